Source: an optimization exercise on an open RTL-to-GDS flow (aim: small area, a short achievable clock period and few clock cycles). Production flows keep margins and buffers that such runs may drop. RTL that was checked went through simulation tests only; none was proved equivalent to the original. Runs are listed by start time; runs that overlapped did not see each other's results, and the first one shown may already differ from the original design. Not every run is shown, and edits may drop behaviour that the tests do not exercise. No functional check of the RTL was part of runs 6 and 16.

File: flow/run.sh
#!/bin/bash
# synth_recipe.tcl (not shown) runs the flow's synth.tcl, then flattens the netlist and writes it again
# the make line also repeats each setting of config.mk as NAME=value (left out here)
make -C /OpenROAD-flow-scripts/flow DESIGN_CONFIG=/design/flow/config.mk WORK_HOME=/design/flow/orfs CLKGATE_MAP_FILE= SYNTH_SCRIPT=/design/flow/synth_recipe.tcl finish
File: flow/config.mk
export PLATFORM = sky130hd
export DESIGN_NAME = geofence
export DESIGN_NICKNAME = geofence
export VERILOG_FILES = /design/flow/design.v
export SDC_FILE = /design/flow/constraint.sdc
export NUM_CORES = 4
export LEC_CHECK = 0
export CAP_MARGIN = 20
export CORE_MARGIN = 2
export CORE_UTILIZATION = 40
export PLACE_DENSITY = 0.6
export SLEW_MARGIN = 20
File: flow/constraint.sdc
create_clock -name core_clock -period 10.0 [get_ports {clk}]
set_input_delay 2.0000 -clock core_clock [delete_from_list [all_inputs] [get_ports {clk}]]
set_output_delay 2.0000 -clock core_clock [all_outputs]
set_load 0.01 [all_outputs]
File: flow/design.v
module geofence (clk, reset, X, Y, valid, is_inside);
input               clk;
input               reset;
input       [9:0]   X;
input       [9:0]   Y;
output              valid;
output  reg     is_inside;
reg         [19:0]  OBJ;     
reg         [19:0]  SEN0;    
reg         [19:0]  SEN1;
reg         [19:0]  SEN2;
reg         [19:0]  SEN3;
reg         [19:0]  SEN4;
reg         [19:0]  SEN5;
reg         [19:0]  A;
reg         [19:0]  B;
reg         [19:0]  C;
wire                buff_out;  
reg         [2:0]   cnt;             
reg         [2:0]   cnt_sort;        
integer i;
reg     [4:0]   state;
reg     [4:0]   nstate;
parameter READ_XY   = 0,
            SORT1   = 1,
            EXCH1   = 2,  
            SORT2   = 3,
            EXCH2   = 4,
            SORT3   = 5,
            EXCH3   = 6,
            SORT4   = 7,
            EXCH4   = 8,
            COMP01  = 9,
            COMP12  = 10,  
            COMP23  = 11,
            COMP34  = 12,
            COMP45  = 13,
            COMP50  = 14,
            FINISH  = 15;
assign valid = (state == FINISH) ? 1'b1 : 1'b0;
cross_product u_cross_product(.x0({1'b0, A[19:10]}), .y0({1'b0, A[9:0]}), .x1({1'b0, B[19:10]}), .y1({1'b0, B[9:0]}), .x2({1'b0, C[19:10]}), .y2({1'b0, C[9:0]}), .out(buff_out));
always @(posedge clk or posedge reset) begin
    if (reset) begin
        is_inside <= 1'b1;
    end
    else begin
        if (state == READ_XY) begin
            is_inside <= 1'b1;
        end
        else if (state == COMP01 || state == COMP12 || state == COMP23 || state == COMP34 || state == COMP45 || state == COMP50) begin
            is_inside <= is_inside & (~buff_out);
        end
    end
end
always @(posedge clk or posedge reset) begin : CROSS_PRODUCT_INPUT
    if (reset) begin
        {A, B, C} <= 60'b0;
    end
    else begin
        case (state)
            SORT1   : {A, B, C} <= {SEN0, SEN1, SEN2};
            SORT2   : {A, B, C} <= {SEN0, SEN2, SEN3};
            SORT3   : {A, B, C} <= {SEN0, SEN3, SEN4};
            SORT4   : {A, B, C} <= {SEN0, SEN4, SEN5};
            EXCH4   : {A, B, C} <= {OBJ , SEN0, SEN1};
            COMP01  : {A, B, C} <= {OBJ , SEN1, SEN2};
            COMP12  : {A, B, C} <= {OBJ , SEN2, SEN3};
            COMP23  : {A, B, C} <= {OBJ , SEN3, SEN4};
            COMP34  : {A, B, C} <= {OBJ , SEN4, SEN5};
            COMP45  : {A, B, C} <= {OBJ , SEN5, SEN0};
            default : {A, B, C} <= {A, B, C};
        endcase
    end
end
always @(posedge clk or posedge reset) begin : READ_INPUT
    if (reset) begin
        OBJ     <= 20'b0;
        SEN0    <= 20'b0;
        SEN1    <= 20'b0;
        SEN2    <= 20'b0;
        SEN3    <= 20'b0;
        SEN4    <= 20'b0;
        SEN5    <= 20'b0;
    end
    else begin
        if (state == READ_XY) begin
            case(cnt)
                3'd0 : OBJ  <= {X, Y};
                3'd1 : SEN0 <= {X, Y};
                3'd2 : SEN1 <= {X, Y};
                3'd3 : SEN2 <= {X, Y};
                3'd4 : SEN3 <= {X, Y};
                3'd5 : SEN4 <= {X, Y};
                3'd6 : SEN5 <= {X, Y};
                default : OBJ  <= OBJ;
            endcase
        end
        else begin
            case (state)
                EXCH1 : {SEN1, SEN2} <= (buff_out) ? {SEN2, SEN1} : {SEN1, SEN2};
                EXCH2 : {SEN2, SEN3} <= (buff_out) ? {SEN3, SEN2} : {SEN2, SEN3};
                EXCH3 : {SEN3, SEN4} <= (buff_out) ? {SEN4, SEN3} : {SEN3, SEN4};
                EXCH4 : {SEN4, SEN5} <= (buff_out) ? {SEN5, SEN4} : {SEN4, SEN5};
                default : OBJ  <= OBJ;
            endcase
        end
    end
end
always @(posedge clk or posedge reset) begin
    if (reset) begin
        cnt_sort <= 3'd0;
    end
    else begin
        if (state == FINISH) begin
            cnt_sort <= 3'd0;
        end
        else if (state == EXCH4) begin
            cnt_sort <= cnt_sort + 3'd1;
        end
    end
end
always @(posedge clk or posedge reset) begin : COUNTER_INPUT
    if (reset) begin
        cnt <= 3'b0;
    end
    else begin
        if (state == FINISH) begin
            cnt <= 3'b0;
        end
        else if (state == READ_XY) begin
            cnt <= cnt + 3'b1;
        end
    end
end
always @(*) begin
    case(state)
        READ_XY : nstate = (cnt == 3'd6) ? SORT1 : READ_XY;
        SORT1   : nstate = EXCH1;
        EXCH1   : nstate = SORT2;
        SORT2   : nstate = EXCH2;
        EXCH2   : nstate = SORT3;
        SORT3   : nstate = EXCH3;
        EXCH3   : nstate = SORT4;
        SORT4   : nstate = EXCH4;
        EXCH4   : nstate = (cnt_sort == 3'd3) ? COMP01 : SORT1;
        COMP01  : nstate = COMP12;
        COMP12  : nstate = COMP23;
        COMP23  : nstate = COMP34;
        COMP34  : nstate = COMP45;
        COMP45  : nstate = COMP50;
        COMP50  : nstate = FINISH;
        FINISH  : nstate = READ_XY;
        default : nstate = READ_XY;
    endcase
end
always @(posedge clk or posedge reset) begin
    if (reset) begin
        state <= READ_XY;
    end
    else begin
        state <= nstate;
    end
end
endmodule
module cross_product(x0, y0, x1, y1, x2, y2, out);
    input signed    [10:0]  x0, y0;  
    input signed    [10:0]  x1, y1;
    input signed    [10:0]  x2, y2;
    output          out;  
    wire signed     [10:0]  x1_x0;  
    wire signed     [10:0]  y2_y0;  
    wire signed     [10:0]  x2_x0;  
    wire signed     [10:0]  y1_y0;  
    wire signed     [20:0]  Ax_By;  
    wire signed     [20:0]  Bx_Ay;  
    assign x1_x0 = x1 - x0;
    assign y2_y0 = y2 - y0;
    assign x2_x0 = x2 - x0;
    assign y1_y0 = y1 - y0;
    assign Ax_By = x1_x0 * y2_y0; 
    assign Bx_Ay = x2_x0 * y1_y0;
    assign out = (Ax_By > Bx_Ay) ? 1'b1 : 1'b0;
endmodule
==> impl_summary.log, run 1 <==
[metrics] H-tree levels: 1
[metrics] post-layout instance count excluding filler cells: 3155
[metrics] Clk Tree Root Cell: sky130_fd_sc_hd__clkbuf_16
[metrics] Pre-Repair DR Iteration Count: 10
[metrics] worst setup path class: reg -> reg
[metrics] required time of the worst setup path: 10.39 ns
[metrics] reg-to-reg endpoint: SEN3[11]$_DFFE_PP0P_
[metrics] antenna viol nets, final: 0
[metrics] placeable core area: 54000 um^2
[metrics] Max Cap Viol: 0
[metrics] global route total overflow: 0
[metrics] Worst Reg-to-Reg Cells: 34
[metrics] placed wire-length estimate: 47100 um
[metrics] filler cell count: 5199
[metrics] Max Root-Sink Buffers: 3
[metrics] crit end category: flop
[metrics] share of the clock period used by the worst path: 94.7%
[metrics] number of global-route vias before repair: 18300
[metrics] launch point of the worst reg-to-reg path: B[10]$_DFFE_PP0P_
[metrics] count of port buffers added during placement: 23
[metrics] CP peak stage delay: 0.56 ns
[metrics] slew at the pin closest to its max-slew limit: 1.05 ns
[metrics] Die Ht: 238 um
[metrics] Synth top area share: 23.9%
[metrics] clock network latency to the later pin of the worst-skew pair: 0.51 ns
[metrics] number of design rule violations left after detail routing: 0
[metrics] endpoint arrival time on the critical path: 9.87 ns
[metrics] combined area of the multi-input logic cells: 14900 um^2
[metrics] layout cells sized above 1: 8.62%
[metrics] combined flip-flop and latch cell area: 5280 um^2
[metrics] count of yosys warnings during synthesis: 1
[metrics] result of the run: no timing/DRC/antenna violations
[metrics] Setup violations, final: 0
[metrics] maximum number of pins on one net before global-route repair: 138
[metrics] Initial Util: 40.7%
[metrics] number of design-rule violations left by the first detailed-router iteration: 1800
[metrics] synth top area cells: sky130_fd_sc_hd__dfrtp_1, sky130_fd_sc_hd__fa_1, sky130_fd_sc_hd__ha_1
[metrics] number of endpoints with negative hold slack in the final report: 0
[metrics] clock-pin slew on the worst setup and hold paths: 0.06 ns
[metrics] post-synthesis cell type with the largest combined area: sky130_fd_sc_hd__dfrtp_1
[metrics] mean instance size in the synthesized netlist: 8.91 um^2
[metrics] width of the die: 238 um
[metrics] part of the Yosys area used for sequential elements: 24.0%
[metrics] finished layout cell area: 23800 um^2
[metrics] std cell rows: 85
[metrics] last weighted congestion value of the routability-driven placer: 0.869
[metrics] classification of the worst-slack hold path: reg -> reg
[metrics] type of origin of the critical path: flop
[metrics] wire length of the first global-routing pass: 103000 um
[metrics] nets: 2853
[metrics] initial antenna violation count: 2
[metrics] Fin Clk Skew: 0.0126 ns
[metrics] cell total after placement: 3114
[metrics] Area growth, synth to finish: 8.56%
[metrics] library cell appearing most often on the critical path: sky130_fd_sc_hd__fa_1
[metrics] Vias/cell: 5.60
[metrics] number of instances in the synthesized netlist: 2466
[metrics] RSZ-0062 raised after global routing: false
[metrics] wire length after detailed routing: 63500 um
[metrics] Final TNS setup: 0 ns
[metrics] routed length per placed instance: 20.1 um
[metrics] number of clock sinks: 211
[metrics] number of register bits inferred by synthesis: 211
[metrics] all-layer global routing usage: 22.7%
[metrics] number of top-level pins: 24
[metrics] via count: 17700
[metrics] Syn Std Cell Area: 22000 um^2
[metrics] antenna diode instance count: 0
[metrics] total cell area at the placement stage: 23100 um^2
[metrics] dominant register cell in the synthesized netlist: sky130_fd_sc_hd__dfrtp_1
[metrics] Post-synth EDFFs: 0
[metrics] Net Count, Synth: 2876
[metrics] maximum fanout count along the critical path: 14
[metrics] area enclosed by the die boundary: 56800 um^2
[metrics] r2r setup slk: 0.53 ns
[metrics] CTS tree: yes
[metrics] slowest stage cell, crit path: sky130_fd_sc_hd__fa_1
[metrics] Slew HR: 29.3%
[metrics] Critical path destination: SEN3[11]$_DFFE_PP0P_
[metrics] Netlist cell types: 63
[metrics] number of clock buffers inserted by TritonCTS: 22
[metrics] fmax: 106 MHz
[metrics] post-synthesis async set-or-reset flop share: 100%
[metrics] number of pins with negative max-slew slack in the final report: 0
[metrics] beginning of the critical path: B[10]$_DFFE_PP0P_
[metrics] hold path start: OBJ[19]$_DFFE_PP0P_
[metrics] shortest period the worst path allows: 9.47 ns
## through the flow
step                utilization, %  setup slack [ns]  hold slack (ns)
finish                        44.1             0.528            0.475
global route                  44.1            0.0130            0.502
CTS                           44.1             0.406            0.480
detailed placement            42.7             0.390            0.470
global placement              42.6             0.635            0.459
floorplan                        -              1.44            0.446
## worst min path at each step
stage | end | slack (ns) | cells past startpoint
after global routing | A[12]$_DFFE_PP0P_ | 0.50 | 2
after detailed placement | A[11]$_DFFE_PP0P_ | 0.47 | 2
after CTS | A[19]$_DFFE_PP0P_ | 0.48 | 2
after floorplan | A[0]$_DFFE_PP0P_ | 0.45 | 2
final | A[19]$_DFFE_PP0P_ | 0.48 | 2
after global placement | A[12]$_DFFE_PP0P_ | 0.46 | 2
## worst max-delay path: cells and delay by family, from the launching register on
| family | cells | cell delay [ns] |
|---|---|---|
| adder cells (fa/ha/maj) | 9 | 3.73 |
| XOR/XNOR | 2 | 0.71 |
| AO/OA/AOI/OAI | 10 | 2.29 |
| multiplexers | 1 | 0.37 |
| AND/OR/NAND/NOR | 7 | 1.37 |
| buffers and inverters | 5 | 0.52 |
| flip-flops | 1 | 0.36 |
## timing repair
| item | 4_1_cts | 5_1_grt |
|---|---|---|
| setup buffers | 0 | 1 |
| gates resized for setup | 0 | 7 |
| hold buffers | 0 | 0 |
| endpoints found under the setup margin | 0 | 97 |
## kinds of logic (layout without fill, tap and decap cells)
logic type / count (synthesis) / count (layout) / share of synthesized area [%]
compound gates: 452 / 452 / 14.3
xor+xnor: 96 / 96 / 3.83
fa+ha+maj: 388 / 388 / 30.0
buf+inv: 495 / 488 / 8.71
flops: 211 / 211 / 24.0
mux: 85 / 85 / 4.67
simple gates: 739 / 739 / 14.4
## placed cells by master, fill, tap and decap left out, drive strengths merged, types with 40 or more instances in the layout
master,Yosys,layout
a21oi,96,96
o21ai,65,65
inv,368,368
a31oi,83,83
a222oi,40,40
nor2,252,252
mux2,80,80
ha,158,158
xnor2,61,61
nand3,56,56
nand2,292,292
buf,30,57
fa,230,230
a221oi,42,42
dfrtp,210,210
## area by class of cell
type / count / area share, %
multi-input combinational: 1760 / 62.3
sequential: 211 / 22.1
inverter: 368 / 5.82
tap: 696 / 3.65
clock buffer: 35 / 2.90
timing repair buffer: 80 / 2.83
clock inverter: 5 / 0.315
## synth_stat cells, types with 56 or more instances
cell type                  count
sky130_fd_sc_hd__clkbuf_1     96
sky130_fd_sc_hd__xnor2_1      61
sky130_fd_sc_hd__mux2_2       60
sky130_fd_sc_hd__nor2_1      252
sky130_fd_sc_hd__nand3_1      56
sky130_fd_sc_hd__ha_1        158
sky130_fd_sc_hd__a31oi_1      81
sky130_fd_sc_hd__nand2_1     292
sky130_fd_sc_hd__dfrtp_1     210
sky130_fd_sc_hd__a21oi_1      96
sky130_fd_sc_hd__o21ai_0      59
sky130_fd_sc_hd__inv_1       368
sky130_fd_sc_hd__fa_1        230
## layer usage
metal / part of all wire (%) / wire (um) / up-vias / track usage [%]
met5: 0.027 / 17 / - / 0
met4: 3.0 / 1870 / 2 / 7.29
met3: 6.2 / 3960 / 116 / 2.05
met2: 46 / 29500 / 682 / 37.5
met1: 44 / 28100 / 8708 / 31.6
li1: - / - / 8146 / -
Testbench counts, summed over its fixed seeds: cycles 147,200.
Power of run 1 is not shown: default switching activity piles up to over one toggle a cycle in this logic, so the estimate is an artifact.
==> run 2: changes to the inputs <==
==> flow/design.v (replaced) <==
module geofence (clk, reset, X, Y, valid, is_inside);
input               clk;
input               reset;
input       [9:0]   X;
input       [9:0]   Y;
output  reg         valid;
output  reg         is_inside;
reg     [3:0]   cnt;         
reg     [9:0]   PX, PY;
reg signed [10:0] VX, VY;    
reg signed [10:0] LX, LY, RX, RY;
reg             deg;         
wire signed [10:0] dx = {1'b0, X} - {1'b0, PX};
wire signed [10:0] dy = {1'b0, Y} - {1'b0, PY};
wire signed [21:0] a = LX * VY - LY * VX;
wire signed [21:0] b = VX * RY - VY * RX;
wire a_neg = a[21];
wire b_neg = b[21];
wire a_pos = ~a[21] & (|a);
wire b_pos = ~b[21] & (|b);
wire v_zero = ~(|VX) & ~(|VY);
wire opp = (|LX) ? (VX[10] ^ LX[10]) : (VY[10] ^ LY[10]);
wire first = (cnt == 4'd2);
wire step  = (cnt >= 4'd2) && (cnt <= 4'd7);
wire cov_now = v_zero | (~a_pos & ~b_pos & (~deg | opp));
always @(posedge clk or posedge reset) begin
    if (reset) begin
        cnt   <= 4'd0;
        valid <= 1'b0;
    end else begin
        cnt   <= (cnt == 4'd8) ? 4'd0 : cnt + 4'd1;
        valid <= (cnt == 4'd7);
    end
end
always @(posedge clk) begin
    if (cnt == 4'd0) begin
        PX <= X;
        PY <= Y;
    end
    VX <= dx;
    VY <= dy;
    if (first) begin
        LX <= VX; LY <= VY;
        RX <= VX; RY <= VY;
        deg <= 1'b1;
        is_inside <= v_zero;
    end else if (step) begin
        if (a_neg) begin LX <= VX; LY <= VY; end
        if (b_neg) begin RX <= VX; RY <= VY; end
        if (a_neg | b_neg) deg <= 1'b0;
        is_inside <= is_inside | cov_now;
    end
end
endmodule
==> run 2 against run 1 <==
Still clean on timing, DRC and antenna. Clock skew shrank 0.0049 ns. Global-route usage shrank 3.5 points. Worst hold slack gained 0.021 ns. Via count shrank 10%. Register-to-register slack gained 1.6 ns. Cell count grew 1.8%. Flip-flop and latch count shrank 118. Sequential share of layout area shrank 12 points. Critical path type unchanged. Critical endpoint is now is_inside$_DFFE_PP_.
==> impl_summary.log, run 2 <==
[metrics] Post-synth EDFFs: 65 (was 0)
[metrics] Slew HR: 35.2% (was 29.3%)
[metrics] post-synthesis cell type with the largest combined area: sky130_fd_sc_hd__fa_1 (was sky130_fd_sc_hd__dfrtp_1)
[metrics] count of yosys warnings during synthesis: 1 (unchanged)
[metrics] number of clock sinks: 93 (was 211)
[metrics] antenna viol nets, final: 0 (unchanged)
[metrics] Max Root-Sink Buffers: 2 (was 3)
[metrics] required time of the worst setup path: 10.23 ns (was 10.39 ns)
[metrics] Synth top area share: 44.8% (was 23.9%)
[metrics] crit end category: flop (unchanged)
[metrics] Post-CTS Resized: 0 (unchanged)
[metrics] antenna diode instance count: 0 (unchanged)
[metrics] RSZ-0062 raised after global routing: false (unchanged)
[metrics] Initial Util: 40.3% (was 40.7%)
[metrics] placed wire-length estimate: 44800 um (was 47100 um)
[metrics] synth top area cells: sky130_fd_sc_hd__fa_1, sky130_fd_sc_hd__inv_1, sky130_fd_sc_hd__ha_1 (was sky130_fd_sc_hd__dfrtp_1, sky130_fd_sc_hd__fa_1, sky130_fd_sc_hd__ha_1)
[metrics] Setup violations, final: 0 (unchanged)
[metrics] number of global-route vias before repair: 17600 (was 18300)
[metrics] Final TNS setup: 0 ns (unchanged)
[metrics] combined flip-flop and latch cell area: 2540 um^2 (was 5280 um^2)
[metrics] critical-path cell list: buf_4 -> nand2_1 -> fa_1 -> inv_1 -> fa_1 -> inv_1 -> fa_1 -> inv_1 -> fa_1 -> fa_1 -> fa_1 -> inv_1 -> fa_1 -> inv_1 -> ha_1 -> o21a_1 -> o21ai_0 -> nor2b_1 -> o21ai_0 -> nand4_1 -> nor3_1 -> nand3_1 -> o41ai_1 -> a221o_1
[metrics] post-synthesis async set-or-reset flop share: 5.38% (was 100%)
[metrics] worst setup path class: reg -> reg (unchanged)
[metrics] commonest non-fill, non-tap cells in the layout: sky130_fd_sc_hd__inv_1, sky130_fd_sc_hd__fa_1, sky130_fd_sc_hd__and2_1, sky130_fd_sc_hd__nand2_1, sky130_fd_sc_hd__ha_1 (was sky130_fd_sc_hd__inv_1, sky130_fd_sc_hd__nand2_1, sky130_fd_sc_hd__nor2_1, sky130_fd_sc_hd__fa_1, sky130_fd_sc_hd__dfrtp_1)
[metrics] Worst Reg-to-Reg Cells: 24 (was 34)
[metrics] area enclosed by the die boundary: 61400 um^2 (was 56800 um^2)
[metrics] number of top-level pins: 24 (unchanged)
[metrics] initial antenna violation count: 0 (was 2)
[metrics] Fin Clk Skew: 0.00770 ns (was 0.0126 ns)
[metrics] filler cell count: 5697 (was 5199)
[metrics] Net Count, Synth: 3218 (was 2876)
[metrics] count of port buffers added during placement: 23 (unchanged)
[metrics] width of the die: 248 um (was 238 um)
[metrics] nets: 3176 (was 2853)
[metrics] clock network latency to the later pin of the worst-skew pair: 0.36 ns (was 0.51 ns)
[metrics] mean instance size in the synthesized netlist: 9.59 um^2 (was 8.91 um^2)
[metrics] fmax: 126 MHz (was 106 MHz)
[metrics] number of endpoints with negative hold slack in the final report: 0 (unchanged)
[metrics] part of the Yosys area used for sequential elements: 10.7% (was 24.0%)
[metrics] maximum fanout count along the critical path: 27 (was 14)
[metrics] wire length after detailed routing: 54500 um (was 63500 um)
[metrics] slew at the pin closest to its max-slew limit: 0.971 ns (was 1.05 ns)
[metrics] all-layer global routing usage: 19.2% (was 22.7%)
[metrics] number of design-rule violations left by the first detailed-router iteration: 933 (was 1800)
[metrics] H-tree levels: 3 (was 1)
[metrics] Max Cap Viol: 0 (unchanged)
[metrics] result of the run: no timing/DRC/antenna violations (unchanged)
[metrics] number of pins with negative max-slew slack in the final report: 0 (unchanged)
[metrics] Die Ht: 248 um (was 238 um)
[metrics] number of clock buffers inserted by TritonCTS: 9 (was 22)
[metrics] routed length per placed instance: 17.0 um (was 20.1 um)
[metrics] Clk Tree Root Cell: sky130_fd_sc_hd__clkbuf_16 (unchanged)
[metrics] layout cells sized above 1: 2.66% (was 8.62%)
[metrics] share of the clock period used by the worst path: 79.1% (was 94.7%)
[metrics] type of origin of the critical path: flop (unchanged)
[metrics] dominant register cell in the synthesized netlist: sky130_fd_sc_hd__edfxtp_1 (was sky130_fd_sc_hd__dfrtp_1)
[metrics] via count: 15800 (was 17700)
[metrics] Vias/cell: 4.92 (was 5.60)
[metrics] global route total overflow: 0 (unchanged)
[metrics] last weighted congestion value of the routability-driven placer: 0.902 (was 0.869)
[metrics] number of design rule violations left after detail routing: 0 (unchanged)
[metrics] Post-CTS Hold Buffers: 0 (unchanged)
[metrics] placeable core area: 58900 um^2 (was 54000 um^2)
[metrics] clock-pin slew on the worst setup and hold paths: 0.07 ns (was 0.06 ns)
[metrics] number of instances in the synthesized netlist: 2477 (was 2466)
[metrics] Syn Std Cell Area: 23800 um^2 (was 22000 um^2)
[metrics] Area growth, synth to finish: 5.47% (was 8.56%)
[metrics] number of register bits inferred by synthesis: 93 (was 211)
[metrics] commonest cells in the netlist: sky130_fd_sc_hd__inv_1, sky130_fd_sc_hd__fa_1, sky130_fd_sc_hd__and2_1 (was sky130_fd_sc_hd__inv_1, sky130_fd_sc_hd__nand2_1, sky130_fd_sc_hd__nor2_1)
[metrics] wire length of the first global-routing pass: 92300 um (was 103000 um)
[metrics] maximum number of pins on one net before global-route repair: 28 (was 138)
[metrics] leading cell type by number of instances after synthesis: sky130_fd_sc_hd__inv_1 (unchanged)
[metrics] depth of the worst hold-timing path: 1 (was 2)
[metrics] Pre-Repair DR Iteration Count: 7 (was 10)
[metrics] combined area of the multi-input logic cells: 18200 um^2 (was 14900 um^2)
[metrics] commonest non-fill, non-tap cell in the layout: sky130_fd_sc_hd__inv_1 (unchanged)
[metrics] slowest stage cell, crit path: sky130_fd_sc_hd__o41ai_1 (was sky130_fd_sc_hd__fa_1)
[metrics] shortest period the worst path allows: 7.91 ns (was 9.47 ns)
[metrics] Setup Fix Bufs, Post-CTS: 0 (unchanged)
[metrics] endpoint arrival time on the critical path: 8.14 ns (was 9.87 ns)
[metrics] CTS tree: yes (unchanged)
[metrics] std cell rows: 89 (was 85)
[metrics] CP peak stage delay: 0.74 ns (was 0.56 ns)
[metrics] Netlist cell types: 77 (was 63)
[metrics] classification of the worst-slack hold path: reg -> reg (unchanged)
[metrics] library cell appearing most often on the critical path: sky130_fd_sc_hd__fa_1 (unchanged)
[run 2: through the flow]
stage	std cells	instance area [um^2]	setup slack [ns]	util (%)	hold slack, ns
finish	3213	25100	2.09	42.5	0.496
global route	3213	25100	1.60	42.5	0.509
CTS	3213	25000	1.95	42.5	0.493
detailed placement	3197	24700	1.96	42.0	0.486
global placement	3196	24700	2.12	42.0	0.467
floorplan	2477	23800	2.25	-	0.424
[run 2: cell type report]
class                      count  share of cell area, %
multi-input combinational   1597                   72.8
inverter                     687                   10.3
clock buffer                   9                  0.899
tap                          773                   3.86
clock inverter                 7                  0.370
sequential                    93                   10.1
timing repair buffer          47                   1.65
[run 2: critical path: cells and delay by family (launching register included)]
kind / cells / cell delay [ns]
and+or+nand+nor: 5 / 0.85
adders and majority gates: 8 / 4.23
buffers and inverters: 6 / 0.74
AOI/OAI and AO/OA: 5 / 1.65
DFF: 1 / 0.31
[run 2: final timing paths]
kind,startpoint,slack (ns),end
min in group asynchronous,reset,1.87,cnt[2]$_DFF_PP0_
hold / removal,cnt[0]$_DFF_PP0_,0.50,cnt[0]$_DFF_PP0_
setup / recovery,VX[10]$_DFF_P_,2.09,is_inside$_DFFE_PP_
hold reg to reg,cnt[0]$_DFF_PP0_,0.50,cnt[0]$_DFF_PP0_
setup reg to reg,VX[10]$_DFF_P_,2.09,is_inside$_DFFE_PP_
max in group asynchronous,reset,7.96,cnt[3]$_DFF_PP0_
[run 2: kinds of logic after synthesis]
group,count (synthesis),share of synthesized area (%)
AOI/OAI and AO/OA,159,4.79
xor gates and xnor gates,61,2.31
adders and majority gates,719,54.7
buffers and inverters,787,12.6
DFF,93,10.7
muxes,5,0.216
and+or+nand+nor,653,14.7
[run 2: routing by layer]
metal  wire, um  track usage, %  vias up
li1           -               -     7184
met1      23800            25.9     8174
met2      27000            33.0      365
met3       2150            1.90       78
met4       1550            5.53        0
met5          0               0        -
Testbench counts for the RTL of run 2, summed over its fixed seeds: cycles 28,800.
Power of run 2 is left out for the same reason.
==> run 3: changes to the inputs <==
--- a/flow/design.v
+++ b/flow/design.v
@@ -14,8 +14,7 @@
 wire signed [10:0] dy = {1'b0, Y} - {1'b0, PY};
-wire signed [21:0] a = LX * VY - LY * VX;
-wire signed [21:0] b = VX * RY - VY * RX;
-wire a_neg = a[21];
-wire b_neg = b[21];
-wire a_pos = ~a[21] & (|a);
-wire b_pos = ~b[21] & (|b);
+wire a_neg, a_zero, b_neg, b_zero;
+cross_sign u_a (.ax(LX), .ay(LY), .bx(VX), .by(VY), .neg(a_neg), .zero(a_zero));
+cross_sign u_b (.ax(VX), .ay(VY), .bx(RX), .by(RY), .neg(b_neg), .zero(b_zero));
+wire a_pos = ~a_neg & ~a_zero;
+wire b_pos = ~b_neg & ~b_zero;
 wire v_zero = ~(|VX) & ~(|VY);
@@ -54 +53,941 @@
 endmodule
+module cross_sign (ax, ay, bx, by, neg, zero);
+input  [10:0] ax, ay, bx, by;
+output neg, zero;
+wire t1;
+wire t2;
+wire t3;
+wire t4;
+wire t5;
+wire t6;
+wire t7;
+wire t8;
+wire t9;
+wire t10;
+wire t11;
+wire t12;
+wire t13;
+wire t14;
+wire t15;
+wire t16;
+wire t17;
+wire t18;
+wire t19;
+wire t20;
+wire t21;
+wire t22;
+wire t23;
+wire t24;
+wire t25;
+wire t26;
+wire t27;
+wire t28;
+wire t29;
+wire t30;
+wire t31;
+wire t32;
+wire t33;
+wire t34;
+wire t35;
+wire t36;
+wire t37;
+wire t38;
+wire t39;
+wire t40;
+wire t41;
+wire t42;
+wire t43;
+wire t44;
+wire t45;
+wire t46;
+wire t47;
+wire t48;
+wire t49;
+wire t50;
+wire t51;
+wire t52;
+wire t53;
+wire t54;
+wire t55;
+wire t56;
+wire t57;
+wire t58;
+wire t59;
+wire t60;
+wire t61;
+wire t62;
+wire t63;
+wire t64;
+wire t65;
+wire t66;
+wire t67;
+wire t68;
+wire t69;
+wire t70;
+wire t71;
+wire t72;
+wire t73;
+wire t74;
+wire t75;
+wire t76;
+wire t77;
+wire t78;
+wire t79;
+wire t80;
+wire t81;
+wire t82;
+wire t83;
+wire t84;
+wire t85;
+wire t86;
+wire t87;
+wire t88;
+wire t89;
+wire t90;
+wire t91;
+wire t92;
+wire t93;
+wire t94;
+wire t95;
+wire t96;
+wire t97;
+wire t98;
+wire t99;
+wire t100;
+wire t101;
+wire t102;
+wire t103;
+wire t104;
+wire t105;
+wire t106;
+wire t107;
+wire t108;
+wire t109;
+wire t110;
+wire t111;
+wire t112;
+wire t113;
+wire t114;
+wire t115;
+wire t116;
+wire t117;
+wire t118;
+wire t119;
+wire t120;
+wire t121;
+wire t122;
+wire t123;
+wire t124;
+wire t125;
+wire t126;
+wire t127;
+wire t128;
+wire t129;
+wire t130;
+wire t131;
+wire t132;
+wire t133;
+wire t134;
+wire t135;
+wire t136;
+wire t137;
+wire t138;
+wire t139;
+wire t140;
+wire t141;
+wire t142;
+wire t143;
+wire t144;
+wire t145;
+wire t146;
+wire t147;
+wire t148;
+wire t149;
+wire t150;
+wire t151;
+wire t152;
+wire t153;
+wire t154;
+wire t155;
+wire t156;
+wire t157;
+wire t158;
+wire t159;
+wire t160;
+wire t161;
+wire t162;
+wire t163;
+wire t164;
+wire t165;
+wire t166;
+wire t167;
+wire t168;
+wire t169;
+wire t170;
+wire t171;
+wire t172;
+wire t173;
+wire t174;
+wire t175;
+wire t176;
+wire t177;
+wire t178;
+wire t179;
+wire t180;
+wire t181;
+wire t182;
+wire t183;
+wire t184;
+wire t185;
+wire t186;
+wire t187;
+wire t188;
+wire t189;
+wire t190;
+wire t191;
+wire t192;
+wire t193;
+wire t194;
+wire t195;
+wire t196;
+wire t197;
+wire t198;
+wire t199;
+wire t200;
+wire t201;
+wire t202;
+wire t203;
+wire t204;
+wire t205;
+wire t206;
+wire t207;
+wire t208;
+wire t209;
+wire t210;
+wire t211;
+wire t212;
+wire t213;
+wire t214;
+wire t215;
+wire t216;
+wire t217;
+wire t218;
+wire t219;
+wire t220;
+wire t221;
+wire t222;
+wire t223;
+wire t224;
+wire t225;
+wire t226;
+wire t227;
+wire t228;
+wire t229;
+wire t230;
+wire t231;
+wire t232;
+wire t233;
+wire t234;
+wire t235;
+wire t236;
+wire t237;
+wire t238;
+wire t239;
+wire t240;
+wire t241;
+wire t242;
+wire t243;
+wire t244;
+wire t245;
+wire t246;
+wire t247;
+wire t248;
+wire t249;
+wire t250;
+wire t251;
+wire t252;
+wire t253;
+wire t254;
+wire t255;
+wire t256;
+wire t257;
+wire t258;
+wire t259;
+wire t260;
+wire t261;
+wire t262;
+wire t263;
+wire t264;
+wire t265;
+wire t266;
+wire t267;
+wire t268;
+wire t269;
+wire t270;
+wire t271;
+wire t272;
+wire t273;
+wire t274;
+wire t275;
+wire t276;
+wire t277;
+wire t278;
+wire t279;
+wire t280;
+wire t281;
+wire t282;
+wire t283;
+wire t284;
+wire t285;
+wire t286;
+wire t287;
+wire t288;
+wire t289;
+wire t290;
+wire t291;
+wire t292;
+wire t293;
+wire t294;
+wire t295;
+wire t296;
+wire t297;
+wire t298;
+wire t299;
+wire t300;
+wire t301;
+wire t302;
+wire t303;
+wire t304;
+wire t305;
+wire t306;
+wire t307;
+wire t308;
+wire t309;
+wire t310;
+wire t311;
+wire t312;
+wire t313;
+wire t314;
+wire t315;
+wire t316;
+wire t317;
+wire t318;
+wire t319;
+wire t320;
+wire t321;
+wire t322;
+wire t323;
+wire t324;
+wire t325;
+wire t326;
+wire t327;
+wire t328;
+wire t329;
+wire t330;
+wire t331;
+wire t332;
+wire t333;
+wire t334;
+wire t335;
+wire t336;
+wire t337;
+wire t338;
+wire t339;
+wire t340;
+wire t341;
+wire t342;
+wire t343;
+wire t344;
+wire t345;
+wire t346;
+wire t347;
+wire t348;
+wire t349;
+wire t350;
+wire t351;
+wire t352;
+wire t353;
+wire t354;
+wire t355;
+wire t356;
+wire t357;
+wire t358;
+wire t359;
+wire t360;
+wire t361;
+wire t362;
+wire t363;
+wire t364;
+wire t365;
+wire t366;
+wire t367;
+wire t368;
+wire t369;
+wire t370;
+wire t371;
+wire t372;
+wire t373;
+wire t374;
+wire t375;
+wire t376;
+wire t377;
+wire t378;
+wire t379;
+wire t380;
+wire t381;
+wire t382;
+wire t383;
+wire t384;
+wire t385;
+wire t386;
+wire t387;
+wire t388;
+wire t389;
+wire t390;
+wire t391;
+wire t392;
+wire t393;
+wire t394;
+wire t395;
+wire t396;
+wire t397;
+wire t398;
+wire t399;
+wire t400;
+wire t401;
+wire t402;
+wire t403;
+wire t404;
+wire t405;
+wire t406;
+wire t407;
+wire t408;
+wire t409;
+wire t410;
+wire t411;
+wire t412;
+wire t413;
+wire t414;
+wire t415;
+wire t416;
+wire t417;
+wire t418;
+wire t419;
+wire t420;
+wire t421;
+wire t422;
+wire t423;
+wire t424;
+wire t425;
+wire t426;
+wire t427;
+wire t428;
+wire t429;
+wire t430;
+wire t431;
+wire t432;
+wire t433;
+wire t434;
+wire t435;
+wire t436;
+wire t437;
+wire t438;
+wire t439;
+wire t440;
+wire t441;
+wire t442;
+wire t443;
+wire t444;
+wire t445;
+wire t446;
+assign t1 = 1'b1 ^ (ax[0] & by[9]) ^ (ax[1] & by[8]);
+assign t2 = (1'b1 & (ax[0] & by[9])) | (1'b1 & (ax[1] & by[8])) | ((ax[0] & by[9]) & (ax[1] & by[8]));
+assign t3 = 1'b1 ^ (ax[1] & by[9]) ^ (ax[2] & by[8]);
+assign t4 = (1'b1 & (ax[1] & by[9])) | (1'b1 & (ax[2] & by[8])) | ((ax[1] & by[9]) & (ax[2] & by[8]));
+assign t5 = (ax[3] & by[7]) ^ (ax[4] & by[6]) ^ (ax[5] & by[5]);
+assign t6 = ((ax[3] & by[7]) & (ax[4] & by[6])) | ((ax[3] & by[7]) & (ax[5] & by[5])) | ((ax[4] & by[6]) & (ax[5] & by[5]));
+assign t7 = (ax[6] & by[4]) ^ (ax[7] & by[3]);
+assign t8 = (ax[6] & by[4]) & (ax[7] & by[3]);
+assign t9 = 1'b1 ^ (ax[2] & by[9]) ^ (ax[3] & by[8]);
+assign t10 = (1'b1 & (ax[2] & by[9])) | (1'b1 & (ax[3] & by[8])) | ((ax[2] & by[9]) & (ax[3] & by[8]));
+assign t11 = (ax[4] & by[7]) ^ (ax[5] & by[6]) ^ (ax[6] & by[5]);
+assign t12 = ((ax[4] & by[7]) & (ax[5] & by[6])) | ((ax[4] & by[7]) & (ax[6] & by[5])) | ((ax[5] & by[6]) & (ax[6] & by[5]));
+assign t13 = (ax[7] & by[4]) ^ (ax[8] & by[3]);
+assign t14 = (ax[7] & by[4]) & (ax[8] & by[3]);
+assign t15 = (ax[3] & by[9]) ^ (ax[4] & by[8]) ^ (ax[5] & by[7]);
+assign t16 = ((ax[3] & by[9]) & (ax[4] & by[8])) | ((ax[3] & by[9]) & (ax[5] & by[7])) | ((ax[4] & by[8]) & (ax[5] & by[7]));
+assign t17 = 1'b1 ^ (ax[0] & by[6]) ^ (ax[1] & by[5]);
+assign t18 = (1'b1 & (ax[0] & by[6])) | (1'b1 & (ax[1] & by[5])) | ((ax[0] & by[6]) & (ax[1] & by[5]));
+assign t19 = 1'b1 ^ (ax[0] & by[7]) ^ (ax[1] & by[6]);
+assign t20 = (1'b1 & (ax[0] & by[7])) | (1'b1 & (ax[1] & by[6])) | ((ax[0] & by[7]) & (ax[1] & by[6]));
+assign t21 = (ax[2] & by[5]) ^ (ax[3] & by[4]) ^ (ax[4] & by[3]);
+assign t22 = ((ax[2] & by[5]) & (ax[3] & by[4])) | ((ax[2] & by[5]) & (ax[4] & by[3])) | ((ax[3] & by[4]) & (ax[4] & by[3]));
+assign t23 = (ax[5] & by[2]) ^ (ax[6] & by[1]);
+assign t24 = (ax[5] & by[2]) & (ax[6] & by[1]);
+assign t25 = 1'b1 ^ (ax[0] & by[8]) ^ (ax[1] & by[7]);
+assign t26 = (1'b1 & (ax[0] & by[8])) | (1'b1 & (ax[1] & by[7])) | ((ax[0] & by[8]) & (ax[1] & by[7]));
+assign t27 = (ax[2] & by[6]) ^ (ax[3] & by[5]) ^ (ax[4] & by[4]);
+assign t28 = ((ax[2] & by[6]) & (ax[3] & by[5])) | ((ax[2] & by[6]) & (ax[4] & by[4])) | ((ax[3] & by[5]) & (ax[4] & by[4]));
+assign t29 = (ax[5] & by[3]) ^ (ax[6] & by[2]) ^ (ax[7] & by[1]);
+assign t30 = ((ax[5] & by[3]) & (ax[6] & by[2])) | ((ax[5] & by[3]) & (ax[7] & by[1])) | ((ax[6] & by[2]) & (ax[7] & by[1]));
+assign t31 = (ax[8] & by[0]) ^ ~(ay[0] & bx[8]) ^ ~(ay[1] & bx[7]);
+assign t32 = ((ax[8] & by[0]) & ~(ay[0] & bx[8])) | ((ax[8] & by[0]) & ~(ay[1] & bx[7])) | (~(ay[0] & bx[8]) & ~(ay[1] & bx[7]));
+assign t33 = ~(ay[2] & bx[6]) ^ ~(ay[3] & bx[5]);
+assign t34 = ~(ay[2] & bx[6]) & ~(ay[3] & bx[5]);
+assign t35 = t1 ^ (ax[2] & by[7]) ^ (ax[3] & by[6]);
+assign t36 = (t1 & (ax[2] & by[7])) | (t1 & (ax[3] & by[6])) | ((ax[2] & by[7]) & (ax[3] & by[6]));
+assign t37 = (ax[4] & by[5]) ^ (ax[5] & by[4]) ^ (ax[6] & by[3]);
+assign t38 = ((ax[4] & by[5]) & (ax[5] & by[4])) | ((ax[4] & by[5]) & (ax[6] & by[3])) | ((ax[5] & by[4]) & (ax[6] & by[3]));
+assign t39 = (ax[7] & by[2]) ^ (ax[8] & by[1]) ^ (ax[9] & by[0]);
+assign t40 = ((ax[7] & by[2]) & (ax[8] & by[1])) | ((ax[7] & by[2]) & (ax[9] & by[0])) | ((ax[8] & by[1]) & (ax[9] & by[0]));
+assign t41 = ~(ay[0] & bx[9]) ^ ~(ay[1] & bx[8]) ^ ~(ay[2] & bx[7]);
+assign t42 = (~(ay[0] & bx[9]) & ~(ay[1] & bx[8])) | (~(ay[0] & bx[9]) & ~(ay[2] & bx[7])) | (~(ay[1] & bx[8]) & ~(ay[2] & bx[7]));
+assign t43 = ~(ay[3] & bx[6]) ^ ~(ay[4] & bx[5]) ^ ~(ay[5] & bx[4]);
+assign t44 = (~(ay[3] & bx[6]) & ~(ay[4] & bx[5])) | (~(ay[3] & bx[6]) & ~(ay[5] & bx[4])) | (~(ay[4] & bx[5]) & ~(ay[5] & bx[4]));
+assign t45 = ~(ay[6] & bx[3]) ^ ~(ay[7] & bx[2]);
+assign t46 = ~(ay[6] & bx[3]) & ~(ay[7] & bx[2]);
+assign t47 = t2 ^ t3 ^ t5;
+assign t48 = (t2 & t3) | (t2 & t5) | (t3 & t5);
+assign t49 = t7 ^ (ax[8] & by[2]) ^ (ax[9] & by[1]);
+assign t50 = (t7 & (ax[8] & by[2])) | (t7 & (ax[9] & by[1])) | ((ax[8] & by[2]) & (ax[9] & by[1]));
+assign t51 = (ay[0] & bx[10]) ^ (ay[10] & bx[0]) ^ ~(ax[0] & by[10]);
+assign t52 = ((ay[0] & bx[10]) & (ay[10] & bx[0])) | ((ay[0] & bx[10]) & ~(ax[0] & by[10])) | ((ay[10] & bx[0]) & ~(ax[0] & by[10]));
+assign t53 = ~(ax[10] & by[0]) ^ ~(ay[1] & bx[9]) ^ ~(ay[2] & bx[8]);
+assign t54 = (~(ax[10] & by[0]) & ~(ay[1] & bx[9])) | (~(ax[10] & by[0]) & ~(ay[2] & bx[8])) | (~(ay[1] & bx[9]) & ~(ay[2] & bx[8]));
+assign t55 = ~(ay[3] & bx[7]) ^ ~(ay[4] & bx[6]) ^ ~(ay[5] & bx[5]);
+assign t56 = (~(ay[3] & bx[7]) & ~(ay[4] & bx[6])) | (~(ay[3] & bx[7]) & ~(ay[5] & bx[5])) | (~(ay[4] & bx[6]) & ~(ay[5] & bx[5]));
+assign t57 = ~(ay[6] & bx[4]) ^ ~(ay[7] & bx[3]) ^ ~(ay[8] & bx[2]);
+assign t58 = (~(ay[6] & bx[4]) & ~(ay[7] & bx[3])) | (~(ay[6] & bx[4]) & ~(ay[8] & bx[2])) | (~(ay[7] & bx[3]) & ~(ay[8] & bx[2]));
+assign t59 = t4 ^ t6 ^ t8;
+assign t60 = (t4 & t6) | (t4 & t8) | (t6 & t8);
+assign t61 = t9 ^ t11 ^ t13;
+assign t62 = (t9 & t11) | (t9 & t13) | (t11 & t13);
+assign t63 = (ax[9] & by[2]) ^ (ay[10] & bx[1]) ^ (ay[1] & bx[10]);
+assign t64 = ((ax[9] & by[2]) & (ay[10] & bx[1])) | ((ax[9] & by[2]) & (ay[1] & bx[10])) | ((ay[10] & bx[1]) & (ay[1] & bx[10]));
+assign t65 = ~(ax[10] & by[1]) ^ ~(ax[1] & by[10]) ^ ~(ay[2] & bx[9]);
+assign t66 = (~(ax[10] & by[1]) & ~(ax[1] & by[10])) | (~(ax[10] & by[1]) & ~(ay[2] & bx[9])) | (~(ax[1] & by[10]) & ~(ay[2] & bx[9]));
+assign t67 = ~(ay[3] & bx[8]) ^ ~(ay[4] & bx[7]) ^ ~(ay[5] & bx[6]);
+assign t68 = (~(ay[3] & bx[8]) & ~(ay[4] & bx[7])) | (~(ay[3] & bx[8]) & ~(ay[5] & bx[6])) | (~(ay[4] & bx[7]) & ~(ay[5] & bx[6]));
+assign t69 = ~(ay[6] & bx[5]) ^ ~(ay[7] & bx[4]) ^ ~(ay[8] & bx[3]);
+assign t70 = (~(ay[6] & bx[5]) & ~(ay[7] & bx[4])) | (~(ay[6] & bx[5]) & ~(ay[8] & bx[3])) | (~(ay[7] & bx[4]) & ~(ay[8] & bx[3]));
+assign t71 = t10 ^ t12 ^ t14;
+assign t72 = (t10 & t12) | (t10 & t14) | (t12 & t14);
+assign t73 = t15 ^ (ax[6] & by[6]) ^ (ax[7] & by[5]);
+assign t74 = (t15 & (ax[6] & by[6])) | (t15 & (ax[7] & by[5])) | ((ax[6] & by[6]) & (ax[7] & by[5]));
+assign t75 = (ax[8] & by[4]) ^ (ax[9] & by[3]) ^ (ay[10] & bx[2]);
+assign t76 = ((ax[8] & by[4]) & (ax[9] & by[3])) | ((ax[8] & by[4]) & (ay[10] & bx[2])) | ((ax[9] & by[3]) & (ay[10] & bx[2]));
+assign t77 = (ay[2] & bx[10]) ^ ~(ax[10] & by[2]) ^ ~(ax[2] & by[10]);
+assign t78 = ((ay[2] & bx[10]) & ~(ax[10] & by[2])) | ((ay[2] & bx[10]) & ~(ax[2] & by[10])) | (~(ax[10] & by[2]) & ~(ax[2] & by[10]));
+assign t79 = ~(ay[3] & bx[9]) ^ ~(ay[4] & bx[8]) ^ ~(ay[5] & bx[7]);
+assign t80 = (~(ay[3] & bx[9]) & ~(ay[4] & bx[8])) | (~(ay[3] & bx[9]) & ~(ay[5] & bx[7])) | (~(ay[4] & bx[8]) & ~(ay[5] & bx[7]));
+assign t81 = ~(ay[6] & bx[6]) ^ ~(ay[7] & bx[5]) ^ ~(ay[8] & bx[4]);
+assign t82 = (~(ay[6] & bx[6]) & ~(ay[7] & bx[5])) | (~(ay[6] & bx[6]) & ~(ay[8] & bx[4])) | (~(ay[7] & bx[5]) & ~(ay[8] & bx[4]));
+assign t83 = t16 ^ (ax[4] & by[9]) ^ (ax[5] & by[8]);
+assign t84 = (t16 & (ax[4] & by[9])) | (t16 & (ax[5] & by[8])) | ((ax[4] & by[9]) & (ax[5] & by[8]));
+assign t85 = (ax[6] & by[7]) ^ (ax[7] & by[6]) ^ (ax[8] & by[5]);
+assign t86 = ((ax[6] & by[7]) & (ax[7] & by[6])) | ((ax[6] & by[7]) & (ax[8] & by[5])) | ((ax[7] & by[6]) & (ax[8] & by[5]));
+assign t87 = (ax[9] & by[4]) ^ (ay[10] & bx[3]) ^ (ay[3] & bx[10]);
+assign t88 = ((ax[9] & by[4]) & (ay[10] & bx[3])) | ((ax[9] & by[4]) & (ay[3] & bx[10])) | ((ay[10] & bx[3]) & (ay[3] & bx[10]));
+assign t89 = ~(ax[10] & by[3]) ^ ~(ax[3] & by[10]) ^ ~(ay[4] & bx[9]);
+assign t90 = (~(ax[10] & by[3]) & ~(ax[3] & by[10])) | (~(ax[10] & by[3]) & ~(ay[4] & bx[9])) | (~(ax[3] & by[10]) & ~(ay[4] & bx[9]));
+assign t91 = ~(ay[5] & bx[8]) ^ ~(ay[6] & bx[7]) ^ ~(ay[7] & bx[6]);
+assign t92 = (~(ay[5] & bx[8]) & ~(ay[6] & bx[7])) | (~(ay[5] & bx[8]) & ~(ay[7] & bx[6])) | (~(ay[6] & bx[7]) & ~(ay[7] & bx[6]));
+assign t93 = (ax[5] & by[9]) ^ (ax[6] & by[8]) ^ (ax[7] & by[7]);
+assign t94 = ((ax[5] & by[9]) & (ax[6] & by[8])) | ((ax[5] & by[9]) & (ax[7] & by[7])) | ((ax[6] & by[8]) & (ax[7] & by[7]));
+assign t95 = (ax[8] & by[6]) ^ (ax[9] & by[5]) ^ (ay[10] & bx[4]);
+assign t96 = ((ax[8] & by[6]) & (ax[9] & by[5])) | ((ax[8] & by[6]) & (ay[10] & bx[4])) | ((ax[9] & by[5]) & (ay[10] & bx[4]));
+assign t97 = (ay[4] & bx[10]) ^ ~(ax[10] & by[4]) ^ ~(ax[4] & by[10]);
+assign t98 = ((ay[4] & bx[10]) & ~(ax[10] & by[4])) | ((ay[4] & bx[10]) & ~(ax[4] & by[10])) | (~(ax[10] & by[4]) & ~(ax[4] & by[10]));
+assign t99 = (ax[6] & by[9]) ^ (ax[7] & by[8]) ^ (ax[8] & by[7]);
+assign t100 = ((ax[6] & by[9]) & (ax[7] & by[8])) | ((ax[6] & by[9]) & (ax[8] & by[7])) | ((ax[7] & by[8]) & (ax[8] & by[7]));
+assign t101 = 1'b1 ^ (ax[0] & by[4]) ^ (ax[1] & by[3]);
+assign t102 = (1'b1 & (ax[0] & by[4])) | (1'b1 & (ax[1] & by[3])) | ((ax[0] & by[4]) & (ax[1] & by[3]));
+assign t103 = 1'b1 ^ (ax[0] & by[5]) ^ (ax[1] & by[4]);
+assign t104 = (1'b1 & (ax[0] & by[5])) | (1'b1 & (ax[1] & by[4])) | ((ax[0] & by[5]) & (ax[1] & by[4]));
+assign t105 = (ax[2] & by[3]) ^ (ax[3] & by[2]) ^ (ax[4] & by[1]);
+assign t106 = ((ax[2] & by[3]) & (ax[3] & by[2])) | ((ax[2] & by[3]) & (ax[4] & by[1])) | ((ax[3] & by[2]) & (ax[4] & by[1]));
+assign t107 = (ax[5] & by[0]) ^ ~(ay[0] & bx[5]);
+assign t108 = (ax[5] & by[0]) & ~(ay[0] & bx[5]);
+assign t109 = t17 ^ (ax[2] & by[4]) ^ (ax[3] & by[3]);
+assign t110 = (t17 & (ax[2] & by[4])) | (t17 & (ax[3] & by[3])) | ((ax[2] & by[4]) & (ax[3] & by[3]));
+assign t111 = (ax[4] & by[2]) ^ (ax[5] & by[1]) ^ (ax[6] & by[0]);
+assign t112 = ((ax[4] & by[2]) & (ax[5] & by[1])) | ((ax[4] & by[2]) & (ax[6] & by[0])) | ((ax[5] & by[1]) & (ax[6] & by[0]));
+assign t113 = ~(ay[0] & bx[6]) ^ ~(ay[1] & bx[5]) ^ ~(ay[2] & bx[4]);
+assign t114 = (~(ay[0] & bx[6]) & ~(ay[1] & bx[5])) | (~(ay[0] & bx[6]) & ~(ay[2] & bx[4])) | (~(ay[1] & bx[5]) & ~(ay[2] & bx[4]));
+assign t115 = ~(ay[3] & bx[3]) ^ ~(ay[4] & bx[2]);
+assign t116 = ~(ay[3] & bx[3]) & ~(ay[4] & bx[2]);
+assign t117 = t18 ^ t19 ^ t21;
+assign t118 = (t18 & t19) | (t18 & t21) | (t19 & t21);
+assign t119 = t23 ^ (ax[7] & by[0]) ^ ~(ay[0] & bx[7]);
+assign t120 = (t23 & (ax[7] & by[0])) | (t23 & ~(ay[0] & bx[7])) | ((ax[7] & by[0]) & ~(ay[0] & bx[7]));
+assign t121 = ~(ay[1] & bx[6]) ^ ~(ay[2] & bx[5]) ^ ~(ay[3] & bx[4]);
+assign t122 = (~(ay[1] & bx[6]) & ~(ay[2] & bx[5])) | (~(ay[1] & bx[6]) & ~(ay[3] & bx[4])) | (~(ay[2] & bx[5]) & ~(ay[3] & bx[4]));
+assign t123 = ~(ay[4] & bx[3]) ^ ~(ay[5] & bx[2]) ^ ~(ay[6] & bx[1]);
+assign t124 = (~(ay[4] & bx[3]) & ~(ay[5] & bx[2])) | (~(ay[4] & bx[3]) & ~(ay[6] & bx[1])) | (~(ay[5] & bx[2]) & ~(ay[6] & bx[1]));
+assign t125 = t20 ^ t22 ^ t24;
+assign t126 = (t20 & t22) | (t20 & t24) | (t22 & t24);
+assign t127 = t25 ^ t27 ^ t29;
+assign t128 = (t25 & t27) | (t25 & t29) | (t27 & t29);
+assign t129 = t31 ^ t33 ^ ~(ay[4] & bx[4]);
+assign t130 = (t31 & t33) | (t31 & ~(ay[4] & bx[4])) | (t33 & ~(ay[4] & bx[4]));
+assign t131 = ~(ay[5] & bx[3]) ^ ~(ay[6] & bx[2]) ^ ~(ay[7] & bx[1]);
+assign t132 = (~(ay[5] & bx[3]) & ~(ay[6] & bx[2])) | (~(ay[5] & bx[3]) & ~(ay[7] & bx[1])) | (~(ay[6] & bx[2]) & ~(ay[7] & bx[1]));
+assign t133 = t26 ^ t28 ^ t30;
+assign t134 = (t26 & t28) | (t26 & t30) | (t28 & t30);
+assign t135 = t32 ^ t34 ^ t35;
+assign t136 = (t32 & t34) | (t32 & t35) | (t34 & t35);
+assign t137 = t37 ^ t39 ^ t41;
+assign t138 = (t37 & t39) | (t37 & t41) | (t39 & t41);
+assign t139 = t43 ^ t45 ^ ~(ay[8] & bx[1]);
+assign t140 = (t43 & t45) | (t43 & ~(ay[8] & bx[1])) | (t45 & ~(ay[8] & bx[1]));
+assign t141 = t36 ^ t38 ^ t40;
+assign t142 = (t36 & t38) | (t36 & t40) | (t38 & t40);
+assign t143 = t42 ^ t44 ^ t46;
+assign t144 = (t42 & t44) | (t42 & t46) | (t44 & t46);
+assign t145 = t47 ^ t49 ^ t51;
+assign t146 = (t47 & t49) | (t47 & t51) | (t49 & t51);
+assign t147 = t53 ^ t55 ^ t57;
+assign t148 = (t53 & t55) | (t53 & t57) | (t55 & t57);
+assign t149 = t48 ^ t50 ^ t52;
+assign t150 = (t48 & t50) | (t48 & t52) | (t50 & t52);
+assign t151 = t54 ^ t56 ^ t58;
+assign t152 = (t54 & t56) | (t54 & t58) | (t56 & t58);
+assign t153 = t59 ^ t61 ^ t63;
+assign t154 = (t59 & t61) | (t59 & t63) | (t61 & t63);
+assign t155 = t65 ^ t67 ^ t69;
+assign t156 = (t65 & t67) | (t65 & t69) | (t67 & t69);
+assign t157 = t60 ^ t62 ^ t64;
+assign t158 = (t60 & t62) | (t60 & t64) | (t62 & t64);
+assign t159 = t66 ^ t68 ^ t70;
+assign t160 = (t66 & t68) | (t66 & t70) | (t68 & t70);
+assign t161 = t71 ^ t73 ^ t75;
+assign t162 = (t71 & t73) | (t71 & t75) | (t73 & t75);
+assign t163 = t77 ^ t79 ^ t81;
+assign t164 = (t77 & t79) | (t77 & t81) | (t79 & t81);
+assign t165 = t72 ^ t74 ^ t76;
+assign t166 = (t72 & t74) | (t72 & t76) | (t74 & t76);
+assign t167 = t78 ^ t80 ^ t82;
+assign t168 = (t78 & t80) | (t78 & t82) | (t80 & t82);
+assign t169 = t83 ^ t85 ^ t87;
+assign t170 = (t83 & t85) | (t83 & t87) | (t85 & t87);
+assign t171 = t89 ^ t91 ^ ~(ay[8] & bx[5]);
+assign t172 = (t89 & t91) | (t89 & ~(ay[8] & bx[5])) | (t91 & ~(ay[8] & bx[5]));
+assign t173 = t84 ^ t86 ^ t88;
+assign t174 = (t84 & t86) | (t84 & t88) | (t86 & t88);
+assign t175 = t90 ^ t92 ^ t93;
+assign t176 = (t90 & t92) | (t90 & t93) | (t92 & t93);
+assign t177 = t95 ^ t97 ^ ~(ay[5] & bx[9]);
+assign t178 = (t95 & t97) | (t95 & ~(ay[5] & bx[9])) | (t97 & ~(ay[5] & bx[9]));
+assign t179 = ~(ay[6] & bx[8]) ^ ~(ay[7] & bx[7]) ^ ~(ay[8] & bx[6]);
+assign t180 = (~(ay[6] & bx[8]) & ~(ay[7] & bx[7])) | (~(ay[6] & bx[8]) & ~(ay[8] & bx[6])) | (~(ay[7] & bx[7]) & ~(ay[8] & bx[6]));
+assign t181 = t94 ^ t96 ^ t98;
+assign t182 = (t94 & t96) | (t94 & t98) | (t96 & t98);
+assign t183 = t99 ^ (ax[9] & by[6]) ^ (ay[10] & bx[5]);
+assign t184 = (t99 & (ax[9] & by[6])) | (t99 & (ay[10] & bx[5])) | ((ax[9] & by[6]) & (ay[10] & bx[5]));
+assign t185 = (ay[5] & bx[10]) ^ ~(ax[10] & by[5]) ^ ~(ax[5] & by[10]);
+assign t186 = ((ay[5] & bx[10]) & ~(ax[10] & by[5])) | ((ay[5] & bx[10]) & ~(ax[5] & by[10])) | (~(ax[10] & by[5]) & ~(ax[5] & by[10]));
+assign t187 = ~(ay[6] & bx[9]) ^ ~(ay[7] & bx[8]) ^ ~(ay[8] & bx[7]);
+assign t188 = (~(ay[6] & bx[9]) & ~(ay[7] & bx[8])) | (~(ay[6] & bx[9]) & ~(ay[8] & bx[7])) | (~(ay[7] & bx[8]) & ~(ay[8] & bx[7]));
+assign t189 = t100 ^ (ax[7] & by[9]) ^ (ax[8] & by[8]);
+assign t190 = (t100 & (ax[7] & by[9])) | (t100 & (ax[8] & by[8])) | ((ax[7] & by[9]) & (ax[8] & by[8]));
+assign t191 = (ax[9] & by[7]) ^ (ay[10] & bx[6]) ^ (ay[6] & bx[10]);
+assign t192 = ((ax[9] & by[7]) & (ay[10] & bx[6])) | ((ax[9] & by[7]) & (ay[6] & bx[10])) | ((ay[10] & bx[6]) & (ay[6] & bx[10]));
+assign t193 = ~(ax[10] & by[6]) ^ ~(ax[6] & by[10]) ^ ~(ay[7] & bx[9]);
+assign t194 = (~(ax[10] & by[6]) & ~(ax[6] & by[10])) | (~(ax[10] & by[6]) & ~(ay[7] & bx[9])) | (~(ax[6] & by[10]) & ~(ay[7] & bx[9]));
+assign t195 = (ax[8] & by[9]) ^ (ax[9] & by[8]) ^ (ay[10] & bx[7]);
+assign t196 = ((ax[8] & by[9]) & (ax[9] & by[8])) | ((ax[8] & by[9]) & (ay[10] & bx[7])) | ((ax[9] & by[8]) & (ay[10] & bx[7]));
+assign t197 = 1'b1 ^ (ax[0] & by[2]);
+assign t198 = 1'b1 & (ax[0] & by[2]);
+assign t199 = 1'b1 ^ (ax[0] & by[3]) ^ (ax[1] & by[2]);
+assign t200 = (1'b1 & (ax[0] & by[3])) | (1'b1 & (ax[1] & by[2])) | ((ax[0] & by[3]) & (ax[1] & by[2]));
+assign t201 = (ax[2] & by[1]) ^ (ax[3] & by[0]) ^ ~(ay[0] & bx[3]);
+assign t202 = ((ax[2] & by[1]) & (ax[3] & by[0])) | ((ax[2] & by[1]) & ~(ay[0] & bx[3])) | ((ax[3] & by[0]) & ~(ay[0] & bx[3]));
+assign t203 = t101 ^ (ax[2] & by[2]) ^ (ax[3] & by[1]);
+assign t204 = (t101 & (ax[2] & by[2])) | (t101 & (ax[3] & by[1])) | ((ax[2] & by[2]) & (ax[3] & by[1]));
+assign t205 = (ax[4] & by[0]) ^ ~(ay[0] & bx[4]) ^ ~(ay[1] & bx[3]);
+assign t206 = ((ax[4] & by[0]) & ~(ay[0] & bx[4])) | ((ax[4] & by[0]) & ~(ay[1] & bx[3])) | (~(ay[0] & bx[4]) & ~(ay[1] & bx[3]));
+assign t207 = ~(ay[2] & bx[2]) ^ ~(ay[3] & bx[1]);
+assign t208 = ~(ay[2] & bx[2]) & ~(ay[3] & bx[1]);
+assign t209 = t102 ^ t103 ^ t105;
+assign t210 = (t102 & t103) | (t102 & t105) | (t103 & t105);
+assign t211 = t107 ^ ~(ay[1] & bx[4]) ^ ~(ay[2] & bx[3]);
+assign t212 = (t107 & ~(ay[1] & bx[4])) | (t107 & ~(ay[2] & bx[3])) | (~(ay[1] & bx[4]) & ~(ay[2] & bx[3]));
+assign t213 = ~(ay[3] & bx[2]) ^ ~(ay[4] & bx[1]) ^ ~(ay[5] & bx[0]);
+assign t214 = (~(ay[3] & bx[2]) & ~(ay[4] & bx[1])) | (~(ay[3] & bx[2]) & ~(ay[5] & bx[0])) | (~(ay[4] & bx[1]) & ~(ay[5] & bx[0]));
+assign t215 = t104 ^ t106 ^ t108;
+assign t216 = (t104 & t106) | (t104 & t108) | (t106 & t108);
+assign t217 = t109 ^ t111 ^ t113;
+assign t218 = (t109 & t111) | (t109 & t113) | (t111 & t113);
+assign t219 = t115 ^ ~(ay[5] & bx[1]) ^ ~(ay[6] & bx[0]);
+assign t220 = (t115 & ~(ay[5] & bx[1])) | (t115 & ~(ay[6] & bx[0])) | (~(ay[5] & bx[1]) & ~(ay[6] & bx[0]));
+assign t221 = t110 ^ t112 ^ t114;
+assign t222 = (t110 & t112) | (t110 & t114) | (t112 & t114);
+assign t223 = t116 ^ t117 ^ t119;
+assign t224 = (t116 & t117) | (t116 & t119) | (t117 & t119);
+assign t225 = t121 ^ t123 ^ ~(ay[7] & bx[0]);
+assign t226 = (t121 & t123) | (t121 & ~(ay[7] & bx[0])) | (t123 & ~(ay[7] & bx[0]));
+assign t227 = t118 ^ t120 ^ t122;
+assign t228 = (t118 & t120) | (t118 & t122) | (t120 & t122);
+assign t229 = t124 ^ t125 ^ t127;
+assign t230 = (t124 & t125) | (t124 & t127) | (t125 & t127);
+assign t231 = t129 ^ t131 ^ ~(ay[8] & bx[0]);
+assign t232 = (t129 & t131) | (t129 & ~(ay[8] & bx[0])) | (t131 & ~(ay[8] & bx[0]));
+assign t233 = t126 ^ t128 ^ t130;
+assign t234 = (t126 & t128) | (t126 & t130) | (t128 & t130);
+assign t235 = t132 ^ t133 ^ t135;
+assign t236 = (t132 & t133) | (t132 & t135) | (t133 & t135);
+assign t237 = t137 ^ t139 ^ ~(ay[9] & bx[0]);
+assign t238 = (t137 & t139) | (t137 & ~(ay[9] & bx[0])) | (t139 & ~(ay[9] & bx[0]));
+assign t239 = t134 ^ t136 ^ t138;
+assign t240 = (t134 & t136) | (t134 & t138) | (t136 & t138);
+assign t241 = t140 ^ t141 ^ t143;
+assign t242 = (t140 & t141) | (t140 & t143) | (t141 & t143);
+assign t243 = t145 ^ t147 ^ ~(ay[9] & bx[1]);
+assign t244 = (t145 & t147) | (t145 & ~(ay[9] & bx[1])) | (t147 & ~(ay[9] & bx[1]));
+assign t245 = t142 ^ t144 ^ t146;
+assign t246 = (t142 & t144) | (t142 & t146) | (t144 & t146);
+assign t247 = t148 ^ t149 ^ t151;
+assign t248 = (t148 & t149) | (t148 & t151) | (t149 & t151);
+assign t249 = t153 ^ t155 ^ ~(ay[9] & bx[2]);
+assign t250 = (t153 & t155) | (t153 & ~(ay[9] & bx[2])) | (t155 & ~(ay[9] & bx[2]));
+assign t251 = t150 ^ t152 ^ t154;
+assign t252 = (t150 & t152) | (t150 & t154) | (t152 & t154);
+assign t253 = t156 ^ t157 ^ t159;
+assign t254 = (t156 & t157) | (t156 & t159) | (t157 & t159);
+assign t255 = t161 ^ t163 ^ ~(ay[9] & bx[3]);
+assign t256 = (t161 & t163) | (t161 & ~(ay[9] & bx[3])) | (t163 & ~(ay[9] & bx[3]));
+assign t257 = t158 ^ t160 ^ t162;
+assign t258 = (t158 & t160) | (t158 & t162) | (t160 & t162);
+assign t259 = t164 ^ t165 ^ t167;
+assign t260 = (t164 & t165) | (t164 & t167) | (t165 & t167);
+assign t261 = t169 ^ t171 ^ ~(ay[9] & bx[4]);
+assign t262 = (t169 & t171) | (t169 & ~(ay[9] & bx[4])) | (t171 & ~(ay[9] & bx[4]));
+assign t263 = t166 ^ t168 ^ t170;
+assign t264 = (t166 & t168) | (t166 & t170) | (t168 & t170);
+assign t265 = t172 ^ t173 ^ t175;
+assign t266 = (t172 & t173) | (t172 & t175) | (t173 & t175);
+assign t267 = t177 ^ t179 ^ ~(ay[9] & bx[5]);
+assign t268 = (t177 & t179) | (t177 & ~(ay[9] & bx[5])) | (t179 & ~(ay[9] & bx[5]));
+assign t269 = t174 ^ t176 ^ t178;
+assign t270 = (t174 & t176) | (t174 & t178) | (t176 & t178);
+assign t271 = t180 ^ t181 ^ t183;
+assign t272 = (t180 & t181) | (t180 & t183) | (t181 & t183);
+assign t273 = t185 ^ t187 ^ ~(ay[9] & bx[6]);
+assign t274 = (t185 & t187) | (t185 & ~(ay[9] & bx[6])) | (t187 & ~(ay[9] & bx[6]));
+assign t275 = t182 ^ t184 ^ t186;
+assign t276 = (t182 & t184) | (t182 & t186) | (t184 & t186);
+assign t277 = t188 ^ t189 ^ t191;
+assign t278 = (t188 & t189) | (t188 & t191) | (t189 & t191);
+assign t279 = t193 ^ ~(ay[8] & bx[8]) ^ ~(ay[9] & bx[7]);
+assign t280 = (t193 & ~(ay[8] & bx[8])) | (t193 & ~(ay[9] & bx[7])) | (~(ay[8] & bx[8]) & ~(ay[9] & bx[7]));
+assign t281 = t190 ^ t192 ^ t194;
+assign t282 = (t190 & t192) | (t190 & t194) | (t192 & t194);
+assign t283 = t195 ^ (ay[7] & bx[10]) ^ ~(ax[10] & by[7]);
+assign t284 = (t195 & (ay[7] & bx[10])) | (t195 & ~(ax[10] & by[7])) | ((ay[7] & bx[10]) & ~(ax[10] & by[7]));
+assign t285 = ~(ax[7] & by[10]) ^ ~(ay[8] & bx[9]) ^ ~(ay[9] & bx[8]);
+assign t286 = (~(ax[7] & by[10]) & ~(ay[8] & bx[9])) | (~(ax[7] & by[10]) & ~(ay[9] & bx[8])) | (~(ay[8] & bx[9]) & ~(ay[9] & bx[8]));
+assign t287 = t196 ^ (ax[9] & by[9]) ^ (ay[10] & bx[8]);
+assign t288 = (t196 & (ax[9] & by[9])) | (t196 & (ay[10] & bx[8])) | ((ax[9] & by[9]) & (ay[10] & bx[8]));
+assign t289 = (ay[8] & bx[10]) ^ ~(ax[10] & by[8]) ^ ~(ax[8] & by[10]);
+assign t290 = ((ay[8] & bx[10]) & ~(ax[10] & by[8])) | ((ay[8] & bx[10]) & ~(ax[8] & by[10])) | (~(ax[10] & by[8]) & ~(ax[8] & by[10]));
+assign t291 = 1'b1 ^ (ax[0] & by[1]);
+assign t292 = 1'b1 & (ax[0] & by[1]);
+assign t293 = t197 ^ (ax[1] & by[1]) ^ (ax[2] & by[0]);
+assign t294 = (t197 & (ax[1] & by[1])) | (t197 & (ax[2] & by[0])) | ((ax[1] & by[1]) & (ax[2] & by[0]));
+assign t295 = ~(ay[0] & bx[2]) ^ ~(ay[1] & bx[1]);
+assign t296 = ~(ay[0] & bx[2]) & ~(ay[1] & bx[1]);
+assign t297 = t198 ^ t199 ^ t201;
+assign t298 = (t198 & t199) | (t198 & t201) | (t199 & t201);
+assign t299 = ~(ay[1] & bx[2]) ^ ~(ay[2] & bx[1]) ^ ~(ay[3] & bx[0]);
+assign t300 = (~(ay[1] & bx[2]) & ~(ay[2] & bx[1])) | (~(ay[1] & bx[2]) & ~(ay[3] & bx[0])) | (~(ay[2] & bx[1]) & ~(ay[3] & bx[0]));
+assign t301 = t200 ^ t202 ^ t203;
+assign t302 = (t200 & t202) | (t200 & t203) | (t202 & t203);
+assign t303 = t205 ^ t207 ^ ~(ay[4] & bx[0]);
+assign t304 = (t205 & t207) | (t205 & ~(ay[4] & bx[0])) | (t207 & ~(ay[4] & bx[0]));
+assign t305 = t204 ^ t206 ^ t208;
+assign t306 = (t204 & t206) | (t204 & t208) | (t206 & t208);
+assign t307 = t209 ^ t211 ^ t213;
+assign t308 = (t209 & t211) | (t209 & t213) | (t211 & t213);
+assign t309 = t210 ^ t212 ^ t214;
+assign t310 = (t210 & t212) | (t210 & t214) | (t212 & t214);
+assign t311 = t215 ^ t217 ^ t219;
+assign t312 = (t215 & t217) | (t215 & t219) | (t217 & t219);
+assign t313 = t216 ^ t218 ^ t220;
+assign t314 = (t216 & t218) | (t216 & t220) | (t218 & t220);
+assign t315 = t221 ^ t223 ^ t225;
+assign t316 = (t221 & t223) | (t221 & t225) | (t223 & t225);
+assign t317 = t222 ^ t224 ^ t226;
+assign t318 = (t222 & t224) | (t222 & t226) | (t224 & t226);
+assign t319 = t227 ^ t229 ^ t231;
+assign t320 = (t227 & t229) | (t227 & t231) | (t229 & t231);
+assign t321 = t228 ^ t230 ^ t232;
+assign t322 = (t228 & t230) | (t228 & t232) | (t230 & t232);
+assign t323 = t233 ^ t235 ^ t237;
+assign t324 = (t233 & t235) | (t233 & t237) | (t235 & t237);
+assign t325 = t234 ^ t236 ^ t238;
+assign t326 = (t234 & t236) | (t234 & t238) | (t236 & t238);
+assign t327 = t239 ^ t241 ^ t243;
+assign t328 = (t239 & t241) | (t239 & t243) | (t241 & t243);
+assign t329 = t240 ^ t242 ^ t244;
+assign t330 = (t240 & t242) | (t240 & t244) | (t242 & t244);
+assign t331 = t245 ^ t247 ^ t249;
+assign t332 = (t245 & t247) | (t245 & t249) | (t247 & t249);
+assign t333 = t246 ^ t248 ^ t250;
+assign t334 = (t246 & t248) | (t246 & t250) | (t248 & t250);
+assign t335 = t251 ^ t253 ^ t255;
+assign t336 = (t251 & t253) | (t251 & t255) | (t253 & t255);
+assign t337 = t252 ^ t254 ^ t256;
+assign t338 = (t252 & t254) | (t252 & t256) | (t254 & t256);
+assign t339 = t257 ^ t259 ^ t261;
+assign t340 = (t257 & t259) | (t257 & t261) | (t259 & t261);
+assign t341 = t258 ^ t260 ^ t262;
+assign t342 = (t258 & t260) | (t258 & t262) | (t260 & t262);
+assign t343 = t263 ^ t265 ^ t267;
+assign t344 = (t263 & t265) | (t263 & t267) | (t265 & t267);
+assign t345 = t264 ^ t266 ^ t268;
+assign t346 = (t264 & t266) | (t264 & t268) | (t266 & t268);
+assign t347 = t269 ^ t271 ^ t273;
+assign t348 = (t269 & t271) | (t269 & t273) | (t271 & t273);
+assign t349 = t270 ^ t272 ^ t274;
+assign t350 = (t270 & t272) | (t270 & t274) | (t272 & t274);
+assign t351 = t275 ^ t277 ^ t279;
+assign t352 = (t275 & t277) | (t275 & t279) | (t277 & t279);
+assign t353 = t276 ^ t278 ^ t280;
+assign t354 = (t276 & t278) | (t276 & t280) | (t278 & t280);
+assign t355 = t281 ^ t283 ^ t285;
+assign t356 = (t281 & t283) | (t281 & t285) | (t283 & t285);
+assign t357 = t282 ^ t284 ^ t286;
+assign t358 = (t282 & t284) | (t282 & t286) | (t284 & t286);
+assign t359 = t287 ^ t289 ^ ~(ay[9] & bx[9]);
+assign t360 = (t287 & t289) | (t287 & ~(ay[9] & bx[9])) | (t289 & ~(ay[9] & bx[9]));
+assign t361 = t288 ^ t290 ^ (ay[10] & bx[9]);
+assign t362 = (t288 & t290) | (t288 & (ay[10] & bx[9])) | (t290 & (ay[10] & bx[9]));
+assign t363 = (ay[9] & bx[10]) ^ ~(ax[10] & by[9]) ^ ~(ax[9] & by[10]);
+assign t364 = ((ay[9] & bx[10]) & ~(ax[10] & by[9])) | ((ay[9] & bx[10]) & ~(ax[9] & by[10])) | (~(ax[10] & by[9]) & ~(ax[9] & by[10]));
+assign t365 = t291 ^ (ax[1] & by[0]);
+assign t366 = t291 & (ax[1] & by[0]);
+assign t367 = t292 ^ t293 ^ t295;
+assign t368 = (t292 & t293) | (t292 & t295) | (t293 & t295);
+assign t369 = t294 ^ t296 ^ t297;
+assign t370 = (t294 & t296) | (t294 & t297) | (t296 & t297);
+assign t371 = t298 ^ t300 ^ t301;
+assign t372 = (t298 & t300) | (t298 & t301) | (t300 & t301);
+assign t373 = t302 ^ t304 ^ t305;
+assign t374 = (t302 & t304) | (t302 & t305) | (t304 & t305);
+assign t375 = t306 ^ t308 ^ t309;
+assign t376 = (t306 & t308) | (t306 & t309) | (t308 & t309);
+assign t377 = t310 ^ t312 ^ t313;
+assign t378 = (t310 & t312) | (t310 & t313) | (t312 & t313);
+assign t379 = t314 ^ t316 ^ t317;
+assign t380 = (t314 & t316) | (t314 & t317) | (t316 & t317);
+assign t381 = t318 ^ t320 ^ t321;
+assign t382 = (t318 & t320) | (t318 & t321) | (t320 & t321);
+assign t383 = t322 ^ t324 ^ t325;
+assign t384 = (t322 & t324) | (t322 & t325) | (t324 & t325);
+assign t385 = t326 ^ t328 ^ t329;
+assign t386 = (t326 & t328) | (t326 & t329) | (t328 & t329);
+assign t387 = t330 ^ t332 ^ t333;
+assign t388 = (t330 & t332) | (t330 & t333) | (t332 & t333);
+assign t389 = t334 ^ t336 ^ t337;
+assign t390 = (t334 & t336) | (t334 & t337) | (t336 & t337);
+assign t391 = t338 ^ t340 ^ t341;
+assign t392 = (t338 & t340) | (t338 & t341) | (t340 & t341);
+assign t393 = t342 ^ t344 ^ t345;
+assign t394 = (t342 & t344) | (t342 & t345) | (t344 & t345);
+assign t395 = t346 ^ t348 ^ t349;
+assign t396 = (t346 & t348) | (t346 & t349) | (t348 & t349);
+assign t397 = t350 ^ t352 ^ t353;
+assign t398 = (t350 & t352) | (t350 & t353) | (t352 & t353);
+assign t399 = t354 ^ t356 ^ t357;
+assign t400 = (t354 & t356) | (t354 & t357) | (t356 & t357);
+assign t401 = t358 ^ t360 ^ t361;
+assign t402 = (t358 & t360) | (t358 & t361) | (t360 & t361);
+assign t403 = t362 ^ t364 ^ (ax[10] & by[10]);
+assign t404 = (t362 & t364) | (t362 & (ax[10] & by[10])) | (t364 & (ax[10] & by[10]));
+assign t405 = 1'b1 ^ (ax[0] & by[0]);
+assign t406 = 1'b1 & (ax[0] & by[0]);
+assign t407 = t365 ^ ~(ay[0] & bx[1]) ^ ~(ay[1] & bx[0]);
+assign t408 = (t365 & ~(ay[0] & bx[1])) | (t365 & ~(ay[1] & bx[0])) | (~(ay[0] & bx[1]) & ~(ay[1] & bx[0]));
+assign t409 = t366 ^ t367 ^ ~(ay[2] & bx[0]);
+assign t410 = (t366 & t367) | (t366 & ~(ay[2] & bx[0])) | (t367 & ~(ay[2] & bx[0]));
+assign t411 = t368 ^ t369 ^ t299;
+assign t412 = (t368 & t369) | (t368 & t299) | (t369 & t299);
+assign t413 = t370 ^ t371 ^ t303;
+assign t414 = (t370 & t371) | (t370 & t303) | (t371 & t303);
+assign t415 = t372 ^ t373 ^ t307;
+assign t416 = (t372 & t373) | (t372 & t307) | (t373 & t307);
+assign t417 = t374 ^ t375 ^ t311;
+assign t418 = (t374 & t375) | (t374 & t311) | (t375 & t311);
+assign t419 = t376 ^ t377 ^ t315;
+assign t420 = (t376 & t377) | (t376 & t315) | (t377 & t315);
+assign t421 = t378 ^ t379 ^ t319;
+assign t422 = (t378 & t379) | (t378 & t319) | (t379 & t319);
+assign t423 = t380 ^ t381 ^ t323;
+assign t424 = (t380 & t381) | (t380 & t323) | (t381 & t323);
+assign t425 = t382 ^ t383 ^ t327;
+assign t426 = (t382 & t383) | (t382 & t327) | (t383 & t327);
+assign t427 = t384 ^ t385 ^ t331;
+assign t428 = (t384 & t385) | (t384 & t331) | (t385 & t331);
+assign t429 = t386 ^ t387 ^ t335;
+assign t430 = (t386 & t387) | (t386 & t335) | (t387 & t335);
+assign t431 = t388 ^ t389 ^ t339;
+assign t432 = (t388 & t389) | (t388 & t339) | (t389 & t339);
+assign t433 = t390 ^ t391 ^ t343;
+assign t434 = (t390 & t391) | (t390 & t343) | (t391 & t343);
+assign t435 = t392 ^ t393 ^ t347;
+assign t436 = (t392 & t393) | (t392 & t347) | (t393 & t347);
+assign t437 = t394 ^ t395 ^ t351;
+assign t438 = (t394 & t395) | (t394 & t351) | (t395 & t351);
+assign t439 = t396 ^ t397 ^ t355;
+assign t440 = (t396 & t397) | (t396 & t355) | (t397 & t355);
+assign t441 = t398 ^ t399 ^ t359;
+assign t442 = (t398 & t399) | (t398 & t359) | (t399 & t359);
+assign t443 = t400 ^ t401 ^ t363;
+assign t444 = (t400 & t401) | (t400 & t363) | (t401 & t363);
+assign t445 = t402 ^ t403 ^ ~(ay[10] & bx[10]);
+assign t446 = (t402 & t403) | (t402 & ~(ay[10] & bx[10])) | (t403 & ~(ay[10] & bx[10]));
+wire [21:0] ra = {t404, t444, t442, t440, t438, t436, t434, t432, t430, t428, t426, t424, t422, t420, t418, t416, t414, t412, t410, t408, t406, t405};
+wire [21:0] rb = {t446, t445, t443, t441, t439, t437, t435, t433, t431, t429, t427, t425, t423, t421, t419, t417, t415, t413, t411, t409, t407, ~(ay[0] & bx[0])};
+wire g0_0 = (ra[1] & rb[1]) | ((ra[1] | rb[1]) & (ra[0] & rb[0]));
+wire p0_0 = (ra[1] | rb[1]) & (ra[0] | rb[0]);
+wire g0_2 = (ra[3] & rb[3]) | ((ra[3] | rb[3]) & (ra[2] & rb[2]));
+wire p0_2 = (ra[3] | rb[3]) & (ra[2] | rb[2]);
+wire g0_4 = (ra[5] & rb[5]) | ((ra[5] | rb[5]) & (ra[4] & rb[4]));
+wire p0_4 = (ra[5] | rb[5]) & (ra[4] | rb[4]);
+wire g0_6 = (ra[7] & rb[7]) | ((ra[7] | rb[7]) & (ra[6] & rb[6]));
+wire p0_6 = (ra[7] | rb[7]) & (ra[6] | rb[6]);
+wire g0_8 = (ra[9] & rb[9]) | ((ra[9] | rb[9]) & (ra[8] & rb[8]));
+wire p0_8 = (ra[9] | rb[9]) & (ra[8] | rb[8]);
+wire g0_10 = (ra[11] & rb[11]) | ((ra[11] | rb[11]) & (ra[10] & rb[10]));
+wire p0_10 = (ra[11] | rb[11]) & (ra[10] | rb[10]);
+wire g0_12 = (ra[13] & rb[13]) | ((ra[13] | rb[13]) & (ra[12] & rb[12]));
+wire p0_12 = (ra[13] | rb[13]) & (ra[12] | rb[12]);
+wire g0_14 = (ra[15] & rb[15]) | ((ra[15] | rb[15]) & (ra[14] & rb[14]));
+wire p0_14 = (ra[15] | rb[15]) & (ra[14] | rb[14]);
+wire g0_16 = (ra[17] & rb[17]) | ((ra[17] | rb[17]) & (ra[16] & rb[16]));
+wire p0_16 = (ra[17] | rb[17]) & (ra[16] | rb[16]);
+wire g0_18 = (ra[19] & rb[19]) | ((ra[19] | rb[19]) & (ra[18] & rb[18]));
+wire p0_18 = (ra[19] | rb[19]) & (ra[18] | rb[18]);
+wire g1_0 = g0_2 | (p0_2 & g0_0);
+wire p1_0 = p0_2 & p0_0;
+wire g1_2 = g0_6 | (p0_6 & g0_4);
+wire p1_2 = p0_6 & p0_4;
+wire g1_4 = g0_10 | (p0_10 & g0_8);
+wire p1_4 = p0_10 & p0_8;
+wire g1_6 = g0_14 | (p0_14 & g0_12);
+wire p1_6 = p0_14 & p0_12;
+wire g1_8 = g0_18 | (p0_18 & g0_16);
+wire p1_8 = p0_18 & p0_16;
+wire g2_0 = g1_2 | (p1_2 & g1_0);
+wire p2_0 = p1_2 & p1_0;
+wire g2_2 = g1_6 | (p1_6 & g1_4);
+wire p2_2 = p1_6 & p1_4;
+wire g2_4 = (ra[20] & rb[20]) | ((ra[20] | rb[20]) & g1_8);
+wire p2_4 = (ra[20] | rb[20]) & p1_8;
+wire g3_0 = g2_2 | (p2_2 & g2_0);
+wire p3_0 = p2_2 & p2_0;
+wire g4_0 = g2_4 | (p2_4 & g3_0);
+wire p4_0 = p2_4 & p3_0;
+assign neg = ra[21] ^ rb[21] ^ g4_0;
+assign zero = ((ra ^ rb) == {(ra[20:0] | rb[20:0]), 1'b0});
+endmodule
==> run 3 against run 2 <==
Still clean. Clock skew is 0.0032 ns higher. Core utilization is 0.25 points higher. First-iteration DRC count is 19% lower.
==> impl_summary.log, run 3 <==
[metrics] Initial Util: 40.3% (about the same)
[metrics] Vias/cell: 5.00 (was 4.92)
[metrics] Post-Place Setup Slack: 2.69 ns (was 1.96 ns)
[metrics] Pre-Repair DR Iteration Count: 5 (was 7)
[metrics] clock-pin slew on the worst setup and hold paths: 0.06 ns (was 0.07 ns)
[metrics] initial antenna violation count: 0 (unchanged)
[metrics] via count: 12600 (was 15800)
[metrics] commonest cells in the netlist: sky130_fd_sc_hd__inv_1, sky130_fd_sc_hd__fa_1, sky130_fd_sc_hd__nand2_1 (was sky130_fd_sc_hd__inv_1, sky130_fd_sc_hd__fa_1, sky130_fd_sc_hd__and2_1)
[metrics] type of origin of the critical path: flop (unchanged)
[metrics] maximum number of pins on one net before global-route repair: 28 (unchanged)
[metrics] Synth top area share: 43.4% (was 44.8%)
[metrics] all-layer global routing usage: 21.0% (was 19.2%)
[metrics] clock network latency to the later pin of the worst-skew pair: 0.35 ns (was 0.36 ns)
[metrics] commonest non-fill, non-tap cell in the layout: sky130_fd_sc_hd__inv_1 (unchanged)
[metrics] nets: 2490 (was 3176)
[metrics] routed length per placed instance: 18.9 um (was 17.0 um)
[metrics] total cell area at the placement stage: 19500 um^2 (was 24700 um^2)
[metrics] layout cells sized above 1: 2.55% (was 2.66%)
[metrics] Setup Fix Bufs, Post-CTS: 0 (unchanged)
[metrics] Post-CTS Hold Buffers: 0 (unchanged)
[metrics] number of instances in the synthesized netlist: 1951 (was 2477)
[metrics] number of endpoints with negative hold slack in the final report: 0 (unchanged)
[metrics] width of the die: 220 um (was 248 um)
[metrics] finished layout cell area: 19800 um^2 (was 25100 um^2)
[metrics] Fin Clk Skew: 0.0109 ns (was 0.00770 ns)
[metrics] worst setup path class: reg -> reg (unchanged)
[metrics] r2r setup slk: 2.74 ns (was 2.09 ns)
[metrics] number of top-level pins: 24 (unchanged)
[metrics] minimum hold slack: 0.506 ns (was 0.496 ns)
[metrics] part of the Yosys area used for sequential elements: 13.6% (was 10.7%)
[metrics] mean instance size in the synthesized netlist: 9.55 um^2 (was 9.59 um^2)
[metrics] crit end category: flop (unchanged)
[metrics] Max Root-Sink Buffers: 2 (unchanged)
[metrics] Syn Std Cell Area: 18600 um^2 (was 23800 um^2)
[metrics] slew at the pin closest to its max-slew limit: 0.941 ns (was 0.971 ns)
[metrics] Slew HR: 37.2% (was 35.2%)
[metrics] result of the run: no timing/DRC/antenna violations (unchanged)
[metrics] wire length after detailed routing: 47800 um (was 54500 um)
[metrics] count of yosys warnings during synthesis: 1 (unchanged)
[metrics] dominant register cell in the synthesized netlist: sky130_fd_sc_hd__edfxtp_1 (unchanged)
[metrics] fmax: 138 MHz (was 126 MHz)
[metrics] Post-CTS Resized: 0 (unchanged)
[metrics] Area growth, synth to finish: 6.18% (was 5.47%)
[metrics] required time of the worst setup path: 9.97 ns (was 10.23 ns)
[metrics] Net Count, Synth: 2522 (was 3218)
[metrics] Final TNS setup: 0 ns (unchanged)
[metrics] Die Ht: 220 um (was 248 um)
[metrics] Setup violations, final: 0 (unchanged)
[metrics] global route total overflow: 0 (unchanged)
[metrics] number of register bits inferred by synthesis: 93 (unchanged)
[metrics] H-tree levels: 3 (unchanged)
[metrics] count of port buffers added during placement: 23 (unchanged)
[metrics] number of design-rule violations left by the first detailed-router iteration: 759 (was 933)
[metrics] placeable core area: 46300 um^2 (was 58900 um^2)
[metrics] combined area of the multi-input logic cells: 13900 um^2 (was 18200 um^2)
[metrics] RSZ-0062 raised after global routing: false (unchanged)
[metrics] antenna viol nets, final: 0 (unchanged)
[metrics] combined flip-flop and latch cell area: 2540 um^2 (unchanged)
[metrics] classification of the worst-slack hold path: reg -> reg (unchanged)
[metrics] leading cell type by number of instances after synthesis: sky130_fd_sc_hd__inv_1 (unchanged)
[metrics] number of global-route vias before repair: 14300 (was 17600)
[metrics] Post-synth EDFFs: 65 (unchanged)
[metrics] share of the clock period used by the worst path: 72.6% (was 79.1%)
[metrics] placed wire-length estimate: 35400 um (was 44800 um)
[metrics] std cell rows: 79 (was 89)
[metrics] endpoint arrival time on the critical path: 7.23 ns (was 8.14 ns)
[metrics] area enclosed by the die boundary: 48300 um^2 (was 61400 um^2)
[metrics] Clk Tree Root Cell: sky130_fd_sc_hd__clkbuf_16 (unchanged)
[metrics] CTS tree: yes (unchanged)
[metrics] last weighted congestion value of the routability-driven placer: 0.892 (was 0.902)
[metrics] maximum fanout count along the critical path: 22 (was 27)
[metrics] commonest non-fill, non-tap cells in the layout: sky130_fd_sc_hd__inv_1, sky130_fd_sc_hd__fa_1, sky130_fd_sc_hd__nand2_1, sky130_fd_sc_hd__and2_1, sky130_fd_sc_hd__ha_1 (was sky130_fd_sc_hd__inv_1, sky130_fd_sc_hd__fa_1, sky130_fd_sc_hd__and2_1, sky130_fd_sc_hd__nand2_1, sky130_fd_sc_hd__ha_1)
[metrics] number of design rule violations left after detail routing: 0 (unchanged)
[metrics] Netlist cell types: 44 (was 77)
[metrics] number of pins with negative max-slew slack in the final report: 0 (unchanged)
[metrics] filler cell count: 4553 (was 5697)
[metrics] post-synthesis cell type with the largest combined area: sky130_fd_sc_hd__fa_1 (unchanged)
[metrics] Max Cap Viol: 0 (unchanged)
[metrics] shortest period the worst path allows: 7.26 ns (was 7.91 ns)
[metrics] synth top area cells: sky130_fd_sc_hd__fa_1, sky130_fd_sc_hd__edfxtp_1, sky130_fd_sc_hd__inv_1 (was sky130_fd_sc_hd__fa_1, sky130_fd_sc_hd__inv_1, sky130_fd_sc_hd__ha_1)
[metrics] number of clock buffers inserted by TritonCTS: 9 (unchanged)
[metrics] wire length of the first global-routing pass: 77100 um (was 92300 um)
[metrics] post-synthesis async set-or-reset flop share: 5.38% (unchanged)
[metrics] number of clock sinks: 93 (unchanged)
[metrics] least setup slack across all paths after layout: 2.74 ns (was 2.09 ns)
-- run 3: cell count changes after synthesis, moves of 23 or more --
cell | before | now
sky130_fd_sc_hd__ha_1 | 187 | 145
sky130_fd_sc_hd__fa_1 | 532 | 404
sky130_fd_sc_hd__inv_1 | 686 | 493
sky130_fd_sc_hd__and2_1 | 286 | 238
sky130_fd_sc_hd__nand2_1 | 187 | 267
sky130_fd_sc_hd__nor2_1 | 44 | 21
-- run 3: worst paths after layout --
check | to | startpoint | depth (start not counted)
setup / recovery | RX[4]$_DFFE_PP_ | VY[5]$_DFF_P_ | 19
hold / removal | cnt[0]$_DFF_PP0_ | cnt[0]$_DFF_PP0_ | 1
setup reg to reg | RX[4]$_DFFE_PP_ | VY[5]$_DFF_P_ | 19
hold reg to reg | cnt[0]$_DFF_PP0_ | cnt[0]$_DFF_PP0_ | 1
max in group asynchronous | cnt[2]$_DFF_PP0_ | reset | 2
min in group asynchronous | valid$_DFF_PP0_ | reset | 2
-- run 3: worst max-delay path, cell delays in order, from the launching register on --
cell	delay (ns)
sky130_fd_sc_hd__dfxtp_1	0.80
sky130_fd_sc_hd__buf_4	0.38
sky130_fd_sc_hd__nand2_1	0.12
sky130_fd_sc_hd__fa_1	0.56
sky130_fd_sc_hd__inv_1	0.05
sky130_fd_sc_hd__fa_1	0.51
sky130_fd_sc_hd__inv_1	0.06
sky130_fd_sc_hd__fa_1	0.55
sky130_fd_sc_hd__inv_1	0.06
sky130_fd_sc_hd__fa_1	0.38
sky130_fd_sc_hd__fa_1	0.50
sky130_fd_sc_hd__fa_1	0.55
sky130_fd_sc_hd__ha_1	0.27
sky130_fd_sc_hd__nor3b_1	0.08
sky130_fd_sc_hd__nor3_1	0.17
sky130_fd_sc_hd__o21bai_1	0.11
sky130_fd_sc_hd__nor4_1	0.56
sky130_fd_sc_hd__mux2_2	0.36
sky130_fd_sc_hd__nor2_1	0.12
sky130_fd_sc_hd__a21oi_4	0.67
-- run 3: final cells by class --
type / instances / share of cell area [%]
Sequential cell: 93 / 12.8
Clock inverter: 7 / 0.373
Timing Repair Buffer: 45 / 2.00
Tap cell: 607 / 3.84
Clock buffer: 9 / 1.14
Antenna cell: 1 / 0.0126
Inverter: 494 / 9.37
Multi-Input combinational cell: 1276 / 70.4
-- run 3: kinds of logic (layout without fill, tap and decap cells) --
group                      count (synthesis)  count (layout)  synth area share [%]
and+or+nand+nor                          598             598                  16.2
buffers and inverters                    582             555                  11.7
adders and majority gates                549             549                  53.1
DFF                                       93              93                  13.6
AOI/OAI and AO/OA                         70              70                  2.59
xor gates and xnor gates                  57              57                  2.68
muxes                                      2               2                 0.114
other                                      0               1                     0
-- run 3: metal layers --
metal	share of wire, %	vias to the layer above	GRT usage [%]
met4	3.0	0	6.55
met2	50	403	36.7
li1	-	5579	-
met1	41	6574	26.9
met5	0	-	0
met3	5.5	93	3.15
-- run 3: metrics by stage --
| stage | util [%] | std cells |
|---|---|---|
| after floorplan | - | 1951 |
| after global placement | 42.1 | 2515 |
| after detailed placement | 42.1 | 2515 |
| after CTS | 42.8 | 2531 |
| after global routing | 42.8 | 2531 |
| final | 42.8 | 2532 |
Testbench counts for the RTL of run 3, summed over its fixed seeds: cycles 28,800.
Power of run 3 is left out for the same reason.
==> run 4: changes to the inputs <==
--- a/flow/config.mk
+++ b/flow/config.mk
@@ -7,2 +7,3 @@
 export LEC_CHECK = 0
+export ABC_CLOCK_PERIOD_IN_PS = 5000
 export CAP_MARGIN = 20
@@ -11,2 +12,3 @@
 export PLACE_DENSITY = 0.6
+export SETUP_SLACK_MARGIN = 4
 export SLEW_MARGIN = 20
==> run 4 against run 3 <==
Still clean. Synthesized cell count stayed put. Cell count grew 4.6%. Non-clock buffer count up 116. Critical path depth unchanged. Area after synthesis unchanged. Count of clock-buffer cells in the layout stayed put. Flip-flop and latch count unchanged. Register-to-register slack better by 1.1 ns. Via count increased by 5.2%. First-iteration DRC count up 27%. Global-route usage rose by 2.0 points. Highest routed layer is now met5.
==> impl_summary.log, run 4 <==
[metrics] number of top-level pins: 24 (unchanged)
[metrics] Initial Util: 40.3% (unchanged)
[metrics] CTS tree: yes (unchanged)
[metrics] classification of the worst-slack hold path: reg -> reg (unchanged)
[metrics] synth top area cells: sky130_fd_sc_hd__fa_1, sky130_fd_sc_hd__edfxtp_1, sky130_fd_sc_hd__inv_1 (unchanged)
[metrics] wire length of the first global-routing pass: 83400 um (was 77100 um)
[metrics] Synth top area share: 43.4% (unchanged)
[metrics] Final Core Density: 46.0% (was 42.8%)
[metrics] fmax: 161 MHz (was 138 MHz)
[metrics] all-layer global routing usage: 23.0% (was 21.0%)
[metrics] result of the run: no timing/DRC/antenna violations (unchanged)
[metrics] initial antenna violation count: 4 (was 0)
[metrics] dominant register cell in the synthesized netlist: sky130_fd_sc_hd__edfxtp_1 (unchanged)
[metrics] area enclosed by the die boundary: 48300 um^2 (unchanged)
[metrics] antenna viol nets, final: 0 (unchanged)
[metrics] Clk Tree Root Cell: sky130_fd_sc_hd__clkbuf_16 (unchanged)
[metrics] placed wire-length estimate: 34900 um (was 35400 um)
[metrics] type of origin of the critical path: flop (unchanged)
[metrics] number of endpoints with negative hold slack in the final report: 0 (unchanged)
[metrics] part of the Yosys area used for sequential elements: 13.6% (unchanged)
[metrics] Vias/cell: 5.02 (was 5.00)
[metrics] number of clock buffers inserted by TritonCTS: 9 (unchanged)
[metrics] RSZ-0062 raised after global routing: true (was false)
[metrics] number of register bits inferred by synthesis: 93 (unchanged)
[metrics] global route total overflow: 0 (unchanged)
[metrics] required time of the worst setup path: 10.08 ns (was 9.97 ns)
[metrics] library cell appearing most often on the critical path: sky130_fd_sc_hd__fa_1 (unchanged)
[metrics] Max Cap Viol: 0 (unchanged)
[metrics] number of design rule violations left after detail routing: 0 (unchanged)
[metrics] Final TNS setup: 0 ns (unchanged)
[metrics] endpoint arrival time on the critical path: 6.28 ns (was 7.23 ns)
[metrics] filler cell count: 4355 (was 4553)
[metrics] maximum fanout count along the critical path: 5 (was 22)
[metrics] Netlist cell types: 44 (unchanged)
[metrics] std cell rows: 79 (unchanged)
[metrics] number of design-rule violations left by the first detailed-router iteration: 965 (was 759)
[metrics] routed length per placed instance: 19.5 um (was 18.9 um)
[metrics] wire length after detailed routing: 51700 um (was 47800 um)
[metrics] count of yosys warnings during synthesis: 1 (unchanged)
[metrics] share of the clock period used by the worst path: 62.1% (was 72.6%)
[metrics] Largest delay share family, worst path: adder cells (unchanged)
[metrics] number of global-route vias before repair: 15100 (was 14300)
[metrics] post-synthesis cell type with the largest combined area: sky130_fd_sc_hd__fa_1 (unchanged)
[metrics] CP peak stage delay: 0.56 ns (was 0.80 ns)
[metrics] Syn Std Cell Area: 18600 um^2 (unchanged)
[metrics] combined flip-flop and latch cell area: 2570 um^2 (was 2540 um^2)
[metrics] via count: 13300 (was 12600)
[metrics] clock network latency to the later pin of the worst-skew pair: 0.36 ns (was 0.35 ns)
[metrics] nets: 2608 (was 2490)
[metrics] mean instance size in the synthesized netlist: 9.55 um^2 (unchanged)
[metrics] crit end category: flop (unchanged)
[metrics] Bufs and invs on worst path: 4 (unchanged)
[metrics] placeable core area: 46300 um^2 (unchanged)
[metrics] Pre-Repair DR Iteration Count: 5 (unchanged)
[metrics] slowest stage cell, crit path: sky130_fd_sc_hd__fa_2 (was sky130_fd_sc_hd__dfxtp_1)
[metrics] slew at the pin closest to its max-slew limit: 1.03 ns (was 0.941 ns)
[metrics] Area growth, synth to finish: 14.2% (was 6.18%)
[metrics] Max Root-Sink Buffers: 2 (unchanged)
[metrics] count of port buffers added during placement: 23 (unchanged)
[metrics] number of pins with negative max-slew slack in the final report: 0 (unchanged)
[metrics] post-synthesis async set-or-reset flop share: 5.38% (unchanged)
[metrics] last weighted congestion value of the routability-driven placer: 0.833 (was 0.892)
[metrics] antenna diode instance count: 0 (was 1)
[metrics] Fin Clk Skew: 0.00861 ns (was 0.0109 ns)
[metrics] critical-path cell list: buf_6 -> and2_4 -> fa_1 -> fa_1 -> fa_1 -> fa_2 -> inv_2 -> fa_2 -> fa_1 -> fa_1 -> ha_2 -> or4_4 -> a31oi_4 -> a2111oi_4 -> nor3_2 -> nor2_2 -> buf_6 -> a21oi_4 -> clkbuf_16 (was buf_4 -> nand2_1 -> fa_1 -> inv_1 -> fa_1 -> inv_1 -> fa_1 -> inv_1 -> fa_1 -> fa_1 -> fa_1 -> ha_1 -> nor3b_1 -> nor3_1 -> o21bai_1 -> nor4_1 -> mux2_2 -> nor2_1 -> a21oi_4)
[metrics] number of clock sinks: 93 (unchanged)
[metrics] Post-synth EDFFs: 65 (unchanged)
[metrics] worst setup path class: reg -> reg (unchanged)
[metrics] leading cell type by number of instances after synthesis: sky130_fd_sc_hd__inv_1 (unchanged)
[metrics] H-tree levels: 3 (unchanged)
[metrics] Die Ht: 220 um (unchanged)
[metrics] Net Count, Synth: 2522 (unchanged)
[metrics] maximum number of pins on one net before global-route repair: 28 (unchanged)
[metrics] width of the die: 220 um (unchanged)
[metrics] combined area of the multi-input logic cells: 14200 um^2 (was 13900 um^2)
[metrics] commonest cells in the netlist: sky130_fd_sc_hd__inv_1, sky130_fd_sc_hd__fa_1, sky130_fd_sc_hd__nand2_1 (unchanged)
[metrics] Post-CTS Hold Buffers: 0 (unchanged)
[metrics] shortest period the worst path allows: 6.21 ns (was 7.26 ns)
[metrics] Slew HR: 31.2% (was 37.2%)
[metrics] number of instances in the synthesized netlist: 1951 (unchanged)
[metrics] Setup violations, final: 0 (unchanged)
[metrics] commonest non-fill, non-tap cell in the layout: sky130_fd_sc_hd__inv_1 (unchanged)
[metrics] commonest non-fill, non-tap cells in the layout: sky130_fd_sc_hd__inv_1, sky130_fd_sc_hd__fa_1, sky130_fd_sc_hd__nand2_1, sky130_fd_sc_hd__and2_1, sky130_fd_sc_hd__ha_1 (unchanged)
[metrics] layout cells sized above 1: 11.7% (was 2.55%)
[metrics] clock-pin slew on the worst setup and hold paths: 0.07 ns (was 0.06 ns)
run 4: cell counts after synthesis:
Identical to the previous run, type by type.
run 4: metrics by stage:
| stage | instances | hold WS [ns] | area, um^2 | setup slack (ns) |
|---|---|---|---|---|
| 2_1_floorplan | 1951 | 0.449 | 18800 | 3.96 |
| 3_3_place_gp | 2511 | 0.470 | 19500 | 3.23 |
| 3_5_place_dp | 2511 | 0.487 | 19500 | 3.01 |
| 4_1_cts | 2633 | 0.495 | 21100 | 3.87 |
| 5_1_grt | 2649 | 0.533 | 21300 | 3.59 |
| 6_report | 2649 | 0.494 | 21300 | 3.79 |
run 4: worst paths after layout:
path / from / to / slack (ns) / depth (start not counted)
setup / recovery: LX[3]$_DFFE_PP_ / LY[3]$_DFFE_PP_ / 3.79 / 19
hold / removal: cnt[0]$_DFF_PP0_ / cnt[0]$_DFF_PP0_ / 0.49 / 1
hold reg to reg: cnt[0]$_DFF_PP0_ / cnt[0]$_DFF_PP0_ / 0.49 / 1
setup reg to reg: LX[3]$_DFFE_PP_ / LY[3]$_DFFE_PP_ / 3.79 / 19
min in group asynchronous: reset / valid$_DFF_PP0_ / 1.83 / 2
max in group asynchronous: reset / cnt[3]$_DFF_PP0_ / 8.00 / 2
run 4: layer usage:
layer | wire (um) | track usage, % | share of wire (%)
met1 | 20700 | 29.6 | 40
met3 | 4190 | 4.51 | 8.1
met4 | 2070 | 8.68 | 4.0
met5 | 25 | 0 | 0.048
met2 | 24700 | 38.4 | 48
run 4: timing repair:
item | CTS | global route
pin swaps | 39 | 16
setup buffers | 100 | 15
hold endpoints to repair | 0 | 0
gates cloned | 6 | 1
resized for setup | 92 | 22
endpoints found under the setup margin | 46 | 46
run 4: area by class of cell:
cell class / count / area share, %
clock buffers: 9 / 1.06
clock inverters: 7 / 0.370
inverters: 494 / 8.71
multi-input cells: 1278 / 66.9
flip-flops and latches: 93 / 12.1
well taps: 607 / 3.57
repair buffers: 161 / 7.34
run 4: kinds of logic (layout without fill, tap and decap cells):
group           after synthesis  count (layout)  synth area share (%)
xor+xnor                     57              57                  2.68
mux                           2               2                 0.114
compound gates               70              72                  2.59
fa+ha+maj                   549             549                  53.1
flops                        93              93                  13.6
buf+inv                     582             671                  11.7
simple gates                598             598                  16.2
Power of run 4 is left out for the same reason.
==> run 5: changes to the inputs <==
--- a/flow/config.mk
+++ b/flow/config.mk
@@ -7,3 +7,2 @@
 export LEC_CHECK = 0
-export ABC_CLOCK_PERIOD_IN_PS = 5000
 export CAP_MARGIN = 20
==> run 5 against run 4 <==
Flip-flop and latch count stayed put. Setup slack stayed put. Critical path depth stayed put. Via count stayed put. Count of clock-buffer cells in the layout stayed put. Clock skew stayed put. Synthesized cell count stayed put. Critical endpoint unchanged. Final area stayed put. Worst hold slack stayed put. Core utilization stayed put. First-iteration DRC count stayed put.
==> impl_summary.log, run 5 <==
[metrics] crit end category: flop (unchanged)
[metrics] Netlist cell types: 44 (unchanged)
[metrics] number of design-rule violations left by the first detailed-router iteration: 965 (unchanged)
[metrics] number of instances in the synthesized netlist: 1951 (unchanged)
[metrics] placed wire-length estimate: 34900 um (unchanged)
[metrics] number of clock buffers inserted by TritonCTS: 9 (unchanged)
[metrics] mean instance size in the synthesized netlist: 9.55 um^2 (unchanged)
[metrics] clock network latency to the later pin of the worst-skew pair: 0.36 ns (about the same)
[metrics] initial antenna violation count: 4 (unchanged)
[metrics] Die Ht: 220 um (unchanged)
[metrics] all-layer global routing usage: 23.0% (unchanged)
[metrics] routed length per placed instance: 19.5 um (unchanged)
[metrics] maximum fanout count along the critical path: 5 (unchanged)
[metrics] wire length of the first global-routing pass: 83400 um (unchanged)
[metrics] count of yosys warnings during synthesis: 1 (unchanged)
[metrics] Post-synth EDFFs: 65 (unchanged)
[metrics] library cell appearing most often on the critical path: sky130_fd_sc_hd__fa_1 (unchanged)
[metrics] antenna diode instance count: 0 (unchanged)
[metrics] clock-pin slew on the worst setup and hold paths: 0.07 ns (about the same)
[metrics] Initial Util: 40.3% (unchanged)
[metrics] number of design rule violations left after detail routing: 0 (unchanged)
[metrics] CP peak stage delay: 0.56 ns (about the same)
[metrics] fmax: 161 MHz (unchanged)
[metrics] Setup violations, final: 0 (unchanged)
[metrics] number of clock sinks: 93 (unchanged)
[metrics] area enclosed by the die boundary: 48300 um^2 (unchanged)
[metrics] slew at the pin closest to its max-slew limit: 1.03 ns (unchanged)
[metrics] Slew HR: 31.2% (unchanged)
[metrics] number of pins with negative max-slew slack in the final report: 0 (unchanged)
[metrics] Syn Std Cell Area: 18600 um^2 (unchanged)
[metrics] synth top area cells: sky130_fd_sc_hd__fa_1, sky130_fd_sc_hd__edfxtp_1, sky130_fd_sc_hd__inv_1 (unchanged)
[metrics] placeable core area: 46300 um^2 (unchanged)
[metrics] maximum number of pins on one net before global-route repair: 28 (unchanged)
[metrics] nets: 2608 (unchanged)
[metrics] Vias/cell: 5.02 (unchanged)
[metrics] commonest non-fill, non-tap cell in the layout: sky130_fd_sc_hd__inv_1 (unchanged)
[metrics] required time of the worst setup path: 10.08 ns (about the same)
[metrics] shortest period the worst path allows: 6.21 ns (unchanged)
[metrics] Synth top area share: 43.4% (unchanged)
[metrics] endpoint arrival time on the critical path: 6.28 ns (about the same)
[metrics] share of the clock period used by the worst path: 62.1% (unchanged)
[metrics] post-synthesis async set-or-reset flop share: 5.38% (unchanged)
[metrics] number of global-route vias before repair: 15100 (unchanged)
[metrics] number of top-level pins: 24 (unchanged)
[metrics] wire length after detailed routing: 51700 um (unchanged)
[metrics] count of port buffers added during placement: 23 (unchanged)
[metrics] worst setup path class: reg -> reg (unchanged)
[metrics] type of origin of the critical path: flop (unchanged)
[metrics] commonest cells in the netlist: sky130_fd_sc_hd__inv_1, sky130_fd_sc_hd__fa_1, sky130_fd_sc_hd__nand2_1 (unchanged)
[metrics] Max Cap Viol: 0 (unchanged)
[metrics] std cell rows: 79 (unchanged)
[metrics] Net Count, Synth: 2522 (unchanged)
[metrics] Bufs and invs on worst path: 4 (unchanged)
[metrics] Max Root-Sink Buffers: 2 (unchanged)
[metrics] width of the die: 220 um (unchanged)
[metrics] leading cell type by number of instances after synthesis: sky130_fd_sc_hd__inv_1 (unchanged)
[metrics] Largest delay share family, worst path: adder cells (unchanged)
[metrics] via count: 13300 (unchanged)
[metrics] critical-path cell list: buf_6 -> and2_4 -> fa_1 -> fa_1 -> fa_1 -> fa_2 -> inv_2 -> fa_2 -> fa_1 -> fa_1 -> ha_2 -> or4_4 -> a31oi_4 -> a2111oi_4 -> nor3_2 -> nor2_2 -> buf_6 -> a21oi_4 -> clkbuf_16 (unchanged)
[metrics] post-synthesis cell type with the largest combined area: sky130_fd_sc_hd__fa_1 (unchanged)
[metrics] part of the Yosys area used for sequential elements: 13.6% (unchanged)
[metrics] antenna viol nets, final: 0 (unchanged)
[metrics] last weighted congestion value of the routability-driven placer: 0.833 (unchanged)
[metrics] dominant register cell in the synthesized netlist: sky130_fd_sc_hd__edfxtp_1 (unchanged)
[metrics] Final TNS setup: 0 ns (unchanged)
[metrics] number of register bits inferred by synthesis: 93 (unchanged)
[metrics] Area growth, synth to finish: 14.2% (unchanged)
[metrics] commonest non-fill, non-tap cells in the layout: sky130_fd_sc_hd__inv_1, sky130_fd_sc_hd__fa_1, sky130_fd_sc_hd__nand2_1, sky130_fd_sc_hd__and2_1, sky130_fd_sc_hd__ha_1 (unchanged)
[metrics] RSZ-0062 raised after global routing: true (unchanged)
[metrics] H-tree levels: 3 (unchanged)
[metrics] Clk Tree Root Cell: sky130_fd_sc_hd__clkbuf_16 (unchanged)
[metrics] number of endpoints with negative hold slack in the final report: 0 (unchanged)
[metrics] layout cells sized above 1: 11.7% (unchanged)
[metrics] Pre-Repair DR Iteration Count: 5 (unchanged)
[metrics] CTS tree: yes (unchanged)
[metrics] result of the run: no timing/DRC/antenna violations (unchanged)
[metrics] Fin Clk Skew: 0.00861 ns (unchanged)
[metrics] global route total overflow: 0 (unchanged)
[metrics] slowest stage cell, crit path: sky130_fd_sc_hd__fa_2 (unchanged)
[metrics] classification of the worst-slack hold path: reg -> reg (unchanged)
-- run 5: cell counts after synthesis --
Identical to the previous run, type by type.
-- run 5: timing repair --
action,in CTS,in global routing
setup buffers,100,15
gates resized for setup,92,22
hold buffers,0,0
endpoints found under the setup margin,46,46
pin swaps,39,16
cloned,6,1
-- run 5: worst paths after layout --
path	start	to	slack [ns]	depth (start not counted)
min in group asynchronous	reset	valid$_DFF_PP0_	1.83	2
max	LX[3]$_DFFE_PP_	LY[3]$_DFFE_PP_	3.79	19
min reg2reg	cnt[0]$_DFF_PP0_	cnt[0]$_DFF_PP0_	0.49	1
min	cnt[0]$_DFF_PP0_	cnt[0]$_DFF_PP0_	0.49	1
max in group asynchronous	reset	cnt[3]$_DFF_PP0_	8.00	2
max reg2reg	LX[3]$_DFFE_PP_	LY[3]$_DFFE_PP_	3.79	19
-- run 5: layer usage --
| metal | wire (um) | vias to the layer above | global-route usage, % |
|---|---|---|---|
| li1 | - | 5812 | - |
| met1 | 20700 | 6799 | 29.6 |
| met2 | 24700 | 563 | 38.4 |
| met3 | 4190 | 123 | 4.51 |
| met4 | 2070 | 4 | 8.68 |
| met5 | 25 | - | 0 |
-- run 5: kinds of logic (layout without fill, tap and decap cells) --
logic type               Yosys count  count (layout)  share of synthesized area (%)
flip-flops                        93              93                           13.6
AND/OR/NAND/NOR                  598             598                           16.2
adder cells (fa/ha/maj)          549             549                           53.1
XOR/XNOR                          57              57                           2.68
multiplexers                       2               2                          0.114
AO/OA/AOI/OAI                     70              72                           2.59
buffers and inverters            582             671                           11.7
-- run 5: worst register-to-register path: stages (launching register included) --
cell and delay, ns:
sky130_fd_sc_hd__edfxtp_1 0.44, sky130_fd_sc_hd__buf_6 0.16, sky130_fd_sc_hd__and2_4 0.15, sky130_fd_sc_hd__fa_1 0.46
sky130_fd_sc_hd__fa_1 0.51, sky130_fd_sc_hd__fa_1 0.52, sky130_fd_sc_hd__fa_2 0.56, sky130_fd_sc_hd__inv_2 0.04
sky130_fd_sc_hd__fa_2 0.33, sky130_fd_sc_hd__fa_1 0.51, sky130_fd_sc_hd__fa_1 0.44, sky130_fd_sc_hd__ha_2 0.23
sky130_fd_sc_hd__or4_4 0.44, sky130_fd_sc_hd__a31oi_4 0.20, sky130_fd_sc_hd__a2111oi_4 0.11, sky130_fd_sc_hd__nor3_2 0.18
sky130_fd_sc_hd__nor2_2 0.07, sky130_fd_sc_hd__buf_6 0.14, sky130_fd_sc_hd__a21oi_4 0.23, sky130_fd_sc_hd__clkbuf_16 0.20
-- run 5: through the flow --
stage / utilization, % / hold slack, ns / cells / area [um^2] / setup slack (ns)
6_report: 46.0 / 0.494 / 2649 / 21300 / 3.79
5_1_grt: 46.0 / 0.533 / 2649 / 21300 / 3.59
4_1_cts: 45.5 / 0.495 / 2633 / 21100 / 3.87
3_5_place_dp: 42.1 / 0.487 / 2511 / 19500 / 3.01
3_3_place_gp: 42.1 / 0.470 / 2511 / 19500 / 3.23
2_1_floorplan: - / 0.449 / 1951 / 18800 / 3.96
-- run 5: final cells by class --
class | instances | area [um^2]
Sequential cell | 93 | 2570
Clock buffer | 9 | 225
Tap cell | 607 | 759
Inverter | 494 | 1850
Multi-Input combinational cell | 1278 | 14200
Clock inverter | 7 | 78.8
Timing Repair Buffer | 161 | 1560
Fill cell | 4355 | 25000
Power of run 5 is left out for the same reason.
==> run 6: changes to the inputs <==
==> flow/design.v (replaced) <==
module geofence (clk, reset, X, Y, valid, is_inside);
input               clk;
input               reset;
input       [9:0]   X;
input       [9:0]   Y;
output  reg         valid;
output  reg         is_inside;
reg     [3:0]   cnt;         
reg     [9:0]   PX, PY;
reg signed [10:0] VX, VY;    
reg signed [10:0] LX, LY, RX, RY;
reg             deg;         
wire signed [10:0] dx = {1'b0, X} - {1'b0, PX};
wire signed [10:0] dy = {1'b0, Y} - {1'b0, PY};
wire a_neg, a_zero, b_neg, b_zero;
cross_pair u_ab (.lx(LX), .ly(LY), .rx(RX), .ry(RY), .vx(VX), .vy(VY),
                 .a_neg(a_neg), .a_zero(a_zero), .b_neg(b_neg), .b_zero(b_zero));
wire a_pos = ~a_neg & ~a_zero;
wire b_pos = ~b_neg & ~b_zero;
wire v_zero = ~(|VX) & ~(|VY);
wire opp = (|LX) ? (VX[10] ^ LX[10]) : (VY[10] ^ LY[10]);
wire first = (cnt == 4'd2);
wire step  = (cnt >= 4'd2) && (cnt <= 4'd7);
wire cov_now = v_zero | (~a_pos & ~b_pos & (~deg | opp));
always @(posedge clk or posedge reset) begin
    if (reset) begin
        cnt   <= 4'd0;
        valid <= 1'b0;
    end else begin
        cnt   <= (cnt == 4'd8) ? 4'd0 : cnt + 4'd1;
        valid <= (cnt == 4'd7);
    end
end
always @(posedge clk) begin
    if (cnt == 4'd0) begin
        PX <= X;
        PY <= Y;
    end
    VX <= dx;
    VY <= dy;
    if (first) begin
        LX <= VX; LY <= VY;
        RX <= VX; RY <= VY;
        deg <= 1'b1;
        is_inside <= v_zero;
    end else if (step) begin
        if (a_neg) begin LX <= VX; LY <= VY; end
        if (b_neg) begin RX <= VX; RY <= VY; end
        if (a_neg | b_neg) deg <= 1'b0;
        is_inside <= is_inside | cov_now;
    end
end
endmodule
module cross_pair (lx, ly, rx, ry, vx, vy, a_neg, a_zero, b_neg, b_zero);
input  [10:0] lx, ly, rx, ry, vx, vy;
output a_neg, a_zero, b_neg, b_zero;
wire t1 = vx[0] ^ 1'b0;
wire t2 = (vx[1] & ~vx[0] & ~1'b0) | (~vx[1] & vx[0] & 1'b0);
wire t3 = vx[2] ^ vx[1];
wire t4 = (vx[3] & ~vx[2] & ~vx[1]) | (~vx[3] & vx[2] & vx[1]);
wire t5 = vx[4] ^ vx[3];
wire t6 = (vx[5] & ~vx[4] & ~vx[3]) | (~vx[5] & vx[4] & vx[3]);
wire t7 = vx[6] ^ vx[5];
wire t8 = (vx[7] & ~vx[6] & ~vx[5]) | (~vx[7] & vx[6] & vx[5]);
wire t9 = vx[8] ^ vx[7];
wire t10 = (vx[9] & ~vx[8] & ~vx[7]) | (~vx[9] & vx[8] & vx[7]);
wire t11 = vx[10] ^ vx[9];
wire t12 = (vx[10] & ~vx[10] & ~vx[9]) | (~vx[10] & vx[10] & vx[9]);
wire t13 = vy[0] ^ 1'b0;
wire t14 = (vy[1] & ~vy[0] & ~1'b0) | (~vy[1] & vy[0] & 1'b0);
wire t15 = vy[2] ^ vy[1];
wire t16 = (vy[3] & ~vy[2] & ~vy[1]) | (~vy[3] & vy[2] & vy[1]);
wire t17 = vy[4] ^ vy[3];
wire t18 = (vy[5] & ~vy[4] & ~vy[3]) | (~vy[5] & vy[4] & vy[3]);
wire t19 = vy[6] ^ vy[5];
wire t20 = (vy[7] & ~vy[6] & ~vy[5]) | (~vy[7] & vy[6] & vy[5]);
wire t21 = vy[8] ^ vy[7];
wire t22 = (vy[9] & ~vy[8] & ~vy[7]) | (~vy[9] & vy[8] & vy[7]);
wire t23 = vy[10] ^ vy[9];
wire t24 = (vy[10] & ~vy[10] & ~vy[9]) | (~vy[10] & vy[10] & vy[9]);
wire t25 = ((t13 & lx[0]) ^ vy[1]);
wire t26 = (((t13 & lx[1]) | (t14 & lx[0])) ^ vy[1]);
wire t27 = (((t13 & lx[2]) | (t14 & lx[1])) ^ vy[1]);
wire t28 = (((t13 & lx[3]) | (t14 & lx[2])) ^ vy[1]);
wire t29 = (((t13 & lx[4]) | (t14 & lx[3])) ^ vy[1]);
wire t30 = (((t13 & lx[5]) | (t14 & lx[4])) ^ vy[1]);
wire t31 = (((t13 & lx[6]) | (t14 & lx[5])) ^ vy[1]);
wire t32 = (((t13 & lx[7]) | (t14 & lx[6])) ^ vy[1]);
wire t33 = (((t13 & lx[8]) | (t14 & lx[7])) ^ vy[1]);
wire t34 = (((t13 & lx[9]) | (t14 & lx[8])) ^ vy[1]);
wire t35 = (((t13 & lx[10]) | (t14 & lx[9])) ^ vy[1]);
wire t36 = ~((((t13 & lx[10]) | (t14 & lx[10])) ^ vy[1]));
wire t37 = ((t15 & lx[0]) ^ vy[3]);
wire t38 = (((t15 & lx[1]) | (t16 & lx[0])) ^ vy[3]);
wire t39 = (((t15 & lx[2]) | (t16 & lx[1])) ^ vy[3]);
wire t40 = (((t15 & lx[3]) | (t16 & lx[2])) ^ vy[3]);
wire t41 = (((t15 & lx[4]) | (t16 & lx[3])) ^ vy[3]);
wire t42 = (((t15 & lx[5]) | (t16 & lx[4])) ^ vy[3]);
wire t43 = (((t15 & lx[6]) | (t16 & lx[5])) ^ vy[3]);
wire t44 = (((t15 & lx[7]) | (t16 & lx[6])) ^ vy[3]);
wire t45 = (((t15 & lx[8]) | (t16 & lx[7])) ^ vy[3]);
wire t46 = (((t15 & lx[9]) | (t16 & lx[8])) ^ vy[3]);
wire t47 = (((t15 & lx[10]) | (t16 & lx[9])) ^ vy[3]);
wire t48 = ~((((t15 & lx[10]) | (t16 & lx[10])) ^ vy[3]));
wire t49 = ((t17 & lx[0]) ^ vy[5]);
wire t50 = (((t17 & lx[1]) | (t18 & lx[0])) ^ vy[5]);
wire t51 = (((t17 & lx[2]) | (t18 & lx[1])) ^ vy[5]);
wire t52 = (((t17 & lx[3]) | (t18 & lx[2])) ^ vy[5]);
wire t53 = (((t17 & lx[4]) | (t18 & lx[3])) ^ vy[5]);
wire t54 = (((t17 & lx[5]) | (t18 & lx[4])) ^ vy[5]);
wire t55 = (((t17 & lx[6]) | (t18 & lx[5])) ^ vy[5]);
wire t56 = (((t17 & lx[7]) | (t18 & lx[6])) ^ vy[5]);
wire t57 = (((t17 & lx[8]) | (t18 & lx[7])) ^ vy[5]);
wire t58 = (((t17 & lx[9]) | (t18 & lx[8])) ^ vy[5]);
wire t59 = (((t17 & lx[10]) | (t18 & lx[9])) ^ vy[5]);
wire t60 = ~((((t17 & lx[10]) | (t18 & lx[10])) ^ vy[5]));
wire t61 = ((t19 & lx[0]) ^ vy[7]);
wire t62 = (((t19 & lx[1]) | (t20 & lx[0])) ^ vy[7]);
wire t63 = (((t19 & lx[2]) | (t20 & lx[1])) ^ vy[7]);
wire t64 = (((t19 & lx[3]) | (t20 & lx[2])) ^ vy[7]);
wire t65 = (((t19 & lx[4]) | (t20 & lx[3])) ^ vy[7]);
wire t66 = (((t19 & lx[5]) | (t20 & lx[4])) ^ vy[7]);
wire t67 = (((t19 & lx[6]) | (t20 & lx[5])) ^ vy[7]);
wire t68 = (((t19 & lx[7]) | (t20 & lx[6])) ^ vy[7]);
wire t69 = (((t19 & lx[8]) | (t20 & lx[7])) ^ vy[7]);
wire t70 = (((t19 & lx[9]) | (t20 & lx[8])) ^ vy[7]);
wire t71 = (((t19 & lx[10]) | (t20 & lx[9])) ^ vy[7]);
wire t72 = ~((((t19 & lx[10]) | (t20 & lx[10])) ^ vy[7]));
wire t73 = ((t21 & lx[0]) ^ vy[9]);
wire t74 = (((t21 & lx[1]) | (t22 & lx[0])) ^ vy[9]);
wire t75 = (((t21 & lx[2]) | (t22 & lx[1])) ^ vy[9]);
wire t76 = (((t21 & lx[3]) | (t22 & lx[2])) ^ vy[9]);
wire t77 = (((t21 & lx[4]) | (t22 & lx[3])) ^ vy[9]);
wire t78 = (((t21 & lx[5]) | (t22 & lx[4])) ^ vy[9]);
wire t79 = (((t21 & lx[6]) | (t22 & lx[5])) ^ vy[9]);
wire t80 = (((t21 & lx[7]) | (t22 & lx[6])) ^ vy[9]);
wire t81 = (((t21 & lx[8]) | (t22 & lx[7])) ^ vy[9]);
wire t82 = (((t21 & lx[9]) | (t22 & lx[8])) ^ vy[9]);
wire t83 = (((t21 & lx[10]) | (t22 & lx[9])) ^ vy[9]);
wire t84 = ~((((t21 & lx[10]) | (t22 & lx[10])) ^ vy[9]));
wire t85 = ((t23 & lx[0]) ^ vy[10]);
wire t86 = (((t23 & lx[1]) | (t24 & lx[0])) ^ vy[10]);
wire t87 = (((t23 & lx[2]) | (t24 & lx[1])) ^ vy[10]);
wire t88 = (((t23 & lx[3]) | (t24 & lx[2])) ^ vy[10]);
wire t89 = (((t23 & lx[4]) | (t24 & lx[3])) ^ vy[10]);
wire t90 = (((t23 & lx[5]) | (t24 & lx[4])) ^ vy[10]);
wire t91 = (((t23 & lx[6]) | (t24 & lx[5])) ^ vy[10]);
wire t92 = (((t23 & lx[7]) | (t24 & lx[6])) ^ vy[10]);
wire t93 = (((t23 & lx[8]) | (t24 & lx[7])) ^ vy[10]);
wire t94 = (((t23 & lx[9]) | (t24 & lx[8])) ^ vy[10]);
wire t95 = (((t23 & lx[10]) | (t24 & lx[9])) ^ vy[10]);
wire t96 = ~((((t23 & lx[10]) | (t24 & lx[10])) ^ vy[10]));
wire t97 = ~((t1 & ly[0]) ^ vx[1]);
wire t98 = ~(((t1 & ly[1]) | (t2 & ly[0])) ^ vx[1]);
wire t99 = ~(((t1 & ly[2]) | (t2 & ly[1])) ^ vx[1]);
wire t100 = ~(((t1 & ly[3]) | (t2 & ly[2])) ^ vx[1]);
wire t101 = ~(((t1 & ly[4]) | (t2 & ly[3])) ^ vx[1]);
wire t102 = ~(((t1 & ly[5]) | (t2 & ly[4])) ^ vx[1]);
wire t103 = ~(((t1 & ly[6]) | (t2 & ly[5])) ^ vx[1]);
wire t104 = ~(((t1 & ly[7]) | (t2 & ly[6])) ^ vx[1]);
wire t105 = ~(((t1 & ly[8]) | (t2 & ly[7])) ^ vx[1]);
wire t106 = ~(((t1 & ly[9]) | (t2 & ly[8])) ^ vx[1]);
wire t107 = ~(((t1 & ly[10]) | (t2 & ly[9])) ^ vx[1]);
wire t108 = ~(~(((t1 & ly[10]) | (t2 & ly[10])) ^ vx[1]));
wire t109 = ~((t3 & ly[0]) ^ vx[3]);
wire t110 = ~(((t3 & ly[1]) | (t4 & ly[0])) ^ vx[3]);
wire t111 = ~(((t3 & ly[2]) | (t4 & ly[1])) ^ vx[3]);
wire t112 = ~(((t3 & ly[3]) | (t4 & ly[2])) ^ vx[3]);
wire t113 = ~(((t3 & ly[4]) | (t4 & ly[3])) ^ vx[3]);
wire t114 = ~(((t3 & ly[5]) | (t4 & ly[4])) ^ vx[3]);
wire t115 = ~(((t3 & ly[6]) | (t4 & ly[5])) ^ vx[3]);
wire t116 = ~(((t3 & ly[7]) | (t4 & ly[6])) ^ vx[3]);
wire t117 = ~(((t3 & ly[8]) | (t4 & ly[7])) ^ vx[3]);
wire t118 = ~(((t3 & ly[9]) | (t4 & ly[8])) ^ vx[3]);
wire t119 = ~(((t3 & ly[10]) | (t4 & ly[9])) ^ vx[3]);
wire t120 = ~(~(((t3 & ly[10]) | (t4 & ly[10])) ^ vx[3]));
wire t121 = ~((t5 & ly[0]) ^ vx[5]);
wire t122 = ~(((t5 & ly[1]) | (t6 & ly[0])) ^ vx[5]);
wire t123 = ~(((t5 & ly[2]) | (t6 & ly[1])) ^ vx[5]);
wire t124 = ~(((t5 & ly[3]) | (t6 & ly[2])) ^ vx[5]);
wire t125 = ~(((t5 & ly[4]) | (t6 & ly[3])) ^ vx[5]);
wire t126 = ~(((t5 & ly[5]) | (t6 & ly[4])) ^ vx[5]);
wire t127 = ~(((t5 & ly[6]) | (t6 & ly[5])) ^ vx[5]);
wire t128 = ~(((t5 & ly[7]) | (t6 & ly[6])) ^ vx[5]);
wire t129 = ~(((t5 & ly[8]) | (t6 & ly[7])) ^ vx[5]);
wire t130 = ~(((t5 & ly[9]) | (t6 & ly[8])) ^ vx[5]);
wire t131 = ~(((t5 & ly[10]) | (t6 & ly[9])) ^ vx[5]);
wire t132 = ~(~(((t5 & ly[10]) | (t6 & ly[10])) ^ vx[5]));
wire t133 = ~((t7 & ly[0]) ^ vx[7]);
wire t134 = ~(((t7 & ly[1]) | (t8 & ly[0])) ^ vx[7]);
wire t135 = ~(((t7 & ly[2]) | (t8 & ly[1])) ^ vx[7]);
wire t136 = ~(((t7 & ly[3]) | (t8 & ly[2])) ^ vx[7]);
wire t137 = ~(((t7 & ly[4]) | (t8 & ly[3])) ^ vx[7]);
wire t138 = ~(((t7 & ly[5]) | (t8 & ly[4])) ^ vx[7]);
wire t139 = ~(((t7 & ly[6]) | (t8 & ly[5])) ^ vx[7]);
wire t140 = ~(((t7 & ly[7]) | (t8 & ly[6])) ^ vx[7]);
wire t141 = ~(((t7 & ly[8]) | (t8 & ly[7])) ^ vx[7]);
wire t142 = ~(((t7 & ly[9]) | (t8 & ly[8])) ^ vx[7]);
wire t143 = ~(((t7 & ly[10]) | (t8 & ly[9])) ^ vx[7]);
wire t144 = ~(~(((t7 & ly[10]) | (t8 & ly[10])) ^ vx[7]));
wire t145 = ~((t9 & ly[0]) ^ vx[9]);
wire t146 = ~(((t9 & ly[1]) | (t10 & ly[0])) ^ vx[9]);
wire t147 = ~(((t9 & ly[2]) | (t10 & ly[1])) ^ vx[9]);
wire t148 = ~(((t9 & ly[3]) | (t10 & ly[2])) ^ vx[9]);
wire t149 = ~(((t9 & ly[4]) | (t10 & ly[3])) ^ vx[9]);
wire t150 = ~(((t9 & ly[5]) | (t10 & ly[4])) ^ vx[9]);
wire t151 = ~(((t9 & ly[6]) | (t10 & ly[5])) ^ vx[9]);
wire t152 = ~(((t9 & ly[7]) | (t10 & ly[6])) ^ vx[9]);
wire t153 = ~(((t9 & ly[8]) | (t10 & ly[7])) ^ vx[9]);
wire t154 = ~(((t9 & ly[9]) | (t10 & ly[8])) ^ vx[9]);
wire t155 = ~(((t9 & ly[10]) | (t10 & ly[9])) ^ vx[9]);
wire t156 = ~(~(((t9 & ly[10]) | (t10 & ly[10])) ^ vx[9]));
wire t157 = ~((t11 & ly[0]) ^ vx[10]);
wire t158 = ~(((t11 & ly[1]) | (t12 & ly[0])) ^ vx[10]);
wire t159 = ~(((t11 & ly[2]) | (t12 & ly[1])) ^ vx[10]);
wire t160 = ~(((t11 & ly[3]) | (t12 & ly[2])) ^ vx[10]);
wire t161 = ~(((t11 & ly[4]) | (t12 & ly[3])) ^ vx[10]);
wire t162 = ~(((t11 & ly[5]) | (t12 & ly[4])) ^ vx[10]);
wire t163 = ~(((t11 & ly[6]) | (t12 & ly[5])) ^ vx[10]);
wire t164 = ~(((t11 & ly[7]) | (t12 & ly[6])) ^ vx[10]);
wire t165 = ~(((t11 & ly[8]) | (t12 & ly[7])) ^ vx[10]);
wire t166 = ~(((t11 & ly[9]) | (t12 & ly[8])) ^ vx[10]);
wire t167 = ~(((t11 & ly[10]) | (t12 & ly[9])) ^ vx[10]);
wire t168 = ~(~(((t11 & ly[10]) | (t12 & ly[10])) ^ vx[10]));
wire t169 = vy[10] ^ ~vx[10];
wire t170 = vy[10] & ~vx[10];
wire t171 = t31 ^ t41;
wire t172 = t31 & t41;
wire t173 = t33 ^ t43 ^ t53;
wire t174 = (t33 & t43) | (t33 & t53) | (t43 & t53);
wire t175 = t63 ^ t73;
wire t176 = t63 & t73;
wire t177 = t34 ^ t44 ^ t54;
wire t178 = (t34 & t44) | (t34 & t54) | (t44 & t54);
wire t179 = t64 ^ t74;
wire t180 = t64 & t74;
wire t181 = t35 ^ t45 ^ t55;
wire t182 = (t35 & t45) | (t35 & t55) | (t45 & t55);
wire t183 = t65 ^ t75 ^ t85;
wire t184 = (t65 & t75) | (t65 & t85) | (t75 & t85);
wire t185 = t107 ^ t117 ^ t127;
wire t186 = (t107 & t117) | (t107 & t127) | (t117 & t127);
wire t187 = t36 ^ t46 ^ t56;
wire t188 = (t36 & t46) | (t36 & t56) | (t46 & t56);
wire t189 = t66 ^ t76 ^ t86;
wire t190 = (t66 & t76) | (t66 & t86) | (t76 & t86);
wire t191 = t108 ^ t118 ^ t128;
wire t192 = (t108 & t118) | (t108 & t128) | (t118 & t128);
wire t193 = t138 ^ t148;
wire t194 = t138 & t148;
wire t195 = t47 ^ t57 ^ t67;
wire t196 = (t47 & t57) | (t47 & t67) | (t57 & t67);
wire t197 = t77 ^ t87 ^ t119;
wire t198 = (t77 & t87) | (t77 & t119) | (t87 & t119);
wire t199 = t129 ^ t139 ^ t149;
wire t200 = (t129 & t139) | (t129 & t149) | (t139 & t149);
wire t201 = t48 ^ t58 ^ t68;
wire t202 = (t48 & t58) | (t48 & t68) | (t58 & t68);
wire t203 = t78 ^ t88 ^ t120;
wire t204 = (t78 & t88) | (t78 & t120) | (t88 & t120);
wire t205 = t130 ^ t140;
wire t206 = t130 & t140;
wire t207 = t59 ^ t69 ^ t79;
wire t208 = (t59 & t69) | (t59 & t79) | (t69 & t79);
wire t209 = t60 ^ t70;
wire t210 = t60 & t70;
wire t211 = t29 ^ t39 ^ t49;
wire t212 = (t29 & t39) | (t29 & t49) | (t39 & t49);
wire t213 = t30 ^ t40;
wire t214 = t30 & t40;
wire t215 = t171 ^ t51 ^ t61;
wire t216 = (t171 & t51) | (t171 & t61) | (t51 & t61);
wire t217 = vy[7] ^ t103 ^ t113;
wire t218 = (vy[7] & t103) | (vy[7] & t113) | (t103 & t113);
wire t219 = t172 ^ t32 ^ t42;
wire t220 = (t172 & t32) | (t172 & t42) | (t32 & t42);
wire t221 = t52 ^ t62 ^ t104;
wire t222 = (t52 & t62) | (t52 & t104) | (t62 & t104);
wire t223 = t114 ^ t124;
wire t224 = t114 & t124;
wire t225 = t173 ^ t175 ^ vy[9];
wire t226 = (t173 & t175) | (t173 & vy[9]) | (t175 & vy[9]);
wire t227 = t105 ^ t115 ^ t125;
wire t228 = (t105 & t115) | (t105 & t125) | (t115 & t125);
wire t229 = t135 ^ t145 ^ ~vx[9];
wire t230 = (t135 & t145) | (t135 & ~vx[9]) | (t145 & ~vx[9]);
wire t231 = t174 ^ t176 ^ t177;
wire t232 = (t174 & t176) | (t174 & t177) | (t176 & t177);
wire t233 = t179 ^ t106 ^ t116;
wire t234 = (t179 & t106) | (t179 & t116) | (t106 & t116);
wire t235 = t126 ^ t136 ^ t146;
wire t236 = (t126 & t136) | (t126 & t146) | (t136 & t146);
wire t237 = t178 ^ t180 ^ t181;
wire t238 = (t178 & t180) | (t178 & t181) | (t180 & t181);
wire t239 = t183 ^ t185 ^ t137;
wire t240 = (t183 & t185) | (t183 & t137) | (t185 & t137);
wire t241 = t147 ^ t157 ^ t169;
wire t242 = (t147 & t157) | (t147 & t169) | (t157 & t169);
wire t243 = t182 ^ t184 ^ t186;
wire t244 = (t182 & t184) | (t182 & t186) | (t184 & t186);
wire t245 = t187 ^ t189 ^ t191;
wire t246 = (t187 & t189) | (t187 & t191) | (t189 & t191);
wire t247 = t193 ^ t158 ^ t170;
wire t248 = (t193 & t158) | (t193 & t170) | (t158 & t170);
wire t249 = t188 ^ t190 ^ t192;
wire t250 = (t188 & t190) | (t188 & t192) | (t190 & t192);
wire t251 = t194 ^ t195 ^ t197;
wire t252 = (t194 & t195) | (t194 & t197) | (t195 & t197);
wire t253 = t199 ^ t159 ^ 1'b1;
wire t254 = (t199 & t159) | (t199 & 1'b1) | (t159 & 1'b1);
wire t255 = t196 ^ t198 ^ t200;
wire t256 = (t196 & t198) | (t196 & t200) | (t198 & t200);
wire t257 = t201 ^ t203 ^ t205;
wire t258 = (t201 & t203) | (t201 & t205) | (t203 & t205);
wire t259 = t150 ^ t160 ^ 1'b1;
wire t260 = (t150 & t160) | (t150 & 1'b1) | (t160 & 1'b1);
wire t261 = t202 ^ t204 ^ t206;
wire t262 = (t202 & t204) | (t202 & t206) | (t204 & t206);
wire t263 = t207 ^ t89 ^ t131;
wire t264 = (t207 & t89) | (t207 & t131) | (t89 & t131);
wire t265 = t141 ^ t151 ^ t161;
wire t266 = (t141 & t151) | (t141 & t161) | (t151 & t161);
wire t267 = t208 ^ t209 ^ t80;
wire t268 = (t208 & t209) | (t208 & t80) | (t209 & t80);
wire t269 = t90 ^ t132 ^ t142;
wire t270 = (t90 & t132) | (t90 & t142) | (t132 & t142);
wire t271 = t152 ^ t162 ^ 1'b1;
wire t272 = (t152 & t162) | (t152 & 1'b1) | (t162 & 1'b1);
wire t273 = t210 ^ t71 ^ t81;
wire t274 = (t210 & t71) | (t210 & t81) | (t71 & t81);
wire t275 = t91 ^ t143 ^ t153;
wire t276 = (t91 & t143) | (t91 & t153) | (t143 & t153);
wire t277 = t72 ^ t82 ^ t92;
wire t278 = (t72 & t82) | (t72 & t92) | (t82 & t92);
wire t279 = t144 ^ t154;
wire t280 = t144 & t154;
wire t281 = t27 ^ t37 ^ vy[3];
wire t282 = (t27 & t37) | (t27 & vy[3]) | (t37 & vy[3]);
wire t283 = t28 ^ t38;
wire t284 = t28 & t38;
wire t285 = t211 ^ vy[5] ^ t101;
wire t286 = (t211 & vy[5]) | (t211 & t101) | (vy[5] & t101);
wire t287 = t111 ^ t121;
wire t288 = t111 & t121;
wire t289 = t212 ^ t213 ^ t50;
wire t290 = (t212 & t213) | (t212 & t50) | (t213 & t50);
wire t291 = t102 ^ t112 ^ t122;
wire t292 = (t102 & t112) | (t102 & t122) | (t112 & t122);
wire t293 = t214 ^ t215 ^ t217;
wire t294 = (t214 & t215) | (t214 & t217) | (t215 & t217);
wire t295 = t123 ^ t133 ^ ~vx[7];
wire t296 = (t123 & t133) | (t123 & ~vx[7]) | (t133 & ~vx[7]);
wire t297 = t216 ^ t218 ^ t219;
wire t298 = (t216 & t218) | (t216 & t219) | (t218 & t219);
wire t299 = t221 ^ t223 ^ t134;
wire t300 = (t221 & t223) | (t221 & t134) | (t223 & t134);
wire t301 = t220 ^ t222 ^ t224;
wire t302 = (t220 & t222) | (t220 & t224) | (t222 & t224);
wire t303 = t225 ^ t227 ^ t229;
wire t304 = (t225 & t227) | (t225 & t229) | (t227 & t229);
wire t305 = t226 ^ t228 ^ t230;
wire t306 = (t226 & t228) | (t226 & t230) | (t228 & t230);
wire t307 = t231 ^ t233 ^ t235;
wire t308 = (t231 & t233) | (t231 & t235) | (t233 & t235);
wire t309 = t232 ^ t234 ^ t236;
wire t310 = (t232 & t234) | (t232 & t236) | (t234 & t236);
wire t311 = t237 ^ t239 ^ t241;
wire t312 = (t237 & t239) | (t237 & t241) | (t239 & t241);
wire t313 = t238 ^ t240 ^ t242;
wire t314 = (t238 & t240) | (t238 & t242) | (t240 & t242);
wire t315 = t243 ^ t245 ^ t247;
wire t316 = (t243 & t245) | (t243 & t247) | (t245 & t247);
wire t317 = t244 ^ t246 ^ t248;
wire t318 = (t244 & t246) | (t244 & t248) | (t246 & t248);
wire t319 = t249 ^ t251 ^ t253;
wire t320 = (t249 & t251) | (t249 & t253) | (t251 & t253);
wire t321 = t250 ^ t252 ^ t254;
wire t322 = (t250 & t252) | (t250 & t254) | (t252 & t254);
wire t323 = t255 ^ t257 ^ t259;
wire t324 = (t255 & t257) | (t255 & t259) | (t257 & t259);
wire t325 = t256 ^ t258 ^ t260;
wire t326 = (t256 & t258) | (t256 & t260) | (t258 & t260);
wire t327 = t261 ^ t263 ^ t265;
wire t328 = (t261 & t263) | (t261 & t265) | (t263 & t265);
wire t329 = t262 ^ t264 ^ t266;
wire t330 = (t262 & t264) | (t262 & t266) | (t264 & t266);
wire t331 = t267 ^ t269 ^ t271;
wire t332 = (t267 & t269) | (t267 & t271) | (t269 & t271);
wire t333 = t268 ^ t270 ^ t272;
wire t334 = (t268 & t270) | (t268 & t272) | (t270 & t272);
wire t335 = t273 ^ t275 ^ t163;
wire t336 = (t273 & t275) | (t273 & t163) | (t275 & t163);
wire t337 = t274 ^ t276 ^ t277;
wire t338 = (t274 & t276) | (t274 & t277) | (t276 & t277);
wire t339 = t279 ^ t164 ^ 1'b1;
wire t340 = (t279 & t164) | (t279 & 1'b1) | (t164 & 1'b1);
wire t341 = t278 ^ t280 ^ t83;
wire t342 = (t278 & t280) | (t278 & t83) | (t280 & t83);
wire t343 = t93 ^ t155 ^ t165;
wire t344 = (t93 & t155) | (t93 & t165) | (t155 & t165);
wire t345 = t84 ^ t94 ^ t156;
wire t346 = (t84 & t94) | (t84 & t156) | (t94 & t156);
wire t347 = t166 ^ 1'b1;
wire t348 = t166 & 1'b1;
wire t349 = t25 ^ vy[1];
wire t350 = t25 & vy[1];
wire t351 = t281 ^ t99;
wire t352 = t281 & t99;
wire t353 = t282 ^ t283 ^ t100;
wire t354 = (t282 & t283) | (t282 & t100) | (t283 & t100);
wire t355 = t284 ^ t285 ^ t287;
wire t356 = (t284 & t285) | (t284 & t287) | (t285 & t287);
wire t357 = t286 ^ t288 ^ t289;
wire t358 = (t286 & t288) | (t286 & t289) | (t288 & t289);
wire t359 = t290 ^ t292 ^ t293;
wire t360 = (t290 & t292) | (t290 & t293) | (t292 & t293);
wire t361 = t294 ^ t296 ^ t297;
wire t362 = (t294 & t296) | (t294 & t297) | (t296 & t297);
wire t363 = t298 ^ t300 ^ t301;
wire t364 = (t298 & t300) | (t298 & t301) | (t300 & t301);
wire t365 = t302 ^ t304 ^ t305;
wire t366 = (t302 & t304) | (t302 & t305) | (t304 & t305);
wire t367 = t306 ^ t308 ^ t309;
wire t368 = (t306 & t308) | (t306 & t309) | (t308 & t309);
wire t369 = t310 ^ t312 ^ t313;
wire t370 = (t310 & t312) | (t310 & t313) | (t312 & t313);
wire t371 = t314 ^ t316 ^ t317;
wire t372 = (t314 & t316) | (t314 & t317) | (t316 & t317);
wire t373 = t318 ^ t320 ^ t321;
wire t374 = (t318 & t320) | (t318 & t321) | (t320 & t321);
wire t375 = t322 ^ t324 ^ t325;
wire t376 = (t322 & t324) | (t322 & t325) | (t324 & t325);
wire t377 = t326 ^ t328 ^ t329;
wire t378 = (t326 & t328) | (t326 & t329) | (t328 & t329);
wire t379 = t330 ^ t332 ^ t333;
wire t380 = (t330 & t332) | (t330 & t333) | (t332 & t333);
wire t381 = t334 ^ t336 ^ t337;
wire t382 = (t334 & t336) | (t334 & t337) | (t336 & t337);
wire t383 = t338 ^ t340 ^ t341;
wire t384 = (t338 & t340) | (t338 & t341) | (t340 & t341);
wire t385 = t342 ^ t344 ^ t345;
wire t386 = (t342 & t344) | (t342 & t345) | (t344 & t345);
wire t387 = t346 ^ t348 ^ t95;
wire t388 = (t346 & t348) | (t346 & t95) | (t348 & t95);
wire t389 = t96 ^ t168;
wire t390 = t96 & t168;
wire t391 = t349 ^ t97;
wire t392 = t349 & t97;
wire t393 = t350 ^ t26 ^ t98;
wire t394 = (t350 & t26) | (t350 & t98) | (t26 & t98);
wire t395 = t351 ^ t109 ^ ~vx[3];
wire t396 = (t351 & t109) | (t351 & ~vx[3]) | (t109 & ~vx[3]);
wire t397 = t352 ^ t353 ^ t110;
wire t398 = (t352 & t353) | (t352 & t110) | (t353 & t110);
wire t399 = t354 ^ t355 ^ ~vx[5];
wire t400 = (t354 & t355) | (t354 & ~vx[5]) | (t355 & ~vx[5]);
wire t401 = t356 ^ t357 ^ t291;
wire t402 = (t356 & t357) | (t356 & t291) | (t357 & t291);
wire t403 = t358 ^ t359 ^ t295;
wire t404 = (t358 & t359) | (t358 & t295) | (t359 & t295);
wire t405 = t360 ^ t361 ^ t299;
wire t406 = (t360 & t361) | (t360 & t299) | (t361 & t299);
wire t407 = t362 ^ t363 ^ t303;
wire t408 = (t362 & t363) | (t362 & t303) | (t363 & t303);
wire t409 = t364 ^ t365 ^ t307;
wire t410 = (t364 & t365) | (t364 & t307) | (t365 & t307);
wire t411 = t366 ^ t367 ^ t311;
wire t412 = (t366 & t367) | (t366 & t311) | (t367 & t311);
wire t413 = t368 ^ t369 ^ t315;
wire t414 = (t368 & t369) | (t368 & t315) | (t369 & t315);
wire t415 = t370 ^ t371 ^ t319;
wire t416 = (t370 & t371) | (t370 & t319) | (t371 & t319);
wire t417 = t372 ^ t373 ^ t323;
wire t418 = (t372 & t373) | (t372 & t323) | (t373 & t323);
wire t419 = t374 ^ t375 ^ t327;
wire t420 = (t374 & t375) | (t374 & t327) | (t375 & t327);
wire t421 = t376 ^ t377 ^ t331;
wire t422 = (t376 & t377) | (t376 & t331) | (t377 & t331);
wire t423 = t378 ^ t379 ^ t335;
wire t424 = (t378 & t379) | (t378 & t335) | (t379 & t335);
wire t425 = t380 ^ t381 ^ t339;
wire t426 = (t380 & t381) | (t380 & t339) | (t381 & t339);
wire t427 = t382 ^ t383 ^ t343;
wire t428 = (t382 & t383) | (t382 & t343) | (t383 & t343);
wire t429 = t384 ^ t385 ^ t347;
wire t430 = (t384 & t385) | (t384 & t347) | (t385 & t347);
wire t431 = t386 ^ t387 ^ t167;
wire t432 = (t386 & t387) | (t386 & t167) | (t387 & t167);
wire t433 = t388 ^ t389 ^ 1'b1;
wire t434 = (t388 & t389) | (t388 & 1'b1) | (t389 & 1'b1);
wire t435 = t391 & ~vx[1];
wire t436 = t391 | ~vx[1];
wire t437 = t392 & t393;
wire t438 = t392 | t393;
wire t439 = t394 & t395;
wire t440 = t394 | t395;
wire t441 = t396 & t397;
wire t442 = t396 | t397;
wire t443 = t398 & t399;
wire t444 = t398 | t399;
wire t445 = t400 & t401;
wire t446 = t400 | t401;
wire t447 = t402 & t403;
wire t448 = t402 | t403;
wire t449 = t404 & t405;
wire t450 = t404 | t405;
wire t451 = t406 & t407;
wire t452 = t406 | t407;
wire t453 = t408 & t409;
wire t454 = t408 | t409;
wire t455 = t410 & t411;
wire t456 = t410 | t411;
wire t457 = t412 & t413;
wire t458 = t412 | t413;
wire t459 = t414 & t415;
wire t460 = t414 | t415;
wire t461 = t416 & t417;
wire t462 = t416 | t417;
wire t463 = t418 & t419;
wire t464 = t418 | t419;
wire t465 = t420 & t421;
wire t466 = t420 | t421;
wire t467 = t422 & t423;
wire t468 = t422 | t423;
wire t469 = t424 & t425;
wire t470 = t424 | t425;
wire t471 = t426 & t427;
wire t472 = t426 | t427;
wire t473 = t428 & t429;
wire t474 = t428 | t429;
wire t475 = t430 & t431;
wire t476 = t430 | t431;
wire t477 = t437 | (t438 & t435);
wire t478 = t438 & t436;
wire t479 = t441 | (t442 & t439);
wire t480 = t442 & t440;
wire t481 = t445 | (t446 & t443);
wire t482 = t446 & t444;
wire t483 = t449 | (t450 & t447);
wire t484 = t450 & t448;
wire t485 = t453 | (t454 & t451);
wire t486 = t454 & t452;
wire t487 = t457 | (t458 & t455);
wire t488 = t458 & t456;
wire t489 = t461 | (t462 & t459);
wire t490 = t462 & t460;
wire t491 = t465 | (t466 & t463);
wire t492 = t466 & t464;
wire t493 = t469 | (t470 & t467);
wire t494 = t470 & t468;
wire t495 = t473 | (t474 & t471);
wire t496 = t474 & t472;
wire t497 = t479 | (t480 & t477);
wire t498 = t480 & t478;
wire t499 = t483 | (t484 & t481);
wire t500 = t484 & t482;
wire t501 = t487 | (t488 & t485);
wire t502 = t488 & t486;
wire t503 = t491 | (t492 & t489);
wire t504 = t492 & t490;
wire t505 = t495 | (t496 & t493);
wire t506 = t496 & t494;
wire t507 = t499 | (t500 & t497);
wire t508 = t500 & t498;
wire t509 = t503 | (t504 & t501);
wire t510 = t504 & t502;
wire t511 = t475 | (t476 & t505);
wire t512 = t476 & t506;
wire t513 = t509 | (t510 & t507);
wire t514 = t510 & t508;
wire t515 = t511 | (t512 & t513);
wire t516 = t512 & t514;
wire t517 = t432 ^ t433 ^ t515;
wire t518 = (t391 ^ ~vx[1]);
wire t519 = (t392 ^ t393) ^ (t391 | ~vx[1]);
wire t520 = (t394 ^ t395) ^ (t392 | t393);
wire t521 = (t396 ^ t397) ^ (t394 | t395);
wire t522 = (t398 ^ t399) ^ (t396 | t397);
wire t523 = (t400 ^ t401) ^ (t398 | t399);
wire t524 = (t402 ^ t403) ^ (t400 | t401);
wire t525 = (t404 ^ t405) ^ (t402 | t403);
wire t526 = (t406 ^ t407) ^ (t404 | t405);
wire t527 = (t408 ^ t409) ^ (t406 | t407);
wire t528 = (t410 ^ t411) ^ (t408 | t409);
wire t529 = (t412 ^ t413) ^ (t410 | t411);
wire t530 = (t414 ^ t415) ^ (t412 | t413);
wire t531 = (t416 ^ t417) ^ (t414 | t415);
wire t532 = (t418 ^ t419) ^ (t416 | t417);
wire t533 = (t420 ^ t421) ^ (t418 | t419);
wire t534 = (t422 ^ t423) ^ (t420 | t421);
wire t535 = (t424 ^ t425) ^ (t422 | t423);
wire t536 = (t426 ^ t427) ^ (t424 | t425);
wire t537 = (t428 ^ t429) ^ (t426 | t427);
wire t538 = (t430 ^ t431) ^ (t428 | t429);
wire t539 = (t432 ^ t433) ^ (t430 | t431);
wire t540 = ~(t518 | t519 | t520 | t521 | t522 | t523 | t524 | t525 | t526 | t527 | t528 | t529 | t530 | t531 | t532 | t533 | t534 | t535 | t536 | t537 | t538 | t539);
wire t541 = ((t1 & ry[0]) ^ vx[1]);
wire t542 = (((t1 & ry[1]) | (t2 & ry[0])) ^ vx[1]);
wire t543 = (((t1 & ry[2]) | (t2 & ry[1])) ^ vx[1]);
wire t544 = (((t1 & ry[3]) | (t2 & ry[2])) ^ vx[1]);
wire t545 = (((t1 & ry[4]) | (t2 & ry[3])) ^ vx[1]);
wire t546 = (((t1 & ry[5]) | (t2 & ry[4])) ^ vx[1]);
wire t547 = (((t1 & ry[6]) | (t2 & ry[5])) ^ vx[1]);
wire t548 = (((t1 & ry[7]) | (t2 & ry[6])) ^ vx[1]);
wire t549 = (((t1 & ry[8]) | (t2 & ry[7])) ^ vx[1]);
wire t550 = (((t1 & ry[9]) | (t2 & ry[8])) ^ vx[1]);
wire t551 = (((t1 & ry[10]) | (t2 & ry[9])) ^ vx[1]);
wire t552 = ~((((t1 & ry[10]) | (t2 & ry[10])) ^ vx[1]));
wire t553 = ((t3 & ry[0]) ^ vx[3]);
wire t554 = (((t3 & ry[1]) | (t4 & ry[0])) ^ vx[3]);
wire t555 = (((t3 & ry[2]) | (t4 & ry[1])) ^ vx[3]);
wire t556 = (((t3 & ry[3]) | (t4 & ry[2])) ^ vx[3]);
wire t557 = (((t3 & ry[4]) | (t4 & ry[3])) ^ vx[3]);
wire t558 = (((t3 & ry[5]) | (t4 & ry[4])) ^ vx[3]);
wire t559 = (((t3 & ry[6]) | (t4 & ry[5])) ^ vx[3]);
wire t560 = (((t3 & ry[7]) | (t4 & ry[6])) ^ vx[3]);
wire t561 = (((t3 & ry[8]) | (t4 & ry[7])) ^ vx[3]);
wire t562 = (((t3 & ry[9]) | (t4 & ry[8])) ^ vx[3]);
wire t563 = (((t3 & ry[10]) | (t4 & ry[9])) ^ vx[3]);
wire t564 = ~((((t3 & ry[10]) | (t4 & ry[10])) ^ vx[3]));
wire t565 = ((t5 & ry[0]) ^ vx[5]);
wire t566 = (((t5 & ry[1]) | (t6 & ry[0])) ^ vx[5]);
wire t567 = (((t5 & ry[2]) | (t6 & ry[1])) ^ vx[5]);
wire t568 = (((t5 & ry[3]) | (t6 & ry[2])) ^ vx[5]);
wire t569 = (((t5 & ry[4]) | (t6 & ry[3])) ^ vx[5]);
wire t570 = (((t5 & ry[5]) | (t6 & ry[4])) ^ vx[5]);
wire t571 = (((t5 & ry[6]) | (t6 & ry[5])) ^ vx[5]);
wire t572 = (((t5 & ry[7]) | (t6 & ry[6])) ^ vx[5]);
wire t573 = (((t5 & ry[8]) | (t6 & ry[7])) ^ vx[5]);
wire t574 = (((t5 & ry[9]) | (t6 & ry[8])) ^ vx[5]);
wire t575 = (((t5 & ry[10]) | (t6 & ry[9])) ^ vx[5]);
wire t576 = ~((((t5 & ry[10]) | (t6 & ry[10])) ^ vx[5]));
wire t577 = ((t7 & ry[0]) ^ vx[7]);
wire t578 = (((t7 & ry[1]) | (t8 & ry[0])) ^ vx[7]);
wire t579 = (((t7 & ry[2]) | (t8 & ry[1])) ^ vx[7]);
wire t580 = (((t7 & ry[3]) | (t8 & ry[2])) ^ vx[7]);
wire t581 = (((t7 & ry[4]) | (t8 & ry[3])) ^ vx[7]);
wire t582 = (((t7 & ry[5]) | (t8 & ry[4])) ^ vx[7]);
wire t583 = (((t7 & ry[6]) | (t8 & ry[5])) ^ vx[7]);
wire t584 = (((t7 & ry[7]) | (t8 & ry[6])) ^ vx[7]);
wire t585 = (((t7 & ry[8]) | (t8 & ry[7])) ^ vx[7]);
wire t586 = (((t7 & ry[9]) | (t8 & ry[8])) ^ vx[7]);
wire t587 = (((t7 & ry[10]) | (t8 & ry[9])) ^ vx[7]);
wire t588 = ~((((t7 & ry[10]) | (t8 & ry[10])) ^ vx[7]));
wire t589 = ((t9 & ry[0]) ^ vx[9]);
wire t590 = (((t9 & ry[1]) | (t10 & ry[0])) ^ vx[9]);
wire t591 = (((t9 & ry[2]) | (t10 & ry[1])) ^ vx[9]);
wire t592 = (((t9 & ry[3]) | (t10 & ry[2])) ^ vx[9]);
wire t593 = (((t9 & ry[4]) | (t10 & ry[3])) ^ vx[9]);
wire t594 = (((t9 & ry[5]) | (t10 & ry[4])) ^ vx[9]);
wire t595 = (((t9 & ry[6]) | (t10 & ry[5])) ^ vx[9]);
wire t596 = (((t9 & ry[7]) | (t10 & ry[6])) ^ vx[9]);
wire t597 = (((t9 & ry[8]) | (t10 & ry[7])) ^ vx[9]);
wire t598 = (((t9 & ry[9]) | (t10 & ry[8])) ^ vx[9]);
wire t599 = (((t9 & ry[10]) | (t10 & ry[9])) ^ vx[9]);
wire t600 = ~((((t9 & ry[10]) | (t10 & ry[10])) ^ vx[9]));
wire t601 = ((t11 & ry[0]) ^ vx[10]);
wire t602 = (((t11 & ry[1]) | (t12 & ry[0])) ^ vx[10]);
wire t603 = (((t11 & ry[2]) | (t12 & ry[1])) ^ vx[10]);
wire t604 = (((t11 & ry[3]) | (t12 & ry[2])) ^ vx[10]);
wire t605 = (((t11 & ry[4]) | (t12 & ry[3])) ^ vx[10]);
wire t606 = (((t11 & ry[5]) | (t12 & ry[4])) ^ vx[10]);
wire t607 = (((t11 & ry[6]) | (t12 & ry[5])) ^ vx[10]);
wire t608 = (((t11 & ry[7]) | (t12 & ry[6])) ^ vx[10]);
wire t609 = (((t11 & ry[8]) | (t12 & ry[7])) ^ vx[10]);
wire t610 = (((t11 & ry[9]) | (t12 & ry[8])) ^ vx[10]);
wire t611 = (((t11 & ry[10]) | (t12 & ry[9])) ^ vx[10]);
wire t612 = ~((((t11 & ry[10]) | (t12 & ry[10])) ^ vx[10]));
wire t613 = ~((t13 & rx[0]) ^ vy[1]);
wire t614 = ~(((t13 & rx[1]) | (t14 & rx[0])) ^ vy[1]);
wire t615 = ~(((t13 & rx[2]) | (t14 & rx[1])) ^ vy[1]);
wire t616 = ~(((t13 & rx[3]) | (t14 & rx[2])) ^ vy[1]);
wire t617 = ~(((t13 & rx[4]) | (t14 & rx[3])) ^ vy[1]);
wire t618 = ~(((t13 & rx[5]) | (t14 & rx[4])) ^ vy[1]);
wire t619 = ~(((t13 & rx[6]) | (t14 & rx[5])) ^ vy[1]);
wire t620 = ~(((t13 & rx[7]) | (t14 & rx[6])) ^ vy[1]);
wire t621 = ~(((t13 & rx[8]) | (t14 & rx[7])) ^ vy[1]);
wire t622 = ~(((t13 & rx[9]) | (t14 & rx[8])) ^ vy[1]);
wire t623 = ~(((t13 & rx[10]) | (t14 & rx[9])) ^ vy[1]);
wire t624 = ~(~(((t13 & rx[10]) | (t14 & rx[10])) ^ vy[1]));
wire t625 = ~((t15 & rx[0]) ^ vy[3]);
wire t626 = ~(((t15 & rx[1]) | (t16 & rx[0])) ^ vy[3]);
wire t627 = ~(((t15 & rx[2]) | (t16 & rx[1])) ^ vy[3]);
wire t628 = ~(((t15 & rx[3]) | (t16 & rx[2])) ^ vy[3]);
wire t629 = ~(((t15 & rx[4]) | (t16 & rx[3])) ^ vy[3]);
wire t630 = ~(((t15 & rx[5]) | (t16 & rx[4])) ^ vy[3]);
wire t631 = ~(((t15 & rx[6]) | (t16 & rx[5])) ^ vy[3]);
wire t632 = ~(((t15 & rx[7]) | (t16 & rx[6])) ^ vy[3]);
wire t633 = ~(((t15 & rx[8]) | (t16 & rx[7])) ^ vy[3]);
wire t634 = ~(((t15 & rx[9]) | (t16 & rx[8])) ^ vy[3]);
wire t635 = ~(((t15 & rx[10]) | (t16 & rx[9])) ^ vy[3]);
wire t636 = ~(~(((t15 & rx[10]) | (t16 & rx[10])) ^ vy[3]));
wire t637 = ~((t17 & rx[0]) ^ vy[5]);
wire t638 = ~(((t17 & rx[1]) | (t18 & rx[0])) ^ vy[5]);
wire t639 = ~(((t17 & rx[2]) | (t18 & rx[1])) ^ vy[5]);
wire t640 = ~(((t17 & rx[3]) | (t18 & rx[2])) ^ vy[5]);
wire t641 = ~(((t17 & rx[4]) | (t18 & rx[3])) ^ vy[5]);
wire t642 = ~(((t17 & rx[5]) | (t18 & rx[4])) ^ vy[5]);
wire t643 = ~(((t17 & rx[6]) | (t18 & rx[5])) ^ vy[5]);
wire t644 = ~(((t17 & rx[7]) | (t18 & rx[6])) ^ vy[5]);
wire t645 = ~(((t17 & rx[8]) | (t18 & rx[7])) ^ vy[5]);
wire t646 = ~(((t17 & rx[9]) | (t18 & rx[8])) ^ vy[5]);
wire t647 = ~(((t17 & rx[10]) | (t18 & rx[9])) ^ vy[5]);
wire t648 = ~(~(((t17 & rx[10]) | (t18 & rx[10])) ^ vy[5]));
wire t649 = ~((t19 & rx[0]) ^ vy[7]);
wire t650 = ~(((t19 & rx[1]) | (t20 & rx[0])) ^ vy[7]);
wire t651 = ~(((t19 & rx[2]) | (t20 & rx[1])) ^ vy[7]);
wire t652 = ~(((t19 & rx[3]) | (t20 & rx[2])) ^ vy[7]);
wire t653 = ~(((t19 & rx[4]) | (t20 & rx[3])) ^ vy[7]);
wire t654 = ~(((t19 & rx[5]) | (t20 & rx[4])) ^ vy[7]);
wire t655 = ~(((t19 & rx[6]) | (t20 & rx[5])) ^ vy[7]);
wire t656 = ~(((t19 & rx[7]) | (t20 & rx[6])) ^ vy[7]);
wire t657 = ~(((t19 & rx[8]) | (t20 & rx[7])) ^ vy[7]);
wire t658 = ~(((t19 & rx[9]) | (t20 & rx[8])) ^ vy[7]);
wire t659 = ~(((t19 & rx[10]) | (t20 & rx[9])) ^ vy[7]);
wire t660 = ~(~(((t19 & rx[10]) | (t20 & rx[10])) ^ vy[7]));
wire t661 = ~((t21 & rx[0]) ^ vy[9]);
wire t662 = ~(((t21 & rx[1]) | (t22 & rx[0])) ^ vy[9]);
wire t663 = ~(((t21 & rx[2]) | (t22 & rx[1])) ^ vy[9]);
wire t664 = ~(((t21 & rx[3]) | (t22 & rx[2])) ^ vy[9]);
wire t665 = ~(((t21 & rx[4]) | (t22 & rx[3])) ^ vy[9]);
wire t666 = ~(((t21 & rx[5]) | (t22 & rx[4])) ^ vy[9]);
wire t667 = ~(((t21 & rx[6]) | (t22 & rx[5])) ^ vy[9]);
wire t668 = ~(((t21 & rx[7]) | (t22 & rx[6])) ^ vy[9]);
wire t669 = ~(((t21 & rx[8]) | (t22 & rx[7])) ^ vy[9]);
wire t670 = ~(((t21 & rx[9]) | (t22 & rx[8])) ^ vy[9]);
wire t671 = ~(((t21 & rx[10]) | (t22 & rx[9])) ^ vy[9]);
wire t672 = ~(~(((t21 & rx[10]) | (t22 & rx[10])) ^ vy[9]));
wire t673 = ~((t23 & rx[0]) ^ vy[10]);
wire t674 = ~(((t23 & rx[1]) | (t24 & rx[0])) ^ vy[10]);
wire t675 = ~(((t23 & rx[2]) | (t24 & rx[1])) ^ vy[10]);
wire t676 = ~(((t23 & rx[3]) | (t24 & rx[2])) ^ vy[10]);
wire t677 = ~(((t23 & rx[4]) | (t24 & rx[3])) ^ vy[10]);
wire t678 = ~(((t23 & rx[5]) | (t24 & rx[4])) ^ vy[10]);
wire t679 = ~(((t23 & rx[6]) | (t24 & rx[5])) ^ vy[10]);
wire t680 = ~(((t23 & rx[7]) | (t24 & rx[6])) ^ vy[10]);
wire t681 = ~(((t23 & rx[8]) | (t24 & rx[7])) ^ vy[10]);
wire t682 = ~(((t23 & rx[9]) | (t24 & rx[8])) ^ vy[10]);
wire t683 = ~(((t23 & rx[10]) | (t24 & rx[9])) ^ vy[10]);
wire t684 = ~(~(((t23 & rx[10]) | (t24 & rx[10])) ^ vy[10]));
wire t685 = vx[10] ^ ~vy[10];
wire t686 = vx[10] & ~vy[10];
wire t687 = t547 ^ t557;
wire t688 = t547 & t557;
wire t689 = t549 ^ t559 ^ t569;
wire t690 = (t549 & t559) | (t549 & t569) | (t559 & t569);
wire t691 = t579 ^ t589;
wire t692 = t579 & t589;
wire t693 = t550 ^ t560 ^ t570;
wire t694 = (t550 & t560) | (t550 & t570) | (t560 & t570);
wire t695 = t580 ^ t590;
wire t696 = t580 & t590;
wire t697 = t551 ^ t561 ^ t571;
wire t698 = (t551 & t561) | (t551 & t571) | (t561 & t571);
wire t699 = t581 ^ t591 ^ t601;
wire t700 = (t581 & t591) | (t581 & t601) | (t591 & t601);
wire t701 = t623 ^ t633 ^ t643;
wire t702 = (t623 & t633) | (t623 & t643) | (t633 & t643);
wire t703 = t552 ^ t562 ^ t572;
wire t704 = (t552 & t562) | (t552 & t572) | (t562 & t572);
wire t705 = t582 ^ t592 ^ t602;
wire t706 = (t582 & t592) | (t582 & t602) | (t592 & t602);
wire t707 = t624 ^ t634 ^ t644;
wire t708 = (t624 & t634) | (t624 & t644) | (t634 & t644);
wire t709 = t654 ^ t664;
wire t710 = t654 & t664;
wire t711 = t563 ^ t573 ^ t583;
wire t712 = (t563 & t573) | (t563 & t583) | (t573 & t583);
wire t713 = t593 ^ t603 ^ t635;
wire t714 = (t593 & t603) | (t593 & t635) | (t603 & t635);
wire t715 = t645 ^ t655 ^ t665;
wire t716 = (t645 & t655) | (t645 & t665) | (t655 & t665);
wire t717 = t564 ^ t574 ^ t584;
wire t718 = (t564 & t574) | (t564 & t584) | (t574 & t584);
wire t719 = t594 ^ t604 ^ t636;
wire t720 = (t594 & t604) | (t594 & t636) | (t604 & t636);
wire t721 = t646 ^ t656;
wire t722 = t646 & t656;
wire t723 = t575 ^ t585 ^ t595;
wire t724 = (t575 & t585) | (t575 & t595) | (t585 & t595);
wire t725 = t576 ^ t586;
wire t726 = t576 & t586;
wire t727 = t545 ^ t555 ^ t565;
wire t728 = (t545 & t555) | (t545 & t565) | (t555 & t565);
wire t729 = t546 ^ t556;
wire t730 = t546 & t556;
wire t731 = t687 ^ t567 ^ t577;
wire t732 = (t687 & t567) | (t687 & t577) | (t567 & t577);
wire t733 = vx[7] ^ t619 ^ t629;
wire t734 = (vx[7] & t619) | (vx[7] & t629) | (t619 & t629);
wire t735 = t688 ^ t548 ^ t558;
wire t736 = (t688 & t548) | (t688 & t558) | (t548 & t558);
wire t737 = t568 ^ t578 ^ t620;
wire t738 = (t568 & t578) | (t568 & t620) | (t578 & t620);
wire t739 = t630 ^ t640;
wire t740 = t630 & t640;
wire t741 = t689 ^ t691 ^ vx[9];
wire t742 = (t689 & t691) | (t689 & vx[9]) | (t691 & vx[9]);
wire t743 = t621 ^ t631 ^ t641;
wire t744 = (t621 & t631) | (t621 & t641) | (t631 & t641);
wire t745 = t651 ^ t661 ^ ~vy[9];
wire t746 = (t651 & t661) | (t651 & ~vy[9]) | (t661 & ~vy[9]);
wire t747 = t690 ^ t692 ^ t693;
wire t748 = (t690 & t692) | (t690 & t693) | (t692 & t693);
wire t749 = t695 ^ t622 ^ t632;
wire t750 = (t695 & t622) | (t695 & t632) | (t622 & t632);
wire t751 = t642 ^ t652 ^ t662;
wire t752 = (t642 & t652) | (t642 & t662) | (t652 & t662);
wire t753 = t694 ^ t696 ^ t697;
wire t754 = (t694 & t696) | (t694 & t697) | (t696 & t697);
wire t755 = t699 ^ t701 ^ t653;
wire t756 = (t699 & t701) | (t699 & t653) | (t701 & t653);
wire t757 = t663 ^ t673 ^ t685;
wire t758 = (t663 & t673) | (t663 & t685) | (t673 & t685);
wire t759 = t698 ^ t700 ^ t702;
wire t760 = (t698 & t700) | (t698 & t702) | (t700 & t702);
wire t761 = t703 ^ t705 ^ t707;
wire t762 = (t703 & t705) | (t703 & t707) | (t705 & t707);
wire t763 = t709 ^ t674 ^ t686;
wire t764 = (t709 & t674) | (t709 & t686) | (t674 & t686);
wire t765 = t704 ^ t706 ^ t708;
wire t766 = (t704 & t706) | (t704 & t708) | (t706 & t708);
wire t767 = t710 ^ t711 ^ t713;
wire t768 = (t710 & t711) | (t710 & t713) | (t711 & t713);
wire t769 = t715 ^ t675 ^ 1'b1;
wire t770 = (t715 & t675) | (t715 & 1'b1) | (t675 & 1'b1);
wire t771 = t712 ^ t714 ^ t716;
wire t772 = (t712 & t714) | (t712 & t716) | (t714 & t716);
wire t773 = t717 ^ t719 ^ t721;
wire t774 = (t717 & t719) | (t717 & t721) | (t719 & t721);
wire t775 = t666 ^ t676 ^ 1'b1;
wire t776 = (t666 & t676) | (t666 & 1'b1) | (t676 & 1'b1);
wire t777 = t718 ^ t720 ^ t722;
wire t778 = (t718 & t720) | (t718 & t722) | (t720 & t722);
wire t779 = t723 ^ t605 ^ t647;
wire t780 = (t723 & t605) | (t723 & t647) | (t605 & t647);
wire t781 = t657 ^ t667 ^ t677;
wire t782 = (t657 & t667) | (t657 & t677) | (t667 & t677);
wire t783 = t724 ^ t725 ^ t596;
wire t784 = (t724 & t725) | (t724 & t596) | (t725 & t596);
wire t785 = t606 ^ t648 ^ t658;
wire t786 = (t606 & t648) | (t606 & t658) | (t648 & t658);
wire t787 = t668 ^ t678 ^ 1'b1;
wire t788 = (t668 & t678) | (t668 & 1'b1) | (t678 & 1'b1);
wire t789 = t726 ^ t587 ^ t597;
wire t790 = (t726 & t587) | (t726 & t597) | (t587 & t597);
wire t791 = t607 ^ t659 ^ t669;
wire t792 = (t607 & t659) | (t607 & t669) | (t659 & t669);
wire t793 = t588 ^ t598 ^ t608;
wire t794 = (t588 & t598) | (t588 & t608) | (t598 & t608);
wire t795 = t660 ^ t670;
wire t796 = t660 & t670;
wire t797 = t543 ^ t553 ^ vx[3];
wire t798 = (t543 & t553) | (t543 & vx[3]) | (t553 & vx[3]);
wire t799 = t544 ^ t554;
wire t800 = t544 & t554;
wire t801 = t727 ^ vx[5] ^ t617;
wire t802 = (t727 & vx[5]) | (t727 & t617) | (vx[5] & t617);
wire t803 = t627 ^ t637;
wire t804 = t627 & t637;
wire t805 = t728 ^ t729 ^ t566;
wire t806 = (t728 & t729) | (t728 & t566) | (t729 & t566);
wire t807 = t618 ^ t628 ^ t638;
wire t808 = (t618 & t628) | (t618 & t638) | (t628 & t638);
wire t809 = t730 ^ t731 ^ t733;
wire t810 = (t730 & t731) | (t730 & t733) | (t731 & t733);
wire t811 = t639 ^ t649 ^ ~vy[7];
wire t812 = (t639 & t649) | (t639 & ~vy[7]) | (t649 & ~vy[7]);
wire t813 = t732 ^ t734 ^ t735;
wire t814 = (t732 & t734) | (t732 & t735) | (t734 & t735);
wire t815 = t737 ^ t739 ^ t650;
wire t816 = (t737 & t739) | (t737 & t650) | (t739 & t650);
wire t817 = t736 ^ t738 ^ t740;
wire t818 = (t736 & t738) | (t736 & t740) | (t738 & t740);
wire t819 = t741 ^ t743 ^ t745;
wire t820 = (t741 & t743) | (t741 & t745) | (t743 & t745);
wire t821 = t742 ^ t744 ^ t746;
wire t822 = (t742 & t744) | (t742 & t746) | (t744 & t746);
wire t823 = t747 ^ t749 ^ t751;
wire t824 = (t747 & t749) | (t747 & t751) | (t749 & t751);
wire t825 = t748 ^ t750 ^ t752;
wire t826 = (t748 & t750) | (t748 & t752) | (t750 & t752);
wire t827 = t753 ^ t755 ^ t757;
wire t828 = (t753 & t755) | (t753 & t757) | (t755 & t757);
wire t829 = t754 ^ t756 ^ t758;
wire t830 = (t754 & t756) | (t754 & t758) | (t756 & t758);
wire t831 = t759 ^ t761 ^ t763;
wire t832 = (t759 & t761) | (t759 & t763) | (t761 & t763);
wire t833 = t760 ^ t762 ^ t764;
wire t834 = (t760 & t762) | (t760 & t764) | (t762 & t764);
wire t835 = t765 ^ t767 ^ t769;
wire t836 = (t765 & t767) | (t765 & t769) | (t767 & t769);
wire t837 = t766 ^ t768 ^ t770;
wire t838 = (t766 & t768) | (t766 & t770) | (t768 & t770);
wire t839 = t771 ^ t773 ^ t775;
wire t840 = (t771 & t773) | (t771 & t775) | (t773 & t775);
wire t841 = t772 ^ t774 ^ t776;
wire t842 = (t772 & t774) | (t772 & t776) | (t774 & t776);
wire t843 = t777 ^ t779 ^ t781;
wire t844 = (t777 & t779) | (t777 & t781) | (t779 & t781);
wire t845 = t778 ^ t780 ^ t782;
wire t846 = (t778 & t780) | (t778 & t782) | (t780 & t782);
wire t847 = t783 ^ t785 ^ t787;
wire t848 = (t783 & t785) | (t783 & t787) | (t785 & t787);
wire t849 = t784 ^ t786 ^ t788;
wire t850 = (t784 & t786) | (t784 & t788) | (t786 & t788);
wire t851 = t789 ^ t791 ^ t679;
wire t852 = (t789 & t791) | (t789 & t679) | (t791 & t679);
wire t853 = t790 ^ t792 ^ t793;
wire t854 = (t790 & t792) | (t790 & t793) | (t792 & t793);
wire t855 = t795 ^ t680 ^ 1'b1;
wire t856 = (t795 & t680) | (t795 & 1'b1) | (t680 & 1'b1);
wire t857 = t794 ^ t796 ^ t599;
wire t858 = (t794 & t796) | (t794 & t599) | (t796 & t599);
wire t859 = t609 ^ t671 ^ t681;
wire t860 = (t609 & t671) | (t609 & t681) | (t671 & t681);
wire t861 = t600 ^ t610 ^ t672;
wire t862 = (t600 & t610) | (t600 & t672) | (t610 & t672);
wire t863 = t682 ^ 1'b1;
wire t864 = t682 & 1'b1;
wire t865 = t541 ^ vx[1];
wire t866 = t541 & vx[1];
wire t867 = t797 ^ t615;
wire t868 = t797 & t615;
wire t869 = t798 ^ t799 ^ t616;
wire t870 = (t798 & t799) | (t798 & t616) | (t799 & t616);
wire t871 = t800 ^ t801 ^ t803;
wire t872 = (t800 & t801) | (t800 & t803) | (t801 & t803);
wire t873 = t802 ^ t804 ^ t805;
wire t874 = (t802 & t804) | (t802 & t805) | (t804 & t805);
wire t875 = t806 ^ t808 ^ t809;
wire t876 = (t806 & t808) | (t806 & t809) | (t808 & t809);
wire t877 = t810 ^ t812 ^ t813;
wire t878 = (t810 & t812) | (t810 & t813) | (t812 & t813);
wire t879 = t814 ^ t816 ^ t817;
wire t880 = (t814 & t816) | (t814 & t817) | (t816 & t817);
wire t881 = t818 ^ t820 ^ t821;
wire t882 = (t818 & t820) | (t818 & t821) | (t820 & t821);
wire t883 = t822 ^ t824 ^ t825;
wire t884 = (t822 & t824) | (t822 & t825) | (t824 & t825);
wire t885 = t826 ^ t828 ^ t829;
wire t886 = (t826 & t828) | (t826 & t829) | (t828 & t829);
wire t887 = t830 ^ t832 ^ t833;
wire t888 = (t830 & t832) | (t830 & t833) | (t832 & t833);
wire t889 = t834 ^ t836 ^ t837;
wire t890 = (t834 & t836) | (t834 & t837) | (t836 & t837);
wire t891 = t838 ^ t840 ^ t841;
wire t892 = (t838 & t840) | (t838 & t841) | (t840 & t841);
wire t893 = t842 ^ t844 ^ t845;
wire t894 = (t842 & t844) | (t842 & t845) | (t844 & t845);
wire t895 = t846 ^ t848 ^ t849;
wire t896 = (t846 & t848) | (t846 & t849) | (t848 & t849);
wire t897 = t850 ^ t852 ^ t853;
wire t898 = (t850 & t852) | (t850 & t853) | (t852 & t853);
wire t899 = t854 ^ t856 ^ t857;
wire t900 = (t854 & t856) | (t854 & t857) | (t856 & t857);
wire t901 = t858 ^ t860 ^ t861;
wire t902 = (t858 & t860) | (t858 & t861) | (t860 & t861);
wire t903 = t862 ^ t864 ^ t611;
wire t904 = (t862 & t864) | (t862 & t611) | (t864 & t611);
wire t905 = t612 ^ t684;
wire t906 = t612 & t684;
wire t907 = t865 ^ t613;
wire t908 = t865 & t613;
wire t909 = t866 ^ t542 ^ t614;
wire t910 = (t866 & t542) | (t866 & t614) | (t542 & t614);
wire t911 = t867 ^ t625 ^ ~vy[3];
wire t912 = (t867 & t625) | (t867 & ~vy[3]) | (t625 & ~vy[3]);
wire t913 = t868 ^ t869 ^ t626;
wire t914 = (t868 & t869) | (t868 & t626) | (t869 & t626);
wire t915 = t870 ^ t871 ^ ~vy[5];
wire t916 = (t870 & t871) | (t870 & ~vy[5]) | (t871 & ~vy[5]);
wire t917 = t872 ^ t873 ^ t807;
wire t918 = (t872 & t873) | (t872 & t807) | (t873 & t807);
wire t919 = t874 ^ t875 ^ t811;
wire t920 = (t874 & t875) | (t874 & t811) | (t875 & t811);
wire t921 = t876 ^ t877 ^ t815;
wire t922 = (t876 & t877) | (t876 & t815) | (t877 & t815);
wire t923 = t878 ^ t879 ^ t819;
wire t924 = (t878 & t879) | (t878 & t819) | (t879 & t819);
wire t925 = t880 ^ t881 ^ t823;
wire t926 = (t880 & t881) | (t880 & t823) | (t881 & t823);
wire t927 = t882 ^ t883 ^ t827;
wire t928 = (t882 & t883) | (t882 & t827) | (t883 & t827);
wire t929 = t884 ^ t885 ^ t831;
wire t930 = (t884 & t885) | (t884 & t831) | (t885 & t831);
wire t931 = t886 ^ t887 ^ t835;
wire t932 = (t886 & t887) | (t886 & t835) | (t887 & t835);
wire t933 = t888 ^ t889 ^ t839;
wire t934 = (t888 & t889) | (t888 & t839) | (t889 & t839);
wire t935 = t890 ^ t891 ^ t843;
wire t936 = (t890 & t891) | (t890 & t843) | (t891 & t843);
wire t937 = t892 ^ t893 ^ t847;
wire t938 = (t892 & t893) | (t892 & t847) | (t893 & t847);
wire t939 = t894 ^ t895 ^ t851;
wire t940 = (t894 & t895) | (t894 & t851) | (t895 & t851);
wire t941 = t896 ^ t897 ^ t855;
wire t942 = (t896 & t897) | (t896 & t855) | (t897 & t855);
wire t943 = t898 ^ t899 ^ t859;
wire t944 = (t898 & t899) | (t898 & t859) | (t899 & t859);
wire t945 = t900 ^ t901 ^ t863;
wire t946 = (t900 & t901) | (t900 & t863) | (t901 & t863);
wire t947 = t902 ^ t903 ^ t683;
wire t948 = (t902 & t903) | (t902 & t683) | (t903 & t683);
wire t949 = t904 ^ t905 ^ 1'b1;
wire t950 = (t904 & t905) | (t904 & 1'b1) | (t905 & 1'b1);
wire t951 = t907 & ~vy[1];
wire t952 = t907 | ~vy[1];
wire t953 = t908 & t909;
wire t954 = t908 | t909;
wire t955 = t910 & t911;
wire t956 = t910 | t911;
wire t957 = t912 & t913;
wire t958 = t912 | t913;
wire t959 = t914 & t915;
wire t960 = t914 | t915;
wire t961 = t916 & t917;
wire t962 = t916 | t917;
wire t963 = t918 & t919;
wire t964 = t918 | t919;
wire t965 = t920 & t921;
wire t966 = t920 | t921;
wire t967 = t922 & t923;
wire t968 = t922 | t923;
wire t969 = t924 & t925;
wire t970 = t924 | t925;
wire t971 = t926 & t927;
wire t972 = t926 | t927;
wire t973 = t928 & t929;
wire t974 = t928 | t929;
wire t975 = t930 & t931;
wire t976 = t930 | t931;
wire t977 = t932 & t933;
wire t978 = t932 | t933;
wire t979 = t934 & t935;
wire t980 = t934 | t935;
wire t981 = t936 & t937;
wire t982 = t936 | t937;
wire t983 = t938 & t939;
wire t984 = t938 | t939;
wire t985 = t940 & t941;
wire t986 = t940 | t941;
wire t987 = t942 & t943;
wire t988 = t942 | t943;
wire t989 = t944 & t945;
wire t990 = t944 | t945;
wire t991 = t946 & t947;
wire t992 = t946 | t947;
wire t993 = t953 | (t954 & t951);
wire t994 = t954 & t952;
wire t995 = t957 | (t958 & t955);
wire t996 = t958 & t956;
wire t997 = t961 | (t962 & t959);
wire t998 = t962 & t960;
wire t999 = t965 | (t966 & t963);
wire t1000 = t966 & t964;
wire t1001 = t969 | (t970 & t967);
wire t1002 = t970 & t968;
wire t1003 = t973 | (t974 & t971);
wire t1004 = t974 & t972;
wire t1005 = t977 | (t978 & t975);
wire t1006 = t978 & t976;
wire t1007 = t981 | (t982 & t979);
wire t1008 = t982 & t980;
wire t1009 = t985 | (t986 & t983);
wire t1010 = t986 & t984;
wire t1011 = t989 | (t990 & t987);
wire t1012 = t990 & t988;
wire t1013 = t995 | (t996 & t993);
wire t1014 = t996 & t994;
wire t1015 = t999 | (t1000 & t997);
wire t1016 = t1000 & t998;
wire t1017 = t1003 | (t1004 & t1001);
wire t1018 = t1004 & t1002;
wire t1019 = t1007 | (t1008 & t1005);
wire t1020 = t1008 & t1006;
wire t1021 = t1011 | (t1012 & t1009);
wire t1022 = t1012 & t1010;
wire t1023 = t1015 | (t1016 & t1013);
wire t1024 = t1016 & t1014;
wire t1025 = t1019 | (t1020 & t1017);
wire t1026 = t1020 & t1018;
wire t1027 = t991 | (t992 & t1021);
wire t1028 = t992 & t1022;
wire t1029 = t1025 | (t1026 & t1023);
wire t1030 = t1026 & t1024;
wire t1031 = t1027 | (t1028 & t1029);
wire t1032 = t1028 & t1030;
wire t1033 = t948 ^ t949 ^ t1031;
wire t1034 = (t907 ^ ~vy[1]);
wire t1035 = (t908 ^ t909) ^ (t907 | ~vy[1]);
wire t1036 = (t910 ^ t911) ^ (t908 | t909);
wire t1037 = (t912 ^ t913) ^ (t910 | t911);
wire t1038 = (t914 ^ t915) ^ (t912 | t913);
wire t1039 = (t916 ^ t917) ^ (t914 | t915);
wire t1040 = (t918 ^ t919) ^ (t916 | t917);
wire t1041 = (t920 ^ t921) ^ (t918 | t919);
wire t1042 = (t922 ^ t923) ^ (t920 | t921);
wire t1043 = (t924 ^ t925) ^ (t922 | t923);
wire t1044 = (t926 ^ t927) ^ (t924 | t925);
wire t1045 = (t928 ^ t929) ^ (t926 | t927);
wire t1046 = (t930 ^ t931) ^ (t928 | t929);
wire t1047 = (t932 ^ t933) ^ (t930 | t931);
wire t1048 = (t934 ^ t935) ^ (t932 | t933);
wire t1049 = (t936 ^ t937) ^ (t934 | t935);
wire t1050 = (t938 ^ t939) ^ (t936 | t937);
wire t1051 = (t940 ^ t941) ^ (t938 | t939);
wire t1052 = (t942 ^ t943) ^ (t940 | t941);
wire t1053 = (t944 ^ t945) ^ (t942 | t943);
wire t1054 = (t946 ^ t947) ^ (t944 | t945);
wire t1055 = (t948 ^ t949) ^ (t946 | t947);
wire t1056 = ~(t1034 | t1035 | t1036 | t1037 | t1038 | t1039 | t1040 | t1041 | t1042 | t1043 | t1044 | t1045 | t1046 | t1047 | t1048 | t1049 | t1050 | t1051 | t1052 | t1053 | t1054 | t1055);
assign a_neg = t517;
assign a_zero = t540;
assign b_neg = t1033;
assign b_zero = t1056;
endmodule
==> run 6 against run 5 <==
Register-to-register slack gained 0.23 ns. Clock skew grew 0.0044 ns. Critical path depth grew 4. Final area grew 10%.
==> impl_summary.log, run 6 <==
[metrics] Pre-Repair DR Iteration Count: 6 (was 5)
[metrics] Bufs and invs on worst path: 7 (was 4)
[metrics] number of design-rule violations left by the first detailed-router iteration: 2836 (was 965)
[metrics] number of clock sinks: 93 (unchanged)
[metrics] commonest non-fill, non-tap cells in the layout: sky130_fd_sc_hd__inv_1, sky130_fd_sc_hd__fa_1, sky130_fd_sc_hd__a21oi_1, sky130_fd_sc_hd__nand2_1, sky130_fd_sc_hd__nor2_1 (was sky130_fd_sc_hd__inv_1, sky130_fd_sc_hd__fa_1, sky130_fd_sc_hd__nand2_1, sky130_fd_sc_hd__and2_1, sky130_fd_sc_hd__ha_1)
[metrics] result of the run: no timing/DRC/antenna violations (unchanged)
[metrics] shortest period the worst path allows: 5.98 ns (was 6.21 ns)
[metrics] Slew HR: 37.4% (was 31.2%)
[metrics] wire length of the first global-routing pass: 113000 um (was 83400 um)
[metrics] all-layer global routing usage: 28.9% (was 23.0%)
[metrics] area fraction in compound gates after synthesis: 23.0% (was 2.59%)
[metrics] type of origin of the critical path: flop (unchanged)
[metrics] count of port buffers added during placement: 23 (unchanged)
[metrics] nets: 2927 (was 2608)
[metrics] maximum number of pins on one net before global-route repair: 74 (was 28)
[metrics] fmax: 167 MHz (was 161 MHz)
[metrics] fraction of the mapped netlist area in simple logic gates: 12.2% (was 16.2%)
[metrics] filler cell count: 4746 (was 4355)
[metrics] slowest stage cell, crit path: sky130_fd_sc_hd__fa_2 (unchanged)
[metrics] number of instances in the synthesized netlist: 2559 (was 1951)
[metrics] CP peak stage delay: 0.54 ns (was 0.56 ns)
[metrics] xor and xnor fraction of the mapped netlist area: 4.80% (was 2.68%)
[metrics] number of global-route vias before repair: 18300 (was 15100)
[metrics] Max Cap Viol: 0 (unchanged)
[metrics] dominant register cell in the synthesized netlist: sky130_fd_sc_hd__edfxtp_1 (unchanged)
[metrics] clock-pin slew on the worst setup and hold paths: 0.07 ns (about the same)
[metrics] required time of the worst setup path: 10.09 ns (was 10.08 ns)
[metrics] number of design rule violations left after detail routing: 0 (unchanged)
[metrics] placeable core area: 49200 um^2 (was 46300 um^2)
[metrics] post-synthesis adder-cell area fraction: 34.0% (was 53.1%)
[metrics] Syn Std Cell Area: 20000 um^2 (was 18600 um^2)
[metrics] combined area of the multi-input logic cells: 15900 um^2 (was 14200 um^2)
[metrics] Post-CTS Hold Buffers: 0 (unchanged)
[metrics] crit end category: flop (unchanged)
[metrics] global route total overflow: 0 (unchanged)
[metrics] number of clock buffers inserted by TritonCTS: 9 (unchanged)
[metrics] clock network latency to the later pin of the worst-skew pair: 0.37 ns (was 0.36 ns)
[metrics] Largest delay share family, worst path: adder cells (unchanged)
[metrics] Net Count, Synth: 2941 (was 2522)
[metrics] Final TNS setup: 0 ns (unchanged)
[metrics] commonest non-fill, non-tap cell in the layout: sky130_fd_sc_hd__inv_1 (unchanged)
[metrics] part of the Yosys area used for sequential elements: 12.7% (was 13.6%)
[metrics] Setup violations, final: 0 (unchanged)
[metrics] share of synthesized area spent on multiplexers: 1.50% (was 0.114%)
[metrics] Max Root-Sink Buffers: 2 (unchanged)
[metrics] antenna viol nets, final: 0 (unchanged)
[metrics] placed wire-length estimate: 50300 um (was 34900 um)
[metrics] number of top-level pins: 24 (unchanged)
[metrics] combinational family with the most area after synthesis: adder cells (unchanged)
[metrics] share of the clock period used by the worst path: 59.8% (was 62.1%)
[metrics] maximum fanout count along the critical path: 20 (was 5)
[metrics] combined flip-flop and latch cell area: 2600 um^2 (was 2570 um^2)
[metrics] CTS tree: yes (unchanged)
[metrics] width of the die: 228 um (was 220 um)
[metrics] antenna diode instance count: 0 (unchanged)
[metrics] post-synthesis cell type with the largest combined area: sky130_fd_sc_hd__fa_1 (unchanged)
[metrics] leading cell type by number of instances after synthesis: sky130_fd_sc_hd__inv_1 (unchanged)
[metrics] mean instance size in the synthesized netlist: 7.81 um^2 (was 9.55 um^2)
[metrics] layout cells sized above 1: 15.5% (was 11.7%)
[metrics] slew at the pin closest to its max-slew limit: 0.938 ns (was 1.03 ns)
[metrics] RSZ-0062 raised after global routing: true (unchanged)
[metrics] synth top area cells: sky130_fd_sc_hd__fa_1, sky130_fd_sc_hd__edfxtp_1, sky130_fd_sc_hd__ha_1 (was sky130_fd_sc_hd__fa_1, sky130_fd_sc_hd__edfxtp_1, sky130_fd_sc_hd__inv_1)
[metrics] endpoint arrival time on the critical path: 6.07 ns (was 6.28 ns)
[metrics] post-synthesis async set-or-reset flop share: 5.38% (unchanged)
[metrics] critical-path cell list: buf_12 -> xor2_4 -> and2_4 -> buf_12 -> a22oi_2 -> o21ai_1 -> fa_2 -> inv_1 -> fa_1 -> inv_2 -> fa_1 -> fa_2 -> inv_1 -> fa_2 -> inv_1 -> ha_2 -> or4_1 -> nor2_2 -> o21ai_2 -> and2_4 -> xnor2_4 -> a21oi_4 -> clkbuf_16 (was buf_6 -> and2_4 -> fa_1 -> fa_1 -> fa_1 -> fa_2 -> inv_2 -> fa_2 -> fa_1 -> fa_1 -> ha_2 -> or4_4 -> a31oi_4 -> a2111oi_4 -> nor3_2 -> nor2_2 -> buf_6 -> a21oi_4 -> clkbuf_16)
[metrics] std cell rows: 81 (was 79)
[metrics] last weighted congestion value of the routability-driven placer: 0.921 (was 0.833)
[metrics] Synth top area share: 21.6% (was 43.4%)
[metrics] wire length after detailed routing: 76600 um (was 51700 um)
[metrics] Post-synth EDFFs: 65 (unchanged)
[metrics] r2r setup slk: 4.02 ns (was 3.79 ns)
[metrics] via count: 19600 (was 13300)
[metrics] area enclosed by the die boundary: 51800 um^2 (was 48300 um^2)
[metrics] initial antenna violation count: 1 (was 4)
[metrics] Netlist cell types: 62 (was 44)
[metrics] commonest cells in the netlist: sky130_fd_sc_hd__inv_1, sky130_fd_sc_hd__fa_1, sky130_fd_sc_hd__clkbuf_1 (was sky130_fd_sc_hd__inv_1, sky130_fd_sc_hd__fa_1, sky130_fd_sc_hd__nand2_1)
[metrics] number of endpoints with negative hold slack in the final report: 0 (unchanged)
[metrics] number of register bits inferred by synthesis: 93 (unchanged)
[metrics] classification of the worst-slack hold path: reg -> reg (unchanged)
[metrics] H-tree levels: 3 (unchanged)
[metrics] Initial Util: 40.7% (was 40.3%)
[metrics] number of pins with negative max-slew slack in the final report: 0 (unchanged)
[metrics] Die Ht: 228 um (was 220 um)
[metrics] Vias/cell: 6.10 (was 5.02)
[metrics] Clk Tree Root Cell: sky130_fd_sc_hd__clkbuf_16 (unchanged)
[metrics] count of yosys warnings during synthesis: 1 (unchanged)
[metrics] Area growth, synth to finish: 17.5% (was 14.2%)
[metrics] routed length per placed instance: 23.8 um (was 19.5 um)
[metrics] Fin Clk Skew: 0.0130 ns (was 0.00861 ns)
[metrics] worst setup path class: reg -> reg (unchanged)
[run 6: routing by layer]
layer / GRT usage (%) / part of all wire (%) / wire length, um
met1: 37.7 / 38 / 28900
met2: 44.8 / 44 / 33500
met3: 6.21 / 12 / 9000
met4: 15.5 / 6.8 / 5180
met5: 0 / 0.014 / 11
[run 6: kinds of logic (layout without fill, tap and decap cells)]
family          count (synthesis)  count (layout)
buf+inv                       622             608
mux                            28              28
fa+ha+maj                     427             427
flops                          93              93
xor+xnor                      108             108
compound gates                732             734
simple gates                  549             552
[run 6: final timing paths]
check,start,end,cells after the start
worst max register to register,VY[8]$_DFF_P_,LX[4]$_DFFE_PP_,23
worst max-delay path,VY[8]$_DFF_P_,LX[4]$_DFFE_PP_,23
worst min-delay path,PX[0]$_DFFE_PN_,VX[0]$_DFF_P_,2
min in group asynchronous,reset,valid$_DFF_PP0_,2
max in group asynchronous,reset,cnt[1]$_DFF_PP0_,2
worst min register to register,PX[0]$_DFFE_PN_,VX[0]$_DFF_P_,2
[run 6: area by class of cell]
| type | instances | area share (%) |
|---|---|---|
| multi-input combinational | 1849 | 67.7 |
| sequential | 93 | 11.1 |
| timing repair buffer | 227 | 10.5 |
| inverter | 365 | 5.98 |
| tap | 664 | 3.54 |
| clock buffer | 11 | 1.03 |
| clock inverter | 5 | 0.181 |
[run 6: through the flow]
step | worst slack (ns) | hold slack (ns) | area [um^2] | utilization [%] | cells
after global placement | 2.73 | 0.467 | 20500 | 41.6 | 3035
after floorplan | 4.01 | 0.420 | 20000 | - | 2559
final | 4.02 | 0.511 | 23500 | 47.8 | 3214
after global routing | 3.90 | 0.527 | 23500 | 47.8 | 3214
after detailed placement | 2.50 | 0.495 | 20500 | 41.6 | 3035
after CTS | 4.00 | 0.505 | 22100 | 44.9 | 3127
[run 6: worst min-delay path: stages, from the launching register on]
cell and delay, ns:
sky130_fd_sc_hd__edfxtp_1 0.33, sky130_fd_sc_hd__ha_1 0.12, sky130_fd_sc_hd__inv_1 0.03
[run 6: repair_timing]
| item | 4_1_cts | 5_1_grt |
|---|---|---|
| setup endpoints to repair | 46 | 46 |
| pin swaps | 13 | 31 |
| buffers inserted | 66 | 78 |
| gates resized for setup | 131 | 130 |
| cloned | 10 | 8 |
Power of run 6 is left out for the same reason.
==> run 7: changes to the inputs <==
==> flow/design.v: back to that of run 3 <==
==> flow/flow/run.sh (new file) <==
#!/bin/bash
# Standard ORFS layout, with one extra step between synthesis and floorplan:
# flow/polfix.py rewrites the synthesized netlist (same registers, same
# function) to drop the inverters between full adders and to turn half
# adders with an unused output into plain gates.
set -euo pipefail
bash standard.sh synth > synth.log 2>&1
R=orfs/results/${FLOW_PLATFORM}/geofence/base
cp $R/1_2_yosys.v 1_2_yosys.orig.v
python3 flow/polfix.py $R/1_2_yosys.v > polfix.log 2>&1
bash standard.sh finish > finish.log 2>&1
==> flow/flow/polfix.py (new file) <==
#!/usr/bin/env python3
"""Clean up a Yosys gate netlist (sky130hd) without changing its function
or its registers:
  * a half adder whose SUM (COUT) drives nothing becomes an and2 (xor2);
  * full adders are self-dual (inverting all three inputs inverts both
    outputs), so each full adder may be flipped; the flips are chosen by
    local search to need as few inverters as possible, and the inverters
    are then rebuilt, one per net that needs its inverse.
usage: polfix.py netlist.v  (rewritten in place)"""
import re, sys

path = sys.argv[1]
txt = open(path).read()
m = re.search(r'\n\s*sky130_fd_sc_hd__', txt)
head, body = txt[:m.start() + 1], txt[m.start() + 1:]
end = body.rindex('endmodule')
tail = body[end:]
body = body[:end]
cell_re = re.compile(r'\s*(sky130_fd_sc_hd__\w+)\s+(\\\S+ |\S+)\s*\((.*?)\);\s*', re.S)
pin_re = re.compile(r'\.(\w+)\(\s*((?:\\\S+ )|[^()\s]+)\s*\)')
cells = []
pos = 0
while pos < len(body):
    mm = cell_re.match(body, pos)
    if not mm:
        raise SystemExit(f"cannot parse near: {body[pos:pos+200]!r}")
    typ, name, pins = mm.group(1), mm.group(2), mm.group(3)
    cells.append({"type": typ, "name": name, "pins": {p: n.strip() if not n.startswith('\\') else n
                                                      for p, n in pin_re.findall(pins)}})
    pos = mm.end()

ports = set()
mh = re.search(r'module\s+\w+\s*\((.*?)\);', head, re.S)
for p in mh.group(1).split(','):
    ports.add(p.strip())
def is_port(n):
    base = n.split('[')[0].strip()
    return base in ports

OUTS = {"X", "Y", "Q", "Q_N", "SUM", "COUT", "HI", "LO"}
def norm(n):
    return n.strip()

def loads_of():
    ld = {}
    for i, c in enumerate(cells):
        for p, n in c["pins"].items():
            if p not in OUTS:
                ld.setdefault(norm(n), []).append((i, p))
    return ld

# 1. half adders with one output unused
ld = loads_of()
nha = 0
for c in cells:
    if re.fullmatch(r'sky130_fd_sc_hd__ha_\d', c["type"]):
        s, co = c["pins"].get("SUM"), c["pins"].get("COUT")
        if s is not None and norm(s) not in ld and not is_port(s):
            c["type"] = "sky130_fd_sc_hd__and2_1"
            c["pins"] = {"A": c["pins"]["A"], "B": c["pins"]["B"], "X": co}
            nha += 1
        elif co is not None and norm(co) not in ld and not is_port(co):
            c["type"] = "sky130_fd_sc_hd__xor2_1"
            c["pins"] = {"A": c["pins"]["A"], "B": c["pins"]["B"], "X": s}
            nha += 1

# 2. full adder polarity
drv = {}
for i, c in enumerate(cells):
    for p, n in c["pins"].items():
        if p in OUTS:
            drv[norm(n)] = (i, p)
ld = loads_of()
isinv = lambda c: re.fullmatch(r'sky130_fd_sc_hd__inv_\d+', c["type"]) is not None
isfa = lambda c: re.fullmatch(r'sky130_fd_sc_hd__fa_\d+', c["type"]) is not None
removable = set()
for i, c in enumerate(cells):
    if isinv(c) and not is_port(c["pins"]["A"]) and not is_port(c["pins"]["Y"]):
        removable.add(i)
def resolve(n):
    n = norm(n); pol = 0
    seen = 0
    while n in drv and drv[n][0] in removable:
        n = norm(cells[drv[n][0]]["pins"]["A"]); pol ^= 1
        seen += 1
        if seen > 100: raise SystemExit("inverter loop")
    return n, pol
# every load pin of a kept cell, with the root net and polarity it wants
reqs = []     # (cell, pin, root, pol)
for i, c in enumerate(cells):
    if i in removable: continue
    for p, n in c["pins"].items():
        if p in OUTS: continue
        r, pol = resolve(n)
        reqs.append((i, p, r, pol))
before_inv = len(removable)
fa_ids = [i for i, c in enumerate(cells) if isfa(c)]
flip = {i: 0 for i in fa_ids}
by_root = {}
for k, (i, p, r, pol) in enumerate(reqs):
    by_root.setdefault(r, []).append(k)
def root_phys(r):
    d = drv.get(r)
    if d and d[0] in flip: return flip[d[0]]
    return 0
def need(k):
    i, p, r, pol = reqs[k]
    return pol ^ flip.get(i, 0) ^ root_phys(r)
def root_cost(r):
    return 1 if any(need(k) for k in by_root.get(r, [])) else 0
fa_roots = {}
for i in fa_ids:
    rs = set()
    for p in ("A", "B", "CIN"):
        rs.add(resolve(cells[i]["pins"][p])[0])
    for p in ("SUM", "COUT"):
        if p in cells[i]["pins"]: rs.add(norm(cells[i]["pins"][p]))
    fa_roots[i] = rs
total0 = sum(root_cost(r) for r in by_root)
improved = True
it = 0
while improved and it < 50:
    improved = False; it += 1
    for i in fa_ids:
        rs = fa_roots[i]
        b = sum(root_cost(r) for r in rs)
        flip[i] ^= 1
        a = sum(root_cost(r) for r in rs)
        if a < b:
            improved = True
        else:
            flip[i] ^= 1
# simulated annealing on top of the greedy result
import random, math
rng = random.Random(1)
cur = sum(root_cost(r) for r in by_root)
best = cur; best_flip = dict(flip)
T = 2.0
steps = 200000
for st in range(steps):
    i = fa_ids[rng.randrange(len(fa_ids))]
    rs = fa_roots[i]
    b = sum(root_cost(r) for r in rs)
    flip[i] ^= 1
    a = sum(root_cost(r) for r in rs)
    d = a - b
    if d <= 0 or rng.random() < math.exp(-d / T):
        cur += d
        if cur < best:
            best = cur; best_flip = dict(flip)
    else:
        flip[i] ^= 1
    T = max(0.02, 2.0 * (1 - st / steps))
flip.update(best_flip)
total1 = sum(root_cost(r) for r in by_root)
# rebuild
newcells = [c for i, c in enumerate(cells) if i not in removable]
idx_map = {}
j = 0
for i in range(len(cells)):
    if i not in removable:
        idx_map[i] = j; j += 1
invnet = {}
extra_wires = []
for r, ks in by_root.items():
    if any(need(k) for k in ks):
        nn = f"polfix_n{len(invnet)}"
        invnet[r] = nn
        extra_wires.append(nn)
        newcells.append({"type": "sky130_fd_sc_hd__inv_1", "name": f"polfix_inv{len(invnet)}",
                         "pins": {"A": r, "Y": nn}})
for k, (i, p, r, pol) in enumerate(reqs):
    c = newcells[idx_map[i]]
    c["pins"][p] = invnet[r] if need(k) else r
# nets that were only inverter outputs and now float are simply unused wires
def esc(n):
    n = n.strip()
    return n + " " if n.startswith("\\") else n
out = [head.rstrip('\n')]
for w in extra_wires:
    out.append(f"  wire {w};")
for c in newcells:
    pins = ",\n".join(f"    .{p}({esc(n)})" for p, n in c["pins"].items())
    out.append(f"  {c['type']} {c['name']} (\n{pins}\n  );")
out.append(tail)
open(path, "w").write("\n".join(out))
print(f"polfix: {nha} half adders reduced, inverters {before_inv} -> {total0} (merged) -> {total1}, "
      f"{sum(flip.values())} of {len(fa_ids)} full adders flipped, {it} passes")
==> flow/standard.sh (new file) <==
#!/bin/bash
# synth_recipe.tcl (not shown) runs the flow's synth.tcl, then flattens the netlist and writes it again
# the make line also repeats each setting of config.mk as NAME=value (left out here)
make -C /OpenROAD-flow-scripts/flow DESIGN_CONFIG=/design/flow/config.mk WORK_HOME=/design/flow/orfs CLKGATE_MAP_FILE= SYNTH_SCRIPT=/design/flow/synth_recipe.tcl "${@:-finish}"
--- a/flow/config.mk
+++ b/flow/config.mk
@@ -11,3 +11,3 @@
 export PLACE_DENSITY = 0.6
-export SETUP_SLACK_MARGIN = 4
+export SETUP_SLACK_MARGIN = 5
 export SLEW_MARGIN = 20
removed: flow/run.sh
==> run 7 against run 6 <==
Critical endpoint is now LX[2]$_DFFE_PP_. Flip-flop and latch count stayed put. Critical path depth decreased by 4. Fmax down 1.8%. Via count is 36% lower. Global-route usage shrank 5.6 points. Critical path type unchanged. Count of clock-buffer cells in the layout is 1 lower.
==> impl_summary.log, run 7 <==
[metrics] number of top-level pins: 24 (unchanged)
[metrics] Clk Tree Root Cell: sky130_fd_sc_hd__clkbuf_16 (unchanged)
[metrics] clock network latency to the later pin of the worst-skew pair: 0.35 ns (was 0.37 ns)
[metrics] Max Cap Viol: 0 (unchanged)
[metrics] layout cells sized above 1: 16.0% (was 15.5%)
[metrics] placeable core area: 43300 um^2 (was 49200 um^2)
[metrics] width of the die: 214 um (was 228 um)
[metrics] slowest stage cell, crit path: sky130_fd_sc_hd__fa_2 (unchanged)
[metrics] endpoint arrival time on the critical path: 6.15 ns (was 6.07 ns)
[metrics] Largest delay share family, worst path: adder cells (unchanged)
[metrics] CTS tree: yes (unchanged)
[metrics] number of design-rule violations left by the first detailed-router iteration: 830 (was 2836)
[metrics] total cell area at the placement stage: 18500 um^2 (was 20500 um^2)
[metrics] area enclosed by the die boundary: 45700 um^2 (was 51800 um^2)
[metrics] number of global-route vias before repair: 14000 (was 18300)
[metrics] type of origin of the critical path: flop (unchanged)
[metrics] number of design rule violations left after detail routing: 0 (unchanged)
[metrics] number of endpoints with negative hold slack in the final report: 0 (unchanged)
[metrics] slew at the pin closest to its max-slew limit: 0.912 ns (was 0.938 ns)
[metrics] Area growth, synth to finish: 17.0% (was 17.5%)
[metrics] worst setup path class: reg -> reg (unchanged)
[metrics] Slew HR: 39.1% (was 37.4%)
[metrics] Fin Clk Skew: 0.0146 ns (was 0.0130 ns)
[metrics] count of port buffers added during placement: 23 (unchanged)
[metrics] count of yosys warnings during synthesis: 1 (unchanged)
[metrics] clock-pin slew on the worst setup and hold paths: 0.08 ns (was 0.07 ns)
[metrics] routed length per placed instance: 20.8 um (was 23.8 um)
[metrics] required time of the worst setup path: 10.06 ns (was 10.09 ns)
[metrics] placed wire-length estimate: 33900 um (was 50300 um)
[metrics] nets: 2377 (was 2927)
[metrics] maximum number of pins on one net before global-route repair: 28 (was 74)
[metrics] fmax: 164 MHz (was 167 MHz)
[metrics] commonest non-fill, non-tap cell in the layout: sky130_fd_sc_hd__fa_1 (was sky130_fd_sc_hd__inv_1)
[metrics] Pre-Repair DR Iteration Count: 5 (was 6)
[metrics] share of the clock period used by the worst path: 60.9% (was 59.8%)
[metrics] number of pins with negative max-slew slack in the final report: 0 (unchanged)
[metrics] least setup slack across all paths after layout: 3.91 ns (was 4.02 ns)
[metrics] shortest period the worst path allows: 6.09 ns (was 5.98 ns)
[metrics] Routed met1 length: 19900 um (was 28900 um)
[metrics] Final Core Density: 47.6% (was 47.8%)
[metrics] Net Count, Synth: 2275 (was 2941)
[metrics] result of the run: no timing/DRC/antenna violations (unchanged)
[metrics] antenna diode instance count: 0 (unchanged)
[metrics] Max Root-Sink Buffers: 2 (unchanged)
[metrics] Syn Std Cell Area: 17600 um^2 (was 20000 um^2)
[metrics] antenna viol nets, final: 0 (unchanged)
[metrics] maximum fanout count along the critical path: 11 (was 20)
[metrics] all-layer global routing usage: 23.3% (was 28.9%)
[metrics] Setup violations, final: 0 (unchanged)
[metrics] H-tree levels: 3 (unchanged)
[metrics] Max Used Layer: met5 (unchanged)
[metrics] initial antenna violation count: 1 (unchanged)
[metrics] critical-path cell list: buf_6 -> and2_4 -> fa_1 -> fa_2 -> fa_1 -> fa_2 -> fa_1 -> fa_1 -> fa_1 -> inv_2 -> ha_4 -> or4_4 -> a31oi_4 -> a2111oi_4 -> nor3_2 -> nor2_2 -> buf_12 -> a21oi_4 -> buf_12 (was buf_12 -> xor2_4 -> and2_4 -> buf_12 -> a22oi_2 -> o21ai_1 -> fa_2 -> inv_1 -> fa_1 -> inv_2 -> fa_1 -> fa_2 -> inv_1 -> fa_2 -> inv_1 -> ha_2 -> or4_1 -> nor2_2 -> o21ai_2 -> and2_4 -> xnor2_4 -> a21oi_4 -> clkbuf_16)
[metrics] std cell rows: 76 (was 81)
[metrics] global route total overflow: 0 (unchanged)
[metrics] via count: 12600 (was 19600)
[metrics] number of clock sinks: 93 (unchanged)
[metrics] CP peak stage delay: 0.56 ns (was 0.54 ns)
[metrics] finished layout cell area: 20600 um^2 (was 23500 um^2)
[metrics] Die Ht: 214 um (was 228 um)
[metrics] RSZ-0062 raised after global routing: true (unchanged)
[metrics] wire length after detailed routing: 50800 um (was 76600 um)
[metrics] mean instance size in the synthesized netlist: 10.1 um^2 (was 7.81 um^2)
[metrics] Post-Place Setup Slack: 3.02 ns (was 2.50 ns)
[metrics] last weighted congestion value of the routability-driven placer: 0.839 (was 0.921)
[metrics] routed length on met2: 25100 um (was 33500 um)
[metrics] wire length of the first global-routing pass: 79200 um (was 113000 um)
[metrics] Vias/cell: 5.18 (was 6.10)
[metrics] Final TNS setup: 0 ns (unchanged)
[metrics] classification of the worst-slack hold path: reg -> reg (unchanged)
[metrics] Bufs and invs on worst path: 4 (was 7)
[metrics] number of instances in the synthesized netlist: 1748 (was 2559)
[metrics] library cell appearing most often on the critical path: sky130_fd_sc_hd__fa_1
[metrics] met3 routed wirelength: 3530 um (was 9000 um)
[metrics] crit end category: flop (unchanged)
[metrics] number of clock buffers inserted by TritonCTS: 9 (unchanged)
[metrics] Initial Util: 40.7% (about the same)
[metrics] commonest non-fill, non-tap cells in the layout: sky130_fd_sc_hd__fa_1, sky130_fd_sc_hd__inv_1, sky130_fd_sc_hd__and2_1, sky130_fd_sc_hd__nand2_1, sky130_fd_sc_hd__buf_4 (was sky130_fd_sc_hd__inv_1, sky130_fd_sc_hd__fa_1, sky130_fd_sc_hd__a21oi_1, sky130_fd_sc_hd__nand2_1, sky130_fd_sc_hd__nor2_1)
run 7: cell count changes in the layout (fill, tap and decap cells not counted), moves of 45 or more:
cell,change
sky130_fd_sc_hd__o22ai_1,-99
sky130_fd_sc_hd__and2_1,+271
sky130_fd_sc_hd__fa_2,+45
sky130_fd_sc_hd__nor2_1,-156
sky130_fd_sc_hd__a22oi_1,-73
sky130_fd_sc_hd__nand2_1,+80
sky130_fd_sc_hd__fa_1,+143
sky130_fd_sc_hd__inv_1,-60
sky130_fd_sc_hd__maj3_1,-67
sky130_fd_sc_hd__o21ai_0,-82
sky130_fd_sc_hd__o21ai_1,-67
sky130_fd_sc_hd__a21oi_1,-168
run 7: path summary, 6_finish.rpt:
kind,from,endpoint,slack (ns),cells past startpoint
worst min-delay path,cnt[0]$_DFF_PP0_,cnt[0]$_DFF_PP0_,0.48,1
min in group asynchronous,reset,cnt[1]$_DFF_PP0_,1.84,2
worst max-delay path,LX[3]$_DFFE_PP_,LX[2]$_DFFE_PP_,3.91,19
max in group asynchronous,reset,cnt[0]$_DFF_PP0_,7.99,2
worst min register to register,cnt[0]$_DFF_PP0_,cnt[0]$_DFF_PP0_,0.48,1
worst max register to register,LX[3]$_DFFE_PP_,LX[2]$_DFFE_PP_,3.91,19
run 7: repair_timing:
item	CTS	global route
endpoints found under the setup margin	46	46
gates cloned	7	3
resized for setup	109	32
hold buffers	0	0
buffers inserted	92	36
pin swaps	36	15
run 7: final cells by class:
| cell class | instances | area (um^2) |
|---|---|---|
| fill | 3920 | 22700 |
| multi-input combinational | 1278 | 14100 |
| sequential | 93 | 2580 |
| timing repair buffer | 177 | 1780 |
| inverter | 291 | 1090 |
| tap | 585 | 732 |
| clock buffer | 10 | 229 |
| clock inverter | 6 | 103 |
run 7: through the flow:
step / hold WS [ns] / std cells
floorplan: 0.435 / 1748
global placement: 0.454 / 2286
detailed placement: 0.467 / 2286
CTS: 0.475 / 2401
global route: 0.506 / 2440
finish: 0.481 / 2440
run 7: metal layers:
| metal | track usage (%) | vias up |
|---|---|---|
| met5 | 0 | - |
| met4 | 8.84 | 2 |
| met3 | 3.53 | 143 |
| met2 | 40.3 | 544 |
| met1 | 29.6 | 6485 |
| li1 | - | 5455 |
Testbench counts for the RTL of run 7, summed over its fixed seeds: cycles 28,800.
Power of run 7 is left out for the same reason.
==> run 8: changes to the inputs <==
==> flow/run.sh (new file) <==
#!/bin/bash
# synth_recipe.tcl (not shown) runs the flow's synth.tcl, then flattens the netlist and writes it again
# the make line also repeats each setting of config.mk as NAME=value (left out here)
make -C /OpenROAD-flow-scripts/flow DESIGN_CONFIG=/design/flow/config.mk WORK_HOME=/design/flow/orfs CLKGATE_MAP_FILE= SYNTH_SCRIPT=/design/flow/synth_recipe.tcl finish
removed: flow/flow/run.sh
removed: flow/flow/polfix.py
removed: flow/standard.sh
==> run 8 against run 7 <==
Wire length is 0.49% lower. Register-to-register slack got worse by 0.11 ns. Still clean. Setup slack lost 0.11 ns. Core utilization shrank 2.0 points. Highest routed layer unchanged.
==> impl_summary.log, run 8 <==
[metrics] result of the run: no timing/DRC/antenna violations (unchanged)
[metrics] fmax: 161 MHz (was 164 MHz)
[metrics] antenna viol nets, final: 0 (unchanged)
[metrics] reg-to-reg endpoint: LY[6]$_DFFE_PP_ (was LX[2]$_DFFE_PP_)
[metrics] Initial Util: 40.3% (was 40.7%)
[metrics] initial antenna violation count: 2 (was 1)
[metrics] wire length after detailed routing: 50500 um (was 50800 um)
[metrics] Clk Tree Root Cell: sky130_fd_sc_hd__clkbuf_16 (unchanged)
[metrics] Post-synth EDFFs: 65
[metrics] Final TNS setup: 0 ns (unchanged)
[metrics] last weighted congestion value of the routability-driven placer: 0.850 (was 0.839)
[metrics] commonest non-fill, non-tap cells in the layout: sky130_fd_sc_hd__inv_1, sky130_fd_sc_hd__fa_1, sky130_fd_sc_hd__nand2_1, sky130_fd_sc_hd__and2_1, sky130_fd_sc_hd__ha_1 (was sky130_fd_sc_hd__fa_1, sky130_fd_sc_hd__inv_1, sky130_fd_sc_hd__and2_1, sky130_fd_sc_hd__nand2_1, sky130_fd_sc_hd__buf_4)
[metrics] number of clock sinks: 93 (unchanged)
[metrics] Worst Reg-to-Reg Cells: 18 (was 19)
[metrics] fraction of met3 tracks used by global routing: 4.72% (was 3.53%)
[metrics] CTS tree: yes (unchanged)
[metrics] layout cells sized above 1: 10.7% (was 16.0%)
[metrics] filler cell count: 4362 (was 3920)
[metrics] type of origin of the critical path: flop (unchanged)
[metrics] number of design-rule violations left by the first detailed-router iteration: 861 (was 830)
[metrics] post-synthesis async set-or-reset flop share: 5.38%
[metrics] Net Count, Synth: 2522 (was 2275)
[metrics] slew at the pin closest to its max-slew limit: 1.12 ns (was 0.912 ns)
[metrics] number of endpoints with negative hold slack in the final report: 0 (unchanged)
[metrics] count of port buffers added during placement: 23 (unchanged)
[metrics] least setup slack across all paths after layout: 3.80 ns (was 3.91 ns)
[metrics] mean instance size in the synthesized netlist: 9.55 um^2 (was 10.1 um^2)
[metrics] Slew HR: 24.5% (was 39.1%)
[metrics] worst setup path class: reg -> reg (unchanged)
[metrics] Pre-Repair DR Iteration Count: 5 (unchanged)
[metrics] Fin Clk Skew: 0.00834 ns (was 0.0146 ns)
[metrics] Post-Place Setup Slack: 3.09 ns (was 3.02 ns)
[metrics] area enclosed by the die boundary: 48300 um^2 (was 45700 um^2)
[metrics] hold path start: cnt[0]$_DFF_PP0_ (unchanged)
[metrics] clock network latency to the later pin of the worst-skew pair: 0.34 ns (was 0.35 ns)
[metrics] number of design rule violations left after detail routing: 0 (unchanged)
[metrics] std cell rows: 79 (was 76)
[metrics] Setup violations, final: 0 (unchanged)
[metrics] wire length of the first global-routing pass: 81000 um (was 79200 um)
[metrics] r2r setup slk: 3.80 ns (was 3.91 ns)
[metrics] maximum fanout count along the critical path: 5 (was 11)
[metrics] Post-CTS Hold Buffers: 0 (unchanged)
[metrics] via count: 13100 (was 12600)
[metrics] worst hold path endpoint: cnt[0]$_DFF_PP0_ (unchanged)
[metrics] synth top area cells: sky130_fd_sc_hd__fa_1, sky130_fd_sc_hd__edfxtp_1, sky130_fd_sc_hd__inv_1
[metrics] endpoint arrival time on the critical path: 6.26 ns (was 6.15 ns)
[metrics] H-tree levels: 3 (unchanged)
[metrics] global route total overflow: 0 (unchanged)
[metrics] clock-pin slew on the worst setup and hold paths: 0.06 ns (was 0.08 ns)
[metrics] number of register bits inferred by synthesis: 93
[metrics] classification of the worst-slack hold path: reg -> reg (unchanged)
[metrics] required time of the worst setup path: 10.06 ns (about the same)
[metrics] part of the Yosys area used for sequential elements: 13.6%
[metrics] placed wire-length estimate: 35100 um (was 33900 um)
[metrics] launch point of the worst reg-to-reg path: LX[5]$_DFFE_PP_ (was LX[3]$_DFFE_PP_)
[metrics] count of yosys warnings during synthesis: 1 (unchanged)
[metrics] nets: 2585 (was 2377)
[metrics] GRT busiest layer: met2 (unchanged)
[metrics] Max Cap Viol: 0 (unchanged)
[metrics] placeable core area: 46300 um^2 (was 43300 um^2)
[metrics] Vias/cell: 4.99 (was 5.18)
[metrics] crit end category: flop (unchanged)
[metrics] cell total after placement: 2510 (was 2286)
[metrics] commonest cells in the netlist: sky130_fd_sc_hd__inv_1, sky130_fd_sc_hd__fa_1, sky130_fd_sc_hd__nand2_1
[metrics] Netlist cell types: 44
[metrics] leading cell type by number of instances after synthesis: sky130_fd_sc_hd__inv_1
[metrics] shortest period the worst path allows: 6.20 ns (was 6.09 ns)
[metrics] maximum number of pins on one net before global-route repair: 27 (was 28)
[metrics] number of global-route vias before repair: 14800 (was 14000)
[metrics] RSZ-0062 raised after global routing: true (unchanged)
[metrics] share of the clock period used by the worst path: 62.0% (was 60.9%)
[metrics] routed length per placed instance: 19.2 um (was 20.8 um)
[metrics] Syn Std Cell Area: 18600 um^2 (was 17600 um^2)
[metrics] number of clock buffers inserted by TritonCTS: 9 (unchanged)
[metrics] number of instances in the synthesized netlist: 1951 (was 1748)
[metrics] all-layer global routing usage: 22.3% (was 23.3%)
[metrics] dominant register cell in the synthesized netlist: sky130_fd_sc_hd__edfxtp_1
[metrics] met1 routing resource usage after global routing: 28.1% (was 29.6%)
[metrics] Max Root-Sink Buffers: 2 (unchanged)
[metrics] width of the die: 220 um (was 214 um)
[metrics] number of top-level pins: 24 (unchanged)
[metrics] met2 Usage GRT: 37.8% (was 40.3%)
[metrics] post-synthesis cell type with the largest combined area: sky130_fd_sc_hd__fa_1
[metrics] Final Core Density: 45.6% (was 47.6%)
[metrics] number of pins with negative max-slew slack in the final report: 0 (unchanged)
[metrics] Synth top area share: 43.4%
[metrics] Die Ht: 220 um (was 214 um)
[metrics] post-layout instance count excluding filler cells: 2627 (was 2440)
[metrics] Area growth, synth to finish: 13.2% (was 17.0%)
[metrics] commonest non-fill, non-tap cell in the layout: sky130_fd_sc_hd__inv_1 (was sky130_fd_sc_hd__fa_1)
[metrics] depth of the worst hold-timing path: 1 (unchanged)
## run 8: cell type report
class,instances,area (um^2),share of cell area [%]
Inverter,494,1850,8.79
Timing Repair Buffer,138,1400,6.63
Antenna cell,1,2.50,0.0119
Clock inverter,7,42.5,0.202
Sequential cell,93,2580,12.2
Clock buffer,9,225,1.07
Multi-Input combinational cell,1278,14200,67.5
Tap cell,607,759,3.60
## run 8: repair_timing
item | 4_1_cts | 5_1_grt
pin swaps | 15 | 11
setup buffers | 72 | 21
cloned | 5 | 2
gates resized for setup | 57 | 36
setup endpoints to repair | 46 | 46
## run 8: worst max-delay path, cell delays in order, from the launching register on
cell and delay (ns):
sky130_fd_sc_hd__edfxtp_1 0.52, sky130_fd_sc_hd__and2_4 0.22, sky130_fd_sc_hd__fa_2 0.57, sky130_fd_sc_hd__fa_1 0.43, sky130_fd_sc_hd__fa_1 0.48, sky130_fd_sc_hd__fa_2 0.55
sky130_fd_sc_hd__inv_2 0.04, sky130_fd_sc_hd__fa_2 0.33, sky130_fd_sc_hd__fa_1 0.53, sky130_fd_sc_hd__fa_1 0.45, sky130_fd_sc_hd__ha_2 0.23, sky130_fd_sc_hd__or4_4 0.44
sky130_fd_sc_hd__a31oi_4 0.19, sky130_fd_sc_hd__a2111oi_4 0.12, sky130_fd_sc_hd__nor3_2 0.20, sky130_fd_sc_hd__nor2_2 0.07, sky130_fd_sc_hd__buf_6 0.14, sky130_fd_sc_hd__a21oi_4 0.21
sky130_fd_sc_hd__clkbuf_16 0.19
## run 8: cells by family after synthesis
logic type / after synthesis / synth area share, %
compound gates: 70 / 2.59
xor+xnor: 57 / 2.68
simple gates: 598 / 16.2
buf+inv: 582 / 11.7
flops: 93 / 13.6
fa+ha+maj: 549 / 53.1
mux: 2 / 0.114
## run 8: worst max path at each step
stage	startpoint	to	cells past startpoint
final	LX[5]$_DFFE_PP_	LY[6]$_DFFE_PP_	18
after global routing	RY[6]$_DFFE_PP_	RX[5]$_DFFE_PP_	20
after CTS	LX[3]$_DFFE_PP_	is_inside$_DFFE_PP_	17
after detailed placement	LX[1]$_DFFE_PP_	LY[6]$_DFFE_PP_	19
after global placement	VY[9]$_DFF_P_	LY[6]$_DFFE_PP_	19
after floorplan	LX[5]$_DFFE_PP_	LX[0]$_DFFE_PP_	17
## run 8: metal layers
metal,vias to the layer above,wire [um],share of wire (%)
met4,2,1880,3.7
met2,524,24800,49
li1,5777,-,-
met5,-,13,0.026
met3,124,4090,8.1
met1,6669,19800,39
## run 8: through the flow
stage | hold WS, ns | cell area, um^2
floorplan | 0.449 | 18900
global placement | 0.473 | 19500
detailed placement | 0.490 | 19500
CTS | 0.499 | 20800
global route | 0.538 | 21100
finish | 0.492 | 21100
Power of run 8 is left out for the same reason.
==> run 9: changes to the inputs <==
--- a/flow/config.mk
+++ b/flow/config.mk
@@ -9,4 +9,4 @@
 export CORE_MARGIN = 2
-export CORE_UTILIZATION = 40
-export PLACE_DENSITY = 0.6
+export CORE_UTILIZATION = 60
+export PLACE_DENSITY = 0.75
 export SETUP_SLACK_MARGIN = 5
==> run 9 against run 8 <==
Non-clock buffer count is 2 lower. Sequential share of layout area is 0.11 points higher. Final area is 1.2% lower. Setup slack worse by 0.094 ns. Wire length is 1.6% lower. Clock skew is 0.0039 ns higher. Die area is 33% lower. Cell count is 8.1% lower. Critical path type unchanged.
==> impl_summary.log, run 9 <==
[metrics] width of the die: 180 um (was 220 um)
[metrics] last weighted congestion value of the routability-driven placer: 0.905 (was 0.850)
[metrics] fmax: 159 MHz (was 161 MHz)
[metrics] type of origin of the critical path: flop (unchanged)
[metrics] post-synthesis adder-cell area fraction: 53.1% (unchanged)
[metrics] Syn Std Cell Area: 18600 um^2 (unchanged)
[metrics] area fraction in compound gates after synthesis: 2.59% (unchanged)
[metrics] area enclosed by the die boundary: 32500 um^2 (was 48300 um^2)
[metrics] Clk Tree Root Cell: sky130_fd_sc_hd__clkbuf_16 (unchanged)
[metrics] Net Count, Synth: 2522 (unchanged)
[metrics] Pre-Repair DR Iteration Count: 5 (unchanged)
[metrics] shortest period the worst path allows: 6.30 ns (was 6.20 ns)
[metrics] routed length per placed instance: 20.6 um (was 19.2 um)
[metrics] number of design-rule violations left by the first detailed-router iteration: 1081 (was 861)
[metrics] worst setup path class: reg -> reg (unchanged)
[metrics] Die Ht: 180 um (was 220 um)
[metrics] fraction of the mapped netlist area in simple logic gates: 16.2% (unchanged)
[metrics] Area growth, synth to finish: 11.8% (was 13.2%)
[metrics] Final TNS setup: 0 ns (unchanged)
[metrics] critical-path cell list: buf_6 -> nand2_2 -> fa_1 -> inv_1 -> fa_1 -> fa_1 -> fa_2 -> inv_2 -> fa_2 -> fa_1 -> fa_1 -> inv_1 -> ha_2 -> nor3b_1 -> nor3_1 -> o21bai_1 -> nor4_4 -> mux2_4 -> nor2_4 -> a21oi_4 -> clkbuf_16 (was and2_4 -> fa_2 -> fa_1 -> fa_1 -> fa_2 -> inv_2 -> fa_2 -> fa_1 -> fa_1 -> ha_2 -> or4_4 -> a31oi_4 -> a2111oi_4 -> nor3_2 -> nor2_2 -> buf_6 -> a21oi_4 -> clkbuf_16)
[metrics] slowest stage cell, crit path: sky130_fd_sc_hd__fa_2 (unchanged)
[metrics] number of instances in the synthesized netlist: 1951 (unchanged)
[metrics] number of clock buffers inserted by TritonCTS: 9 (unchanged)
[metrics] antenna viol nets, final: 0 (unchanged)
[metrics] leading cell type by number of instances after synthesis: sky130_fd_sc_hd__inv_1 (unchanged)
[metrics] CP peak stage delay: 0.55 ns (was 0.57 ns)
[metrics] all-layer global routing usage: 32.3% (was 22.3%)
[metrics] number of register bits inferred by synthesis: 93 (unchanged)
[metrics] global route total overflow: 0 (unchanged)
[metrics] initial antenna violation count: 1 (was 2)
[metrics] Final Core Density: 68.1% (was 45.6%)
[metrics] Setup violations, final: 0 (unchanged)
[metrics] commonest non-fill, non-tap cell in the layout: sky130_fd_sc_hd__inv_1 (unchanged)
[metrics] nets: 2583 (was 2585)
[metrics] library cell appearing most often on the critical path: sky130_fd_sc_hd__fa_1 (unchanged)
[metrics] number of top-level pins: 24 (unchanged)
[metrics] clock network latency to the later pin of the worst-skew pair: 0.35 ns (was 0.34 ns)
[metrics] slew at the pin closest to its max-slew limit: 1.01 ns (was 1.12 ns)
[metrics] filler cell count: 2237 (was 4362)
[metrics] mean instance size in the synthesized netlist: 9.55 um^2 (unchanged)
[metrics] dominant register cell in the synthesized netlist: sky130_fd_sc_hd__edfxtp_1 (unchanged)
[metrics] maximum number of pins on one net before global-route repair: 27 (unchanged)
[metrics] maximum fanout count along the critical path: 5 (unchanged)
[metrics] post-synthesis cell type with the largest combined area: sky130_fd_sc_hd__fa_1 (unchanged)
[metrics] required time of the worst setup path: 10.13 ns (was 10.06 ns)
[metrics] Max Root-Sink Buffers: 2 (unchanged)
[metrics] synth top area cells: sky130_fd_sc_hd__fa_1, sky130_fd_sc_hd__edfxtp_1, sky130_fd_sc_hd__inv_1 (unchanged)
[metrics] xor and xnor fraction of the mapped netlist area: 2.68% (unchanged)
[metrics] classification of the worst-slack hold path: reg -> reg (unchanged)
[metrics] placed wire-length estimate: 33200 um (was 35100 um)
[metrics] count of yosys warnings during synthesis: 1 (unchanged)
[metrics] via count: 13600 (was 13100)
[metrics] clock-pin slew on the worst setup and hold paths: 0.07 ns (was 0.06 ns)
[metrics] result of the run: no timing/DRC/antenna violations (unchanged)
[metrics] placeable core area: 30600 um^2 (was 46300 um^2)
[metrics] Fin Clk Skew: 0.0123 ns (was 0.00834 ns)
[metrics] CTS tree: yes (unchanged)
[metrics] share of synthesized area spent on multiplexers: 0.114% (unchanged)
[metrics] Vias/cell: 5.64 (was 4.99)
[metrics] number of endpoints with negative hold slack in the final report: 0 (unchanged)
[metrics] RSZ-0062 raised after global routing: true (unchanged)
[metrics] combinational family with the most area after synthesis: adder cells (unchanged)
[metrics] wire length after detailed routing: 49700 um (was 50500 um)
[metrics] std cell rows: 64 (was 79)
[metrics] number of design rule violations left after detail routing: 0 (unchanged)
[metrics] Initial Util: 60.9% (was 40.3%)
[metrics] Max Cap Viol: 0 (unchanged)
[metrics] layout cells sized above 1: 11.1% (was 10.7%)
[metrics] number of pins with negative max-slew slack in the final report: 0 (unchanged)
[metrics] Post-synth EDFFs: 65 (unchanged)
[metrics] post-synthesis async set-or-reset flop share: 5.38% (unchanged)
[metrics] Netlist cell types: 44 (unchanged)
[metrics] number of global-route vias before repair: 15600 (was 14800)
[metrics] number of clock sinks: 93 (unchanged)
[metrics] commonest non-fill, non-tap cells in the layout: sky130_fd_sc_hd__inv_1, sky130_fd_sc_hd__fa_1, sky130_fd_sc_hd__nand2_1, sky130_fd_sc_hd__and2_1, sky130_fd_sc_hd__ha_1 (unchanged)
[metrics] Slew HR: 31.9% (was 24.5%)
[metrics] share of the clock period used by the worst path: 63.0% (was 62.0%)
[metrics] Synth top area share: 43.4% (unchanged)
[metrics] part of the Yosys area used for sequential elements: 13.6% (unchanged)
[metrics] H-tree levels: 3 (unchanged)
[metrics] endpoint arrival time on the critical path: 6.42 ns (was 6.26 ns)
[metrics] commonest cells in the netlist: sky130_fd_sc_hd__inv_1, sky130_fd_sc_hd__fa_1, sky130_fd_sc_hd__nand2_1 (unchanged)
[metrics] wire length of the first global-routing pass: 80400 um (was 81000 um)
[metrics] count of port buffers added during placement: 23 (unchanged)
[metrics] crit end category: flop (unchanged)
## run 9: critical path, delay by kind of cell, from the launching register on
family / cells / cell delay (ns)
adder cells (fa/ha/maj): 8 / 3.52
AO/OA/AOI/OAI: 2 / 0.24
flip-flops: 1 / 0.52
multiplexers: 1 / 0.38
AND/OR/NAND/NOR: 5 / 0.91
buffers and inverters: 5 / 0.49
## run 9: path summary, 6_finish.rpt
path / from / slack [ns] / depth (start not counted) / end
min: cnt[0]$_DFF_PP0_ / 0.49 / 1 / cnt[0]$_DFF_PP0_
min in group asynchronous: reset / 1.86 / 2 / valid$_DFF_PP0_
max in group asynchronous: reset / 7.97 / 2 / cnt[0]$_DFF_PP0_
min reg2reg: cnt[0]$_DFF_PP0_ / 0.49 / 1 / cnt[0]$_DFF_PP0_
max: RY[7]$_DFFE_PP_ / 3.70 / 21 / RX[1]$_DFFE_PP_
max reg2reg: RY[7]$_DFFE_PP_ / 3.70 / 21 / RX[1]$_DFFE_PP_
## run 9: per-layer routing
metal  routed length, um  track usage, %
met5                   0               0
met4                3040            17.6
met3                4950            6.91
met2               24100            54.7
met1               17600            38.5
## run 9: kinds of logic after synthesis
family | count (synthesis)
and+or+nand+nor | 598
buffers and inverters | 582
adders and majority gates | 549
DFF | 93
AOI/OAI and AO/OA | 70
xor gates and xnor gates | 57
muxes | 2
## run 9: per-stage QoR
stage / hold WS (ns) / instance area [um^2] / std cells / setup WS (ns)
2_1_floorplan: 0.449 / 18900 / 1951 / 3.96
3_3_place_gp: 0.478 / 19300 / 2299 / 3.08
3_5_place_dp: 0.497 / 19300 / 2299 / 2.94
4_1_cts: 0.505 / 20700 / 2404 / 3.77
5_1_grt: 0.553 / 20800 / 2413 / 3.52
6_report: 0.494 / 20800 / 2414 / 3.70
## run 9: final cells by class
type	count	area (um^2)	area share (%)
clock buffers	10	229	1.10
repair buffers	136	1310	6.30
inverters	494	1850	8.90
diodes	1	2.50	0.0120
well taps	396	495	2.38
multi-input cells	1278	14300	68.5
flip-flops and latches	93	2570	12.3
clock inverters	6	93.8	0.450
## run 9: timing repair
item,4_1_cts,5_1_grt
resized for setup,78,25
buffers inserted,83,9
pin swaps,34,19
hold buffers,0,0
hold endpoints to repair,0,0
gates cloned,6,0
endpoints found under the setup margin,46,46
Power of run 9 is left out for the same reason.
==> run 10: changes to the inputs <==
==> flow/flow/run.sh (new file) <==
#!/bin/bash
# Standard ORFS layout, with one extra step between synthesis and floorplan:
# flow/polfix.py rewrites the synthesized netlist (same registers, same
# function) to drop the inverters between full adders and to turn half
# adders with an unused output into plain gates.
set -euo pipefail
bash standard.sh synth > synth.log 2>&1
R=orfs/results/${FLOW_PLATFORM}/geofence/base
cp $R/1_2_yosys.v 1_2_yosys.orig.v
python3 flow/polfix.py $R/1_2_yosys.v > polfix.log 2>&1
bash standard.sh finish > finish.log 2>&1
==> flow/flow/polfix.py (new file) <==
#!/usr/bin/env python3
"""Clean up a Yosys gate netlist (sky130hd) without changing its function
or its registers:
  * a half adder whose SUM (COUT) drives nothing becomes an and2 (xor2);
  * full adders are self-dual (inverting all three inputs inverts both
    outputs), so each full adder may be flipped; the flips are chosen by
    local search to need as few inverters as possible, and the inverters
    are then rebuilt, one per net that needs its inverse.
usage: polfix.py netlist.v  (rewritten in place)"""
import re, sys

path = sys.argv[1]
txt = open(path).read()
m = re.search(r'\n\s*sky130_fd_sc_hd__', txt)
head, body = txt[:m.start() + 1], txt[m.start() + 1:]
end = body.rindex('endmodule')
tail = body[end:]
body = body[:end]
cell_re = re.compile(r'\s*(sky130_fd_sc_hd__\w+)\s+(\\\S+ |\S+)\s*\((.*?)\);\s*', re.S)
pin_re = re.compile(r'\.(\w+)\(\s*((?:\\\S+ )|[^()\s]+)\s*\)')
cells = []
pos = 0
while pos < len(body):
    mm = cell_re.match(body, pos)
    if not mm:
        raise SystemExit(f"cannot parse near: {body[pos:pos+200]!r}")
    typ, name, pins = mm.group(1), mm.group(2), mm.group(3)
    cells.append({"type": typ, "name": name, "pins": {p: n.strip() if not n.startswith('\\') else n
                                                      for p, n in pin_re.findall(pins)}})
    pos = mm.end()

ports = set()
mh = re.search(r'module\s+\w+\s*\((.*?)\);', head, re.S)
for p in mh.group(1).split(','):
    ports.add(p.strip())
def is_port(n):
    base = n.split('[')[0].strip()
    return base in ports

OUTS = {"X", "Y", "Q", "Q_N", "SUM", "COUT", "HI", "LO"}
def norm(n):
    return n.strip()

def loads_of():
    ld = {}
    for i, c in enumerate(cells):
        for p, n in c["pins"].items():
            if p not in OUTS:
                ld.setdefault(norm(n), []).append((i, p))
    return ld

# 1. half adders with one output unused
ld = loads_of()
nha = 0
for c in cells:
    if re.fullmatch(r'sky130_fd_sc_hd__ha_\d', c["type"]):
        s, co = c["pins"].get("SUM"), c["pins"].get("COUT")
        if s is not None and norm(s) not in ld and not is_port(s):
            c["type"] = "sky130_fd_sc_hd__and2_1"
            c["pins"] = {"A": c["pins"]["A"], "B": c["pins"]["B"], "X": co}
            nha += 1
        elif co is not None and norm(co) not in ld and not is_port(co):
            c["type"] = "sky130_fd_sc_hd__xor2_1"
            c["pins"] = {"A": c["pins"]["A"], "B": c["pins"]["B"], "X": s}
            nha += 1

# 2. polarity: full adders may be flipped (self-dual); 2-input AND-family
# gates may flip inputs and/or output (De Morgan, cell swap); XOR-family
# gates absorb input inversions and may flip their output for free.
drv = {}
for i, c in enumerate(cells):
    for p, n in c["pins"].items():
        if p in OUTS:
            drv[norm(n)] = (i, p)
ld = loads_of()
isinv = lambda c: re.fullmatch(r'sky130_fd_sc_hd__inv_\d+', c["type"]) is not None
isfa = lambda c: re.fullmatch(r'sky130_fd_sc_hd__fa_\d+', c["type"]) is not None
ANDF = {"sky130_fd_sc_hd__and2_1": (0, 0), "sky130_fd_sc_hd__nand2_1": (0, 1),
        "sky130_fd_sc_hd__nor2_1": (1, 0), "sky130_fd_sc_hd__or2_1": (1, 1)}
ANDF_BY = {v: k for k, v in ANDF.items()}
XORF = {"sky130_fd_sc_hd__xor2_1": 0, "sky130_fd_sc_hd__xnor2_1": 1}
INV_AREA = 3.7536
OUTPIN = {"sky130_fd_sc_hd__and2_1": "X", "sky130_fd_sc_hd__or2_1": "X", "sky130_fd_sc_hd__xor2_1": "X",
          "sky130_fd_sc_hd__nand2_1": "Y", "sky130_fd_sc_hd__nor2_1": "Y", "sky130_fd_sc_hd__xnor2_1": "Y"}
def andf_area(i1, o1):
    return 3.7536 if (i1 ^ o1) else 6.256
removable = set()
for i, c in enumerate(cells):
    if isinv(c) and not is_port(c["pins"]["A"]) and not is_port(c["pins"]["Y"]):
        removable.add(i)
def resolve(n):
    n = norm(n); pol = 0
    seen = 0
    while n in drv and drv[n][0] in removable:
        n = norm(cells[drv[n][0]]["pins"]["A"]); pol ^= 1
        seen += 1
        if seen > 100: raise SystemExit("inverter loop")
    return n, pol
kind = {}
for i, c in enumerate(cells):
    if i in removable: continue
    if isfa(c): kind[i] = "fa"
    elif c["type"] in ANDF and set(c["pins"]) in ({"A", "B", "X"}, {"A", "B", "Y"}): kind[i] = "and"
    elif c["type"] in XORF and set(c["pins"]) in ({"A", "B", "X"}, {"A", "B", "Y"}): kind[i] = "xor"
fi = {i: 0 for i in kind}
fo = {i: 0 for i in kind}
reqs = []     # (cell, pin, root, pol)
for i, c in enumerate(cells):
    if i in removable: continue
    for p, n in c["pins"].items():
        if p in OUTS: continue
        r, pol = resolve(n)
        reqs.append((i, p, r, pol))
before_inv = len(removable)
by_root = {}
for k, (i, p, r, pol) in enumerate(reqs):
    by_root.setdefault(r, []).append(k)
def root_phys(r):
    d = drv.get(r)
    if d and d[0] in fo: return fo[d[0]]
    return 0
def mismatch(k):
    i, p, r, pol = reqs[k]
    return pol ^ fi.get(i, 0) ^ root_phys(r)
def need(k):
    if kind.get(reqs[k][0]) == "xor": return 0
    return mismatch(k)
def root_cost(r):
    return INV_AREA if any(need(k) for k in by_root.get(r, [])) else 0.0
def cell_cost(i):
    if kind.get(i) == "and":
        i0, o0 = ANDF[cells[i]["type"]]
        return andf_area(i0 ^ fi[i], o0 ^ fo[i])
    return 0.0
touch = {}
for i in kind:
    rs = set()
    for p, n in cells[i]["pins"].items():
        if p in OUTS: rs.add(norm(n))
        else: rs.add(resolve(n)[0])
    touch[i] = rs
var_ids = list(kind)
def total():
    return sum(root_cost(r) for r in by_root) + sum(cell_cost(i) for i in kind)
cost0 = total()
import random, math
rng = random.Random(1)
def move(i, which):
    if kind[i] == "fa":
        fi[i] ^= 1; fo[i] ^= 1
    elif kind[i] == "and":
        if which == 0: fi[i] ^= 1
        elif which == 1: fo[i] ^= 1
        else: fi[i] ^= 1; fo[i] ^= 1
    else:
        fo[i] ^= 1
def local(i):
    return sum(root_cost(r) for r in touch[i]) + cell_cost(i)
cur = cost0; best = cur
best_state = (dict(fi), dict(fo))
steps = 300000
for st in range(steps):
    T = max(0.05, 4.0 * (1 - st / steps))
    i = var_ids[rng.randrange(len(var_ids))]
    w = rng.randrange(3)
    b = local(i)
    move(i, w)
    a = local(i)
    d = a - b
    if d <= 0 or rng.random() < math.exp(-d / T):
        cur += d
        if cur < best - 1e-9:
            best = cur; best_state = (dict(fi), dict(fo))
    else:
        move(i, w)
fi.update(best_state[0]); fo.update(best_state[1])
cost1 = total()
# rebuild
newcells = [c for i, c in enumerate(cells) if i not in removable]
idx_map = {}
j = 0
for i in range(len(cells)):
    if i not in removable:
        idx_map[i] = j; j += 1
invnet = {}
extra_wires = []
for r, ks in by_root.items():
    if any(need(k) for k in ks):
        nn = f"polfix_n{len(invnet)}"
        invnet[r] = nn
        extra_wires.append(nn)
        newcells.append({"type": "sky130_fd_sc_hd__inv_1", "name": f"polfix_inv{len(invnet)}",
                         "pins": {"A": r, "Y": nn}})
xpar = {}
for k, (i, p, r, pol) in enumerate(reqs):
    c = newcells[idx_map[i]]
    if kind.get(i) == "xor":
        c["pins"][p] = r
        xpar[i] = xpar.get(i, 0) ^ mismatch(k)
    else:
        c["pins"][p] = invnet[r] if need(k) else r
nswap = 0
for i, kd in kind.items():
    c = newcells[idx_map[i]]
    if kd == "and":
        i0, o0 = ANDF[c["type"]]
        t = ANDF_BY[(i0 ^ fi[i], o0 ^ fo[i])]
    elif kd == "xor":
        t0 = XORF[c["type"]]
        t1 = t0 ^ fo[i] ^ xpar.get(i, 0)
        t = "sky130_fd_sc_hd__xnor2_1" if t1 else "sky130_fd_sc_hd__xor2_1"
    else:
        continue
    if t != c["type"]:
        nswap += 1
        onet = c["pins"].get("X", c["pins"].get("Y"))
        c["pins"] = {"A": c["pins"]["A"], "B": c["pins"]["B"],
                     OUTPIN[t]: onet}
        c["type"] = t
total0 = cost0; total1 = cost1
# nets that were only inverter outputs and now float are simply unused wires
def esc(n):
    n = n.strip()
    return n + " " if n.startswith("\\") else n
out = [head.rstrip('\n')]
for w in extra_wires:
    out.append(f"  wire {w};")
for c in newcells:
    pins = ",\n".join(f"    .{p}({esc(n)})" for p, n in c["pins"].items())
    out.append(f"  {c['type']} {c['name']} (\n{pins}\n  );")
out.append(tail)
open(path, "w").write("\n".join(out))
print(f"polfix: {nha} half adders reduced, {before_inv} inverters removed, {len(invnet)} rebuilt, "
      f"{nswap} gates swapped, polarity cost {total0:.1f} -> {total1:.1f} um2")
==> flow/standard.sh (new file) <==
#!/bin/bash
# synth_recipe.tcl (not shown) runs the flow's synth.tcl, then flattens the netlist and writes it again
# the make line also repeats each setting of config.mk as NAME=value (left out here)
make -C /OpenROAD-flow-scripts/flow DESIGN_CONFIG=/design/flow/config.mk WORK_HOME=/design/flow/orfs CLKGATE_MAP_FILE= SYNTH_SCRIPT=/design/flow/synth_recipe.tcl "${@:-finish}"
--- a/flow/config.mk
+++ b/flow/config.mk
@@ -9,4 +9,4 @@
 export CORE_MARGIN = 2
-export CORE_UTILIZATION = 60
-export PLACE_DENSITY = 0.75
+export CORE_UTILIZATION = 40
+export PLACE_DENSITY = 0.6
 export SETUP_SLACK_MARGIN = 5
removed: flow/run.sh
==> run 10 against run 9 <==
Still clean. Flip-flop and latch count did not move. Via count fell by 9.5%. Non-clock buffer count rose by 3. Final area fell by 8.4%. Fmax rose by 0.88%. Count of clock-buffer cells in the layout did not move. Cell count fell by 6.3%. Die area rose by 33%. Global-route usage fell by 5.8 points. Critical path depth did not move. Clock skew rose by 0.0043 ns. Core utilization fell by 21 points. Critical path type unchanged. Highest routed layer unchanged.
==> impl_summary.log, run 10 <==
[metrics] all-layer global routing usage: 26.5% (was 32.3%)
[metrics] antenna viol nets, final: 0 (unchanged)
[metrics] wire length of the first global-routing pass: 84400 um (was 80400 um)
[metrics] CTS tree: yes (unchanged)
[metrics] required time of the worst setup path: 10.13 ns (about the same)
[metrics] number of clock buffers inserted by TritonCTS: 9 (unchanged)
[metrics] routed length per placed instance: 24.2 um (was 20.6 um)
[metrics] width of the die: 208 um (was 180 um)
[metrics] wire length after detailed routing: 54700 um (was 49700 um)
[metrics] Die Ht: 208 um (was 180 um)
[metrics] via count: 12300 (was 13600)
[metrics] number of top-level pins: 24 (unchanged)
[metrics] commonest non-fill, non-tap cells in the layout: sky130_fd_sc_hd__fa_1, sky130_fd_sc_hd__nand2_1, sky130_fd_sc_hd__nor2_1, sky130_fd_sc_hd__inv_1, sky130_fd_sc_hd__ha_1 (was sky130_fd_sc_hd__inv_1, sky130_fd_sc_hd__fa_1, sky130_fd_sc_hd__nand2_1, sky130_fd_sc_hd__and2_1, sky130_fd_sc_hd__ha_1)
[metrics] maximum number of pins on one net before global-route repair: 27 (unchanged)
[metrics] Post-CTS Hold Buffers: 0 (unchanged)
[metrics] Initial Util: 40.7% (was 60.9%)
[metrics] Net Count, Synth: 2188 (was 2522)
[metrics] maximum fanout count along the critical path: 6 (was 5)
[metrics] commonest non-fill, non-tap cell in the layout: sky130_fd_sc_hd__fa_1 (was sky130_fd_sc_hd__inv_1)
[metrics] shortest period the worst path allows: 6.24 ns (was 6.30 ns)
[metrics] Area growth, synth to finish: 14.7% (was 11.8%)
[metrics] Pre-Repair DR Iteration Count: 6 (was 5)
[metrics] Max Root-Sink Buffers: 2 (unchanged)
[metrics] fmax: 160 MHz (was 159 MHz)
[metrics] number of instances in the synthesized netlist: 1661 (was 1951)
[metrics] clock-pin slew on the worst setup and hold paths: 0.08 ns (was 0.07 ns)
[metrics] launch point of the worst reg-to-reg path: RY[7]$_DFFE_PP_ (unchanged)
[metrics] Fin Clk Skew: 0.0166 ns (was 0.0123 ns)
[metrics] number of design-rule violations left by the first detailed-router iteration: 1098 (was 1081)
[metrics] number of design rule violations left after detail routing: 0 (unchanged)
[metrics] Vias/cell: 5.45 (was 5.64)
[metrics] initial antenna violation count: 0 (was 1)
[metrics] antenna diode instance count: 0 (was 1)
[metrics] crit end category: flop (unchanged)
[metrics] Clk Tree Root Cell: sky130_fd_sc_hd__clkbuf_16 (unchanged)
[metrics] number of clock sinks: 93 (unchanged)
[metrics] beginning of the critical path: RY[7]$_DFFE_PP_ (unchanged)
[metrics] area enclosed by the die boundary: 43300 um^2 (was 32500 um^2)
[metrics] RSZ-0062 raised after global routing: true (unchanged)
[metrics] slew at the pin closest to its max-slew limit: 0.947 ns (was 1.01 ns)
[metrics] clock network latency to the later pin of the worst-skew pair: 0.36 ns (was 0.35 ns)
[metrics] H-tree levels: 3 (unchanged)
[metrics] r2r setup slk: 3.76 ns (was 3.70 ns)
[metrics] type of origin of the critical path: flop (unchanged)
[metrics] std cell rows: 74 (was 64)
[metrics] Setup violations, final: 0 (unchanged)
[metrics] Critical path destination: RX[1]$_DFFE_PP_ (unchanged)
[metrics] result of the run: no timing/DRC/antenna violations (unchanged)
[metrics] number of endpoints with negative hold slack in the final report: 0 (unchanged)
[metrics] Final TNS setup: 0 ns (unchanged)
[metrics] filler cell count: 3806 (was 2237)
[metrics] last weighted congestion value of the routability-driven placer: 0.953 (was 0.905)
[metrics] Worst Reg-to-Reg Cells: 21 (unchanged)
[metrics] Syn Std Cell Area: 16700 um^2 (was 18600 um^2)
[metrics] placed wire-length estimate: 39700 um (was 33200 um)
[metrics] classification of the worst-slack hold path: reg -> reg (unchanged)
[metrics] number of pins with negative max-slew slack in the final report: 0 (unchanged)
[metrics] number of global-route vias before repair: 14100 (was 15600)
[metrics] reg-to-reg endpoint: RX[1]$_DFFE_PP_ (unchanged)
[metrics] nets: 2252 (was 2583)
[metrics] placeable core area: 40900 um^2 (was 30600 um^2)
[metrics] Max Cap Viol: 0 (unchanged)
[metrics] count of yosys warnings during synthesis: 1 (unchanged)
[metrics] endpoint arrival time on the critical path: 6.37 ns (was 6.42 ns)
[metrics] mean instance size in the synthesized netlist: 10.0 um^2 (was 9.55 um^2)
[metrics] share of the clock period used by the worst path: 62.4% (was 63.0%)
[metrics] worst setup path class: reg -> reg (unchanged)
[metrics] Slew HR: 36.8% (was 31.9%)
[metrics] layout cells sized above 1: 14.8% (was 11.1%)
[metrics] global route total overflow: 0 (unchanged)
[metrics] count of port buffers added during placement: 23 (unchanged)
[run 10: changes by cell type in the layout (fill, tap and decap cells not counted), moves of 6 or more]
| cell | delta |
|---|---|
| sky130_fd_sc_hd__nor2_1 | +193 |
| sky130_fd_sc_hd__fa_2 | +21 |
| sky130_fd_sc_hd__inv_1 | -304 |
| sky130_fd_sc_hd__buf_6 | -8 |
| sky130_fd_sc_hd__clkinvlp_4 | +11 |
| sky130_fd_sc_hd__and2_1 | -203 |
| sky130_fd_sc_hd__buf_4 | +6 |
| sky130_fd_sc_hd__nor2_2 | +10 |
| sky130_fd_sc_hd__ha_2 | -6 |
| sky130_fd_sc_hd__ha_1 | -36 |
| sky130_fd_sc_hd__nand2_1 | +45 |
| sky130_fd_sc_hd__fa_1 | -21 |
[run 10: critical path, cell delays in order, from the launching register on]
cell                       delay, ns
sky130_fd_sc_hd__edfxtp_1       0.47
sky130_fd_sc_hd__buf_6          0.17
sky130_fd_sc_hd__inv_2          0.06
sky130_fd_sc_hd__nor2_2         0.04
sky130_fd_sc_hd__fa_1           0.41
sky130_fd_sc_hd__fa_2           0.60
sky130_fd_sc_hd__fa_2           0.47
sky130_fd_sc_hd__fa_2           0.40
sky130_fd_sc_hd__fa_2           0.35
sky130_fd_sc_hd__fa_1           0.50
sky130_fd_sc_hd__fa_1           0.54
sky130_fd_sc_hd__inv_2          0.06
sky130_fd_sc_hd__ha_4           0.17
sky130_fd_sc_hd__nor4_4         0.35
sky130_fd_sc_hd__nand3_2        0.16
sky130_fd_sc_hd__a211oi_4       0.29
sky130_fd_sc_hd__nor4_4         0.10
sky130_fd_sc_hd__mux2_4         0.37
sky130_fd_sc_hd__nor2_4         0.14
sky130_fd_sc_hd__buf_6          0.14
sky130_fd_sc_hd__a21oi_4        0.06
sky130_fd_sc_hd__buf_6          0.16
[run 10: cell type report]
type                    instances  area [um^2]  share of cell area [%]
multi-input cells            1278        13400                    70.2
well taps                     532          666                    3.49
repair buffers                139         1340                    7.04
clock inverters                 6         68.8                   0.360
flip-flops and latches         93         2580                    13.5
inverters                     204          803                    4.21
clock buffers                  10          229                    1.20
[run 10: metal layers]
| layer | up-vias | GRT usage [%] | routed length (um) |
|---|---|---|---|
| met5 | - | 0 | 0 |
| met4 | 0 | 10.6 | 2470 |
| met3 | 150 | 6.87 | 5460 |
| met2 | 615 | 42.8 | 25600 |
| met1 | 6377 | 34.1 | 21200 |
| li1 | 5195 | - | - |
[run 10: how the worst min path moves through the flow]
stage	from	endpoint	slack [ns]	cells after the start
floorplan	cnt[0]$_DFF_PP0_	cnt[0]$_DFF_PP0_	0.44	1
global placement	cnt[0]$_DFF_PP0_	cnt[0]$_DFF_PP0_	0.46	1
detailed placement	cnt[0]$_DFF_PP0_	cnt[0]$_DFF_PP0_	0.47	1
CTS	cnt[0]$_DFF_PP0_	cnt[0]$_DFF_PP0_	0.48	1
global route	cnt[0]$_DFF_PP0_	cnt[0]$_DFF_PP0_	0.50	1
finish	cnt[0]$_DFF_PP0_	cnt[0]$_DFF_PP0_	0.49	1
[run 10: timing repair]
item | CTS | global route
pin swaps | 36 | 23
setup endpoints to repair | 46 | 46
endpoints found under the hold margin | 0 | 0
setup buffers | 87 | 15
gates cloned | 5 | 0
gates resized for setup | 90 | 46
[run 10: per-stage QoR]
| step | util, % | cells | hold WS, ns | area, um^2 | worst slack [ns] |
|---|---|---|---|---|---|
| final | 46.7 | 2262 | 0.487 | 19100 | 3.76 |
| after detailed placement | 42.5 | 2139 | 0.471 | 17400 | 2.63 |
| after global placement | 42.5 | 2139 | 0.456 | 17400 | 2.70 |
| after floorplan | - | 1661 | 0.444 | 16800 | 4.12 |
| after CTS | 46.0 | 2247 | 0.481 | 18800 | 3.72 |
| after global routing | 46.7 | 2262 | 0.503 | 19100 | 3.63 |
Power of run 10 is left out for the same reason.
==> run 11: changes to the inputs <==
==> flow/design.v (replaced) <==
module geofence (clk, reset, X, Y, valid, is_inside);
input               clk;
input               reset;
input       [9:0]   X;
input       [9:0]   Y;
output  reg         valid;
output  reg         is_inside;
reg     [3:0]   cnt;         
reg     [9:0]   PX, PY;
reg signed [10:0] VX, VY;    
reg signed [11:0] VD;        
reg signed [10:0] LX, LY, RX, RY;
reg             deg;         
wire signed [10:0] dx = {1'b0, X} - {1'b0, PX};
wire signed [10:0] dy = {1'b0, Y} - {1'b0, PY};
wire signed [11:0] dd = {1'b0, PX} - {1'b0, X} + {1'b0, Y} - {1'b0, PY};
wire a_neg, a_zero, b_neg, b_zero;
cross_pair u_ab (.lx(LX), .ly(LY), .rx(RX), .ry(RY), .vx(VX), .vy(VY), .d(VD),
                 .a_neg(a_neg), .a_zero(a_zero), .b_neg(b_neg), .b_zero(b_zero));
wire a_pos = ~a_neg & ~a_zero;
wire b_pos = ~b_neg & ~b_zero;
wire v_zero = ~(|VX) & ~(|VY);
wire opp = (|LX) ? (VX[10] ^ LX[10]) : (VY[10] ^ LY[10]);
wire first = (cnt == 4'd2);
wire step  = (cnt >= 4'd2) && (cnt <= 4'd7);
wire cov_now = v_zero | (~a_pos & ~b_pos & (~deg | opp));
always @(posedge clk or posedge reset) begin
    if (reset) begin
        cnt   <= 4'd0;
        valid <= 1'b0;
    end else begin
        cnt   <= (cnt == 4'd8) ? 4'd0 : cnt + 4'd1;
        valid <= (cnt == 4'd7);
    end
end
always @(posedge clk) begin
    if (cnt == 4'd0) begin
        PX <= X;
        PY <= Y;
    end
    VX <= dx;
    VY <= dy;
    VD <= dd;
    if (first) begin
        LX <= VX; LY <= VY;
        RX <= VX; RY <= VY;
        deg <= 1'b1;
        is_inside <= v_zero;
    end else if (step) begin
        if (a_neg) begin LX <= VX; LY <= VY; end
        if (b_neg) begin RX <= VX; RY <= VY; end
        if (a_neg | b_neg) deg <= 1'b0;
        is_inside <= is_inside | cov_now;
    end
end
endmodule
module cross_pair (lx, ly, rx, ry, vx, vy, d, a_neg, a_zero, b_neg, b_zero);
input  [10:0] lx, ly, rx, ry, vx, vy;
input  [11:0] d;
output a_neg, a_zero, b_neg, b_zero;
wire t1 = lx[0] & ~ly[0];
wire t2 = ~lx[0] & ly[0];
wire t3 = lx[0] & ly[0];
wire t4 = (t1 & vy[0]) | (t2 & ~vx[0]) | (t3 & d[0]);
wire t5 = (t1 & vy[1]) | (t2 & ~vx[1]) | (t3 & d[1]);
wire t6 = (t1 & vy[2]) | (t2 & ~vx[2]) | (t3 & d[2]);
wire t7 = (t1 & vy[3]) | (t2 & ~vx[3]) | (t3 & d[3]);
wire t8 = (t1 & vy[4]) | (t2 & ~vx[4]) | (t3 & d[4]);
wire t9 = (t1 & vy[5]) | (t2 & ~vx[5]) | (t3 & d[5]);
wire t10 = (t1 & vy[6]) | (t2 & ~vx[6]) | (t3 & d[6]);
wire t11 = (t1 & vy[7]) | (t2 & ~vx[7]) | (t3 & d[7]);
wire t12 = (t1 & vy[8]) | (t2 & ~vx[8]) | (t3 & d[8]);
wire t13 = (t1 & vy[9]) | (t2 & ~vx[9]) | (t3 & d[9]);
wire t14 = (t1 & vy[10]) | (t2 & ~vx[10]) | (t3 & d[10]);
wire t15 = ~((t1 & vy[10]) | (t2 & ~vx[10]) | (t3 & d[11]));
wire t16 = t2;
wire t17 = lx[1] & ~ly[1];
wire t18 = ~lx[1] & ly[1];
wire t19 = lx[1] & ly[1];
wire t20 = (t17 & vy[0]) | (t18 & ~vx[0]) | (t19 & d[0]);
wire t21 = (t17 & vy[1]) | (t18 & ~vx[1]) | (t19 & d[1]);
wire t22 = (t17 & vy[2]) | (t18 & ~vx[2]) | (t19 & d[2]);
wire t23 = (t17 & vy[3]) | (t18 & ~vx[3]) | (t19 & d[3]);
wire t24 = (t17 & vy[4]) | (t18 & ~vx[4]) | (t19 & d[4]);
wire t25 = (t17 & vy[5]) | (t18 & ~vx[5]) | (t19 & d[5]);
wire t26 = (t17 & vy[6]) | (t18 & ~vx[6]) | (t19 & d[6]);
wire t27 = (t17 & vy[7]) | (t18 & ~vx[7]) | (t19 & d[7]);
wire t28 = (t17 & vy[8]) | (t18 & ~vx[8]) | (t19 & d[8]);
wire t29 = (t17 & vy[9]) | (t18 & ~vx[9]) | (t19 & d[9]);
wire t30 = (t17 & vy[10]) | (t18 & ~vx[10]) | (t19 & d[10]);
wire t31 = ~((t17 & vy[10]) | (t18 & ~vx[10]) | (t19 & d[11]));
wire t32 = t18;
wire t33 = lx[2] & ~ly[2];
wire t34 = ~lx[2] & ly[2];
wire t35 = lx[2] & ly[2];
wire t36 = (t33 & vy[0]) | (t34 & ~vx[0]) | (t35 & d[0]);
wire t37 = (t33 & vy[1]) | (t34 & ~vx[1]) | (t35 & d[1]);
wire t38 = (t33 & vy[2]) | (t34 & ~vx[2]) | (t35 & d[2]);
wire t39 = (t33 & vy[3]) | (t34 & ~vx[3]) | (t35 & d[3]);
wire t40 = (t33 & vy[4]) | (t34 & ~vx[4]) | (t35 & d[4]);
wire t41 = (t33 & vy[5]) | (t34 & ~vx[5]) | (t35 & d[5]);
wire t42 = (t33 & vy[6]) | (t34 & ~vx[6]) | (t35 & d[6]);
wire t43 = (t33 & vy[7]) | (t34 & ~vx[7]) | (t35 & d[7]);
wire t44 = (t33 & vy[8]) | (t34 & ~vx[8]) | (t35 & d[8]);
wire t45 = (t33 & vy[9]) | (t34 & ~vx[9]) | (t35 & d[9]);
wire t46 = (t33 & vy[10]) | (t34 & ~vx[10]) | (t35 & d[10]);
wire t47 = ~((t33 & vy[10]) | (t34 & ~vx[10]) | (t35 & d[11]));
wire t48 = t34;
wire t49 = lx[3] & ~ly[3];
wire t50 = ~lx[3] & ly[3];
wire t51 = lx[3] & ly[3];
wire t52 = (t49 & vy[0]) | (t50 & ~vx[0]) | (t51 & d[0]);
wire t53 = (t49 & vy[1]) | (t50 & ~vx[1]) | (t51 & d[1]);
wire t54 = (t49 & vy[2]) | (t50 & ~vx[2]) | (t51 & d[2]);
wire t55 = (t49 & vy[3]) | (t50 & ~vx[3]) | (t51 & d[3]);
wire t56 = (t49 & vy[4]) | (t50 & ~vx[4]) | (t51 & d[4]);
wire t57 = (t49 & vy[5]) | (t50 & ~vx[5]) | (t51 & d[5]);
wire t58 = (t49 & vy[6]) | (t50 & ~vx[6]) | (t51 & d[6]);
wire t59 = (t49 & vy[7]) | (t50 & ~vx[7]) | (t51 & d[7]);
wire t60 = (t49 & vy[8]) | (t50 & ~vx[8]) | (t51 & d[8]);
wire t61 = (t49 & vy[9]) | (t50 & ~vx[9]) | (t51 & d[9]);
wire t62 = (t49 & vy[10]) | (t50 & ~vx[10]) | (t51 & d[10]);
wire t63 = ~((t49 & vy[10]) | (t50 & ~vx[10]) | (t51 & d[11]));
wire t64 = t50;
wire t65 = lx[4] & ~ly[4];
wire t66 = ~lx[4] & ly[4];
wire t67 = lx[4] & ly[4];
wire t68 = (t65 & vy[0]) | (t66 & ~vx[0]) | (t67 & d[0]);
wire t69 = (t65 & vy[1]) | (t66 & ~vx[1]) | (t67 & d[1]);
wire t70 = (t65 & vy[2]) | (t66 & ~vx[2]) | (t67 & d[2]);
wire t71 = (t65 & vy[3]) | (t66 & ~vx[3]) | (t67 & d[3]);
wire t72 = (t65 & vy[4]) | (t66 & ~vx[4]) | (t67 & d[4]);
wire t73 = (t65 & vy[5]) | (t66 & ~vx[5]) | (t67 & d[5]);
wire t74 = (t65 & vy[6]) | (t66 & ~vx[6]) | (t67 & d[6]);
wire t75 = (t65 & vy[7]) | (t66 & ~vx[7]) | (t67 & d[7]);
wire t76 = (t65 & vy[8]) | (t66 & ~vx[8]) | (t67 & d[8]);
wire t77 = (t65 & vy[9]) | (t66 & ~vx[9]) | (t67 & d[9]);
wire t78 = (t65 & vy[10]) | (t66 & ~vx[10]) | (t67 & d[10]);
wire t79 = ~((t65 & vy[10]) | (t66 & ~vx[10]) | (t67 & d[11]));
wire t80 = t66;
wire t81 = lx[5] & ~ly[5];
wire t82 = ~lx[5] & ly[5];
wire t83 = lx[5] & ly[5];
wire t84 = (t81 & vy[0]) | (t82 & ~vx[0]) | (t83 & d[0]);
wire t85 = (t81 & vy[1]) | (t82 & ~vx[1]) | (t83 & d[1]);
wire t86 = (t81 & vy[2]) | (t82 & ~vx[2]) | (t83 & d[2]);
wire t87 = (t81 & vy[3]) | (t82 & ~vx[3]) | (t83 & d[3]);
wire t88 = (t81 & vy[4]) | (t82 & ~vx[4]) | (t83 & d[4]);
wire t89 = (t81 & vy[5]) | (t82 & ~vx[5]) | (t83 & d[5]);
wire t90 = (t81 & vy[6]) | (t82 & ~vx[6]) | (t83 & d[6]);
wire t91 = (t81 & vy[7]) | (t82 & ~vx[7]) | (t83 & d[7]);
wire t92 = (t81 & vy[8]) | (t82 & ~vx[8]) | (t83 & d[8]);
wire t93 = (t81 & vy[9]) | (t82 & ~vx[9]) | (t83 & d[9]);
wire t94 = (t81 & vy[10]) | (t82 & ~vx[10]) | (t83 & d[10]);
wire t95 = ~((t81 & vy[10]) | (t82 & ~vx[10]) | (t83 & d[11]));
wire t96 = t82;
wire t97 = lx[6] & ~ly[6];
wire t98 = ~lx[6] & ly[6];
wire t99 = lx[6] & ly[6];
wire t100 = (t97 & vy[0]) | (t98 & ~vx[0]) | (t99 & d[0]);
wire t101 = (t97 & vy[1]) | (t98 & ~vx[1]) | (t99 & d[1]);
wire t102 = (t97 & vy[2]) | (t98 & ~vx[2]) | (t99 & d[2]);
wire t103 = (t97 & vy[3]) | (t98 & ~vx[3]) | (t99 & d[3]);
wire t104 = (t97 & vy[4]) | (t98 & ~vx[4]) | (t99 & d[4]);
wire t105 = (t97 & vy[5]) | (t98 & ~vx[5]) | (t99 & d[5]);
wire t106 = (t97 & vy[6]) | (t98 & ~vx[6]) | (t99 & d[6]);
wire t107 = (t97 & vy[7]) | (t98 & ~vx[7]) | (t99 & d[7]);
wire t108 = (t97 & vy[8]) | (t98 & ~vx[8]) | (t99 & d[8]);
wire t109 = (t97 & vy[9]) | (t98 & ~vx[9]) | (t99 & d[9]);
wire t110 = (t97 & vy[10]) | (t98 & ~vx[10]) | (t99 & d[10]);
wire t111 = ~((t97 & vy[10]) | (t98 & ~vx[10]) | (t99 & d[11]));
wire t112 = t98;
wire t113 = lx[7] & ~ly[7];
wire t114 = ~lx[7] & ly[7];
wire t115 = lx[7] & ly[7];
wire t116 = (t113 & vy[0]) | (t114 & ~vx[0]) | (t115 & d[0]);
wire t117 = (t113 & vy[1]) | (t114 & ~vx[1]) | (t115 & d[1]);
wire t118 = (t113 & vy[2]) | (t114 & ~vx[2]) | (t115 & d[2]);
wire t119 = (t113 & vy[3]) | (t114 & ~vx[3]) | (t115 & d[3]);
wire t120 = (t113 & vy[4]) | (t114 & ~vx[4]) | (t115 & d[4]);
wire t121 = (t113 & vy[5]) | (t114 & ~vx[5]) | (t115 & d[5]);
wire t122 = (t113 & vy[6]) | (t114 & ~vx[6]) | (t115 & d[6]);
wire t123 = (t113 & vy[7]) | (t114 & ~vx[7]) | (t115 & d[7]);
wire t124 = (t113 & vy[8]) | (t114 & ~vx[8]) | (t115 & d[8]);
wire t125 = (t113 & vy[9]) | (t114 & ~vx[9]) | (t115 & d[9]);
wire t126 = (t113 & vy[10]) | (t114 & ~vx[10]) | (t115 & d[10]);
wire t127 = ~((t113 & vy[10]) | (t114 & ~vx[10]) | (t115 & d[11]));
wire t128 = t114;
wire t129 = lx[8] & ~ly[8];
wire t130 = ~lx[8] & ly[8];
wire t131 = lx[8] & ly[8];
wire t132 = (t129 & vy[0]) | (t130 & ~vx[0]) | (t131 & d[0]);
wire t133 = (t129 & vy[1]) | (t130 & ~vx[1]) | (t131 & d[1]);
wire t134 = (t129 & vy[2]) | (t130 & ~vx[2]) | (t131 & d[2]);
wire t135 = (t129 & vy[3]) | (t130 & ~vx[3]) | (t131 & d[3]);
wire t136 = (t129 & vy[4]) | (t130 & ~vx[4]) | (t131 & d[4]);
wire t137 = (t129 & vy[5]) | (t130 & ~vx[5]) | (t131 & d[5]);
wire t138 = (t129 & vy[6]) | (t130 & ~vx[6]) | (t131 & d[6]);
wire t139 = (t129 & vy[7]) | (t130 & ~vx[7]) | (t131 & d[7]);
wire t140 = (t129 & vy[8]) | (t130 & ~vx[8]) | (t131 & d[8]);
wire t141 = (t129 & vy[9]) | (t130 & ~vx[9]) | (t131 & d[9]);
wire t142 = (t129 & vy[10]) | (t130 & ~vx[10]) | (t131 & d[10]);
wire t143 = ~((t129 & vy[10]) | (t130 & ~vx[10]) | (t131 & d[11]));
wire t144 = t130;
wire t145 = lx[9] & ~ly[9];
wire t146 = ~lx[9] & ly[9];
wire t147 = lx[9] & ly[9];
wire t148 = (t145 & vy[0]) | (t146 & ~vx[0]) | (t147 & d[0]);
wire t149 = (t145 & vy[1]) | (t146 & ~vx[1]) | (t147 & d[1]);
wire t150 = (t145 & vy[2]) | (t146 & ~vx[2]) | (t147 & d[2]);
wire t151 = (t145 & vy[3]) | (t146 & ~vx[3]) | (t147 & d[3]);
wire t152 = (t145 & vy[4]) | (t146 & ~vx[4]) | (t147 & d[4]);
wire t153 = (t145 & vy[5]) | (t146 & ~vx[5]) | (t147 & d[5]);
wire t154 = (t145 & vy[6]) | (t146 & ~vx[6]) | (t147 & d[6]);
wire t155 = (t145 & vy[7]) | (t146 & ~vx[7]) | (t147 & d[7]);
wire t156 = (t145 & vy[8]) | (t146 & ~vx[8]) | (t147 & d[8]);
wire t157 = (t145 & vy[9]) | (t146 & ~vx[9]) | (t147 & d[9]);
wire t158 = (t145 & vy[10]) | (t146 & ~vx[10]) | (t147 & d[10]);
wire t159 = ~((t145 & vy[10]) | (t146 & ~vx[10]) | (t147 & d[11]));
wire t160 = t146;
wire t161 = lx[10] & ~ly[10];
wire t162 = ~lx[10] & ly[10];
wire t163 = lx[10] & ly[10];
wire t164 = (t161 & ~vy[0]) | (t162 & vx[0]) | (t163 & ~d[0]);
wire t165 = (t161 & ~vy[1]) | (t162 & vx[1]) | (t163 & ~d[1]);
wire t166 = (t161 & ~vy[2]) | (t162 & vx[2]) | (t163 & ~d[2]);
wire t167 = (t161 & ~vy[3]) | (t162 & vx[3]) | (t163 & ~d[3]);
wire t168 = (t161 & ~vy[4]) | (t162 & vx[4]) | (t163 & ~d[4]);
wire t169 = (t161 & ~vy[5]) | (t162 & vx[5]) | (t163 & ~d[5]);
wire t170 = (t161 & ~vy[6]) | (t162 & vx[6]) | (t163 & ~d[6]);
wire t171 = (t161 & ~vy[7]) | (t162 & vx[7]) | (t163 & ~d[7]);
wire t172 = (t161 & ~vy[8]) | (t162 & vx[8]) | (t163 & ~d[8]);
wire t173 = (t161 & ~vy[9]) | (t162 & vx[9]) | (t163 & ~d[9]);
wire t174 = (t161 & ~vy[10]) | (t162 & vx[10]) | (t163 & ~d[10]);
wire t175 = ~((t161 & ~vy[10]) | (t162 & vx[10]) | (t163 & ~d[11]));
wire t176 = t161 | t163;
wire t177 = t12 ^ t27;
wire t178 = t12 & t27;
wire t179 = t13 ^ t28 ^ t43;
wire t180 = (t13 & t28) | (t13 & t43) | (t28 & t43);
wire t181 = t58 ^ t73;
wire t182 = t58 & t73;
wire t183 = t14 ^ t29 ^ t44;
wire t184 = (t14 & t29) | (t14 & t44) | (t29 & t44);
wire t185 = t59 ^ t74 ^ t89;
wire t186 = (t59 & t74) | (t59 & t89) | (t74 & t89);
wire t187 = t104 ^ t119;
wire t188 = t104 & t119;
wire t189 = t15 ^ t30 ^ t45;
wire t190 = (t15 & t30) | (t15 & t45) | (t30 & t45);
wire t191 = t60 ^ t75 ^ t90;
wire t192 = (t60 & t75) | (t60 & t90) | (t75 & t90);
wire t193 = t105 ^ t120 ^ t135;
wire t194 = (t105 & t120) | (t105 & t135) | (t120 & t135);
wire t195 = t31 ^ t46 ^ t61;
wire t196 = (t31 & t46) | (t31 & t61) | (t46 & t61);
wire t197 = t76 ^ t91 ^ t106;
wire t198 = (t76 & t91) | (t76 & t106) | (t91 & t106);
wire t199 = t47 ^ t62 ^ t77;
wire t200 = (t47 & t62) | (t47 & t77) | (t62 & t77);
wire t201 = t9 ^ t24;
wire t202 = t9 & t24;
wire t203 = t10 ^ t25 ^ t40;
wire t204 = (t10 & t25) | (t10 & t40) | (t25 & t40);
wire t205 = t55 ^ t70;
wire t206 = t55 & t70;
wire t207 = t11 ^ t26 ^ t41;
wire t208 = (t11 & t26) | (t11 & t41) | (t26 & t41);
wire t209 = t56 ^ t71 ^ t86;
wire t210 = (t56 & t71) | (t56 & t86) | (t71 & t86);
wire t211 = t101 ^ t116;
wire t212 = t101 & t116;
wire t213 = t177 ^ t42 ^ t57;
wire t214 = (t177 & t42) | (t177 & t57) | (t42 & t57);
wire t215 = t72 ^ t87 ^ t102;
wire t216 = (t72 & t87) | (t72 & t102) | (t87 & t102);
wire t217 = t117 ^ t132 ^ t144;
wire t218 = (t117 & t132) | (t117 & t144) | (t132 & t144);
wire t219 = t178 ^ t179 ^ t181;
wire t220 = (t178 & t179) | (t178 & t181) | (t179 & t181);
wire t221 = t88 ^ t103 ^ t118;
wire t222 = (t88 & t103) | (t88 & t118) | (t103 & t118);
wire t223 = t133 ^ t148 ^ t160;
wire t224 = (t133 & t148) | (t133 & t160) | (t148 & t160);
wire t225 = t180 ^ t182 ^ t183;
wire t226 = (t180 & t182) | (t180 & t183) | (t182 & t183);
wire t227 = t185 ^ t187 ^ t134;
wire t228 = (t185 & t187) | (t185 & t134) | (t187 & t134);
wire t229 = t149 ^ t164 ^ t176;
wire t230 = (t149 & t164) | (t149 & t176) | (t164 & t176);
wire t231 = t184 ^ t186 ^ t188;
wire t232 = (t184 & t186) | (t184 & t188) | (t186 & t188);
wire t233 = t189 ^ t191 ^ t193;
wire t234 = (t189 & t191) | (t189 & t193) | (t191 & t193);
wire t235 = t150 ^ t165 ^ 1'b1;
wire t236 = (t150 & t165) | (t150 & 1'b1) | (t165 & 1'b1);
wire t237 = t190 ^ t192 ^ t194;
wire t238 = (t190 & t192) | (t190 & t194) | (t192 & t194);
wire t239 = t195 ^ t197 ^ t121;
wire t240 = (t195 & t197) | (t195 & t121) | (t197 & t121);
wire t241 = t136 ^ t151 ^ t166;
wire t242 = (t136 & t151) | (t136 & t166) | (t151 & t166);
wire t243 = t196 ^ t198 ^ t199;
wire t244 = (t196 & t198) | (t196 & t199) | (t198 & t199);
wire t245 = t92 ^ t107 ^ t122;
wire t246 = (t92 & t107) | (t92 & t122) | (t107 & t122);
wire t247 = t137 ^ t152 ^ t167;
wire t248 = (t137 & t152) | (t137 & t167) | (t152 & t167);
wire t249 = t200 ^ t63 ^ t78;
wire t250 = (t200 & t63) | (t200 & t78) | (t63 & t78);
wire t251 = t93 ^ t108 ^ t123;
wire t252 = (t93 & t108) | (t93 & t123) | (t108 & t123);
wire t253 = t138 ^ t153 ^ t168;
wire t254 = (t138 & t153) | (t138 & t168) | (t153 & t168);
wire t255 = t79 ^ t94 ^ t109;
wire t256 = (t79 & t94) | (t79 & t109) | (t94 & t109);
wire t257 = t124 ^ t139 ^ t154;
wire t258 = (t124 & t139) | (t124 & t154) | (t139 & t154);
wire t259 = t95 ^ t110 ^ t125;
wire t260 = (t95 & t110) | (t95 & t125) | (t110 & t125);
wire t261 = t7 ^ t22;
wire t262 = t7 & t22;
wire t263 = t8 ^ t23 ^ t38;
wire t264 = (t8 & t23) | (t8 & t38) | (t23 & t38);
wire t265 = t53 ^ t68;
wire t266 = t53 & t68;
wire t267 = t201 ^ t39 ^ t54;
wire t268 = (t201 & t39) | (t201 & t54) | (t39 & t54);
wire t269 = t69 ^ t84 ^ t96;
wire t270 = (t69 & t84) | (t69 & t96) | (t84 & t96);
wire t271 = t202 ^ t203 ^ t205;
wire t272 = (t202 & t203) | (t202 & t205) | (t203 & t205);
wire t273 = t85 ^ t100 ^ t112;
wire t274 = (t85 & t100) | (t85 & t112) | (t100 & t112);
wire t275 = t204 ^ t206 ^ t207;
wire t276 = (t204 & t206) | (t204 & t207) | (t206 & t207);
wire t277 = t209 ^ t211 ^ t128;
wire t278 = (t209 & t211) | (t209 & t128) | (t211 & t128);
wire t279 = t208 ^ t210 ^ t212;
wire t280 = (t208 & t210) | (t208 & t212) | (t210 & t212);
wire t281 = t213 ^ t215 ^ t217;
wire t282 = (t213 & t215) | (t213 & t217) | (t215 & t217);
wire t283 = t214 ^ t216 ^ t218;
wire t284 = (t214 & t216) | (t214 & t218) | (t216 & t218);
wire t285 = t219 ^ t221 ^ t223;
wire t286 = (t219 & t221) | (t219 & t223) | (t221 & t223);
wire t287 = t220 ^ t222 ^ t224;
wire t288 = (t220 & t222) | (t220 & t224) | (t222 & t224);
wire t289 = t225 ^ t227 ^ t229;
wire t290 = (t225 & t227) | (t225 & t229) | (t227 & t229);
wire t291 = t226 ^ t228 ^ t230;
wire t292 = (t226 & t228) | (t226 & t230) | (t228 & t230);
wire t293 = t231 ^ t233 ^ t235;
wire t294 = (t231 & t233) | (t231 & t235) | (t233 & t235);
wire t295 = t232 ^ t234 ^ t236;
wire t296 = (t232 & t234) | (t232 & t236) | (t234 & t236);
wire t297 = t237 ^ t239 ^ t241;
wire t298 = (t237 & t239) | (t237 & t241) | (t239 & t241);
wire t299 = t238 ^ t240 ^ t242;
wire t300 = (t238 & t240) | (t238 & t242) | (t240 & t242);
wire t301 = t243 ^ t245 ^ t247;
wire t302 = (t243 & t245) | (t243 & t247) | (t245 & t247);
wire t303 = t244 ^ t246 ^ t248;
wire t304 = (t244 & t246) | (t244 & t248) | (t246 & t248);
wire t305 = t249 ^ t251 ^ t253;
wire t306 = (t249 & t251) | (t249 & t253) | (t251 & t253);
wire t307 = t250 ^ t252 ^ t254;
wire t308 = (t250 & t252) | (t250 & t254) | (t252 & t254);
wire t309 = t255 ^ t257 ^ t169;
wire t310 = (t255 & t257) | (t255 & t169) | (t257 & t169);
wire t311 = t256 ^ t258 ^ t259;
wire t312 = (t256 & t258) | (t256 & t259) | (t258 & t259);
wire t313 = t140 ^ t155 ^ t170;
wire t314 = (t140 & t155) | (t140 & t170) | (t155 & t170);
wire t315 = t260 ^ t111 ^ t126;
wire t316 = (t260 & t111) | (t260 & t126) | (t111 & t126);
wire t317 = t141 ^ t156 ^ t171;
wire t318 = (t141 & t156) | (t141 & t171) | (t156 & t171);
wire t319 = t127 ^ t142 ^ t157;
wire t320 = (t127 & t142) | (t127 & t157) | (t142 & t157);
wire t321 = t6 ^ t21;
wire t322 = t6 & t21;
wire t323 = t261 ^ t37 ^ t52;
wire t324 = (t261 & t37) | (t261 & t52) | (t37 & t52);
wire t325 = t262 ^ t263 ^ t265;
wire t326 = (t262 & t263) | (t262 & t265) | (t263 & t265);
wire t327 = t264 ^ t266 ^ t267;
wire t328 = (t264 & t266) | (t264 & t267) | (t266 & t267);
wire t329 = t268 ^ t270 ^ t271;
wire t330 = (t268 & t270) | (t268 & t271) | (t270 & t271);
wire t331 = t272 ^ t274 ^ t275;
wire t332 = (t272 & t274) | (t272 & t275) | (t274 & t275);
wire t333 = t276 ^ t278 ^ t279;
wire t334 = (t276 & t278) | (t276 & t279) | (t278 & t279);
wire t335 = t280 ^ t282 ^ t283;
wire t336 = (t280 & t282) | (t280 & t283) | (t282 & t283);
wire t337 = t284 ^ t286 ^ t287;
wire t338 = (t284 & t286) | (t284 & t287) | (t286 & t287);
wire t339 = t288 ^ t290 ^ t291;
wire t340 = (t288 & t290) | (t288 & t291) | (t290 & t291);
wire t341 = t292 ^ t294 ^ t295;
wire t342 = (t292 & t294) | (t292 & t295) | (t294 & t295);
wire t343 = t296 ^ t298 ^ t299;
wire t344 = (t296 & t298) | (t296 & t299) | (t298 & t299);
wire t345 = t300 ^ t302 ^ t303;
wire t346 = (t300 & t302) | (t300 & t303) | (t302 & t303);
wire t347 = t304 ^ t306 ^ t307;
wire t348 = (t304 & t306) | (t304 & t307) | (t306 & t307);
wire t349 = t308 ^ t310 ^ t311;
wire t350 = (t308 & t310) | (t308 & t311) | (t310 & t311);
wire t351 = t312 ^ t314 ^ t315;
wire t352 = (t312 & t314) | (t312 & t315) | (t314 & t315);
wire t353 = t316 ^ t318 ^ t319;
wire t354 = (t316 & t318) | (t316 & t319) | (t318 & t319);
wire t355 = t320 ^ t143 ^ t158;
wire t356 = (t320 & t143) | (t320 & t158) | (t143 & t158);
wire t357 = t5 ^ t20;
wire t358 = t5 & t20;
wire t359 = t321 ^ t36 ^ t48;
wire t360 = (t321 & t36) | (t321 & t48) | (t36 & t48);
wire t361 = t322 ^ t323 ^ t64;
wire t362 = (t322 & t323) | (t322 & t64) | (t323 & t64);
wire t363 = t324 ^ t325 ^ t80;
wire t364 = (t324 & t325) | (t324 & t80) | (t325 & t80);
wire t365 = t326 ^ t327 ^ t269;
wire t366 = (t326 & t327) | (t326 & t269) | (t327 & t269);
wire t367 = t328 ^ t329 ^ t273;
wire t368 = (t328 & t329) | (t328 & t273) | (t329 & t273);
wire t369 = t330 ^ t331 ^ t277;
wire t370 = (t330 & t331) | (t330 & t277) | (t331 & t277);
wire t371 = t332 ^ t333 ^ t281;
wire t372 = (t332 & t333) | (t332 & t281) | (t333 & t281);
wire t373 = t334 ^ t335 ^ t285;
wire t374 = (t334 & t335) | (t334 & t285) | (t335 & t285);
wire t375 = t336 ^ t337 ^ t289;
wire t376 = (t336 & t337) | (t336 & t289) | (t337 & t289);
wire t377 = t338 ^ t339 ^ t293;
wire t378 = (t338 & t339) | (t338 & t293) | (t339 & t293);
wire t379 = t340 ^ t341 ^ t297;
wire t380 = (t340 & t341) | (t340 & t297) | (t341 & t297);
wire t381 = t342 ^ t343 ^ t301;
wire t382 = (t342 & t343) | (t342 & t301) | (t343 & t301);
wire t383 = t344 ^ t345 ^ t305;
wire t384 = (t344 & t345) | (t344 & t305) | (t345 & t305);
wire t385 = t346 ^ t347 ^ t309;
wire t386 = (t346 & t347) | (t346 & t309) | (t347 & t309);
wire t387 = t348 ^ t349 ^ t313;
wire t388 = (t348 & t349) | (t348 & t313) | (t349 & t313);
wire t389 = t350 ^ t351 ^ t317;
wire t390 = (t350 & t351) | (t350 & t317) | (t351 & t317);
wire t391 = t352 ^ t353 ^ t172;
wire t392 = (t352 & t353) | (t352 & t172) | (t353 & t172);
wire t393 = t354 ^ t355 ^ t173;
wire t394 = (t354 & t355) | (t354 & t173) | (t355 & t173);
wire t395 = t356 ^ t159 ^ t174;
wire t396 = (t356 & t159) | (t356 & t174) | (t159 & t174);
wire t397 = t4 & t16;
wire t398 = t4 | t16;
wire t399 = t357 & t32;
wire t400 = t357 | t32;
wire t401 = t358 & t359;
wire t402 = t358 | t359;
wire t403 = t360 & t361;
wire t404 = t360 | t361;
wire t405 = t362 & t363;
wire t406 = t362 | t363;
wire t407 = t364 & t365;
wire t408 = t364 | t365;
wire t409 = t366 & t367;
wire t410 = t366 | t367;
wire t411 = t368 & t369;
wire t412 = t368 | t369;
wire t413 = t370 & t371;
wire t414 = t370 | t371;
wire t415 = t372 & t373;
wire t416 = t372 | t373;
wire t417 = t374 & t375;
wire t418 = t374 | t375;
wire t419 = t376 & t377;
wire t420 = t376 | t377;
wire t421 = t378 & t379;
wire t422 = t378 | t379;
wire t423 = t380 & t381;
wire t424 = t380 | t381;
wire t425 = t382 & t383;
wire t426 = t382 | t383;
wire t427 = t384 & t385;
wire t428 = t384 | t385;
wire t429 = t386 & t387;
wire t430 = t386 | t387;
wire t431 = t388 & t389;
wire t432 = t388 | t389;
wire t433 = t390 & t391;
wire t434 = t390 | t391;
wire t435 = t392 & t393;
wire t436 = t392 | t393;
wire t437 = t394 & t395;
wire t438 = t394 | t395;
wire t439 = t399 | (t400 & t397);
wire t440 = t400 & t398;
wire t441 = t403 | (t404 & t401);
wire t442 = t404 & t402;
wire t443 = t407 | (t408 & t405);
wire t444 = t408 & t406;
wire t445 = t411 | (t412 & t409);
wire t446 = t412 & t410;
wire t447 = t415 | (t416 & t413);
wire t448 = t416 & t414;
wire t449 = t419 | (t420 & t417);
wire t450 = t420 & t418;
wire t451 = t423 | (t424 & t421);
wire t452 = t424 & t422;
wire t453 = t427 | (t428 & t425);
wire t454 = t428 & t426;
wire t455 = t431 | (t432 & t429);
wire t456 = t432 & t430;
wire t457 = t435 | (t436 & t433);
wire t458 = t436 & t434;
wire t459 = t441 | (t442 & t439);
wire t460 = t442 & t440;
wire t461 = t445 | (t446 & t443);
wire t462 = t446 & t444;
wire t463 = t449 | (t450 & t447);
wire t464 = t450 & t448;
wire t465 = t453 | (t454 & t451);
wire t466 = t454 & t452;
wire t467 = t457 | (t458 & t455);
wire t468 = t458 & t456;
wire t469 = t461 | (t462 & t459);
wire t470 = t462 & t460;
wire t471 = t465 | (t466 & t463);
wire t472 = t466 & t464;
wire t473 = t437 | (t438 & t467);
wire t474 = t438 & t468;
wire t475 = t471 | (t472 & t469);
wire t476 = t472 & t470;
wire t477 = t473 | (t474 & t475);
wire t478 = t474 & t476;
wire t479 = t396 ^ t175 ^ t477;
wire t480 = (t4 ^ t16);
wire t481 = (t357 ^ t32) ^ (t4 | t16);
wire t482 = (t358 ^ t359) ^ (t357 | t32);
wire t483 = (t360 ^ t361) ^ (t358 | t359);
wire t484 = (t362 ^ t363) ^ (t360 | t361);
wire t485 = (t364 ^ t365) ^ (t362 | t363);
wire t486 = (t366 ^ t367) ^ (t364 | t365);
wire t487 = (t368 ^ t369) ^ (t366 | t367);
wire t488 = (t370 ^ t371) ^ (t368 | t369);
wire t489 = (t372 ^ t373) ^ (t370 | t371);
wire t490 = (t374 ^ t375) ^ (t372 | t373);
wire t491 = (t376 ^ t377) ^ (t374 | t375);
wire t492 = (t378 ^ t379) ^ (t376 | t377);
wire t493 = (t380 ^ t381) ^ (t378 | t379);
wire t494 = (t382 ^ t383) ^ (t380 | t381);
wire t495 = (t384 ^ t385) ^ (t382 | t383);
wire t496 = (t386 ^ t387) ^ (t384 | t385);
wire t497 = (t388 ^ t389) ^ (t386 | t387);
wire t498 = (t390 ^ t391) ^ (t388 | t389);
wire t499 = (t392 ^ t393) ^ (t390 | t391);
wire t500 = (t394 ^ t395) ^ (t392 | t393);
wire t501 = (t396 ^ t175) ^ (t394 | t395);
wire t502 = ~(t480 | t481 | t482 | t483 | t484 | t485 | t486 | t487 | t488 | t489 | t490 | t491 | t492 | t493 | t494 | t495 | t496 | t497 | t498 | t499 | t500 | t501);
wire t503 = ry[0] & ~rx[0];
wire t504 = ~ry[0] & rx[0];
wire t505 = ry[0] & rx[0];
wire t506 = (t503 & vx[0]) | (t504 & ~vy[0]) | (t505 & ~d[0]);
wire t507 = (t503 & vx[1]) | (t504 & ~vy[1]) | (t505 & ~d[1]);
wire t508 = (t503 & vx[2]) | (t504 & ~vy[2]) | (t505 & ~d[2]);
wire t509 = (t503 & vx[3]) | (t504 & ~vy[3]) | (t505 & ~d[3]);
wire t510 = (t503 & vx[4]) | (t504 & ~vy[4]) | (t505 & ~d[4]);
wire t511 = (t503 & vx[5]) | (t504 & ~vy[5]) | (t505 & ~d[5]);
wire t512 = (t503 & vx[6]) | (t504 & ~vy[6]) | (t505 & ~d[6]);
wire t513 = (t503 & vx[7]) | (t504 & ~vy[7]) | (t505 & ~d[7]);
wire t514 = (t503 & vx[8]) | (t504 & ~vy[8]) | (t505 & ~d[8]);
wire t515 = (t503 & vx[9]) | (t504 & ~vy[9]) | (t505 & ~d[9]);
wire t516 = (t503 & vx[10]) | (t504 & ~vy[10]) | (t505 & ~d[10]);
wire t517 = ~((t503 & vx[10]) | (t504 & ~vy[10]) | (t505 & ~d[11]));
wire t518 = t504 | t505;
wire t519 = ry[1] & ~rx[1];
wire t520 = ~ry[1] & rx[1];
wire t521 = ry[1] & rx[1];
wire t522 = (t519 & vx[0]) | (t520 & ~vy[0]) | (t521 & ~d[0]);
wire t523 = (t519 & vx[1]) | (t520 & ~vy[1]) | (t521 & ~d[1]);
wire t524 = (t519 & vx[2]) | (t520 & ~vy[2]) | (t521 & ~d[2]);
wire t525 = (t519 & vx[3]) | (t520 & ~vy[3]) | (t521 & ~d[3]);
wire t526 = (t519 & vx[4]) | (t520 & ~vy[4]) | (t521 & ~d[4]);
wire t527 = (t519 & vx[5]) | (t520 & ~vy[5]) | (t521 & ~d[5]);
wire t528 = (t519 & vx[6]) | (t520 & ~vy[6]) | (t521 & ~d[6]);
wire t529 = (t519 & vx[7]) | (t520 & ~vy[7]) | (t521 & ~d[7]);
wire t530 = (t519 & vx[8]) | (t520 & ~vy[8]) | (t521 & ~d[8]);
wire t531 = (t519 & vx[9]) | (t520 & ~vy[9]) | (t521 & ~d[9]);
wire t532 = (t519 & vx[10]) | (t520 & ~vy[10]) | (t521 & ~d[10]);
wire t533 = ~((t519 & vx[10]) | (t520 & ~vy[10]) | (t521 & ~d[11]));
wire t534 = t520 | t521;
wire t535 = ry[2] & ~rx[2];
wire t536 = ~ry[2] & rx[2];
wire t537 = ry[2] & rx[2];
wire t538 = (t535 & vx[0]) | (t536 & ~vy[0]) | (t537 & ~d[0]);
wire t539 = (t535 & vx[1]) | (t536 & ~vy[1]) | (t537 & ~d[1]);
wire t540 = (t535 & vx[2]) | (t536 & ~vy[2]) | (t537 & ~d[2]);
wire t541 = (t535 & vx[3]) | (t536 & ~vy[3]) | (t537 & ~d[3]);
wire t542 = (t535 & vx[4]) | (t536 & ~vy[4]) | (t537 & ~d[4]);
wire t543 = (t535 & vx[5]) | (t536 & ~vy[5]) | (t537 & ~d[5]);
wire t544 = (t535 & vx[6]) | (t536 & ~vy[6]) | (t537 & ~d[6]);
wire t545 = (t535 & vx[7]) | (t536 & ~vy[7]) | (t537 & ~d[7]);
wire t546 = (t535 & vx[8]) | (t536 & ~vy[8]) | (t537 & ~d[8]);
wire t547 = (t535 & vx[9]) | (t536 & ~vy[9]) | (t537 & ~d[9]);
wire t548 = (t535 & vx[10]) | (t536 & ~vy[10]) | (t537 & ~d[10]);
wire t549 = ~((t535 & vx[10]) | (t536 & ~vy[10]) | (t537 & ~d[11]));
wire t550 = t536 | t537;
wire t551 = ry[3] & ~rx[3];
wire t552 = ~ry[3] & rx[3];
wire t553 = ry[3] & rx[3];
wire t554 = (t551 & vx[0]) | (t552 & ~vy[0]) | (t553 & ~d[0]);
wire t555 = (t551 & vx[1]) | (t552 & ~vy[1]) | (t553 & ~d[1]);
wire t556 = (t551 & vx[2]) | (t552 & ~vy[2]) | (t553 & ~d[2]);
wire t557 = (t551 & vx[3]) | (t552 & ~vy[3]) | (t553 & ~d[3]);
wire t558 = (t551 & vx[4]) | (t552 & ~vy[4]) | (t553 & ~d[4]);
wire t559 = (t551 & vx[5]) | (t552 & ~vy[5]) | (t553 & ~d[5]);
wire t560 = (t551 & vx[6]) | (t552 & ~vy[6]) | (t553 & ~d[6]);
wire t561 = (t551 & vx[7]) | (t552 & ~vy[7]) | (t553 & ~d[7]);
wire t562 = (t551 & vx[8]) | (t552 & ~vy[8]) | (t553 & ~d[8]);
wire t563 = (t551 & vx[9]) | (t552 & ~vy[9]) | (t553 & ~d[9]);
wire t564 = (t551 & vx[10]) | (t552 & ~vy[10]) | (t553 & ~d[10]);
wire t565 = ~((t551 & vx[10]) | (t552 & ~vy[10]) | (t553 & ~d[11]));
wire t566 = t552 | t553;
wire t567 = ry[4] & ~rx[4];
wire t568 = ~ry[4] & rx[4];
wire t569 = ry[4] & rx[4];
wire t570 = (t567 & vx[0]) | (t568 & ~vy[0]) | (t569 & ~d[0]);
wire t571 = (t567 & vx[1]) | (t568 & ~vy[1]) | (t569 & ~d[1]);
wire t572 = (t567 & vx[2]) | (t568 & ~vy[2]) | (t569 & ~d[2]);
wire t573 = (t567 & vx[3]) | (t568 & ~vy[3]) | (t569 & ~d[3]);
wire t574 = (t567 & vx[4]) | (t568 & ~vy[4]) | (t569 & ~d[4]);
wire t575 = (t567 & vx[5]) | (t568 & ~vy[5]) | (t569 & ~d[5]);
wire t576 = (t567 & vx[6]) | (t568 & ~vy[6]) | (t569 & ~d[6]);
wire t577 = (t567 & vx[7]) | (t568 & ~vy[7]) | (t569 & ~d[7]);
wire t578 = (t567 & vx[8]) | (t568 & ~vy[8]) | (t569 & ~d[8]);
wire t579 = (t567 & vx[9]) | (t568 & ~vy[9]) | (t569 & ~d[9]);
wire t580 = (t567 & vx[10]) | (t568 & ~vy[10]) | (t569 & ~d[10]);
wire t581 = ~((t567 & vx[10]) | (t568 & ~vy[10]) | (t569 & ~d[11]));
wire t582 = t568 | t569;
wire t583 = ry[5] & ~rx[5];
wire t584 = ~ry[5] & rx[5];
wire t585 = ry[5] & rx[5];
wire t586 = (t583 & vx[0]) | (t584 & ~vy[0]) | (t585 & ~d[0]);
wire t587 = (t583 & vx[1]) | (t584 & ~vy[1]) | (t585 & ~d[1]);
wire t588 = (t583 & vx[2]) | (t584 & ~vy[2]) | (t585 & ~d[2]);
wire t589 = (t583 & vx[3]) | (t584 & ~vy[3]) | (t585 & ~d[3]);
wire t590 = (t583 & vx[4]) | (t584 & ~vy[4]) | (t585 & ~d[4]);
wire t591 = (t583 & vx[5]) | (t584 & ~vy[5]) | (t585 & ~d[5]);
wire t592 = (t583 & vx[6]) | (t584 & ~vy[6]) | (t585 & ~d[6]);
wire t593 = (t583 & vx[7]) | (t584 & ~vy[7]) | (t585 & ~d[7]);
wire t594 = (t583 & vx[8]) | (t584 & ~vy[8]) | (t585 & ~d[8]);
wire t595 = (t583 & vx[9]) | (t584 & ~vy[9]) | (t585 & ~d[9]);
wire t596 = (t583 & vx[10]) | (t584 & ~vy[10]) | (t585 & ~d[10]);
wire t597 = ~((t583 & vx[10]) | (t584 & ~vy[10]) | (t585 & ~d[11]));
wire t598 = t584 | t585;
wire t599 = ry[6] & ~rx[6];
wire t600 = ~ry[6] & rx[6];
wire t601 = ry[6] & rx[6];
wire t602 = (t599 & vx[0]) | (t600 & ~vy[0]) | (t601 & ~d[0]);
wire t603 = (t599 & vx[1]) | (t600 & ~vy[1]) | (t601 & ~d[1]);
wire t604 = (t599 & vx[2]) | (t600 & ~vy[2]) | (t601 & ~d[2]);
wire t605 = (t599 & vx[3]) | (t600 & ~vy[3]) | (t601 & ~d[3]);
wire t606 = (t599 & vx[4]) | (t600 & ~vy[4]) | (t601 & ~d[4]);
wire t607 = (t599 & vx[5]) | (t600 & ~vy[5]) | (t601 & ~d[5]);
wire t608 = (t599 & vx[6]) | (t600 & ~vy[6]) | (t601 & ~d[6]);
wire t609 = (t599 & vx[7]) | (t600 & ~vy[7]) | (t601 & ~d[7]);
wire t610 = (t599 & vx[8]) | (t600 & ~vy[8]) | (t601 & ~d[8]);
wire t611 = (t599 & vx[9]) | (t600 & ~vy[9]) | (t601 & ~d[9]);
wire t612 = (t599 & vx[10]) | (t600 & ~vy[10]) | (t601 & ~d[10]);
wire t613 = ~((t599 & vx[10]) | (t600 & ~vy[10]) | (t601 & ~d[11]));
wire t614 = t600 | t601;
wire t615 = ry[7] & ~rx[7];
wire t616 = ~ry[7] & rx[7];
wire t617 = ry[7] & rx[7];
wire t618 = (t615 & vx[0]) | (t616 & ~vy[0]) | (t617 & ~d[0]);
wire t619 = (t615 & vx[1]) | (t616 & ~vy[1]) | (t617 & ~d[1]);
wire t620 = (t615 & vx[2]) | (t616 & ~vy[2]) | (t617 & ~d[2]);
wire t621 = (t615 & vx[3]) | (t616 & ~vy[3]) | (t617 & ~d[3]);
wire t622 = (t615 & vx[4]) | (t616 & ~vy[4]) | (t617 & ~d[4]);
wire t623 = (t615 & vx[5]) | (t616 & ~vy[5]) | (t617 & ~d[5]);
wire t624 = (t615 & vx[6]) | (t616 & ~vy[6]) | (t617 & ~d[6]);
wire t625 = (t615 & vx[7]) | (t616 & ~vy[7]) | (t617 & ~d[7]);
wire t626 = (t615 & vx[8]) | (t616 & ~vy[8]) | (t617 & ~d[8]);
wire t627 = (t615 & vx[9]) | (t616 & ~vy[9]) | (t617 & ~d[9]);
wire t628 = (t615 & vx[10]) | (t616 & ~vy[10]) | (t617 & ~d[10]);
wire t629 = ~((t615 & vx[10]) | (t616 & ~vy[10]) | (t617 & ~d[11]));
wire t630 = t616 | t617;
wire t631 = ry[8] & ~rx[8];
wire t632 = ~ry[8] & rx[8];
wire t633 = ry[8] & rx[8];
wire t634 = (t631 & vx[0]) | (t632 & ~vy[0]) | (t633 & ~d[0]);
wire t635 = (t631 & vx[1]) | (t632 & ~vy[1]) | (t633 & ~d[1]);
wire t636 = (t631 & vx[2]) | (t632 & ~vy[2]) | (t633 & ~d[2]);
wire t637 = (t631 & vx[3]) | (t632 & ~vy[3]) | (t633 & ~d[3]);
wire t638 = (t631 & vx[4]) | (t632 & ~vy[4]) | (t633 & ~d[4]);
wire t639 = (t631 & vx[5]) | (t632 & ~vy[5]) | (t633 & ~d[5]);
wire t640 = (t631 & vx[6]) | (t632 & ~vy[6]) | (t633 & ~d[6]);
wire t641 = (t631 & vx[7]) | (t632 & ~vy[7]) | (t633 & ~d[7]);
wire t642 = (t631 & vx[8]) | (t632 & ~vy[8]) | (t633 & ~d[8]);
wire t643 = (t631 & vx[9]) | (t632 & ~vy[9]) | (t633 & ~d[9]);
wire t644 = (t631 & vx[10]) | (t632 & ~vy[10]) | (t633 & ~d[10]);
wire t645 = ~((t631 & vx[10]) | (t632 & ~vy[10]) | (t633 & ~d[11]));
wire t646 = t632 | t633;
wire t647 = ry[9] & ~rx[9];
wire t648 = ~ry[9] & rx[9];
wire t649 = ry[9] & rx[9];
wire t650 = (t647 & vx[0]) | (t648 & ~vy[0]) | (t649 & ~d[0]);
wire t651 = (t647 & vx[1]) | (t648 & ~vy[1]) | (t649 & ~d[1]);
wire t652 = (t647 & vx[2]) | (t648 & ~vy[2]) | (t649 & ~d[2]);
wire t653 = (t647 & vx[3]) | (t648 & ~vy[3]) | (t649 & ~d[3]);
wire t654 = (t647 & vx[4]) | (t648 & ~vy[4]) | (t649 & ~d[4]);
wire t655 = (t647 & vx[5]) | (t648 & ~vy[5]) | (t649 & ~d[5]);
wire t656 = (t647 & vx[6]) | (t648 & ~vy[6]) | (t649 & ~d[6]);
wire t657 = (t647 & vx[7]) | (t648 & ~vy[7]) | (t649 & ~d[7]);
wire t658 = (t647 & vx[8]) | (t648 & ~vy[8]) | (t649 & ~d[8]);
wire t659 = (t647 & vx[9]) | (t648 & ~vy[9]) | (t649 & ~d[9]);
wire t660 = (t647 & vx[10]) | (t648 & ~vy[10]) | (t649 & ~d[10]);
wire t661 = ~((t647 & vx[10]) | (t648 & ~vy[10]) | (t649 & ~d[11]));
wire t662 = t648 | t649;
wire t663 = ry[10] & ~rx[10];
wire t664 = ~ry[10] & rx[10];
wire t665 = ry[10] & rx[10];
wire t666 = (t663 & ~vx[0]) | (t664 & vy[0]) | (t665 & d[0]);
wire t667 = (t663 & ~vx[1]) | (t664 & vy[1]) | (t665 & d[1]);
wire t668 = (t663 & ~vx[2]) | (t664 & vy[2]) | (t665 & d[2]);
wire t669 = (t663 & ~vx[3]) | (t664 & vy[3]) | (t665 & d[3]);
wire t670 = (t663 & ~vx[4]) | (t664 & vy[4]) | (t665 & d[4]);
wire t671 = (t663 & ~vx[5]) | (t664 & vy[5]) | (t665 & d[5]);
wire t672 = (t663 & ~vx[6]) | (t664 & vy[6]) | (t665 & d[6]);
wire t673 = (t663 & ~vx[7]) | (t664 & vy[7]) | (t665 & d[7]);
wire t674 = (t663 & ~vx[8]) | (t664 & vy[8]) | (t665 & d[8]);
wire t675 = (t663 & ~vx[9]) | (t664 & vy[9]) | (t665 & d[9]);
wire t676 = (t663 & ~vx[10]) | (t664 & vy[10]) | (t665 & d[10]);
wire t677 = ~((t663 & ~vx[10]) | (t664 & vy[10]) | (t665 & d[11]));
wire t678 = t663;
wire t679 = t514 ^ t529;
wire t680 = t514 & t529;
wire t681 = t515 ^ t530 ^ t545;
wire t682 = (t515 & t530) | (t515 & t545) | (t530 & t545);
wire t683 = t560 ^ t575;
wire t684 = t560 & t575;
wire t685 = t516 ^ t531 ^ t546;
wire t686 = (t516 & t531) | (t516 & t546) | (t531 & t546);
wire t687 = t561 ^ t576 ^ t591;
wire t688 = (t561 & t576) | (t561 & t591) | (t576 & t591);
wire t689 = t606 ^ t621;
wire t690 = t606 & t621;
wire t691 = t517 ^ t532 ^ t547;
wire t692 = (t517 & t532) | (t517 & t547) | (t532 & t547);
wire t693 = t562 ^ t577 ^ t592;
wire t694 = (t562 & t577) | (t562 & t592) | (t577 & t592);
wire t695 = t607 ^ t622 ^ t637;
wire t696 = (t607 & t622) | (t607 & t637) | (t622 & t637);
wire t697 = t533 ^ t548 ^ t563;
wire t698 = (t533 & t548) | (t533 & t563) | (t548 & t563);
wire t699 = t578 ^ t593 ^ t608;
wire t700 = (t578 & t593) | (t578 & t608) | (t593 & t608);
wire t701 = t549 ^ t564 ^ t579;
wire t702 = (t549 & t564) | (t549 & t579) | (t564 & t579);
wire t703 = t511 ^ t526;
wire t704 = t511 & t526;
wire t705 = t512 ^ t527 ^ t542;
wire t706 = (t512 & t527) | (t512 & t542) | (t527 & t542);
wire t707 = t557 ^ t572;
wire t708 = t557 & t572;
wire t709 = t513 ^ t528 ^ t543;
wire t710 = (t513 & t528) | (t513 & t543) | (t528 & t543);
wire t711 = t558 ^ t573 ^ t588;
wire t712 = (t558 & t573) | (t558 & t588) | (t573 & t588);
wire t713 = t603 ^ t618;
wire t714 = t603 & t618;
wire t715 = t679 ^ t544 ^ t559;
wire t716 = (t679 & t544) | (t679 & t559) | (t544 & t559);
wire t717 = t574 ^ t589 ^ t604;
wire t718 = (t574 & t589) | (t574 & t604) | (t589 & t604);
wire t719 = t619 ^ t634 ^ t646;
wire t720 = (t619 & t634) | (t619 & t646) | (t634 & t646);
wire t721 = t680 ^ t681 ^ t683;
wire t722 = (t680 & t681) | (t680 & t683) | (t681 & t683);
wire t723 = t590 ^ t605 ^ t620;
wire t724 = (t590 & t605) | (t590 & t620) | (t605 & t620);
wire t725 = t635 ^ t650 ^ t662;
wire t726 = (t635 & t650) | (t635 & t662) | (t650 & t662);
wire t727 = t682 ^ t684 ^ t685;
wire t728 = (t682 & t684) | (t682 & t685) | (t684 & t685);
wire t729 = t687 ^ t689 ^ t636;
wire t730 = (t687 & t689) | (t687 & t636) | (t689 & t636);
wire t731 = t651 ^ t666 ^ t678;
wire t732 = (t651 & t666) | (t651 & t678) | (t666 & t678);
wire t733 = t686 ^ t688 ^ t690;
wire t734 = (t686 & t688) | (t686 & t690) | (t688 & t690);
wire t735 = t691 ^ t693 ^ t695;
wire t736 = (t691 & t693) | (t691 & t695) | (t693 & t695);
wire t737 = t652 ^ t667 ^ 1'b1;
wire t738 = (t652 & t667) | (t652 & 1'b1) | (t667 & 1'b1);
wire t739 = t692 ^ t694 ^ t696;
wire t740 = (t692 & t694) | (t692 & t696) | (t694 & t696);
wire t741 = t697 ^ t699 ^ t623;
wire t742 = (t697 & t699) | (t697 & t623) | (t699 & t623);
wire t743 = t638 ^ t653 ^ t668;
wire t744 = (t638 & t653) | (t638 & t668) | (t653 & t668);
wire t745 = t698 ^ t700 ^ t701;
wire t746 = (t698 & t700) | (t698 & t701) | (t700 & t701);
wire t747 = t594 ^ t609 ^ t624;
wire t748 = (t594 & t609) | (t594 & t624) | (t609 & t624);
wire t749 = t639 ^ t654 ^ t669;
wire t750 = (t639 & t654) | (t639 & t669) | (t654 & t669);
wire t751 = t702 ^ t565 ^ t580;
wire t752 = (t702 & t565) | (t702 & t580) | (t565 & t580);
wire t753 = t595 ^ t610 ^ t625;
wire t754 = (t595 & t610) | (t595 & t625) | (t610 & t625);
wire t755 = t640 ^ t655 ^ t670;
wire t756 = (t640 & t655) | (t640 & t670) | (t655 & t670);
wire t757 = t581 ^ t596 ^ t611;
wire t758 = (t581 & t596) | (t581 & t611) | (t596 & t611);
wire t759 = t626 ^ t641 ^ t656;
wire t760 = (t626 & t641) | (t626 & t656) | (t641 & t656);
wire t761 = t597 ^ t612 ^ t627;
wire t762 = (t597 & t612) | (t597 & t627) | (t612 & t627);
wire t763 = t509 ^ t524;
wire t764 = t509 & t524;
wire t765 = t510 ^ t525 ^ t540;
wire t766 = (t510 & t525) | (t510 & t540) | (t525 & t540);
wire t767 = t555 ^ t570;
wire t768 = t555 & t570;
wire t769 = t703 ^ t541 ^ t556;
wire t770 = (t703 & t541) | (t703 & t556) | (t541 & t556);
wire t771 = t571 ^ t586 ^ t598;
wire t772 = (t571 & t586) | (t571 & t598) | (t586 & t598);
wire t773 = t704 ^ t705 ^ t707;
wire t774 = (t704 & t705) | (t704 & t707) | (t705 & t707);
wire t775 = t587 ^ t602 ^ t614;
wire t776 = (t587 & t602) | (t587 & t614) | (t602 & t614);
wire t777 = t706 ^ t708 ^ t709;
wire t778 = (t706 & t708) | (t706 & t709) | (t708 & t709);
wire t779 = t711 ^ t713 ^ t630;
wire t780 = (t711 & t713) | (t711 & t630) | (t713 & t630);
wire t781 = t710 ^ t712 ^ t714;
wire t782 = (t710 & t712) | (t710 & t714) | (t712 & t714);
wire t783 = t715 ^ t717 ^ t719;
wire t784 = (t715 & t717) | (t715 & t719) | (t717 & t719);
wire t785 = t716 ^ t718 ^ t720;
wire t786 = (t716 & t718) | (t716 & t720) | (t718 & t720);
wire t787 = t721 ^ t723 ^ t725;
wire t788 = (t721 & t723) | (t721 & t725) | (t723 & t725);
wire t789 = t722 ^ t724 ^ t726;
wire t790 = (t722 & t724) | (t722 & t726) | (t724 & t726);
wire t791 = t727 ^ t729 ^ t731;
wire t792 = (t727 & t729) | (t727 & t731) | (t729 & t731);
wire t793 = t728 ^ t730 ^ t732;
wire t794 = (t728 & t730) | (t728 & t732) | (t730 & t732);
wire t795 = t733 ^ t735 ^ t737;
wire t796 = (t733 & t735) | (t733 & t737) | (t735 & t737);
wire t797 = t734 ^ t736 ^ t738;
wire t798 = (t734 & t736) | (t734 & t738) | (t736 & t738);
wire t799 = t739 ^ t741 ^ t743;
wire t800 = (t739 & t741) | (t739 & t743) | (t741 & t743);
wire t801 = t740 ^ t742 ^ t744;
wire t802 = (t740 & t742) | (t740 & t744) | (t742 & t744);
wire t803 = t745 ^ t747 ^ t749;
wire t804 = (t745 & t747) | (t745 & t749) | (t747 & t749);
wire t805 = t746 ^ t748 ^ t750;
wire t806 = (t746 & t748) | (t746 & t750) | (t748 & t750);
wire t807 = t751 ^ t753 ^ t755;
wire t808 = (t751 & t753) | (t751 & t755) | (t753 & t755);
wire t809 = t752 ^ t754 ^ t756;
wire t810 = (t752 & t754) | (t752 & t756) | (t754 & t756);
wire t811 = t757 ^ t759 ^ t671;
wire t812 = (t757 & t759) | (t757 & t671) | (t759 & t671);
wire t813 = t758 ^ t760 ^ t761;
wire t814 = (t758 & t760) | (t758 & t761) | (t760 & t761);
wire t815 = t642 ^ t657 ^ t672;
wire t816 = (t642 & t657) | (t642 & t672) | (t657 & t672);
wire t817 = t762 ^ t613 ^ t628;
wire t818 = (t762 & t613) | (t762 & t628) | (t613 & t628);
wire t819 = t643 ^ t658 ^ t673;
wire t820 = (t643 & t658) | (t643 & t673) | (t658 & t673);
wire t821 = t629 ^ t644 ^ t659;
wire t822 = (t629 & t644) | (t629 & t659) | (t644 & t659);
wire t823 = t508 ^ t523;
wire t824 = t508 & t523;
wire t825 = t763 ^ t539 ^ t554;
wire t826 = (t763 & t539) | (t763 & t554) | (t539 & t554);
wire t827 = t764 ^ t765 ^ t767;
wire t828 = (t764 & t765) | (t764 & t767) | (t765 & t767);
wire t829 = t766 ^ t768 ^ t769;
wire t830 = (t766 & t768) | (t766 & t769) | (t768 & t769);
wire t831 = t770 ^ t772 ^ t773;
wire t832 = (t770 & t772) | (t770 & t773) | (t772 & t773);
wire t833 = t774 ^ t776 ^ t777;
wire t834 = (t774 & t776) | (t774 & t777) | (t776 & t777);
wire t835 = t778 ^ t780 ^ t781;
wire t836 = (t778 & t780) | (t778 & t781) | (t780 & t781);
wire t837 = t782 ^ t784 ^ t785;
wire t838 = (t782 & t784) | (t782 & t785) | (t784 & t785);
wire t839 = t786 ^ t788 ^ t789;
wire t840 = (t786 & t788) | (t786 & t789) | (t788 & t789);
wire t841 = t790 ^ t792 ^ t793;
wire t842 = (t790 & t792) | (t790 & t793) | (t792 & t793);
wire t843 = t794 ^ t796 ^ t797;
wire t844 = (t794 & t796) | (t794 & t797) | (t796 & t797);
wire t845 = t798 ^ t800 ^ t801;
wire t846 = (t798 & t800) | (t798 & t801) | (t800 & t801);
wire t847 = t802 ^ t804 ^ t805;
wire t848 = (t802 & t804) | (t802 & t805) | (t804 & t805);
wire t849 = t806 ^ t808 ^ t809;
wire t850 = (t806 & t808) | (t806 & t809) | (t808 & t809);
wire t851 = t810 ^ t812 ^ t813;
wire t852 = (t810 & t812) | (t810 & t813) | (t812 & t813);
wire t853 = t814 ^ t816 ^ t817;
wire t854 = (t814 & t816) | (t814 & t817) | (t816 & t817);
wire t855 = t818 ^ t820 ^ t821;
wire t856 = (t818 & t820) | (t818 & t821) | (t820 & t821);
wire t857 = t822 ^ t645 ^ t660;
wire t858 = (t822 & t645) | (t822 & t660) | (t645 & t660);
wire t859 = t507 ^ t522;
wire t860 = t507 & t522;
wire t861 = t823 ^ t538 ^ t550;
wire t862 = (t823 & t538) | (t823 & t550) | (t538 & t550);
wire t863 = t824 ^ t825 ^ t566;
wire t864 = (t824 & t825) | (t824 & t566) | (t825 & t566);
wire t865 = t826 ^ t827 ^ t582;
wire t866 = (t826 & t827) | (t826 & t582) | (t827 & t582);
wire t867 = t828 ^ t829 ^ t771;
wire t868 = (t828 & t829) | (t828 & t771) | (t829 & t771);
wire t869 = t830 ^ t831 ^ t775;
wire t870 = (t830 & t831) | (t830 & t775) | (t831 & t775);
wire t871 = t832 ^ t833 ^ t779;
wire t872 = (t832 & t833) | (t832 & t779) | (t833 & t779);
wire t873 = t834 ^ t835 ^ t783;
wire t874 = (t834 & t835) | (t834 & t783) | (t835 & t783);
wire t875 = t836 ^ t837 ^ t787;
wire t876 = (t836 & t837) | (t836 & t787) | (t837 & t787);
wire t877 = t838 ^ t839 ^ t791;
wire t878 = (t838 & t839) | (t838 & t791) | (t839 & t791);
wire t879 = t840 ^ t841 ^ t795;
wire t880 = (t840 & t841) | (t840 & t795) | (t841 & t795);
wire t881 = t842 ^ t843 ^ t799;
wire t882 = (t842 & t843) | (t842 & t799) | (t843 & t799);
wire t883 = t844 ^ t845 ^ t803;
wire t884 = (t844 & t845) | (t844 & t803) | (t845 & t803);
wire t885 = t846 ^ t847 ^ t807;
wire t886 = (t846 & t847) | (t846 & t807) | (t847 & t807);
wire t887 = t848 ^ t849 ^ t811;
wire t888 = (t848 & t849) | (t848 & t811) | (t849 & t811);
wire t889 = t850 ^ t851 ^ t815;
wire t890 = (t850 & t851) | (t850 & t815) | (t851 & t815);
wire t891 = t852 ^ t853 ^ t819;
wire t892 = (t852 & t853) | (t852 & t819) | (t853 & t819);
wire t893 = t854 ^ t855 ^ t674;
wire t894 = (t854 & t855) | (t854 & t674) | (t855 & t674);
wire t895 = t856 ^ t857 ^ t675;
wire t896 = (t856 & t857) | (t856 & t675) | (t857 & t675);
wire t897 = t858 ^ t661 ^ t676;
wire t898 = (t858 & t661) | (t858 & t676) | (t661 & t676);
wire t899 = t506 & t518;
wire t900 = t506 | t518;
wire t901 = t859 & t534;
wire t902 = t859 | t534;
wire t903 = t860 & t861;
wire t904 = t860 | t861;
wire t905 = t862 & t863;
wire t906 = t862 | t863;
wire t907 = t864 & t865;
wire t908 = t864 | t865;
wire t909 = t866 & t867;
wire t910 = t866 | t867;
wire t911 = t868 & t869;
wire t912 = t868 | t869;
wire t913 = t870 & t871;
wire t914 = t870 | t871;
wire t915 = t872 & t873;
wire t916 = t872 | t873;
wire t917 = t874 & t875;
wire t918 = t874 | t875;
wire t919 = t876 & t877;
wire t920 = t876 | t877;
wire t921 = t878 & t879;
wire t922 = t878 | t879;
wire t923 = t880 & t881;
wire t924 = t880 | t881;
wire t925 = t882 & t883;
wire t926 = t882 | t883;
wire t927 = t884 & t885;
wire t928 = t884 | t885;
wire t929 = t886 & t887;
wire t930 = t886 | t887;
wire t931 = t888 & t889;
wire t932 = t888 | t889;
wire t933 = t890 & t891;
wire t934 = t890 | t891;
wire t935 = t892 & t893;
wire t936 = t892 | t893;
wire t937 = t894 & t895;
wire t938 = t894 | t895;
wire t939 = t896 & t897;
wire t940 = t896 | t897;
wire t941 = t901 | (t902 & t899);
wire t942 = t902 & t900;
wire t943 = t905 | (t906 & t903);
wire t944 = t906 & t904;
wire t945 = t909 | (t910 & t907);
wire t946 = t910 & t908;
wire t947 = t913 | (t914 & t911);
wire t948 = t914 & t912;
wire t949 = t917 | (t918 & t915);
wire t950 = t918 & t916;
wire t951 = t921 | (t922 & t919);
wire t952 = t922 & t920;
wire t953 = t925 | (t926 & t923);
wire t954 = t926 & t924;
wire t955 = t929 | (t930 & t927);
wire t956 = t930 & t928;
wire t957 = t933 | (t934 & t931);
wire t958 = t934 & t932;
wire t959 = t937 | (t938 & t935);
wire t960 = t938 & t936;
wire t961 = t943 | (t944 & t941);
wire t962 = t944 & t942;
wire t963 = t947 | (t948 & t945);
wire t964 = t948 & t946;
wire t965 = t951 | (t952 & t949);
wire t966 = t952 & t950;
wire t967 = t955 | (t956 & t953);
wire t968 = t956 & t954;
wire t969 = t959 | (t960 & t957);
wire t970 = t960 & t958;
wire t971 = t963 | (t964 & t961);
wire t972 = t964 & t962;
wire t973 = t967 | (t968 & t965);
wire t974 = t968 & t966;
wire t975 = t939 | (t940 & t969);
wire t976 = t940 & t970;
wire t977 = t973 | (t974 & t971);
wire t978 = t974 & t972;
wire t979 = t975 | (t976 & t977);
wire t980 = t976 & t978;
wire t981 = t898 ^ t677 ^ t979;
wire t982 = (t506 ^ t518);
wire t983 = (t859 ^ t534) ^ (t506 | t518);
wire t984 = (t860 ^ t861) ^ (t859 | t534);
wire t985 = (t862 ^ t863) ^ (t860 | t861);
wire t986 = (t864 ^ t865) ^ (t862 | t863);
wire t987 = (t866 ^ t867) ^ (t864 | t865);
wire t988 = (t868 ^ t869) ^ (t866 | t867);
wire t989 = (t870 ^ t871) ^ (t868 | t869);
wire t990 = (t872 ^ t873) ^ (t870 | t871);
wire t991 = (t874 ^ t875) ^ (t872 | t873);
wire t992 = (t876 ^ t877) ^ (t874 | t875);
wire t993 = (t878 ^ t879) ^ (t876 | t877);
wire t994 = (t880 ^ t881) ^ (t878 | t879);
wire t995 = (t882 ^ t883) ^ (t880 | t881);
wire t996 = (t884 ^ t885) ^ (t882 | t883);
wire t997 = (t886 ^ t887) ^ (t884 | t885);
wire t998 = (t888 ^ t889) ^ (t886 | t887);
wire t999 = (t890 ^ t891) ^ (t888 | t889);
wire t1000 = (t892 ^ t893) ^ (t890 | t891);
wire t1001 = (t894 ^ t895) ^ (t892 | t893);
wire t1002 = (t896 ^ t897) ^ (t894 | t895);
wire t1003 = (t898 ^ t677) ^ (t896 | t897);
wire t1004 = ~(t982 | t983 | t984 | t985 | t986 | t987 | t988 | t989 | t990 | t991 | t992 | t993 | t994 | t995 | t996 | t997 | t998 | t999 | t1000 | t1001 | t1002 | t1003);
assign a_neg = t479;
assign a_zero = t502;
assign b_neg = t981;
assign b_zero = t1004;
endmodule
==> run 11 against run 10 <==
Final area increased by 1.1%. First-iteration DRC count grew 47%. Die area down 0.41%. Via count is 15% higher. Wire length up 2.6%. Flip-flop and latch count grew 12. Non-clock buffer count increased by 40. Global-route usage decreased by 0.78 points. Synthesized cell count increased by 7.9%. Register-to-register slack better by 0.45 ns. Area after synthesis shrank 0.42%.
==> impl_summary.log, run 11 <==
[metrics] result of the run: no timing/DRC/antenna violations (unchanged)
[metrics] CP peak stage delay: 0.55 ns (was 0.60 ns)
[metrics] fmax: 173 MHz (was 160 MHz)
[metrics] required time of the worst setup path: 10.08 ns (was 10.13 ns)
[metrics] Net Count, Synth: 2122 (was 2188)
[metrics] antenna viol nets, final: 0 (unchanged)
[metrics] width of the die: 208 um (about the same)
[metrics] Worst Reg-to-Reg Cells: 21 (unchanged)
[metrics] number of design rule violations left after detail routing: 0 (unchanged)
[metrics] std cell rows: 74 (unchanged)
[metrics] count of port buffers added during placement: 23 (unchanged)
[metrics] nets: 2145 (was 2252)
[metrics] shortest period the worst path allows: 5.79 ns (was 6.24 ns)
[metrics] wire length of the first global-routing pass: 85700 um (was 84400 um)
[metrics] maximum fanout count along the critical path: 13 (was 6)
[metrics] Slew HR: 47.9% (was 36.8%)
[metrics] filler cell count: 3833 (was 3806)
[metrics] finished layout cell area: 19300 um^2 (was 19100 um^2)
[metrics] Die Ht: 208 um (about the same)
[metrics] crit end category: flop (unchanged)
[metrics] number of design-rule violations left by the first detailed-router iteration: 1610 (was 1098)
[metrics] critical-path cell list: buf_6 -> inv_1 -> mux2i_1 -> a22oi_1 -> fa_1 -> inv_1 -> fa_2 -> fa_2 -> fa_2 -> fa_1 -> inv_1 -> ha_2 -> or4_4 -> nor3_4 -> o2111ai_2 -> a41oi_2 -> nor4b_4 -> xnor2_2 -> buf_6 -> o21ai_4 -> buf_6 (was buf_6 -> inv_2 -> nor2_2 -> fa_1 -> fa_2 -> fa_2 -> fa_2 -> fa_2 -> fa_1 -> fa_1 -> inv_2 -> ha_4 -> nor4_4 -> nand3_2 -> a211oi_4 -> nor4_4 -> mux2_4 -> nor2_4 -> buf_6 -> a21oi_4 -> buf_6)
[metrics] flip-flop count of the largest register, all copies and words added: 12
[metrics] reg-to-reg endpoint: LY[7]$_DFFE_PP_ (was RX[1]$_DFFE_PP_)
[metrics] last weighted congestion value of the routability-driven placer: 0.915 (was 0.953)
[metrics] initial antenna violation count: 0 (unchanged)
[metrics] commonest non-fill, non-tap cell in the layout: sky130_fd_sc_hd__fa_1 (unchanged)
[metrics] antenna diode instance count: 0 (unchanged)
[metrics] area enclosed by the die boundary: 43100 um^2 (was 43300 um^2)
[metrics] Max Cap Viol: 0 (unchanged)
[metrics] CTS tree: yes (unchanged)
[metrics] number of clock buffers inserted by TritonCTS: 9 (unchanged)
[metrics] clock network latency to the later pin of the worst-skew pair: 0.36 ns (about the same)
[metrics] worst setup path class: reg -> reg (unchanged)
[metrics] count of yosys warnings during synthesis: 1 (unchanged)
[metrics] number of endpoints with negative hold slack in the final report: 0 (unchanged)
[metrics] Setup violations, final: 0 (unchanged)
[metrics] total cell area at the placement stage: 17300 um^2 (was 17400 um^2)
[metrics] layout cells sized above 1: 17.8% (was 14.8%)
[metrics] r2r setup slk: 4.21 ns (was 3.76 ns)
[metrics] share of the clock period used by the worst path: 57.9% (was 62.4%)
[metrics] number of clock sinks: 105 (was 93)
[metrics] Final Core Density: 47.2% (was 46.7%)
[metrics] Fin Clk Skew: 0.0168 ns (was 0.0166 ns)
[metrics] classification of the worst-slack hold path: reg -> reg (unchanged)
[metrics] Area growth, synth to finish: 16.4% (was 14.7%)
[metrics] Max Root-Sink Buffers: 2 (unchanged)
[metrics] number of top-level pins: 24 (unchanged)
[metrics] clock-pin slew on the worst setup and hold paths: 0.08 ns (about the same)
[metrics] number of pins with negative max-slew slack in the final report: 0 (unchanged)
[metrics] register with the highest flop count: VD
[metrics] placeable core area: 40900 um^2 (unchanged)
[metrics] global route total overflow: 0 (unchanged)
[metrics] RSZ-0062 raised after global routing: true (unchanged)
[metrics] wire length after detailed routing: 56100 um (was 54700 um)
[metrics] maximum number of pins on one net before global-route repair: 47 (was 27)
[metrics] worst hold path endpoint: cnt[0]$_DFF_PP0_ (unchanged)
[metrics] Vias/cell: 6.04 (was 5.45)
[metrics] Initial Util: 40.5% (was 40.7%)
[metrics] Syn Std Cell Area: 16600 um^2 (was 16700 um^2)
[metrics] slowest stage cell, crit path: sky130_fd_sc_hd__fa_1 (was sky130_fd_sc_hd__fa_2)
[metrics] via count: 14200 (was 12300)
[metrics] placed wire-length estimate: 36400 um (was 39700 um)
[metrics] H-tree levels: 3 (unchanged)
[metrics] all-layer global routing usage: 25.7% (was 26.5%)
[metrics] routed length per placed instance: 23.9 um (was 24.2 um)
[metrics] launch point of the worst reg-to-reg path: VD[6]$_DFF_P_ (was RY[7]$_DFFE_PP_)
[metrics] Post-Place Setup Slack: 2.95 ns (was 2.63 ns)
[metrics] mean instance size in the synthesized netlist: 9.26 um^2 (was 10.0 um^2)
[metrics] slew at the pin closest to its max-slew limit: 0.771 ns (was 0.947 ns)
[metrics] number of global-route vias before repair: 14600 (was 14100)
[metrics] number of instances in the synthesized netlist: 1792 (was 1661)
[metrics] depth of the worst hold-timing path: 1 (unchanged)
[metrics] Pre-Repair DR Iteration Count: 6 (unchanged)
[metrics] Clk Tree Root Cell: sky130_fd_sc_hd__clkbuf_16 (unchanged)
[metrics] endpoint arrival time on the critical path: 5.87 ns (was 6.37 ns)
[metrics] type of origin of the critical path: flop (unchanged)
[metrics] hold path start: cnt[0]$_DFF_PP0_ (unchanged)
[metrics] least setup slack across all paths after layout: 4.21 ns (was 3.76 ns)
[metrics] Post-CTS Hold Buffers: 0 (unchanged)
[metrics] commonest non-fill, non-tap cells in the layout: sky130_fd_sc_hd__fa_1, sky130_fd_sc_hd__inv_1, sky130_fd_sc_hd__nand2_1, sky130_fd_sc_hd__a22o_1, sky130_fd_sc_hd__o21ai_0 (was sky130_fd_sc_hd__fa_1, sky130_fd_sc_hd__nand2_1, sky130_fd_sc_hd__nor2_1, sky130_fd_sc_hd__inv_1, sky130_fd_sc_hd__ha_1)
[metrics] Final TNS setup: 0 ns (unchanged)
-- run 11: how the worst max path moves through the flow --
stage                            endpoint            start  cells after the start  slack, ns
after detailed placement  LY[7]$_DFFE_PP_  LX[0]$_DFFE_PP_                     17       2.95
after floorplan           LX[0]$_DFFE_PP_  LY[2]$_DFFE_PP_                     17       4.41
final                     LY[7]$_DFFE_PP_    VD[6]$_DFF_P_                     21       4.21
after global routing      RX[3]$_DFFE_PP_  RY[6]$_DFFE_PP_                     19       4.02
after CTS                 LY[1]$_DFFE_PP_  LX[3]$_DFFE_PP_                     19       4.16
after global placement    LY[7]$_DFFE_PP_  LX[1]$_DFFE_PP_                     16       3.21
-- run 11: repair_timing --
item                       CTS  global route
pin swaps                   45            25
buffers inserted            98            17
cloned                       4             0
setup endpoints to repair   51            50
resized for setup          109            57
-- run 11: routing by layer --
metal / wire length, um / share of wire [%] / track usage [%]
met1: 22200 / 40 / 33.3
met2: 25500 / 45 / 40.9
met3: 5630 / 10 / 5.98
met4: 2740 / 4.9 / 12.0
met5: 0 / 0 / 0
-- run 11: final cells by class --
class	count	area [um^2]	area share, %
clock inverter	7	98.8	0.512
clock buffer	9	225	1.17
inverter	165	619	3.21
tap	532	666	3.45
sequential	105	2790	14.5
timing repair buffer	179	1680	8.68
multi-input combinational	1355	13200	68.5
-- run 11: metrics by stage --
stage               hold WS (ns)  std cells
floorplan                  0.422       1792
global placement           0.450       2217
detailed placement         0.456       2217
CTS                        0.469       2335
global route               0.520       2352
finish                     0.465       2352
-- run 11: worst max-delay path, delay by kind of cell (launching register included) --
family	cells	cell delay, ns
compound gates	4	0.71
xor+xnor	1	0.15
fa+ha+maj	6	2.47
buf+inv	6	0.82
flops	1	0.43
mux	1	0.15
simple gates	3	0.80
Testbench counts for the RTL of run 11, summed over its fixed seeds: cycles 28,800.
Power of run 11 is left out for the same reason.
==> run 12: changes to the inputs <==
--- a/flow/config.mk
+++ b/flow/config.mk
@@ -11,3 +11,3 @@
 export PLACE_DENSITY = 0.6
-export SETUP_SLACK_MARGIN = 5
+export SETUP_SLACK_MARGIN = 3
 export SLEW_MARGIN = 20
==> run 12 against run 11 <==
Highest routed layer unchanged. Setup slack got worse by 0.90 ns. Global-route usage down 0.73 points. Cell count decreased by 3.8%. Via count is 2.7% lower. Largest cell class unchanged. Still clean on timing, DRC and antenna.
==> impl_summary.log, run 12 <==
[metrics] result of the run: no timing/DRC/antenna violations (unchanged)
[metrics] slew at the pin closest to its max-slew limit: 0.936 ns (was 0.771 ns)
[metrics] wire length after detailed routing: 54100 um (was 56100 um)
[metrics] layout cells sized above 1: 8.09% (was 17.8%)
[metrics] Area growth, synth to finish: 7.10% (was 16.4%)
[metrics] flip-flop count of the largest register, all copies and words added: 12 (unchanged)
[metrics] maximum fanout count along the critical path: 13 (unchanged)
[metrics] crit end category: flop (unchanged)
[metrics] wire length of the first global-routing pass: 83700 um (was 85700 um)
[metrics] std cell rows: 74 (unchanged)
[metrics] Clk Tree Root Cell: sky130_fd_sc_hd__clkbuf_16 (unchanged)
[metrics] clock network latency to the later pin of the worst-skew pair: 0.36 ns (about the same)
[metrics] Max Root-Sink Buffers: 2 (unchanged)
[metrics] Net Count, Synth: 2122 (unchanged)
[metrics] count of yosys warnings during synthesis: 1 (unchanged)
[metrics] Final TNS setup: 0 ns (unchanged)
[metrics] area enclosed by the die boundary: 43100 um^2 (unchanged)
[metrics] number of top-level pins: 24 (unchanged)
[metrics] filler cell count: 4004 (was 3833)
[metrics] Syn Std Cell Area: 16600 um^2 (unchanged)
[metrics] clock-pin slew on the worst setup and hold paths: 0.08 ns (about the same)
[metrics] number of endpoints with negative hold slack in the final report: 0 (unchanged)
[metrics] number of pins with negative max-slew slack in the final report: 0 (unchanged)
[metrics] placeable core area: 40900 um^2 (unchanged)
[metrics] Max Cap Viol: 0 (unchanged)
[metrics] Vias/cell: 6.11 (was 6.04)
[metrics] commonest non-fill, non-tap cells in the layout: sky130_fd_sc_hd__fa_1, sky130_fd_sc_hd__inv_1, sky130_fd_sc_hd__nand2_1, sky130_fd_sc_hd__a22o_1, sky130_fd_sc_hd__o21ai_0 (unchanged)
[metrics] commonest non-fill, non-tap cell in the layout: sky130_fd_sc_hd__fa_1 (unchanged)
[metrics] share of the clock period used by the worst path: 66.9% (was 57.9%)
[metrics] CTS tree: yes (unchanged)
[metrics] finished layout cell area: 17800 um^2 (was 19300 um^2)
[metrics] shortest period the worst path allows: 6.69 ns (was 5.79 ns)
[metrics] RSZ-0062 raised after global routing: false (was true)
[metrics] Post-CTS Hold Buffers: 0 (unchanged)
[metrics] maximum number of pins on one net before global-route repair: 28 (was 47)
[metrics] classification of the worst-slack hold path: reg -> reg (unchanged)
[metrics] number of clock buffers inserted by TritonCTS: 9 (unchanged)
[metrics] nets: 2056 (was 2145)
[metrics] Setup violations, final: 0 (unchanged)
[metrics] type of origin of the critical path: flop (unchanged)
[metrics] register with the highest flop count: VD (unchanged)
[metrics] antenna diode instance count: 0 (unchanged)
[metrics] antenna viol nets, final: 0 (unchanged)
[metrics] Fin Clk Skew: 0.0112 ns (was 0.0168 ns)
[metrics] fmax: 150 MHz (was 173 MHz)
[metrics] endpoint arrival time on the critical path: 6.69 ns (was 5.87 ns)
[metrics] Die Ht: 208 um (unchanged)
[metrics] number of instances in the synthesized netlist: 1792 (unchanged)
[metrics] mean instance size in the synthesized netlist: 9.26 um^2 (unchanged)
[metrics] placed wire-length estimate: 37300 um (was 36400 um)
[metrics] last weighted congestion value of the routability-driven placer: 0.917 (was 0.915)
[metrics] routed length per placed instance: 23.9 um (about the same)
[metrics] initial antenna violation count: 0 (unchanged)
[metrics] global route total overflow: 0 (unchanged)
[metrics] minimum hold slack: 0.468 ns (was 0.465 ns)
[metrics] Slew HR: 37.5% (was 47.9%)
[metrics] r2r setup slk: 3.31 ns (was 4.21 ns)
[metrics] Pre-Repair DR Iteration Count: 6 (unchanged)
[metrics] via count: 13800 (was 14200)
[metrics] all-layer global routing usage: 25.0% (was 25.7%)
[metrics] number of design rule violations left after detail routing: 0 (unchanged)
[metrics] total cell area at the placement stage: 17200 um^2 (was 17300 um^2)
[metrics] worst setup path class: reg -> reg (unchanged)
[metrics] count of port buffers added during placement: 23 (unchanged)
[metrics] width of the die: 208 um (unchanged)
[metrics] H-tree levels: 3 (unchanged)
[metrics] Initial Util: 40.5% (unchanged)
[metrics] number of clock sinks: 105 (unchanged)
[metrics] number of global-route vias before repair: 14200 (was 14600)
[metrics] number of design-rule violations left by the first detailed-router iteration: 1361 (was 1610)
[metrics] required time of the worst setup path: 10.00 ns (was 10.08 ns)
-- run 12: cell count changes in the layout (fill, tap and decap cells not counted), sizes merged --
cell / delta
dlymetal6s2s: -1
clkinvlp: -1
dlygate4sd2: -2
inv: +1
clkdlybuf4s50: +3
bufinv: -1
buf: -87
bufbuf: -1
-- run 12: per-stage QoR --
stage | instances | setup slack (ns) | utilization [%]
final | 2263 | 3.31 | 43.4
after global routing | 2263 | 3.03 | 43.4
after CTS | 2236 | 3.02 | 42.8
after detailed placement | 2218 | 2.48 | 41.9
after global placement | 2218 | 2.68 | 41.9
after floorplan | 1792 | 3.41 | -
-- run 12: routing by layer --
metal | up-vias | routed length, um | GRT usage [%]
met1 | 6716 | 21200 | 32.1
li1 | 6101 | - | -
met2 | 814 | 25400 | 41.2
met3 | 186 | 4920 | 4.40
met4 | 0 | 2620 | 11.4
met5 | - | 0 | 0
-- run 12: layout make-up --
class                      instances  area, um^2  share of cell area (%)
clock buffer                      10         239                    1.35
clock inverter                     6        67.6                   0.380
inverter                         165         619                    3.49
multi-input combinational       1355       12700                    71.3
sequential                       105        2780                    15.6
tap                              532         666                    3.75
timing repair buffer              90         733                    4.13
-- run 12: worst paths after layout --
path                       depth (start not counted)               end        startpoint
hold reg to reg                                    1  cnt[0]$_DFF_PP0_  cnt[0]$_DFF_PP0_
hold / removal                                     1  cnt[0]$_DFF_PP0_  cnt[0]$_DFF_PP0_
max in group asynchronous                          2   valid$_DFF_PP0_             reset
min in group asynchronous                          2  cnt[3]$_DFF_PP0_             reset
setup / recovery                                  17   RY[5]$_DFFE_PP_   RY[5]$_DFFE_PP_
setup reg to reg                                  17   RY[5]$_DFFE_PP_   RY[5]$_DFFE_PP_
-- run 12: timing repair --
action	in CTS	in global routing
pin swaps	0	1
setup buffers	1	26
setup endpoints to repair	44	45
gates resized for setup	12	7
cloned	1	1
-- run 12: critical path, stage by stage (launching register included) --
cell,delay [ns]
sky130_fd_sc_hd__edfxtp_1,0.77
sky130_fd_sc_hd__nor2b_2,0.55
sky130_fd_sc_hd__a22oi_1,0.20
sky130_fd_sc_hd__fa_1,0.51
sky130_fd_sc_hd__inv_1,0.06
sky130_fd_sc_hd__fa_1,0.49
sky130_fd_sc_hd__fa_1,0.43
sky130_fd_sc_hd__fa_1,0.50
sky130_fd_sc_hd__fa_1,0.52
sky130_fd_sc_hd__inv_1,0.05
sky130_fd_sc_hd__ha_1,0.22
sky130_fd_sc_hd__or4_1,0.56
sky130_fd_sc_hd__a311oi_2,0.20
sky130_fd_sc_hd__o211ai_1,0.12
sky130_fd_sc_hd__a41o_1,0.27
sky130_fd_sc_hd__nand3_2,0.11
sky130_fd_sc_hd__xor2_2,0.17
sky130_fd_sc_hd__o21ai_2,0.58
Power of run 12 is left out for the same reason.
==> run 13: changes to the inputs <==
--- a/flow/config.mk
+++ b/flow/config.mk
@@ -10,4 +10,4 @@
 export CORE_UTILIZATION = 40
-export PLACE_DENSITY = 0.6
-export SETUP_SLACK_MARGIN = 3
+export PLACE_DENSITY = 0.75
+export SETUP_SLACK_MARGIN = 5
 export SLEW_MARGIN = 20
==> run 13 against run 12 <==
Still clean on timing, DRC and antenna. Via count up 8.3%. Core utilization up 4.7 points. Die area unchanged. Count of clock-buffer cells in the layout unchanged. Register-to-register slack better by 0.89 ns. Non-clock buffer count up 117. Clock skew about the same. Synthesized cell count unchanged. Fmax up 15%. Worst hold slack better by 0.030 ns. Global-route usage up 0.48 points. Highest routed layer unchanged.
==> impl_summary.log, run 13 <==
[metrics] Clk Tree Root Cell: sky130_fd_sc_hd__clkbuf_16 (unchanged)
[metrics] share of the clock period used by the worst path: 57.9% (was 66.9%)
[metrics] last weighted congestion value of the routability-driven placer: 0.933 (was 0.917)
[metrics] count of port buffers added during placement: 23 (unchanged)
[metrics] placed wire-length estimate: 35300 um (was 37300 um)
[metrics] all-layer global routing usage: 25.5% (was 25.0%)
[metrics] count of yosys warnings during synthesis: 1 (unchanged)
[metrics] via count: 15000 (was 13800)
[metrics] r2r setup slk: 4.21 ns (was 3.31 ns)
[metrics] RSZ-0062 raised after global routing: true (was false)
[metrics] Area growth, synth to finish: 18.7% (was 7.10%)
[metrics] shortest period the worst path allows: 5.79 ns (was 6.69 ns)
[metrics] Final TNS setup: 0 ns (unchanged)
[metrics] Setup violations, final: 0 (unchanged)
[metrics] filler cell count: 3629 (was 4004)
[metrics] maximum fanout count along the critical path: 5 (was 13)
[metrics] area enclosed by the die boundary: 43100 um^2 (unchanged)
[metrics] commonest non-fill, non-tap cell in the layout: sky130_fd_sc_hd__fa_1 (unchanged)
[metrics] number of global-route vias before repair: 15300 (was 14200)
[metrics] Slew HR: 48.0% (was 37.5%)
[metrics] total cell area at the placement stage: 17300 um^2 (was 17200 um^2)
[metrics] type of origin of the critical path: flop (unchanged)
[metrics] fraction of met3 tracks used by global routing: 6.23% (was 4.40%)
[metrics] initial antenna violation count: 0 (unchanged)
[metrics] Max Cap Viol: 0 (unchanged)
[metrics] number of clock buffers inserted by TritonCTS: 9 (unchanged)
[metrics] clock network latency to the later pin of the worst-skew pair: 0.36 ns (about the same)
[metrics] Vias/cell: 6.29 (was 6.11)
[metrics] Initial Util: 40.5% (unchanged)
[metrics] Max Root-Sink Buffers: 2 (unchanged)
[metrics] Fin Clk Skew: 0.0113 ns (was 0.0112 ns)
[metrics] Largest delay share family, worst path: adder cells (unchanged)
[metrics] Worst Reg-to-Reg Cells: 20 (was 17)
[metrics] classification of the worst-slack hold path: reg -> reg (unchanged)
[metrics] nets: 2173 (was 2056)
[metrics] layout cells sized above 1: 20.7% (was 8.09%)
[metrics] number of design rule violations left after detail routing: 0 (unchanged)
[metrics] clock-pin slew on the worst setup and hold paths: 0.08 ns (about the same)
[metrics] number of top-level pins: 24 (unchanged)
[metrics] number of clock sinks: 105 (unchanged)
[metrics] Die Ht: 208 um (unchanged)
[metrics] Pre-Repair DR Iteration Count: 8 (was 6)
[metrics] CP peak stage delay: 0.57 ns (was 0.77 ns)
[metrics] met2 Usage GRT: 39.7% (was 41.2%)
[metrics] fmax: 173 MHz (was 150 MHz)
[metrics] slowest stage cell, crit path: sky130_fd_sc_hd__fa_1 (was sky130_fd_sc_hd__edfxtp_1)
[metrics] commonest non-fill, non-tap cells in the layout: sky130_fd_sc_hd__fa_1, sky130_fd_sc_hd__inv_1, sky130_fd_sc_hd__nand2_1, sky130_fd_sc_hd__a22o_1, sky130_fd_sc_hd__mux2i_1 (was sky130_fd_sc_hd__fa_1, sky130_fd_sc_hd__inv_1, sky130_fd_sc_hd__nand2_1, sky130_fd_sc_hd__a22o_1, sky130_fd_sc_hd__o21ai_0)
[metrics] mean instance size in the synthesized netlist: 9.26 um^2 (unchanged)
[metrics] finished layout cell area: 19700 um^2 (was 17800 um^2)
[metrics] Syn Std Cell Area: 16600 um^2 (unchanged)
[metrics] global route total overflow: 0 (unchanged)
[metrics] number of pins with negative max-slew slack in the final report: 0 (unchanged)
[metrics] launch point of the worst reg-to-reg path: RX[3]$_DFFE_PP_ (was RY[5]$_DFFE_PP_)
[metrics] result of the run: no timing/DRC/antenna violations (unchanged)
[metrics] Bufs and invs on worst path: 5 (was 2)
[metrics] required time of the worst setup path: 10.08 ns (was 10.00 ns)
[metrics] maximum number of pins on one net before global-route repair: 29 (was 28)
[metrics] number of design-rule violations left by the first detailed-router iteration: 2047 (was 1361)
[metrics] library cell appearing most often on the critical path: sky130_fd_sc_hd__fa_1 (unchanged)
[metrics] placeable core area: 40900 um^2 (unchanged)
[metrics] number of endpoints with negative hold slack in the final report: 0 (unchanged)
[metrics] reg-to-reg endpoint: RX[4]$_DFFE_PP_ (was RY[5]$_DFFE_PP_)
[metrics] depth of the worst hold-timing path: 1 (unchanged)
[metrics] wire length after detailed routing: 57000 um (was 54100 um)
[metrics] cell total after placement: 2213 (was 2218)
[metrics] crit end category: flop (unchanged)
[metrics] worst setup path class: reg -> reg (unchanged)
[metrics] worst hold path endpoint: cnt[0]$_DFF_PP0_ (unchanged)
[metrics] minimum hold slack: 0.498 ns (was 0.468 ns)
[metrics] endpoint arrival time on the critical path: 5.88 ns (was 6.69 ns)
[metrics] wire length of the first global-routing pass: 86700 um (was 83700 um)
[metrics] H-tree levels: 3 (unchanged)
[metrics] slew at the pin closest to its max-slew limit: 0.770 ns (was 0.936 ns)
[metrics] std cell rows: 74 (unchanged)
[metrics] antenna diode instance count: 0 (unchanged)
[metrics] antenna viol nets, final: 0 (unchanged)
[metrics] routed length per placed instance: 23.9 um (about the same)
[metrics] Net Count, Synth: 2122 (unchanged)
[metrics] width of the die: 208 um (unchanged)
[metrics] critical-path cell list: nor2b_4 -> buf_6 -> a22oi_2 -> fa_1 -> inv_2 -> fa_2 -> fa_1 -> fa_1 -> fa_1 -> inv_1 -> ha_2 -> or4_4 -> a311oi_2 -> o211ai_1 -> a41o_1 -> nand3_4 -> xor2_4 -> buf_12 -> o21ai_4 -> clkbuf_16 (was nor2b_2 -> a22oi_1 -> fa_1 -> inv_1 -> fa_1 -> fa_1 -> fa_1 -> fa_1 -> inv_1 -> ha_1 -> or4_1 -> a311oi_2 -> o211ai_1 -> a41o_1 -> nand3_2 -> xor2_2 -> o21ai_2)
[metrics] GRT busiest layer: met2 (unchanged)
[metrics] number of instances in the synthesized netlist: 1792 (unchanged)
[metrics] hold path start: cnt[0]$_DFF_PP0_ (unchanged)
[metrics] met1 routing resource usage after global routing: 32.9% (was 32.1%)
[metrics] post-layout instance count excluding filler cells: 2380 (was 2263)
[metrics] flip-flop count of the largest register, all copies and words added: 12 (unchanged)
[metrics] register with the highest flop count: VD (unchanged)
[metrics] CTS tree: yes (unchanged)
-- run 13: cell types whose count changed in the layout (fill, tap and decap cells not counted), sizes merged --
cell           previous run  this run
bufbuf                    0         1
dlymetal6s2s              0         1
buf                      67       181
clkbuf                   10        14
clkinv                    2         1
clkinvlp                  0         1
dlygate4sd2               0         1
clkdlybuf4s50            23        19
-- run 13: cell type report --
type                            instances  area, um^2  area share, %
Multi-Input combinational cell       1355       13400           67.8
Sequential cell                       105        2790           14.2
Timing Repair Buffer                  207        1960           9.96
Tap cell                              532         666           3.38
Inverter                              165         623           3.16
Clock buffer                           10         239           1.21
Clock inverter                          6        57.6          0.292
-- run 13: through the flow --
step | worst slack, ns | utilization, %
floorplan | 4.41 | -
global placement | 3.17 | 42.3
detailed placement | 3.01 | 42.3
CTS | 4.31 | 46.3
global route | 4.06 | 48.1
finish | 4.21 | 48.1
-- run 13: how the worst max path moves through the flow --
stage	startpoint	end	cells past startpoint
after CTS	LX[3]$_DFFE_PP_	LY[6]$_DFFE_PP_	22
after floorplan	LY[2]$_DFFE_PP_	LX[0]$_DFFE_PP_	17
after detailed placement	LX[1]$_DFFE_PP_	LX[8]$_DFFE_PP_	16
final	RX[3]$_DFFE_PP_	RX[4]$_DFFE_PP_	20
after global routing	RX[6]$_DFFE_PP_	RX[4]$_DFFE_PP_	18
after global placement	RY[5]$_DFFE_PP_	RX[10]$_DFFE_PP_	17
-- run 13: layer usage --
layer  wire length, um  part of all wire [%]
met1             20800                    37
met2             25500                    45
met3              7120                    12
met4              3510                   6.2
met5                 0                     0
-- run 13: what timing repair did --
action                                  4_1_cts  5_1_grt
resized for setup                           123       94
setup buffers                               106       40
endpoints found under the hold margin         0        0
endpoints found under the setup margin       51       50
hold buffers                                  0        0
pin swaps                                    46       45
cloned                                        3        2
Power of run 13 is left out for the same reason.
==> run 14: changes to the inputs <==
--- a/flow/config.mk
+++ b/flow/config.mk
@@ -7,7 +7,7 @@
 export LEC_CHECK = 0
-export CAP_MARGIN = 20
+export CAP_MARGIN = 0
 export CORE_MARGIN = 2
 export CORE_UTILIZATION = 40
-export PLACE_DENSITY = 0.75
+export PLACE_DENSITY = 0.6
 export SETUP_SLACK_MARGIN = 5
-export SLEW_MARGIN = 20
+export SLEW_MARGIN = 0
==> run 14 against run 13 <==
Wire length down 1.5%. Largest cell class unchanged. Via count decreased by 5.1%. Area after synthesis unchanged.
==> impl_summary.log, run 14 <==
[metrics] number of clock buffers inserted by TritonCTS: 9 (unchanged)
[metrics] RSZ-0062 raised after global routing: true (unchanged)
[metrics] width of the die: 208 um (unchanged)
[metrics] CP peak stage delay: 0.55 ns (was 0.57 ns)
[metrics] worst setup path class: reg -> reg (unchanged)
[metrics] routed length on met2: 25500 um (about the same)
[metrics] initial antenna violation count: 0 (unchanged)
[metrics] count of port buffers added during placement: 23 (unchanged)
[metrics] number of top-level pins: 24 (unchanged)
[metrics] commonest non-fill, non-tap cell in the layout: sky130_fd_sc_hd__fa_1 (unchanged)
[metrics] Clk Tree Root Cell: sky130_fd_sc_hd__clkbuf_16 (unchanged)
[metrics] launch point of the worst reg-to-reg path: VD[6]$_DFF_P_ (was RX[3]$_DFFE_PP_)
[metrics] type of origin of the critical path: flop (unchanged)
[metrics] Pre-Repair DR Iteration Count: 6 (was 8)
[metrics] required time of the worst setup path: 10.08 ns (about the same)
[metrics] classification of the worst-slack hold path: reg -> reg (unchanged)
[metrics] number of pins with negative max-slew slack in the final report: 0 (unchanged)
[metrics] std cell rows: 74 (unchanged)
[metrics] maximum number of pins on one net before global-route repair: 47 (was 29)
[metrics] Net Count, Synth: 2122 (unchanged)
[metrics] all-layer global routing usage: 25.7% (was 25.5%)
[metrics] Bufs and invs on worst path: 6 (was 5)
[metrics] register with the highest flop count: VD (unchanged)
[metrics] Routed met1 length: 22200 um (was 20800 um)
[metrics] Max Cap Viol: 0 (unchanged)
[metrics] global route total overflow: 0 (unchanged)
[metrics] slew at the pin closest to its max-slew limit: 0.771 ns (was 0.770 ns)
[metrics] Final TNS setup: 0 ns (unchanged)
[metrics] Fin Clk Skew: 0.0168 ns (was 0.0113 ns)
[metrics] Max Root-Sink Buffers: 2 (unchanged)
[metrics] placed wire-length estimate: 36400 um (was 35300 um)
[metrics] Final Core Density: 47.2% (was 48.1%)
[metrics] H-tree levels: 3 (unchanged)
[metrics] Die Ht: 208 um (unchanged)
[metrics] Initial Util: 40.5% (unchanged)
[metrics] placeable core area: 40900 um^2 (unchanged)
[metrics] mean instance size in the synthesized netlist: 9.26 um^2 (unchanged)
[metrics] Max Used Layer: met4 (unchanged)
[metrics] shortest period the worst path allows: 5.79 ns (about the same)
[metrics] antenna diode instance count: 0 (unchanged)
[metrics] last weighted congestion value of the routability-driven placer: 0.915 (was 0.933)
[metrics] clock network latency to the later pin of the worst-skew pair: 0.36 ns (about the same)
[metrics] Slew HR: 47.9% (was 48.0%)
[metrics] routed length per placed instance: 23.9 um (about the same)
[metrics] Syn Std Cell Area: 16600 um^2 (unchanged)
[metrics] Largest delay share family, worst path: adder cells (unchanged)
[metrics] share of the clock period used by the worst path: 57.9% (about the same)
[metrics] r2r setup slk: 4.21 ns (about the same)
[metrics] layout cells sized above 1: 17.8% (was 20.7%)
[metrics] result of the run: no timing/DRC/antenna violations (unchanged)
[metrics] number of global-route vias before repair: 14600 (was 15300)
[metrics] number of endpoints with negative hold slack in the final report: 0 (unchanged)
[metrics] area enclosed by the die boundary: 43100 um^2 (unchanged)
[metrics] number of clock sinks: 105 (unchanged)
[metrics] Vias/cell: 6.04 (was 6.29)
[metrics] worst hold path endpoint: cnt[0]$_DFF_PP0_ (unchanged)
[metrics] wire length of the first global-routing pass: 85700 um (was 86700 um)
[metrics] antenna viol nets, final: 0 (unchanged)
[metrics] endpoint arrival time on the critical path: 5.87 ns (was 5.88 ns)
[metrics] clock-pin slew on the worst setup and hold paths: 0.08 ns (about the same)
[metrics] via count: 14200 (was 15000)
[metrics] hold path start: cnt[0]$_DFF_PP0_ (unchanged)
[metrics] critical-path cell list: buf_6 -> inv_1 -> mux2i_1 -> a22oi_1 -> fa_1 -> inv_1 -> fa_2 -> fa_2 -> fa_2 -> fa_1 -> inv_1 -> ha_2 -> or4_4 -> nor3_4 -> o2111ai_2 -> a41oi_2 -> nor4b_4 -> xnor2_2 -> buf_6 -> o21ai_4 -> buf_6 (was nor2b_4 -> buf_6 -> a22oi_2 -> fa_1 -> inv_2 -> fa_2 -> fa_1 -> fa_1 -> fa_1 -> inv_1 -> ha_2 -> or4_4 -> a311oi_2 -> o211ai_1 -> a41o_1 -> nand3_4 -> xor2_4 -> buf_12 -> o21ai_4 -> clkbuf_16)
[metrics] number of design-rule violations left by the first detailed-router iteration: 1610 (was 2047)
[metrics] flip-flop count of the largest register, all copies and words added: 12 (unchanged)
[metrics] reg-to-reg endpoint: LY[7]$_DFFE_PP_ (was RX[4]$_DFFE_PP_)
[metrics] Area growth, synth to finish: 16.4% (was 18.7%)
[metrics] wire length after detailed routing: 56100 um (was 57000 um)
[metrics] nets: 2145 (was 2173)
[metrics] number of instances in the synthesized netlist: 1792 (unchanged)
[metrics] commonest non-fill, non-tap cells in the layout: sky130_fd_sc_hd__fa_1, sky130_fd_sc_hd__inv_1, sky130_fd_sc_hd__nand2_1, sky130_fd_sc_hd__a22o_1, sky130_fd_sc_hd__o21ai_0 (was sky130_fd_sc_hd__fa_1, sky130_fd_sc_hd__inv_1, sky130_fd_sc_hd__nand2_1, sky130_fd_sc_hd__a22o_1, sky130_fd_sc_hd__mux2i_1)
[metrics] number of design rule violations left after detail routing: 0 (unchanged)
[metrics] Worst Reg-to-Reg Cells: 21 (was 20)
[metrics] crit end category: flop (unchanged)
[metrics] maximum fanout count along the critical path: 13 (was 5)
[metrics] CTS tree: yes (unchanged)
[metrics] slowest stage cell, crit path: sky130_fd_sc_hd__fa_1 (unchanged)
[metrics] depth of the worst hold-timing path: 1 (unchanged)
[metrics] fmax: 173 MHz (about the same)
[metrics] Setup violations, final: 0 (unchanged)
[metrics] count of yosys warnings during synthesis: 1 (unchanged)
[metrics] met3 routed wirelength: 5630 um (was 7120 um)
run 14: worst max path at each step:
stage                     from               to  cells after the start
6_report         VD[6]$_DFF_P_  LY[7]$_DFFE_PP_                     21
4_1_cts        LX[3]$_DFFE_PP_  LY[1]$_DFFE_PP_                     19
3_5_place_dp   LX[0]$_DFFE_PP_  LY[7]$_DFFE_PP_                     17
2_1_floorplan  LY[2]$_DFFE_PP_  LX[0]$_DFFE_PP_                     17
3_3_place_gp   LX[1]$_DFFE_PP_  LY[7]$_DFFE_PP_                     16
5_1_grt        RY[6]$_DFFE_PP_  RX[3]$_DFFE_PP_                     19
run 14: per-layer routing:
layer	up-vias	track usage [%]
li1	6286	-
met1	6885	33.3
met2	828	40.9
met3	202	5.98
met4	0	12.0
met5	-	0
run 14: area by class of cell:
class                           count  area, um^2
Fill cell                        3833       21600
Inverter                          165         619
Clock inverter                      7        98.8
Sequential cell                   105        2790
Tap cell                          532         666
Multi-Input combinational cell   1355       13200
Clock buffer                        9         225
Timing Repair Buffer              179        1680
run 14: metrics by stage:
stage | setup slack [ns] | cell area, um^2 | hold WS [ns] | instances
5_1_grt | 4.02 | 19300 | 0.520 | 2352
2_1_floorplan | 4.41 | 17000 | 0.422 | 1792
3_3_place_gp | 3.21 | 17300 | 0.450 | 2217
6_report | 4.21 | 19300 | 0.465 | 2352
3_5_place_dp | 2.95 | 17300 | 0.456 | 2217
4_1_cts | 4.16 | 19000 | 0.469 | 2335
run 14: repair_timing:
item | in CTS | in global routing
gates cloned | 4 | 0
resized for setup | 109 | 57
hold buffers | 0 | 0
buffers inserted | 98 | 17
setup endpoints to repair | 51 | 50
pin swaps | 45 | 25
run 14: worst reg2reg max path, stage by stage, from the launching register on:
cell and delay, ns:
sky130_fd_sc_hd__dfxtp_4 0.43, sky130_fd_sc_hd__buf_6 0.24, sky130_fd_sc_hd__inv_1 0.14, sky130_fd_sc_hd__mux2i_1 0.15
sky130_fd_sc_hd__a22oi_1 0.12, sky130_fd_sc_hd__fa_1 0.52, sky130_fd_sc_hd__inv_1 0.07, sky130_fd_sc_hd__fa_2 0.45
sky130_fd_sc_hd__fa_2 0.38, sky130_fd_sc_hd__fa_2 0.38, sky130_fd_sc_hd__fa_1 0.55, sky130_fd_sc_hd__inv_1 0.06
sky130_fd_sc_hd__ha_2 0.19, sky130_fd_sc_hd__or4_4 0.55, sky130_fd_sc_hd__nor3_4 0.15, sky130_fd_sc_hd__o2111ai_2 0.14
sky130_fd_sc_hd__a41oi_2 0.26, sky130_fd_sc_hd__nor4b_4 0.10, sky130_fd_sc_hd__xnor2_2 0.15, sky130_fd_sc_hd__buf_6 0.15
sky130_fd_sc_hd__o21ai_4 0.19, sky130_fd_sc_hd__buf_6 0.16
Power of run 14 is left out for the same reason.
==> run 15: changes to the inputs <==
--- a/flow/config.mk
+++ b/flow/config.mk
@@ -7,3 +7,4 @@
 export LEC_CHECK = 0
-export CAP_MARGIN = 0
+export ABC_AREA = 1
+export CAP_MARGIN = 20
 export CORE_MARGIN = 2
@@ -12,2 +13,2 @@
 export SETUP_SLACK_MARGIN = 5
-export SLEW_MARGIN = 0
+export SLEW_MARGIN = 20
==> run 15 against run 14 <==
Via count increased by 5.5%. First-iteration DRC count rose by 14%. Non-clock buffer count increased by 7. Count of clock-buffer cells in the layout increased by 2. Critical path depth stayed put. Core utilization rose by 2.3 points. Global-route usage rose by 6.5 points. Synthesized cell count rose by 1.1%. Flip-flop and latch count unchanged. Critical path type unchanged. Largest cell class unchanged.
==> impl_summary.log, run 15 <==
[metrics] Max Root-Sink Buffers: 2 (unchanged)
[metrics] Pre-Repair DR Iteration Count: 6 (unchanged)
[metrics] CP peak stage delay: 0.55 ns (about the same)
[metrics] fmax: 185 MHz (was 173 MHz)
[metrics] Post-CTS Hold Buffers: 0 (unchanged)
[metrics] number of instances in the synthesized netlist: 1811 (was 1792)
[metrics] layout cells sized above 1: 22.3% (was 17.8%)
[metrics] minimum hold slack: 0.490 ns (was 0.465 ns)
[metrics] number of clock sinks: 105 (unchanged)
[metrics] commonest non-fill, non-tap cell in the layout: sky130_fd_sc_hd__nand2_1 (was sky130_fd_sc_hd__fa_1)
[metrics] Final Core Density: 49.5% (was 47.2%)
[metrics] mean instance size in the synthesized netlist: 8.43 um^2 (was 9.26 um^2)
[metrics] Net Count, Synth: 2141 (was 2122)
[metrics] shortest period the worst path allows: 5.39 ns (was 5.79 ns)
[metrics] Clk Tree Root Cell: sky130_fd_sc_hd__clkbuf_16 (unchanged)
[metrics] number of global-route vias before repair: 15000 (was 14600)
[metrics] r2r setup slk: 4.61 ns (was 4.21 ns)
[metrics] number of design-rule violations left by the first detailed-router iteration: 1838 (was 1610)
[metrics] endpoint arrival time on the critical path: 5.44 ns (was 5.87 ns)
[metrics] commonest non-fill, non-tap cells in the layout: sky130_fd_sc_hd__nand2_1, sky130_fd_sc_hd__inv_1, sky130_fd_sc_hd__fa_1, sky130_fd_sc_hd__o221ai_1, sky130_fd_sc_hd__buf_4 (was sky130_fd_sc_hd__fa_1, sky130_fd_sc_hd__inv_1, sky130_fd_sc_hd__nand2_1, sky130_fd_sc_hd__a22o_1, sky130_fd_sc_hd__o21ai_0)
[metrics] antenna diode instance count: 0 (unchanged)
[metrics] number of pins with negative max-slew slack in the final report: 0 (unchanged)
[metrics] combined area of the multi-input logic cells: 12200 um^2 (was 13200 um^2)
[metrics] Initial Util: 40.5% (about the same)
[metrics] slowest stage cell, crit path: sky130_fd_sc_hd__dfxtp_4 (was sky130_fd_sc_hd__fa_1)
[metrics] number of top-level pins: 24 (unchanged)
[metrics] RSZ-0062 raised after global routing: true (unchanged)
[metrics] clock-pin slew on the worst setup and hold paths: 0.07 ns (was 0.08 ns)
[metrics] std cell rows: 71 (was 74)
[metrics] count of port buffers added during placement: 23 (unchanged)
[metrics] Vias/cell: 6.21 (was 6.04)
[metrics] slew at the pin closest to its max-slew limit: 1.42 ns (was 0.771 ns)
[metrics] result of the run: no timing/DRC/antenna violations (unchanged)
[metrics] clock network latency to the later pin of the worst-skew pair: 0.35 ns (was 0.36 ns)
[metrics] width of the die: 199 um (was 208 um)
[metrics] placed wire-length estimate: 44000 um (was 36400 um)
[metrics] last weighted congestion value of the routability-driven placer: 0.989 (was 0.915)
[metrics] CTS tree: yes (unchanged)
[metrics] placeable core area: 37700 um^2 (was 40900 um^2)
[metrics] library cell appearing most often on the critical path: sky130_fd_sc_hd__fa_1
[metrics] number of clock buffers inserted by TritonCTS: 9 (unchanged)
[metrics] Max Used Layer: met4 (unchanged)
[metrics] share of the clock period used by the worst path: 53.9% (was 57.9%)
[metrics] number of endpoints with negative hold slack in the final report: 0 (unchanged)
[metrics] met3 routed wirelength: 6970 um (was 5630 um)
[metrics] combined flip-flop and latch cell area: 2820 um^2 (was 2790 um^2)
[metrics] nets: 2226 (was 2145)
[metrics] H-tree levels: 3 (unchanged)
[metrics] classification of the worst-slack hold path: reg -> reg (unchanged)
[metrics] Setup violations, final: 0 (unchanged)
[metrics] Area growth, synth to finish: 22.0% (was 16.4%)
[metrics] area enclosed by the die boundary: 39800 um^2 (was 43100 um^2)
[metrics] wire length after detailed routing: 62900 um (was 56100 um)
[metrics] via count: 15000 (was 14200)
[metrics] critical-path cell list: clkinv_2 -> o22ai_1 -> a21oi_1 -> fa_1 -> inv_1 -> fa_1 -> fa_1 -> fa_1 -> fa_1 -> inv_1 -> ha_1 -> nor3_4 -> nor2b_1 -> nand2_1 -> nand2_2 -> nand2_4 -> nand2_2 -> nand2_2 -> nand2_4 -> nand2_8 -> nand2_8 (was buf_6 -> inv_1 -> mux2i_1 -> a22oi_1 -> fa_1 -> inv_1 -> fa_2 -> fa_2 -> fa_2 -> fa_1 -> inv_1 -> ha_2 -> or4_4 -> nor3_4 -> o2111ai_2 -> a41oi_2 -> nor4b_4 -> xnor2_2 -> buf_6 -> o21ai_4 -> buf_6)
[metrics] Syn Std Cell Area: 15300 um^2 (was 16600 um^2)
[metrics] type of origin of the critical path: flop (unchanged)
[metrics] number of design rule violations left after detail routing: 0 (unchanged)
[metrics] Final TNS setup: 0 ns (unchanged)
[metrics] maximum fanout count along the critical path: 17 (was 13)
[metrics] worst setup path class: reg -> reg (unchanged)
[metrics] all-layer global routing usage: 32.2% (was 25.7%)
[metrics] initial antenna violation count: 0 (unchanged)
[metrics] Die Ht: 199 um (was 208 um)
[metrics] Routed met1 length: 24700 um (was 22200 um)
[metrics] wire length of the first global-routing pass: 93700 um (was 85700 um)
[metrics] routed length on met2: 26600 um (was 25500 um)
[metrics] global route total overflow: 0 (unchanged)
[metrics] Max Cap Viol: 0 (unchanged)
[metrics] flip-flop count of the largest register, all copies and words added: 12 (unchanged)
[metrics] Slew HR: 4.88% (was 47.9%)
[metrics] maximum number of pins on one net before global-route repair: 21 (was 47)
[metrics] required time of the worst setup path: 10.05 ns (was 10.08 ns)
[metrics] antenna viol nets, final: 0 (unchanged)
[metrics] routed length per placed instance: 26.1 um (was 23.9 um)
[metrics] count of yosys warnings during synthesis: 1 (unchanged)
[metrics] register with the highest flop count: VD (unchanged)
[metrics] crit end category: flop (unchanged)
[metrics] filler cell count: 3566 (was 3833)
[metrics] Fin Clk Skew: 0.00897 ns (was 0.0168 ns)
## run 15: cell types whose count changed in the layout (fill, tap and decap cells not counted), moves of 22 or more
cell	before	now
sky130_fd_sc_hd__o221ai_1	1	152
sky130_fd_sc_hd__a22o_1	142	1
sky130_fd_sc_hd__mux2i_1	132	0
sky130_fd_sc_hd__nand2_1	145	266
sky130_fd_sc_hd__o21ai_0	134	30
sky130_fd_sc_hd__a22oi_1	66	0
sky130_fd_sc_hd__a21oi_1	42	106
sky130_fd_sc_hd__o22ai_1	1	62
sky130_fd_sc_hd__inv_1	160	220
sky130_fd_sc_hd__buf_4	111	145
sky130_fd_sc_hd__nand2_4	0	29
sky130_fd_sc_hd__xnor2_1	44	16
sky130_fd_sc_hd__mux2_2	26	0
sky130_fd_sc_hd__buf_6	28	6
## run 15: area by class of cell
cell class / instances / area share (%)
repair buffers: 186 / 8.65
clock buffers: 11 / 1.25
inverters: 273 / 6.01
multi-input cells: 1321 / 65.3
well taps: 511 / 3.43
clock inverters: 5 / 0.248
flip-flops and latches: 105 / 15.1
## run 15: final timing paths
| path | from | end | cells after the start |
|---|---|---|---|
| min reg2reg | deg$_SDFFE_PP1P_ | deg$_SDFFE_PP1P_ | 2 |
| min in group asynchronous | reset | valid$_DFF_PP0_ | 2 |
| max | VX[5]$_DFF_P_ | RX[8]$_DFFE_PP_ | 21 |
| min | deg$_SDFFE_PP1P_ | deg$_SDFFE_PP1P_ | 2 |
| max in group asynchronous | reset | cnt[1]$_DFF_PP0_ | 2 |
| max reg2reg | VX[5]$_DFF_P_ | RX[8]$_DFFE_PP_ | 21 |
## run 15: layer usage
layer / vias to the layer above / global-route usage, %
met3: 280 / 7.16
li1: 6370 / -
met2: 1119 / 48.5
met4: 0 / 18.1
met1: 7216 / 42.8
met5: - / 0
## run 15: through the flow
step	setup slack, ns	cell area [um^2]	instances
global placement	3.44	16000	2256
detailed placement	3.41	16000	2256
floorplan	5.01	15300	1811
finish	4.61	18600	2412
global route	4.44	18600	2412
CTS	4.57	17900	2379
## run 15: worst max-delay path, delay by kind of cell (launching register included)
kind,cells,cell delay (ns)
AOI/OAI and AO/OA,2,0.31
adders and majority gates,6,2.65
buffers and inverters,3,0.39
DFF,1,0.55
and+or+nand+nor,10,1.16
## run 15: repair_timing
action / 4_1_cts / 5_1_grt
endpoints found under the setup margin: 52 / 50
buffers inserted: 101 / 33
resized for setup: 224 / 113
gates cloned: 6 / 0
pin swaps: 49 / 58
Power of run 15 is left out for the same reason.
==> run 16: changes to the inputs <==
--- a/flow/design.v
+++ b/flow/design.v
@@ -11,2 +11,4 @@
 reg signed [11:0] VD;        
+reg        [10:0] NVX, NVY;  
+reg        [11:0] NVD;       
 reg signed [10:0] LX, LY, RX, RY;
@@ -18,2 +20,3 @@
 cross_pair u_ab (.lx(LX), .ly(LY), .rx(RX), .ry(RY), .vx(VX), .vy(VY), .d(VD),
+                 .nvx(NVX), .nvy(NVY), .nd(NVD),
                  .a_neg(a_neg), .a_zero(a_zero), .b_neg(b_neg), .b_zero(b_zero));
@@ -43,2 +46,5 @@
     VD <= dd;
+    NVX <= ~dx;
+    NVY <= ~dy;
+    NVD <= ~dd;
     if (first) begin
@@ -56,5 +62,5 @@
 endmodule
-module cross_pair (lx, ly, rx, ry, vx, vy, d, a_neg, a_zero, b_neg, b_zero);
-input  [10:0] lx, ly, rx, ry, vx, vy;
-input  [11:0] d;
+module cross_pair (lx, ly, rx, ry, vx, vy, d, nvx, nvy, nd, a_neg, a_zero, b_neg, b_zero);
+input  [10:0] lx, ly, rx, ry, vx, vy, nvx, nvy;
+input  [11:0] d, nd;
 output a_neg, a_zero, b_neg, b_zero;
@@ -63,14 +69,14 @@
 wire t3 = lx[0] & ly[0];
-wire t4 = (t1 & vy[0]) | (t2 & ~vx[0]) | (t3 & d[0]);
-wire t5 = (t1 & vy[1]) | (t2 & ~vx[1]) | (t3 & d[1]);
-wire t6 = (t1 & vy[2]) | (t2 & ~vx[2]) | (t3 & d[2]);
-wire t7 = (t1 & vy[3]) | (t2 & ~vx[3]) | (t3 & d[3]);
-wire t8 = (t1 & vy[4]) | (t2 & ~vx[4]) | (t3 & d[4]);
-wire t9 = (t1 & vy[5]) | (t2 & ~vx[5]) | (t3 & d[5]);
-wire t10 = (t1 & vy[6]) | (t2 & ~vx[6]) | (t3 & d[6]);
-wire t11 = (t1 & vy[7]) | (t2 & ~vx[7]) | (t3 & d[7]);
-wire t12 = (t1 & vy[8]) | (t2 & ~vx[8]) | (t3 & d[8]);
-wire t13 = (t1 & vy[9]) | (t2 & ~vx[9]) | (t3 & d[9]);
-wire t14 = (t1 & vy[10]) | (t2 & ~vx[10]) | (t3 & d[10]);
-wire t15 = ~((t1 & vy[10]) | (t2 & ~vx[10]) | (t3 & d[11]));
+wire t4 = (t1 & vy[0]) | (t2 & nvx[0]) | (t3 & d[0]);
+wire t5 = (t1 & vy[1]) | (t2 & nvx[1]) | (t3 & d[1]);
+wire t6 = (t1 & vy[2]) | (t2 & nvx[2]) | (t3 & d[2]);
+wire t7 = (t1 & vy[3]) | (t2 & nvx[3]) | (t3 & d[3]);
+wire t8 = (t1 & vy[4]) | (t2 & nvx[4]) | (t3 & d[4]);
+wire t9 = (t1 & vy[5]) | (t2 & nvx[5]) | (t3 & d[5]);
+wire t10 = (t1 & vy[6]) | (t2 & nvx[6]) | (t3 & d[6]);
+wire t11 = (t1 & vy[7]) | (t2 & nvx[7]) | (t3 & d[7]);
+wire t12 = (t1 & vy[8]) | (t2 & nvx[8]) | (t3 & d[8]);
+wire t13 = (t1 & vy[9]) | (t2 & nvx[9]) | (t3 & d[9]);
+wire t14 = (t1 & vy[10]) | (t2 & nvx[10]) | (t3 & d[10]);
+wire t15 = ~((t1 & vy[10]) | (t2 & nvx[10]) | (t3 & d[11]));
 wire t16 = t2;
@@ -79,14 +85,14 @@
 wire t19 = lx[1] & ly[1];
-wire t20 = (t17 & vy[0]) | (t18 & ~vx[0]) | (t19 & d[0]);
-wire t21 = (t17 & vy[1]) | (t18 & ~vx[1]) | (t19 & d[1]);
-wire t22 = (t17 & vy[2]) | (t18 & ~vx[2]) | (t19 & d[2]);
-wire t23 = (t17 & vy[3]) | (t18 & ~vx[3]) | (t19 & d[3]);
-wire t24 = (t17 & vy[4]) | (t18 & ~vx[4]) | (t19 & d[4]);
-wire t25 = (t17 & vy[5]) | (t18 & ~vx[5]) | (t19 & d[5]);
-wire t26 = (t17 & vy[6]) | (t18 & ~vx[6]) | (t19 & d[6]);
-wire t27 = (t17 & vy[7]) | (t18 & ~vx[7]) | (t19 & d[7]);
-wire t28 = (t17 & vy[8]) | (t18 & ~vx[8]) | (t19 & d[8]);
-wire t29 = (t17 & vy[9]) | (t18 & ~vx[9]) | (t19 & d[9]);
-wire t30 = (t17 & vy[10]) | (t18 & ~vx[10]) | (t19 & d[10]);
-wire t31 = ~((t17 & vy[10]) | (t18 & ~vx[10]) | (t19 & d[11]));
+wire t20 = (t17 & vy[0]) | (t18 & nvx[0]) | (t19 & d[0]);
+wire t21 = (t17 & vy[1]) | (t18 & nvx[1]) | (t19 & d[1]);
+wire t22 = (t17 & vy[2]) | (t18 & nvx[2]) | (t19 & d[2]);
+wire t23 = (t17 & vy[3]) | (t18 & nvx[3]) | (t19 & d[3]);
+wire t24 = (t17 & vy[4]) | (t18 & nvx[4]) | (t19 & d[4]);
+wire t25 = (t17 & vy[5]) | (t18 & nvx[5]) | (t19 & d[5]);
+wire t26 = (t17 & vy[6]) | (t18 & nvx[6]) | (t19 & d[6]);
+wire t27 = (t17 & vy[7]) | (t18 & nvx[7]) | (t19 & d[7]);
+wire t28 = (t17 & vy[8]) | (t18 & nvx[8]) | (t19 & d[8]);
+wire t29 = (t17 & vy[9]) | (t18 & nvx[9]) | (t19 & d[9]);
+wire t30 = (t17 & vy[10]) | (t18 & nvx[10]) | (t19 & d[10]);
+wire t31 = ~((t17 & vy[10]) | (t18 & nvx[10]) | (t19 & d[11]));
 wire t32 = t18;
@@ -95,14 +101,14 @@
 wire t35 = lx[2] & ly[2];
-wire t36 = (t33 & vy[0]) | (t34 & ~vx[0]) | (t35 & d[0]);
-wire t37 = (t33 & vy[1]) | (t34 & ~vx[1]) | (t35 & d[1]);
-wire t38 = (t33 & vy[2]) | (t34 & ~vx[2]) | (t35 & d[2]);
-wire t39 = (t33 & vy[3]) | (t34 & ~vx[3]) | (t35 & d[3]);
-wire t40 = (t33 & vy[4]) | (t34 & ~vx[4]) | (t35 & d[4]);
-wire t41 = (t33 & vy[5]) | (t34 & ~vx[5]) | (t35 & d[5]);
-wire t42 = (t33 & vy[6]) | (t34 & ~vx[6]) | (t35 & d[6]);
-wire t43 = (t33 & vy[7]) | (t34 & ~vx[7]) | (t35 & d[7]);
-wire t44 = (t33 & vy[8]) | (t34 & ~vx[8]) | (t35 & d[8]);
-wire t45 = (t33 & vy[9]) | (t34 & ~vx[9]) | (t35 & d[9]);
-wire t46 = (t33 & vy[10]) | (t34 & ~vx[10]) | (t35 & d[10]);
-wire t47 = ~((t33 & vy[10]) | (t34 & ~vx[10]) | (t35 & d[11]));
+wire t36 = (t33 & vy[0]) | (t34 & nvx[0]) | (t35 & d[0]);
+wire t37 = (t33 & vy[1]) | (t34 & nvx[1]) | (t35 & d[1]);
+wire t38 = (t33 & vy[2]) | (t34 & nvx[2]) | (t35 & d[2]);
+wire t39 = (t33 & vy[3]) | (t34 & nvx[3]) | (t35 & d[3]);
+wire t40 = (t33 & vy[4]) | (t34 & nvx[4]) | (t35 & d[4]);
+wire t41 = (t33 & vy[5]) | (t34 & nvx[5]) | (t35 & d[5]);
+wire t42 = (t33 & vy[6]) | (t34 & nvx[6]) | (t35 & d[6]);
+wire t43 = (t33 & vy[7]) | (t34 & nvx[7]) | (t35 & d[7]);
+wire t44 = (t33 & vy[8]) | (t34 & nvx[8]) | (t35 & d[8]);
+wire t45 = (t33 & vy[9]) | (t34 & nvx[9]) | (t35 & d[9]);
+wire t46 = (t33 & vy[10]) | (t34 & nvx[10]) | (t35 & d[10]);
+wire t47 = ~((t33 & vy[10]) | (t34 & nvx[10]) | (t35 & d[11]));
 wire t48 = t34;
@@ -111,14 +117,14 @@
 wire t51 = lx[3] & ly[3];
-wire t52 = (t49 & vy[0]) | (t50 & ~vx[0]) | (t51 & d[0]);
-wire t53 = (t49 & vy[1]) | (t50 & ~vx[1]) | (t51 & d[1]);
-wire t54 = (t49 & vy[2]) | (t50 & ~vx[2]) | (t51 & d[2]);
-wire t55 = (t49 & vy[3]) | (t50 & ~vx[3]) | (t51 & d[3]);
-wire t56 = (t49 & vy[4]) | (t50 & ~vx[4]) | (t51 & d[4]);
-wire t57 = (t49 & vy[5]) | (t50 & ~vx[5]) | (t51 & d[5]);
-wire t58 = (t49 & vy[6]) | (t50 & ~vx[6]) | (t51 & d[6]);
-wire t59 = (t49 & vy[7]) | (t50 & ~vx[7]) | (t51 & d[7]);
-wire t60 = (t49 & vy[8]) | (t50 & ~vx[8]) | (t51 & d[8]);
-wire t61 = (t49 & vy[9]) | (t50 & ~vx[9]) | (t51 & d[9]);
-wire t62 = (t49 & vy[10]) | (t50 & ~vx[10]) | (t51 & d[10]);
-wire t63 = ~((t49 & vy[10]) | (t50 & ~vx[10]) | (t51 & d[11]));
+wire t52 = (t49 & vy[0]) | (t50 & nvx[0]) | (t51 & d[0]);
+wire t53 = (t49 & vy[1]) | (t50 & nvx[1]) | (t51 & d[1]);
+wire t54 = (t49 & vy[2]) | (t50 & nvx[2]) | (t51 & d[2]);
+wire t55 = (t49 & vy[3]) | (t50 & nvx[3]) | (t51 & d[3]);
+wire t56 = (t49 & vy[4]) | (t50 & nvx[4]) | (t51 & d[4]);
+wire t57 = (t49 & vy[5]) | (t50 & nvx[5]) | (t51 & d[5]);
+wire t58 = (t49 & vy[6]) | (t50 & nvx[6]) | (t51 & d[6]);
+wire t59 = (t49 & vy[7]) | (t50 & nvx[7]) | (t51 & d[7]);
+wire t60 = (t49 & vy[8]) | (t50 & nvx[8]) | (t51 & d[8]);
+wire t61 = (t49 & vy[9]) | (t50 & nvx[9]) | (t51 & d[9]);
+wire t62 = (t49 & vy[10]) | (t50 & nvx[10]) | (t51 & d[10]);
+wire t63 = ~((t49 & vy[10]) | (t50 & nvx[10]) | (t51 & d[11]));
 wire t64 = t50;
@@ -127,14 +133,14 @@
 wire t67 = lx[4] & ly[4];
-wire t68 = (t65 & vy[0]) | (t66 & ~vx[0]) | (t67 & d[0]);
-wire t69 = (t65 & vy[1]) | (t66 & ~vx[1]) | (t67 & d[1]);
-wire t70 = (t65 & vy[2]) | (t66 & ~vx[2]) | (t67 & d[2]);
-wire t71 = (t65 & vy[3]) | (t66 & ~vx[3]) | (t67 & d[3]);
-wire t72 = (t65 & vy[4]) | (t66 & ~vx[4]) | (t67 & d[4]);
-wire t73 = (t65 & vy[5]) | (t66 & ~vx[5]) | (t67 & d[5]);
-wire t74 = (t65 & vy[6]) | (t66 & ~vx[6]) | (t67 & d[6]);
-wire t75 = (t65 & vy[7]) | (t66 & ~vx[7]) | (t67 & d[7]);
-wire t76 = (t65 & vy[8]) | (t66 & ~vx[8]) | (t67 & d[8]);
-wire t77 = (t65 & vy[9]) | (t66 & ~vx[9]) | (t67 & d[9]);
-wire t78 = (t65 & vy[10]) | (t66 & ~vx[10]) | (t67 & d[10]);
-wire t79 = ~((t65 & vy[10]) | (t66 & ~vx[10]) | (t67 & d[11]));
+wire t68 = (t65 & vy[0]) | (t66 & nvx[0]) | (t67 & d[0]);
+wire t69 = (t65 & vy[1]) | (t66 & nvx[1]) | (t67 & d[1]);
+wire t70 = (t65 & vy[2]) | (t66 & nvx[2]) | (t67 & d[2]);
+wire t71 = (t65 & vy[3]) | (t66 & nvx[3]) | (t67 & d[3]);
+wire t72 = (t65 & vy[4]) | (t66 & nvx[4]) | (t67 & d[4]);
+wire t73 = (t65 & vy[5]) | (t66 & nvx[5]) | (t67 & d[5]);
+wire t74 = (t65 & vy[6]) | (t66 & nvx[6]) | (t67 & d[6]);
+wire t75 = (t65 & vy[7]) | (t66 & nvx[7]) | (t67 & d[7]);
+wire t76 = (t65 & vy[8]) | (t66 & nvx[8]) | (t67 & d[8]);
+wire t77 = (t65 & vy[9]) | (t66 & nvx[9]) | (t67 & d[9]);
+wire t78 = (t65 & vy[10]) | (t66 & nvx[10]) | (t67 & d[10]);
+wire t79 = ~((t65 & vy[10]) | (t66 & nvx[10]) | (t67 & d[11]));
 wire t80 = t66;
@@ -143,14 +149,14 @@
 wire t83 = lx[5] & ly[5];
-wire t84 = (t81 & vy[0]) | (t82 & ~vx[0]) | (t83 & d[0]);
-wire t85 = (t81 & vy[1]) | (t82 & ~vx[1]) | (t83 & d[1]);
-wire t86 = (t81 & vy[2]) | (t82 & ~vx[2]) | (t83 & d[2]);
-wire t87 = (t81 & vy[3]) | (t82 & ~vx[3]) | (t83 & d[3]);
-wire t88 = (t81 & vy[4]) | (t82 & ~vx[4]) | (t83 & d[4]);
-wire t89 = (t81 & vy[5]) | (t82 & ~vx[5]) | (t83 & d[5]);
-wire t90 = (t81 & vy[6]) | (t82 & ~vx[6]) | (t83 & d[6]);
-wire t91 = (t81 & vy[7]) | (t82 & ~vx[7]) | (t83 & d[7]);
-wire t92 = (t81 & vy[8]) | (t82 & ~vx[8]) | (t83 & d[8]);
-wire t93 = (t81 & vy[9]) | (t82 & ~vx[9]) | (t83 & d[9]);
-wire t94 = (t81 & vy[10]) | (t82 & ~vx[10]) | (t83 & d[10]);
-wire t95 = ~((t81 & vy[10]) | (t82 & ~vx[10]) | (t83 & d[11]));
+wire t84 = (t81 & vy[0]) | (t82 & nvx[0]) | (t83 & d[0]);
+wire t85 = (t81 & vy[1]) | (t82 & nvx[1]) | (t83 & d[1]);
+wire t86 = (t81 & vy[2]) | (t82 & nvx[2]) | (t83 & d[2]);
+wire t87 = (t81 & vy[3]) | (t82 & nvx[3]) | (t83 & d[3]);
+wire t88 = (t81 & vy[4]) | (t82 & nvx[4]) | (t83 & d[4]);
+wire t89 = (t81 & vy[5]) | (t82 & nvx[5]) | (t83 & d[5]);
+wire t90 = (t81 & vy[6]) | (t82 & nvx[6]) | (t83 & d[6]);
+wire t91 = (t81 & vy[7]) | (t82 & nvx[7]) | (t83 & d[7]);
+wire t92 = (t81 & vy[8]) | (t82 & nvx[8]) | (t83 & d[8]);
+wire t93 = (t81 & vy[9]) | (t82 & nvx[9]) | (t83 & d[9]);
+wire t94 = (t81 & vy[10]) | (t82 & nvx[10]) | (t83 & d[10]);
+wire t95 = ~((t81 & vy[10]) | (t82 & nvx[10]) | (t83 & d[11]));
 wire t96 = t82;
@@ -159,14 +165,14 @@
 wire t99 = lx[6] & ly[6];
-wire t100 = (t97 & vy[0]) | (t98 & ~vx[0]) | (t99 & d[0]);
-wire t101 = (t97 & vy[1]) | (t98 & ~vx[1]) | (t99 & d[1]);
-wire t102 = (t97 & vy[2]) | (t98 & ~vx[2]) | (t99 & d[2]);
-wire t103 = (t97 & vy[3]) | (t98 & ~vx[3]) | (t99 & d[3]);
-wire t104 = (t97 & vy[4]) | (t98 & ~vx[4]) | (t99 & d[4]);
-wire t105 = (t97 & vy[5]) | (t98 & ~vx[5]) | (t99 & d[5]);
-wire t106 = (t97 & vy[6]) | (t98 & ~vx[6]) | (t99 & d[6]);
-wire t107 = (t97 & vy[7]) | (t98 & ~vx[7]) | (t99 & d[7]);
-wire t108 = (t97 & vy[8]) | (t98 & ~vx[8]) | (t99 & d[8]);
-wire t109 = (t97 & vy[9]) | (t98 & ~vx[9]) | (t99 & d[9]);
-wire t110 = (t97 & vy[10]) | (t98 & ~vx[10]) | (t99 & d[10]);
-wire t111 = ~((t97 & vy[10]) | (t98 & ~vx[10]) | (t99 & d[11]));
+wire t100 = (t97 & vy[0]) | (t98 & nvx[0]) | (t99 & d[0]);
+wire t101 = (t97 & vy[1]) | (t98 & nvx[1]) | (t99 & d[1]);
+wire t102 = (t97 & vy[2]) | (t98 & nvx[2]) | (t99 & d[2]);
+wire t103 = (t97 & vy[3]) | (t98 & nvx[3]) | (t99 & d[3]);
+wire t104 = (t97 & vy[4]) | (t98 & nvx[4]) | (t99 & d[4]);
+wire t105 = (t97 & vy[5]) | (t98 & nvx[5]) | (t99 & d[5]);
+wire t106 = (t97 & vy[6]) | (t98 & nvx[6]) | (t99 & d[6]);
+wire t107 = (t97 & vy[7]) | (t98 & nvx[7]) | (t99 & d[7]);
+wire t108 = (t97 & vy[8]) | (t98 & nvx[8]) | (t99 & d[8]);
+wire t109 = (t97 & vy[9]) | (t98 & nvx[9]) | (t99 & d[9]);
+wire t110 = (t97 & vy[10]) | (t98 & nvx[10]) | (t99 & d[10]);
+wire t111 = ~((t97 & vy[10]) | (t98 & nvx[10]) | (t99 & d[11]));
 wire t112 = t98;
@@ -175,14 +181,14 @@
 wire t115 = lx[7] & ly[7];
-wire t116 = (t113 & vy[0]) | (t114 & ~vx[0]) | (t115 & d[0]);
-wire t117 = (t113 & vy[1]) | (t114 & ~vx[1]) | (t115 & d[1]);
-wire t118 = (t113 & vy[2]) | (t114 & ~vx[2]) | (t115 & d[2]);
-wire t119 = (t113 & vy[3]) | (t114 & ~vx[3]) | (t115 & d[3]);
-wire t120 = (t113 & vy[4]) | (t114 & ~vx[4]) | (t115 & d[4]);
-wire t121 = (t113 & vy[5]) | (t114 & ~vx[5]) | (t115 & d[5]);
-wire t122 = (t113 & vy[6]) | (t114 & ~vx[6]) | (t115 & d[6]);
-wire t123 = (t113 & vy[7]) | (t114 & ~vx[7]) | (t115 & d[7]);
-wire t124 = (t113 & vy[8]) | (t114 & ~vx[8]) | (t115 & d[8]);
-wire t125 = (t113 & vy[9]) | (t114 & ~vx[9]) | (t115 & d[9]);
-wire t126 = (t113 & vy[10]) | (t114 & ~vx[10]) | (t115 & d[10]);
-wire t127 = ~((t113 & vy[10]) | (t114 & ~vx[10]) | (t115 & d[11]));
+wire t116 = (t113 & vy[0]) | (t114 & nvx[0]) | (t115 & d[0]);
+wire t117 = (t113 & vy[1]) | (t114 & nvx[1]) | (t115 & d[1]);
+wire t118 = (t113 & vy[2]) | (t114 & nvx[2]) | (t115 & d[2]);
+wire t119 = (t113 & vy[3]) | (t114 & nvx[3]) | (t115 & d[3]);
+wire t120 = (t113 & vy[4]) | (t114 & nvx[4]) | (t115 & d[4]);
+wire t121 = (t113 & vy[5]) | (t114 & nvx[5]) | (t115 & d[5]);
+wire t122 = (t113 & vy[6]) | (t114 & nvx[6]) | (t115 & d[6]);
+wire t123 = (t113 & vy[7]) | (t114 & nvx[7]) | (t115 & d[7]);
+wire t124 = (t113 & vy[8]) | (t114 & nvx[8]) | (t115 & d[8]);
+wire t125 = (t113 & vy[9]) | (t114 & nvx[9]) | (t115 & d[9]);
+wire t126 = (t113 & vy[10]) | (t114 & nvx[10]) | (t115 & d[10]);
+wire t127 = ~((t113 & vy[10]) | (t114 & nvx[10]) | (t115 & d[11]));
 wire t128 = t114;
@@ -191,14 +197,14 @@
 wire t131 = lx[8] & ly[8];
-wire t132 = (t129 & vy[0]) | (t130 & ~vx[0]) | (t131 & d[0]);
-wire t133 = (t129 & vy[1]) | (t130 & ~vx[1]) | (t131 & d[1]);
-wire t134 = (t129 & vy[2]) | (t130 & ~vx[2]) | (t131 & d[2]);
-wire t135 = (t129 & vy[3]) | (t130 & ~vx[3]) | (t131 & d[3]);
-wire t136 = (t129 & vy[4]) | (t130 & ~vx[4]) | (t131 & d[4]);
-wire t137 = (t129 & vy[5]) | (t130 & ~vx[5]) | (t131 & d[5]);
-wire t138 = (t129 & vy[6]) | (t130 & ~vx[6]) | (t131 & d[6]);
-wire t139 = (t129 & vy[7]) | (t130 & ~vx[7]) | (t131 & d[7]);
-wire t140 = (t129 & vy[8]) | (t130 & ~vx[8]) | (t131 & d[8]);
-wire t141 = (t129 & vy[9]) | (t130 & ~vx[9]) | (t131 & d[9]);
-wire t142 = (t129 & vy[10]) | (t130 & ~vx[10]) | (t131 & d[10]);
-wire t143 = ~((t129 & vy[10]) | (t130 & ~vx[10]) | (t131 & d[11]));
+wire t132 = (t129 & vy[0]) | (t130 & nvx[0]) | (t131 & d[0]);
+wire t133 = (t129 & vy[1]) | (t130 & nvx[1]) | (t131 & d[1]);
+wire t134 = (t129 & vy[2]) | (t130 & nvx[2]) | (t131 & d[2]);
+wire t135 = (t129 & vy[3]) | (t130 & nvx[3]) | (t131 & d[3]);
+wire t136 = (t129 & vy[4]) | (t130 & nvx[4]) | (t131 & d[4]);
+wire t137 = (t129 & vy[5]) | (t130 & nvx[5]) | (t131 & d[5]);
+wire t138 = (t129 & vy[6]) | (t130 & nvx[6]) | (t131 & d[6]);
+wire t139 = (t129 & vy[7]) | (t130 & nvx[7]) | (t131 & d[7]);
+wire t140 = (t129 & vy[8]) | (t130 & nvx[8]) | (t131 & d[8]);
+wire t141 = (t129 & vy[9]) | (t130 & nvx[9]) | (t131 & d[9]);
+wire t142 = (t129 & vy[10]) | (t130 & nvx[10]) | (t131 & d[10]);
+wire t143 = ~((t129 & vy[10]) | (t130 & nvx[10]) | (t131 & d[11]));
 wire t144 = t130;
@@ -207,14 +213,14 @@
 wire t147 = lx[9] & ly[9];
-wire t148 = (t145 & vy[0]) | (t146 & ~vx[0]) | (t147 & d[0]);
-wire t149 = (t145 & vy[1]) | (t146 & ~vx[1]) | (t147 & d[1]);
-wire t150 = (t145 & vy[2]) | (t146 & ~vx[2]) | (t147 & d[2]);
-wire t151 = (t145 & vy[3]) | (t146 & ~vx[3]) | (t147 & d[3]);
-wire t152 = (t145 & vy[4]) | (t146 & ~vx[4]) | (t147 & d[4]);
-wire t153 = (t145 & vy[5]) | (t146 & ~vx[5]) | (t147 & d[5]);
-wire t154 = (t145 & vy[6]) | (t146 & ~vx[6]) | (t147 & d[6]);
-wire t155 = (t145 & vy[7]) | (t146 & ~vx[7]) | (t147 & d[7]);
-wire t156 = (t145 & vy[8]) | (t146 & ~vx[8]) | (t147 & d[8]);
-wire t157 = (t145 & vy[9]) | (t146 & ~vx[9]) | (t147 & d[9]);
-wire t158 = (t145 & vy[10]) | (t146 & ~vx[10]) | (t147 & d[10]);
-wire t159 = ~((t145 & vy[10]) | (t146 & ~vx[10]) | (t147 & d[11]));
+wire t148 = (t145 & vy[0]) | (t146 & nvx[0]) | (t147 & d[0]);
+wire t149 = (t145 & vy[1]) | (t146 & nvx[1]) | (t147 & d[1]);
+wire t150 = (t145 & vy[2]) | (t146 & nvx[2]) | (t147 & d[2]);
+wire t151 = (t145 & vy[3]) | (t146 & nvx[3]) | (t147 & d[3]);
+wire t152 = (t145 & vy[4]) | (t146 & nvx[4]) | (t147 & d[4]);
+wire t153 = (t145 & vy[5]) | (t146 & nvx[5]) | (t147 & d[5]);
+wire t154 = (t145 & vy[6]) | (t146 & nvx[6]) | (t147 & d[6]);
+wire t155 = (t145 & vy[7]) | (t146 & nvx[7]) | (t147 & d[7]);
+wire t156 = (t145 & vy[8]) | (t146 & nvx[8]) | (t147 & d[8]);
+wire t157 = (t145 & vy[9]) | (t146 & nvx[9]) | (t147 & d[9]);
+wire t158 = (t145 & vy[10]) | (t146 & nvx[10]) | (t147 & d[10]);
+wire t159 = ~((t145 & vy[10]) | (t146 & nvx[10]) | (t147 & d[11]));
 wire t160 = t146;
@@ -223,14 +229,14 @@
 wire t163 = lx[10] & ly[10];
-wire t164 = (t161 & ~vy[0]) | (t162 & vx[0]) | (t163 & ~d[0]);
-wire t165 = (t161 & ~vy[1]) | (t162 & vx[1]) | (t163 & ~d[1]);
-wire t166 = (t161 & ~vy[2]) | (t162 & vx[2]) | (t163 & ~d[2]);
-wire t167 = (t161 & ~vy[3]) | (t162 & vx[3]) | (t163 & ~d[3]);
-wire t168 = (t161 & ~vy[4]) | (t162 & vx[4]) | (t163 & ~d[4]);
-wire t169 = (t161 & ~vy[5]) | (t162 & vx[5]) | (t163 & ~d[5]);
-wire t170 = (t161 & ~vy[6]) | (t162 & vx[6]) | (t163 & ~d[6]);
-wire t171 = (t161 & ~vy[7]) | (t162 & vx[7]) | (t163 & ~d[7]);
-wire t172 = (t161 & ~vy[8]) | (t162 & vx[8]) | (t163 & ~d[8]);
-wire t173 = (t161 & ~vy[9]) | (t162 & vx[9]) | (t163 & ~d[9]);
-wire t174 = (t161 & ~vy[10]) | (t162 & vx[10]) | (t163 & ~d[10]);
-wire t175 = ~((t161 & ~vy[10]) | (t162 & vx[10]) | (t163 & ~d[11]));
+wire t164 = (t161 & nvy[0]) | (t162 & vx[0]) | (t163 & nd[0]);
+wire t165 = (t161 & nvy[1]) | (t162 & vx[1]) | (t163 & nd[1]);
+wire t166 = (t161 & nvy[2]) | (t162 & vx[2]) | (t163 & nd[2]);
+wire t167 = (t161 & nvy[3]) | (t162 & vx[3]) | (t163 & nd[3]);
+wire t168 = (t161 & nvy[4]) | (t162 & vx[4]) | (t163 & nd[4]);
+wire t169 = (t161 & nvy[5]) | (t162 & vx[5]) | (t163 & nd[5]);
+wire t170 = (t161 & nvy[6]) | (t162 & vx[6]) | (t163 & nd[6]);
+wire t171 = (t161 & nvy[7]) | (t162 & vx[7]) | (t163 & nd[7]);
+wire t172 = (t161 & nvy[8]) | (t162 & vx[8]) | (t163 & nd[8]);
+wire t173 = (t161 & nvy[9]) | (t162 & vx[9]) | (t163 & nd[9]);
+wire t174 = (t161 & nvy[10]) | (t162 & vx[10]) | (t163 & nd[10]);
+wire t175 = ~((t161 & nvy[10]) | (t162 & vx[10]) | (t163 & nd[11]));
 wire t176 = t161 | t163;
@@ -565,14 +571,14 @@
 wire t505 = ry[0] & rx[0];
-wire t506 = (t503 & vx[0]) | (t504 & ~vy[0]) | (t505 & ~d[0]);
-wire t507 = (t503 & vx[1]) | (t504 & ~vy[1]) | (t505 & ~d[1]);
-wire t508 = (t503 & vx[2]) | (t504 & ~vy[2]) | (t505 & ~d[2]);
-wire t509 = (t503 & vx[3]) | (t504 & ~vy[3]) | (t505 & ~d[3]);
-wire t510 = (t503 & vx[4]) | (t504 & ~vy[4]) | (t505 & ~d[4]);
-wire t511 = (t503 & vx[5]) | (t504 & ~vy[5]) | (t505 & ~d[5]);
-wire t512 = (t503 & vx[6]) | (t504 & ~vy[6]) | (t505 & ~d[6]);
-wire t513 = (t503 & vx[7]) | (t504 & ~vy[7]) | (t505 & ~d[7]);
-wire t514 = (t503 & vx[8]) | (t504 & ~vy[8]) | (t505 & ~d[8]);
-wire t515 = (t503 & vx[9]) | (t504 & ~vy[9]) | (t505 & ~d[9]);
-wire t516 = (t503 & vx[10]) | (t504 & ~vy[10]) | (t505 & ~d[10]);
-wire t517 = ~((t503 & vx[10]) | (t504 & ~vy[10]) | (t505 & ~d[11]));
+wire t506 = (t503 & vx[0]) | (t504 & nvy[0]) | (t505 & nd[0]);
+wire t507 = (t503 & vx[1]) | (t504 & nvy[1]) | (t505 & nd[1]);
+wire t508 = (t503 & vx[2]) | (t504 & nvy[2]) | (t505 & nd[2]);
+wire t509 = (t503 & vx[3]) | (t504 & nvy[3]) | (t505 & nd[3]);
+wire t510 = (t503 & vx[4]) | (t504 & nvy[4]) | (t505 & nd[4]);
+wire t511 = (t503 & vx[5]) | (t504 & nvy[5]) | (t505 & nd[5]);
+wire t512 = (t503 & vx[6]) | (t504 & nvy[6]) | (t505 & nd[6]);
+wire t513 = (t503 & vx[7]) | (t504 & nvy[7]) | (t505 & nd[7]);
+wire t514 = (t503 & vx[8]) | (t504 & nvy[8]) | (t505 & nd[8]);
+wire t515 = (t503 & vx[9]) | (t504 & nvy[9]) | (t505 & nd[9]);
+wire t516 = (t503 & vx[10]) | (t504 & nvy[10]) | (t505 & nd[10]);
+wire t517 = ~((t503 & vx[10]) | (t504 & nvy[10]) | (t505 & nd[11]));
 wire t518 = t504 | t505;
@@ -581,14 +587,14 @@
 wire t521 = ry[1] & rx[1];
-wire t522 = (t519 & vx[0]) | (t520 & ~vy[0]) | (t521 & ~d[0]);
-wire t523 = (t519 & vx[1]) | (t520 & ~vy[1]) | (t521 & ~d[1]);
-wire t524 = (t519 & vx[2]) | (t520 & ~vy[2]) | (t521 & ~d[2]);
-wire t525 = (t519 & vx[3]) | (t520 & ~vy[3]) | (t521 & ~d[3]);
-wire t526 = (t519 & vx[4]) | (t520 & ~vy[4]) | (t521 & ~d[4]);
-wire t527 = (t519 & vx[5]) | (t520 & ~vy[5]) | (t521 & ~d[5]);
-wire t528 = (t519 & vx[6]) | (t520 & ~vy[6]) | (t521 & ~d[6]);
-wire t529 = (t519 & vx[7]) | (t520 & ~vy[7]) | (t521 & ~d[7]);
-wire t530 = (t519 & vx[8]) | (t520 & ~vy[8]) | (t521 & ~d[8]);
-wire t531 = (t519 & vx[9]) | (t520 & ~vy[9]) | (t521 & ~d[9]);
-wire t532 = (t519 & vx[10]) | (t520 & ~vy[10]) | (t521 & ~d[10]);
-wire t533 = ~((t519 & vx[10]) | (t520 & ~vy[10]) | (t521 & ~d[11]));
+wire t522 = (t519 & vx[0]) | (t520 & nvy[0]) | (t521 & nd[0]);
+wire t523 = (t519 & vx[1]) | (t520 & nvy[1]) | (t521 & nd[1]);
+wire t524 = (t519 & vx[2]) | (t520 & nvy[2]) | (t521 & nd[2]);
+wire t525 = (t519 & vx[3]) | (t520 & nvy[3]) | (t521 & nd[3]);
+wire t526 = (t519 & vx[4]) | (t520 & nvy[4]) | (t521 & nd[4]);
+wire t527 = (t519 & vx[5]) | (t520 & nvy[5]) | (t521 & nd[5]);
+wire t528 = (t519 & vx[6]) | (t520 & nvy[6]) | (t521 & nd[6]);
+wire t529 = (t519 & vx[7]) | (t520 & nvy[7]) | (t521 & nd[7]);
+wire t530 = (t519 & vx[8]) | (t520 & nvy[8]) | (t521 & nd[8]);
+wire t531 = (t519 & vx[9]) | (t520 & nvy[9]) | (t521 & nd[9]);
+wire t532 = (t519 & vx[10]) | (t520 & nvy[10]) | (t521 & nd[10]);
+wire t533 = ~((t519 & vx[10]) | (t520 & nvy[10]) | (t521 & nd[11]));
 wire t534 = t520 | t521;
@@ -597,14 +603,14 @@
 wire t537 = ry[2] & rx[2];
-wire t538 = (t535 & vx[0]) | (t536 & ~vy[0]) | (t537 & ~d[0]);
-wire t539 = (t535 & vx[1]) | (t536 & ~vy[1]) | (t537 & ~d[1]);
-wire t540 = (t535 & vx[2]) | (t536 & ~vy[2]) | (t537 & ~d[2]);
-wire t541 = (t535 & vx[3]) | (t536 & ~vy[3]) | (t537 & ~d[3]);
-wire t542 = (t535 & vx[4]) | (t536 & ~vy[4]) | (t537 & ~d[4]);
-wire t543 = (t535 & vx[5]) | (t536 & ~vy[5]) | (t537 & ~d[5]);
-wire t544 = (t535 & vx[6]) | (t536 & ~vy[6]) | (t537 & ~d[6]);
-wire t545 = (t535 & vx[7]) | (t536 & ~vy[7]) | (t537 & ~d[7]);
-wire t546 = (t535 & vx[8]) | (t536 & ~vy[8]) | (t537 & ~d[8]);
-wire t547 = (t535 & vx[9]) | (t536 & ~vy[9]) | (t537 & ~d[9]);
-wire t548 = (t535 & vx[10]) | (t536 & ~vy[10]) | (t537 & ~d[10]);
-wire t549 = ~((t535 & vx[10]) | (t536 & ~vy[10]) | (t537 & ~d[11]));
+wire t538 = (t535 & vx[0]) | (t536 & nvy[0]) | (t537 & nd[0]);
+wire t539 = (t535 & vx[1]) | (t536 & nvy[1]) | (t537 & nd[1]);
+wire t540 = (t535 & vx[2]) | (t536 & nvy[2]) | (t537 & nd[2]);
+wire t541 = (t535 & vx[3]) | (t536 & nvy[3]) | (t537 & nd[3]);
+wire t542 = (t535 & vx[4]) | (t536 & nvy[4]) | (t537 & nd[4]);
+wire t543 = (t535 & vx[5]) | (t536 & nvy[5]) | (t537 & nd[5]);
+wire t544 = (t535 & vx[6]) | (t536 & nvy[6]) | (t537 & nd[6]);
+wire t545 = (t535 & vx[7]) | (t536 & nvy[7]) | (t537 & nd[7]);
+wire t546 = (t535 & vx[8]) | (t536 & nvy[8]) | (t537 & nd[8]);
+wire t547 = (t535 & vx[9]) | (t536 & nvy[9]) | (t537 & nd[9]);
+wire t548 = (t535 & vx[10]) | (t536 & nvy[10]) | (t537 & nd[10]);
+wire t549 = ~((t535 & vx[10]) | (t536 & nvy[10]) | (t537 & nd[11]));
 wire t550 = t536 | t537;
@@ -613,14 +619,14 @@
 wire t553 = ry[3] & rx[3];
-wire t554 = (t551 & vx[0]) | (t552 & ~vy[0]) | (t553 & ~d[0]);
-wire t555 = (t551 & vx[1]) | (t552 & ~vy[1]) | (t553 & ~d[1]);
-wire t556 = (t551 & vx[2]) | (t552 & ~vy[2]) | (t553 & ~d[2]);
-wire t557 = (t551 & vx[3]) | (t552 & ~vy[3]) | (t553 & ~d[3]);
-wire t558 = (t551 & vx[4]) | (t552 & ~vy[4]) | (t553 & ~d[4]);
-wire t559 = (t551 & vx[5]) | (t552 & ~vy[5]) | (t553 & ~d[5]);
-wire t560 = (t551 & vx[6]) | (t552 & ~vy[6]) | (t553 & ~d[6]);
-wire t561 = (t551 & vx[7]) | (t552 & ~vy[7]) | (t553 & ~d[7]);
-wire t562 = (t551 & vx[8]) | (t552 & ~vy[8]) | (t553 & ~d[8]);
-wire t563 = (t551 & vx[9]) | (t552 & ~vy[9]) | (t553 & ~d[9]);
-wire t564 = (t551 & vx[10]) | (t552 & ~vy[10]) | (t553 & ~d[10]);
-wire t565 = ~((t551 & vx[10]) | (t552 & ~vy[10]) | (t553 & ~d[11]));
+wire t554 = (t551 & vx[0]) | (t552 & nvy[0]) | (t553 & nd[0]);
+wire t555 = (t551 & vx[1]) | (t552 & nvy[1]) | (t553 & nd[1]);
+wire t556 = (t551 & vx[2]) | (t552 & nvy[2]) | (t553 & nd[2]);
+wire t557 = (t551 & vx[3]) | (t552 & nvy[3]) | (t553 & nd[3]);
+wire t558 = (t551 & vx[4]) | (t552 & nvy[4]) | (t553 & nd[4]);
+wire t559 = (t551 & vx[5]) | (t552 & nvy[5]) | (t553 & nd[5]);
+wire t560 = (t551 & vx[6]) | (t552 & nvy[6]) | (t553 & nd[6]);
+wire t561 = (t551 & vx[7]) | (t552 & nvy[7]) | (t553 & nd[7]);
+wire t562 = (t551 & vx[8]) | (t552 & nvy[8]) | (t553 & nd[8]);
+wire t563 = (t551 & vx[9]) | (t552 & nvy[9]) | (t553 & nd[9]);
+wire t564 = (t551 & vx[10]) | (t552 & nvy[10]) | (t553 & nd[10]);
+wire t565 = ~((t551 & vx[10]) | (t552 & nvy[10]) | (t553 & nd[11]));
 wire t566 = t552 | t553;
@@ -629,14 +635,14 @@
 wire t569 = ry[4] & rx[4];
-wire t570 = (t567 & vx[0]) | (t568 & ~vy[0]) | (t569 & ~d[0]);
-wire t571 = (t567 & vx[1]) | (t568 & ~vy[1]) | (t569 & ~d[1]);
-wire t572 = (t567 & vx[2]) | (t568 & ~vy[2]) | (t569 & ~d[2]);
-wire t573 = (t567 & vx[3]) | (t568 & ~vy[3]) | (t569 & ~d[3]);
-wire t574 = (t567 & vx[4]) | (t568 & ~vy[4]) | (t569 & ~d[4]);
-wire t575 = (t567 & vx[5]) | (t568 & ~vy[5]) | (t569 & ~d[5]);
-wire t576 = (t567 & vx[6]) | (t568 & ~vy[6]) | (t569 & ~d[6]);
-wire t577 = (t567 & vx[7]) | (t568 & ~vy[7]) | (t569 & ~d[7]);
-wire t578 = (t567 & vx[8]) | (t568 & ~vy[8]) | (t569 & ~d[8]);
-wire t579 = (t567 & vx[9]) | (t568 & ~vy[9]) | (t569 & ~d[9]);
-wire t580 = (t567 & vx[10]) | (t568 & ~vy[10]) | (t569 & ~d[10]);
-wire t581 = ~((t567 & vx[10]) | (t568 & ~vy[10]) | (t569 & ~d[11]));
+wire t570 = (t567 & vx[0]) | (t568 & nvy[0]) | (t569 & nd[0]);
+wire t571 = (t567 & vx[1]) | (t568 & nvy[1]) | (t569 & nd[1]);
+wire t572 = (t567 & vx[2]) | (t568 & nvy[2]) | (t569 & nd[2]);
+wire t573 = (t567 & vx[3]) | (t568 & nvy[3]) | (t569 & nd[3]);
+wire t574 = (t567 & vx[4]) | (t568 & nvy[4]) | (t569 & nd[4]);
+wire t575 = (t567 & vx[5]) | (t568 & nvy[5]) | (t569 & nd[5]);
+wire t576 = (t567 & vx[6]) | (t568 & nvy[6]) | (t569 & nd[6]);
+wire t577 = (t567 & vx[7]) | (t568 & nvy[7]) | (t569 & nd[7]);
+wire t578 = (t567 & vx[8]) | (t568 & nvy[8]) | (t569 & nd[8]);
+wire t579 = (t567 & vx[9]) | (t568 & nvy[9]) | (t569 & nd[9]);
+wire t580 = (t567 & vx[10]) | (t568 & nvy[10]) | (t569 & nd[10]);
+wire t581 = ~((t567 & vx[10]) | (t568 & nvy[10]) | (t569 & nd[11]));
 wire t582 = t568 | t569;
@@ -645,14 +651,14 @@
 wire t585 = ry[5] & rx[5];
-wire t586 = (t583 & vx[0]) | (t584 & ~vy[0]) | (t585 & ~d[0]);
-wire t587 = (t583 & vx[1]) | (t584 & ~vy[1]) | (t585 & ~d[1]);
-wire t588 = (t583 & vx[2]) | (t584 & ~vy[2]) | (t585 & ~d[2]);
-wire t589 = (t583 & vx[3]) | (t584 & ~vy[3]) | (t585 & ~d[3]);
-wire t590 = (t583 & vx[4]) | (t584 & ~vy[4]) | (t585 & ~d[4]);
-wire t591 = (t583 & vx[5]) | (t584 & ~vy[5]) | (t585 & ~d[5]);
-wire t592 = (t583 & vx[6]) | (t584 & ~vy[6]) | (t585 & ~d[6]);
-wire t593 = (t583 & vx[7]) | (t584 & ~vy[7]) | (t585 & ~d[7]);
-wire t594 = (t583 & vx[8]) | (t584 & ~vy[8]) | (t585 & ~d[8]);
-wire t595 = (t583 & vx[9]) | (t584 & ~vy[9]) | (t585 & ~d[9]);
-wire t596 = (t583 & vx[10]) | (t584 & ~vy[10]) | (t585 & ~d[10]);
-wire t597 = ~((t583 & vx[10]) | (t584 & ~vy[10]) | (t585 & ~d[11]));
+wire t586 = (t583 & vx[0]) | (t584 & nvy[0]) | (t585 & nd[0]);
+wire t587 = (t583 & vx[1]) | (t584 & nvy[1]) | (t585 & nd[1]);
+wire t588 = (t583 & vx[2]) | (t584 & nvy[2]) | (t585 & nd[2]);
+wire t589 = (t583 & vx[3]) | (t584 & nvy[3]) | (t585 & nd[3]);
+wire t590 = (t583 & vx[4]) | (t584 & nvy[4]) | (t585 & nd[4]);
+wire t591 = (t583 & vx[5]) | (t584 & nvy[5]) | (t585 & nd[5]);
+wire t592 = (t583 & vx[6]) | (t584 & nvy[6]) | (t585 & nd[6]);
+wire t593 = (t583 & vx[7]) | (t584 & nvy[7]) | (t585 & nd[7]);
+wire t594 = (t583 & vx[8]) | (t584 & nvy[8]) | (t585 & nd[8]);
+wire t595 = (t583 & vx[9]) | (t584 & nvy[9]) | (t585 & nd[9]);
+wire t596 = (t583 & vx[10]) | (t584 & nvy[10]) | (t585 & nd[10]);
+wire t597 = ~((t583 & vx[10]) | (t584 & nvy[10]) | (t585 & nd[11]));
 wire t598 = t584 | t585;
@@ -661,14 +667,14 @@
 wire t601 = ry[6] & rx[6];
-wire t602 = (t599 & vx[0]) | (t600 & ~vy[0]) | (t601 & ~d[0]);
-wire t603 = (t599 & vx[1]) | (t600 & ~vy[1]) | (t601 & ~d[1]);
-wire t604 = (t599 & vx[2]) | (t600 & ~vy[2]) | (t601 & ~d[2]);
-wire t605 = (t599 & vx[3]) | (t600 & ~vy[3]) | (t601 & ~d[3]);
-wire t606 = (t599 & vx[4]) | (t600 & ~vy[4]) | (t601 & ~d[4]);
-wire t607 = (t599 & vx[5]) | (t600 & ~vy[5]) | (t601 & ~d[5]);
-wire t608 = (t599 & vx[6]) | (t600 & ~vy[6]) | (t601 & ~d[6]);
-wire t609 = (t599 & vx[7]) | (t600 & ~vy[7]) | (t601 & ~d[7]);
-wire t610 = (t599 & vx[8]) | (t600 & ~vy[8]) | (t601 & ~d[8]);
-wire t611 = (t599 & vx[9]) | (t600 & ~vy[9]) | (t601 & ~d[9]);
-wire t612 = (t599 & vx[10]) | (t600 & ~vy[10]) | (t601 & ~d[10]);
-wire t613 = ~((t599 & vx[10]) | (t600 & ~vy[10]) | (t601 & ~d[11]));
+wire t602 = (t599 & vx[0]) | (t600 & nvy[0]) | (t601 & nd[0]);
+wire t603 = (t599 & vx[1]) | (t600 & nvy[1]) | (t601 & nd[1]);
+wire t604 = (t599 & vx[2]) | (t600 & nvy[2]) | (t601 & nd[2]);
+wire t605 = (t599 & vx[3]) | (t600 & nvy[3]) | (t601 & nd[3]);
+wire t606 = (t599 & vx[4]) | (t600 & nvy[4]) | (t601 & nd[4]);
+wire t607 = (t599 & vx[5]) | (t600 & nvy[5]) | (t601 & nd[5]);
+wire t608 = (t599 & vx[6]) | (t600 & nvy[6]) | (t601 & nd[6]);
+wire t609 = (t599 & vx[7]) | (t600 & nvy[7]) | (t601 & nd[7]);
+wire t610 = (t599 & vx[8]) | (t600 & nvy[8]) | (t601 & nd[8]);
+wire t611 = (t599 & vx[9]) | (t600 & nvy[9]) | (t601 & nd[9]);
+wire t612 = (t599 & vx[10]) | (t600 & nvy[10]) | (t601 & nd[10]);
+wire t613 = ~((t599 & vx[10]) | (t600 & nvy[10]) | (t601 & nd[11]));
 wire t614 = t600 | t601;
@@ -677,14 +683,14 @@
 wire t617 = ry[7] & rx[7];
-wire t618 = (t615 & vx[0]) | (t616 & ~vy[0]) | (t617 & ~d[0]);
-wire t619 = (t615 & vx[1]) | (t616 & ~vy[1]) | (t617 & ~d[1]);
-wire t620 = (t615 & vx[2]) | (t616 & ~vy[2]) | (t617 & ~d[2]);
-wire t621 = (t615 & vx[3]) | (t616 & ~vy[3]) | (t617 & ~d[3]);
-wire t622 = (t615 & vx[4]) | (t616 & ~vy[4]) | (t617 & ~d[4]);
-wire t623 = (t615 & vx[5]) | (t616 & ~vy[5]) | (t617 & ~d[5]);
-wire t624 = (t615 & vx[6]) | (t616 & ~vy[6]) | (t617 & ~d[6]);
-wire t625 = (t615 & vx[7]) | (t616 & ~vy[7]) | (t617 & ~d[7]);
-wire t626 = (t615 & vx[8]) | (t616 & ~vy[8]) | (t617 & ~d[8]);
-wire t627 = (t615 & vx[9]) | (t616 & ~vy[9]) | (t617 & ~d[9]);
-wire t628 = (t615 & vx[10]) | (t616 & ~vy[10]) | (t617 & ~d[10]);
-wire t629 = ~((t615 & vx[10]) | (t616 & ~vy[10]) | (t617 & ~d[11]));
+wire t618 = (t615 & vx[0]) | (t616 & nvy[0]) | (t617 & nd[0]);
+wire t619 = (t615 & vx[1]) | (t616 & nvy[1]) | (t617 & nd[1]);
+wire t620 = (t615 & vx[2]) | (t616 & nvy[2]) | (t617 & nd[2]);
+wire t621 = (t615 & vx[3]) | (t616 & nvy[3]) | (t617 & nd[3]);
+wire t622 = (t615 & vx[4]) | (t616 & nvy[4]) | (t617 & nd[4]);
+wire t623 = (t615 & vx[5]) | (t616 & nvy[5]) | (t617 & nd[5]);
+wire t624 = (t615 & vx[6]) | (t616 & nvy[6]) | (t617 & nd[6]);
+wire t625 = (t615 & vx[7]) | (t616 & nvy[7]) | (t617 & nd[7]);
+wire t626 = (t615 & vx[8]) | (t616 & nvy[8]) | (t617 & nd[8]);
+wire t627 = (t615 & vx[9]) | (t616 & nvy[9]) | (t617 & nd[9]);
+wire t628 = (t615 & vx[10]) | (t616 & nvy[10]) | (t617 & nd[10]);
+wire t629 = ~((t615 & vx[10]) | (t616 & nvy[10]) | (t617 & nd[11]));
 wire t630 = t616 | t617;
@@ -693,14 +699,14 @@
 wire t633 = ry[8] & rx[8];
-wire t634 = (t631 & vx[0]) | (t632 & ~vy[0]) | (t633 & ~d[0]);
-wire t635 = (t631 & vx[1]) | (t632 & ~vy[1]) | (t633 & ~d[1]);
-wire t636 = (t631 & vx[2]) | (t632 & ~vy[2]) | (t633 & ~d[2]);
-wire t637 = (t631 & vx[3]) | (t632 & ~vy[3]) | (t633 & ~d[3]);
-wire t638 = (t631 & vx[4]) | (t632 & ~vy[4]) | (t633 & ~d[4]);
-wire t639 = (t631 & vx[5]) | (t632 & ~vy[5]) | (t633 & ~d[5]);
-wire t640 = (t631 & vx[6]) | (t632 & ~vy[6]) | (t633 & ~d[6]);
-wire t641 = (t631 & vx[7]) | (t632 & ~vy[7]) | (t633 & ~d[7]);
-wire t642 = (t631 & vx[8]) | (t632 & ~vy[8]) | (t633 & ~d[8]);
-wire t643 = (t631 & vx[9]) | (t632 & ~vy[9]) | (t633 & ~d[9]);
-wire t644 = (t631 & vx[10]) | (t632 & ~vy[10]) | (t633 & ~d[10]);
-wire t645 = ~((t631 & vx[10]) | (t632 & ~vy[10]) | (t633 & ~d[11]));
+wire t634 = (t631 & vx[0]) | (t632 & nvy[0]) | (t633 & nd[0]);
+wire t635 = (t631 & vx[1]) | (t632 & nvy[1]) | (t633 & nd[1]);
+wire t636 = (t631 & vx[2]) | (t632 & nvy[2]) | (t633 & nd[2]);
+wire t637 = (t631 & vx[3]) | (t632 & nvy[3]) | (t633 & nd[3]);
+wire t638 = (t631 & vx[4]) | (t632 & nvy[4]) | (t633 & nd[4]);
+wire t639 = (t631 & vx[5]) | (t632 & nvy[5]) | (t633 & nd[5]);
+wire t640 = (t631 & vx[6]) | (t632 & nvy[6]) | (t633 & nd[6]);
+wire t641 = (t631 & vx[7]) | (t632 & nvy[7]) | (t633 & nd[7]);
+wire t642 = (t631 & vx[8]) | (t632 & nvy[8]) | (t633 & nd[8]);
+wire t643 = (t631 & vx[9]) | (t632 & nvy[9]) | (t633 & nd[9]);
+wire t644 = (t631 & vx[10]) | (t632 & nvy[10]) | (t633 & nd[10]);
+wire t645 = ~((t631 & vx[10]) | (t632 & nvy[10]) | (t633 & nd[11]));
 wire t646 = t632 | t633;
@@ -709,14 +715,14 @@
 wire t649 = ry[9] & rx[9];
-wire t650 = (t647 & vx[0]) | (t648 & ~vy[0]) | (t649 & ~d[0]);
-wire t651 = (t647 & vx[1]) | (t648 & ~vy[1]) | (t649 & ~d[1]);
-wire t652 = (t647 & vx[2]) | (t648 & ~vy[2]) | (t649 & ~d[2]);
-wire t653 = (t647 & vx[3]) | (t648 & ~vy[3]) | (t649 & ~d[3]);
-wire t654 = (t647 & vx[4]) | (t648 & ~vy[4]) | (t649 & ~d[4]);
-wire t655 = (t647 & vx[5]) | (t648 & ~vy[5]) | (t649 & ~d[5]);
-wire t656 = (t647 & vx[6]) | (t648 & ~vy[6]) | (t649 & ~d[6]);
-wire t657 = (t647 & vx[7]) | (t648 & ~vy[7]) | (t649 & ~d[7]);
-wire t658 = (t647 & vx[8]) | (t648 & ~vy[8]) | (t649 & ~d[8]);
-wire t659 = (t647 & vx[9]) | (t648 & ~vy[9]) | (t649 & ~d[9]);
-wire t660 = (t647 & vx[10]) | (t648 & ~vy[10]) | (t649 & ~d[10]);
-wire t661 = ~((t647 & vx[10]) | (t648 & ~vy[10]) | (t649 & ~d[11]));
+wire t650 = (t647 & vx[0]) | (t648 & nvy[0]) | (t649 & nd[0]);
+wire t651 = (t647 & vx[1]) | (t648 & nvy[1]) | (t649 & nd[1]);
+wire t652 = (t647 & vx[2]) | (t648 & nvy[2]) | (t649 & nd[2]);
+wire t653 = (t647 & vx[3]) | (t648 & nvy[3]) | (t649 & nd[3]);
+wire t654 = (t647 & vx[4]) | (t648 & nvy[4]) | (t649 & nd[4]);
+wire t655 = (t647 & vx[5]) | (t648 & nvy[5]) | (t649 & nd[5]);
+wire t656 = (t647 & vx[6]) | (t648 & nvy[6]) | (t649 & nd[6]);
+wire t657 = (t647 & vx[7]) | (t648 & nvy[7]) | (t649 & nd[7]);
+wire t658 = (t647 & vx[8]) | (t648 & nvy[8]) | (t649 & nd[8]);
+wire t659 = (t647 & vx[9]) | (t648 & nvy[9]) | (t649 & nd[9]);
+wire t660 = (t647 & vx[10]) | (t648 & nvy[10]) | (t649 & nd[10]);
+wire t661 = ~((t647 & vx[10]) | (t648 & nvy[10]) | (t649 & nd[11]));
 wire t662 = t648 | t649;
@@ -725,14 +731,14 @@
 wire t665 = ry[10] & rx[10];
-wire t666 = (t663 & ~vx[0]) | (t664 & vy[0]) | (t665 & d[0]);
-wire t667 = (t663 & ~vx[1]) | (t664 & vy[1]) | (t665 & d[1]);
-wire t668 = (t663 & ~vx[2]) | (t664 & vy[2]) | (t665 & d[2]);
-wire t669 = (t663 & ~vx[3]) | (t664 & vy[3]) | (t665 & d[3]);
-wire t670 = (t663 & ~vx[4]) | (t664 & vy[4]) | (t665 & d[4]);
-wire t671 = (t663 & ~vx[5]) | (t664 & vy[5]) | (t665 & d[5]);
-wire t672 = (t663 & ~vx[6]) | (t664 & vy[6]) | (t665 & d[6]);
-wire t673 = (t663 & ~vx[7]) | (t664 & vy[7]) | (t665 & d[7]);
-wire t674 = (t663 & ~vx[8]) | (t664 & vy[8]) | (t665 & d[8]);
-wire t675 = (t663 & ~vx[9]) | (t664 & vy[9]) | (t665 & d[9]);
-wire t676 = (t663 & ~vx[10]) | (t664 & vy[10]) | (t665 & d[10]);
-wire t677 = ~((t663 & ~vx[10]) | (t664 & vy[10]) | (t665 & d[11]));
+wire t666 = (t663 & nvx[0]) | (t664 & vy[0]) | (t665 & d[0]);
+wire t667 = (t663 & nvx[1]) | (t664 & vy[1]) | (t665 & d[1]);
+wire t668 = (t663 & nvx[2]) | (t664 & vy[2]) | (t665 & d[2]);
+wire t669 = (t663 & nvx[3]) | (t664 & vy[3]) | (t665 & d[3]);
+wire t670 = (t663 & nvx[4]) | (t664 & vy[4]) | (t665 & d[4]);
+wire t671 = (t663 & nvx[5]) | (t664 & vy[5]) | (t665 & d[5]);
+wire t672 = (t663 & nvx[6]) | (t664 & vy[6]) | (t665 & d[6]);
+wire t673 = (t663 & nvx[7]) | (t664 & vy[7]) | (t665 & d[7]);
+wire t674 = (t663 & nvx[8]) | (t664 & vy[8]) | (t665 & d[8]);
+wire t675 = (t663 & nvx[9]) | (t664 & vy[9]) | (t665 & d[9]);
+wire t676 = (t663 & nvx[10]) | (t664 & vy[10]) | (t665 & d[10]);
+wire t677 = ~((t663 & nvx[10]) | (t664 & vy[10]) | (t665 & d[11]));
 wire t678 = t663;
==> run 16 against run 15 <==
Setup slack worse by 0.10 ns. Sequential share of layout area up 2.5 points. Still clean on timing, DRC and antenna. Global-route usage up 0.15 points. Fmax down 1.8%. Die area up 4.9%. Non-clock buffer count down 11.
==> impl_summary.log, run 16 <==
[metrics] CTS tree: yes (unchanged)
[metrics] Max Root-Sink Buffers: 2 (unchanged)
[metrics] met2 Usage GRT: 49.4% (was 48.5%)
[metrics] std cell rows: 73 (was 71)
[metrics] Setup violations, final: 0 (unchanged)
[metrics] endpoint arrival time on the critical path: 5.64 ns (was 5.44 ns)
[metrics] GRT busiest layer: met2 (unchanged)
[metrics] reg-to-reg endpoint: RY[2]$_DFFE_PP_ (was RX[8]$_DFFE_PP_)
[metrics] routed length per placed instance: 26.6 um (was 26.1 um)
[metrics] Die Ht: 204 um (was 199 um)
[metrics] Worst Reg-to-Reg Cells: 19 (was 21)
[metrics] number of endpoints with negative hold slack in the final report: 0 (unchanged)
[metrics] number of clock sinks: 139 (was 105)
[metrics] share of the clock period used by the worst path: 54.9% (was 53.9%)
[metrics] CP peak stage delay: 0.71 ns (was 0.55 ns)
[metrics] mean instance size in the synthesized netlist: 8.61 um^2 (was 8.43 um^2)
[metrics] met1 routing resource usage after global routing: 43.0% (was 42.8%)
[metrics] maximum fanout count along the critical path: 8 (was 17)
[metrics] number of clock buffers inserted by TritonCTS: 17 (was 9)
[metrics] antenna viol nets, final: 0 (unchanged)
[metrics] worst setup path class: reg -> reg (unchanged)
[metrics] clock-pin slew on the worst setup and hold paths: 0.07 ns (about the same)
[metrics] Pre-Repair DR Iteration Count: 8 (was 6)
[metrics] area enclosed by the die boundary: 41700 um^2 (was 39800 um^2)
[metrics] slew at the pin closest to its max-slew limit: 0.991 ns (was 1.42 ns)
[metrics] filler cell count: 3716 (was 3566)
[metrics] number of global-route vias before repair: 15300 (was 15000)
[metrics] clock network latency to the later pin of the worst-skew pair: 0.44 ns (was 0.35 ns)
[metrics] hold path start: deg$_SDFFE_PP1P_ (unchanged)
[metrics] wire length of the first global-routing pass: 98300 um (was 93700 um)
[metrics] type of origin of the critical path: flop (unchanged)
[metrics] count of yosys warnings during synthesis: 1 (unchanged)
[metrics] maximum number of pins on one net before global-route repair: 21 (unchanged)
[metrics] Post-Place Setup Slack: 3.59 ns (was 3.41 ns)
[metrics] classification of the worst-slack hold path: reg -> reg (unchanged)
[metrics] placeable core area: 39600 um^2 (was 37700 um^2)
[metrics] finished layout cell area: 19900 um^2 (was 18600 um^2)
[metrics] Initial Util: 40.5% (about the same)
[metrics] commonest non-fill, non-tap cells in the layout: sky130_fd_sc_hd__nand2_1, sky130_fd_sc_hd__inv_1, sky130_fd_sc_hd__fa_1, sky130_fd_sc_hd__o221ai_1, sky130_fd_sc_hd__buf_4 (unchanged)
[metrics] count of port buffers added during placement: 23 (unchanged)
[metrics] Max Cap Viol: 0 (unchanged)
[metrics] H-tree levels: 4 (was 3)
[metrics] number of pins with negative max-slew slack in the final report: 0 (unchanged)
[metrics] critical-path cell list: inv_1 -> o221ai_1 -> fa_1 -> fa_2 -> fa_2 -> fa_1 -> inv_2 -> ha_4 -> nor2_4 -> nand2_1 -> and2b_1 -> nand2_1 -> nand2_2 -> nand2_2 -> and2_1 -> or2_1 -> and2_4 -> nand2_8 -> and2_4 (was clkinv_2 -> o22ai_1 -> a21oi_1 -> fa_1 -> inv_1 -> fa_1 -> fa_1 -> fa_1 -> fa_1 -> inv_1 -> ha_1 -> nor3_4 -> nor2b_1 -> nand2_1 -> nand2_2 -> nand2_4 -> nand2_2 -> nand2_2 -> nand2_4 -> nand2_8 -> nand2_8)
[metrics] launch point of the worst reg-to-reg path: VY[0]$_DFF_P_ (was VX[5]$_DFF_P_)
[metrics] r2r setup slk: 4.51 ns (was 4.61 ns)
[metrics] Net Count, Synth: 2192 (was 2141)
[metrics] number of design rule violations left after detail routing: 0 (unchanged)
[metrics] global route total overflow: 0 (unchanged)
[metrics] crit end category: flop (unchanged)
[metrics] layout cells sized above 1: 24.2% (was 22.3%)
[metrics] Slew HR: 33.9% (was 4.88%)
[metrics] fraction of met3 tracks used by global routing: 7.68% (was 7.16%)
[metrics] all-layer global routing usage: 32.3% (was 32.2%)
[metrics] fmax: 182 MHz (was 185 MHz)
[metrics] largest registers: NVD (12), VD (12)
[metrics] Area growth, synth to finish: 24.1% (was 22.0%)
[metrics] depth of the worst hold-timing path: 2 (unchanged)
[metrics] least setup slack across all paths after layout: 4.51 ns (was 4.61 ns)
[metrics] minimum hold slack: 0.485 ns (was 0.490 ns)
[metrics] Final TNS setup: 0 ns (unchanged)
[metrics] slowest stage cell, crit path: sky130_fd_sc_hd__dfxtp_1 (was sky130_fd_sc_hd__dfxtp_4)
[metrics] width of the die: 204 um (was 199 um)
[metrics] antenna diode instance count: 0 (unchanged)
[metrics] placed wire-length estimate: 50200 um (was 44000 um)
[metrics] initial antenna violation count: 0 (unchanged)
[metrics] beginning of the critical path: VY[0]$_DFF_P_ (was VX[5]$_DFF_P_)
[metrics] nets: 2318 (was 2226)
[metrics] wire length after detailed routing: 67100 um (was 62900 um)
[metrics] number of design-rule violations left by the first detailed-router iteration: 1845 (was 1838)
[metrics] number of top-level pins: 24 (unchanged)
[metrics] last weighted congestion value of the routability-driven placer: 1.04 (was 0.989)
[metrics] total cell area at the placement stage: 16900 um^2 (was 16000 um^2)
[metrics] Syn Std Cell Area: 16000 um^2 (was 15300 um^2)
[metrics] worst hold path endpoint: deg$_SDFFE_PP1P_ (unchanged)
[metrics] number of instances in the synthesized netlist: 1862 (was 1811)
[metrics] result of the run: no timing/DRC/antenna violations (unchanged)
[metrics] Fin Clk Skew: 0.0126 ns (was 0.00897 ns)
[metrics] Vias/cell: 6.12 (was 6.21)
[metrics] shortest period the worst path allows: 5.49 ns (was 5.39 ns)
[metrics] Post-CTS Hold Buffers: 0 (unchanged)
[metrics] Clk Tree Root Cell: sky130_fd_sc_hd__clkbuf_16 (unchanged)
[metrics] RSZ-0062 raised after global routing: true (unchanged)
[metrics] required time of the worst setup path: 10.14 ns (was 10.05 ns)
[metrics] via count: 15400 (was 15000)
run 16: layout make-up:
cell class                 count  area, um^2  share of cell area (%)
inverter                     330        1380                    6.94
clock buffer                  18         450                    2.26
sequential                   139        3500                    17.6
multi-input combinational   1325       12300                    61.7
tap                          525         657                    3.30
clock inverter                14         165                   0.830
timing repair buffer         175        1460                    7.33
run 16: worst max path at each step:
stage                                endpoint  cells after the start
final                         RY[2]$_DFFE_PP_                     19
after global routing      is_inside$_DFFE_PP_                     25
after CTS                     RY[1]$_DFFE_PP_                     23
after detailed placement      RX[1]$_DFFE_PP_                     21
after global placement        RX[4]$_DFFE_PP_                     21
after floorplan               NVD[10]$_DFF_P_                     22
run 16: routing by layer:
layer | routed length (um) | vias up
li1 | - | 6620
met1 | 26500 | 7476
met2 | 29300 | 1084
met3 | 7370 | 268
met4 | 3890 | 0
met5 | 0 | -
run 16: stage by stage:
| stage | std cells | utilization (%) |
|---|---|---|
| after floorplan | 1862 | - |
| after global placement | 2342 | 42.7 |
| after detailed placement | 2342 | 42.7 |
| after CTS | 2490 | 48.8 |
| after global routing | 2526 | 50.2 |
| final | 2526 | 50.2 |
run 16: repair_timing:
item / in CTS / in global routing
resized for setup: 263 / 70
gates cloned: 6 / 0
setup endpoints to repair: 56 / 54
pin swaps: 53 / 53
setup buffers: 110 / 36
run 16: worst max-delay path, delay by kind of cell, from the launching register on:
kind	cells	cell delay, ns
compound gates	1	0.49
fa+ha+maj	5	2.13
buf+inv	2	0.43
flops	1	0.71
simple gates	11	1.43
Power of run 16 is left out for the same reason.
==> run 17: changes to the inputs <==
==> flow/design.v: back to that of run 11 <==
--- a/flow/config.mk
+++ b/flow/config.mk
@@ -11,3 +11,3 @@
 export CORE_UTILIZATION = 40
-export PLACE_DENSITY = 0.6
+export PLACE_DENSITY = 0.5
 export SETUP_SLACK_MARGIN = 5
==> run 17 against run 16 <==
Final area down 4.1%. Fmax increased by 3.7%. Count of clock-buffer cells in the layout fell by 9. Global-route usage is 0.25 points higher. Still clean on timing, DRC and antenna. Synthesized cell count is 2.7% lower. Critical path depth up 4. Via count shrank 2.2%. Largest cell class unchanged. Sequential share of layout area shrank 2.8 points. Register-to-register slack better by 0.19 ns. Setup slack better by 0.19 ns. Area after synthesis down 4.8%. Die area is 4.7% lower.
==> impl_summary.log, run 17 <==
[metrics] type of origin of the critical path: flop (unchanged)
[metrics] required time of the worst setup path: 10.05 ns (was 10.14 ns)
[metrics] worst setup path class: reg -> reg (unchanged)
[metrics] Syn Std Cell Area: 15300 um^2 (was 16000 um^2)
[metrics] RSZ-0062 raised after global routing: true (unchanged)
[metrics] number of clock buffers inserted by TritonCTS: 9 (was 17)
[metrics] filler cell count: 3612 (was 3716)
[metrics] Post-Place Setup Slack: 3.49 ns (was 3.59 ns)
[metrics] register with the highest flop count: VD
[metrics] commonest non-fill, non-tap cells in the layout: sky130_fd_sc_hd__nand2_1, sky130_fd_sc_hd__inv_1, sky130_fd_sc_hd__buf_4, sky130_fd_sc_hd__fa_1, sky130_fd_sc_hd__o221ai_1 (was sky130_fd_sc_hd__nand2_1, sky130_fd_sc_hd__inv_1, sky130_fd_sc_hd__fa_1, sky130_fd_sc_hd__o221ai_1, sky130_fd_sc_hd__buf_4)
[metrics] cell total after placement: 2255 (was 2342)
[metrics] Pre-Repair DR Iteration Count: 6 (was 8)
[metrics] antenna viol nets, final: 0 (unchanged)
[metrics] number of design-rule violations left by the first detailed-router iteration: 1924 (was 1845)
[metrics] wire length after detailed routing: 63800 um (was 67100 um)
[metrics] maximum number of pins on one net before global-route repair: 21 (unchanged)
[metrics] number of global-route vias before repair: 14900 (was 15300)
[metrics] classification of the worst-slack hold path: reg -> reg (unchanged)
[metrics] Vias/cell: 6.16 (was 6.12)
[metrics] Max Root-Sink Buffers: 2 (unchanged)
[metrics] crit end category: flop (unchanged)
[metrics] H-tree levels: 3 (was 4)
[metrics] post-layout instance count excluding filler cells: 2453 (was 2526)
[metrics] layout cells sized above 1: 26.1% (was 24.2%)
[metrics] Post-CTS Hold Buffers: 0 (unchanged)
[metrics] routed length per placed instance: 26.0 um (was 26.6 um)
[metrics] Die Ht: 199 um (was 204 um)
[metrics] clock-pin slew on the worst setup and hold paths: 0.07 ns (about the same)
[metrics] Setup violations, final: 0 (unchanged)
[metrics] count of yosys warnings during synthesis: 1 (unchanged)
[metrics] Net Count, Synth: 2141 (was 2192)
[metrics] number of pins with negative max-slew slack in the final report: 0 (unchanged)
[metrics] area enclosed by the die boundary: 39800 um^2 (was 41700 um^2)
[metrics] shortest period the worst path allows: 5.30 ns (was 5.49 ns)
[metrics] std cell rows: 71 (was 73)
[metrics] flip-flop count of the largest register, all copies and words added: 12
[metrics] number of instances in the synthesized netlist: 1811 (was 1862)
[metrics] number of top-level pins: 24 (unchanged)
[metrics] placed wire-length estimate: 44500 um (was 50200 um)
[metrics] least setup slack across all paths after layout: 4.70 ns (was 4.51 ns)
[metrics] share of the clock period used by the worst path: 53.0% (was 54.9%)
[metrics] endpoint arrival time on the critical path: 5.34 ns (was 5.64 ns)
[metrics] count of port buffers added during placement: 23 (unchanged)
[metrics] number of endpoints with negative hold slack in the final report: 0 (unchanged)
[metrics] Clk Tree Root Cell: sky130_fd_sc_hd__clkbuf_16 (unchanged)
[metrics] slew at the pin closest to its max-slew limit: 0.884 ns (was 0.991 ns)
[metrics] clock network latency to the later pin of the worst-skew pair: 0.35 ns (was 0.44 ns)
[metrics] nets: 2267 (was 2318)
[metrics] placeable core area: 37700 um^2 (was 39600 um^2)
[metrics] last weighted congestion value of the routability-driven placer: 0.965 (was 1.04)
[metrics] Max Cap Viol: 0 (unchanged)
[metrics] initial antenna violation count: 0 (unchanged)
[metrics] Slew HR: 41.0% (was 33.9%)
[metrics] Area growth, synth to finish: 24.9% (was 24.1%)
[metrics] number of clock sinks: 105 (was 139)
[metrics] Final TNS setup: 0 ns (unchanged)
[metrics] width of the die: 199 um (was 204 um)
[metrics] mean instance size in the synthesized netlist: 8.43 um^2 (was 8.61 um^2)
[metrics] all-layer global routing usage: 32.6% (was 32.3%)
[metrics] wire length of the first global-routing pass: 94000 um (was 98300 um)
[metrics] Initial Util: 40.5% (about the same)
[metrics] CTS tree: yes (unchanged)
[metrics] maximum fanout count along the critical path: 18 (was 8)
[metrics] via count: 15100 (was 15400)
[metrics] fmax: 189 MHz (was 182 MHz)
[metrics] antenna diode instance count: 0 (unchanged)
[metrics] Fin Clk Skew: 0.00898 ns (was 0.0126 ns)
[metrics] global route total overflow: 0 (unchanged)
[metrics] number of design rule violations left after detail routing: 0 (unchanged)
[metrics] result of the run: no timing/DRC/antenna violations (unchanged)
[metrics] commonest non-fill, non-tap cell in the layout: sky130_fd_sc_hd__nand2_1
[run 17: worst paths after layout]
kind / start / to / slack, ns / cells after the start
max: VY[5]$_DFF_P_ / RX[0]$_DFFE_PP_ / 4.70 / 23
min: deg$_SDFFE_PP1P_ / deg$_SDFFE_PP1P_ / 0.47 / 2
max reg2reg: VY[5]$_DFF_P_ / RX[0]$_DFFE_PP_ / 4.70 / 23
min reg2reg: deg$_SDFFE_PP1P_ / deg$_SDFFE_PP1P_ / 0.47 / 2
max in group asynchronous: reset / cnt[1]$_DFF_PP0_ / 7.97 / 2
min in group asynchronous: reset / cnt[0]$_DFF_PP0_ / 1.84 / 2
[run 17: worst max-delay path, stage by stage (launching register included)]
cell and delay [ns]:
sky130_fd_sc_hd__dfxtp_1 0.31, sky130_fd_sc_hd__buf_4 0.32, sky130_fd_sc_hd__clkinvlp_4 0.36, sky130_fd_sc_hd__buf_4 0.24
sky130_fd_sc_hd__nand2_1 0.05, sky130_fd_sc_hd__o221ai_1 0.10, sky130_fd_sc_hd__ha_1 0.31, sky130_fd_sc_hd__fa_2 0.47
sky130_fd_sc_hd__fa_1 0.47, sky130_fd_sc_hd__fa_1 0.49, sky130_fd_sc_hd__fa_1 0.51, sky130_fd_sc_hd__inv_1 0.05
sky130_fd_sc_hd__ha_1 0.23, sky130_fd_sc_hd__nor2_4 0.12, sky130_fd_sc_hd__nand3_1 0.09, sky130_fd_sc_hd__nand3_2 0.09
sky130_fd_sc_hd__a21oi_2 0.06, sky130_fd_sc_hd__nand2_2 0.12, sky130_fd_sc_hd__nand2_4 0.09, sky130_fd_sc_hd__nand2_4 0.10
sky130_fd_sc_hd__nand2_4 0.06, sky130_fd_sc_hd__nand2_4 0.10, sky130_fd_sc_hd__nand2_8 0.11, sky130_fd_sc_hd__nand2_8 0.15
[run 17: cell type report]
type | count | area [um^2] | area share (%)
inverter | 273 | 1160 | 6.07
timing repair buffer | 226 | 1890 | 9.89
timing repair inverter | 1 | 5.00 | 0.0262
clock inverter | 7 | 60.1 | 0.315
clock buffer | 9 | 225 | 1.18
multi-input combinational | 1321 | 12300 | 64.4
sequential | 105 | 2820 | 14.8
tap | 511 | 639 | 3.35
[run 17: timing repair]
item	4_1_cts	5_1_grt
endpoints found under the setup margin	52	49
buffers inserted	148	27
pin swaps	67	54
resized for setup	290	94
cloned	6	1
[run 17: stage by stage]
stage	hold WS (ns)	utilization [%]	area, um^2
global route	0.500	50.6	19100
finish	0.474	50.6	19100
global placement	0.466	42.4	16000
floorplan	0.424	-	15300
CTS	0.472	48.9	18400
detailed placement	0.467	42.4	16000
[run 17: routing by layer]
layer,part of all wire (%),GRT usage [%],vias up,wire length (um)
li1,-,-,6450,-
met1,40,44.2,7301,25500
met2,43,49.7,1110,27400
met3,12,6.99,243,7460
met4,5.5,15.3,0,3510
met5,0,0,-,0
Testbench counts for the RTL of run 17, summed over its fixed seeds: cycles 28,800.
Power of run 17 is left out for the same reason.
==> run 18: changes to the inputs <==
--- a/flow/config.mk
+++ b/flow/config.mk
@@ -11,4 +11,4 @@
 export CORE_UTILIZATION = 40
-export PLACE_DENSITY = 0.5
-export SETUP_SLACK_MARGIN = 5
+export PLACE_DENSITY = 0.6
+export SETUP_SLACK_MARGIN = 3
 export SLEW_MARGIN = 20
==> run 18 against run 17 <==
Cell count fell by 7.1%. Non-clock buffer count fell by 166. Wire length is 7.7% lower. Worst hold slack better by 0.087 ns.
==> impl_summary.log, run 18 <==
[metrics] Post-CTS Hold Buffers: 0 (unchanged)
[metrics] nets: 2094 (was 2267)
[metrics] antenna diode instance count: 0 (unchanged)
[metrics] critical-path cell list: clkinvlp_4 -> buf_4 -> nand2_1 -> o21ai_0 -> a31oi_1 -> fa_1 -> fa_1 -> fa_1 -> fa_1 -> fa_1 -> inv_1 -> ha_1 -> or2_1 -> nor3_2 -> nor2b_1 -> nand2_1 -> nand2_1 -> nand2_1 -> nand2_1 -> nand2_1 -> nand2_1 -> nand2_1 -> nand2_2 (was buf_4 -> clkinvlp_4 -> buf_4 -> nand2_1 -> o221ai_1 -> ha_1 -> fa_2 -> fa_1 -> fa_1 -> fa_1 -> inv_1 -> ha_1 -> nor2_4 -> nand3_1 -> nand3_2 -> a21oi_2 -> nand2_2 -> nand2_4 -> nand2_4 -> nand2_4 -> nand2_4 -> nand2_8 -> nand2_8)
[metrics] Pre-Repair DR Iteration Count: 9 (was 6)
[metrics] last weighted congestion value of the routability-driven placer: 0.980 (was 0.965)
[metrics] global route total overflow: 0 (unchanged)
[metrics] wire length of the first global-routing pass: 88200 um (was 94000 um)
[metrics] Bufs and invs on worst path: 3 (was 4)
[metrics] CTS tree: yes (unchanged)
[metrics] RSZ-0062 raised after global routing: false (was true)
[metrics] number of design rule violations left after detail routing: 0 (unchanged)
[metrics] placeable core area: 37700 um^2 (unchanged)
[metrics] commonest non-fill, non-tap cells in the layout: sky130_fd_sc_hd__nand2_1, sky130_fd_sc_hd__inv_1, sky130_fd_sc_hd__fa_1, sky130_fd_sc_hd__o221ai_1, sky130_fd_sc_hd__a21oi_1 (was sky130_fd_sc_hd__nand2_1, sky130_fd_sc_hd__inv_1, sky130_fd_sc_hd__buf_4, sky130_fd_sc_hd__fa_1, sky130_fd_sc_hd__o221ai_1)
[metrics] clock-pin slew on the worst setup and hold paths: 0.07 ns (about the same)
[metrics] number of global-route vias before repair: 14100 (was 14900)
[metrics] Slew HR: 33.2% (was 41.0%)
[metrics] number of clock buffers inserted by TritonCTS: 9 (unchanged)
[metrics] via count: 14000 (was 15100)
[metrics] number of clock sinks: 105 (unchanged)
[metrics] area enclosed by the die boundary: 39800 um^2 (unchanged)
[metrics] std cell rows: 71 (unchanged)
[metrics] Fin Clk Skew: 0.00902 ns (was 0.00898 ns)
[metrics] endpoint arrival time on the critical path: 6.74 ns (was 5.34 ns)
[metrics] slowest stage cell, crit path: sky130_fd_sc_hd__dfxtp_1 (was sky130_fd_sc_hd__fa_1)
[metrics] register with the highest flop count: VD (unchanged)
[metrics] Area growth, synth to finish: 6.50% (was 24.9%)
[metrics] antenna viol nets, final: 0 (unchanged)
[metrics] count of port buffers added during placement: 23 (unchanged)
[metrics] wire length after detailed routing: 58900 um (was 63800 um)
[metrics] combined area of the multi-input logic cells: 11000 um^2 (was 12300 um^2)
[metrics] count of yosys warnings during synthesis: 1 (unchanged)
[metrics] number of design-rule violations left by the first detailed-router iteration: 2020 (was 1924)
[metrics] filler cell count: 3773 (was 3612)
[metrics] crit end category: flop (unchanged)
[metrics] share of the clock period used by the worst path: 67.6% (was 53.0%)
[metrics] combined flip-flop and latch cell area: 2780 um^2 (was 2820 um^2)
[metrics] number of instances in the synthesized netlist: 1811 (unchanged)
[metrics] clock network latency to the later pin of the worst-skew pair: 0.35 ns (about the same)
[metrics] number of pins with negative max-slew slack in the final report: 0 (unchanged)
[metrics] fmax: 148 MHz (was 189 MHz)
[metrics] maximum fanout count along the critical path: 22 (was 18)
[metrics] result of the run: no timing/DRC/antenna violations (unchanged)
[metrics] Net Count, Synth: 2141 (unchanged)
[metrics] Largest delay share family, worst path: adder cells (unchanged)
[metrics] required time of the worst setup path: 9.98 ns (was 10.05 ns)
[metrics] depth of the critical timing path with buffers and inverters included: 23 (unchanged)
[metrics] Clk Tree Root Cell: sky130_fd_sc_hd__clkbuf_16 (unchanged)
[metrics] Die Ht: 199 um (unchanged)
[metrics] all-layer global routing usage: 30.3% (was 32.6%)
[metrics] depth of the worst hold-timing path: 2 (unchanged)
[metrics] Worst Reg-to-Reg Cells: 23 (unchanged)
[metrics] flip-flop count of the largest register, all copies and words added: 12 (unchanged)
[metrics] shortest period the worst path allows: 6.76 ns (was 5.30 ns)
[metrics] placed wire-length estimate: 44000 um (was 44500 um)
[metrics] mean instance size in the synthesized netlist: 8.43 um^2 (unchanged)
[metrics] width of the die: 199 um (unchanged)
[metrics] minimum hold slack: 0.561 ns (was 0.474 ns)
[metrics] slew at the pin closest to its max-slew limit: 1.00 ns (was 0.884 ns)
[metrics] commonest non-fill, non-tap cell in the layout: sky130_fd_sc_hd__nand2_1 (unchanged)
[metrics] number of endpoints with negative hold slack in the final report: 0 (unchanged)
[metrics] Vias/cell: 6.13 (was 6.16)
[metrics] Max Root-Sink Buffers: 2 (unchanged)
[metrics] routed length per placed instance: 25.9 um (was 26.0 um)
[metrics] Setup violations, final: 0 (unchanged)
[metrics] Initial Util: 40.5% (unchanged)
[metrics] CP peak stage delay: 0.88 ns (was 0.51 ns)
[metrics] Syn Std Cell Area: 15300 um^2 (unchanged)
[metrics] type of origin of the critical path: flop (unchanged)
[metrics] Final TNS setup: 0 ns (unchanged)
[metrics] Max Cap Viol: 0 (unchanged)
[metrics] worst setup path class: reg -> reg (unchanged)
[metrics] layout cells sized above 1: 4.01% (was 26.1%)
[metrics] H-tree levels: 3 (unchanged)
[metrics] initial antenna violation count: 0 (unchanged)
[metrics] classification of the worst-slack hold path: reg -> reg (unchanged)
[metrics] library cell appearing most often on the critical path: sky130_fd_sc_hd__nand2_1 (was sky130_fd_sc_hd__nand2_4)
[metrics] number of top-level pins: 24 (unchanged)
[metrics] maximum number of pins on one net before global-route repair: 23 (was 21)
==> run 18: cell type report <==
type,count,share of cell area [%]
multi-input combinational,1315,67.8
clock buffer,9,1.38
timing repair buffer,60,3.12
tap,511,3.93
inverter,273,6.32
sequential,105,17.1
clock inverter,7,0.362
==> run 18: stage by stage <==
step | util, % | instances | worst slack (ns) | instance area (um^2)
floorplan | - | 1811 | 4.47 | 15300
global placement | 42.3 | 2261 | 2.82 | 15900
detailed placement | 42.3 | 2261 | 2.77 | 15900
CTS | 43.1 | 2277 | 3.07 | 16200
global route | 43.2 | 2280 | 3.00 | 16300
finish | 43.2 | 2280 | 3.24 | 16300
==> run 18: path summary, 6_finish.rpt <==
| check | start | to | slack [ns] |
|---|---|---|---|
| max in group asynchronous | reset | cnt[1]$_DFF_PP0_ | 7.98 |
| min | cnt[2]$_DFF_PP0_ | valid$_DFF_PP0_ | 0.56 |
| min reg2reg | cnt[2]$_DFF_PP0_ | valid$_DFF_PP0_ | 0.56 |
| max reg2reg | VY[10]$_DFF_P_ | RY[7]$_DFFE_PP_ | 3.24 |
| min in group asynchronous | reset | valid$_DFF_PP0_ | 1.85 |
| max | VY[10]$_DFF_P_ | RY[7]$_DFFE_PP_ | 3.24 |
==> run 18: per-layer routing <==
layer	vias to the layer above	part of all wire [%]	routed length, um	track usage, %
met2	964	43	25500	46.8
met1	6718	41	24300	41.1
met4	0	4.5	2650	12.0
met5	-	0	0	0
li1	6095	-	-	-
met3	206	11	6440	7.32
==> run 18: worst register-to-register path, delay by kind of cell, from the launching register on <==
kind | cells | cell delay (ns)
flops | 1 | 0.88
simple gates | 12 | 1.88
compound gates | 2 | 0.45
buf+inv | 3 | 0.50
fa+ha+maj | 6 | 2.66
==> run 18: timing repair <==
action                     CTS  global route
cloned                       0             0
resized for setup            1             2
setup endpoints to repair   22            44
setup buffers                0             3
Power of run 18 is left out for the same reason.
==> run 19: changes to the inputs <==
--- a/flow/config.mk
+++ b/flow/config.mk
@@ -12,3 +12,3 @@
 export PLACE_DENSITY = 0.6
-export SETUP_SLACK_MARGIN = 3
+export SETUP_SLACK_MARGIN = 2
 export SLEW_MARGIN = 20
==> run 19 against run 18 <==
Still clean on timing, DRC and antenna. Wire length shrank 0.15%. Die area is the same. Register-to-register slack lost 0.60 ns. Global-route usage is essentially flat. Critical path type unchanged.
==> impl_summary.log, run 19 <==
[metrics] CP peak stage delay: 0.82 ns (was 0.88 ns)
[metrics] placed wire-length estimate: 44000 um (unchanged)
[metrics] fmax: 136 MHz (was 148 MHz)
[metrics] endpoint arrival time on the critical path: 7.32 ns (was 6.74 ns)
[metrics] shortest period the worst path allows: 7.35 ns (was 6.76 ns)
[metrics] antenna viol nets, final: 0 (unchanged)
[metrics] filler cell count: 3777 (was 3773)
[metrics] number of top-level pins: 24 (unchanged)
[metrics] number of design-rule violations left by the first detailed-router iteration: 1923 (was 2020)
[metrics] flip-flop count of the largest register, all copies and words added: 12 (unchanged)
[metrics] count of yosys warnings during synthesis: 1 (unchanged)
[metrics] Setup violations, final: 0 (unchanged)
[metrics] slowest stage cell, crit path: sky130_fd_sc_hd__dfxtp_1 (unchanged)
[metrics] Final TNS setup: 0 ns (unchanged)
[metrics] area enclosed by the die boundary: 39800 um^2 (unchanged)
[metrics] antenna diode instance count: 0 (unchanged)
[metrics] Clk Tree Root Cell: sky130_fd_sc_hd__clkbuf_16 (unchanged)
[metrics] library cell appearing most often on the critical path: sky130_fd_sc_hd__nand2_1 (unchanged)
[metrics] worst setup path class: reg -> reg (unchanged)
[metrics] result of the run: no timing/DRC/antenna violations (unchanged)
[metrics] number of clock buffers inserted by TritonCTS: 9 (unchanged)
[metrics] Initial Util: 40.5% (unchanged)
[metrics] CTS tree: yes (unchanged)
[metrics] commonest non-fill, non-tap cells in the layout: sky130_fd_sc_hd__nand2_1, sky130_fd_sc_hd__inv_1, sky130_fd_sc_hd__fa_1, sky130_fd_sc_hd__o221ai_1, sky130_fd_sc_hd__a21oi_1 (unchanged)
[metrics] Syn Std Cell Area: 15300 um^2 (unchanged)
[metrics] Setup Fix Bufs, Post-CTS: 0 (unchanged)
[metrics] number of design rule violations left after detail routing: 0 (unchanged)
[metrics] initial antenna violation count: 0 (unchanged)
[metrics] wire length of the first global-routing pass: 88200 um (about the same)
[metrics] share of the clock period used by the worst path: 73.5% (was 67.6%)
[metrics] width of the die: 199 um (unchanged)
[metrics] classification of the worst-slack hold path: reg -> reg (unchanged)
[metrics] wire length after detailed routing: 58900 um (about the same)
[metrics] H-tree levels: 3 (unchanged)
[metrics] number of endpoints with negative hold slack in the final report: 0 (unchanged)
[metrics] placeable core area: 37700 um^2 (unchanged)
[metrics] slew at the pin closest to its max-slew limit: 1.03 ns (was 1.00 ns)
[metrics] layout cells sized above 1: 3.68% (was 4.01%)
[metrics] last weighted congestion value of the routability-driven placer: 0.980 (unchanged)
[metrics] number of global-route vias before repair: 14100 (about the same)
[metrics] std cell rows: 71 (unchanged)
[metrics] maximum number of pins on one net before global-route repair: 23 (unchanged)
[metrics] Die Ht: 199 um (unchanged)
[metrics] Max Cap Viol: 0 (unchanged)
[metrics] count of port buffers added during placement: 23 (unchanged)
[metrics] required time of the worst setup path: 9.97 ns (was 9.98 ns)
[metrics] clock network latency to the later pin of the worst-skew pair: 0.35 ns (about the same)
[metrics] Fin Clk Skew: 0.00956 ns (was 0.00902 ns)
[metrics] via count: 14100 (was 14000)
[metrics] register with the highest flop count: VD (unchanged)
[metrics] commonest non-fill, non-tap cell in the layout: sky130_fd_sc_hd__nand2_1 (unchanged)
[metrics] Area growth, synth to finish: 6.30% (was 6.50%)
[metrics] global route total overflow: 0 (unchanged)
[metrics] nets: 2091 (was 2094)
[metrics] clock-pin slew on the worst setup and hold paths: 0.07 ns (about the same)
[metrics] number of instances in the synthesized netlist: 1811 (unchanged)
[metrics] Pre-Repair DR Iteration Count: 6 (was 9)
[metrics] mean instance size in the synthesized netlist: 8.43 um^2 (unchanged)
[metrics] routed length per placed instance: 25.8 um (was 25.9 um)
[metrics] Post-CTS Resized: 0 (was 1)
[metrics] maximum fanout count along the critical path: 22 (unchanged)
[metrics] Vias/cell: 6.20 (was 6.13)
[metrics] Net Count, Synth: 2141 (unchanged)
[metrics] RSZ-0062 raised after global routing: false (unchanged)
[metrics] critical-path cell list: inv_1 -> nand2_1 -> o21ai_0 -> a31oi_1 -> fa_1 -> fa_1 -> fa_1 -> fa_1 -> fa_1 -> inv_1 -> ha_1 -> or2_1 -> nor3_2 -> nor2b_1 -> nand2_1 -> nand2_1 -> nand2_1 -> nand2_1 -> nand2_1 -> nand2_1 -> nand2_1 -> nand2_1 (was clkinvlp_4 -> buf_4 -> nand2_1 -> o21ai_0 -> a31oi_1 -> fa_1 -> fa_1 -> fa_1 -> fa_1 -> fa_1 -> inv_1 -> ha_1 -> or2_1 -> nor3_2 -> nor2b_1 -> nand2_1 -> nand2_1 -> nand2_1 -> nand2_1 -> nand2_1 -> nand2_1 -> nand2_1 -> nand2_2)
[metrics] Slew HR: 31.2% (was 33.2%)
[metrics] Max Root-Sink Buffers: 2 (unchanged)
[metrics] Post-CTS Hold Buffers: 0 (unchanged)
[metrics] type of origin of the critical path: flop (unchanged)
[metrics] all-layer global routing usage: 30.3% (about the same)
[metrics] crit end category: flop (unchanged)
[metrics] number of clock sinks: 105 (unchanged)
[metrics] number of pins with negative max-slew slack in the final report: 0 (unchanged)
==> run 19: final cells by class <==
class                           instances  area [um^2]  share of cell area, %
Sequential cell                       105         2780                   17.1
Multi-Input combinational cell       1315        11000                   67.9
Clock buffer                            9          225                   1.39
Inverter                              273         1020                   6.31
Tap cell                              511          639                   3.94
Timing Repair Buffer                   57          485                   2.99
Clock inverter                          7         58.8                  0.362
==> run 19: worst paths after layout <==
check	start	cells after the start	slack, ns	to
worst max-delay path	VY[10]$_DFF_P_	22	2.65	RX[3]$_DFFE_PP_
worst min-delay path	cnt[2]$_DFF_PP0_	2	0.56	valid$_DFF_PP0_
worst max register to register	VY[10]$_DFF_P_	22	2.65	RX[3]$_DFFE_PP_
worst min register to register	cnt[2]$_DFF_PP0_	2	0.56	valid$_DFF_PP0_
max in group asynchronous	reset	2	7.98	cnt[1]$_DFF_PP0_
min in group asynchronous	reset	2	1.85	valid$_DFF_PP0_
==> run 19: critical path, delay by kind of cell, from the launching register on <==
kind | cells | cell delay (ns)
AO/OA/AOI/OAI | 2 | 0.46
flip-flops | 1 | 0.82
AND/OR/NAND/NOR | 12 | 2.30
buffers and inverters | 2 | 0.72
adder cells (fa/ha/maj) | 6 | 2.67
==> run 19: per-stage QoR <==
stage / utilization (%) / std cells / area, um^2 / hold WS, ns / setup slack, ns
6_report: 43.1 / 2277 / 16200 / 0.562 / 2.65
5_1_grt: 43.1 / 2277 / 16200 / 0.572 / 2.35
4_1_cts: 43.1 / 2277 / 16200 / 0.546 / 2.78
3_5_place_dp: 42.3 / 2261 / 15900 / 0.530 / 2.77
3_3_place_gp: 42.3 / 2261 / 15900 / 0.541 / 2.82
2_1_floorplan: - / 1811 / 15300 / 0.420 / 4.47
==> run 19: per-layer routing <==
layer	routed length [um]	global-route usage, %	vias to the layer above
li1	-	-	6098
met1	24300	41.1	6783
met2	25300	46.7	1011
met3	6430	7.29	221
met4	2830	12.0	0
met5	0	0	-
Power of run 19 is left out for the same reason.
==> run 20: changes to the inputs <==
--- a/flow/config.mk
+++ b/flow/config.mk
@@ -12,3 +12,3 @@
 export PLACE_DENSITY = 0.6
-export SETUP_SLACK_MARGIN = 2
+export SETUP_SLACK_MARGIN = 4
 export SLEW_MARGIN = 20
==> run 20 against run 19 <==
Critical path depth rose by 2. Wire length increased by 1.2%. Count of clock-buffer cells in the layout stayed put. Flip-flop and latch count did not move. Highest routed layer unchanged. First-iteration DRC count shrank 1.3%. Clock skew is essentially flat. Critical endpoint is now is_inside$_DFFE_PP_.
==> impl_summary.log, run 20 <==
[metrics] depth of the worst hold-timing path: 2 (unchanged)
[metrics] mean instance size in the synthesized netlist: 8.43 um^2 (unchanged)
[metrics] std cell rows: 71 (unchanged)
[metrics] layout cells sized above 1: 8.15% (was 3.68%)
[metrics] commonest non-fill, non-tap cell in the layout: sky130_fd_sc_hd__nand2_1 (unchanged)
[metrics] maximum fanout count along the critical path: 15 (was 22)
[metrics] antenna diode instance count: 0 (unchanged)
[metrics] finished layout cell area: 16700 um^2 (was 16200 um^2)
[metrics] launch point of the worst reg-to-reg path: VX[7]$_DFF_P_ (was VY[10]$_DFF_P_)
[metrics] number of design rule violations left after detail routing: 0 (unchanged)
[metrics] flip-flop count of the largest register, all copies and words added: 12 (unchanged)
[metrics] count of port buffers added during placement: 23 (unchanged)
[metrics] clock network latency to the later pin of the worst-skew pair: 0.35 ns (about the same)
[metrics] wire length after detailed routing: 59600 um (was 58900 um)
[metrics] Syn Std Cell Area: 15300 um^2 (unchanged)
[metrics] maximum number of pins on one net before global-route repair: 23 (unchanged)
[metrics] placed wire-length estimate: 44000 um (unchanged)
[metrics] number of pins with negative max-slew slack in the final report: 0 (unchanged)
[metrics] number of instances in the synthesized netlist: 1811 (unchanged)
[metrics] Pre-Repair DR Iteration Count: 8 (was 6)
[metrics] Final TNS setup: 0 ns (unchanged)
[metrics] number of top-level pins: 24 (unchanged)
[metrics] nets: 2128 (was 2091)
[metrics] commonest non-fill, non-tap cells in the layout: sky130_fd_sc_hd__nand2_1, sky130_fd_sc_hd__inv_1, sky130_fd_sc_hd__fa_1, sky130_fd_sc_hd__o221ai_1, sky130_fd_sc_hd__a21oi_1 (unchanged)
[metrics] beginning of the critical path: VX[7]$_DFF_P_ (was VY[10]$_DFF_P_)
[metrics] r2r setup slk: 4.15 ns (was 2.65 ns)
[metrics] last weighted congestion value of the routability-driven placer: 0.980 (unchanged)
[metrics] endpoint arrival time on the critical path: 5.95 ns (was 7.32 ns)
[metrics] Area growth, synth to finish: 9.60% (was 6.30%)
[metrics] slew at the pin closest to its max-slew limit: 1.34 ns (was 1.03 ns)
[metrics] total cell area at the placement stage: 15900 um^2 (unchanged)
[metrics] post-layout instance count excluding filler cells: 2314 (was 2277)
[metrics] CTS tree: yes (unchanged)
[metrics] cell total after placement: 2261 (unchanged)
[metrics] Setup violations, final: 0 (unchanged)
[metrics] number of global-route vias before repair: 14200 (was 14100)
[metrics] Max Cap Viol: 0 (unchanged)
[metrics] worst setup path class: reg -> reg (unchanged)
[metrics] result of the run: no timing/DRC/antenna violations (unchanged)
[metrics] all-layer global routing usage: 30.5% (was 30.3%)
[metrics] routed length per placed instance: 25.8 um (about the same)
[metrics] area enclosed by the die boundary: 39800 um^2 (unchanged)
[metrics] Worst Reg-to-Reg Cells: 24 (was 22)
[metrics] clock-pin slew on the worst setup and hold paths: 0.08 ns (was 0.07 ns)
[metrics] count of yosys warnings during synthesis: 1 (unchanged)
[metrics] combined flip-flop and latch cell area: 2790 um^2 (was 2780 um^2)
[metrics] global route total overflow: 0 (unchanged)
[metrics] H-tree levels: 3 (unchanged)
[metrics] initial antenna violation count: 0 (unchanged)
[metrics] register with the highest flop count: VD (unchanged)
[metrics] combined area of the multi-input logic cells: 11200 um^2 (was 11000 um^2)
[metrics] Die Ht: 199 um (unchanged)
[metrics] share of the clock period used by the worst path: 58.5% (was 73.5%)
[metrics] Vias/cell: 6.16 (was 6.20)
[metrics] number of design-rule violations left by the first detailed-router iteration: 1898 (was 1923)
[metrics] filler cell count: 3757 (was 3777)
[metrics] type of origin of the critical path: flop (unchanged)
[metrics] Net Count, Synth: 2141 (unchanged)
[metrics] required time of the worst setup path: 10.10 ns (was 9.97 ns)
[metrics] Fin Clk Skew: 0.00933 ns (was 0.00956 ns)
[metrics] classification of the worst-slack hold path: reg -> reg (unchanged)
[metrics] RSZ-0062 raised after global routing: false (unchanged)
[metrics] number of clock sinks: 105 (unchanged)
[metrics] number of clock buffers inserted by TritonCTS: 9 (unchanged)
[metrics] fmax: 171 MHz (was 136 MHz)
[metrics] via count: 14300 (was 14100)
[metrics] number of endpoints with negative hold slack in the final report: 0 (unchanged)
[metrics] width of the die: 199 um (unchanged)
[metrics] Initial Util: 40.5% (unchanged)
[metrics] Slew HR: 10.2% (was 31.2%)
[metrics] Max Root-Sink Buffers: 2 (unchanged)
[metrics] Clk Tree Root Cell: sky130_fd_sc_hd__clkbuf_16 (unchanged)
[metrics] wire length of the first global-routing pass: 88700 um (was 88200 um)
[metrics] hold path start: cnt[2]$_DFF_PP0_ (unchanged)
[metrics] shortest period the worst path allows: 5.85 ns (was 7.35 ns)
[metrics] antenna viol nets, final: 0 (unchanged)
[metrics] crit end category: flop (unchanged)
[metrics] placeable core area: 37700 um^2 (unchanged)
run 20: changes by cell type in the layout (fill, tap and decap cells not counted), sizes merged:
cell      previous run  this run
buf                 34        66
clkinvlp             0        11
inv                266       259
nand2              316       321
clkinv              14        10
run 20: per-stage QoR:
stage	hold slack (ns)	utilization, %	setup slack [ns]
floorplan	0.420	-	4.47
global placement	0.541	42.3	2.82
detailed placement	0.530	42.3	2.77
CTS	0.546	43.4	4.00
global route	0.570	44.4	4.01
finish	0.562	44.4	4.15
run 20: cell type report:
class | instances | area share, %
multi-input cells | 1320 | 67.1
flip-flops and latches | 105 | 16.7
inverters | 273 | 6.37
repair buffers | 89 | 4.36
well taps | 511 | 3.82
clock buffers | 9 | 1.35
clock inverters | 7 | 0.351
run 20: repair_timing:
action	CTS	global route
resized for setup	22	42
pin swaps	1	4
hold buffers	0	0
setup buffers	5	27
endpoints found under the setup margin	46	46
gates cloned	1	4
run 20: critical path, stage by stage (launching register included):
cell	delay, ns
sky130_fd_sc_hd__dfxtp_1	0.30
sky130_fd_sc_hd__buf_4	0.20
sky130_fd_sc_hd__inv_1	0.49
sky130_fd_sc_hd__o22ai_1	0.18
sky130_fd_sc_hd__a21oi_1	0.22
sky130_fd_sc_hd__fa_1	0.46
sky130_fd_sc_hd__inv_1	0.10
sky130_fd_sc_hd__fa_1	0.45
sky130_fd_sc_hd__fa_1	0.42
sky130_fd_sc_hd__fa_1	0.43
sky130_fd_sc_hd__fa_1	0.55
sky130_fd_sc_hd__inv_1	0.05
sky130_fd_sc_hd__ha_1	0.19
sky130_fd_sc_hd__or2_1	0.24
sky130_fd_sc_hd__nor3_2	0.14
sky130_fd_sc_hd__nor2b_1	0.15
sky130_fd_sc_hd__nand2_1	0.06
sky130_fd_sc_hd__nand2_1	0.12
sky130_fd_sc_hd__nand2_1	0.09
sky130_fd_sc_hd__nand3_1	0.15
sky130_fd_sc_hd__nand3_1	0.24
sky130_fd_sc_hd__nand3_1	0.15
sky130_fd_sc_hd__nand2_1	0.06
sky130_fd_sc_hd__nand2_1	0.05
sky130_fd_sc_hd__nand2_1	0.07
run 20: metal layers:
layer | share of wire, % | vias up | global-route usage [%]
li1 | - | 6181 | -
met1 | 41 | 6883 | 41.3
met2 | 43 | 979 | 46.5
met3 | 11 | 215 | 7.51
met4 | 4.9 | 0 | 12.7
met5 | 0 | - | 0
run 20: worst paths after layout:
check / to
min in group asynchronous: valid$_DFF_PP0_
setup / recovery: is_inside$_DFFE_PP_
setup reg to reg: is_inside$_DFFE_PP_
hold / removal: valid$_DFF_PP0_
max in group asynchronous: cnt[1]$_DFF_PP0_
hold reg to reg: valid$_DFF_PP0_
Power of run 20 is left out for the same reason.
==> run 21: changes to the inputs <==
==> flow/run.sh (new file) <==
#!/bin/bash
# synth_recipe.tcl (not shown) runs the flow's synth.tcl, then flattens the netlist and writes it again
# the make line also repeats each setting of config.mk as NAME=value (left out here)
make -C /OpenROAD-flow-scripts/flow DESIGN_CONFIG=/design/flow/config.mk WORK_HOME=/design/flow/orfs CLKGATE_MAP_FILE= SYNTH_SCRIPT=/design/flow/synth_recipe.tcl finish
removed: flow/flow/run.sh
removed: flow/flow/polfix.py
removed: flow/standard.sh
==> run 21 against run 20 <==
Via count grew 5.9%. Count of clock-buffer cells in the layout grew 1. Synthesized cell count grew 11%. Register-to-register slack gained 0.07 ns. Global-route usage shrank 1.4 points. Fmax grew 1.2%. Wire length grew 2.9%. Final area grew 9.2%. Core utilization grew 0.42 points. Cell count grew 10%. Flip-flop and latch count is the same.
==> impl_summary.log, run 21 <==
[metrics] endpoint arrival time on the critical path: 5.81 ns (was 5.95 ns)
[metrics] hold path start: VX[10]$_DFF_P_ (was cnt[2]$_DFF_PP0_)
[metrics] classification of the worst-slack hold path: reg -> reg (unchanged)
[metrics] Area growth, synth to finish: 11.1% (was 9.60%)
[metrics] commonest cells in the netlist: sky130_fd_sc_hd__inv_1, sky130_fd_sc_hd__nand2_1, sky130_fd_sc_hd__fa_1
[metrics] area enclosed by the die boundary: 42800 um^2 (was 39800 um^2)
[metrics] Max Cap Viol: 0 (unchanged)
[metrics] dominant register cell in the synthesized netlist: sky130_fd_sc_hd__edfxtp_1
[metrics] number of endpoints with negative hold slack in the final report: 0 (unchanged)
[metrics] maximum fanout count along the critical path: 10 (was 15)
[metrics] post-layout instance count excluding filler cells: 2554 (was 2314)
[metrics] commonest non-fill, non-tap cells in the layout: sky130_fd_sc_hd__inv_1, sky130_fd_sc_hd__nand2_1, sky130_fd_sc_hd__fa_1, sky130_fd_sc_hd__o221ai_1, sky130_fd_sc_hd__ha_1 (was sky130_fd_sc_hd__nand2_1, sky130_fd_sc_hd__inv_1, sky130_fd_sc_hd__fa_1, sky130_fd_sc_hd__o221ai_1, sky130_fd_sc_hd__a21oi_1)
[metrics] commonest non-fill, non-tap cell in the layout: sky130_fd_sc_hd__inv_1 (was sky130_fd_sc_hd__nand2_1)
[metrics] Final Core Density: 44.9% (was 44.4%)
[metrics] number of clock sinks: 105 (unchanged)
[metrics] Die Ht: 207 um (was 199 um)
[metrics] placed wire-length estimate: 45400 um (was 44000 um)
[metrics] Vias/cell: 5.91 (was 6.16)
[metrics] result of the run: no timing/DRC/antenna violations (unchanged)
[metrics] fmax: 173 MHz (was 171 MHz)
[metrics] Synth top area share: 25.7%
[metrics] Setup violations, final: 0 (unchanged)
[metrics] number of design-rule violations left by the first detailed-router iteration: 1865 (was 1898)
[metrics] crit end category: flop (unchanged)
[metrics] Post-synth EDFFs: 65
[metrics] number of top-level pins: 24 (unchanged)
[metrics] flip-flop count of the largest register, all copies and words added: 12 (unchanged)
[metrics] routed length per placed instance: 24.0 um (was 25.8 um)
[metrics] H-tree levels: 3 (unchanged)
[metrics] count of yosys warnings during synthesis: 1 (unchanged)
[metrics] width of the die: 207 um (was 199 um)
[metrics] Syn Std Cell Area: 16400 um^2 (was 15300 um^2)
[metrics] required time of the worst setup path: 10.03 ns (was 10.10 ns)
[metrics] leading cell type by number of instances after synthesis: sky130_fd_sc_hd__inv_1
[metrics] Clk Tree Root Cell: sky130_fd_sc_hd__clkbuf_16 (unchanged)
[metrics] Fin Clk Skew: 0.0125 ns (was 0.00933 ns)
[metrics] Pre-Repair DR Iteration Count: 6 (was 8)
[metrics] number of global-route vias before repair: 14900 (was 14200)
[metrics] launch point of the worst reg-to-reg path: LX[8]$_DFFE_PP_ (was VX[7]$_DFF_P_)
[metrics] Worst Reg-to-Reg Cells: 21 (was 24)
[metrics] clock network latency to the later pin of the worst-skew pair: 0.37 ns (was 0.35 ns)
[metrics] count of port buffers added during placement: 23 (unchanged)
[metrics] synth top area cells: sky130_fd_sc_hd__fa_1, sky130_fd_sc_hd__edfxtp_1, sky130_fd_sc_hd__ha_1
[metrics] via count: 15100 (was 14300)
[metrics] register with the highest flop count: VD (unchanged)
[metrics] depth of the worst hold-timing path: 0 (was 2)
[metrics] worst setup path class: reg -> reg (unchanged)
[metrics] Net Count, Synth: 2392 (was 2141)
[metrics] post-synthesis async set-or-reset flop share: 4.76%
[metrics] std cell rows: 74 (was 71)
[metrics] nets: 2401 (was 2128)
[metrics] Post-CTS Hold Buffers: 0 (unchanged)
[metrics] Slew HR: 11.4% (was 10.2%)
[metrics] antenna diode instance count: 0 (unchanged)
[metrics] shortest period the worst path allows: 5.78 ns (was 5.85 ns)
[metrics] number of register bits inferred by synthesis: 105
[metrics] layout cells sized above 1: 9.89% (was 8.15%)
[metrics] cell total after placement: 2473 (was 2261)
[metrics] beginning of the critical path: LX[8]$_DFFE_PP_ (was VX[7]$_DFF_P_)
[metrics] placeable core area: 40700 um^2 (was 37700 um^2)
[metrics] clock-pin slew on the worst setup and hold paths: 0.08 ns (about the same)
[metrics] number of clock buffers inserted by TritonCTS: 9 (unchanged)
[metrics] share of the clock period used by the worst path: 57.8% (was 58.5%)
[metrics] Initial Util: 40.4% (was 40.5%)
[metrics] Final TNS setup: 0 ns (unchanged)
[metrics] global route total overflow: 0 (unchanged)
[metrics] antenna viol nets, final: 0 (unchanged)
[metrics] last weighted congestion value of the routability-driven placer: 0.998 (was 0.980)
[metrics] number of design rule violations left after detail routing: 0 (unchanged)
[metrics] wire length of the first global-routing pass: 92100 um (was 88700 um)
[metrics] post-synthesis cell type with the largest combined area: sky130_fd_sc_hd__fa_1
[metrics] filler cell count: 4063 (was 3757)
[metrics] type of origin of the critical path: flop (unchanged)
[metrics] Netlist cell types: 44
[metrics] Max Root-Sink Buffers: 2 (unchanged)
[metrics] number of instances in the synthesized netlist: 2008 (was 1811)
[metrics] part of the Yosys area used for sequential elements: 16.9%
[metrics] slew at the pin closest to its max-slew limit: 1.33 ns (was 1.34 ns)
[metrics] RSZ-0062 raised after global routing: false (unchanged)
[metrics] number of pins with negative max-slew slack in the final report: 0 (unchanged)
[metrics] maximum number of pins on one net before global-route repair: 23 (unchanged)
[metrics] all-layer global routing usage: 29.1% (was 30.5%)
[metrics] CTS tree: yes (unchanged)
[metrics] wire length after detailed routing: 61300 um (was 59600 um)
[metrics] mean instance size in the synthesized netlist: 8.19 um^2 (was 8.43 um^2)
[metrics] initial antenna violation count: 0 (unchanged)
run 21: cell types whose count changed in the layout (fill, tap and decap cells not counted), sizes merged, moves of 4 or more:
cell and delta:
and2 -5, buf +22, clkinvlp +4, ha +54, inv +191, nor2 -41, or2 -9, xnor2 -6
xor2 +6
run 21: final timing paths:
path / end / slack [ns]
max: LY[2]$_DFFE_PP_ / 4.22
min: LX[10]$_DFFE_PP_ / 0.53
max reg2reg: LY[2]$_DFFE_PP_ / 4.22
min reg2reg: LX[10]$_DFFE_PP_ / 0.53
max in group asynchronous: cnt[0]$_DFF_PP0_ / 7.98
min in group asynchronous: valid$_DFF_PP0_ / 1.84
run 21: repair_timing:
item                                    4_1_cts  5_1_grt
resized for setup                            33       71
endpoints found under the setup margin       46       46
pin swaps                                     1       10
cloned                                        1        4
setup buffers                                 5       55
run 21: area by class of cell:
cell class	instances	area [um^2]	area share (%)
clock inverter	6	92.6	0.507
multi-input combinational	1320	11800	64.3
timing repair buffer	111	891	4.87
tap	532	666	3.64
inverter	470	1820	9.95
clock buffer	10	250	1.37
sequential	105	2810	15.4
run 21: cell families (layout without fill, tap and decap cells):
group                      after synthesis  count (layout)  synth area share, %
buffers and inverters                  588             597                 13.5
AOI/OAI and AO/OA                      440             440                 18.2
xor gates and xnor gates                52              52                 2.77
and+or+nand+nor                        461             466                 11.5
DFF                                    105             105                 16.9
adders and majority gates              362             362                 37.2
run 21: metal layers:
layer	GRT usage [%]	share of wire [%]	wire length, um
met1	39.9	41	25000
met2	44.5	43	26200
met3	7.38	12	7420
met4	10.7	4.3	2620
met5	0	0	0
run 21: worst max-delay path: stages (launching register included):
cell and delay (ns):
sky130_fd_sc_hd__edfxtp_1 0.44, sky130_fd_sc_hd__nor2_1 0.32, sky130_fd_sc_hd__clkinv_1 0.49, sky130_fd_sc_hd__o221ai_1 0.36, sky130_fd_sc_hd__fa_1 0.48, sky130_fd_sc_hd__fa_1 0.41, sky130_fd_sc_hd__inv_1 0.09, sky130_fd_sc_hd__fa_1 0.44
sky130_fd_sc_hd__fa_1 0.50, sky130_fd_sc_hd__inv_1 0.05, sky130_fd_sc_hd__fa_1 0.52, sky130_fd_sc_hd__inv_1 0.04, sky130_fd_sc_hd__ha_1 0.22, sky130_fd_sc_hd__nor3_1 0.21, sky130_fd_sc_hd__nand2_1 0.08, sky130_fd_sc_hd__nand2_1 0.08
sky130_fd_sc_hd__nand2_1 0.07, sky130_fd_sc_hd__nand2_1 0.07, sky130_fd_sc_hd__nand2_1 0.06, sky130_fd_sc_hd__nand2_1 0.08, sky130_fd_sc_hd__nand2_2 0.16, sky130_fd_sc_hd__nand2_4 0.26
run 21: stage by stage:
stage / cell area, um^2 / worst slack, ns / hold slack (ns)
6_report: 18300 / 4.22 / 0.528
5_1_grt: 18300 / 3.99 / 0.545
2_1_floorplan: 16400 / 4.52 / 0.420
4_1_cts: 17600 / 4.05 / 0.541
3_5_place_dp: 17100 / 2.72 / 0.528
3_3_place_gp: 17100 / 2.75 / 0.516
Power of run 21 is left out for the same reason.
--- run 22: outline of the changes from run 21 ---
flow/design.v: 1069 -> 1151 lines; modules unchanged: 0
  geofence: edited, 56 -> 56 lines
  cross_pair: edited, 1013 -> 1095 lines, shown in part
==> module geofence, changes in run 22 <==
@@ -16,7 +16,7 @@
 wire signed [11:0] dd = {1'b0, PX} - {1'b0, X} + {1'b0, Y} - {1'b0, PY};
-wire a_neg, a_zero, b_neg, b_zero;
+wire a_neg, a_le, b_neg, b_le;
 cross_pair u_ab (.lx(LX), .ly(LY), .rx(RX), .ry(RY), .vx(VX), .vy(VY), .d(VD),
-                 .a_neg(a_neg), .a_zero(a_zero), .b_neg(b_neg), .b_zero(b_zero));
-wire a_pos = ~a_neg & ~a_zero;
-wire b_pos = ~b_neg & ~b_zero;
+                 .a_neg(a_neg), .a_le(a_le), .b_neg(b_neg), .b_le(b_le));
+wire a_pos = ~a_le;
+wire b_pos = ~b_le;
 wire v_zero = ~(|VX) & ~(|VY);
==> module cross_pair as of run 22, first 39 of 1095 lines <==
module cross_pair (lx, ly, rx, ry, vx, vy, d, a_neg, a_le, b_neg, b_le);
input  [10:0] lx, ly, rx, ry, vx, vy;
input  [11:0] d;
output a_neg, a_le, b_neg, b_le;
wire t1 = lx[0] & ~ly[0];
wire t2 = ~lx[0] & ly[0];
wire t3 = lx[0] & ly[0];
wire t4 = (t1 & vy[0]) | (t2 & ~vx[0]) | (t3 & d[0]);
wire t5 = (t1 & vy[1]) | (t2 & ~vx[1]) | (t3 & d[1]);
wire t6 = (t1 & vy[2]) | (t2 & ~vx[2]) | (t3 & d[2]);
wire t7 = (t1 & vy[3]) | (t2 & ~vx[3]) | (t3 & d[3]);
wire t8 = (t1 & vy[4]) | (t2 & ~vx[4]) | (t3 & d[4]);
wire t9 = (t1 & vy[5]) | (t2 & ~vx[5]) | (t3 & d[5]);
wire t10 = (t1 & vy[6]) | (t2 & ~vx[6]) | (t3 & d[6]);
wire t11 = (t1 & vy[7]) | (t2 & ~vx[7]) | (t3 & d[7]);
wire t12 = (t1 & vy[8]) | (t2 & ~vx[8]) | (t3 & d[8]);
wire t13 = (t1 & vy[9]) | (t2 & ~vx[9]) | (t3 & d[9]);
wire t14 = (t1 & vy[10]) | (t2 & ~vx[10]) | (t3 & d[10]);
wire t15 = ~((t1 & vy[10]) | (t2 & ~vx[10]) | (t3 & d[11]));
wire t16 = t2;
wire t17 = lx[1] & ~ly[1];
wire t18 = ~lx[1] & ly[1];
wire t19 = lx[1] & ly[1];
wire t20 = (t17 & vy[0]) | (t18 & ~vx[0]) | (t19 & d[0]);
wire t21 = (t17 & vy[1]) | (t18 & ~vx[1]) | (t19 & d[1]);
wire t22 = (t17 & vy[2]) | (t18 & ~vx[2]) | (t19 & d[2]);
wire t23 = (t17 & vy[3]) | (t18 & ~vx[3]) | (t19 & d[3]);
wire t24 = (t17 & vy[4]) | (t18 & ~vx[4]) | (t19 & d[4]);
wire t25 = (t17 & vy[5]) | (t18 & ~vx[5]) | (t19 & d[5]);
wire t26 = (t17 & vy[6]) | (t18 & ~vx[6]) | (t19 & d[6]);
wire t27 = (t17 & vy[7]) | (t18 & ~vx[7]) | (t19 & d[7]);
wire t28 = (t17 & vy[8]) | (t18 & ~vx[8]) | (t19 & d[8]);
wire t29 = (t17 & vy[9]) | (t18 & ~vx[9]) | (t19 & d[9]);
wire t30 = (t17 & vy[10]) | (t18 & ~vx[10]) | (t19 & d[10]);
wire t31 = ~((t17 & vy[10]) | (t18 & ~vx[10]) | (t19 & d[11]));
wire t32 = t18;
wire t33 = lx[2] & ~ly[2];
wire t34 = ~lx[2] & ly[2];
wire t35 = lx[2] & ly[2];
removed: flow/run.sh
==> flow/flow/run.sh (new file) <==
#!/bin/bash
# Standard ORFS layout, with one extra step between synthesis and floorplan:
# flow/polfix.py rewrites the synthesized netlist (same registers, same
# function) to drop the inverters between full adders and to turn half
# adders with an unused output into plain gates.
set -euo pipefail
bash standard.sh synth > synth.log 2>&1
R=orfs/results/${FLOW_PLATFORM}/geofence/base
cp $R/1_2_yosys.v 1_2_yosys.orig.v
python3 flow/polfix.py $R/1_2_yosys.v > polfix.log 2>&1
bash standard.sh finish > finish.log 2>&1
==> flow/flow/polfix.py: back to that of run 10 <==
==> flow/standard.sh (new file) <==
#!/bin/bash
# synth_recipe.tcl (not shown) runs the flow's synth.tcl, then flattens the netlist and writes it again
# the make line also repeats each setting of config.mk as NAME=value (left out here)
make -C /OpenROAD-flow-scripts/flow DESIGN_CONFIG=/design/flow/config.mk WORK_HOME=/design/flow/orfs CLKGATE_MAP_FILE= SYNTH_SCRIPT=/design/flow/synth_recipe.tcl "${@:-finish}"
==> run 22 against run 21 <==
Critical path depth is 1 lower. First-iteration DRC count is 16% higher. Count of clock-buffer cells in the layout stayed put. Fmax is 1.1% lower. Die area is 10% lower. Setup slack worse by 0.063 ns. Clock skew is 0.0056 ns higher. Worst hold slack worse by 0.032 ns. Core utilization is 1.1 points lower. Synthesized cell count is 14% lower. Flip-flop and latch count stayed put.
==> impl_summary.log, run 22 <==
[metrics] reg-to-reg endpoint: RX[2]$_DFFE_PP_ (was LY[2]$_DFFE_PP_)
[metrics] clock-pin slew on the worst setup and hold paths: 0.09 ns (was 0.08 ns)
[metrics] count of yosys warnings during synthesis: 1 (unchanged)
[metrics] placed wire-length estimate: 38600 um (was 45400 um)
[metrics] depth of the worst hold-timing path: 2 (was 0)
[metrics] Worst Reg-to-Reg Cells: 20 (was 21)
[metrics] maximum fanout count along the critical path: 10 (unchanged)
[metrics] global route total overflow: 0 (unchanged)
[metrics] finished layout cell area: 16000 um^2 (was 18300 um^2)
[metrics] cell total after placement: 2124 (was 2473)
[metrics] Vias/cell: 6.23 (was 5.91)
[metrics] beginning of the critical path: RX[8]$_DFFE_PP_ (was LX[8]$_DFFE_PP_)
[metrics] Initial Util: 40.4% (about the same)
[metrics] commonest non-fill, non-tap cell in the layout: sky130_fd_sc_hd__nand2_1 (was sky130_fd_sc_hd__inv_1)
[metrics] share of the clock period used by the worst path: 58.4% (was 57.8%)
[metrics] Max Cap Viol: 0 (unchanged)
[metrics] fmax: 171 MHz (was 173 MHz)
[metrics] total cell area at the placement stage: 15300 um^2 (was 17100 um^2)
[metrics] Setup violations, final: 0 (unchanged)
[metrics] register with the highest flop count: VD (unchanged)
[metrics] crit end category: flop (unchanged)
[metrics] count of port buffers added during placement: 23 (unchanged)
[metrics] number of pins with negative max-slew slack in the final report: 0 (unchanged)
[metrics] std cell rows: 70 (was 74)
[metrics] wire length after detailed routing: 54100 um (was 61300 um)
[metrics] number of design-rule violations left by the first detailed-router iteration: 2161 (was 1865)
[metrics] Area growth, synth to finish: 8.41% (was 11.1%)
[metrics] area enclosed by the die boundary: 38400 um^2 (was 42800 um^2)
[metrics] clock network latency to the later pin of the worst-skew pair: 0.38 ns (was 0.37 ns)
[metrics] r2r setup slk: 4.16 ns (was 4.22 ns)
[metrics] antenna viol nets, final: 0 (unchanged)
[metrics] maximum number of pins on one net before global-route repair: 23 (unchanged)
[metrics] number of instances in the synthesized netlist: 1721 (was 2008)
[metrics] Final TNS setup: 0 ns (unchanged)
[metrics] number of design rule violations left after detail routing: 0 (unchanged)
[metrics] routed length per placed instance: 25.0 um (was 24.0 um)
[metrics] mean instance size in the synthesized netlist: 8.56 um^2 (was 8.19 um^2)
[metrics] number of top-level pins: 24 (unchanged)
[metrics] post-layout instance count excluding filler cells: 2165 (was 2554)
[metrics] required time of the worst setup path: 10.07 ns (was 10.03 ns)
[metrics] antenna diode instance count: 0 (unchanged)
[metrics] width of the die: 196 um (was 207 um)
[metrics] classification of the worst-slack hold path: reg -> reg (unchanged)
[metrics] Pre-Repair DR Iteration Count: 8 (was 6)
[metrics] number of endpoints with negative hold slack in the final report: 0 (unchanged)
[metrics] Fin Clk Skew: 0.0180 ns (was 0.0125 ns)
[metrics] worst setup path class: reg -> reg (unchanged)
[metrics] nets: 2002 (was 2401)
[metrics] placeable core area: 36400 um^2 (was 40700 um^2)
[metrics] Syn Std Cell Area: 14700 um^2 (was 16400 um^2)
[metrics] layout cells sized above 1: 7.60% (was 9.89%)
[metrics] Die Ht: 196 um (was 207 um)
[metrics] commonest non-fill, non-tap cells in the layout: sky130_fd_sc_hd__nand2_1, sky130_fd_sc_hd__inv_1, sky130_fd_sc_hd__fa_1, sky130_fd_sc_hd__o221ai_1, sky130_fd_sc_hd__a21oi_1 (was sky130_fd_sc_hd__inv_1, sky130_fd_sc_hd__nand2_1, sky130_fd_sc_hd__fa_1, sky130_fd_sc_hd__o221ai_1, sky130_fd_sc_hd__ha_1)
[metrics] Net Count, Synth: 2031 (was 2392)
[metrics] endpoint arrival time on the critical path: 5.91 ns (was 5.81 ns)
[metrics] worst hold path endpoint: deg$_SDFFE_PP1P_ (was LX[10]$_DFFE_PP_)
[metrics] launch point of the worst reg-to-reg path: RX[8]$_DFFE_PP_ (was LX[8]$_DFFE_PP_)
[metrics] all-layer global routing usage: 28.5% (was 29.1%)
[metrics] Clk Tree Root Cell: sky130_fd_sc_hd__clkbuf_16 (unchanged)
[metrics] initial antenna violation count: 1 (was 0)
[metrics] hold path start: deg$_SDFFE_PP1P_ (was VX[10]$_DFF_P_)
[metrics] CTS tree: yes (unchanged)
[metrics] number of global-route vias before repair: 13700 (was 14900)
[metrics] number of clock buffers inserted by TritonCTS: 9 (unchanged)
[metrics] wire length of the first global-routing pass: 82600 um (was 92100 um)
[metrics] Slew HR: 10.8% (was 11.4%)
[metrics] H-tree levels: 3 (unchanged)
[metrics] last weighted congestion value of the routability-driven placer: 0.994 (was 0.998)
[metrics] RSZ-0062 raised after global routing: false (unchanged)
[metrics] Max Root-Sink Buffers: 2 (unchanged)
[metrics] result of the run: no timing/DRC/antenna violations (unchanged)
[metrics] shortest period the worst path allows: 5.84 ns (was 5.78 ns)
[metrics] type of origin of the critical path: flop (unchanged)
[metrics] number of clock sinks: 105 (unchanged)
[metrics] flip-flop count of the largest register, all copies and words added: 12 (unchanged)
[metrics] slew at the pin closest to its max-slew limit: 1.33 ns (about the same)
[metrics] via count: 13500 (was 15100)
==> run 22: per-stage QoR <==
stage	setup WS [ns]	util [%]	hold slack, ns
CTS	4.01	43.3	0.489
global placement	2.72	42.0	0.470
floorplan	4.58	-	0.419
finish	4.16	43.8	0.497
detailed placement	2.82	42.0	0.476
global route	3.98	43.8	0.542
==> run 22: worst max-delay path by stage <==
stage	endpoint	slack, ns	cells after the start
3_5_place_dp	RY[5]$_DFFE_PP_	2.82	20
2_1_floorplan	LX[0]$_DFFE_PP_	4.58	20
6_report	RX[2]$_DFFE_PP_	4.16	20
3_3_place_gp	RX[5]$_DFFE_PP_	2.72	20
5_1_grt	RY[7]$_DFFE_PP_	3.98	21
4_1_cts	RY[5]$_DFFE_PP_	4.01	21
==> run 22: layout make-up <==
type / count / area [um^2]
clock buffers: 10 / 239
clock inverters: 6 / 56.3
fillers: 3543 / 20500
inverters: 270 / 1060
multi-input cells: 1235 / 10600
flip-flops and latches: 105 / 2790
well taps: 468 / 586
repair buffers: 71 / 607
==> run 22: critical path, stage by stage (launching register included) <==
cell and delay, ns:
sky130_fd_sc_hd__edfxtp_1 0.41, sky130_fd_sc_hd__inv_1 0.21, sky130_fd_sc_hd__nand2_1 0.29, sky130_fd_sc_hd__o221ai_1 0.46, sky130_fd_sc_hd__fa_1 0.52, sky130_fd_sc_hd__fa_1 0.47, sky130_fd_sc_hd__fa_1 0.43, sky130_fd_sc_hd__fa_1 0.54
sky130_fd_sc_hd__fa_1 0.43, sky130_fd_sc_hd__or2_1 0.25, sky130_fd_sc_hd__nand2_1 0.06, sky130_fd_sc_hd__clkinv_1 0.07, sky130_fd_sc_hd__nand3_1 0.07, sky130_fd_sc_hd__nand2_1 0.09, sky130_fd_sc_hd__a21oi_2 0.23, sky130_fd_sc_hd__nand2_1 0.14
sky130_fd_sc_hd__nand2_1 0.10, sky130_fd_sc_hd__nand2_1 0.09, sky130_fd_sc_hd__xor2_2 0.19, sky130_fd_sc_hd__nand2_2 0.18, sky130_fd_sc_hd__and2_4 0.27
==> run 22: timing repair <==
action | in CTS | in global routing
gates resized for setup | 27 | 34
setup endpoints to repair | 46 | 46
cloned | 0 | 4
buffers inserted | 14 | 7
pin swaps | 0 | 1
hold buffers | 0 | 0
==> run 22: metal layers <==
metal | vias to the layer above | track usage (%) | wire (um)
met2 | 987 | 43.5 | 23500
li1 | 5848 | - | -
met3 | 174 | 8.13 | 7110
met4 | 0 | 11.7 | 2450
met1 | 6481 | 38.0 | 21100
met5 | - | 0 | 0
Testbench counts for the RTL of run 22, summed over its fixed seeds: cycles 28,800.
Power of run 22 is left out for the same reason.
==> run 23: changes to the inputs <==
--- a/flow/design.v
+++ b/flow/design.v
@@ -15,3 +15,3 @@
 wire signed [10:0] dy = {1'b0, Y} - {1'b0, PY};
-wire signed [11:0] dd = {1'b0, PX} - {1'b0, X} + {1'b0, Y} - {1'b0, PY};
+wire signed [11:0] dd = {dy[10], dy} - {dx[10], dx};
 wire a_neg, a_le, b_neg, b_le;
==> run 23 against run 22 <==
Cell count shrank 3.6%. Synthesized cell count fell by 3.6%. Clock skew shrank 0.0064 ns. First-iteration DRC count shrank 28%. Critical path depth is 4 higher. Count of clock-buffer cells in the layout unchanged. Setup slack worse by 0.014 ns. Worst hold slack got worse by 0.045 ns. Via count decreased by 4.1%. Flip-flop and latch count stayed put. Non-clock buffer count shrank 5. Critical endpoint unchanged.
==> impl_summary.log, run 23 <==
[metrics] Post-Place Setup Slack: 3.39 ns (was 2.82 ns)
[metrics] width of the die: 192 um (was 196 um)
[metrics] Vias/cell: 6.20 (was 6.23)
[metrics] CTS tree: yes (unchanged)
[metrics] number of design-rule violations left by the first detailed-router iteration: 1560 (was 2161)
[metrics] H-tree levels: 3 (unchanged)
[metrics] count of yosys warnings during synthesis: 1 (unchanged)
[metrics] routed length per placed instance: 23.8 um (was 25.0 um)
[metrics] endpoint arrival time on the critical path: 5.91 ns (about the same)
[metrics] layout cells sized above 1: 6.56% (was 7.60%)
[metrics] result of the run: no timing/DRC/antenna violations (unchanged)
[metrics] least setup slack across all paths after layout: 4.14 ns (was 4.16 ns)
[metrics] Die Ht: 192 um (was 196 um)
[metrics] std cell rows: 68 (was 70)
[metrics] Initial Util: 40.8% (was 40.4%)
[metrics] required time of the worst setup path: 10.05 ns (was 10.07 ns)
[metrics] number of design rule violations left after detail routing: 0 (unchanged)
[metrics] number of clock sinks: 105 (unchanged)
[metrics] combined area of the multi-input logic cells: 10100 um^2 (was 10600 um^2)
[metrics] global route total overflow: 0 (unchanged)
[metrics] type of origin of the critical path: flop (unchanged)
[metrics] Max Root-Sink Buffers: 2 (unchanged)
[metrics] wire length after detailed routing: 49700 um (was 54100 um)
[metrics] antenna diode instance count: 0 (unchanged)
[metrics] area enclosed by the die boundary: 37000 um^2 (was 38400 um^2)
[metrics] Final TNS setup: 0 ns (unchanged)
[metrics] RSZ-0062 raised after global routing: false (unchanged)
[metrics] fmax: 171 MHz (about the same)
[metrics] filler cell count: 3382 (was 3543)
[metrics] initial antenna violation count: 0 (was 1)
[metrics] number of instances in the synthesized netlist: 1659 (was 1721)
[metrics] all-layer global routing usage: 27.7% (was 28.5%)
[metrics] commonest non-fill, non-tap cell in the layout: sky130_fd_sc_hd__nand2_1 (unchanged)
[metrics] clock-pin slew on the worst setup and hold paths: 0.08 ns (was 0.09 ns)
[metrics] antenna viol nets, final: 0 (unchanged)
[metrics] Max Cap Viol: 0 (unchanged)
[metrics] count of port buffers added during placement: 23 (unchanged)
[metrics] last weighted congestion value of the routability-driven placer: 1.01 (was 0.994)
[metrics] crit end category: flop (unchanged)
[metrics] maximum fanout count along the critical path: 19 (was 10)
[metrics] mean instance size in the synthesized netlist: 8.54 um^2 (was 8.56 um^2)
[metrics] Syn Std Cell Area: 14200 um^2 (was 14700 um^2)
[metrics] placeable core area: 34700 um^2 (was 36400 um^2)
[metrics] slew at the pin closest to its max-slew limit: 0.944 ns (was 1.33 ns)
[metrics] number of clock buffers inserted by TritonCTS: 9 (unchanged)
[metrics] share of the clock period used by the worst path: 58.6% (was 58.4%)
[metrics] number of pins with negative max-slew slack in the final report: 0 (unchanged)
[metrics] number of top-level pins: 24 (unchanged)
[metrics] Area growth, synth to finish: 7.92% (was 8.41%)
[metrics] routed length on met2: 21700 um (was 23500 um)
[metrics] nets: 1926 (was 2002)
[metrics] placed wire-length estimate: 36400 um (was 38600 um)
[metrics] Fin Clk Skew: 0.0116 ns (was 0.0180 ns)
[metrics] maximum number of pins on one net before global-route repair: 24 (was 23)
[metrics] flip-flop count of the largest register, all copies and words added: 12 (unchanged)
[metrics] Max Used Layer: met4 (unchanged)
[metrics] commonest non-fill, non-tap cells in the layout: sky130_fd_sc_hd__nand2_1, sky130_fd_sc_hd__inv_1, sky130_fd_sc_hd__fa_1, sky130_fd_sc_hd__o221ai_1, sky130_fd_sc_hd__a21oi_1 (unchanged)
[metrics] combined flip-flop and latch cell area: 2800 um^2 (was 2790 um^2)
[metrics] Final Core Density: 44.1% (was 43.8%)
[metrics] wire length of the first global-routing pass: 76700 um (was 82600 um)
[metrics] shortest period the worst path allows: 5.86 ns (was 5.84 ns)
[metrics] classification of the worst-slack hold path: reg -> reg (unchanged)
[metrics] register with the highest flop count: VD (unchanged)
[metrics] number of global-route vias before repair: 12900 (was 13700)
[metrics] worst setup path class: reg -> reg (unchanged)
[metrics] Slew HR: 37.0% (was 10.8%)
[metrics] Post-CTS Hold Buffers: 0 (unchanged)
[metrics] Pre-Repair DR Iteration Count: 7 (was 8)
[metrics] Setup violations, final: 0 (unchanged)
[metrics] Routed met1 length: 19100 um (was 21100 um)
[metrics] Clk Tree Root Cell: sky130_fd_sc_hd__clkbuf_16 (unchanged)
[metrics] via count: 12900 (was 13500)
[metrics] Net Count, Synth: 1958 (was 2031)
[metrics] met3 routed wirelength: 6180 um (was 7110 um)
[metrics] clock network latency to the later pin of the worst-skew pair: 0.36 ns (was 0.38 ns)
[metrics] number of endpoints with negative hold slack in the final report: 0 (unchanged)
## run 23: final timing paths
check	from	endpoint	slack (ns)	depth (start not counted)
worst max-delay path	VX[5]$_DFF_P_	RX[2]$_DFFE_PP_	4.14	24
worst min-delay path	deg$_SDFFE_PP1P_	deg$_SDFFE_PP1P_	0.45	2
worst max register to register	VX[5]$_DFF_P_	RX[2]$_DFFE_PP_	4.14	24
worst min register to register	deg$_SDFFE_PP1P_	deg$_SDFFE_PP1P_	0.45	2
max in group asynchronous	reset	cnt[0]$_DFF_PP0_	8.01	2
min in group asynchronous	reset	valid$_DFF_PP0_	1.83	2
## run 23: final cells by class
cell class              instances  area share (%)
multi-input cells            1180            65.9
inverters                     265            6.62
flip-flops and latches        105            18.3
clock buffers                  10            1.50
repair buffers                 66            3.61
well taps                     455            3.72
clock inverters                 6           0.401
## run 23: what timing repair did
| action | in CTS | in global routing |
|---|---|---|
| hold endpoints to repair | 0 | 0 |
| endpoints found under the setup margin | 45 | 45 |
| cloned | 0 | 1 |
| gates resized for setup | 12 | 40 |
| buffers inserted | 3 | 12 |
## run 23: layer usage
layer | global-route usage, % | up-vias
li1 | - | 5618
met1 | 37.1 | 6160
met2 | 41.8 | 942
met3 | 7.42 | 211
met4 | 12.7 | 0
met5 | 0 | -
## run 23: worst max-delay path, stage by stage, from the launching register on
cell                      delay [ns]
sky130_fd_sc_hd__dfxtp_1        0.32
sky130_fd_sc_hd__buf_4          0.35
sky130_fd_sc_hd__inv_1          0.33
sky130_fd_sc_hd__o22ai_1        0.31
sky130_fd_sc_hd__a31oi_1        0.10
sky130_fd_sc_hd__fa_1           0.56
sky130_fd_sc_hd__inv_1          0.06
sky130_fd_sc_hd__fa_1           0.44
sky130_fd_sc_hd__fa_1           0.41
sky130_fd_sc_hd__fa_1           0.57
sky130_fd_sc_hd__fa_1           0.42
sky130_fd_sc_hd__inv_1          0.08
sky130_fd_sc_hd__nand2_1        0.07
sky130_fd_sc_hd__nand3_1        0.07
sky130_fd_sc_hd__o21ai_0        0.10
sky130_fd_sc_hd__nand2_1        0.07
sky130_fd_sc_hd__nand2_1        0.04
sky130_fd_sc_hd__a21oi_1        0.25
sky130_fd_sc_hd__nand2_1        0.21
sky130_fd_sc_hd__nand2_1        0.12
sky130_fd_sc_hd__nand2_1        0.06
sky130_fd_sc_hd__nand2_1        0.07
sky130_fd_sc_hd__nand2_1        0.08
sky130_fd_sc_hd__nand2_1        0.15
sky130_fd_sc_hd__and2_4         0.31
## run 23: metrics by stage
stage,instance area (um^2),cells,hold WS (ns)
global route,15300,2087,0.474
global placement,14800,2055,0.443
detailed placement,14800,2055,0.438
CTS,15100,2074,0.453
finish,15300,2087,0.451
floorplan,14200,1659,0.419
Testbench counts for the RTL of run 23, summed over its fixed seeds: cycles 28,800.
Power of run 23 is left out for the same reason.
==> run 24: changes to the inputs <==
--- a/flow/config.mk
+++ b/flow/config.mk
@@ -12,3 +12,3 @@
 export PLACE_DENSITY = 0.6
-export SETUP_SLACK_MARGIN = 4
+export SETUP_SLACK_MARGIN = 5
 export SLEW_MARGIN = 20
==> run 24 against run 23 <==
Setup slack better by 0.58 ns. First-iteration DRC count is 35% higher. Die area stayed put. Via count is 11% higher. Count of clock-buffer cells in the layout stayed put. Fmax is 11% higher. Still clean.
==> impl_summary.log, run 24 <==
[metrics] number of clock buffers inserted by TritonCTS: 9 (unchanged)
[metrics] Net Count, Synth: 1958 (unchanged)
[metrics] Area growth, synth to finish: 29.0% (was 7.92%)
[metrics] classification of the worst-slack hold path: reg -> reg (unchanged)
[metrics] slew at the pin closest to its max-slew limit: 0.932 ns (was 0.944 ns)
[metrics] maximum fanout count along the critical path: 6 (was 19)
[metrics] Final TNS setup: 0 ns (unchanged)
[metrics] count of yosys warnings during synthesis: 1 (unchanged)
[metrics] Pre-Repair DR Iteration Count: 10 (was 7)
[metrics] clock-pin slew on the worst setup and hold paths: 0.08 ns (about the same)
[metrics] endpoint arrival time on the critical path: 5.34 ns (was 5.91 ns)
[metrics] number of pins with negative max-slew slack in the final report: 0 (unchanged)
[metrics] Max Root-Sink Buffers: 2 (unchanged)
[metrics] worst setup path class: reg -> reg (unchanged)
[metrics] depth of the worst hold-timing path: 1 (was 2)
[metrics] antenna viol nets, final: 0 (unchanged)
[metrics] via count: 14300 (was 12900)
[metrics] width of the die: 192 um (unchanged)
[metrics] CTS tree: yes (unchanged)
[metrics] Worst Reg-to-Reg Cells: 19 (was 24)
[metrics] commonest non-fill, non-tap cells in the layout: sky130_fd_sc_hd__nand2_1, sky130_fd_sc_hd__inv_1, sky130_fd_sc_hd__buf_4, sky130_fd_sc_hd__fa_1, sky130_fd_sc_hd__o221ai_1 (was sky130_fd_sc_hd__nand2_1, sky130_fd_sc_hd__inv_1, sky130_fd_sc_hd__fa_1, sky130_fd_sc_hd__o221ai_1, sky130_fd_sc_hd__a21oi_1)
[metrics] result of the run: no timing/DRC/antenna violations (unchanged)
[metrics] wire length after detailed routing: 58100 um (was 49700 um)
[metrics] number of clock sinks: 105 (unchanged)
[metrics] count of port buffers added during placement: 23 (unchanged)
[metrics] reg-to-reg endpoint: RX[6]$_DFFE_PP_ (was RX[2]$_DFFE_PP_)
[metrics] last weighted congestion value of the routability-driven placer: 0.974 (was 1.01)
[metrics] Syn Std Cell Area: 14200 um^2 (unchanged)
[metrics] layout cells sized above 1: 29.6% (was 6.56%)
[metrics] crit end category: flop (unchanged)
[metrics] worst hold path endpoint: cnt[0]$_DFF_PP0_ (was deg$_SDFFE_PP1P_)
[metrics] H-tree levels: 3 (unchanged)
[metrics] Max Cap Viol: 0 (unchanged)
[metrics] required time of the worst setup path: 10.06 ns (was 10.05 ns)
[metrics] area enclosed by the die boundary: 37000 um^2 (unchanged)
[metrics] number of design rule violations left after detail routing: 0 (unchanged)
[metrics] shortest period the worst path allows: 5.28 ns (was 5.86 ns)
[metrics] std cell rows: 68 (unchanged)
[metrics] Setup violations, final: 0 (unchanged)
[metrics] RSZ-0062 raised after global routing: true (was false)
[metrics] register with the highest flop count: VD (unchanged)
[metrics] r2r setup slk: 4.72 ns (was 4.14 ns)
[metrics] global route total overflow: 0 (unchanged)
[metrics] flip-flop count of the largest register, all copies and words added: 12 (unchanged)
[metrics] minimum hold slack: 0.469 ns (was 0.451 ns)
[metrics] number of endpoints with negative hold slack in the final report: 0 (unchanged)
[metrics] Fin Clk Skew: 0.0185 ns (was 0.0116 ns)
[metrics] Clk Tree Root Cell: sky130_fd_sc_hd__clkbuf_16 (unchanged)
[metrics] number of top-level pins: 24 (unchanged)
[metrics] filler cell count: 3188 (was 3382)
[metrics] Slew HR: 37.8% (was 37.0%)
[metrics] hold path start: cnt[0]$_DFF_PP0_ (was deg$_SDFFE_PP1P_)
[metrics] commonest non-fill, non-tap cell in the layout: sky130_fd_sc_hd__nand2_1 (unchanged)
[metrics] launch point of the worst reg-to-reg path: RX[3]$_DFFE_PP_ (was VX[5]$_DFF_P_)
[metrics] initial antenna violation count: 0 (unchanged)
[metrics] nets: 2113 (was 1926)
[metrics] placed wire-length estimate: 37500 um (was 36400 um)
[metrics] placeable core area: 34700 um^2 (unchanged)
[metrics] fmax: 189 MHz (was 171 MHz)
[metrics] number of design-rule violations left by the first detailed-router iteration: 2102 (was 1560)
[metrics] number of global-route vias before repair: 14300 (was 12900)
[metrics] wire length of the first global-routing pass: 86300 um (was 76700 um)
[metrics] clock network latency to the later pin of the worst-skew pair: 0.38 ns (was 0.36 ns)
[metrics] Initial Util: 40.8% (unchanged)
[metrics] antenna diode instance count: 0 (unchanged)
[metrics] all-layer global routing usage: 31.7% (was 27.7%)
[metrics] Vias/cell: 6.31 (was 6.20)
[metrics] Die Ht: 192 um (unchanged)
[metrics] mean instance size in the synthesized netlist: 8.54 um^2 (unchanged)
[metrics] maximum number of pins on one net before global-route repair: 24 (unchanged)
[metrics] type of origin of the critical path: flop (unchanged)
[metrics] routed length per placed instance: 25.5 um (was 23.8 um)
[metrics] share of the clock period used by the worst path: 52.8% (was 58.6%)
[metrics] number of instances in the synthesized netlist: 1659 (unchanged)
[run 24: changes by cell type in the layout (fill, tap and decap cells not counted), sizes merged]
cell      previous run  this run
buf                 43       222
clkinv               6        11
bufbuf               0         3
and2                11        16
inv                259       238
clkinvlp             6        22
[run 24: critical path, stage by stage (launching register included)]
cell                       delay [ns]
sky130_fd_sc_hd__edfxtp_1        0.48
sky130_fd_sc_hd__nor2_4          0.17
sky130_fd_sc_hd__inv_2           0.09
sky130_fd_sc_hd__o22ai_1         0.22
sky130_fd_sc_hd__o21bai_4        0.19
sky130_fd_sc_hd__fa_2            0.47
sky130_fd_sc_hd__fa_2            0.38
sky130_fd_sc_hd__fa_1            0.56
sky130_fd_sc_hd__fa_2            0.48
sky130_fd_sc_hd__fa_2            0.62
sky130_fd_sc_hd__o21ai_2         0.07
sky130_fd_sc_hd__buf_4           0.14
sky130_fd_sc_hd__nor3_4          0.24
sky130_fd_sc_hd__nand2_1         0.10
sky130_fd_sc_hd__nand2_2         0.12
sky130_fd_sc_hd__nand2_2         0.07
sky130_fd_sc_hd__nand3_2         0.07
sky130_fd_sc_hd__nand2_2         0.08
sky130_fd_sc_hd__nand2_4         0.13
sky130_fd_sc_hd__and2_4          0.29
[run 24: worst max-delay path by stage]
stage / slack [ns] / startpoint / to / cells after the start
floorplan: 5.00 / VX[7]$_DFF_P_ / RX[0]$_DFFE_PP_ / 20
global placement: 3.33 / VY[10]$_DFF_P_ / RX[5]$_DFFE_PP_ / 20
detailed placement: 3.32 / VY[10]$_DFF_P_ / RY[5]$_DFFE_PP_ / 21
CTS: 4.88 / RY[0]$_DFFE_PP_ / RY[10]$_DFFE_PP_ / 21
global route: 4.65 / RX[3]$_DFFE_PP_ / RY[10]$_DFFE_PP_ / 19
finish: 4.72 / RX[3]$_DFFE_PP_ / RX[6]$_DFFE_PP_ / 19
[run 24: cell type report]
cell class	count	area (um^2)	share of cell area [%]
tap	455	569	3.11
clock inverter	6	67.6	0.370
clock buffer	10	239	1.31
inverter	265	1120	6.10
multi-input combinational	1185	11200	61.2
sequential	105	2820	15.4
timing repair buffer	248	2280	12.5
[run 24: repair_timing]
| action | 4_1_cts | 5_1_grt |
|---|---|---|
| setup buffers | 152 | 39 |
| cloned | 9 | 0 |
| pin swaps | 87 | 69 |
| setup endpoints to repair | 46 | 47 |
| endpoints found under the hold margin | 0 | 0 |
| hold buffers | 0 | 0 |
| resized for setup | 324 | 97 |
[run 24: stage by stage]
stage / instance area, um^2 / cells / setup slack [ns] / util (%)
4_1_cts: 17600 / 2235 / 4.88 / 50.6
5_1_grt: 18300 / 2274 / 4.65 / 52.7
3_3_place_gp: 14800 / 2058 / 3.33 / 42.7
2_1_floorplan: 14200 / 1659 / 5.00 / -
3_5_place_dp: 14800 / 2058 / 3.32 / 42.7
6_report: 18300 / 2274 / 4.72 / 52.7
[run 24: routing by layer]
layer	GRT usage (%)	wire [um]	vias to the layer above
met4	18.3	4040	0
met3	10.0	8210	315
met2	47.3	24700	1223
met1	40.5	21100	6795
li1	-	-	6007
met5	0	0	-
Power of run 24 is left out for the same reason.
==> run 25: changes to the inputs <==
==> flow/run.sh (new file) <==
#!/bin/bash
# synth_recipe.tcl (not shown) runs the flow's synth.tcl, then flattens the netlist and writes it again
# the make line also repeats each setting of config.mk as NAME=value (left out here)
make -C /OpenROAD-flow-scripts/flow DESIGN_CONFIG=/design/flow/config.mk WORK_HOME=/design/flow/orfs CLKGATE_MAP_FILE= SYNTH_SCRIPT=/design/flow/synth_recipe.tcl finish
--- a/flow/config.mk
+++ b/flow/config.mk
@@ -12,3 +12,3 @@
 export PLACE_DENSITY = 0.6
-export SETUP_SLACK_MARGIN = 5
+export SETUP_SLACK_MARGIN = 4
 export SLEW_MARGIN = 20
removed: flow/flow/run.sh
removed: flow/flow/polfix.py
removed: flow/standard.sh
==> run 25 against run 24 <==
Still clean on timing, DRC and antenna. Flip-flop and latch count did not move. Count of clock-buffer cells in the layout unchanged. Register-to-register slack got worse by 0.45 ns. Critical path type unchanged. Critical endpoint is now RX[0]$_DFFE_PP_.
==> impl_summary.log, run 25 <==
[metrics] RSZ-0062 raised after global routing: false (was true)
[metrics] endpoint arrival time on the critical path: 5.82 ns (was 5.34 ns)
[metrics] library cell appearing most often on the critical path: sky130_fd_sc_hd__nand2_1 (was sky130_fd_sc_hd__fa_2)
[metrics] Max Root-Sink Buffers: 2 (unchanged)
[metrics] number of instances in the synthesized netlist: 1821 (was 1659)
[metrics] required time of the worst setup path: 10.08 ns (was 10.06 ns)
[metrics] Post-CTS Hold Buffers: 0 (unchanged)
[metrics] post-synthesis async set-or-reset flop share: 4.76%
[metrics] Worst Reg-to-Reg Cells: 23 (was 19)
[metrics] result of the run: no timing/DRC/antenna violations (unchanged)
[metrics] clock-pin slew on the worst setup and hold paths: 0.09 ns (was 0.08 ns)
[metrics] Largest delay share family, worst path: adder cells (unchanged)
[metrics] commonest non-fill, non-tap cells in the layout: sky130_fd_sc_hd__inv_1, sky130_fd_sc_hd__nand2_1, sky130_fd_sc_hd__fa_1, sky130_fd_sc_hd__o221ai_1, sky130_fd_sc_hd__a21oi_1 (was sky130_fd_sc_hd__nand2_1, sky130_fd_sc_hd__inv_1, sky130_fd_sc_hd__buf_4, sky130_fd_sc_hd__fa_1, sky130_fd_sc_hd__o221ai_1)
[metrics] initial antenna violation count: 0 (unchanged)
[metrics] r2r setup slk: 4.27 ns (was 4.72 ns)
[metrics] Clk Tree Root Cell: sky130_fd_sc_hd__clkbuf_16 (unchanged)
[metrics] post-synthesis cell type with the largest combined area: sky130_fd_sc_hd__fa_1
[metrics] slowest stage cell, crit path: sky130_fd_sc_hd__dfxtp_2 (was sky130_fd_sc_hd__fa_2)
[metrics] maximum number of pins on one net before global-route repair: 24 (unchanged)
[metrics] wire length of the first global-routing pass: 82300 um (was 86300 um)
[metrics] leading cell type by number of instances after synthesis: sky130_fd_sc_hd__inv_1
[metrics] CTS tree: yes (unchanged)
[metrics] depth of the critical timing path with buffers and inverters included: 23 (was 19)
[metrics] number of global-route vias before repair: 13800 (was 14300)
[metrics] part of the Yosys area used for sequential elements: 18.8%
[metrics] crit end category: flop (unchanged)
[metrics] number of clock sinks: 105 (unchanged)
[metrics] number of top-level pins: 24 (unchanged)
[metrics] critical-path cell list: inv_1 -> a31oi_2 -> fa_1 -> fa_1 -> inv_1 -> fa_1 -> fa_1 -> fa_1 -> nand2_1 -> nand3_1 -> o21ai_0 -> nand2_1 -> nand2_1 -> a21oi_2 -> nand2_1 -> nand2_1 -> nand2_1 -> nand2_1 -> nand2_1 -> nand2_1 -> nand2_4 -> clkinvlp_4 -> buf_4 (was nor2_4 -> inv_2 -> o22ai_1 -> o21bai_4 -> fa_2 -> fa_2 -> fa_1 -> fa_2 -> fa_2 -> o21ai_2 -> buf_4 -> nor3_4 -> nand2_1 -> nand2_2 -> nand2_2 -> nand3_2 -> nand2_2 -> nand2_4 -> and2_4)
[metrics] last weighted congestion value of the routability-driven placer: 0.970 (was 0.974)
[metrics] type of origin of the critical path: flop (unchanged)
[metrics] Area growth, synth to finish: 11.6% (was 29.0%)
[metrics] share of the clock period used by the worst path: 57.3% (was 52.8%)
[metrics] count of port buffers added during placement: 23 (unchanged)
[metrics] Synth top area share: 27.5%
[metrics] area enclosed by the die boundary: 38400 um^2 (was 37000 um^2)
[metrics] global route total overflow: 0 (unchanged)
[metrics] Slew HR: 37.1% (was 37.8%)
[metrics] Pre-Repair DR Iteration Count: 7 (was 10)
[metrics] shortest period the worst path allows: 5.73 ns (was 5.28 ns)
[metrics] Initial Util: 40.5% (was 40.8%)
[metrics] Final Core Density: 45.2% (was 52.7%)
[metrics] number of clock buffers inserted by TritonCTS: 9 (unchanged)
[metrics] nets: 2141 (was 2113)
[metrics] flip-flop count of the largest register, all copies and words added: 12 (unchanged)
[metrics] classification of the worst-slack hold path: reg -> reg (unchanged)
[metrics] Setup violations, final: 0 (unchanged)
[metrics] Syn Std Cell Area: 14800 um^2 (was 14200 um^2)
[metrics] slew at the pin closest to its max-slew limit: 0.943 ns (was 0.932 ns)
[metrics] count of yosys warnings during synthesis: 1 (unchanged)
[metrics] reg-to-reg endpoint: RX[0]$_DFFE_PP_ (was RX[6]$_DFFE_PP_)
[metrics] Net Count, Synth: 2122 (was 1958)
[metrics] Die Ht: 196 um (was 192 um)
[metrics] number of pins with negative max-slew slack in the final report: 0 (unchanged)
[metrics] placeable core area: 36400 um^2 (was 34700 um^2)
[metrics] synth top area cells: sky130_fd_sc_hd__fa_1, sky130_fd_sc_hd__edfxtp_1, sky130_fd_sc_hd__inv_1
[metrics] clock network latency to the later pin of the worst-skew pair: 0.37 ns (was 0.38 ns)
[metrics] Post-synth EDFFs: 65
[metrics] beginning of the critical path: VD[11]$_DFF_P_ (was RX[3]$_DFFE_PP_)
[metrics] launch point of the worst reg-to-reg path: VD[11]$_DFF_P_ (was RX[3]$_DFFE_PP_)
[metrics] Bufs and invs on worst path: 4 (was 2)
[metrics] H-tree levels: 3 (unchanged)
[metrics] worst setup path class: reg -> reg (unchanged)
[metrics] commonest cells in the netlist: sky130_fd_sc_hd__inv_1, sky130_fd_sc_hd__nand2_1, sky130_fd_sc_hd__fa_1
[metrics] std cell rows: 70 (was 68)
[metrics] dominant register cell in the synthesized netlist: sky130_fd_sc_hd__edfxtp_1
[metrics] placed wire-length estimate: 39200 um (was 37500 um)
[metrics] CP peak stage delay: 0.58 ns (was 0.62 ns)
[metrics] all-layer global routing usage: 28.6% (was 31.7%)
[metrics] Netlist cell types: 33
[metrics] number of design-rule violations left by the first detailed-router iteration: 1448 (was 2102)
[metrics] Critical path destination: RX[0]$_DFFE_PP_ (was RX[6]$_DFFE_PP_)
[metrics] wire length after detailed routing: 54100 um (was 58100 um)
[metrics] layout cells sized above 1: 10.4% (was 29.6%)
[metrics] Max Cap Viol: 0 (unchanged)
[metrics] filler cell count: 3612 (was 3188)
[metrics] total cell area at the placement stage: 15400 um^2 (was 14800 um^2)
[metrics] maximum fanout count along the critical path: 12 (was 6)
[metrics] mean instance size in the synthesized netlist: 8.10 um^2 (was 8.54 um^2)
[metrics] commonest non-fill, non-tap cell in the layout: sky130_fd_sc_hd__inv_1 (was sky130_fd_sc_hd__nand2_1)
[metrics] register with the highest flop count: VD (unchanged)
[metrics] Final TNS setup: 0 ns (unchanged)
[metrics] Fin Clk Skew: 0.0160 ns (was 0.0185 ns)
[metrics] routed length per placed instance: 23.4 um (was 25.5 um)
[metrics] number of endpoints with negative hold slack in the final report: 0 (unchanged)
[metrics] Vias/cell: 5.90 (was 6.31)
[metrics] via count: 13700 (was 14300)
[metrics] width of the die: 196 um (was 192 um)
[metrics] antenna viol nets, final: 0 (unchanged)
[metrics] antenna diode instance count: 0 (unchanged)
[metrics] number of design rule violations left after detail routing: 0 (unchanged)
[metrics] finished layout cell area: 16500 um^2 (was 18300 um^2)
[metrics] fmax: 174 MHz (was 189 MHz)
[metrics] number of register bits inferred by synthesis: 105
-- run 25: how the worst min path moves through the flow --
stage                     start               end  slack (ns)  cells past startpoint
5_1_grt        cnt[0]$_DFF_PP0_  cnt[0]$_DFF_PP0_        0.53                      1
3_3_place_gp   cnt[0]$_DFF_PP0_  cnt[0]$_DFF_PP0_        0.48                      1
4_1_cts        cnt[3]$_DFF_PP0_   valid$_DFF_PP0_        0.49                      1
6_report       cnt[3]$_DFF_PP0_   valid$_DFF_PP0_        0.48                      1
2_1_floorplan  deg$_SDFFE_PP1P_  deg$_SDFFE_PP1P_        0.42                      2
3_5_place_dp   cnt[3]$_DFF_PP0_   valid$_DFF_PP0_        0.48                      1
-- run 25: what timing repair did --
item | 4_1_cts | 5_1_grt
buffers inserted | 7 | 53
endpoints found under the setup margin | 46 | 45
resized for setup | 27 | 75
cloned | 1 | 2
pin swaps | 0 | 6
-- run 25: area by class of cell --
| cell class | count | area (um^2) | share of cell area [%] |
|---|---|---|---|
| Sequential cell | 105 | 2800 | 17.0 |
| Timing Repair Buffer | 115 | 948 | 5.76 |
| Timing Repair inverter | 2 | 15.0 | 0.0912 |
| Clock buffer | 10 | 229 | 1.39 |
| Clock inverter | 6 | 57.6 | 0.350 |
| Multi-Input combinational cell | 1180 | 10200 | 61.8 |
| Tap cell | 468 | 586 | 3.56 |
| Inverter | 427 | 1650 | 10.0 |
-- run 25: layer usage --
metal | up-vias | track usage (%) | wire length (um)
met5 | - | 0 | 0
met4 | 0 | 12.5 | 2560
met3 | 146 | 7.43 | 5710
met2 | 795 | 45.0 | 24100
met1 | 6671 | 37.3 | 21700
li1 | 6038 | - | -
-- run 25: logic make-up after synthesis --
logic type	synth area share, %
simple gates	12.3
buf+inv	13.7
compound gates	19.4
xor+xnor	1.76
flops	18.8
fa+ha+maj	34.0
-- run 25: metrics by stage --
stage | hold WS (ns) | setup WS [ns] | std cells
6_report | 0.481 | 4.27 | 2313
5_1_grt | 0.526 | 3.98 | 2313
4_1_cts | 0.491 | 3.88 | 2258
3_5_place_dp | 0.478 | 2.92 | 2234
3_3_place_gp | 0.476 | 2.94 | 2234
2_1_floorplan | 0.419 | 4.70 | 1821
Power of run 25 is left out for the same reason.

[separate check: timing with driven ports]
The flow's constraints put no driver on any port. The routed layouts listed below were extracted and timed again, unchanged, in two steps.
Step 1 sets driving cells, clkbuf_16 on the clock port and buf_2 on the other inputs (assumed; they add their load-dependent delay and slew).
Step 2 times the ports against the registers' clock, not the clock port: input delays grow and output delays shrink by t, the midpoint of the rising clock arrivals with the driver on.
a / b / c = ideal ports / drivers / drivers and shift; a / b = the first two.
| run | shift t [ns] | setup slack, ns | hold WS [ns] |
|---|---|---|---|
| run 1 | 0.558 | 0.528 / 0.528 / 0.528 | 0.475 / 0.475 / 0.475 |
| run 2 | 0.397 | 2.090 / 2.090 / 2.090 | 0.496 / 0.496 / 0.496 |
| run 3 | 0.382 | 2.740 / 2.740 / 2.740 | 0.506 / 0.506 / 0.506 |
| run 4 | 0.396 | 3.794 / 3.794 / 3.794 | 0.494 / 0.494 / 0.494 |
| run 5 | 0.396 | 3.794 / 3.794 / 3.794 | 0.494 / 0.494 / 0.494 |
| run 6 | 0.420 | 4.020 / 4.020 / 4.020 | 0.511 / 0.511 / 0.511 |
| run 7 | 0.381 | 3.908 / 3.908 / 3.908 | 0.481 / 0.481 / 0.481 |
| run 8 | 0.368 | 3.797 / 3.797 / 3.797 | 0.492 / 0.492 / 0.492 |
| run 9 | 0.391 | 3.703 / 3.703 / 3.703 | 0.494 / 0.494 / 0.494 |
| run 10 | 0.401 | 3.758 / 3.758 / 3.758 | 0.487 / 0.487 / 0.487 |
| run 11 | 0.398 | 4.210 / 4.210 / 4.210 | 0.465 / 0.465 / 0.465 |
| run 12 | 0.404 | 3.313 / 3.313 / 3.313 | 0.468 / 0.468 / 0.468 |
| run 13 | 0.399 | 4.206 / 4.206 / 4.206 | 0.498 / 0.498 / 0.498 |
| run 14 | 0.398 | 4.210 / 4.210 / 4.210 | 0.465 / 0.465 / 0.465 |
| run 15 | 0.385 | 4.608 / 4.608 / 4.608 | 0.490 / 0.490 / 0.490 |
| run 16 | 0.479 | 4.506 / 4.506 / 4.506 | 0.485 / 0.485 / 0.485 |
| run 17 | 0.389 | 4.701 / 4.701 / 4.701 | 0.474 / 0.474 / 0.474 |
| run 18 | 0.381 | 3.244 / 3.244 / 3.244 | 0.561 / 0.561 / 0.561 |
| run 19 | 0.380 | 2.646 / 2.646 / 2.646 | 0.562 / 0.562 / 0.562 |
| run 20 | 0.379 | 4.153 / 4.153 / 4.124 | 0.562 / 0.562 / 0.562 |
| run 21 | 0.398 | 4.220 / 4.220 / 4.220 | 0.528 / 0.528 / 0.528 |
| run 22 | 0.413 | 4.157 / 4.157 / 4.156 | 0.497 / 0.497 / 0.497 |
| run 23 | 0.392 | 4.143 / 4.143 / 4.143 | 0.451 / 0.451 / 0.451 |
| run 24 | 0.413 | 4.720 / 4.720 / 4.720 | 0.469 / 0.469 / 0.469 |
| run 25 | 0.414 | 4.268 / 4.268 / 4.268 | 0.481 / 0.481 / 0.481 |
After both steps setup and hold are still met in every run listed. For run 20, which loses most, drivers alone change the setup slack by 0.000 ns; drivers and shift together by -0.029 ns.
